From an optimization exercise on the open Yosys and OpenROAD flow, aimed at small area; shortcuts taken in it are not production practice. Function was checked by simulation only, so behaviour that the tests miss may differ from the original. Runs are listed by start time; runs that overlapped did not see each other's results, and the first one shown may already differ from the original design. Some runs may be left out. An edit can pass the tests and still lose a function that they never use.

[design/flow/config.mk]
export PLATFORM = sky130hd
export DESIGN_NAME = fm_demod
export DESIGN_NICKNAME = fm_demod
export VERILOG_FILES = /design/flow/design.v
export SDC_FILE = /design/flow/constraint.sdc
export NUM_CORES = 4
export LEC_CHECK = 0
export CAP_MARGIN = 20
export CORE_MARGIN = 2
export CORE_UTILIZATION = 40
export SLEW_MARGIN = 20
[design/flow/constraint.sdc]
create_clock -name core_clock -period 35.0 [get_ports {clk}]
set_input_delay 7.0000 -clock core_clock [delete_from_list [all_inputs] [get_ports {clk}]]
set_output_delay 7.0000 -clock core_clock [all_outputs]
set_load 0.01 [all_outputs]
[design/flow/design.v]
module filter(
    input CLK,
    input RSTn,
    input CE,
    input signed [9:0] FIR_IN,
    output reg signed [19:0] FIR_OUT
    );
reg signed [9:0] delay_pipeline1 ;
reg signed [9:0] delay_pipeline2 ;
reg signed [9:0] delay_pipeline3 ;
reg signed [9:0] delay_pipeline4 ;
reg signed [9:0] delay_pipeline5 ;
reg signed [9:0] delay_pipeline6 ;
reg signed [9:0] delay_pipeline7 ;
reg signed [9:0] delay_pipeline8 ;
reg signed [9:0] delay_pipeline9 ;
reg signed [9:0] delay_pipeline10 ;
reg signed [9:0] delay_pipeline11 ;
reg signed [9:0] delay_pipeline12 ;
reg signed [9:0] delay_pipeline13 ;
reg signed [9:0] delay_pipeline14 ;
reg signed [9:0] delay_pipeline15 ;
reg signed [9:0] delay_pipeline16 ;
reg signed [9:0] delay_pipeline17 ;
reg signed [9:0] delay_pipeline18 ;
reg signed [9:0] delay_pipeline19 ;
reg signed [9:0] delay_pipeline20 ;
reg signed [9:0] delay_pipeline21 ;
reg signed [9:0] delay_pipeline22 ;
reg signed [9:0] delay_pipeline23 ;
reg signed [9:0] delay_pipeline24 ;
reg signed [9:0] delay_pipeline25 ;
reg signed [9:0] delay_pipeline26 ;
reg signed [9:0] delay_pipeline27 ;
reg signed [9:0] delay_pipeline28 ;
reg signed [9:0] delay_pipeline29 ;
reg signed [9:0] delay_pipeline30 ;
reg signed [9:0] delay_pipeline31 ;
reg signed [9:0] delay_pipeline32 ;
reg signed [9:0] delay_pipeline33 ;
always@(posedge CLK or negedge RSTn)
      if(!RSTn)
             begin
                  delay_pipeline1 <=  10'b0 ;
                  delay_pipeline2 <=  10'b0 ;
                  delay_pipeline3 <=  10'b0 ;
                  delay_pipeline4 <=  10'b0 ;
                  delay_pipeline5 <=  10'b0 ;
                  delay_pipeline6 <=  10'b0 ;
                  delay_pipeline7 <=  10'b0 ;
                  delay_pipeline8 <=  10'b0 ;
                  delay_pipeline9 <=  10'b0 ;
                  delay_pipeline10 <= 10'b0 ;
                  delay_pipeline11 <= 10'b0 ;
                  delay_pipeline12 <= 10'b0 ;
                  delay_pipeline13 <= 10'b0 ;
                  delay_pipeline14 <= 10'b0 ;
                  delay_pipeline15 <= 10'b0 ;
                  delay_pipeline16 <= 10'b0 ;
                  delay_pipeline17 <= 10'b0 ;
                  delay_pipeline18 <= 10'b0 ;
                  delay_pipeline19 <= 10'b0 ;
                  delay_pipeline20 <= 10'b0 ;
                  delay_pipeline21 <= 10'b0 ;
                  delay_pipeline22 <= 10'b0 ;
                  delay_pipeline23 <= 10'b0 ;
                  delay_pipeline24 <= 10'b0 ;
                  delay_pipeline25 <= 10'b0 ;
                  delay_pipeline26 <= 10'b0 ;
                  delay_pipeline27 <= 10'b0 ;
                  delay_pipeline28 <= 10'b0 ;
                  delay_pipeline29 <= 10'b0 ;
                  delay_pipeline30 <= 10'b0 ;
                  delay_pipeline31 <= 10'b0 ;
                  delay_pipeline32 <= 10'b0 ;
                  delay_pipeline33 <= 10'b0 ;
             end
       else if(CE)
             begin
                  delay_pipeline1 <= FIR_IN     ;
                  delay_pipeline2 <= delay_pipeline1 ;
                  delay_pipeline3 <= delay_pipeline2 ;
                  delay_pipeline4 <= delay_pipeline3 ;
                  delay_pipeline5 <= delay_pipeline4 ;
                  delay_pipeline6 <= delay_pipeline5 ;
                  delay_pipeline7 <= delay_pipeline6 ;
                  delay_pipeline8 <= delay_pipeline7 ;
                  delay_pipeline9 <= delay_pipeline8 ;
                  delay_pipeline10 <=   delay_pipeline9;
                  delay_pipeline11 <=   delay_pipeline10 ;
                  delay_pipeline12 <=   delay_pipeline11 ;
                  delay_pipeline13 <=   delay_pipeline12 ;
                  delay_pipeline14 <=   delay_pipeline13 ;
                  delay_pipeline15 <=   delay_pipeline14 ;
                  delay_pipeline16 <=   delay_pipeline15 ;
                  delay_pipeline17 <=   delay_pipeline16 ;
                  delay_pipeline18 <=   delay_pipeline17 ;
                  delay_pipeline19 <=   delay_pipeline18 ;
                  delay_pipeline20 <=   delay_pipeline19 ;
                  delay_pipeline21 <=   delay_pipeline20 ;
                  delay_pipeline22 <=   delay_pipeline21 ;
                  delay_pipeline23 <=   delay_pipeline22 ;
                  delay_pipeline24 <=   delay_pipeline23 ;
                  delay_pipeline25 <=   delay_pipeline24 ;
                  delay_pipeline26 <=   delay_pipeline25 ;
                  delay_pipeline27 <=   delay_pipeline26 ;
                  delay_pipeline28 <=   delay_pipeline27 ;
                  delay_pipeline29 <=   delay_pipeline28 ;
                  delay_pipeline30 <=   delay_pipeline29 ;
                  delay_pipeline31 <=   delay_pipeline30 ;
                  delay_pipeline32 <=   delay_pipeline31 ;
                  delay_pipeline33 <=   delay_pipeline32 ;
             end
wire [7:0] coeff1  = 8'd110;
wire [7:0] coeff2  = 8'd55;
wire [7:0] coeff3  = 8'd68;
wire [7:0] coeff4  = 8'd82;
wire [7:0] coeff5  = 8'd96;
wire [7:0] coeff6  = 8'd110;
wire [7:0] coeff7  = 8'd125;
wire [7:0] coeff8  = 8'd139;
wire [7:0] coeff9  = 8'd153;
wire [7:0] coeff10 = 8'd167;
wire [7:0] coeff11 = 8'd179;
wire [7:0] coeff12 = 8'd190;
wire [7:0] coeff13 = 8'd199;
wire [7:0] coeff14 = 8'd206;
wire [7:0] coeff15 = 8'd212;
wire [7:0] coeff16 = 8'd215;
wire [7:0] coeff17 = 8'd216;
wire [7:0] coeff18 = 8'd215;
wire [7:0] coeff19 = 8'd212;
wire [7:0] coeff20 = 8'd206;
wire [7:0] coeff21 = 8'd199;
wire [7:0] coeff22 = 8'd190;
wire [7:0] coeff23 = 8'd179;
wire [7:0] coeff24 = 8'd167;
wire [7:0] coeff25 = 8'd153;
wire [7:0] coeff26 = 8'd139;
wire [7:0] coeff27 = 8'd125;
wire [7:0] coeff28 = 8'd110;
wire [7:0] coeff29 = 8'd96;
wire [7:0] coeff30 = 8'd82;
wire [7:0] coeff31 = 8'd68;
wire [7:0] coeff32 = 8'd55;
wire [7:0] coeff33 = 8'd110;
reg signed [19:0] multi_data1 ; 
reg signed [19:0] multi_data2 ;
reg signed [19:0] multi_data3 ;
reg signed [19:0] multi_data4 ;
reg signed [19:0] multi_data5 ;
reg signed [19:0] multi_data6 ;
reg signed [19:0] multi_data7 ;
reg signed [19:0] multi_data8 ;
reg signed [19:0] multi_data9 ;
reg signed [19:0] multi_data10 ;
reg signed [19:0] multi_data11 ; 
reg signed [19:0] multi_data12 ;
reg signed [19:0] multi_data13 ;
reg signed [19:0] multi_data14 ;
reg signed [19:0] multi_data15 ;
reg signed [19:0] multi_data16 ;
reg signed [19:0] multi_data17 ;
reg signed [19:0] multi_data18 ;
reg signed [19:0] multi_data19 ;
reg signed [19:0] multi_data20 ;
reg signed [19:0] multi_data21 ; 
reg signed [19:0] multi_data22 ;
reg signed [19:0] multi_data23 ;
reg signed [19:0] multi_data24 ;
reg signed [19:0] multi_data25 ;
reg signed [19:0] multi_data26 ;
reg signed [19:0] multi_data27 ;
reg signed [19:0] multi_data28 ;
reg signed [19:0] multi_data29 ;
reg signed [19:0] multi_data30 ;
reg signed [19:0] multi_data31 ; 
reg signed [19:0] multi_data32 ;
reg signed [19:0] multi_data33 ;
always@(posedge CLK or negedge RSTn)
      if(!RSTn)   begin                               
        multi_data1  <= 20'b0; 
        multi_data2  <= 20'b0;
        multi_data3  <= 20'b0;
        multi_data4  <= 20'b0;
        multi_data5  <= 20'b0;
        multi_data6  <= 20'b0;
        multi_data7  <= 20'b0;
        multi_data8  <= 20'b0;
        multi_data9  <= 20'b0;
        multi_data10 <= 20'b0;
        multi_data11 <= 20'b0;
        multi_data12 <= 20'b0;
        multi_data13 <= 20'b0;
        multi_data14 <= 20'b0;
        multi_data15 <= 20'b0;
        multi_data16 <= 20'b0;
        multi_data17 <= 20'b0;
        multi_data18 <= 20'b0;
        multi_data19 <= 20'b0;
        multi_data20 <= 20'b0;
        multi_data21 <= 20'b0;
        multi_data22 <= 20'b0;
        multi_data23 <= 20'b0;
        multi_data24 <= 20'b0;
        multi_data25 <= 20'b0;
        multi_data26 <= 20'b0;
        multi_data27 <= 20'b0;
        multi_data28 <= 20'b0;
        multi_data29 <= 20'b0;
        multi_data30 <= 20'b0;
        multi_data31 <= 20'b0;
        multi_data32 <= 20'b0;
        multi_data33 <= 20'b0;
        end
       else if(CE) begin
        multi_data1  <= delay_pipeline1  * coeff1  ;
        multi_data2  <= delay_pipeline2  * coeff2 ;
        multi_data3  <= delay_pipeline3  * coeff3 ;
        multi_data4  <= delay_pipeline4  * coeff4 ;
        multi_data5  <= delay_pipeline5  * coeff5 ;
        multi_data6  <= delay_pipeline6  * coeff6 ;
        multi_data7  <= delay_pipeline7  * coeff7 ;
        multi_data8  <= delay_pipeline8  * coeff8 ;
        multi_data9  <= delay_pipeline9  * coeff9 ;
        multi_data10 <= delay_pipeline10 * coeff10;
        multi_data11 <= delay_pipeline11 * coeff11;
        multi_data12 <= delay_pipeline12 * coeff12;
        multi_data13 <= delay_pipeline13 * coeff13;
        multi_data14 <= delay_pipeline14 * coeff14;
        multi_data15 <= delay_pipeline15 * coeff15;
        multi_data16 <= delay_pipeline16 * coeff16;
        multi_data17 <= delay_pipeline17 * coeff17;
        multi_data18 <= delay_pipeline18 * coeff18;
        multi_data19 <= delay_pipeline19 * coeff19;
        multi_data20 <= delay_pipeline20 * coeff20;
        multi_data21 <= delay_pipeline21 * coeff21;
        multi_data22 <= delay_pipeline22 * coeff22;
        multi_data23 <= delay_pipeline23 * coeff23;
        multi_data24 <= delay_pipeline24 * coeff24;
        multi_data25 <= delay_pipeline25 * coeff25;
        multi_data26 <= delay_pipeline26 * coeff26;
        multi_data27 <= delay_pipeline27 * coeff27;
        multi_data28 <= delay_pipeline28 * coeff28;
        multi_data29 <= delay_pipeline29 * coeff29;
        multi_data30 <= delay_pipeline30 * coeff30;
        multi_data31 <= delay_pipeline31 * coeff31;
        multi_data32 <= delay_pipeline32 * coeff32;
        multi_data33 <= delay_pipeline33 * coeff33;
       end
always@(posedge CLK or negedge RSTn)
      if(!RSTn)                                  
          FIR_OUT <= 20'b0 ;
       else if(CE)
       FIR_OUT <= multi_data1 + multi_data2 + multi_data3 + multi_data4 +multi_data5 + multi_data6 + multi_data7 + multi_data8 + multi_data9 + multi_data10+ multi_data11+ multi_data12+ multi_data13+ multi_data14+ multi_data15+ multi_data16+ multi_data17+ multi_data18+ multi_data19+ multi_data20+ multi_data21+ multi_data22+ multi_data23+ multi_data24+ multi_data25+ multi_data26+ multi_data27+ multi_data28+ multi_data29+ multi_data30+ multi_data31+ multi_data32+ multi_data33;
endmodule
module differentiator(
    input en,
    input clk,
    input rstn,
    input [2:0]channel,
    input [9:0] X,
    output wire [9:0] out,
    output wire filter_clk,
    output wire [9:0] un_filtered_out,
    output wire filter_ce_out
);
reg filter_clk_r;
reg filter_ce;
assign filter_ce_out = filter_ce;
assign filter_clk=filter_clk_r;
reg signed [9:0] XI0,XI1,XQ0,XQ1;
wire signed [19:0] temp1,temp2,temp3;
wire signed [9:0] temp4;
wire signed [19:0] filtered;
always @(posedge clk or negedge rstn) begin
    if(!rstn)begin
        XI0 <= 10'b0;
        XQ0 <= 10'b0;
        XI1 <= 10'b0;
        XQ1 <= 10'b0;
        filter_clk_r <= 1'b0;
        filter_ce <= 1'b0;
    end 
    else begin
    filter_ce <= en & ~filter_clk_r;
    if(en) begin
        filter_clk_r <= ~filter_clk_r;
        if(channel==3'b110)
        begin
            XI1 <= XI0;
            XI0 <= X - 10'd512 ;
        end
        else if(channel==3'b100)
        begin
            XQ1 <= XQ0;
            XQ0 <= X - 10'd512;
        end
    end
    end
end
assign temp1 = XI0*XQ1;
assign temp2 = XQ0*XI1;
assign temp3 = temp2 - temp1;
assign temp4 = temp3[19:10] + 10'd512;
assign out = filtered[19:10];
assign un_filtered_out=temp4;
filter filter(
    .CLK(clk),
    .RSTn(rstn),
    .CE(filter_ce),
    .FIR_IN(temp4),
    .FIR_OUT(filtered)
);
endmodule
module SNR_reader (
    input wire clk,
    input wire rstn,
    input wire ce,
    input wire [9:0] filtered,
    input wire [9:0] un_filtered,
    output wire [16:0] SNR
);
reg [7:0] counter;
reg [16:0] SNR_reg,un_filtered_sum,filtered_sum;
assign SNR = SNR_reg;
always @(posedge clk or negedge rstn) begin
    if(~rstn) begin
        counter <= 8'b0;
        SNR_reg <= 17'b0;
        un_filtered_sum <= 17'b0;
        filtered_sum <= 17'b0;
    end
    else if(ce) begin
        if(counter==8'd255) begin
            counter <= 8'b0;
            SNR_reg <= (un_filtered_sum==filtered_sum) ? 17'h1ffff : filtered_sum/(un_filtered_sum-filtered_sum);
            un_filtered_sum <= 17'b0;
            filtered_sum <= 17'b0;
        end
        else begin
            counter <= counter+1'b1;
            un_filtered_sum <= un_filtered_sum + un_filtered;
            filtered_sum <= filtered_sum + filtered;
        end
    end        
end
endmodule
module fm_demod(
    input clk,
    input rstn,
    input en,
    input [2:0] channel,
    input [9:0] X,
    output [9:0] out,
    output [9:0] un_filtered_out,
    output filter_clk,
    output [16:0] snr
);
wire filter_ce;
differentiator differentiator(
    .en(en),
    .clk(clk),
    .rstn(rstn),
    .channel(channel),
    .X(X),
    .out(out),
    .filter_clk(filter_clk),
    .un_filtered_out(un_filtered_out),
    .filter_ce_out(filter_ce)
);
SNR_reader SNR_reader(
    .clk(clk),
    .rstn(rstn),
    .ce(filter_ce),
    .filtered(out),
    .un_filtered(un_filtered_out),
    .SNR(snr)
);
endmodule
[design/flow/run.sh]
#!/bin/bash
# synth_recipe.tcl (not shown) runs the flow's synth.tcl, then flattens the netlist and writes it again
# the make line also repeats each setting of config.mk as NAME=value (left out here)
make -C /OpenROAD-flow-scripts/flow DESIGN_CONFIG=/design/flow/config.mk WORK_HOME=/design/flow/orfs CLKGATE_MAP_FILE= SYNTH_SCRIPT=/design/flow/synth_recipe.tcl finish
==> notes.md, run 1 <==
# TYPE chip_impl_metric gauge
chip_impl_metric{name="die_height",unit="um"} 515
chip_impl_info{name="ctsRootBufferMaster",value="sky130_fd_sc_hd__clkbuf_16"} 1
chip_impl_metric{name="io_buffers",unit=""} 53
chip_impl_metric{name="synth_enable_flop_cells",unit=""} 0
chip_impl_metric{name="initialDrtViolationCount",unit=""} 4001
chip_impl_metric{name="cpPeakStageDelay",unit="ns"} 0.54
chip_impl_metric{name="worst_r2r_path_depth",unit=""} 173
chip_impl_metric{name="multi_input_area",unit="um2"} 72300
chip_impl_metric{name="post-route-period-util",unit="%"} 94.1
chip_impl_metric{name="placement_rows",unit=""} 187
chip_impl_info{name="critical_path.startpoint_type",value="flip-flop"} 1
chip_impl_metric{name="via_count",unit=""} 72100
chip_impl_metric{name="worst_ep_required_time",unit="ns"} 35.65
chip_impl_metric{name="h-tree-depth",unit=""} 3
chip_impl_metric{name="flow.area_growth_from_synthesis",unit="%"} 12.4
chip_impl_info{name="slowest_cell_on_crit_path",value="sky130_fd_sc_hd__or4_1"} 1
chip_impl_info{name="crit_path_start",value="SNR_reader.un_filtered_sum[0]"} 1
chip_impl_metric{name="syn-num-nets",unit=""} 13100
chip_impl_metric{name="core_util_final",unit="%"} 45.2
chip_impl_metric{name="synth_cell_type_count",unit=""} 96
chip_impl_metric{name="slew_margin_rel",unit="%"} 29.9
chip_impl_info{name="status",value="no timing/DRC/antenna violations"} 1
chip_impl_info{name="synth_top_family_by_area",value="adder cells"} 1
chip_impl_metric{name="finalWirelength",unit="um"} 282000
chip_impl_metric{name="drt.antenna.violating_nets",unit=""} 0
chip_impl_metric{name="number_of_antenna_violations_at_the_first_check_in_global_routing",unit=""} 8
chip_impl_metric{name="core_area",unit="um2"} 260000
chip_impl_metric{name="synth.avg_cell_area",unit="um2"} 10.2
chip_impl_metric{name="layout.nets",unit=""} 13600
chip_impl_metric{name="post_drt_wl_per_cell",unit="um"} 19.8
chip_impl_metric{name="timing.final.max_slew_violations",unit=""} 0
chip_impl_metric{name="numClockSinks",unit=""} 938
chip_impl_metric{name="syn-instance-count",unit=""} 10200
chip_impl_metric{name="synth_compound_area_share",unit="%"} 9.44
chip_impl_metric{name="dieWidth",unit="um"} 515
chip_impl_metric{name="nFillCells",unit=""} 24300
chip_impl_metric{name="post_cts_hold_buffer_count",unit=""} 0
chip_impl_metric{name="yosys.area_share.xor_xnor",unit="%"} 4.09
chip_impl_metric{name="synthAdderAreaFrac",unit="%"} 42.9
chip_impl_metric{name="place_inst",unit=""} 14000
chip_impl_metric{name="max_freq",unit="MHz"} 30.3
chip_impl_metric{name="synthesis.yosys.warnings",unit=""} 3
chip_impl_metric{name="initial_standard_cell_utilization_of_the_core",unit="%"} 40.2
chip_impl_metric{name="via_count_of_the_first_global_routing_pass",unit=""} 77600
chip_impl_info{name="hold_class",value="flip-flop to flip-flop"} 1
chip_impl_metric{name="io_pins",unit=""} 54
chip_impl_metric{name="postSynthRegisterBits",unit=""} 938
chip_impl_metric{name="worst-r2r-setup-slack",unit="ns"} 2.05
chip_impl_info{name="path_class",value="flip-flop to flip-flop"} 1
chip_impl_metric{name="worstSkewPairLatency",unit="ns"} 0.78
chip_impl_metric{name="post_route_cell_area",unit="um2"} 117000
chip_impl_metric{name="count_of_final_hold_check_violations",unit=""} 0
chip_impl_info{name="r2r_end",value="SNR_reader.SNR_reg[0]"} 1
chip_impl_metric{name="dp_hpwl",unit="um"} 231000
chip_impl_info{name="synth_ff_type",value="sky130_fd_sc_hd__dfrtp_1"} 1
chip_impl_metric{name="avgViaCountPerCell",unit=""} 5.06
chip_impl_metric{name="clock_skew",unit="ns"} 0.0294
chip_impl_info{name="timing.critical_path.to",value="SNR_reader.SNR_reg[0]"} 1
chip_impl_info{name="most_frequent_standard_cell_in_the_layout_excluding_fill_and_tap_cells",value="sky130_fd_sc_hd__inv_1"} 1
chip_impl_metric{name="first_pass_grt_wire_length",unit="um"} 449000
chip_impl_metric{name="cts_buffers",unit=""} 116
chip_impl_info{name="critPathCaptureType",value="flip-flop"} 1
chip_impl_metric{name="final_layout_size_suffix_gt1_share",unit="%"} 13.3
chip_impl_metric{name="cts-root-to-sink-buffers",unit=""} 3
chip_impl_metric{name="drt_drc_violations_left",unit=""} 0
chip_impl_info{name="cts_tree",value="done"} 1
chip_impl_metric{name="total_grt_overflow",unit=""} 0
chip_impl_metric{name="finalSetupViolations",unit=""} 0
chip_impl_metric{name="clkTransAtPathRegs",unit="ns"} 0.07
chip_impl_info{name="final_cell_mix",value="2169 x sky130_fd_sc_hd__inv_1, 1555 x sky130_fd_sc_hd__ha_1, 1268 x sky130_fd_sc_hd__fa_1"} 1
chip_impl_metric{name="synth.cell_area",unit="um2"} 105000
chip_impl_metric{name="timing.setup.tns",unit="ns"} 0
chip_impl_metric{name="place_congestion",unit=""} 0.932
chip_impl_metric{name="drtPass1Iterations",unit=""} 5
chip_impl_metric{name="global_route.usage.total",unit="%"} 21.7
chip_impl_metric{name="timing_worst_slew_pin_value",unit="ns"} 1.04
chip_impl_metric{name="sequential_cell_area",unit="um2"} 23500
chip_impl_metric{name="synthArstFlopShare",unit="%"} 100
chip_impl_metric{name="synth_sequential_area_ratio",unit="%"} 22.5
chip_impl_metric{name="timing.critical_path.fanout_max",unit=""} 13
chip_impl_metric{name="design.die.area",unit="um2"} 265000
chip_impl_metric{name="placed_cell_area",unit="um2"} 113000
chip_impl_metric{name="final.min_clock_period",unit="ns"} 32.95
chip_impl_metric{name="grt_start_max_net_pins",unit=""} 206
chip_impl_metric{name="cp.arrival",unit="ns"} 33.61
chip_impl_info{name="crit-reg2reg-launch",value="SNR_reader.un_filtered_sum[0]"} 1
chip_impl_metric{name="layout.cells.non_filler",unit=""} 14300
chip_impl_metric{name="maxCapViolations",unit=""} 0
chip_impl_metric{name="area_fraction_in_and_or_nand_and_nor_cells_after_synthesis",unit="%"} 6.36
chip_impl_metric{name="post_synth_mux_area_share",unit="%"} 6.08
## repair_timing
action                                  CTS  global route
gates resized for setup                   0            80
endpoints found under the hold margin     0             0
endpoints found under the setup margin    0             2
setup buffers                             0             8
## routing by layer
layer	routed length (um)	track usage [%]
met1	127000	29.4
met4	10900	7.67
met5	26	0
met3	9770	2.27
met2	134000	36.2
## through the flow
| step | worst slack (ns) | hold WS [ns] |
|---|---|---|
| finish | 2.05 | 0.494 |
| global route | -0.171 | 0.518 |
| CTS | 0.232 | 0.503 |
| detailed placement | 0.510 | 0.488 |
| floorplan | 0.655 | 0.461 |
| global placement | 1.07 | 0.483 |
## kinds of logic after synthesis
kind of cell	Yosys count
adder cells (fa/ha/maj)	2823
flip-flops	938
XOR/XNOR	488
AND/OR/NAND/NOR	1425
buffers and inverters	2408
multiplexers	567
AO/OA/AOI/OAI	1598
## cell usage after synthesis (all sizes together) (77+ instances only)
cell type / count / area (um2)
xor2: 111 / 972
o21a: 78 / 586
ha: 1555 / 19500
xnor2: 377 / 3300
o21bai: 159 / 1190
fa: 1268 / 25400
inv: 2171 / 8150
nand3: 77 / 390
nand2: 537 / 2020
mux2: 545 / 6140
nor2: 361 / 1360
clkbuf: 204 / 766
a21oi: 469 / 2360
a21o: 135 / 1010
nor3: 95 / 480
o21ai: 462 / 2310
dfrtp: 938 / 23500
## worst max-delay path, delay by kind of cell, from the launching register on
family,cells,cell delay [ns]
DFF,1,0.35
muxes,5,1.41
buffers and inverters,23,3.54
AOI/OAI and AO/OA,69,12.36
and+or+nand+nor,58,10.05
adders and majority gates,18,5.08
## worst min path at each step
| stage | startpoint | endpoint | slack [ns] | cells past startpoint |
|---|---|---|---|---|
| after detailed placement | differentiator.filter_clk_r | differentiator.filter_ce | 0.49 | 1 |
| after CTS | differentiator.filter.multi_data18[7] | differentiator.filter.multi_data18[7] | 0.50 | 1 |
| after global placement | SNR_reader.counter[4] | SNR_reader.counter[4] | 0.48 | 1 |
| after floorplan | differentiator.filter.multi_data26[17] | differentiator.filter.multi_data26[17] | 0.46 | 1 |
| final | differentiator.filter_clk_r | differentiator.filter_ce | 0.49 | 1 |
| after global routing | differentiator.filter_clk_r | differentiator.filter_ce | 0.52 | 1 |
## area by class of cell
cell class              count  area share (%)
multi-input cells        6901            61.6
flip-flops and latches    938            20.0
inverters                2173            6.95
repair buffers            632            4.20
well taps                3402            3.62
clock buffers             154            2.88
clock inverters            58           0.768
diodes                      1         0.00213
Power of run 1 is not shown: default switching activity piles up to over one toggle a cycle in this logic, so the estimate is an artifact.
==> run 2, diff against run 1 <==
==> design/flow/design.v (replaced) <==
module filter(
    input CLK,
    input RSTn,
    input CE,
    input [9:0] FIR_IN,
    output [9:0] FIR_OUT
    );
reg phase;
reg [9:0] acc;
reg [19:0] Q;
assign FIR_OUT = acc;
reg [9:0] P1;
reg [9:0] P2;
reg [9:0] P3;
reg [9:0] P4;
reg [9:0] P5;
reg [9:0] P6;
reg [9:0] P7;
reg [9:0] P8;
reg [9:0] P9;
reg [9:0] P10;
reg [9:0] P11;
reg [9:0] P12;
reg [9:0] P13;
reg [9:0] P14;
reg [9:0] P15;
reg [9:0] P16;
reg [9:0] P17;
reg [9:0] P18;
reg [9:0] P19;
reg [9:0] P20;
reg [9:0] P21;
reg [9:0] P22;
reg [9:0] P23;
reg [9:0] P24;
reg [9:0] P25;
reg [9:0] P26;
reg [9:0] P27;
reg [9:0] P28;
reg [9:0] P29;
reg [9:0] P30;
reg [9:0] P31;
reg [9:0] P32;
reg [9:0] P33;
reg [9:0] P34;
wire [9:0] x_in = phase ? FIR_IN : {FIR_IN[4:0], FIR_IN[9:5]};
always @(posedge CLK or negedge RSTn)
  if (!RSTn) begin
    phase <= 1'b0;
    P1 <= 10'd0;
    P2 <= 10'd0;
    P3 <= 10'd0;
    P4 <= 10'd0;
    P5 <= 10'd0;
    P6 <= 10'd0;
    P7 <= 10'd0;
    P8 <= 10'd0;
    P9 <= 10'd0;
    P10 <= 10'd0;
    P11 <= 10'd0;
    P12 <= 10'd0;
    P13 <= 10'd0;
    P14 <= 10'd0;
    P15 <= 10'd0;
    P16 <= 10'd0;
    P17 <= 10'd0;
    P18 <= 10'd0;
    P19 <= 10'd0;
    P20 <= 10'd0;
    P21 <= 10'd0;
    P22 <= 10'd0;
    P23 <= 10'd0;
    P24 <= 10'd0;
    P25 <= 10'd0;
    P26 <= 10'd0;
    P27 <= 10'd0;
    P28 <= 10'd0;
    P29 <= 10'd0;
    P30 <= 10'd0;
    P31 <= 10'd0;
    P32 <= 10'd0;
    P33 <= 10'd0;
    P34 <= 10'd0;
  end else begin
    phase <= ~phase;
    if (CE) begin
      P1 <= x_in;
      P2 <= {P1[4:0], P1[9:5]};
      P3 <= {P2[4:0], P2[9:5]};
      P4 <= {P3[4:0], P3[9:5]};
      P5 <= {P4[4:0], P4[9:5]};
      P6 <= {P5[4:0], P5[9:5]};
      P7 <= {P6[4:0], P6[9:5]};
      P8 <= {P7[4:0], P7[9:5]};
      P9 <= {P8[4:0], P8[9:5]};
      P10 <= {P9[4:0], P9[9:5]};
      P11 <= {P10[4:0], P10[9:5]};
      P12 <= {P11[4:0], P11[9:5]};
      P13 <= {P12[4:0], P12[9:5]};
      P14 <= {P13[4:0], P13[9:5]};
      P15 <= {P14[4:0], P14[9:5]};
      P16 <= {P15[4:0], P15[9:5]};
      P17 <= {P16[4:0], P16[9:5]};
      P18 <= {P17[4:0], P17[9:5]};
      P19 <= {P18[4:0], P18[9:5]};
      P20 <= {P19[4:0], P19[9:5]};
      P21 <= {P20[4:0], P20[9:5]};
      P22 <= {P21[4:0], P21[9:5]};
      P23 <= {P22[4:0], P22[9:5]};
      P24 <= {P23[4:0], P23[9:5]};
      P25 <= {P24[4:0], P24[9:5]};
      P26 <= {P25[4:0], P25[9:5]};
      P27 <= {P26[4:0], P26[9:5]};
      P28 <= {P27[4:0], P27[9:5]};
      P29 <= {P28[4:0], P28[9:5]};
      P30 <= {P29[4:0], P29[9:5]};
      P31 <= {P30[4:0], P30[9:5]};
      P32 <= {P31[4:0], P31[9:5]};
      P33 <= {P32[4:0], P32[9:5]};
      P34 <= {P33[4:0], P33[9:5]};
    end else begin
      P1 <= {P1[4:0], P1[9:5]};
      P2 <= {P2[4:0], P2[9:5]};
      P3 <= {P3[4:0], P3[9:5]};
      P4 <= {P4[4:0], P4[9:5]};
      P5 <= {P5[4:0], P5[9:5]};
      P6 <= {P6[4:0], P6[9:5]};
      P7 <= {P7[4:0], P7[9:5]};
      P8 <= {P8[4:0], P8[9:5]};
      P9 <= {P9[4:0], P9[9:5]};
      P10 <= {P10[4:0], P10[9:5]};
      P11 <= {P11[4:0], P11[9:5]};
      P12 <= {P12[4:0], P12[9:5]};
      P13 <= {P13[4:0], P13[9:5]};
      P14 <= {P14[4:0], P14[9:5]};
      P15 <= {P15[4:0], P15[9:5]};
      P16 <= {P16[4:0], P16[9:5]};
      P17 <= {P17[4:0], P17[9:5]};
      P18 <= {P18[4:0], P18[9:5]};
      P19 <= {P19[4:0], P19[9:5]};
      P20 <= {P20[4:0], P20[9:5]};
      P21 <= {P21[4:0], P21[9:5]};
      P22 <= {P22[4:0], P22[9:5]};
      P23 <= {P23[4:0], P23[9:5]};
      P24 <= {P24[4:0], P24[9:5]};
      P25 <= {P25[4:0], P25[9:5]};
      P26 <= {P26[4:0], P26[9:5]};
      P27 <= {P27[4:0], P27[9:5]};
      P28 <= {P28[4:0], P28[9:5]};
      P29 <= {P29[4:0], P29[9:5]};
      P30 <= {P30[4:0], P30[9:5]};
      P31 <= {P31[4:0], P31[9:5]};
      P32 <= {P32[4:0], P32[9:5]};
      P33 <= {P33[4:0], P33[9:5]};
      P34 <= {P34[4:0], P34[9:5]};
    end
  end
wire [6:0] g1 = P2[4:0] + P7[4:0] + P29[4:0] + P34[4:0];
wire [5:0] g2 = P3[4:0] + P33[4:0];
wire [5:0] g3 = P4[4:0] + P32[4:0];
wire [5:0] g4 = P5[4:0] + P31[4:0];
wire [5:0] g5 = P6[4:0] + P30[4:0];
wire [5:0] g6 = P8[4:0] + P28[4:0];
wire [5:0] g7 = P9[4:0] + P27[4:0];
wire [5:0] g8 = P10[4:0] + P26[4:0];
wire [5:0] g9 = P11[4:0] + P25[4:0];
wire [5:0] g10 = P12[4:0] + P24[4:0];
wire [5:0] g11 = P13[4:0] + P23[4:0];
wire [5:0] g12 = P14[4:0] + P22[4:0];
wire [5:0] g13 = P15[4:0] + P21[4:0];
wire [5:0] g14 = P16[4:0] + P20[4:0];
wire [5:0] g15 = P17[4:0] + P19[4:0];
wire [4:0] g16 = P18[4:0];
wire [17:0] T = ({13'd0, g1} << 7) + ({13'd0, g2} << 6) + ({13'd0, g3} << 2) + ({13'd0, g3} << 6) + ({13'd0, g4} << 1) + ({13'd0, g4} << 4) + ({13'd0, g4} << 6) + ({13'd0, g5} << 7) + ({13'd0, g6} << 0) + ({13'd0, g6} << 7) + ({13'd0, g7} << 4) + ({13'd0, g7} << 7) + ({13'd0, g8} << 0) + ({13'd0, g8} << 5) + ({13'd0, g8} << 7) + ({13'd0, g9} << 3) + ({13'd0, g9} << 5) + ({13'd0, g9} << 7) + ({13'd0, g10} << 2) + ({13'd0, g10} << 8) + ({13'd0, g11} << 8) + ({13'd0, g12} << 3) + ({13'd0, g12} << 8) + ({13'd0, g13} << 4) + ({13'd0, g13} << 8) + ({13'd0, g14} << 2) + ({13'd0, g14} << 4) + ({13'd0, g14} << 8) + ({13'd0, g15} << 8) + ({13'd0, g16} << 8) - ({13'd0, g1} << 1) - ({13'd0, g1} << 4) - ({13'd0, g2} << 0) - ({13'd0, g2} << 3) - ({13'd0, g5} << 5) - ({13'd0, g6} << 2) - ({13'd0, g7} << 0) - ({13'd0, g7} << 2) - ({13'd0, g8} << 3) - ({13'd0, g9} << 0) - ({13'd0, g10} << 0) - ({13'd0, g10} << 4) - ({13'd0, g10} << 6) - ({13'd0, g11} << 1) - ({13'd0, g11} << 6) - ({13'd0, g12} << 0) - ({13'd0, g12} << 6) - ({13'd0, g13} << 1) - ({13'd0, g13} << 6) - ({13'd0, g14} << 6) - ({13'd0, g15} << 0) - ({13'd0, g15} << 3) - ({13'd0, g15} << 5) - ({13'd0, g16} << 3) - ({13'd0, g16} << 5);
wire [19:0] sT = phase ? {T[14:0], 5'd0} : {2'd0, T};
wire [19:0] S = Q + sT;
always @(posedge CLK or negedge RSTn)
  if (!RSTn) begin
    Q <= 20'd0;
    acc <= 10'd0;
  end else begin
    Q <= sT;
    if (CE) acc <= S[19:10];
  end
endmodule
module differentiator(
    input en,
    input clk,
    input rstn,
    input [2:0]channel,
    input [9:0] X,
    output wire [9:0] out,
    output wire filter_clk,
    output wire [9:0] un_filtered_out,
    output wire filter_ce_out
);
reg filter_clk_r;
reg filter_ce;
assign filter_ce_out = filter_ce;
assign filter_clk=filter_clk_r;
reg signed [9:0] XI0,XI1,XQ0,XQ1;
wire signed [19:0] temp1,temp2,temp3;
wire [9:0] temp4;
always @(posedge clk or negedge rstn) begin
    if(!rstn)begin
        XI0 <= 10'b0;
        XQ0 <= 10'b0;
        XI1 <= 10'b0;
        XQ1 <= 10'b0;
        filter_clk_r <= 1'b0;
        filter_ce <= 1'b0;
    end
    else begin
    filter_ce <= en & ~filter_clk_r;
    if(en) begin
        filter_clk_r <= ~filter_clk_r;
        if(channel==3'b110)
        begin
            XI1 <= XI0;
            XI0 <= X - 10'd512 ;
        end
        else if(channel==3'b100)
        begin
            XQ1 <= XQ0;
            XQ0 <= X - 10'd512;
        end
    end
    end
end
assign temp1 = XI0*XQ1;
assign temp2 = XQ0*XI1;
assign temp3 = temp2 - temp1;
assign temp4 = temp3[19:10] + 10'd512;
assign un_filtered_out=temp4;
filter filter(
    .CLK(clk),
    .RSTn(rstn),
    .CE(filter_ce),
    .FIR_IN(temp4),
    .FIR_OUT(out)
);
endmodule
module SNR_reader (
    input wire clk,
    input wire rstn,
    input wire ce,
    input wire [9:0] filtered,
    input wire [9:0] un_filtered,
    output wire [16:0] SNR
);
reg [7:0] counter;
reg [3:0] qx;
reg pa;
reg [16:0] SNR_reg, D, F;
assign SNR = SNR_reg;
wire [16:0] ra [17:5];
wire [16:0] qa;
assign ra[17] = F;
genvar j;
generate for (j = 16; j >= 5; j = j - 1) begin : sa
    wire [16-j:0] a = ra[j+1][16:j];
    wire [16-j:0] b = D[16-j:0];
    wire [17-j:0] dif = {1'b0, a} - {1'b0, b};
    wire ok = (j == 0) ? 1'b1 : ~|(D >> (17-j));
    assign qa[j] = ok & ~dif[17-j];
    if (j > 0)
        assign ra[j] = {qa[j] ? dif[16-j:0] : a, ra[j+1][j-1:0]};
    else
        assign ra[j] = qa[j] ? dif[16-j:0] : a;
end endgenerate
wire [16:0] rb [5:0];
wire [4:0] qb;
assign rb[5] = F;
generate for (j = 4; j >= 0; j = j - 1) begin : sb
    wire [16-j:0] a = rb[j+1][16:j];
    wire [16-j:0] b = D[16-j:0];
    wire [17-j:0] dif = {1'b0, a} - {1'b0, b};
    wire ok = (j == 0) ? 1'b1 : ~|(D >> (17-j));
    assign qb[j] = ok & ~dif[17-j];
    if (j > 0)
        assign rb[j] = {qb[j] ? dif[16-j:0] : a, rb[j+1][j-1:0]};
    else
        assign rb[j] = qb[j] ? dif[16-j:0] : a;
end endgenerate
always @(posedge clk or negedge rstn) begin
    if(~rstn) begin
        counter <= 8'b0;
        qx <= 4'b0;
        pa <= 1'b0;
        SNR_reg <= 17'b0;
        D <= 17'b0;
        F <= 17'b0;
    end
    else if(ce) begin
        if(pa) begin
            pa <= 1'b0;
            counter <= 8'b0;
            SNR_reg <= {qx, counter, qb};
            D <= 17'b0;
            F <= 17'b0;
        end
        else begin
            counter <= counter+1'b1;
            D <= D + un_filtered - filtered;
            F <= F + filtered;
        end
    end
    else if(counter == 8'd255 && !pa) begin
        pa <= 1'b1;
        {qx, counter} <= qa[16:5];
        F <= ra[5];
    end
end
endmodule
module fm_demod(
    input clk,
    input rstn,
    input en,
    input [2:0] channel,
    input [9:0] X,
    output [9:0] out,
    output [9:0] un_filtered_out,
    output filter_clk,
    output [16:0] snr
);
wire filter_ce;
differentiator differentiator(
    .en(en),
    .clk(clk),
    .rstn(rstn),
    .channel(channel),
    .X(X),
    .out(out),
    .filter_clk(filter_clk),
    .un_filtered_out(un_filtered_out),
    .filter_ce_out(filter_ce)
);
SNR_reader SNR_reader(
    .clk(clk),
    .rstn(rstn),
    .ce(filter_ce),
    .filtered(out),
    .un_filtered(un_filtered_out),
    .SNR(snr)
);
endmodule
==> run 2 against run 1 <==
Net effect: still clean; area after synthesis down 55%; non-clock buffer count shrank 534; first-iteration DRC count is 53% lower; cell count fell by 58%; largest cell class unchanged; highest routed layer unchanged.
==> notes.md, run 2 <==
# TYPE chip_impl_metric gauge
chip_impl_info{name="slowest_cell_on_crit_path",value="sky130_fd_sc_hd__o31ai_1"} 1
chip_impl_metric{name="synthDominantCellAreaShare",unit="%"} 25.1
chip_impl_metric{name="count_of_final_hold_check_violations",unit=""} 0
chip_impl_metric{name="maxCapViolations",unit=""} 0
chip_impl_metric{name="synthArstFlopShare",unit="%"} 100
chip_impl_info{name="post-synth-top-area-cell",value="sky130_fd_sc_hd__dfrtp_1"} 1
chip_impl_info{name="ctsRootBufferMaster",value="sky130_fd_sc_hd__clkbuf_16"} 1
chip_impl_metric{name="clock_skew",unit="ns"} 0.0635
chip_impl_metric{name="timing.setup.tns",unit="ns"} 0
chip_impl_info{name="most_frequent_standard_cell_in_the_layout_excluding_fill_and_tap_cells",value="sky130_fd_sc_hd__inv_1"} 1
chip_impl_info{name="worst_hold_startpoint",value="differentiator.filter.P1[4]"} 1
chip_impl_metric{name="dieWidth",unit="um"} 349
chip_impl_info{name="grt_setup_unrepaired",value="false"} 1
chip_impl_metric{name="cts_buffers",unit=""} 58
chip_impl_metric{name="slew_margin_rel",unit="%"} 19.8
chip_impl_metric{name="via_count_of_the_first_global_routing_pass",unit=""} 33100
chip_impl_metric{name="cts-root-to-sink-buffers",unit=""} 3
chip_impl_metric{name="worst_r2r_path_depth",unit=""} 81
chip_impl_info{name="biggest_area_contributors_in_the_synthesized_netlist",value="sky130_fd_sc_hd__dfrtp_1 25%, sky130_fd_sc_hd__fa_1 24%, sky130_fd_sc_hd__ha_1 13%"} 1
chip_impl_metric{name="finalWirelength",unit="um"} 121000
chip_impl_info{name="crit-reg2reg-launch",value="SNR_reader.D[16]"} 1
chip_impl_metric{name="drt_drc_violations_left",unit=""} 0
chip_impl_metric{name="synth.cell_area",unit="um2"} 47500
chip_impl_info{name="yosys.cell_count.top_type",value="sky130_fd_sc_hd__inv_1"} 1
chip_impl_metric{name="io_buffers",unit=""} 53
chip_impl_metric{name="worst-path-buf-inv",unit=""} 7
chip_impl_metric{name="flow.area_growth_from_synthesis",unit="%"} 9.46
chip_impl_metric{name="drt.antenna.violating_nets",unit=""} 0
chip_impl_info{name="synth_ff_type",value="sky130_fd_sc_hd__dfrtp_1"} 1
chip_impl_metric{name="worst_hold_path.num_cells",unit=""} 1
chip_impl_metric{name="worstSkewPairLatency",unit="ns"} 0.70
chip_impl_metric{name="final_layout_size_suffix_gt1_share",unit="%"} 13.7
chip_impl_info{name="hold_class",value="flip-flop to flip-flop"} 1
chip_impl_metric{name="grt_start_max_net_pins",unit=""} 177
chip_impl_metric{name="placement_rows",unit=""} 126
chip_impl_metric{name="h-tree-depth",unit=""} 2
chip_impl_metric{name="worst-r2r-setup-slack",unit="ns"} 13.62
chip_impl_metric{name="first_pass_grt_wire_length",unit="um"} 194000
chip_impl_info{name="critPathCaptureType",value="flip-flop"} 1
chip_impl_info{name="critical_path.startpoint_type",value="flip-flop"} 1
chip_impl_metric{name="synthesis.yosys.warnings",unit=""} 3
chip_impl_metric{name="worst_ep_required_time",unit="ns"} 35.59
chip_impl_metric{name="drtPass1Iterations",unit=""} 6
chip_impl_metric{name="max_freq",unit="MHz"} 46.8
chip_impl_info{name="largest_register",value="differentiator.filter.Q"} 1
chip_impl_metric{name="timing_worst_slew_pin_value",unit="ns"} 1.20
chip_impl_metric{name="global_route.usage.total",unit="%"} 20.5
chip_impl_info{name="endpoint_worst_hold",value="differentiator.filter.P1[9]"} 1
chip_impl_metric{name="cpPeakStageDelay",unit="ns"} 0.73
chip_impl_metric{name="postSynthRegisterBits",unit=""} 477
chip_impl_metric{name="synth_cell_type_count",unit=""} 90
chip_impl_info{name="final_cell_mix",value="691 x sky130_fd_sc_hd__inv_1, 569 x sky130_fd_sc_hd__fa_1, 506 x sky130_fd_sc_hd__ha_1"} 1
chip_impl_metric{name="io_pins",unit=""} 54
chip_impl_metric{name="timing.critical_path.fanout_max",unit=""} 15
chip_impl_info{name="yosys-top-cells-count",value="691 x sky130_fd_sc_hd__inv_1, 569 x sky130_fd_sc_hd__fa_1, 506 x sky130_fd_sc_hd__ha_1"} 1
chip_impl_metric{name="synth_sequential_area_ratio",unit="%"} 25.1
chip_impl_metric{name="total_grt_overflow",unit=""} 0
chip_impl_metric{name="largest_reg_flops",unit=""} 20
chip_impl_metric{name="initialDrtViolationCount",unit=""} 1892
chip_impl_metric{name="numClockSinks",unit=""} 477
chip_impl_metric{name="clkTransAtPathRegs",unit="ns"} 0.07
chip_impl_metric{name="initial_standard_cell_utilization_of_the_core",unit="%"} 40.3
chip_impl_metric{name="dp_hpwl",unit="um"} 97200
chip_impl_metric{name="place_congestion",unit=""} 0.907
chip_impl_metric{name="synth.avg_cell_area",unit="um2"} 10.8
chip_impl_metric{name="timing.final.max_slew_violations",unit=""} 0
chip_impl_metric{name="antenna_cells_inserted",unit=""} 0
chip_impl_info{name="status",value="no timing/DRC/antenna violations"} 1
chip_impl_metric{name="synth_enable_flop_cells",unit=""} 0
chip_impl_info{name="path_common_cell",value="sky130_fd_sc_hd__ha_1"} 1
chip_impl_metric{name="post_cts_buffers",unit=""} 0
chip_impl_metric{name="post_cts_resize_count",unit=""} 0
chip_impl_info{name="path_class",value="flip-flop to flip-flop"} 1
chip_impl_metric{name="layout.nets",unit=""} 5529
chip_impl_metric{name="syn-num-nets",unit=""} 5489
chip_impl_metric{name="die_height",unit="um"} 349
chip_impl_metric{name="final.min_clock_period",unit="ns"} 21.38
chip_impl_info{name="cts_tree",value="done"} 1
chip_impl_metric{name="finalSetupViolations",unit=""} 0
chip_impl_metric{name="design.die.area",unit="um2"} 121000
chip_impl_metric{name="avgViaCountPerCell",unit=""} 5.21
chip_impl_metric{name="number_of_antenna_violations_at_the_first_check_in_global_routing",unit=""} 1
chip_impl_info{name="r2r_end",value="SNR_reader.F[11]"} 1
chip_impl_info{name="cell_family_contributing_the_most_delay_on_the_critical_path",value="compound AO/OA/AOI/OAI gates"} 1
chip_impl_metric{name="post_drt_wl_per_cell",unit="um"} 20.1
chip_impl_metric{name="post-route-period-util",unit="%"} 61.1
chip_impl_metric{name="post_cts_hold_buffer_count",unit=""} 0
chip_impl_metric{name="cp.arrival",unit="ns"} 21.97
chip_impl_metric{name="core_area",unit="um2"} 118000
chip_impl_metric{name="via_count",unit=""} 31400
chip_impl_metric{name="syn-instance-count",unit=""} 4398
-- run 2: cell count changes after synthesis, sizes merged, moves of 95 or more --
| cell | delta |
|---|---|
| inv | -1478 |
| ha | -1049 |
| fa | -699 |
| dfrtp | -461 |
| o21ai | -328 |
| a21oi | -315 |
| nand2 | -295 |
| xnor2 | -241 |
| nor2 | -214 |
| o21bai | -137 |
| mux2 | -112 |
| clkbuf | -95 |
-- run 2: kinds of logic after synthesis --
family	after synthesis	synth area share, %
buffers and inverters	813	6.46
AND/OR/NAND/NOR	731	7.52
AO/OA/AOI/OAI	637	8.90
flip-flops	477	25.1
multiplexers	464	10.9
adder cells (fa/ha/maj)	1075	37.3
XOR/XNOR	201	3.74
-- run 2: per-stage QoR --
stage,setup WS (ns),util (%),instance area [um2],hold WS (ns),instances
floorplan,16.39,-,47500,0.446,4398
global placement,14.18,42.3,49800,0.463,5913
detailed placement,13.90,42.3,49800,0.463,5913
CTS,13.83,44.0,51900,0.458,6021
global route,11.98,44.1,52000,0.479,6022
finish,13.62,44.1,52000,0.445,6022
-- run 2: metal layers --
layer | GRT usage, % | vias to the layer above | part of all wire (%)
met3 | 2.74 | 148 | 4.6
li1 | - | 14700 | -
met4 | 5.15 | 2 | 2.5
met5 | 0 | - | 0.0066
met1 | 28.4 | 15900 | 45
met2 | 33.9 | 594 | 47
-- run 2: cell type report --
class	count	area (um2)
timing repair buffer	98	906
multi-input combinational	3108	32500
clock inverter	33	513
inverter	695	2610
clock buffer	75	1590
tap	1536	1920
sequential	477	11900
fill	11100	65900
-- run 2: worst max-delay path by stage --
| stage | end | depth (start not counted) | startpoint |
|---|---|---|---|
| 2_1_floorplan | SNR_reader.F[15] | 84 | SNR_reader.D[6] |
| 3_3_place_gp | SNR_reader.F[13] | 81 | SNR_reader.D[11] |
| 3_5_place_dp | SNR_reader.F[13] | 82 | SNR_reader.D[11] |
| 4_1_cts | SNR_reader.F[13] | 82 | SNR_reader.D[11] |
| 5_1_grt | SNR_reader.F[11] | 80 | SNR_reader.D[16] |
| 6_report | SNR_reader.F[11] | 81 | SNR_reader.D[16] |
Power of run 2 is left out for the same reason.
==> run 3: too many edits to list; what changed since run 2 <==
design/flow/design.v: 346 -> 2490 lines; modules unchanged: 1
  filter: edited, 185 -> 1103 lines, shown in part
  fa_cell: new, 4 lines
  differentiator: edited, 57 -> 471 lines
  SNR_reader: edited, 72 -> 880 lines, not shown
==> module filter as of run 3, first 96 of 1103 lines <==
module filter(
    input CLK,
    input RSTn,
    input CE,
    input [9:0] FIR_IN,
    output [9:0] FIR_OUT
    );
reg phase;
reg [9:0] acc;
reg [19:0] Q;
assign FIR_OUT = acc;
reg [9:0] P1;
reg [9:0] P2;
reg [9:0] P3;
reg [9:0] P4;
reg [9:0] P5;
reg [9:0] P6;
reg [9:0] P7;
reg [9:0] P8;
reg [9:0] P9;
reg [9:0] P10;
reg [9:0] P11;
reg [9:0] P12;
reg [9:0] P13;
reg [9:0] P14;
reg [9:0] P15;
reg [9:0] P16;
reg [9:0] P17;
reg [9:0] P18;
reg [9:0] P19;
reg [9:0] P20;
reg [9:0] P21;
reg [9:0] P22;
reg [9:0] P23;
reg [9:0] P24;
reg [9:0] P25;
reg [9:0] P26;
reg [9:0] P27;
reg [9:0] P28;
reg [9:0] P29;
reg [9:0] P30;
reg [9:0] P31;
reg [9:0] P32;
reg [9:0] P33;
reg [9:0] P34;
wire [9:0] x_in = phase ? FIR_IN : {FIR_IN[4:0], FIR_IN[9:5]};
always @(posedge CLK or negedge RSTn)
  if (!RSTn) begin
    phase <= 1'b0;
    P1 <= 10'd0;
    P2 <= 10'd0;
    P3 <= 10'd0;
    P4 <= 10'd0;
    P5 <= 10'd0;
    P6 <= 10'd0;
    P7 <= 10'd0;
    P8 <= 10'd0;
    P9 <= 10'd0;
    P10 <= 10'd0;
    P11 <= 10'd0;
    P12 <= 10'd0;
    P13 <= 10'd0;
    P14 <= 10'd0;
    P15 <= 10'd0;
    P16 <= 10'd0;
    P17 <= 10'd0;
    P18 <= 10'd0;
    P19 <= 10'd0;
    P20 <= 10'd0;
    P21 <= 10'd0;
    P22 <= 10'd0;
    P23 <= 10'd0;
    P24 <= 10'd0;
    P25 <= 10'd0;
    P26 <= 10'd0;
    P27 <= 10'd0;
    P28 <= 10'd0;
    P29 <= 10'd0;
    P30 <= 10'd0;
    P31 <= 10'd0;
    P32 <= 10'd0;
    P33 <= 10'd0;
    P34 <= 10'd0;
  end else begin
    phase <= ~phase;
    if (CE) begin
      P1 <= x_in;
      P2 <= {P1[4:0], P1[9:5]};
      P3 <= {P2[4:0], P2[9:5]};
      P4 <= {P3[4:0], P3[9:5]};
      P5 <= {P4[4:0], P4[9:5]};
      P6 <= {P5[4:0], P5[9:5]};
      P7 <= {P6[4:0], P6[9:5]};
      P8 <= {P7[4:0], P7[9:5]};
      P9 <= {P8[4:0], P8[9:5]};
      P10 <= {P9[4:0], P9[9:5]};
==> module fa_cell as of run 3 <==
module fa_cell(input a, input b, input c, output s, output co);
assign s = a ^ b ^ c;
assign co = (a & b) | (a & c) | (b & c);
endmodule
==> module differentiator as of run 3 <==
module differentiator(
    input en,
    input clk,
    input rstn,
    input [2:0]channel,
    input [9:0] X,
    output wire [9:0] out,
    output wire filter_clk,
    output wire [9:0] un_filtered_out,
    output wire filter_ce_out
);
reg filter_clk_r;
reg filter_ce;
assign filter_ce_out = filter_ce;
assign filter_clk=filter_clk_r;
reg [9:0] XI0,XI1,XQ0,XQ1;
always @(posedge clk or negedge rstn) begin
    if(!rstn)begin
        XI0 <= 10'b0;
        XQ0 <= 10'b0;
        XI1 <= 10'b0;
        XQ1 <= 10'b0;
        filter_clk_r <= 1'b0;
        filter_ce <= 1'b0;
    end
    else begin
    filter_ce <= en & ~filter_clk_r;
    if(en) begin
        filter_clk_r <= ~filter_clk_r;
        if(channel==3'b110)
        begin
            XI1 <= XI0;
            XI0 <= X - 10'd512 ;
        end
        else if(channel==3'b100)
        begin
            XQ1 <= XQ0;
            XQ0 <= X - 10'd512;
        end
    end
    end
end
wire d_0;
wire d_1;
wire d_2, d_3;
wire d_4;
wire d_5, d_6;
wire d_7, d_8;
wire d_9, d_10;
wire d_11, d_12;
wire d_13;
wire d_14, d_15;
wire d_16, d_17;
wire d_18, d_19;
wire d_20, d_21;
wire d_22, d_23;
wire d_24, d_25;
wire d_26;
wire d_27, d_28;
wire d_29, d_30;
wire d_31, d_32;
wire d_33, d_34;
wire d_35, d_36;
wire d_37, d_38;
wire d_39, d_40;
wire d_41, d_42;
wire d_43;
wire d_44, d_45;
wire d_46, d_47;
wire d_48, d_49;
wire d_50, d_51;
wire d_52, d_53;
wire d_54, d_55;
wire d_56, d_57;
wire d_58, d_59;
wire d_60, d_61;
wire d_62, d_63;
wire d_64;
wire d_65, d_66;
wire d_67, d_68;
wire d_69, d_70;
wire d_71, d_72;
wire d_73, d_74;
wire d_75, d_76;
wire d_77, d_78;
wire d_79, d_80;
wire d_81, d_82;
wire d_83, d_84;
wire d_85, d_86;
wire d_87, d_88;
wire d_89;
wire d_90, d_91;
wire d_92, d_93;
wire d_94, d_95;
wire d_96, d_97;
wire d_98, d_99;
wire d_100, d_101;
wire d_102, d_103;
wire d_104, d_105;
wire d_106, d_107;
wire d_108, d_109;
wire d_110, d_111;
wire d_112, d_113;
wire d_114, d_115;
wire d_116, d_117;
wire d_118;
wire d_119, d_120;
wire d_121, d_122;
wire d_123, d_124;
wire d_125, d_126;
wire d_127, d_128;
wire d_129, d_130;
wire d_131, d_132;
wire d_133, d_134;
wire d_135, d_136;
wire d_137, d_138;
wire d_139, d_140;
wire d_141, d_142;
wire d_143, d_144;
wire d_145, d_146;
wire d_147, d_148;
wire d_149, d_150;
wire d_151;
wire d_152, d_153;
wire d_154, d_155;
wire d_156, d_157;
wire d_158, d_159;
wire d_160, d_161;
wire d_162, d_163;
wire d_164, d_165;
wire d_166, d_167;
wire d_168, d_169;
wire d_170, d_171;
wire d_172, d_173;
wire d_174, d_175;
wire d_176, d_177;
wire d_178, d_179;
wire d_180, d_181;
wire d_182, d_183;
wire d_184, d_185;
wire d_186, d_187;
wire d_188;
wire d_189, d_190;
wire d_191, d_192;
wire d_193, d_194;
wire d_195, d_196;
wire d_197, d_198;
wire d_199, d_200;
wire d_201, d_202;
wire d_203, d_204;
wire d_205, d_206;
wire d_207, d_208;
wire d_209, d_210;
wire d_211, d_212;
wire d_213, d_214;
wire d_215, d_216;
wire d_217, d_218;
wire d_219, d_220;
wire d_221, d_222;
wire d_223, d_224;
wire d_225;
wire d_226, d_227;
wire d_228, d_229;
wire d_230, d_231;
wire d_232, d_233;
wire d_234, d_235;
wire d_236, d_237;
wire d_238, d_239;
wire d_240, d_241;
wire d_242, d_243;
wire d_244, d_245;
wire d_246, d_247;
wire d_248, d_249;
wire d_250, d_251;
wire d_252, d_253;
wire d_254, d_255;
wire d_256, d_257;
wire d_258, d_259;
wire d_260;
wire d_261, d_262;
wire d_263, d_264;
wire d_265, d_266;
wire d_267, d_268;
wire d_269, d_270;
wire d_271, d_272;
wire d_273, d_274;
wire d_275, d_276;
wire d_277, d_278;
wire d_279, d_280;
wire d_281, d_282;
wire d_283, d_284;
wire d_285, d_286;
wire d_287, d_288;
wire d_289, d_290;
wire d_291;
wire d_292, d_293;
wire d_294, d_295;
wire d_296, d_297;
wire d_298, d_299;
wire d_300, d_301;
wire d_302, d_303;
wire d_304, d_305;
wire d_306, d_307;
wire d_308, d_309;
wire d_310, d_311;
wire d_312, d_313;
wire d_314, d_315;
wire d_316, d_317;
wire d_318;
wire d_319, d_320;
wire d_321, d_322;
wire d_323, d_324;
wire d_325, d_326;
wire d_327, d_328;
wire d_329, d_330;
wire d_331, d_332;
wire d_333, d_334;
wire d_335, d_336;
wire d_337, d_338;
wire d_339, d_340;
wire d_341;
wire d_342, d_343;
wire d_344, d_345;
wire d_346, d_347;
wire d_348, d_349;
wire d_350, d_351;
wire d_352, d_353;
wire d_354, d_355;
wire d_356, d_357;
wire d_358, d_359;
wire d_360;
wire d_361, d_362;
wire d_363, d_364;
wire d_365, d_366;
wire d_367, d_368;
wire d_369, d_370;
wire d_371, d_372;
wire d_373, d_374;
wire d_375;
wire d_376, d_377;
wire d_378, d_379;
wire d_380, d_381;
wire d_382, d_383;
wire d_384, d_385;
wire d_386;
wire d_387, d_388;
wire d_389, d_390;
wire d_391, d_392;
wire d_393;
wire d_394, d_395;
wire d_396;
assign d_0 = (XQ0[0] & XI1[0]) ^ (XI0[0] & XQ1[0]);
assign d_1 = (XQ0[0] & XI1[0]) | ~(XI0[0] & XQ1[0]);
fa_cell d_fa4 (.a((XQ0[0] & XI1[1])), .b((XQ0[1] & XI1[0])), .c(d_1), .s(d_2), .co(d_3));
assign d_4 = ~d_2;
fa_cell d_fa7 (.a((XI0[0] & XQ1[1])), .b((XI0[1] & XQ1[0])), .c(d_4), .s(d_5), .co(d_6));
fa_cell d_fa9 (.a((XQ0[0] & XI1[2])), .b((XQ0[1] & XI1[1])), .c((XQ0[2] & XI1[0])), .s(d_7), .co(d_8));
fa_cell d_fa11 (.a((XI0[0] & XQ1[2])), .b((XI0[1] & XQ1[1])), .c((XI0[2] & XQ1[0])), .s(d_9), .co(d_10));
fa_cell d_fa13 (.a(d_9), .b(d_6), .c(d_5), .s(d_11), .co(d_12));
assign d_13 = ~d_11;
fa_cell d_fa16 (.a(d_7), .b(d_3), .c(d_13), .s(d_14), .co(d_15));
fa_cell d_fa18 (.a((XQ0[0] & XI1[3])), .b((XQ0[1] & XI1[2])), .c((XQ0[2] & XI1[1])), .s(d_16), .co(d_17));
fa_cell d_fa20 (.a((XI0[0] & XQ1[3])), .b((XI0[1] & XQ1[2])), .c((XI0[2] & XQ1[1])), .s(d_18), .co(d_19));
fa_cell d_fa22 (.a((XQ0[3] & XI1[0])), .b(d_8), .c(d_16), .s(d_20), .co(d_21));
fa_cell d_fa24 (.a((XI0[3] & XQ1[0])), .b(d_10), .c(d_18), .s(d_22), .co(d_23));
fa_cell d_fa26 (.a(d_20), .b(d_15), .c(d_14), .s(d_24), .co(d_25));
assign d_26 = ~d_24;
fa_cell d_fa29 (.a(d_22), .b(d_12), .c(d_26), .s(d_27), .co(d_28));
fa_cell d_fa31 (.a((XQ0[0] & XI1[4])), .b((XQ0[1] & XI1[3])), .c((XQ0[2] & XI1[2])), .s(d_29), .co(d_30));
fa_cell d_fa33 (.a((XI0[0] & XQ1[4])), .b((XI0[1] & XQ1[3])), .c((XI0[2] & XQ1[2])), .s(d_31), .co(d_32));
fa_cell d_fa35 (.a((XQ0[3] & XI1[1])), .b((XQ0[4] & XI1[0])), .c(d_17), .s(d_33), .co(d_34));
fa_cell d_fa37 (.a((XI0[3] & XQ1[1])), .b((XI0[4] & XQ1[0])), .c(d_19), .s(d_35), .co(d_36));
fa_cell d_fa39 (.a(d_29), .b(d_33), .c(d_21), .s(d_37), .co(d_38));
fa_cell d_fa41 (.a(d_31), .b(d_35), .c(d_23), .s(d_39), .co(d_40));
fa_cell d_fa43 (.a(d_39), .b(d_28), .c(d_27), .s(d_41), .co(d_42));
assign d_43 = ~d_41;
fa_cell d_fa46 (.a(d_37), .b(d_25), .c(d_43), .s(d_44), .co(d_45));
fa_cell d_fa48 (.a((XQ0[0] & XI1[5])), .b((XQ0[1] & XI1[4])), .c((XQ0[2] & XI1[3])), .s(d_46), .co(d_47));
fa_cell d_fa50 (.a((XQ0[3] & XI1[2])), .b((XQ0[4] & XI1[1])), .c((XQ0[5] & XI1[0])), .s(d_48), .co(d_49));
fa_cell d_fa52 (.a((XI0[0] & XQ1[5])), .b((XI0[1] & XQ1[4])), .c((XI0[2] & XQ1[3])), .s(d_50), .co(d_51));
fa_cell d_fa54 (.a((XI0[3] & XQ1[2])), .b((XI0[4] & XQ1[1])), .c((XI0[5] & XQ1[0])), .s(d_52), .co(d_53));
fa_cell d_fa56 (.a(d_30), .b(d_46), .c(d_48), .s(d_54), .co(d_55));
fa_cell d_fa58 (.a(d_32), .b(d_50), .c(d_52), .s(d_56), .co(d_57));
fa_cell d_fa60 (.a(d_34), .b(d_54), .c(d_38), .s(d_58), .co(d_59));
fa_cell d_fa62 (.a(d_36), .b(d_56), .c(d_40), .s(d_60), .co(d_61));
fa_cell d_fa64 (.a(d_58), .b(d_45), .c(d_44), .s(d_62), .co(d_63));
assign d_64 = ~d_62;
fa_cell d_fa67 (.a(d_60), .b(d_42), .c(d_64), .s(d_65), .co(d_66));
fa_cell d_fa69 (.a((XQ0[0] & XI1[6])), .b((XQ0[1] & XI1[5])), .c((XQ0[2] & XI1[4])), .s(d_67), .co(d_68));
fa_cell d_fa71 (.a((XQ0[3] & XI1[3])), .b((XQ0[4] & XI1[2])), .c((XQ0[5] & XI1[1])), .s(d_69), .co(d_70));
fa_cell d_fa73 (.a((XI0[0] & XQ1[6])), .b((XI0[1] & XQ1[5])), .c((XI0[2] & XQ1[4])), .s(d_71), .co(d_72));
fa_cell d_fa75 (.a((XI0[3] & XQ1[3])), .b((XI0[4] & XQ1[2])), .c((XI0[5] & XQ1[1])), .s(d_73), .co(d_74));
fa_cell d_fa77 (.a((XQ0[6] & XI1[0])), .b(d_47), .c(d_49), .s(d_75), .co(d_76));
fa_cell d_fa79 (.a((XI0[6] & XQ1[0])), .b(d_51), .c(d_53), .s(d_77), .co(d_78));
fa_cell d_fa81 (.a(d_67), .b(d_69), .c(d_75), .s(d_79), .co(d_80));
fa_cell d_fa83 (.a(d_71), .b(d_73), .c(d_77), .s(d_81), .co(d_82));
fa_cell d_fa85 (.a(d_55), .b(d_79), .c(d_59), .s(d_83), .co(d_84));
fa_cell d_fa87 (.a(d_57), .b(d_81), .c(d_61), .s(d_85), .co(d_86));
fa_cell d_fa89 (.a(d_85), .b(d_66), .c(d_65), .s(d_87), .co(d_88));
assign d_89 = ~d_87;
fa_cell d_fa92 (.a(d_83), .b(d_63), .c(d_89), .s(d_90), .co(d_91));
fa_cell d_fa94 (.a((XQ0[0] & XI1[7])), .b((XQ0[1] & XI1[6])), .c((XQ0[2] & XI1[5])), .s(d_92), .co(d_93));
fa_cell d_fa96 (.a((XQ0[3] & XI1[4])), .b((XQ0[4] & XI1[3])), .c((XQ0[5] & XI1[2])), .s(d_94), .co(d_95));
fa_cell d_fa98 (.a((XI0[0] & XQ1[7])), .b((XI0[1] & XQ1[6])), .c((XI0[2] & XQ1[5])), .s(d_96), .co(d_97));
fa_cell d_fa100 (.a((XI0[3] & XQ1[4])), .b((XI0[4] & XQ1[3])), .c((XI0[5] & XQ1[2])), .s(d_98), .co(d_99));
fa_cell d_fa102 (.a((XQ0[6] & XI1[1])), .b((XQ0[7] & XI1[0])), .c(d_68), .s(d_100), .co(d_101));
fa_cell d_fa104 (.a((XI0[6] & XQ1[1])), .b((XI0[7] & XQ1[0])), .c(d_72), .s(d_102), .co(d_103));
fa_cell d_fa106 (.a(d_70), .b(d_92), .c(d_94), .s(d_104), .co(d_105));
fa_cell d_fa108 (.a(d_74), .b(d_96), .c(d_98), .s(d_106), .co(d_107));
fa_cell d_fa110 (.a(d_76), .b(d_100), .c(d_104), .s(d_108), .co(d_109));
fa_cell d_fa112 (.a(d_78), .b(d_102), .c(d_106), .s(d_110), .co(d_111));
fa_cell d_fa114 (.a(d_80), .b(d_108), .c(d_84), .s(d_112), .co(d_113));
fa_cell d_fa116 (.a(d_82), .b(d_110), .c(d_86), .s(d_114), .co(d_115));
fa_cell d_fa118 (.a(d_112), .b(d_91), .c(d_90), .s(d_116), .co(d_117));
assign d_118 = ~d_116;
fa_cell d_fa121 (.a(d_114), .b(d_88), .c(d_118), .s(d_119), .co(d_120));
fa_cell d_fa123 (.a((XQ0[0] & XI1[8])), .b((XQ0[1] & XI1[7])), .c((XQ0[2] & XI1[6])), .s(d_121), .co(d_122));
fa_cell d_fa125 (.a((XQ0[3] & XI1[5])), .b((XQ0[4] & XI1[4])), .c((XQ0[5] & XI1[3])), .s(d_123), .co(d_124));
fa_cell d_fa127 (.a((XQ0[6] & XI1[2])), .b((XQ0[7] & XI1[1])), .c((XQ0[8] & XI1[0])), .s(d_125), .co(d_126));
fa_cell d_fa129 (.a((XI0[0] & XQ1[8])), .b((XI0[1] & XQ1[7])), .c((XI0[2] & XQ1[6])), .s(d_127), .co(d_128));
fa_cell d_fa131 (.a((XI0[3] & XQ1[5])), .b((XI0[4] & XQ1[4])), .c((XI0[5] & XQ1[3])), .s(d_129), .co(d_130));
fa_cell d_fa133 (.a((XI0[6] & XQ1[2])), .b((XI0[7] & XQ1[1])), .c((XI0[8] & XQ1[0])), .s(d_131), .co(d_132));
fa_cell d_fa135 (.a(d_93), .b(d_95), .c(d_121), .s(d_133), .co(d_134));
fa_cell d_fa137 (.a(d_97), .b(d_99), .c(d_127), .s(d_135), .co(d_136));
fa_cell d_fa139 (.a(d_123), .b(d_125), .c(d_101), .s(d_137), .co(d_138));
fa_cell d_fa141 (.a(d_129), .b(d_131), .c(d_103), .s(d_139), .co(d_140));
fa_cell d_fa143 (.a(d_105), .b(d_133), .c(d_137), .s(d_141), .co(d_142));
fa_cell d_fa145 (.a(d_107), .b(d_135), .c(d_139), .s(d_143), .co(d_144));
fa_cell d_fa147 (.a(d_109), .b(d_141), .c(d_113), .s(d_145), .co(d_146));
fa_cell d_fa149 (.a(d_111), .b(d_143), .c(d_115), .s(d_147), .co(d_148));
fa_cell d_fa151 (.a(d_147), .b(d_120), .c(d_119), .s(d_149), .co(d_150));
assign d_151 = ~d_149;
fa_cell d_fa154 (.a(d_145), .b(d_117), .c(d_151), .s(d_152), .co(d_153));
fa_cell d_fa156 (.a((XQ0[1] & XI1[8])), .b((XQ0[2] & XI1[7])), .c((XQ0[3] & XI1[6])), .s(d_154), .co(d_155));
fa_cell d_fa158 (.a((XQ0[4] & XI1[5])), .b((XQ0[5] & XI1[4])), .c((XQ0[6] & XI1[3])), .s(d_156), .co(d_157));
fa_cell d_fa160 (.a((XQ0[7] & XI1[2])), .b((XQ0[8] & XI1[1])), .c((XI0[0] & XQ1[9])), .s(d_158), .co(d_159));
fa_cell d_fa162 (.a((XQ0[0] & XI1[9])), .b((XQ0[9] & XI1[0])), .c((XI0[1] & XQ1[8])), .s(d_160), .co(d_161));
fa_cell d_fa164 (.a((XI0[2] & XQ1[7])), .b((XI0[3] & XQ1[6])), .c((XI0[4] & XQ1[5])), .s(d_162), .co(d_163));
fa_cell d_fa166 (.a((XI0[5] & XQ1[4])), .b((XI0[6] & XQ1[3])), .c((XI0[7] & XQ1[2])), .s(d_164), .co(d_165));
fa_cell d_fa168 (.a((XI0[9] & XQ1[0])), .b(d_122), .c(d_124), .s(d_166), .co(d_167));
fa_cell d_fa170 (.a((XI0[8] & XQ1[1])), .b(d_128), .c(d_130), .s(d_168), .co(d_169));
fa_cell d_fa172 (.a(d_126), .b(d_154), .c(d_156), .s(d_170), .co(d_171));
fa_cell d_fa174 (.a(d_132), .b(d_160), .c(d_162), .s(d_172), .co(d_173));
fa_cell d_fa176 (.a(d_158), .b(d_166), .c(d_134), .s(d_174), .co(d_175));
fa_cell d_fa178 (.a(d_164), .b(d_168), .c(d_136), .s(d_176), .co(d_177));
fa_cell d_fa180 (.a(d_170), .b(d_138), .c(d_174), .s(d_178), .co(d_179));
fa_cell d_fa182 (.a(d_172), .b(d_140), .c(d_176), .s(d_180), .co(d_181));
fa_cell d_fa184 (.a(d_142), .b(d_178), .c(d_146), .s(d_182), .co(d_183));
fa_cell d_fa186 (.a(d_144), .b(d_180), .c(d_148), .s(d_184), .co(d_185));
fa_cell d_fa188 (.a(d_182), .b(d_153), .c(d_152), .s(d_186), .co(d_187));
assign d_188 = ~d_186;
fa_cell d_fa191 (.a(d_184), .b(d_150), .c(d_188), .s(d_189), .co(d_190));
fa_cell d_fa193 (.a((XQ0[2] & XI1[8])), .b((XQ0[3] & XI1[7])), .c((XQ0[4] & XI1[6])), .s(d_191), .co(d_192));
fa_cell d_fa195 (.a((XQ0[5] & XI1[5])), .b((XQ0[6] & XI1[4])), .c((XQ0[7] & XI1[3])), .s(d_193), .co(d_194));
fa_cell d_fa197 (.a((XQ0[8] & XI1[2])), .b((XI0[1] & XQ1[9])), .c((XI0[9] & XQ1[1])), .s(d_195), .co(d_196));
fa_cell d_fa199 (.a((XQ0[1] & XI1[9])), .b((XQ0[9] & XI1[1])), .c((XI0[2] & XQ1[8])), .s(d_197), .co(d_198));
fa_cell d_fa201 (.a((XI0[3] & XQ1[7])), .b((XI0[4] & XQ1[6])), .c((XI0[5] & XQ1[5])), .s(d_199), .co(d_200));
fa_cell d_fa203 (.a((XI0[6] & XQ1[4])), .b((XI0[7] & XQ1[3])), .c((XI0[8] & XQ1[2])), .s(d_201), .co(d_202));
fa_cell d_fa205 (.a(d_155), .b(d_157), .c(d_159), .s(d_203), .co(d_204));
fa_cell d_fa207 (.a(d_161), .b(d_163), .c(d_165), .s(d_205), .co(d_206));
fa_cell d_fa209 (.a(d_191), .b(d_193), .c(d_195), .s(d_207), .co(d_208));
fa_cell d_fa211 (.a(d_197), .b(d_199), .c(d_201), .s(d_209), .co(d_210));
fa_cell d_fa213 (.a(d_167), .b(d_203), .c(d_171), .s(d_211), .co(d_212));
fa_cell d_fa215 (.a(d_169), .b(d_205), .c(d_173), .s(d_213), .co(d_214));
fa_cell d_fa217 (.a(d_207), .b(d_175), .c(d_211), .s(d_215), .co(d_216));
fa_cell d_fa219 (.a(d_209), .b(d_177), .c(d_213), .s(d_217), .co(d_218));
fa_cell d_fa221 (.a(d_179), .b(d_215), .c(d_183), .s(d_219), .co(d_220));
fa_cell d_fa223 (.a(d_181), .b(d_217), .c(d_185), .s(d_221), .co(d_222));
fa_cell d_fa225 (.a(d_221), .b(d_190), .c(d_189), .s(d_223), .co(d_224));
assign d_225 = ~d_223;
fa_cell d_fa228 (.a(d_219), .b(d_187), .c(d_225), .s(d_226), .co(d_227));
fa_cell d_fa230 (.a((XQ0[3] & XI1[8])), .b((XQ0[4] & XI1[7])), .c((XQ0[5] & XI1[6])), .s(d_228), .co(d_229));
fa_cell d_fa232 (.a((XQ0[6] & XI1[5])), .b((XQ0[7] & XI1[4])), .c((XQ0[8] & XI1[3])), .s(d_230), .co(d_231));
fa_cell d_fa234 (.a((XQ0[2] & XI1[9])), .b((XQ0[9] & XI1[2])), .c((XI0[3] & XQ1[8])), .s(d_232), .co(d_233));
fa_cell d_fa236 (.a((XI0[4] & XQ1[7])), .b((XI0[5] & XQ1[6])), .c((XI0[6] & XQ1[5])), .s(d_234), .co(d_235));
fa_cell d_fa238 (.a((XI0[2] & XQ1[9])), .b((XI0[9] & XQ1[2])), .c(d_192), .s(d_236), .co(d_237));
fa_cell d_fa240 (.a((XI0[7] & XQ1[4])), .b((XI0[8] & XQ1[3])), .c(d_198), .s(d_238), .co(d_239));
fa_cell d_fa242 (.a(d_194), .b(d_196), .c(d_228), .s(d_240), .co(d_241));
fa_cell d_fa244 (.a(d_200), .b(d_202), .c(d_232), .s(d_242), .co(d_243));
fa_cell d_fa246 (.a(d_230), .b(d_204), .c(d_236), .s(d_244), .co(d_245));
fa_cell d_fa248 (.a(d_234), .b(d_206), .c(d_238), .s(d_246), .co(d_247));
fa_cell d_fa250 (.a(d_208), .b(d_240), .c(d_212), .s(d_248), .co(d_249));
fa_cell d_fa252 (.a(d_210), .b(d_242), .c(d_214), .s(d_250), .co(d_251));
fa_cell d_fa254 (.a(d_244), .b(d_216), .c(d_248), .s(d_252), .co(d_253));
fa_cell d_fa256 (.a(d_246), .b(d_218), .c(d_250), .s(d_254), .co(d_255));
fa_cell d_fa258 (.a(d_254), .b(d_222), .c(d_224), .s(d_256), .co(d_257));
fa_cell d_fa260 (.a(d_252), .b(d_220), .c(d_227), .s(d_258), .co(d_259));
assign d_260 = ~d_256;
fa_cell d_fa263 (.a(d_226), .b(d_258), .c(d_260), .s(d_261), .co(d_262));
fa_cell d_fa265 (.a((XQ0[4] & XI1[8])), .b((XQ0[5] & XI1[7])), .c((XQ0[6] & XI1[6])), .s(d_263), .co(d_264));
fa_cell d_fa267 (.a((XQ0[7] & XI1[5])), .b((XQ0[8] & XI1[4])), .c((XI0[3] & XQ1[9])), .s(d_265), .co(d_266));
fa_cell d_fa269 (.a((XQ0[3] & XI1[9])), .b((XQ0[9] & XI1[3])), .c((XI0[4] & XQ1[8])), .s(d_267), .co(d_268));
fa_cell d_fa271 (.a((XI0[5] & XQ1[7])), .b((XI0[6] & XQ1[6])), .c((XI0[7] & XQ1[5])), .s(d_269), .co(d_270));
fa_cell d_fa273 (.a((XI0[9] & XQ1[3])), .b(d_229), .c(d_231), .s(d_271), .co(d_272));
fa_cell d_fa275 (.a((XI0[8] & XQ1[4])), .b(d_233), .c(d_235), .s(d_273), .co(d_274));
fa_cell d_fa277 (.a(d_263), .b(d_265), .c(d_237), .s(d_275), .co(d_276));
fa_cell d_fa279 (.a(d_267), .b(d_269), .c(d_239), .s(d_277), .co(d_278));
fa_cell d_fa281 (.a(d_271), .b(d_241), .c(d_245), .s(d_279), .co(d_280));
fa_cell d_fa283 (.a(d_273), .b(d_243), .c(d_247), .s(d_281), .co(d_282));
fa_cell d_fa285 (.a(d_275), .b(d_249), .c(d_279), .s(d_283), .co(d_284));
fa_cell d_fa287 (.a(d_277), .b(d_251), .c(d_281), .s(d_285), .co(d_286));
fa_cell d_fa289 (.a(d_255), .b(d_285), .c(d_257), .s(d_287), .co(d_288));
fa_cell d_fa291 (.a(d_253), .b(d_283), .c(d_259), .s(d_289), .co(d_290));
assign d_291 = ~d_287;
fa_cell d_fa294 (.a(d_262), .b(d_289), .c(d_291), .s(d_292), .co(d_293));
fa_cell d_fa296 (.a((XQ0[5] & XI1[8])), .b((XQ0[6] & XI1[7])), .c((XQ0[7] & XI1[6])), .s(d_294), .co(d_295));
fa_cell d_fa298 (.a((XQ0[8] & XI1[5])), .b((XI0[4] & XQ1[9])), .c((XI0[9] & XQ1[4])), .s(d_296), .co(d_297));
fa_cell d_fa300 (.a((XQ0[4] & XI1[9])), .b((XQ0[9] & XI1[4])), .c((XI0[5] & XQ1[8])), .s(d_298), .co(d_299));
fa_cell d_fa302 (.a((XI0[6] & XQ1[7])), .b((XI0[7] & XQ1[6])), .c((XI0[8] & XQ1[5])), .s(d_300), .co(d_301));
fa_cell d_fa304 (.a(d_264), .b(d_266), .c(d_294), .s(d_302), .co(d_303));
fa_cell d_fa306 (.a(d_268), .b(d_270), .c(d_298), .s(d_304), .co(d_305));
fa_cell d_fa308 (.a(d_296), .b(d_272), .c(d_302), .s(d_306), .co(d_307));
fa_cell d_fa310 (.a(d_300), .b(d_274), .c(d_304), .s(d_308), .co(d_309));
fa_cell d_fa312 (.a(d_276), .b(d_306), .c(d_280), .s(d_310), .co(d_311));
fa_cell d_fa314 (.a(d_278), .b(d_308), .c(d_282), .s(d_312), .co(d_313));
fa_cell d_fa316 (.a(d_286), .b(d_312), .c(d_288), .s(d_314), .co(d_315));
fa_cell d_fa318 (.a(d_284), .b(d_310), .c(d_290), .s(d_316), .co(d_317));
assign d_318 = ~d_314;
fa_cell d_fa321 (.a(d_293), .b(d_316), .c(d_318), .s(d_319), .co(d_320));
fa_cell d_fa323 (.a((XQ0[6] & XI1[8])), .b((XQ0[7] & XI1[7])), .c((XQ0[8] & XI1[6])), .s(d_321), .co(d_322));
fa_cell d_fa325 (.a((XQ0[5] & XI1[9])), .b((XQ0[9] & XI1[5])), .c((XI0[6] & XQ1[8])), .s(d_323), .co(d_324));
fa_cell d_fa327 (.a((XI0[5] & XQ1[9])), .b((XI0[9] & XQ1[5])), .c(d_295), .s(d_325), .co(d_326));
fa_cell d_fa329 (.a((XI0[7] & XQ1[7])), .b((XI0[8] & XQ1[6])), .c(d_299), .s(d_327), .co(d_328));
fa_cell d_fa331 (.a(d_297), .b(d_321), .c(d_325), .s(d_329), .co(d_330));
fa_cell d_fa333 (.a(d_301), .b(d_323), .c(d_327), .s(d_331), .co(d_332));
fa_cell d_fa335 (.a(d_303), .b(d_307), .c(d_329), .s(d_333), .co(d_334));
fa_cell d_fa337 (.a(d_305), .b(d_309), .c(d_331), .s(d_335), .co(d_336));
fa_cell d_fa339 (.a(d_335), .b(d_313), .c(d_315), .s(d_337), .co(d_338));
fa_cell d_fa341 (.a(d_333), .b(d_311), .c(d_317), .s(d_339), .co(d_340));
assign d_341 = ~d_337;
fa_cell d_fa344 (.a(d_320), .b(d_339), .c(d_341), .s(d_342), .co(d_343));
fa_cell d_fa346 (.a((XQ0[7] & XI1[8])), .b((XQ0[8] & XI1[7])), .c((XI0[6] & XQ1[9])), .s(d_344), .co(d_345));
fa_cell d_fa348 (.a((XQ0[6] & XI1[9])), .b((XQ0[9] & XI1[6])), .c((XI0[7] & XQ1[8])), .s(d_346), .co(d_347));
fa_cell d_fa350 (.a((XI0[9] & XQ1[6])), .b(d_322), .c(d_344), .s(d_348), .co(d_349));
fa_cell d_fa352 (.a((XI0[8] & XQ1[7])), .b(d_324), .c(d_346), .s(d_350), .co(d_351));
fa_cell d_fa354 (.a(d_326), .b(d_348), .c(d_330), .s(d_352), .co(d_353));
fa_cell d_fa356 (.a(d_328), .b(d_350), .c(d_332), .s(d_354), .co(d_355));
fa_cell d_fa358 (.a(d_354), .b(d_336), .c(d_338), .s(d_356), .co(d_357));
fa_cell d_fa360 (.a(d_352), .b(d_334), .c(d_340), .s(d_358), .co(d_359));
assign d_360 = ~d_356;
fa_cell d_fa363 (.a(d_343), .b(d_358), .c(d_360), .s(d_361), .co(d_362));
fa_cell d_fa365 (.a((XQ0[8] & XI1[8])), .b((XI0[7] & XQ1[9])), .c((XI0[9] & XQ1[7])), .s(d_363), .co(d_364));
fa_cell d_fa367 (.a((XQ0[7] & XI1[9])), .b((XQ0[9] & XI1[7])), .c((XI0[8] & XQ1[8])), .s(d_365), .co(d_366));
fa_cell d_fa369 (.a(d_345), .b(d_363), .c(d_349), .s(d_367), .co(d_368));
fa_cell d_fa371 (.a(d_347), .b(d_365), .c(d_351), .s(d_369), .co(d_370));
fa_cell d_fa373 (.a(d_369), .b(d_355), .c(d_357), .s(d_371), .co(d_372));
fa_cell d_fa375 (.a(d_367), .b(d_353), .c(d_359), .s(d_373), .co(d_374));
assign d_375 = ~d_371;
fa_cell d_fa378 (.a(d_362), .b(d_373), .c(d_375), .s(d_376), .co(d_377));
fa_cell d_fa380 (.a((XI0[8] & XQ1[9])), .b((XI0[9] & XQ1[8])), .c(d_364), .s(d_378), .co(d_379));
fa_cell d_fa382 (.a((XQ0[8] & XI1[9])), .b((XQ0[9] & XI1[8])), .c(d_366), .s(d_380), .co(d_381));
fa_cell d_fa384 (.a(d_380), .b(d_370), .c(d_372), .s(d_382), .co(d_383));
fa_cell d_fa386 (.a(d_378), .b(d_368), .c(d_374), .s(d_384), .co(d_385));
assign d_386 = ~d_382;
fa_cell d_fa389 (.a(d_377), .b(d_384), .c(d_386), .s(d_387), .co(d_388));
fa_cell d_fa391 (.a((XI0[9] & XQ1[9])), .b(d_381), .c(d_383), .s(d_389), .co(d_390));
fa_cell d_fa393 (.a((XQ0[9] & XI1[9])), .b(d_379), .c(d_385), .s(d_391), .co(d_392));
assign d_393 = ~d_389;
fa_cell d_fa396 (.a(d_388), .b(d_391), .c(d_393), .s(d_394), .co(d_395));
assign d_396 = d_390 ^ d_392 ^ d_395;
wire [9:0] temp3 = {~d_396, d_394, d_387, d_376, d_361, d_342, d_319, d_292, d_261, ~d_226};
wire [9:0] temp4 = temp3 + 10'd512;
assign un_filtered_out=temp4;
filter filter(
    .CLK(clk),
    .RSTn(rstn),
    .CE(filter_ce),
    .FIR_IN(temp4),
    .FIR_OUT(out)
);
endmodule
--- a/design/flow/config.mk
+++ b/design/flow/config.mk
@@ -9,3 +9,4 @@
 export CORE_MARGIN = 2
 export CORE_UTILIZATION = 40
 export SLEW_MARGIN = 20
+export SYNTH_HIERARCHICAL = 1
==> run 3 against run 2 <==
Net effect: critical path depth rose by 26; synthesized cell count shrank 41%; routed wire length down 23%; worst setup slack worse by 12 ns; design area down 19%; via count down 34%; utilization grew 0.14 points; sequential cell count unchanged; critical endpoint unchanged; first-iteration DRC count down 34%; cell count fell by 34%; count of clock-buffer cells in the layout up 7; maximum frequency is 37% lower.
==> notes.md, run 3 <==
# TYPE chip_impl_metric gauge
chip_impl_info{name="status",value="no timing/DRC/antenna violations"} 1
chip_impl_metric{name="number_of_antenna_violations_at_the_first_check_in_global_routing",unit=""} 3
chip_impl_metric{name="global_route.usage.total",unit="%"} 19.8
chip_impl_info{name="slowest_cell_on_crit_path",value="sky130_fd_sc_hd__dfstp_4"} 1
chip_impl_info{name="final_cell_mix",value="756 x sky130_fd_sc_hd__fa_1, 459 x sky130_fd_sc_hd__dfrtp_1, 425 x sky130_fd_sc_hd__mux2_2"} 1
chip_impl_info{name="yosys-top-cells-count",value="761 x sky130_fd_sc_hd__fa_1, 460 x sky130_fd_sc_hd__dfrtp_1, 425 x sky130_fd_sc_hd__mux2_2"} 1
chip_impl_metric{name="post_route_cell_area",unit="um2"} 42000
chip_impl_metric{name="slew_margin_rel",unit="%"} 17.9
chip_impl_metric{name="postSynthRegisterBits",unit=""} 477
chip_impl_metric{name="synth_enable_flop_cells",unit=""} 0
chip_impl_metric{name="cpPeakStageDelay",unit="ns"} 0.71
chip_impl_metric{name="syn-instance-count",unit=""} 2608
chip_impl_metric{name="synth.cell_area",unit="um2"} 38300
chip_impl_info{name="r2r_end",value="SNR_reader.F[11]"} 1
chip_impl_metric{name="finalWirelength",unit="um"} 92700
chip_impl_metric{name="design.die.area",unit="um2"} 98300
chip_impl_metric{name="worst_r2r_path_depth",unit=""} 107
chip_impl_info{name="post-synth-top-area-cell",value="sky130_fd_sc_hd__fa_1"} 1
chip_impl_info{name="cts_tree",value="done"} 1
chip_impl_metric{name="total_grt_overflow",unit=""} 0
chip_impl_metric{name="final_layout_size_suffix_gt1_share",unit="%"} 25.0
chip_impl_metric{name="die_height",unit="um"} 313
chip_impl_metric{name="via_count_of_the_first_global_routing_pass",unit=""} 24500
chip_impl_metric{name="initialDrtViolationCount",unit=""} 1242
chip_impl_info{name="largest_register",value="differentiator.filter.Q"} 1
chip_impl_metric{name="max_freq",unit="MHz"} 29.6
chip_impl_info{name="biggest_area_contributors_in_the_synthesized_netlist",value="sky130_fd_sc_hd__fa_1 40%, sky130_fd_sc_hd__dfrtp_1 30%, sky130_fd_sc_hd__mux2_2 12%"} 1
chip_impl_metric{name="timing.final.max_slew_violations",unit=""} 0
chip_impl_metric{name="count_of_final_hold_check_violations",unit=""} 0
chip_impl_info{name="critPathCaptureType",value="flip-flop"} 1
chip_impl_metric{name="initial_standard_cell_utilization_of_the_core",unit="%"} 40.3
chip_impl_info{name="endpoint_worst_hold",value="differentiator.filter.P34[2]"} 1
chip_impl_metric{name="synth_sequential_area_ratio",unit="%"} 31.2
chip_impl_metric{name="synthDominantCellAreaShare",unit="%"} 39.8
chip_impl_metric{name="h-tree-depth",unit=""} 2
chip_impl_info{name="path_common_cell",value="sky130_fd_sc_hd__fa_1"} 1
chip_impl_metric{name="timing.critical_path.fanout_max",unit=""} 11
chip_impl_metric{name="drt_drc_violations_left",unit=""} 0
chip_impl_metric{name="flow.area_growth_from_synthesis",unit="%"} 9.66
chip_impl_metric{name="synthArstFlopShare",unit="%"} 100
chip_impl_metric{name="cts_buffers",unit=""} 55
chip_impl_metric{name="syn-num-nets",unit=""} 3434
chip_impl_metric{name="core_area",unit="um2"} 95000
chip_impl_info{name="synth_ff_type",value="sky130_fd_sc_hd__dfrtp_1"} 1
chip_impl_metric{name="numClockSinks",unit=""} 477
chip_impl_metric{name="largest_reg_flops",unit=""} 20
chip_impl_metric{name="grt_start_max_net_pins",unit=""} 202
chip_impl_metric{name="placed_cell_area",unit="um2"} 40000
chip_impl_metric{name="drtPass1Iterations",unit=""} 5
chip_impl_metric{name="cp.arrival",unit="ns"} 34.28
chip_impl_info{name="critical_path.startpoint_type",value="flip-flop"} 1
chip_impl_metric{name="cts-root-to-sink-buffers",unit=""} 3
chip_impl_metric{name="io_buffers",unit=""} 53
chip_impl_metric{name="avgViaCountPerCell",unit=""} 5.28
chip_impl_metric{name="worst_hold_path.num_cells",unit=""} 1
chip_impl_metric{name="clkTransAtPathRegs",unit="ns"} 0.06
chip_impl_metric{name="synth_cell_type_count",unit=""} 78
chip_impl_metric{name="worstSkewPairLatency",unit="ns"} 0.64
chip_impl_info{name="crit-reg2reg-launch",value="SNR_reader.Dn[13]"} 1
chip_impl_metric{name="first_pass_grt_wire_length",unit="um"} 148000
chip_impl_metric{name="post_drt_wl_per_cell",unit="um"} 23.5
chip_impl_metric{name="drt.antenna.violating_nets",unit=""} 0
chip_impl_metric{name="synth.avg_cell_area",unit="um2"} 14.7
chip_impl_info{name="worst_hold_startpoint",value="differentiator.filter.P34[7]"} 1
chip_impl_metric{name="worst_ep_required_time",unit="ns"} 35.53
chip_impl_metric{name="placement_rows",unit=""} 113
chip_impl_metric{name="via_count",unit=""} 20800
chip_impl_metric{name="maxCapViolations",unit=""} 0
chip_impl_info{name="ctsRootBufferMaster",value="sky130_fd_sc_hd__clkbuf_16"} 1
chip_impl_info{name="yosys.cell_count.top_type",value="sky130_fd_sc_hd__fa_1"} 1
chip_impl_info{name="path_class",value="flip-flop to flip-flop"} 1
chip_impl_info{name="most_frequent_standard_cell_in_the_layout_excluding_fill_and_tap_cells",value="sky130_fd_sc_hd__fa_1"} 1
chip_impl_metric{name="finalSetupViolations",unit=""} 0
chip_impl_info{name="hold_class",value="flip-flop to flip-flop"} 1
chip_impl_metric{name="synthesis.yosys.warnings",unit=""} 9
chip_impl_metric{name="dieWidth",unit="um"} 313
chip_impl_metric{name="timing_worst_slew_pin_value",unit="ns"} 1.23
chip_impl_metric{name="post-route-period-util",unit="%"} 96.4
chip_impl_metric{name="io_pins",unit=""} 54
chip_impl_metric{name="post_cts_hold_buffer_count",unit=""} 0
chip_impl_metric{name="worst-r2r-setup-slack",unit="ns"} 1.25
chip_impl_metric{name="layout.nets",unit=""} 3465
chip_impl_metric{name="dp_hpwl",unit="um"} 73300
chip_impl_metric{name="place_congestion",unit=""} 0.940
chip_impl_metric{name="final.min_clock_period",unit="ns"} 33.75
chip_impl_metric{name="clock_skew",unit="ns"} 0.0252
-- run 3: logic make-up (layout without fill, tap and decap cells) --
family	count (synthesis)	in the layout	share of synthesized area, %
AOI/OAI and AO/OA	175	175	3.05
xor gates and xnor gates	12	12	0.274
adders and majority gates	810	810	41.4
buffers and inverters	227	304	3.15
DFF	477	477	31.2
muxes	487	487	14.6
other	0	1	0
and+or+nand+nor	420	420	6.32
-- run 3: area by class of cell --
cell class	count	area, um2
antenna	1	2.50
clock buffer	82	1650
clock inverter	21	272
fill	8451	53000
inverter	98	368
multi-input combinational	1904	25200
sequential	477	12000
tap	1265	1580
timing repair buffer	103	936
-- run 3: through the flow --
step / utilization [%] / hold slack (ns) / instances / setup WS, ns / TNS (ns)
5_1_grt: 44.2 / 0.498 / 3950 / -0.0417 / -0.0417
3_3_place_gp: 42.1 / 0.465 / 3842 / 1.09 / 0
2_1_floorplan: - / 0.446 / 2608 / 2.26 / 0
4_1_cts: 44.1 / 0.476 / 3945 / 0.555 / 0
3_5_place_dp: 42.1 / 0.468 / 3842 / 0.673 / 0
6_report: 44.2 / 0.474 / 3951 / 1.25 / 0
-- run 3: worst max-delay path: cells and delay by family (launching register included) --
kind                       cells  cell delay (ns)
adders and majority gates     64            25.85
and+or+nand+nor               25             4.14
AOI/OAI and AO/OA             14             2.35
DFF                            1             0.71
muxes                          2             0.34
buffers and inverters          2             0.21
-- run 3: metal layers --
metal  routed length, um  vias to the layer above  part of all wire, %  global-route usage, %
met5                   0                        -                    0                      0
met4                2240                        0                  2.4                   5.05
met3                4970                      137                  5.4                   3.65
met2               44100                      515                   48                   31.5
met1               41400                    11500                   45                   28.3
li1                    -                     8719                    -                      -
-- run 3: worst max-delay path by stage --
stage | startpoint | end | slack, ns | cells after the start
after floorplan | SNR_reader.Dn[7] | SNR_reader.F[11] | 2.26 | 109
after global placement | SNR_reader.Dn[11] | SNR_reader.F[11] | 1.09 | 107
after detailed placement | SNR_reader.Dn[11] | SNR_reader.F[11] | 0.67 | 107
after CTS | SNR_reader.Dn[11] | SNR_reader.F[11] | 0.56 | 107
after global routing | SNR_reader.Dn[13] | SNR_reader.F[11] | -0.04 | 107
final | SNR_reader.Dn[13] | SNR_reader.F[11] | 1.25 | 107
-- run 3: modules after synthesis, one instance, submodules excluded, excerpt --
module | cells | cell area, um2 | flip-flops and latches | copies in the design
filter | 865 | 14300 | 371 | 1
SNR_reader | 620 | 5440 | 64 | 1
differentiator | 362 | 3310 | 42 | 1
fa_cell | 1 | 20.0 | 0 | 761
-- run 3: timing repair --
action                                 CTS  global route
setup endpoints to repair                0            13
resized for setup                        0            23
endpoints found under the hold margin    0             0
setup buffers                            0             5
Power of run 3 is left out for the same reason.
## Run 4: large edit since run 3, in outline
design/flow/design.v: 2490 -> 2430 lines; modules unchanged: 3
  filter: edited, 1103 -> 1043 lines, shown in part
  differentiator: edited, 471 -> 471 lines
==> module filter, changes in run 4, first 55 of 1632 lines <==
@@ -43,7 +43,7 @@
 reg [9:0] P32;
 reg [9:0] P33;
 reg [9:0] P34;
-wire [9:0] x_in = phase ? FIR_IN : {FIR_IN[4:0], FIR_IN[9:5]};
+wire [9:0] x_in = phase ? ~FIR_IN : {FIR_IN[4:0], FIR_IN[9:5]};
 always @(posedge CLK or negedge RSTn)
   if (!RSTn) begin
     phase <= 1'b0;
@@ -84,90 +84,91 @@
   end else begin
     phase <= ~phase;
     if (CE) begin
-      P1 <= x_in;
-      P2 <= {P1[4:0], P1[9:5]};
-      P3 <= {P2[4:0], P2[9:5]};
-      P4 <= {P3[4:0], P3[9:5]};
-      P5 <= {P4[4:0], P4[9:5]};
-      P6 <= {P5[4:0], P5[9:5]};
-      P7 <= {P6[4:0], P6[9:5]};
-      P8 <= {P7[4:0], P7[9:5]};
-      P9 <= {P8[4:0], P8[9:5]};
-      P10 <= {P9[4:0], P9[9:5]};
-      P11 <= {P10[4:0], P10[9:5]};
-      P12 <= {P11[4:0], P11[9:5]};
-      P13 <= {P12[4:0], P12[9:5]};
-      P14 <= {P13[4:0], P13[9:5]};
-      P15 <= {P14[4:0], P14[9:5]};
-      P16 <= {P15[4:0], P15[9:5]};
-      P17 <= {P16[4:0], P16[9:5]};
-      P18 <= {P17[4:0], P17[9:5]};
-      P19 <= {P18[4:0], P18[9:5]};
-      P20 <= {P19[4:0], P19[9:5]};
-      P21 <= {P20[4:0], P20[9:5]};
-      P22 <= {P21[4:0], P21[9:5]};
-      P23 <= {P22[4:0], P22[9:5]};
-      P24 <= {P23[4:0], P23[9:5]};
-      P25 <= {P24[4:0], P24[9:5]};
-      P26 <= {P25[4:0], P25[9:5]};
-      P27 <= {P26[4:0], P26[9:5]};
-      P28 <= {P27[4:0], P27[9:5]};
-      P29 <= {P28[4:0], P28[9:5]};
-      P30 <= {P29[4:0], P29[9:5]};
-      P31 <= {P30[4:0], P30[9:5]};
-      P32 <= {P31[4:0], P31[9:5]};
-      P33 <= {P32[4:0], P32[9:5]};
-      P34 <= {P33[4:0], P33[9:5]};
+      P1 <= ~x_in;
+      P2 <= ~{P1[4:0], P1[9:5]};
+      P3 <= ~{P2[4:0], P2[9:5]};
+      P4 <= ~{P3[4:0], P3[9:5]};
+      P5 <= ~{P4[4:0], P4[9:5]};
+      P6 <= ~{P5[4:0], P5[9:5]};
+      P7 <= ~{P6[4:0], P6[9:5]};
+      P8 <= ~{P7[4:0], P7[9:5]};
==> module differentiator as of run 4 <==
module differentiator(
    input en,
    input clk,
    input rstn,
    input [2:0]channel,
    input [9:0] X,
    output wire [9:0] out,
    output wire filter_clk,
    output wire [9:0] un_filtered_out,
    output wire filter_ce_out
);
reg filter_clk_r;
reg filter_ce;
assign filter_ce_out = filter_ce;
assign filter_clk=filter_clk_r;
reg [9:0] XI0,XI1,XQ0,XQ1;
always @(posedge clk or negedge rstn) begin
    if(!rstn)begin
        XI0 <= 10'b0;
        XQ0 <= 10'b0;
        XI1 <= 10'b0;
        XQ1 <= 10'b0;
        filter_clk_r <= 1'b0;
        filter_ce <= 1'b0;
    end
    else begin
    filter_ce <= en & ~filter_clk_r;
    if(en) begin
        filter_clk_r <= ~filter_clk_r;
        if(channel==3'b110)
        begin
            XI1 <= XI0;
            XI0 <= X - 10'd512 ;
        end
        else if(channel==3'b100)
        begin
            XQ1 <= XQ0;
            XQ0 <= X - 10'd512;
        end
    end
    end
end
wire d_0;
wire d_1;
wire d_2, d_3;
wire d_4;
wire d_5, d_6;
wire d_7, d_8;
wire d_9, d_10;
wire d_11, d_12;
wire d_13;
wire d_14, d_15;
wire d_16, d_17;
wire d_18, d_19;
wire d_20, d_21;
wire d_22, d_23;
wire d_24, d_25;
wire d_26;
wire d_27, d_28;
wire d_29, d_30;
wire d_31, d_32;
wire d_33, d_34;
wire d_35, d_36;
wire d_37, d_38;
wire d_39, d_40;
wire d_41, d_42;
wire d_43;
wire d_44, d_45;
wire d_46, d_47;
wire d_48, d_49;
wire d_50, d_51;
wire d_52, d_53;
wire d_54, d_55;
wire d_56, d_57;
wire d_58, d_59;
wire d_60, d_61;
wire d_62, d_63;
wire d_64;
wire d_65, d_66;
wire d_67, d_68;
wire d_69, d_70;
wire d_71, d_72;
wire d_73, d_74;
wire d_75, d_76;
wire d_77, d_78;
wire d_79, d_80;
wire d_81, d_82;
wire d_83, d_84;
wire d_85, d_86;
wire d_87, d_88;
wire d_89;
wire d_90, d_91;
wire d_92, d_93;
wire d_94, d_95;
wire d_96, d_97;
wire d_98, d_99;
wire d_100, d_101;
wire d_102, d_103;
wire d_104, d_105;
wire d_106, d_107;
wire d_108, d_109;
wire d_110, d_111;
wire d_112, d_113;
wire d_114, d_115;
wire d_116, d_117;
wire d_118;
wire d_119, d_120;
wire d_121, d_122;
wire d_123, d_124;
wire d_125, d_126;
wire d_127, d_128;
wire d_129, d_130;
wire d_131, d_132;
wire d_133, d_134;
wire d_135, d_136;
wire d_137, d_138;
wire d_139, d_140;
wire d_141, d_142;
wire d_143, d_144;
wire d_145, d_146;
wire d_147, d_148;
wire d_149, d_150;
wire d_151;
wire d_152, d_153;
wire d_154, d_155;
wire d_156, d_157;
wire d_158, d_159;
wire d_160, d_161;
wire d_162, d_163;
wire d_164, d_165;
wire d_166, d_167;
wire d_168, d_169;
wire d_170, d_171;
wire d_172, d_173;
wire d_174, d_175;
wire d_176, d_177;
wire d_178, d_179;
wire d_180, d_181;
wire d_182, d_183;
wire d_184, d_185;
wire d_186, d_187;
wire d_188;
wire d_189, d_190;
wire d_191, d_192;
wire d_193, d_194;
wire d_195, d_196;
wire d_197, d_198;
wire d_199, d_200;
wire d_201, d_202;
wire d_203, d_204;
wire d_205, d_206;
wire d_207, d_208;
wire d_209, d_210;
wire d_211, d_212;
wire d_213, d_214;
wire d_215, d_216;
wire d_217, d_218;
wire d_219, d_220;
wire d_221, d_222;
wire d_223, d_224;
wire d_225;
wire d_226, d_227;
wire d_228, d_229;
wire d_230, d_231;
wire d_232, d_233;
wire d_234, d_235;
wire d_236, d_237;
wire d_238, d_239;
wire d_240, d_241;
wire d_242, d_243;
wire d_244, d_245;
wire d_246, d_247;
wire d_248, d_249;
wire d_250, d_251;
wire d_252, d_253;
wire d_254, d_255;
wire d_256, d_257;
wire d_258, d_259;
wire d_260;
wire d_261, d_262;
wire d_263, d_264;
wire d_265, d_266;
wire d_267, d_268;
wire d_269, d_270;
wire d_271, d_272;
wire d_273, d_274;
wire d_275, d_276;
wire d_277, d_278;
wire d_279, d_280;
wire d_281, d_282;
wire d_283, d_284;
wire d_285, d_286;
wire d_287, d_288;
wire d_289, d_290;
wire d_291;
wire d_292, d_293;
wire d_294, d_295;
wire d_296, d_297;
wire d_298, d_299;
wire d_300, d_301;
wire d_302, d_303;
wire d_304, d_305;
wire d_306, d_307;
wire d_308, d_309;
wire d_310, d_311;
wire d_312, d_313;
wire d_314, d_315;
wire d_316, d_317;
wire d_318;
wire d_319, d_320;
wire d_321, d_322;
wire d_323, d_324;
wire d_325, d_326;
wire d_327, d_328;
wire d_329, d_330;
wire d_331, d_332;
wire d_333, d_334;
wire d_335, d_336;
wire d_337, d_338;
wire d_339, d_340;
wire d_341;
wire d_342, d_343;
wire d_344, d_345;
wire d_346, d_347;
wire d_348, d_349;
wire d_350, d_351;
wire d_352, d_353;
wire d_354, d_355;
wire d_356, d_357;
wire d_358, d_359;
wire d_360;
wire d_361, d_362;
wire d_363, d_364;
wire d_365, d_366;
wire d_367, d_368;
wire d_369, d_370;
wire d_371, d_372;
wire d_373, d_374;
wire d_375;
wire d_376, d_377;
wire d_378, d_379;
wire d_380, d_381;
wire d_382, d_383;
wire d_384, d_385;
wire d_386;
wire d_387, d_388;
wire d_389, d_390;
wire d_391, d_392;
wire d_393;
wire d_394, d_395;
wire d_396;
assign d_0 = ~(XQ0[0] & XI1[0]) ^ ~(XI0[0] & XQ1[0]);
assign d_1 = ~~(XQ0[0] & XI1[0]) | ~(XI0[0] & XQ1[0]);
fa_cell d_fa4 (.a(~(XI0[0] & XQ1[1])), .b(~(XI0[1] & XQ1[0])), .c(d_1), .s(d_2), .co(d_3));
assign d_4 = ~d_2;
fa_cell d_fa7 (.a(~(XQ0[0] & XI1[1])), .b(~(XQ0[1] & XI1[0])), .c(d_4), .s(d_5), .co(d_6));
fa_cell d_fa9 (.a(~(XI0[0] & XQ1[2])), .b(~(XI0[1] & XQ1[1])), .c(~(XI0[2] & XQ1[0])), .s(d_7), .co(d_8));
fa_cell d_fa11 (.a(~(XQ0[0] & XI1[2])), .b(~(XQ0[1] & XI1[1])), .c(~(XQ0[2] & XI1[0])), .s(d_9), .co(d_10));
fa_cell d_fa13 (.a(d_9), .b(d_6), .c(d_5), .s(d_11), .co(d_12));
assign d_13 = ~d_11;
fa_cell d_fa16 (.a(d_7), .b(d_3), .c(d_13), .s(d_14), .co(d_15));
fa_cell d_fa18 (.a(~(XI0[0] & XQ1[3])), .b(~(XI0[1] & XQ1[2])), .c(~(XI0[2] & XQ1[1])), .s(d_16), .co(d_17));
fa_cell d_fa20 (.a(~(XQ0[0] & XI1[3])), .b(~(XQ0[1] & XI1[2])), .c(~(XQ0[2] & XI1[1])), .s(d_18), .co(d_19));
fa_cell d_fa22 (.a(~(XI0[3] & XQ1[0])), .b(d_8), .c(d_16), .s(d_20), .co(d_21));
fa_cell d_fa24 (.a(~(XQ0[3] & XI1[0])), .b(d_10), .c(d_18), .s(d_22), .co(d_23));
fa_cell d_fa26 (.a(d_20), .b(d_15), .c(d_14), .s(d_24), .co(d_25));
assign d_26 = ~d_24;
fa_cell d_fa29 (.a(d_22), .b(d_12), .c(d_26), .s(d_27), .co(d_28));
fa_cell d_fa31 (.a(~(XI0[0] & XQ1[4])), .b(~(XI0[1] & XQ1[3])), .c(~(XI0[2] & XQ1[2])), .s(d_29), .co(d_30));
fa_cell d_fa33 (.a(~(XQ0[0] & XI1[4])), .b(~(XQ0[1] & XI1[3])), .c(~(XQ0[2] & XI1[2])), .s(d_31), .co(d_32));
fa_cell d_fa35 (.a(~(XI0[3] & XQ1[1])), .b(~(XI0[4] & XQ1[0])), .c(d_17), .s(d_33), .co(d_34));
fa_cell d_fa37 (.a(~(XQ0[3] & XI1[1])), .b(~(XQ0[4] & XI1[0])), .c(d_19), .s(d_35), .co(d_36));
fa_cell d_fa39 (.a(d_29), .b(d_33), .c(d_21), .s(d_37), .co(d_38));
fa_cell d_fa41 (.a(d_31), .b(d_35), .c(d_23), .s(d_39), .co(d_40));
fa_cell d_fa43 (.a(d_39), .b(d_28), .c(d_27), .s(d_41), .co(d_42));
assign d_43 = ~d_41;
fa_cell d_fa46 (.a(d_37), .b(d_25), .c(d_43), .s(d_44), .co(d_45));
fa_cell d_fa48 (.a(~(XI0[0] & XQ1[5])), .b(~(XI0[1] & XQ1[4])), .c(~(XI0[2] & XQ1[3])), .s(d_46), .co(d_47));
fa_cell d_fa50 (.a(~(XI0[3] & XQ1[2])), .b(~(XI0[4] & XQ1[1])), .c(~(XI0[5] & XQ1[0])), .s(d_48), .co(d_49));
fa_cell d_fa52 (.a(~(XQ0[0] & XI1[5])), .b(~(XQ0[1] & XI1[4])), .c(~(XQ0[2] & XI1[3])), .s(d_50), .co(d_51));
fa_cell d_fa54 (.a(~(XQ0[3] & XI1[2])), .b(~(XQ0[4] & XI1[1])), .c(~(XQ0[5] & XI1[0])), .s(d_52), .co(d_53));
fa_cell d_fa56 (.a(d_30), .b(d_46), .c(d_48), .s(d_54), .co(d_55));
fa_cell d_fa58 (.a(d_32), .b(d_50), .c(d_52), .s(d_56), .co(d_57));
fa_cell d_fa60 (.a(d_34), .b(d_54), .c(d_38), .s(d_58), .co(d_59));
fa_cell d_fa62 (.a(d_36), .b(d_56), .c(d_40), .s(d_60), .co(d_61));
fa_cell d_fa64 (.a(d_58), .b(d_45), .c(d_44), .s(d_62), .co(d_63));
assign d_64 = ~d_62;
fa_cell d_fa67 (.a(d_60), .b(d_42), .c(d_64), .s(d_65), .co(d_66));
fa_cell d_fa69 (.a(~(XI0[0] & XQ1[6])), .b(~(XI0[1] & XQ1[5])), .c(~(XI0[2] & XQ1[4])), .s(d_67), .co(d_68));
fa_cell d_fa71 (.a(~(XI0[3] & XQ1[3])), .b(~(XI0[4] & XQ1[2])), .c(~(XI0[5] & XQ1[1])), .s(d_69), .co(d_70));
fa_cell d_fa73 (.a(~(XQ0[0] & XI1[6])), .b(~(XQ0[1] & XI1[5])), .c(~(XQ0[2] & XI1[4])), .s(d_71), .co(d_72));
fa_cell d_fa75 (.a(~(XQ0[3] & XI1[3])), .b(~(XQ0[4] & XI1[2])), .c(~(XQ0[5] & XI1[1])), .s(d_73), .co(d_74));
fa_cell d_fa77 (.a(~(XI0[6] & XQ1[0])), .b(d_47), .c(d_49), .s(d_75), .co(d_76));
fa_cell d_fa79 (.a(~(XQ0[6] & XI1[0])), .b(d_51), .c(d_53), .s(d_77), .co(d_78));
fa_cell d_fa81 (.a(d_67), .b(d_69), .c(d_75), .s(d_79), .co(d_80));
fa_cell d_fa83 (.a(d_71), .b(d_73), .c(d_77), .s(d_81), .co(d_82));
fa_cell d_fa85 (.a(d_55), .b(d_79), .c(d_59), .s(d_83), .co(d_84));
fa_cell d_fa87 (.a(d_57), .b(d_81), .c(d_61), .s(d_85), .co(d_86));
fa_cell d_fa89 (.a(d_85), .b(d_66), .c(d_65), .s(d_87), .co(d_88));
assign d_89 = ~d_87;
fa_cell d_fa92 (.a(d_83), .b(d_63), .c(d_89), .s(d_90), .co(d_91));
fa_cell d_fa94 (.a(~(XI0[0] & XQ1[7])), .b(~(XI0[1] & XQ1[6])), .c(~(XI0[2] & XQ1[5])), .s(d_92), .co(d_93));
fa_cell d_fa96 (.a(~(XI0[3] & XQ1[4])), .b(~(XI0[4] & XQ1[3])), .c(~(XI0[5] & XQ1[2])), .s(d_94), .co(d_95));
fa_cell d_fa98 (.a(~(XQ0[0] & XI1[7])), .b(~(XQ0[1] & XI1[6])), .c(~(XQ0[2] & XI1[5])), .s(d_96), .co(d_97));
fa_cell d_fa100 (.a(~(XQ0[3] & XI1[4])), .b(~(XQ0[4] & XI1[3])), .c(~(XQ0[5] & XI1[2])), .s(d_98), .co(d_99));
fa_cell d_fa102 (.a(~(XI0[6] & XQ1[1])), .b(~(XI0[7] & XQ1[0])), .c(d_68), .s(d_100), .co(d_101));
fa_cell d_fa104 (.a(~(XQ0[6] & XI1[1])), .b(~(XQ0[7] & XI1[0])), .c(d_72), .s(d_102), .co(d_103));
fa_cell d_fa106 (.a(d_70), .b(d_92), .c(d_94), .s(d_104), .co(d_105));
fa_cell d_fa108 (.a(d_74), .b(d_96), .c(d_98), .s(d_106), .co(d_107));
fa_cell d_fa110 (.a(d_76), .b(d_100), .c(d_104), .s(d_108), .co(d_109));
fa_cell d_fa112 (.a(d_78), .b(d_102), .c(d_106), .s(d_110), .co(d_111));
fa_cell d_fa114 (.a(d_80), .b(d_108), .c(d_84), .s(d_112), .co(d_113));
fa_cell d_fa116 (.a(d_82), .b(d_110), .c(d_86), .s(d_114), .co(d_115));
fa_cell d_fa118 (.a(d_112), .b(d_91), .c(d_90), .s(d_116), .co(d_117));
assign d_118 = ~d_116;
fa_cell d_fa121 (.a(d_114), .b(d_88), .c(d_118), .s(d_119), .co(d_120));
fa_cell d_fa123 (.a(~(XI0[0] & XQ1[8])), .b(~(XI0[1] & XQ1[7])), .c(~(XI0[2] & XQ1[6])), .s(d_121), .co(d_122));
fa_cell d_fa125 (.a(~(XI0[3] & XQ1[5])), .b(~(XI0[4] & XQ1[4])), .c(~(XI0[5] & XQ1[3])), .s(d_123), .co(d_124));
fa_cell d_fa127 (.a(~(XI0[6] & XQ1[2])), .b(~(XI0[7] & XQ1[1])), .c(~(XI0[8] & XQ1[0])), .s(d_125), .co(d_126));
fa_cell d_fa129 (.a(~(XQ0[0] & XI1[8])), .b(~(XQ0[1] & XI1[7])), .c(~(XQ0[2] & XI1[6])), .s(d_127), .co(d_128));
fa_cell d_fa131 (.a(~(XQ0[3] & XI1[5])), .b(~(XQ0[4] & XI1[4])), .c(~(XQ0[5] & XI1[3])), .s(d_129), .co(d_130));
fa_cell d_fa133 (.a(~(XQ0[6] & XI1[2])), .b(~(XQ0[7] & XI1[1])), .c(~(XQ0[8] & XI1[0])), .s(d_131), .co(d_132));
fa_cell d_fa135 (.a(d_93), .b(d_95), .c(d_121), .s(d_133), .co(d_134));
fa_cell d_fa137 (.a(d_97), .b(d_99), .c(d_127), .s(d_135), .co(d_136));
fa_cell d_fa139 (.a(d_123), .b(d_125), .c(d_101), .s(d_137), .co(d_138));
fa_cell d_fa141 (.a(d_129), .b(d_131), .c(d_103), .s(d_139), .co(d_140));
fa_cell d_fa143 (.a(d_105), .b(d_133), .c(d_137), .s(d_141), .co(d_142));
fa_cell d_fa145 (.a(d_107), .b(d_135), .c(d_139), .s(d_143), .co(d_144));
fa_cell d_fa147 (.a(d_109), .b(d_141), .c(d_113), .s(d_145), .co(d_146));
fa_cell d_fa149 (.a(d_111), .b(d_143), .c(d_115), .s(d_147), .co(d_148));
fa_cell d_fa151 (.a(d_147), .b(d_120), .c(d_119), .s(d_149), .co(d_150));
assign d_151 = ~d_149;
fa_cell d_fa154 (.a(d_145), .b(d_117), .c(d_151), .s(d_152), .co(d_153));
fa_cell d_fa156 (.a(~(XQ0[0] & XI1[9])), .b(~(XQ0[9] & XI1[0])), .c(~(XI0[1] & XQ1[8])), .s(d_154), .co(d_155));
fa_cell d_fa158 (.a(~(XI0[2] & XQ1[7])), .b(~(XI0[3] & XQ1[6])), .c(~(XI0[4] & XQ1[5])), .s(d_156), .co(d_157));
fa_cell d_fa160 (.a(~(XI0[5] & XQ1[4])), .b(~(XI0[6] & XQ1[3])), .c(~(XI0[7] & XQ1[2])), .s(d_158), .co(d_159));
fa_cell d_fa162 (.a(~(XQ0[1] & XI1[8])), .b(~(XQ0[2] & XI1[7])), .c(~(XQ0[3] & XI1[6])), .s(d_160), .co(d_161));
fa_cell d_fa164 (.a(~(XQ0[4] & XI1[5])), .b(~(XQ0[5] & XI1[4])), .c(~(XQ0[6] & XI1[3])), .s(d_162), .co(d_163));
fa_cell d_fa166 (.a(~(XQ0[7] & XI1[2])), .b(~(XQ0[8] & XI1[1])), .c(~(XI0[0] & XQ1[9])), .s(d_164), .co(d_165));
fa_cell d_fa168 (.a(~(XI0[8] & XQ1[1])), .b(d_122), .c(d_124), .s(d_166), .co(d_167));
fa_cell d_fa170 (.a(~(XI0[9] & XQ1[0])), .b(d_128), .c(d_130), .s(d_168), .co(d_169));
fa_cell d_fa172 (.a(d_126), .b(d_154), .c(d_156), .s(d_170), .co(d_171));
fa_cell d_fa174 (.a(d_132), .b(d_160), .c(d_162), .s(d_172), .co(d_173));
fa_cell d_fa176 (.a(d_158), .b(d_166), .c(d_134), .s(d_174), .co(d_175));
fa_cell d_fa178 (.a(d_164), .b(d_168), .c(d_136), .s(d_176), .co(d_177));
fa_cell d_fa180 (.a(d_170), .b(d_138), .c(d_174), .s(d_178), .co(d_179));
fa_cell d_fa182 (.a(d_172), .b(d_140), .c(d_176), .s(d_180), .co(d_181));
fa_cell d_fa184 (.a(d_142), .b(d_178), .c(d_146), .s(d_182), .co(d_183));
fa_cell d_fa186 (.a(d_144), .b(d_180), .c(d_148), .s(d_184), .co(d_185));
fa_cell d_fa188 (.a(d_182), .b(d_153), .c(d_152), .s(d_186), .co(d_187));
assign d_188 = ~d_186;
fa_cell d_fa191 (.a(d_184), .b(d_150), .c(d_188), .s(d_189), .co(d_190));
fa_cell d_fa193 (.a(~(XQ0[1] & XI1[9])), .b(~(XQ0[9] & XI1[1])), .c(~(XI0[2] & XQ1[8])), .s(d_191), .co(d_192));
fa_cell d_fa195 (.a(~(XI0[3] & XQ1[7])), .b(~(XI0[4] & XQ1[6])), .c(~(XI0[5] & XQ1[5])), .s(d_193), .co(d_194));
fa_cell d_fa197 (.a(~(XI0[6] & XQ1[4])), .b(~(XI0[7] & XQ1[3])), .c(~(XI0[8] & XQ1[2])), .s(d_195), .co(d_196));
fa_cell d_fa199 (.a(~(XQ0[2] & XI1[8])), .b(~(XQ0[3] & XI1[7])), .c(~(XQ0[4] & XI1[6])), .s(d_197), .co(d_198));
fa_cell d_fa201 (.a(~(XQ0[5] & XI1[5])), .b(~(XQ0[6] & XI1[4])), .c(~(XQ0[7] & XI1[3])), .s(d_199), .co(d_200));
fa_cell d_fa203 (.a(~(XQ0[8] & XI1[2])), .b(~(XI0[1] & XQ1[9])), .c(~(XI0[9] & XQ1[1])), .s(d_201), .co(d_202));
fa_cell d_fa205 (.a(d_155), .b(d_157), .c(d_159), .s(d_203), .co(d_204));
fa_cell d_fa207 (.a(d_161), .b(d_163), .c(d_165), .s(d_205), .co(d_206));
fa_cell d_fa209 (.a(d_191), .b(d_193), .c(d_195), .s(d_207), .co(d_208));
fa_cell d_fa211 (.a(d_197), .b(d_199), .c(d_201), .s(d_209), .co(d_210));
fa_cell d_fa213 (.a(d_167), .b(d_203), .c(d_171), .s(d_211), .co(d_212));
fa_cell d_fa215 (.a(d_169), .b(d_205), .c(d_173), .s(d_213), .co(d_214));
fa_cell d_fa217 (.a(d_207), .b(d_175), .c(d_211), .s(d_215), .co(d_216));
fa_cell d_fa219 (.a(d_209), .b(d_177), .c(d_213), .s(d_217), .co(d_218));
fa_cell d_fa221 (.a(d_179), .b(d_215), .c(d_183), .s(d_219), .co(d_220));
fa_cell d_fa223 (.a(d_181), .b(d_217), .c(d_185), .s(d_221), .co(d_222));
fa_cell d_fa225 (.a(d_221), .b(d_190), .c(d_189), .s(d_223), .co(d_224));
assign d_225 = ~d_223;
fa_cell d_fa228 (.a(d_219), .b(d_187), .c(d_225), .s(d_226), .co(d_227));
fa_cell d_fa230 (.a(~(XQ0[2] & XI1[9])), .b(~(XQ0[9] & XI1[2])), .c(~(XI0[3] & XQ1[8])), .s(d_228), .co(d_229));
fa_cell d_fa232 (.a(~(XI0[4] & XQ1[7])), .b(~(XI0[5] & XQ1[6])), .c(~(XI0[6] & XQ1[5])), .s(d_230), .co(d_231));
fa_cell d_fa234 (.a(~(XQ0[3] & XI1[8])), .b(~(XQ0[4] & XI1[7])), .c(~(XQ0[5] & XI1[6])), .s(d_232), .co(d_233));
fa_cell d_fa236 (.a(~(XQ0[6] & XI1[5])), .b(~(XQ0[7] & XI1[4])), .c(~(XQ0[8] & XI1[3])), .s(d_234), .co(d_235));
fa_cell d_fa238 (.a(~(XI0[7] & XQ1[4])), .b(~(XI0[8] & XQ1[3])), .c(d_192), .s(d_236), .co(d_237));
fa_cell d_fa240 (.a(~(XI0[2] & XQ1[9])), .b(~(XI0[9] & XQ1[2])), .c(d_198), .s(d_238), .co(d_239));
fa_cell d_fa242 (.a(d_194), .b(d_196), .c(d_228), .s(d_240), .co(d_241));
fa_cell d_fa244 (.a(d_200), .b(d_202), .c(d_232), .s(d_242), .co(d_243));
fa_cell d_fa246 (.a(d_230), .b(d_204), .c(d_236), .s(d_244), .co(d_245));
fa_cell d_fa248 (.a(d_234), .b(d_206), .c(d_238), .s(d_246), .co(d_247));
fa_cell d_fa250 (.a(d_208), .b(d_240), .c(d_212), .s(d_248), .co(d_249));
fa_cell d_fa252 (.a(d_210), .b(d_242), .c(d_214), .s(d_250), .co(d_251));
fa_cell d_fa254 (.a(d_244), .b(d_216), .c(d_248), .s(d_252), .co(d_253));
fa_cell d_fa256 (.a(d_246), .b(d_218), .c(d_250), .s(d_254), .co(d_255));
fa_cell d_fa258 (.a(d_254), .b(d_222), .c(d_224), .s(d_256), .co(d_257));
fa_cell d_fa260 (.a(d_252), .b(d_220), .c(d_227), .s(d_258), .co(d_259));
assign d_260 = ~d_256;
fa_cell d_fa263 (.a(d_226), .b(d_258), .c(d_260), .s(d_261), .co(d_262));
fa_cell d_fa265 (.a(~(XQ0[3] & XI1[9])), .b(~(XQ0[9] & XI1[3])), .c(~(XI0[4] & XQ1[8])), .s(d_263), .co(d_264));
fa_cell d_fa267 (.a(~(XI0[5] & XQ1[7])), .b(~(XI0[6] & XQ1[6])), .c(~(XI0[7] & XQ1[5])), .s(d_265), .co(d_266));
fa_cell d_fa269 (.a(~(XQ0[4] & XI1[8])), .b(~(XQ0[5] & XI1[7])), .c(~(XQ0[6] & XI1[6])), .s(d_267), .co(d_268));
fa_cell d_fa271 (.a(~(XQ0[7] & XI1[5])), .b(~(XQ0[8] & XI1[4])), .c(~(XI0[3] & XQ1[9])), .s(d_269), .co(d_270));
fa_cell d_fa273 (.a(~(XI0[8] & XQ1[4])), .b(d_229), .c(d_231), .s(d_271), .co(d_272));
fa_cell d_fa275 (.a(~(XI0[9] & XQ1[3])), .b(d_233), .c(d_235), .s(d_273), .co(d_274));
fa_cell d_fa277 (.a(d_263), .b(d_265), .c(d_237), .s(d_275), .co(d_276));
fa_cell d_fa279 (.a(d_267), .b(d_269), .c(d_239), .s(d_277), .co(d_278));
fa_cell d_fa281 (.a(d_271), .b(d_241), .c(d_245), .s(d_279), .co(d_280));
fa_cell d_fa283 (.a(d_273), .b(d_243), .c(d_247), .s(d_281), .co(d_282));
fa_cell d_fa285 (.a(d_275), .b(d_249), .c(d_279), .s(d_283), .co(d_284));
fa_cell d_fa287 (.a(d_277), .b(d_251), .c(d_281), .s(d_285), .co(d_286));
fa_cell d_fa289 (.a(d_255), .b(d_285), .c(d_257), .s(d_287), .co(d_288));
fa_cell d_fa291 (.a(d_253), .b(d_283), .c(d_259), .s(d_289), .co(d_290));
assign d_291 = ~d_287;
fa_cell d_fa294 (.a(d_262), .b(d_289), .c(d_291), .s(d_292), .co(d_293));
fa_cell d_fa296 (.a(~(XQ0[4] & XI1[9])), .b(~(XQ0[9] & XI1[4])), .c(~(XI0[5] & XQ1[8])), .s(d_294), .co(d_295));
fa_cell d_fa298 (.a(~(XI0[6] & XQ1[7])), .b(~(XI0[7] & XQ1[6])), .c(~(XI0[8] & XQ1[5])), .s(d_296), .co(d_297));
fa_cell d_fa300 (.a(~(XQ0[5] & XI1[8])), .b(~(XQ0[6] & XI1[7])), .c(~(XQ0[7] & XI1[6])), .s(d_298), .co(d_299));
fa_cell d_fa302 (.a(~(XQ0[8] & XI1[5])), .b(~(XI0[4] & XQ1[9])), .c(~(XI0[9] & XQ1[4])), .s(d_300), .co(d_301));
fa_cell d_fa304 (.a(d_264), .b(d_266), .c(d_294), .s(d_302), .co(d_303));
fa_cell d_fa306 (.a(d_268), .b(d_270), .c(d_298), .s(d_304), .co(d_305));
fa_cell d_fa308 (.a(d_296), .b(d_272), .c(d_302), .s(d_306), .co(d_307));
fa_cell d_fa310 (.a(d_300), .b(d_274), .c(d_304), .s(d_308), .co(d_309));
fa_cell d_fa312 (.a(d_276), .b(d_306), .c(d_280), .s(d_310), .co(d_311));
fa_cell d_fa314 (.a(d_278), .b(d_308), .c(d_282), .s(d_312), .co(d_313));
fa_cell d_fa316 (.a(d_286), .b(d_312), .c(d_288), .s(d_314), .co(d_315));
fa_cell d_fa318 (.a(d_284), .b(d_310), .c(d_290), .s(d_316), .co(d_317));
assign d_318 = ~d_314;
fa_cell d_fa321 (.a(d_293), .b(d_316), .c(d_318), .s(d_319), .co(d_320));
fa_cell d_fa323 (.a(~(XQ0[5] & XI1[9])), .b(~(XQ0[9] & XI1[5])), .c(~(XI0[6] & XQ1[8])), .s(d_321), .co(d_322));
fa_cell d_fa325 (.a(~(XQ0[6] & XI1[8])), .b(~(XQ0[7] & XI1[7])), .c(~(XQ0[8] & XI1[6])), .s(d_323), .co(d_324));
fa_cell d_fa327 (.a(~(XI0[7] & XQ1[7])), .b(~(XI0[8] & XQ1[6])), .c(d_295), .s(d_325), .co(d_326));
fa_cell d_fa329 (.a(~(XI0[5] & XQ1[9])), .b(~(XI0[9] & XQ1[5])), .c(d_299), .s(d_327), .co(d_328));
fa_cell d_fa331 (.a(d_297), .b(d_321), .c(d_325), .s(d_329), .co(d_330));
fa_cell d_fa333 (.a(d_301), .b(d_323), .c(d_327), .s(d_331), .co(d_332));
fa_cell d_fa335 (.a(d_303), .b(d_307), .c(d_329), .s(d_333), .co(d_334));
fa_cell d_fa337 (.a(d_305), .b(d_309), .c(d_331), .s(d_335), .co(d_336));
fa_cell d_fa339 (.a(d_335), .b(d_313), .c(d_315), .s(d_337), .co(d_338));
fa_cell d_fa341 (.a(d_333), .b(d_311), .c(d_317), .s(d_339), .co(d_340));
assign d_341 = ~d_337;
fa_cell d_fa344 (.a(d_320), .b(d_339), .c(d_341), .s(d_342), .co(d_343));
fa_cell d_fa346 (.a(~(XQ0[6] & XI1[9])), .b(~(XQ0[9] & XI1[6])), .c(~(XI0[7] & XQ1[8])), .s(d_344), .co(d_345));
fa_cell d_fa348 (.a(~(XQ0[7] & XI1[8])), .b(~(XQ0[8] & XI1[7])), .c(~(XI0[6] & XQ1[9])), .s(d_346), .co(d_347));
fa_cell d_fa350 (.a(~(XI0[8] & XQ1[7])), .b(d_322), .c(d_344), .s(d_348), .co(d_349));
fa_cell d_fa352 (.a(~(XI0[9] & XQ1[6])), .b(d_324), .c(d_346), .s(d_350), .co(d_351));
fa_cell d_fa354 (.a(d_326), .b(d_348), .c(d_330), .s(d_352), .co(d_353));
fa_cell d_fa356 (.a(d_328), .b(d_350), .c(d_332), .s(d_354), .co(d_355));
fa_cell d_fa358 (.a(d_354), .b(d_336), .c(d_338), .s(d_356), .co(d_357));
fa_cell d_fa360 (.a(d_352), .b(d_334), .c(d_340), .s(d_358), .co(d_359));
assign d_360 = ~d_356;
fa_cell d_fa363 (.a(d_343), .b(d_358), .c(d_360), .s(d_361), .co(d_362));
fa_cell d_fa365 (.a(~(XQ0[7] & XI1[9])), .b(~(XQ0[9] & XI1[7])), .c(~(XI0[8] & XQ1[8])), .s(d_363), .co(d_364));
fa_cell d_fa367 (.a(~(XQ0[8] & XI1[8])), .b(~(XI0[7] & XQ1[9])), .c(~(XI0[9] & XQ1[7])), .s(d_365), .co(d_366));
fa_cell d_fa369 (.a(d_345), .b(d_363), .c(d_349), .s(d_367), .co(d_368));
fa_cell d_fa371 (.a(d_347), .b(d_365), .c(d_351), .s(d_369), .co(d_370));
fa_cell d_fa373 (.a(d_369), .b(d_355), .c(d_357), .s(d_371), .co(d_372));
fa_cell d_fa375 (.a(d_367), .b(d_353), .c(d_359), .s(d_373), .co(d_374));
assign d_375 = ~d_371;
fa_cell d_fa378 (.a(d_362), .b(d_373), .c(d_375), .s(d_376), .co(d_377));
fa_cell d_fa380 (.a(~(XQ0[8] & XI1[9])), .b(~(XQ0[9] & XI1[8])), .c(d_364), .s(d_378), .co(d_379));
fa_cell d_fa382 (.a(~(XI0[8] & XQ1[9])), .b(~(XI0[9] & XQ1[8])), .c(d_366), .s(d_380), .co(d_381));
fa_cell d_fa384 (.a(d_380), .b(d_370), .c(d_372), .s(d_382), .co(d_383));
fa_cell d_fa386 (.a(d_378), .b(d_368), .c(d_374), .s(d_384), .co(d_385));
assign d_386 = ~d_382;
fa_cell d_fa389 (.a(d_377), .b(d_384), .c(d_386), .s(d_387), .co(d_388));
fa_cell d_fa391 (.a(~(XQ0[9] & XI1[9])), .b(d_381), .c(d_383), .s(d_389), .co(d_390));
fa_cell d_fa393 (.a(~(XI0[9] & XQ1[9])), .b(d_379), .c(d_385), .s(d_391), .co(d_392));
assign d_393 = ~d_389;
fa_cell d_fa396 (.a(d_388), .b(d_391), .c(d_393), .s(d_394), .co(d_395));
assign d_396 = d_390 ^ d_392 ^ d_395;
wire [9:0] temp3 = {~d_396, d_394, d_387, d_376, d_361, d_342, d_319, d_292, d_261, ~d_226};
wire [9:0] temp4 = temp3 + 10'd512;
assign un_filtered_out=temp4;
filter filter(
    .CLK(clk),
    .RSTn(rstn),
    .CE(filter_ce),
    .FIR_IN(temp4),
    .FIR_OUT(out)
);
endmodule
==> run 4 against run 3 <==
Net effect: count of clock-buffer cells in the layout fell by 7; routed wire length is 6.6% lower; still clean on timing, DRC and antenna; via count shrank 2.5%; register-to-register slack better by 0.29 ns; largest cell class unchanged; critical path depth is 3 higher; non-clock buffer count rose by 11; design area is 5.8% lower; sequential cell count stayed put; sequential share of layout area up 1.7 points.
==> notes.md, run 4 <==
# TYPE chip_impl_metric gauge
chip_impl_metric{name="h-tree-depth",unit=""} 2
chip_impl_info{name="status",value="no timing/DRC/antenna violations"} 1
chip_impl_info{name="ctsRootBufferMaster",value="sky130_fd_sc_hd__clkbuf_16"} 1
chip_impl_metric{name="die_height",unit="um"} 303
chip_impl_info{name="slowest_cell_on_crit_path",value="sky130_fd_sc_hd__dfstp_4"} 1
chip_impl_metric{name="number_of_antenna_violations_at_the_first_check_in_global_routing",unit=""} 1
chip_impl_metric{name="slew_margin_rel",unit="%"} 29.2
chip_impl_info{name="worst_hold_startpoint",value="differentiator.filter.P34[6]"} 1
chip_impl_info{name="post-synth-top-area-cell",value="sky130_fd_sc_hd__fa_1"} 1
chip_impl_metric{name="final.min_clock_period",unit="ns"} 33.46
chip_impl_metric{name="synth.cell_area",unit="um2"} 35700
chip_impl_metric{name="synth_sequential_area_ratio",unit="%"} 33.5
chip_impl_info{name="critical_path.startpoint_type",value="flip-flop"} 1
chip_impl_metric{name="initialDrtViolationCount",unit=""} 1230
chip_impl_metric{name="numClockSinks",unit=""} 477
chip_impl_metric{name="syn-num-nets",unit=""} 3348
chip_impl_info{name="synth_ff_type",value="sky130_fd_sc_hd__dfrtp_1"} 1
chip_impl_metric{name="largest_reg_flops",unit=""} 20
chip_impl_info{name="crit-reg2reg-launch",value="SNR_reader.Dn[10]"} 1
chip_impl_metric{name="post-route-period-util",unit="%"} 95.6
chip_impl_metric{name="postSynthRegisterBits",unit=""} 477
chip_impl_metric{name="drt_drc_violations_left",unit=""} 0
chip_impl_metric{name="clock_skew",unit="ns"} 0.0487
chip_impl_metric{name="flow.area_growth_from_synthesis",unit="%"} 11.0
chip_impl_info{name="path_common_cell",value="sky130_fd_sc_hd__fa_1"} 1
chip_impl_metric{name="worst_r2r_path_depth",unit=""} 110
chip_impl_info{name="yosys.cell_count.top_type",value="sky130_fd_sc_hd__fa_1"} 1
chip_impl_metric{name="synth_cell_type_count",unit=""} 65
chip_impl_info{name="grt_setup_unrepaired",value="false"} 1
chip_impl_metric{name="dp_hpwl",unit="um"} 66600
chip_impl_metric{name="post_drt_wl_per_cell",unit="um"} 22.6
chip_impl_metric{name="finalSetupViolations",unit=""} 0
chip_impl_metric{name="cts_buffers",unit=""} 56
chip_impl_metric{name="io_pins",unit=""} 54
chip_impl_metric{name="synthDominantCellAreaShare",unit="%"} 37.8
chip_impl_metric{name="grt_start_max_net_pins",unit=""} 181
chip_impl_metric{name="worstSkewPairLatency",unit="ns"} 0.66
chip_impl_info{name="critPathCaptureType",value="flip-flop"} 1
chip_impl_metric{name="count_of_final_hold_check_violations",unit=""} 0
chip_impl_metric{name="final_layout_size_suffix_gt1_share",unit="%"} 11.9
chip_impl_info{name="biggest_area_contributors_in_the_synthesized_netlist",value="sky130_fd_sc_hd__fa_1 38%, sky130_fd_sc_hd__dfrtp_1 32%, sky130_fd_sc_hd__mux2i_1 9.8%"} 1
chip_impl_metric{name="finalWirelength",unit="um"} 86600
chip_impl_metric{name="design.die.area",unit="um2"} 91600
chip_impl_metric{name="placement_rows",unit=""} 109
chip_impl_info{name="path_class",value="flip-flop to flip-flop"} 1
chip_impl_info{name="hold_class",value="flip-flop to flip-flop"} 1
chip_impl_metric{name="antenna_cells_inserted",unit=""} 0
chip_impl_info{name="endpoint_worst_hold",value="differentiator.filter.P34[1]"} 1
chip_impl_info{name="r2r_end",value="SNR_reader.F[11]"} 1
chip_impl_info{name="yosys-top-cells-count",value="673 x sky130_fd_sc_hd__fa_1, 460 x sky130_fd_sc_hd__dfrtp_1, 349 x sky130_fd_sc_hd__mux2i_1"} 1
chip_impl_metric{name="worst-r2r-setup-slack",unit="ns"} 1.54
chip_impl_metric{name="cts-root-to-sink-buffers",unit=""} 3
chip_impl_metric{name="layout.nets",unit=""} 3384
chip_impl_metric{name="initial_standard_cell_utilization_of_the_core",unit="%"} 40.4
chip_impl_metric{name="worst_ep_required_time",unit="ns"} 35.50
chip_impl_info{name="most_frequent_standard_cell_in_the_layout_excluding_fill_and_tap_cells",value="sky130_fd_sc_hd__fa_1"} 1
chip_impl_metric{name="drt.antenna.violating_nets",unit=""} 0
chip_impl_metric{name="synth_enable_flop_cells",unit=""} 0
chip_impl_metric{name="synth.avg_cell_area",unit="um2"} 13.8
chip_impl_metric{name="dieWidth",unit="um"} 303
chip_impl_metric{name="first_pass_grt_wire_length",unit="um"} 140000
chip_impl_metric{name="core_area",unit="um2"} 88400
chip_impl_metric{name="timing.critical_path.fanout_max",unit=""} 11
chip_impl_metric{name="timing.setup.tns",unit="ns"} 0
chip_impl_metric{name="synthesis.yosys.warnings",unit=""} 9
chip_impl_metric{name="timing.final.max_slew_violations",unit=""} 0
chip_impl_metric{name="via_count_of_the_first_global_routing_pass",unit=""} 23700
chip_impl_metric{name="place_congestion",unit=""} 0.888
chip_impl_metric{name="syn-instance-count",unit=""} 2586
chip_impl_metric{name="timing_worst_slew_pin_value",unit="ns"} 1.06
chip_impl_metric{name="max_freq",unit="MHz"} 29.9
chip_impl_metric{name="cp.arrival",unit="ns"} 33.96
chip_impl_metric{name="maxCapViolations",unit=""} 0
chip_impl_metric{name="avgViaCountPerCell",unit=""} 5.30
chip_impl_metric{name="total_grt_overflow",unit=""} 0
chip_impl_metric{name="cpPeakStageDelay",unit="ns"} 0.69
chip_impl_metric{name="via_count",unit=""} 20300
chip_impl_info{name="cts_tree",value="done"} 1
chip_impl_metric{name="io_buffers",unit=""} 53
chip_impl_metric{name="clkTransAtPathRegs",unit="ns"} 0.07
chip_impl_info{name="largest_register",value="differentiator.filter.Q"} 1
chip_impl_metric{name="global_route.usage.total",unit="%"} 19.9
chip_impl_metric{name="worst_hold_path.num_cells",unit=""} 1
chip_impl_metric{name="post_cts_hold_buffer_count",unit=""} 0
chip_impl_info{name="final_cell_mix",value="671 x sky130_fd_sc_hd__fa_1, 459 x sky130_fd_sc_hd__dfrtp_1, 349 x sky130_fd_sc_hd__mux2i_1"} 1
chip_impl_metric{name="drtPass1Iterations",unit=""} 5
chip_impl_metric{name="synthArstFlopShare",unit="%"} 100
==> run 4: cell types whose count changed after synthesis, sizes merged, moves of 6 or more <==
cell / previous run / this run
a221oi: 1 / 7
and2: 205 / 7
ha: 49 / 73
clkbuf: 64 / 75
o211ai: 2 / 10
nand2: 61 / 281
nor2: 62 / 76
mux2i: 20 / 349
inv: 98 / 110
fa: 761 / 673
o21ai: 49 / 59
or2: 6 / 0
mux2: 467 / 125
==> run 4: final cells by class <==
class | instances | area (um2)
fill | 7853 | 48800
clock inverter | 31 | 500
multi-input combinational | 1863 | 22600
tap | 1165 | 1460
timing repair buffer | 114 | 1040
inverter | 110 | 413
sequential | 477 | 12000
clock buffer | 75 | 1590
==> run 4: metrics by stage <==
step | hold slack (ns) | cells | instance area, um2 | utilization [%] | setup slack [ns]
after floorplan | 0.398 | 2586 | 35700 | - | 2.04
after global placement | 0.409 | 3704 | 37200 | 42.1 | 1.02
after detailed placement | 0.403 | 3704 | 37200 | 42.1 | 0.382
after CTS | 0.411 | 3810 | 39300 | 44.5 | 0.327
after global routing | 0.433 | 3835 | 39600 | 44.8 | 0.0430
final | 0.401 | 3835 | 39600 | 44.8 | 1.54
==> run 4: worst max-delay path by stage <==
| stage | from | to | slack [ns] | depth (start not counted) |
|---|---|---|---|---|
| after floorplan | SNR_reader.Dn[4] | SNR_reader.F[11] | 2.04 | 113 |
| after global placement | SNR_reader.Dn[9] | SNR_reader.F[15] | 1.02 | 109 |
| after detailed placement | SNR_reader.Dn[9] | SNR_reader.F[15] | 0.38 | 109 |
| after CTS | SNR_reader.Dn[9] | SNR_reader.F[15] | 0.33 | 109 |
| after global routing | SNR_reader.Dn[10] | SNR_reader.F[16] | 0.04 | 110 |
| final | SNR_reader.Dn[10] | SNR_reader.F[11] | 1.54 | 110 |
==> run 4: per-module statistics from Yosys (local to each module, per instance), excerpt <==
module          area [um2]  times used  flip-flops and latches
fa_cell               20.0         672                       0
differentiator        2750           1                      42
filter               14200           1                     371
SNR_reader            5280           1                      64
==> run 4: per-layer routing <==
layer  global-route usage (%)  part of all wire, %
met4                     5.52                  2.8
met5                        0                0.017
met3                     3.22                  4.5
met2                     33.4                   50
met1                     26.9                   43
==> run 4: worst max-delay path, delay by kind of cell (launching register included) <==
family	cells	cell delay, ns
AOI/OAI and AO/OA	10	1.53
adders and majority gates	66	26.17
buffers and inverters	3	0.35
DFF	1	0.69
muxes	3	0.56
and+or+nand+nor	28	4.00
==> run 4: cells by family after synthesis <==
group,Yosys count,synth area share (%)
multiplexers,474,14.0
AO/OA/AOI/OAI,177,3.10
adder cells (fa/ha/maj),746,40.3
AND/OR/NAND/NOR,453,5.50
XOR/XNOR,13,0.358
flip-flops,477,33.5
buffers and inverters,246,3.24
==> run 4: repair_timing <==
item / in CTS / in global routing
gates resized for setup: 0 / 17
setup endpoints to repair: 0 / 13
buffers inserted: 0 / 24
Power of run 4 is left out for the same reason.
==> run 5, diff against run 4 <==
--- a/design/flow/config.mk
+++ b/design/flow/config.mk
@@ -7,6 +7,7 @@
 export LEC_CHECK = 0
 export CAP_MARGIN = 20
 export CORE_MARGIN = 2
-export CORE_UTILIZATION = 40
+export CORE_UTILIZATION = 65
+export CTS_BUF_LIST = sky130_fd_sc_hd__clkbuf_4 sky130_fd_sc_hd__clkbuf_8
 export SLEW_MARGIN = 20
 export SYNTH_HIERARCHICAL = 1
==> run 5 against run 4 <==
Net effect: maximum frequency is 0.77% lower; routed wire length fell by 5.0%; utilization up 27 points; synthesized cell count unchanged; hold slack improved by 0.012 ns; global-route usage is 11 points higher; sequential share of layout area grew 0.69 points; sequential cell count unchanged; critical path depth rose by 1; via count rose by 2.2%.
==> notes.md, run 5 <==
# TYPE chip_impl_metric gauge
chip_impl_metric{name="core_area",unit="um2"} 54000
chip_impl_info{name="worst_hold_startpoint",value="differentiator.filter.P34[7]"} 1
chip_impl_metric{name="numClockSinks",unit=""} 477
chip_impl_metric{name="synthArstFlopShare",unit="%"} 100
chip_impl_metric{name="cts_buffers",unit=""} 84
chip_impl_info{name="synth_ff_type",value="sky130_fd_sc_hd__dfrtp_1"} 1
chip_impl_metric{name="synth_cell_type_count",unit=""} 65
chip_impl_info{name="path_common_cell",value="sky130_fd_sc_hd__fa_1"} 1
chip_impl_metric{name="dieWidth",unit="um"} 238
chip_impl_metric{name="number_of_antenna_violations_at_the_first_check_in_global_routing",unit=""} 2
chip_impl_metric{name="count_of_final_hold_check_violations",unit=""} 0
chip_impl_metric{name="io_pins",unit=""} 54
chip_impl_metric{name="synth.avg_cell_area",unit="um2"} 13.8
chip_impl_info{name="critPathCaptureType",value="flip-flop"} 1
chip_impl_info{name="critical_path.startpoint_type",value="flip-flop"} 1
chip_impl_metric{name="sequential_cell_area",unit="um2"} 12000
chip_impl_metric{name="multi_input_area",unit="um2"} 22600
chip_impl_metric{name="via_count",unit=""} 20800
chip_impl_metric{name="initial_standard_cell_utilization_of_the_core",unit="%"} 66.0
chip_impl_info{name="grt_setup_unrepaired",value="false"} 1
chip_impl_metric{name="first_pass_grt_wire_length",unit="um"} 133000
chip_impl_metric{name="total_grt_overflow",unit=""} 0
chip_impl_metric{name="post-route-period-util",unit="%"} 96.3
chip_impl_metric{name="die_height",unit="um"} 238
chip_impl_metric{name="via_count_of_the_first_global_routing_pass",unit=""} 23000
chip_impl_info{name="crit-reg2reg-launch",value="SNR_reader.Dn[10]"} 1
chip_impl_metric{name="finalWirelength",unit="um"} 82300
chip_impl_metric{name="synth_enable_flop_cells",unit=""} 0
chip_impl_metric{name="grt_start_max_net_pins",unit=""} 144
chip_impl_info{name="yosys.cell_count.top_type",value="sky130_fd_sc_hd__fa_1"} 1
chip_impl_metric{name="global_route.usage.total",unit="%"} 31.3
chip_impl_metric{name="clkTransAtPathRegs",unit="ns"} 0.06
chip_impl_metric{name="syn-num-nets",unit=""} 3348
chip_impl_info{name="biggest_area_contributors_in_the_synthesized_netlist",value="sky130_fd_sc_hd__fa_1 38%, sky130_fd_sc_hd__dfrtp_1 32%, sky130_fd_sc_hd__mux2i_1 9.8%"} 1
chip_impl_metric{name="largest_reg_flops",unit=""} 20
chip_impl_metric{name="timing.setup.tns",unit="ns"} 0
chip_impl_info{name="status",value="no timing/DRC/antenna violations"} 1
chip_impl_metric{name="synthDominantCellAreaShare",unit="%"} 37.8
chip_impl_metric{name="synthesis.yosys.warnings",unit=""} 9
chip_impl_metric{name="max_freq",unit="MHz"} 29.7
chip_impl_metric{name="flow.area_growth_from_synthesis",unit="%"} 8.61
chip_impl_metric{name="cts-root-to-sink-buffers",unit=""} 3
chip_impl_metric{name="timing.critical_path.fanout_max",unit=""} 12
chip_impl_info{name="hold_class",value="flip-flop to flip-flop"} 1
chip_impl_info{name="most_frequent_standard_cell_in_the_layout_excluding_fill_and_tap_cells",value="sky130_fd_sc_hd__fa_1"} 1
chip_impl_metric{name="final_layout_size_suffix_gt1_share",unit="%"} 13.4
chip_impl_metric{name="postSynthRegisterBits",unit=""} 477
chip_impl_metric{name="placement_rows",unit=""} 85
chip_impl_metric{name="cpPeakStageDelay",unit="ns"} 0.67
chip_impl_metric{name="drt_drc_violations_left",unit=""} 0
chip_impl_metric{name="worst_ep_required_time",unit="ns"} 35.54
chip_impl_info{name="crit_path_start",value="SNR_reader.Dn[10]"} 1
chip_impl_info{name="final_cell_mix",value="670 x sky130_fd_sc_hd__fa_1, 459 x sky130_fd_sc_hd__dfrtp_1, 349 x sky130_fd_sc_hd__mux2i_1"} 1
chip_impl_metric{name="h-tree-depth",unit=""} 3
chip_impl_metric{name="nFillCells",unit=""} 3693
chip_impl_info{name="slowest_cell_on_crit_path",value="sky130_fd_sc_hd__dfstp_4"} 1
chip_impl_metric{name="place_congestion",unit=""} 0.932
chip_impl_info{name="largest_register",value="differentiator.filter.Q"} 1
chip_impl_metric{name="synth_sequential_area_ratio",unit="%"} 33.5
chip_impl_metric{name="drtPass1Iterations",unit=""} 5
chip_impl_metric{name="avgViaCountPerCell",unit=""} 6.10
chip_impl_metric{name="post_drt_wl_per_cell",unit="um"} 24.2
chip_impl_metric{name="slew_margin_rel",unit="%"} 27.9
chip_impl_metric{name="io_buffers",unit=""} 53
chip_impl_metric{name="cp.arrival",unit="ns"} 34.26
chip_impl_metric{name="clock_skew",unit="ns"} 0.0343
chip_impl_metric{name="maxCapViolations",unit=""} 0
chip_impl_info{name="post-synth-top-area-cell",value="sky130_fd_sc_hd__fa_1"} 1
chip_impl_metric{name="drt.antenna.violating_nets",unit=""} 0
chip_impl_metric{name="worstSkewPairLatency",unit="ns"} 0.70
chip_impl_info{name="ctsRootBufferMaster",value="sky130_fd_sc_hd__clkbuf_8"} 1
chip_impl_metric{name="layout.nets",unit=""} 3412
chip_impl_info{name="yosys-top-cells-count",value="673 x sky130_fd_sc_hd__fa_1, 460 x sky130_fd_sc_hd__dfrtp_1, 349 x sky130_fd_sc_hd__mux2i_1"} 1
chip_impl_info{name="path_class",value="flip-flop to flip-flop"} 1
chip_impl_metric{name="syn-instance-count",unit=""} 2586
chip_impl_metric{name="design.die.area",unit="um2"} 56800
chip_impl_metric{name="initialDrtViolationCount",unit=""} 1451
chip_impl_metric{name="timing_worst_slew_pin_value",unit="ns"} 1.08
chip_impl_metric{name="dp_hpwl",unit="um"} 63300
chip_impl_info{name="cts_tree",value="done"} 1
chip_impl_metric{name="final.min_clock_period",unit="ns"} 33.72
chip_impl_metric{name="finalSetupViolations",unit=""} 0
chip_impl_metric{name="synth.cell_area",unit="um2"} 35700
chip_impl_metric{name="timing.final.max_slew_violations",unit=""} 0
==> run 5: cell counts after synthesis <==
Identical to the previous run, type by type.
==> run 5: cells by family after synthesis <==
family / share of synthesized area [%]
AOI/OAI and AO/OA: 3.10
xor gates and xnor gates: 0.358
adders and majority gates: 40.3
buffers and inverters: 3.24
DFF: 33.5
muxes: 14.0
and+or+nand+nor: 5.50
==> run 5: critical path, delay by kind of cell, from the launching register on <==
family | cells | cell delay, ns
DFF | 1 | 0.67
buffers and inverters | 4 | 0.54
AOI/OAI and AO/OA | 10 | 1.44
muxes | 3 | 0.56
adders and majority gates | 66 | 26.22
and+or+nand+nor | 28 | 4.16
==> run 5: per-stage QoR <==
stage | hold slack (ns) | std cells | cell area [um2] | utilization [%] | setup slack (ns)
after CTS | 0.414 | 3375 | 38400 | 71.1 | 0.0904
after floorplan | 0.398 | 2586 | 35700 | - | 2.04
final | 0.413 | 3406 | 38700 | 71.7 | 1.28
after global placement | 0.402 | 3231 | 36600 | 67.7 | 0.947
after detailed placement | 0.413 | 3231 | 36600 | 67.7 | 0.107
after global routing | 0.432 | 3405 | 38700 | 71.7 | 0.0320
==> run 5: layout make-up <==
cell class	count	share of cell area, %
Timing Repair Buffer	114	2.67
Multi-Input combinational cell	1863	58.4
Antenna cell	2	0.0129
Sequential cell	477	30.9
Tap cell	696	2.25
Clock buffer	127	4.08
Clock inverter	17	0.646
Inverter	110	1.07
==> run 5: Yosys stat by module, one instance, submodules excluded, excerpt <==
| module | flops+latches | cells | copies in the design | area [um2] |
|---|---|---|---|---|
| filter | 371 | 906 | 1 | 14200 |
| fa_cell | 0 | 1 | 672 | 20.0 |
| differentiator | 42 | 362 | 1 | 2750 |
| SNR_reader | 64 | 646 | 1 | 5280 |
==> run 5: per-layer routing <==
metal / track usage [%] / up-vias / share of wire (%)
met5: 0 / - / 0
met4: 8.75 / 0 / 2.5
met2: 45.6 / 680 / 45
met3: 7.14 / 131 / 7.8
met1: 48.1 / 11300 / 44
li1: - / 8697 / -
==> run 5: final timing paths <==
path / to / slack [ns] / cells after the start
worst max-delay path: SNR_reader.F[15] / 1.28 / 111
worst min-delay path: differentiator.filter.P34[2] / 0.41 / 1
worst max register to register: SNR_reader.F[15] / 1.28 / 111
worst min register to register: differentiator.filter.P34[2] / 0.41 / 1
max in group asynchronous: differentiator.filter.P19[8] / 26.04 / 4
min in group asynchronous: SNR_reader.counter[2] / 6.31 / 1
==> run 5: what timing repair did <==
item / CTS / global route
hold buffers: 0 / 0
setup endpoints to repair: 0 / 13
gates resized for setup: 0 / 20
setup buffers: 0 / 27
Power of run 5 is left out for the same reason.
==> run 6, diff against run 5 <==
--- a/design/flow/config.mk
+++ b/design/flow/config.mk
@@ -9,5 +9,7 @@
 export CORE_MARGIN = 2
 export CORE_UTILIZATION = 65
 export CTS_BUF_LIST = sky130_fd_sc_hd__clkbuf_4 sky130_fd_sc_hd__clkbuf_8
+export CTS_CLUSTER_DIAMETER = 60
+export CTS_CLUSTER_SIZE = 20
 export SLEW_MARGIN = 20
 export SYNTH_HIERARCHICAL = 1
==> run 6 against run 5 <==
Net effect: cell count down 2.2%; register-to-register slack worse by 0.05 ns; hold slack better by 0.011 ns; non-clock buffer count unchanged; clock skew up 0.0036 ns; area after synthesis unchanged; die area unchanged; first-iteration DRC count down 4.5%; count of clock-buffer cells in the layout down 82.
==> notes.md, run 6 <==
# TYPE chip_impl_metric gauge
chip_impl_metric{name="dieWidth",unit="um"} 238
chip_impl_metric{name="h-tree-depth",unit=""} 2
chip_impl_metric{name="cpPeakStageDelay",unit="ns"} 0.69
chip_impl_info{name="cell_family_contributing_the_most_delay_on_the_critical_path",value="adder cells"} 1
chip_impl_metric{name="synth_sequential_area_ratio",unit="%"} 33.5
chip_impl_metric{name="numClockSinks",unit=""} 477
chip_impl_metric{name="design.die.area",unit="um2"} 56800
chip_impl_metric{name="slew_margin_rel",unit="%"} 28.0
chip_impl_info{name="final_cell_mix",value="670 x sky130_fd_sc_hd__fa_1, 459 x sky130_fd_sc_hd__dfrtp_1, 349 x sky130_fd_sc_hd__mux2i_1"} 1
chip_impl_metric{name="finalSetupViolations",unit=""} 0
chip_impl_metric{name="cp.arrival",unit="ns"} 34.30
chip_impl_info{name="path_class",value="flip-flop to flip-flop"} 1
chip_impl_metric{name="drt.antenna.violating_nets",unit=""} 0
chip_impl_metric{name="via_count",unit=""} 20400
chip_impl_metric{name="postSynthRegisterBits",unit=""} 477
chip_impl_metric{name="syn-num-nets",unit=""} 3348
chip_impl_metric{name="flow.area_growth_from_synthesis",unit="%"} 6.09
chip_impl_info{name="slowest_cell_on_crit_path",value="sky130_fd_sc_hd__dfstp_4"} 1
chip_impl_info{name="biggest_area_contributors_in_the_synthesized_netlist",value="sky130_fd_sc_hd__fa_1 38%, sky130_fd_sc_hd__dfrtp_1 32%, sky130_fd_sc_hd__mux2i_1 9.8%"} 1
chip_impl_metric{name="synth.cell_area",unit="um2"} 35700
chip_impl_info{name="most_frequent_standard_cell_in_the_layout_excluding_fill_and_tap_cells",value="sky130_fd_sc_hd__fa_1"} 1
chip_impl_metric{name="io_pins",unit=""} 54
chip_impl_metric{name="grt_start_max_net_pins",unit=""} 144
chip_impl_metric{name="global_route.usage.total",unit="%"} 30.7
chip_impl_metric{name="final.min_clock_period",unit="ns"} 33.77
chip_impl_metric{name="timing.setup.tns",unit="ns"} 0
chip_impl_metric{name="core_area",unit="um2"} 54000
chip_impl_metric{name="synthDominantCellAreaShare",unit="%"} 37.8
chip_impl_metric{name="clock_skew",unit="ns"} 0.0378
chip_impl_info{name="post-synth-top-area-cell",value="sky130_fd_sc_hd__fa_1"} 1
chip_impl_metric{name="synth_enable_flop_cells",unit=""} 0
chip_impl_metric{name="worst-path-buf-inv",unit=""} 4
chip_impl_metric{name="worst_ep_required_time",unit="ns"} 35.53
chip_impl_metric{name="post-route-period-util",unit="%"} 96.5
chip_impl_metric{name="dp_hpwl",unit="um"} 63300
chip_impl_metric{name="layout.cells.non_filler",unit=""} 3331
chip_impl_metric{name="initialDrtViolationCount",unit=""} 1385
chip_impl_metric{name="final_layout_size_suffix_gt1_share",unit="%"} 11.0
chip_impl_metric{name="synthArstFlopShare",unit="%"} 100
chip_impl_metric{name="worst-r2r-setup-slack",unit="ns"} 1.23
chip_impl_info{name="ctsRootBufferMaster",value="sky130_fd_sc_hd__clkbuf_8"} 1
chip_impl_metric{name="synth.avg_cell_area",unit="um2"} 13.8
chip_impl_metric{name="syn-instance-count",unit=""} 2586
chip_impl_metric{name="finalWirelength",unit="um"} 81400
chip_impl_metric{name="worstSkewPairLatency",unit="ns"} 0.67
chip_impl_metric{name="synth_cell_type_count",unit=""} 65
chip_impl_metric{name="worst_slack",unit="ns"} 1.23
chip_impl_info{name="critical_path.startpoint_type",value="flip-flop"} 1
chip_impl_info{name="synth_ff_type",value="sky130_fd_sc_hd__dfrtp_1"} 1
chip_impl_metric{name="place_congestion",unit=""} 0.932
chip_impl_metric{name="via_count_of_the_first_global_routing_pass",unit=""} 22400
chip_impl_metric{name="preCtsSetupSlack",unit="ns"} 0.107
chip_impl_metric{name="initial_standard_cell_utilization_of_the_core",unit="%"} 66.0
chip_impl_metric{name="number_of_antenna_violations_at_the_first_check_in_global_routing",unit=""} 1
chip_impl_metric{name="maxCapViolations",unit=""} 0
chip_impl_info{name="critPathCaptureType",value="flip-flop"} 1
chip_impl_metric{name="drtPass1Iterations",unit=""} 5
chip_impl_metric{name="max_freq",unit="MHz"} 29.6
chip_impl_metric{name="avgViaCountPerCell",unit=""} 6.14
chip_impl_metric{name="timing.final.max_slew_violations",unit=""} 0
chip_impl_metric{name="layout.nets",unit=""} 3369
chip_impl_info{name="status",value="no timing/DRC/antenna violations"} 1
chip_impl_metric{name="io_buffers",unit=""} 53
chip_impl_metric{name="cts_buffers",unit=""} 41
chip_impl_metric{name="die_height",unit="um"} 238
chip_impl_info{name="yosys-top-cells-count",value="673 x sky130_fd_sc_hd__fa_1, 460 x sky130_fd_sc_hd__dfrtp_1, 349 x sky130_fd_sc_hd__mux2i_1"} 1
chip_impl_info{name="largest_register",value="differentiator.filter.Q"} 1
chip_impl_metric{name="post_drt_wl_per_cell",unit="um"} 24.4
chip_impl_metric{name="synthesis.yosys.warnings",unit=""} 9
chip_impl_metric{name="largest_reg_flops",unit=""} 20
chip_impl_metric{name="clkTransAtPathRegs",unit="ns"} 0.12
chip_impl_metric{name="timing.critical_path.fanout_max",unit=""} 12
chip_impl_metric{name="timing_worst_slew_pin_value",unit="ns"} 1.08
chip_impl_metric{name="placement_rows",unit=""} 85
chip_impl_info{name="path_common_cell",value="sky130_fd_sc_hd__fa_1"} 1
chip_impl_metric{name="total_grt_overflow",unit=""} 0
chip_impl_metric{name="drt_drc_violations_left",unit=""} 0
chip_impl_info{name="cts_tree",value="done"} 1
chip_impl_metric{name="first_pass_grt_wire_length",unit="um"} 131000
chip_impl_metric{name="count_of_final_hold_check_violations",unit=""} 0
chip_impl_info{name="hold_class",value="flip-flop to flip-flop"} 1
chip_impl_info{name="yosys.cell_count.top_type",value="sky130_fd_sc_hd__fa_1"} 1
chip_impl_metric{name="cts-root-to-sink-buffers",unit=""} 3
chip_impl_metric{name="post_cts_hold_buffer_count",unit=""} 0
chip_impl_metric{name="place_inst",unit=""} 3231
run 6: changes by cell type in the layout (fill, tap and decap cells not counted), moves of 2 or more:
cell / previous run / this run
sky130_fd_sc_hd__clkbuf_8: 100 / 44
sky130_fd_sc_hd__clkbuf_4: 27 / 1
sky130_fd_sc_hd__bufinv_16: 4 / 1
sky130_fd_sc_hd__clkinv_4: 0 / 3
sky130_fd_sc_hd__inv_12: 1 / 4
sky130_fd_sc_hd__inv_16: 0 / 3
sky130_fd_sc_hd__inv_8: 1 / 3
run 6: stage by stage:
step                      instance area, um2  utilization [%]  hold WS, ns
final                                  37800             70.0        0.425
after global routing                   37800             70.0        0.440
after CTS                              37500             69.5        0.427
after detailed placement               36600             67.7        0.413
after global placement                 36600             67.7        0.402
after floorplan                        35700                -        0.398
run 6: layer usage:
layer	up-vias	GRT usage (%)	part of all wire, %
met3	106	6.46	7.5
li1	8567	-	-
met5	-	0	0
met2	655	45.2	46
met1	11100	48.0	45
met4	0	7.08	2.2
run 6: path summary, 6_finish.rpt:
kind | depth (start not counted) | end | start
setup reg to reg | 110 | SNR_reader.F[14] | SNR_reader.Dn[10]
hold reg to reg | 1 | differentiator.filter.P34[2] | differentiator.filter.P34[7]
hold / removal | 1 | differentiator.filter.P34[2] | differentiator.filter.P34[7]
max in group asynchronous | 3 | differentiator.filter.P10[3] | rstn
setup / recovery | 110 | SNR_reader.F[14] | SNR_reader.Dn[10]
min in group asynchronous | 1 | SNR_reader.counter[2] | rstn
run 6: kinds of logic (layout without fill, tap and decap cells):
logic type / after synthesis / after routing / share of synthesized area, %
AO/OA/AOI/OAI: 177 / 177 / 3.10
adder cells (fa/ha/maj): 746 / 746 / 40.3
AND/OR/NAND/NOR: 453 / 453 / 5.50
other: 0 / 1 / 0
multiplexers: 474 / 474 / 14.0
XOR/XNOR: 13 / 13 / 0.358
buffers and inverters: 246 / 294 / 3.24
flip-flops: 477 / 477 / 33.5
run 6: layout make-up:
type | instances | area (um2)
multi-input cells | 1863 | 22600
flip-flops and latches | 477 | 12000
inverters | 110 | 413
clock inverters | 25 | 319
clock buffers | 45 | 613
fillers | 3786 | 16200
repair buffers | 114 | 1030
diodes | 1 | 2.50
well taps | 696 | 871
run 6: modules after synthesis (local to each module, per instance), excerpt:
module,cells inside,cell area [um2],flip-flops and latches
SNR_reader,646,5280,64
fa_cell,1,20.0,0
differentiator,362,2750,42
filter,906,14200,371
run 6: what timing repair did:
| action | 4_1_cts | 5_1_grt |
|---|---|---|
| setup buffers | 0 | 27 |
| resized for setup | 0 | 20 |
| setup endpoints to repair | 0 | 13 |
| endpoints found under the hold margin | 0 | 0 |
Power of run 6 is left out for the same reason.
==> run 7, diff against run 6 <==
--- a/design/flow/config.mk
+++ b/design/flow/config.mk
@@ -8,8 +8,8 @@
 export CAP_MARGIN = 20
 export CORE_MARGIN = 2
 export CORE_UTILIZATION = 65
-export CTS_BUF_LIST = sky130_fd_sc_hd__clkbuf_4 sky130_fd_sc_hd__clkbuf_8
-export CTS_CLUSTER_DIAMETER = 60
-export CTS_CLUSTER_SIZE = 20
+export CTS_BUF_LIST = sky130_fd_sc_hd__clkbuf_8 sky130_fd_sc_hd__clkbuf_16
+export CTS_CLUSTER_DIAMETER = 100
+export CTS_CLUSTER_SIZE = 30
 export SLEW_MARGIN = 20
 export SYNTH_HIERARCHICAL = 1
==> run 7 against run 6 <==
Net effect: largest cell class unchanged; routed wire length is 0.75% lower; clock skew is 0.010 ns higher; sequential share of layout area up 0.053 points; maximum frequency rose by 0.12%; worst setup slack improved by 0.039 ns; still clean on timing, DRC and antenna; utilization down 0.12 points; count of clock-buffer cells in the layout decreased by 20.
==> notes.md, run 7 <==
# TYPE chip_impl_metric gauge
chip_impl_info{name="status",value="no timing/DRC/antenna violations"} 1
chip_impl_info{name="final_cell_mix",value="670 x sky130_fd_sc_hd__fa_1, 459 x sky130_fd_sc_hd__dfrtp_1, 349 x sky130_fd_sc_hd__mux2i_1"} 1
chip_impl_metric{name="number_of_antenna_violations_at_the_first_check_in_global_routing",unit=""} 0
chip_impl_metric{name="place_congestion",unit=""} 0.932
chip_impl_metric{name="layout.nets",unit=""} 3352
chip_impl_metric{name="post-route-period-util",unit="%"} 96.4
chip_impl_metric{name="worst-path-buf-inv",unit=""} 4
chip_impl_metric{name="core_util_final",unit="%"} 69.9
chip_impl_metric{name="clkTransAtPathRegs",unit="ns"} 0.11
chip_impl_metric{name="via_count",unit=""} 20400
chip_impl_metric{name="synth.cell_area",unit="um2"} 35700
chip_impl_metric{name="avgViaCountPerCell",unit=""} 6.18
chip_impl_metric{name="initial_standard_cell_utilization_of_the_core",unit="%"} 66.0
chip_impl_info{name="critPathCaptureType",value="flip-flop"} 1
chip_impl_info{name="hold_class",value="flip-flop to flip-flop"} 1
chip_impl_metric{name="synth.avg_cell_area",unit="um2"} 13.8
chip_impl_metric{name="grt_start_max_net_pins",unit=""} 144
chip_impl_info{name="critical_path.startpoint_type",value="flip-flop"} 1
chip_impl_metric{name="io_pins",unit=""} 54
chip_impl_metric{name="maxCapViolations",unit=""} 0
chip_impl_metric{name="timing.setup.tns",unit="ns"} 0
chip_impl_info{name="endpoint_worst_hold",value="differentiator.filter.P34[2]"} 1
chip_impl_metric{name="place_inst",unit=""} 3231
chip_impl_info{name="crit-reg2reg-launch",value="SNR_reader.Dn[10]"} 1
chip_impl_metric{name="via_count_of_the_first_global_routing_pass",unit=""} 22300
chip_impl_metric{name="initialDrtViolationCount",unit=""} 1448
chip_impl_metric{name="flow.area_growth_from_synthesis",unit="%"} 5.91
chip_impl_metric{name="finalSetupViolations",unit=""} 0
chip_impl_metric{name="nFillCells",unit=""} 3788
chip_impl_metric{name="antenna_cells_inserted",unit=""} 0
chip_impl_info{name="cell_family_contributing_the_most_delay_on_the_critical_path",value="adder cells"} 1
chip_impl_metric{name="finalWirelength",unit="um"} 80800
chip_impl_metric{name="global_route.usage.total",unit="%"} 30.5
chip_impl_metric{name="timing_worst_slew_pin_value",unit="ns"} 1.09
chip_impl_info{name="path_common_cell",value="sky130_fd_sc_hd__fa_1"} 1
chip_impl_info{name="largest_register",value="differentiator.filter.Q"} 1
chip_impl_metric{name="design.die.area",unit="um2"} 56800
chip_impl_metric{name="postSynthRegisterBits",unit=""} 477
chip_impl_info{name="biggest_area_contributors_in_the_synthesized_netlist",value="sky130_fd_sc_hd__fa_1 38%, sky130_fd_sc_hd__dfrtp_1 32%, sky130_fd_sc_hd__mux2i_1 9.8%"} 1
chip_impl_metric{name="final.min_clock_period",unit="ns"} 33.73
chip_impl_metric{name="synth_sequential_area_ratio",unit="%"} 33.5
chip_impl_metric{name="cts-root-to-sink-buffers",unit=""} 3
chip_impl_metric{name="synth_enable_flop_cells",unit=""} 0
chip_impl_info{name="cts_tree",value="done"} 1
chip_impl_metric{name="largest_reg_flops",unit=""} 20
chip_impl_info{name="yosys.cell_count.top_type",value="sky130_fd_sc_hd__fa_1"} 1
chip_impl_metric{name="numClockSinks",unit=""} 477
chip_impl_metric{name="core_area",unit="um2"} 54000
chip_impl_metric{name="timing.final.max_slew_violations",unit=""} 0
chip_impl_metric{name="synthArstFlopShare",unit="%"} 100
chip_impl_metric{name="worst_hold_path.num_cells",unit=""} 1
chip_impl_metric{name="worst_ep_required_time",unit="ns"} 35.48
chip_impl_metric{name="worst_r2r_path_depth",unit=""} 111
chip_impl_metric{name="worstSkewPairLatency",unit="ns"} 0.62
chip_impl_metric{name="total_grt_overflow",unit=""} 0
chip_impl_metric{name="drt.antenna.violating_nets",unit=""} 0
chip_impl_metric{name="synthDominantCellAreaShare",unit="%"} 37.8
chip_impl_metric{name="cts_buffers",unit=""} 25
chip_impl_info{name="worst_hold_startpoint",value="differentiator.filter.P34[7]"} 1
chip_impl_metric{name="worst-r2r-setup-slack",unit="ns"} 1.27
chip_impl_metric{name="layout.cells.non_filler",unit=""} 3298
chip_impl_info{name="most_frequent_standard_cell_in_the_layout_excluding_fill_and_tap_cells",value="sky130_fd_sc_hd__fa_1"} 1
chip_impl_metric{name="dp_hpwl",unit="um"} 63300
chip_impl_metric{name="clock_skew",unit="ns"} 0.0480
chip_impl_metric{name="slew_margin_rel",unit="%"} 27.2
chip_impl_metric{name="synth_cell_type_count",unit=""} 65
chip_impl_metric{name="first_pass_grt_wire_length",unit="um"} 131000
chip_impl_metric{name="placement_rows",unit=""} 85
chip_impl_metric{name="drtPass1Iterations",unit=""} 6
chip_impl_info{name="ctsRootBufferMaster",value="sky130_fd_sc_hd__clkbuf_16"} 1
chip_impl_metric{name="timing.critical_path.fanout_max",unit=""} 12
chip_impl_metric{name="multi_input_area",unit="um2"} 22600
chip_impl_metric{name="cpPeakStageDelay",unit="ns"} 0.69
chip_impl_metric{name="synthesis.yosys.warnings",unit=""} 9
chip_impl_metric{name="max_freq",unit="MHz"} 29.6
chip_impl_info{name="r2r_end",value="SNR_reader.F[15]"} 1
chip_impl_info{name="slowest_cell_on_crit_path",value="sky130_fd_sc_hd__dfstp_4"} 1
chip_impl_metric{name="final_layout_size_suffix_gt1_share",unit="%"} 9.80
chip_impl_metric{name="sequential_cell_area",unit="um2"} 12000
chip_impl_metric{name="die_height",unit="um"} 238
chip_impl_info{name="post-synth-top-area-cell",value="sky130_fd_sc_hd__fa_1"} 1
chip_impl_metric{name="cp.arrival",unit="ns"} 34.21
chip_impl_info{name="synth_ff_type",value="sky130_fd_sc_hd__dfrtp_1"} 1
chip_impl_metric{name="dieWidth",unit="um"} 238
chip_impl_metric{name="count_of_final_hold_check_violations",unit=""} 0
chip_impl_metric{name="post_drt_wl_per_cell",unit="um"} 24.5
chip_impl_metric{name="io_buffers",unit=""} 53
chip_impl_metric{name="drt_drc_violations_left",unit=""} 0
chip_impl_info{name="path_class",value="flip-flop to flip-flop"} 1
chip_impl_metric{name="h-tree-depth",unit=""} 1
chip_impl_info{name="yosys-top-cells-count",value="673 x sky130_fd_sc_hd__fa_1, 460 x sky130_fd_sc_hd__dfrtp_1, 349 x sky130_fd_sc_hd__mux2i_1"} 1
chip_impl_metric{name="syn-instance-count",unit=""} 2586
chip_impl_metric{name="syn-num-nets",unit=""} 3348
-- run 7: what timing repair did --
item | 4_1_cts | 5_1_grt
hold buffers | 0 | 0
setup buffers | 0 | 26
gates resized for setup | 0 | 20
setup endpoints to repair | 0 | 13
-- run 7: how the worst max path moves through the flow --
stage / start / endpoint / slack [ns] / cells after the start
finish: SNR_reader.Dn[10] / SNR_reader.F[15] / 1.27 / 111
global route: SNR_reader.Dn[10] / SNR_reader.F[15] / -0.02 / 111
CTS: SNR_reader.Dn[9] / SNR_reader.F[15] / 0.07 / 110
detailed placement: SNR_reader.Dn[9] / SNR_reader.F[15] / 0.11 / 110
global placement: SNR_reader.Dn[9] / SNR_reader.F[15] / 0.95 / 110
floorplan: SNR_reader.Dn[4] / SNR_reader.F[11] / 2.04 / 113
-- run 7: final cells by class --
cell class	count	area share, %
Clock buffer	25	1.66
Clock inverter	14	0.669
Inverter	110	1.09
Multi-Input combinational cell	1863	59.9
Sequential cell	477	31.7
Tap cell	696	2.31
Timing Repair Buffer	113	2.72
-- run 7: cells by family after synthesis --
kind of cell / count (synthesis) / synth area share (%)
adder cells (fa/ha/maj): 746 / 40.3
flip-flops: 477 / 33.5
multiplexers: 474 / 14.0
AND/OR/NAND/NOR: 453 / 5.50
buffers and inverters: 246 / 3.24
AO/OA/AOI/OAI: 177 / 3.10
XOR/XNOR: 13 / 0.358
-- run 7: per-layer routing --
layer | vias to the layer above | routed length, um | GRT usage, % | share of wire [%]
li1 | 8543 | - | - | -
met1 | 11100 | 36400 | 48.3 | 45
met2 | 643 | 36600 | 45.0 | 45
met3 | 91 | 6170 | 5.73 | 7.6
met4 | 0 | 1620 | 6.04 | 2.0
met5 | - | 0 | 0 | 0
-- run 7: stage by stage --
step	hold slack, ns	worst slack (ns)	cell area (um2)
6_report	0.422	1.27	37800
5_1_grt	0.437	-0.0190	37800
4_1_cts	0.423	0.0737	37500
3_5_place_dp	0.413	0.107	36600
3_3_place_gp	0.402	0.947	36600
2_1_floorplan	0.398	2.04	35700
-- run 7: per-module statistics from Yosys (local to each module, per instance), excerpt --
module,cell area (um2),flops+latches
SNR_reader,5280,64
fa_cell,20.0,0
differentiator,2750,42
filter,14200,371
Power of run 7 is left out for the same reason.
==> run 8, diff against run 7 <==
--- a/design/flow/design.v
+++ b/design/flow/design.v
@@ -301,20 +301,22 @@
 wire f_238, f_239;
 wire f_240, f_241;
 wire f_242, f_243;
-wire f_244, f_245;
+wire f_244;
+wire f_245;
 wire f_246;
 wire f_247;
-wire f_248, f_249;
+wire f_248;
+wire f_249;
 wire f_250, f_251;
 wire f_252, f_253;
 wire f_254, f_255;
-wire f_256;
-wire f_257;
+wire f_256, f_257;
 wire f_258;
 wire f_259;
 wire f_260;
 wire f_261;
-wire f_262, f_263;
+wire f_262;
+wire f_263;
 wire f_264, f_265;
 wire f_266, f_267;
 wire f_268, f_269;
@@ -322,16 +324,15 @@
 wire f_272, f_273;
 wire f_274;
 wire f_275;
-wire f_276;
-wire f_277;
+wire f_276, f_277;
 wire f_278, f_279;
 wire f_280, f_281;
 wire f_282, f_283;
 wire f_284, f_285;
 wire f_286, f_287;
-wire f_288, f_289;
-wire f_290;
-wire f_291;
+wire f_288;
+wire f_289;
+wire f_290, f_291;
 wire f_292, f_293;
 wire f_294, f_295;
 wire f_296, f_297;
@@ -339,61 +340,65 @@
 wire f_300, f_301;
 wire f_302;
 wire f_303;
-wire f_304, f_305;
+wire f_304;
+wire f_305;
 wire f_306, f_307;
 wire f_308, f_309;
 wire f_310, f_311;
 wire f_312, f_313;
-wire f_314;
-wire f_315;
+wire f_314, f_315;
 wire f_316;
 wire f_317;
 wire f_318, f_319;
-wire f_320;
-wire f_321, f_322;
-wire f_323, f_324;
-wire f_325, f_326;
-wire f_327, f_328;
+wire f_320, f_321;
+wire f_322, f_323;
+wire f_324, f_325;
+wire f_326, f_327;
+wire f_328;
 wire f_329;
-wire f_330, f_331;
+wire f_330;
+wire f_331;
 wire f_332;
 wire f_333;
 wire f_334, f_335;
-wire f_336, f_337;
+wire f_336;
+wire f_337;
 wire f_338, f_339;
 wire f_340, f_341;
 wire f_342, f_343;
-wire f_344, f_345;
-wire f_346;
-wire f_347, f_348;
-wire f_349, f_350;
-wire f_351, f_352;
-wire f_353, f_354;
-wire f_355, f_356;
-wire f_357, f_358;
-wire f_359, f_360;
-wire f_361, f_362;
-wire f_363, f_364;
-wire f_365;
+wire f_344;
+wire f_345;
+wire f_346, f_347;
+wire f_348, f_349;
+wire f_350, f_351;
+wire f_352, f_353;
+wire f_354, f_355;
+wire f_356;
+wire f_357;
+wire f_358, f_359;
+wire f_360, f_361;
+wire f_362, f_363;
+wire f_364, f_365;
 wire f_366, f_367;
 wire f_368, f_369;
 wire f_370, f_371;
-wire f_372, f_373;
-wire f_374, f_375;
-wire f_376, f_377;
-wire f_378, f_379;
-wire f_380, f_381;
-wire f_382, f_383;
-wire f_384, f_385;
-wire f_386, f_387;
-wire f_388;
+wire f_372;
+wire f_373, f_374;
+wire f_375;
+wire f_376;
+wire f_377, f_378;
+wire f_379, f_380;
+wire f_381, f_382;
+wire f_383, f_384;
+wire f_385, f_386;
+wire f_387, f_388;
 wire f_389, f_390;
-wire f_391;
-wire f_392;
+wire f_391, f_392;
 wire f_393, f_394;
 wire f_395, f_396;
 wire f_397, f_398;
-wire f_399, f_400;
+wire f_399;
+wire f_400;
 wire f_401, f_402;
 wire f_403, f_404;
 wire f_405, f_406;
@@ -404,105 +409,105 @@
 wire f_415, f_416;
 wire f_417, f_418;
 wire f_419, f_420;
-wire f_421;
-wire f_422;
+wire f_421, f_422;
 wire f_423, f_424;
 wire f_425, f_426;
-wire f_427, f_428;
-wire f_429, f_430;
-wire f_431, f_432;
-wire f_433, f_434;
-wire f_435, f_436;
-wire f_437, f_438;
-wire f_439, f_440;
-wire f_441, f_442;
-wire f_443, f_444;
-wire f_445, f_446;
-wire f_447, f_448;
-wire f_449, f_450;
-wire f_451, f_452;
-wire f_453, f_454;
-wire f_455, f_456;
-wire f_457;
+wire f_427;
+wire f_428, f_429;
+wire f_430, f_431;
+wire f_432, f_433;
+wire f_434, f_435;
+wire f_436, f_437;
+wire f_438, f_439;
+wire f_440, f_441;
+wire f_442, f_443;
+wire f_444, f_445;
+wire f_446, f_447;
+wire f_448, f_449;
+wire f_450, f_451;
+wire f_452, f_453;
+wire f_454, f_455;
+wire f_456, f_457;
 wire f_458, f_459;
 wire f_460, f_461;
-wire f_462, f_463;
-wire f_464, f_465;
-wire f_466, f_467;
-wire f_468, f_469;
-wire f_470, f_471;
-wire f_472, f_473;
-wire f_474, f_475;
-wire f_476, f_477;
-wire f_478, f_479;
-wire f_480, f_481;
-wire f_482, f_483;
-wire f_484, f_485;
-wire f_486, f_487;
-wire f_488, f_489;
-wire f_490, f_491;
-wire f_492, f_493;
-wire f_494, f_495;
-wire f_496;
+wire f_462;
+wire f_463, f_464;
+wire f_465, f_466;
+wire f_467, f_468;
+wire f_469, f_470;
+wire f_471, f_472;
+wire f_473, f_474;
+wire f_475, f_476;
+wire f_477, f_478;
+wire f_479, f_480;
+wire f_481, f_482;
+wire f_483, f_484;
+wire f_485, f_486;
+wire f_487, f_488;
+wire f_489, f_490;
+wire f_491, f_492;
+wire f_493, f_494;
+wire f_495, f_496;
 wire f_497, f_498;
-wire f_499, f_500;
-wire f_501, f_502;
-wire f_503, f_504;
-wire f_505, f_506;
-wire f_507, f_508;
-wire f_509, f_510;
-wire f_511, f_512;
-wire f_513, f_514;
-wire f_515, f_516;
-wire f_517, f_518;
-wire f_519, f_520;
-wire f_521, f_522;
-wire f_523, f_524;
-wire f_525, f_526;
-wire f_527, f_528;
-wire f_529, f_530;
-wire f_531, f_532;
-wire f_533;
+wire f_499;
+wire f_500, f_501;
+wire f_502;
+wire f_503;
+wire f_504, f_505;
+wire f_506, f_507;
+wire f_508, f_509;
+wire f_510, f_511;
+wire f_512, f_513;
+wire f_514, f_515;
+wire f_516, f_517;
+wire f_518, f_519;
+wire f_520, f_521;
+wire f_522, f_523;
+wire f_524, f_525;
+wire f_526, f_527;
+wire f_528, f_529;
+wire f_530, f_531;
+wire f_532, f_533;
 wire f_534, f_535;
 wire f_536, f_537;
-wire f_538, f_539;
-wire f_540, f_541;
-wire f_542, f_543;
-wire f_544, f_545;
-wire f_546, f_547;
-wire f_548, f_549;
-wire f_550, f_551;
-wire f_552, f_553;
-wire f_554, f_555;
-wire f_556, f_557;
-wire f_558, f_559;
-wire f_560, f_561;
-wire f_562, f_563;
-wire f_564, f_565;
-wire f_566, f_567;
-wire f_568;
+wire f_538;
+wire f_539, f_540;
+wire f_541;
+wire f_542;
+wire f_543, f_544;
+wire f_545, f_546;
+wire f_547, f_548;
+wire f_549, f_550;
+wire f_551, f_552;
+wire f_553, f_554;
+wire f_555, f_556;
+wire f_557, f_558;
+wire f_559, f_560;
+wire f_561, f_562;
+wire f_563, f_564;
+wire f_565, f_566;
+wire f_567, f_568;
 wire f_569, f_570;
-wire f_571;
-wire f_572;
+wire f_571, f_572;
 wire f_573, f_574;
-wire f_575, f_576;
-wire f_577, f_578;
-wire f_579, f_580;
-wire f_581, f_582;
-wire f_583, f_584;
-wire f_585, f_586;
-wire f_587, f_588;
-wire f_589, f_590;
-wire f_591, f_592;
-wire f_593, f_594;
-wire f_595, f_596;
-wire f_597, f_598;
-wire f_599, f_600;
-wire f_601;
+wire f_575;
+wire f_576, f_577;
+wire f_578, f_579;
+wire f_580, f_581;
+wire f_582, f_583;
+wire f_584, f_585;
+wire f_586, f_587;
+wire f_588, f_589;
+wire f_590, f_591;
+wire f_592, f_593;
+wire f_594, f_595;
+wire f_596, f_597;
+wire f_598, f_599;
+wire f_600, f_601;
 wire f_602, f_603;
-wire f_604;
-wire f_605;
-wire f_606, f_607;
+wire f_604, f_605;
+wire f_606;
+wire f_607;
 wire f_608, f_609;
 wire f_610, f_611;
 wire f_612, f_613;
@@ -513,9 +518,10 @@
 wire f_622, f_623;
 wire f_624, f_625;
 wire f_626, f_627;
-wire f_628, f_629;
-wire f_630;
-wire f_631, f_632;
+wire f_628;
+wire f_629, f_630;
+wire f_631;
+wire f_632;
 wire f_633, f_634;
 wire f_635, f_636;
 wire f_637, f_638;
@@ -536,15 +542,15 @@
 wire f_665, f_666;
 wire f_667, f_668;
 wire f_669, f_670;
-wire f_671, f_672;
-wire f_673;
-wire f_674;
+wire f_671;
+wire f_672;
+wire f_673, f_674;
 wire f_675, f_676;
-wire f_677, f_678;
+wire f_677;
+wire f_678;
 wire f_679, f_680;
 wire f_681, f_682;
-wire f_683, f_684;
-wire f_685;
+wire f_683;
 assign f_0 = P2[0] ^ P34[0];
 assign f_1 = P2[0] & P34[0];
 fa_cell f_fa4 (.a(P2[1]), .b(P34[1]), .c(f_1), .s(f_2), .co(f_3));
@@ -641,20 +647,20 @@
 fa_cell f_fa156 (.a(P17[2]), .b(P19[2]), .c(f_153), .s(f_154), .co(f_155));
 fa_cell f_fa158 (.a(P17[3]), .b(P19[3]), .c(f_155), .s(f_156), .co(f_157));
 fa_cell f_fa160 (.a(P17[4]), .b(P19[4]), .c(f_157), .s(f_158), .co(f_159));
-assign f_160 = f_100 ^ f_10;
-assign f_161 = f_100 & f_10;
-fa_cell f_fa164 (.a(f_161), .b(f_102), .c(f_12), .s(f_162), .co(f_163));
-fa_cell f_fa166 (.a(f_104), .b(f_14), .c(f_163), .s(f_164), .co(f_165));
-fa_cell f_fa168 (.a(f_106), .b(f_16), .c(f_165), .s(f_166), .co(f_167));
-fa_cell f_fa170 (.a(f_108), .b(f_18), .c(f_167), .s(f_168), .co(f_169));
-fa_cell f_fa172 (.a(f_109), .b(f_19), .c(f_169), .s(f_170), .co(f_171));
-assign f_172 = f_110 ^ f_130;
-assign f_173 = f_110 & f_130;
-fa_cell f_fa176 (.a(f_173), .b(f_112), .c(f_132), .s(f_174), .co(f_175));
-fa_cell f_fa178 (.a(f_114), .b(f_134), .c(f_175), .s(f_176), .co(f_177));
-fa_cell f_fa180 (.a(f_116), .b(f_136), .c(f_177), .s(f_178), .co(f_179));
-fa_cell f_fa182 (.a(f_118), .b(f_138), .c(f_179), .s(f_180), .co(f_181));
-fa_cell f_fa184 (.a(f_119), .b(f_139), .c(f_181), .s(f_182), .co(f_183));
+assign f_160 = f_110 ^ f_130;
+assign f_161 = f_110 & f_130;
+fa_cell f_fa164 (.a(f_161), .b(f_112), .c(f_132), .s(f_162), .co(f_163));
+fa_cell f_fa166 (.a(f_114), .b(f_134), .c(f_163), .s(f_164), .co(f_165));
+fa_cell f_fa168 (.a(f_116), .b(f_136), .c(f_165), .s(f_166), .co(f_167));
+fa_cell f_fa170 (.a(f_118), .b(f_138), .c(f_167), .s(f_168), .co(f_169));
+fa_cell f_fa172 (.a(f_119), .b(f_139), .c(f_169), .s(f_170), .co(f_171));
+assign f_172 = f_100 ^ f_80;
+assign f_173 = f_100 & f_80;
+fa_cell f_fa176 (.a(f_173), .b(f_102), .c(f_82), .s(f_174), .co(f_175));
+fa_cell f_fa178 (.a(f_104), .b(f_84), .c(f_175), .s(f_176), .co(f_177));
+fa_cell f_fa180 (.a(f_106), .b(f_86), .c(f_177), .s(f_178), .co(f_179));
+fa_cell f_fa182 (.a(f_108), .b(f_88), .c(f_179), .s(f_180), .co(f_181));
+fa_cell f_fa184 (.a(f_109), .b(f_89), .c(f_181), .s(f_182), .co(f_183));
 assign f_184 = f_140 ^ f_150;
 assign f_185 = f_140 & f_150;
 fa_cell f_fa188 (.a(f_185), .b(f_142), .c(f_152), .s(f_186), .co(f_187));
@@ -662,280 +668,286 @@
 fa_cell f_fa192 (.a(f_146), .b(f_156), .c(f_189), .s(f_190), .co(f_191));
 fa_cell f_fa194 (.a(f_148), .b(f_158), .c(f_191), .s(f_192), .co(f_193));
 fa_cell f_fa196 (.a(f_149), .b(f_159), .c(f_193), .s(f_194), .co(f_195));
-assign f_196 = f_162 ^ f_50;
-assign f_197 = f_162 & f_50;
-fa_cell f_fa200 (.a(f_52), .b(f_197), .c(f_164), .s(f_198), .co(f_199));
-fa_cell f_fa202 (.a(f_54), .b(f_199), .c(f_166), .s(f_200), .co(f_201));
-fa_cell f_fa204 (.a(f_56), .b(f_201), .c(f_168), .s(f_202), .co(f_203));
-fa_cell f_fa206 (.a(f_58), .b(f_170), .c(f_203), .s(f_204), .co(f_205));
-fa_cell f_fa208 (.a(f_59), .b(f_171), .c(f_205), .s(f_206), .co(f_207));
-assign f_208 = f_90 ^ f_120;
-assign f_209 = f_90 & f_120;
-fa_cell f_fa212 (.a(f_209), .b(f_92), .c(f_122), .s(f_210), .co(f_211));
-fa_cell f_fa214 (.a(f_94), .b(f_124), .c(f_211), .s(f_212), .co(f_213));
-fa_cell f_fa216 (.a(f_96), .b(f_126), .c(f_213), .s(f_214), .co(f_215));
-fa_cell f_fa218 (.a(f_98), .b(f_128), .c(f_215), .s(f_216), .co(f_217));
-fa_cell f_fa220 (.a(f_99), .b(f_129), .c(f_217), .s(f_218), .co(f_219));
-assign f_220 = f_196 ^ f_0;
-assign f_221 = f_196 & f_0;
-fa_cell f_fa224 (.a(f_2), .b(f_221), .c(f_198), .s(f_222), .co(f_223));
-fa_cell f_fa226 (.a(f_4), .b(f_200), .c(f_223), .s(f_224), .co(f_225));
-fa_cell f_fa228 (.a(f_6), .b(f_225), .c(f_202), .s(f_226), .co(f_227));
-fa_cell f_fa230 (.a(f_8), .b(f_204), .c(f_227), .s(f_228), .co(f_229));
-fa_cell f_fa232 (.a(f_9), .b(f_206), .c(f_229), .s(f_230), .co(f_231));
+assign f_196 = f_90 ^ f_70;
+assign f_197 = f_90 & f_70;
+fa_cell f_fa200 (.a(f_197), .b(f_92), .c(f_72), .s(f_198), .co(f_199));
+fa_cell f_fa202 (.a(f_94), .b(f_74), .c(f_199), .s(f_200), .co(f_201));
+fa_cell f_fa204 (.a(f_96), .b(f_76), .c(f_201), .s(f_202), .co(f_203));
+fa_cell f_fa206 (.a(f_98), .b(f_78), .c(f_203), .s(f_204), .co(f_205));
+fa_cell f_fa208 (.a(f_99), .b(f_79), .c(f_205), .s(f_206), .co(f_207));
+assign f_208 = f_0 ^ f_50;
+assign f_209 = f_0 & f_50;
+fa_cell f_fa212 (.a(f_209), .b(f_2), .c(f_52), .s(f_210), .co(f_211));
+fa_cell f_fa214 (.a(f_4), .b(f_54), .c(f_211), .s(f_212), .co(f_213));
+fa_cell f_fa216 (.a(f_6), .b(f_56), .c(f_213), .s(f_214), .co(f_215));
+fa_cell f_fa218 (.a(f_8), .b(f_58), .c(f_215), .s(f_216), .co(f_217));
+fa_cell f_fa220 (.a(f_9), .b(f_59), .c(f_217), .s(f_218), .co(f_219));
+assign f_220 = f_196 ^ f_120;
+assign f_221 = f_196 & f_120;
+fa_cell f_fa224 (.a(f_221), .b(f_122), .c(f_198), .s(f_222), .co(f_223));
+fa_cell f_fa226 (.a(f_124), .b(f_200), .c(f_223), .s(f_224), .co(f_225));
+fa_cell f_fa228 (.a(f_126), .b(f_202), .c(f_225), .s(f_226), .co(f_227));
+fa_cell f_fa230 (.a(f_128), .b(f_204), .c(f_227), .s(f_228), .co(f_229));
+fa_cell f_fa232 (.a(f_129), .b(f_206), .c(f_229), .s(f_230), .co(f_231));
 assign f_232 = f_207 ^ f_231;
 assign f_233 = f_207 & f_231;
-assign f_234 = f_70 ^ f_80;
-assign f_235 = f_70 & f_80;
-fa_cell f_fa238 (.a(f_235), .b(f_72), .c(f_82), .s(f_236), .co(f_237));
-fa_cell f_fa240 (.a(f_74), .b(f_84), .c(f_237), .s(f_238), .co(f_239));
-fa_cell f_fa242 (.a(f_76), .b(f_86), .c(f_239), .s(f_240), .co(f_241));
-fa_cell f_fa244 (.a(f_78), .b(f_88), .c(f_241), .s(f_242), .co(f_243));
-fa_cell f_fa246 (.a(f_79), .b(f_89), .c(f_243), .s(f_244), .co(f_245));
-assign f_246 = f_184 ^ P18[0];
-assign f_247 = f_184 & P18[0];
-fa_cell f_fa250 (.a(P18[1]), .b(f_247), .c(f_186), .s(f_248), .co(f_249));
-fa_cell f_fa252 (.a(P18[2]), .b(f_188), .c(f_249), .s(f_250), .co(f_251));
-fa_cell f_fa254 (.a(P18[3]), .b(f_190), .c(f_251), .s(f_252), .co(f_253));
-fa_cell f_fa256 (.a(P18[4]), .b(f_192), .c(f_253), .s(f_254), .co(f_255));
-assign f_256 = f_194 ^ f_255;
-assign f_257 = f_194 & f_255;
-assign f_258 = f_195 ^ f_257;
-assign f_259 = f_195 & f_257;
-assign f_260 = f_220 ^ f_172;
-assign f_261 = f_220 & f_172;
-fa_cell f_fa264 (.a(f_174), .b(f_261), .c(f_222), .s(f_262), .co(f_263));
-fa_cell f_fa266 (.a(f_176), .b(f_224), .c(f_263), .s(f_264), .co(f_265));
-fa_cell f_fa268 (.a(f_178), .b(f_265), .c(f_226), .s(f_266), .co(f_267));
-fa_cell f_fa270 (.a(f_180), .b(f_228), .c(f_267), .s(f_268), .co(f_269));
-fa_cell f_fa272 (.a(f_182), .b(f_230), .c(f_269), .s(f_270), .co(f_271));
-fa_cell f_fa274 (.a(f_183), .b(f_232), .c(f_271), .s(f_272), .co(f_273));
-assign f_274 = f_233 ^ f_273;
-assign f_275 = f_233 & f_273;
-assign f_276 = f_208 ^ f_234;
-assign f_277 = f_208 & f_234;
-fa_cell f_fa280 (.a(f_277), .b(f_210), .c(f_236), .s(f_278), .co(f_279));
-fa_cell f_fa282 (.a(f_212), .b(f_238), .c(f_279), .s(f_280), .co(f_281));
-fa_cell f_fa284 (.a(f_214), .b(f_240), .c(f_281), .s(f_282), .co(f_283));
-fa_cell f_fa286 (.a(f_216), .b(f_242), .c(f_283), .s(f_284), .co(f_285));
-fa_cell f_fa288 (.a(f_218), .b(f_244), .c(f_285), .s(f_286), .co(f_287));
-fa_cell f_fa290 (.a(f_219), .b(f_245), .c(f_287), .s(f_288), .co(f_289));
-assign f_290 = f_100 ^ f_60;
-assign f_291 = f_100 & f_60;
-fa_cell f_fa294 (.a(f_291), .b(f_102), .c(f_62), .s(f_292), .co(f_293));
-fa_cell f_fa296 (.a(f_104), .b(f_64), .c(f_293), .s(f_294), .co(f_295));
-fa_cell f_fa298 (.a(f_106), .b(f_66), .c(f_295), .s(f_296), .co(f_297));
-fa_cell f_fa300 (.a(f_108), .b(f_68), .c(f_297), .s(f_298), .co(f_299));
-fa_cell f_fa302 (.a(f_109), .b(f_69), .c(f_299), .s(f_300), .co(f_301));
-assign f_302 = f_292 ^ f_246;
-assign f_303 = f_292 & f_246;
-fa_cell f_fa306 (.a(f_303), .b(f_294), .c(f_248), .s(f_304), .co(f_305));
-fa_cell f_fa308 (.a(f_296), .b(f_305), .c(f_250), .s(f_306), .co(f_307));
-fa_cell f_fa310 (.a(f_298), .b(f_307), .c(f_252), .s(f_308), .co(f_309));
-fa_cell f_fa312 (.a(f_300), .b(f_254), .c(f_309), .s(f_310), .co(f_311));
-fa_cell f_fa314 (.a(f_301), .b(f_256), .c(f_311), .s(f_312), .co(f_313));
-assign f_314 = f_258 ^ f_313;
-assign f_315 = f_258 & f_313;
-assign f_316 = f_259 ^ f_315;
-assign f_317 = f_259 & f_315;
-fa_cell f_fa320 (.a(f_150), .b(f_208), .c(f_160), .s(f_318), .co(f_319));
-assign f_320 = ~f_318;
-fa_cell f_fa323 (.a(f_60), .b(f_234), .c(f_320), .s(f_321), .co(f_322));
-fa_cell f_fa325 (.a(f_30), .b(f_70), .c(f_62), .s(f_323), .co(f_324));
-fa_cell f_fa327 (.a(f_152), .b(f_319), .c(f_210), .s(f_325), .co(f_326));
-fa_cell f_fa329 (.a(f_236), .b(f_323), .c(f_322), .s(f_327), .co(f_328));
-assign f_329 = ~f_325;
-fa_cell f_fa332 (.a(f_321), .b(f_327), .c(f_329), .s(f_330), .co(f_331));
-assign f_332 = f_260 ^ f_330;
-assign f_333 = ~f_260 | f_330;
-fa_cell f_fa336 (.a(f_20), .b(f_32), .c(f_72), .s(f_334), .co(f_335));
-fa_cell f_fa338 (.a(f_140), .b(f_290), .c(f_154), .s(f_336), .co(f_337));
-fa_cell f_fa340 (.a(f_64), .b(f_324), .c(f_334), .s(f_338), .co(f_339));
-fa_cell f_fa342 (.a(f_212), .b(f_336), .c(f_326), .s(f_340), .co(f_341));
-fa_cell f_fa344 (.a(f_238), .b(f_338), .c(f_328), .s(f_342), .co(f_343));
-fa_cell f_fa346 (.a(f_331), .b(f_342), .c(f_333), .s(f_344), .co(f_345));
-assign f_346 = ~f_344;
-fa_cell f_fa349 (.a(f_340), .b(f_262), .c(f_346), .s(f_347), .co(f_348));
-fa_cell f_fa351 (.a(f_276), .b(f_22), .c(f_34), .s(f_349), .co(f_350));
-fa_cell f_fa353 (.a(f_160), .b(f_142), .c(f_302), .s(f_351), .co(f_352));
-fa_cell f_fa355 (.a(f_74), .b(f_335), .c(f_66), .s(f_353), .co(f_354));
-fa_cell f_fa357 (.a(f_156), .b(f_337), .c(f_351), .s(f_355), .co(f_356));
-fa_cell f_fa359 (.a(f_349), .b(f_339), .c(f_240), .s(f_357), .co(f_358));
-fa_cell f_fa361 (.a(f_214), .b(f_341), .c(f_355), .s(f_359), .co(f_360));
-fa_cell f_fa363 (.a(f_353), .b(f_343), .c(f_357), .s(f_361), .co(f_362));
-fa_cell f_fa365 (.a(f_359), .b(f_264), .c(f_348), .s(f_363), .co(f_364));
-assign f_365 = ~f_363;
-fa_cell f_fa368 (.a(f_361), .b(f_345), .c(f_365), .s(f_366), .co(f_367));
-fa_cell f_fa370 (.a(f_30), .b(f_80), .c(f_130), .s(f_368), .co(f_369));
-fa_cell f_fa372 (.a(f_368), .b(f_24), .c(f_36), .s(f_370), .co(f_371));
-fa_cell f_fa374 (.a(f_76), .b(f_350), .c(f_278), .s(f_372), .co(f_373));
-fa_cell f_fa376 (.a(f_144), .b(f_220), .c(f_352), .s(f_374), .co(f_375));
-fa_cell f_fa378 (.a(f_68), .b(f_354), .c(f_370), .s(f_376), .co(f_377));
-fa_cell f_fa380 (.a(f_158), .b(f_304), .c(f_356), .s(f_378), .co(f_379));
-fa_cell f_fa382 (.a(f_372), .b(f_358), .c(f_242), .s(f_380), .co(f_381));
-fa_cell f_fa384 (.a(f_374), .b(f_216), .c(f_360), .s(f_382), .co(f_383));
-fa_cell f_fa386 (.a(f_376), .b(f_362), .c(f_380), .s(f_384), .co(f_385));
-fa_cell f_fa388 (.a(f_378), .b(f_382), .c(f_266), .s(f_386), .co(f_387));
-assign f_388 = ~f_364;
-fa_cell f_fa391 (.a(f_384), .b(f_367), .c(f_388), .s(f_389), .co(f_390));
-assign f_391 = f_386 ^ f_389;
-assign f_392 = ~f_386 | f_389;
-fa_cell f_fa395 (.a(f_40), .b(f_90), .c(f_369), .s(f_393), .co(f_394));
-fa_cell f_fa397 (.a(f_32), .b(f_82), .c(f_132), .s(f_395), .co(f_396));
-fa_cell f_fa399 (.a(f_393), .b(f_395), .c(f_26), .s(f_397), .co(f_398));
-fa_cell f_fa401 (.a(f_246), .b(f_146), .c(f_159), .s(f_399), .co(f_400));
-fa_cell f_fa403 (.a(f_69), .b(f_38), .c(f_78), .s(f_401), .co(f_402));
-fa_cell f_fa405 (.a(f_371), .b(f_397), .c(f_373), .s(f_403), .co(f_404));
-fa_cell f_fa407 (.a(f_280), .b(f_377), .c(f_401), .s(f_405), .co(f_406));
-fa_cell f_fa409 (.a(f_375), .b(f_399), .c(f_222), .s(f_407), .co(f_408));
-fa_cell f_fa411 (.a(f_403), .b(f_244), .c(f_381), .s(f_409), .co(f_410));
-fa_cell f_fa413 (.a(f_306), .b(f_379), .c(f_218), .s(f_411), .co(f_412));
-fa_cell f_fa415 (.a(f_405), .b(f_385), .c(f_409), .s(f_413), .co(f_414));
-fa_cell f_fa417 (.a(f_407), .b(f_383), .c(f_411), .s(f_415), .co(f_416));
-fa_cell f_fa419 (.a(f_415), .b(f_268), .c(f_387), .s(f_417), .co(f_418));
-fa_cell f_fa421 (.a(f_413), .b(f_390), .c(f_392), .s(f_419), .co(f_420));
-assign f_421 = f_417 ^ f_419;
-assign f_422 = ~f_417 | f_419;
-fa_cell f_fa425 (.a(f_20), .b(f_30), .c(f_40), .s(f_423), .co(f_424));
-fa_cell f_fa427 (.a(f_120), .b(f_172), .c(f_160), .s(f_425), .co(f_426));
-fa_cell f_fa429 (.a(f_42), .b(f_92), .c(f_423), .s(f_427), .co(f_428));
-fa_cell f_fa431 (.a(f_425), .b(f_394), .c(f_34), .s(f_429), .co(f_430));
-fa_cell f_fa433 (.a(f_84), .b(f_134), .c(f_396), .s(f_431), .co(f_432));
-fa_cell f_fa435 (.a(f_427), .b(f_429), .c(f_431), .s(f_433), .co(f_434));
-fa_cell f_fa437 (.a(f_39), .b(f_79), .c(f_28), .s(f_435), .co(f_436));
-fa_cell f_fa439 (.a(f_248), .b(f_148), .c(f_400), .s(f_437), .co(f_438));
-fa_cell f_fa441 (.a(f_398), .b(f_433), .c(f_402), .s(f_439), .co(f_440));
-fa_cell f_fa443 (.a(f_435), .b(f_404), .c(f_282), .s(f_441), .co(f_442));
-fa_cell f_fa445 (.a(f_245), .b(f_406), .c(f_439), .s(f_443), .co(f_444));
-fa_cell f_fa447 (.a(f_219), .b(f_437), .c(f_224), .s(f_445), .co(f_446));
-fa_cell f_fa449 (.a(f_408), .b(f_308), .c(f_412), .s(f_447), .co(f_448));
-fa_cell f_fa451 (.a(f_441), .b(f_410), .c(f_443), .s(f_449), .co(f_450));
-fa_cell f_fa453 (.a(f_445), .b(f_416), .c(f_447), .s(f_451), .co(f_452));
-fa_cell f_fa455 (.a(f_451), .b(f_270), .c(f_418), .s(f_453), .co(f_454));
-fa_cell f_fa457 (.a(f_414), .b(f_449), .c(f_420), .s(f_455), .co(f_456));
-assign f_457 = ~f_453;
-fa_cell f_fa460 (.a(f_422), .b(f_455), .c(f_457), .s(f_458), .co(f_459));
-fa_cell f_fa462 (.a(f_290), .b(f_424), .c(f_276), .s(f_460), .co(f_461));
-fa_cell f_fa464 (.a(f_22), .b(f_32), .c(f_42), .s(f_462), .co(f_463));
-fa_cell f_fa466 (.a(f_122), .b(f_426), .c(f_44), .s(f_464), .co(f_465));
-fa_cell f_fa468 (.a(f_94), .b(f_428), .c(f_460), .s(f_466), .co(f_467));
-fa_cell f_fa470 (.a(f_174), .b(f_462), .c(f_36), .s(f_468), .co(f_469));
-fa_cell f_fa472 (.a(f_86), .b(f_136), .c(f_430), .s(f_470), .co(f_471));
-fa_cell f_fa474 (.a(f_432), .b(f_464), .c(f_466), .s(f_472), .co(f_473));
-fa_cell f_fa476 (.a(f_29), .b(f_260), .c(f_434), .s(f_474), .co(f_475));
-fa_cell f_fa478 (.a(f_468), .b(f_470), .c(f_472), .s(f_476), .co(f_477));
-fa_cell f_fa480 (.a(f_149), .b(f_250), .c(f_438), .s(f_478), .co(f_479));
-fa_cell f_fa482 (.a(f_436), .b(f_474), .c(f_440), .s(f_480), .co(f_481));
-fa_cell f_fa484 (.a(f_476), .b(f_284), .c(f_442), .s(f_482), .co(f_483));
-fa_cell f_fa486 (.a(f_444), .b(f_480), .c(f_482), .s(f_484), .co(f_485));
-fa_cell f_fa488 (.a(f_478), .b(f_446), .c(f_226), .s(f_486), .co(f_487));
-fa_cell f_fa490 (.a(f_310), .b(f_448), .c(f_486), .s(f_488), .co(f_489));
-fa_cell f_fa492 (.a(f_452), .b(f_488), .c(f_272), .s(f_490), .co(f_491));
-fa_cell f_fa494 (.a(f_450), .b(f_484), .c(f_456), .s(f_492), .co(f_493));
-fa_cell f_fa496 (.a(f_459), .b(f_492), .c(f_458), .s(f_494), .co(f_495));
-assign f_496 = ~f_494;
-fa_cell f_fa499 (.a(f_454), .b(f_490), .c(f_496), .s(f_497), .co(f_498));
-fa_cell f_fa501 (.a(f_461), .b(f_24), .c(f_34), .s(f_499), .co(f_500));
-fa_cell f_fa503 (.a(f_44), .b(f_124), .c(f_463), .s(f_501), .co(f_502));
-fa_cell f_fa505 (.a(f_302), .b(f_46), .c(f_96), .s(f_503), .co(f_504));
-fa_cell f_fa507 (.a(f_465), .b(f_467), .c(f_176), .s(f_505), .co(f_506));
-fa_cell f_fa509 (.a(f_499), .b(f_501), .c(f_278), .s(f_507), .co(f_508));
-fa_cell f_fa511 (.a(f_38), .b(f_88), .c(f_138), .s(f_509), .co(f_510));
-fa_cell f_fa513 (.a(f_469), .b(f_471), .c(f_503), .s(f_511), .co(f_512));
-fa_cell f_fa515 (.a(f_473), .b(f_505), .c(f_507), .s(f_513), .co(f_514));
-fa_cell f_fa517 (.a(f_475), .b(f_509), .c(f_511), .s(f_515), .co(f_516));
-fa_cell f_fa519 (.a(f_477), .b(f_513), .c(f_515), .s(f_517), .co(f_518));
-fa_cell f_fa521 (.a(f_481), .b(f_262), .c(f_286), .s(f_519), .co(f_520));
-fa_cell f_fa523 (.a(f_483), .b(f_517), .c(f_485), .s(f_521), .co(f_522));
-fa_cell f_fa525 (.a(f_252), .b(f_479), .c(f_228), .s(f_523), .co(f_524));
-fa_cell f_fa527 (.a(f_312), .b(f_487), .c(f_489), .s(f_525), .co(f_526));
-fa_cell f_fa529 (.a(f_523), .b(f_525), .c(f_274), .s(f_527), .co(f_528));
-fa_cell f_fa531 (.a(f_519), .b(f_521), .c(f_493), .s(f_529), .co(f_530));
-fa_cell f_fa533 (.a(f_491), .b(f_527), .c(f_498), .s(f_531), .co(f_532));
-assign f_533 = ~f_531;
-fa_cell f_fa536 (.a(f_529), .b(f_495), .c(f_533), .s(f_534), .co(f_535));
-fa_cell f_fa538 (.a(f_26), .b(f_36), .c(f_46), .s(f_536), .co(f_537));
-fa_cell f_fa540 (.a(f_126), .b(f_500), .c(f_502), .s(f_538), .co(f_539));
-fa_cell f_fa542 (.a(f_39), .b(f_89), .c(f_139), .s(f_540), .co(f_541));
-fa_cell f_fa544 (.a(f_48), .b(f_98), .c(f_504), .s(f_542), .co(f_543));
-fa_cell f_fa546 (.a(f_506), .b(f_178), .c(f_536), .s(f_544), .co(f_545));
-fa_cell f_fa548 (.a(f_538), .b(f_508), .c(f_280), .s(f_546), .co(f_547));
-fa_cell f_fa550 (.a(f_304), .b(f_510), .c(f_540), .s(f_548), .co(f_549));
-fa_cell f_fa552 (.a(f_512), .b(f_542), .c(f_544), .s(f_550), .co(f_551));
-fa_cell f_fa554 (.a(f_514), .b(f_546), .c(f_548), .s(f_552), .co(f_553));
-fa_cell f_fa556 (.a(f_516), .b(f_550), .c(f_552), .s(f_554), .co(f_555));
-fa_cell f_fa558 (.a(f_518), .b(f_264), .c(f_288), .s(f_556), .co(f_557));
-fa_cell f_fa560 (.a(f_520), .b(f_554), .c(f_522), .s(f_558), .co(f_559));
-fa_cell f_fa562 (.a(f_254), .b(f_314), .c(f_230), .s(f_560), .co(f_561));
-fa_cell f_fa564 (.a(f_524), .b(f_526), .c(f_560), .s(f_562), .co(f_563));
-fa_cell f_fa566 (.a(f_275), .b(f_562), .c(f_528), .s(f_564), .co(f_565));
-fa_cell f_fa568 (.a(f_556), .b(f_558), .c(f_530), .s(f_566), .co(f_567));
-assign f_568 = ~f_564;
-fa_cell f_fa571 (.a(f_566), .b(f_535), .c(f_568), .s(f_569), .co(f_570));
-assign f_571 = f_532 ^ f_569;
-assign f_572 = ~f_532 | f_569;
-fa_cell f_fa575 (.a(f_49), .b(f_99), .c(f_28), .s(f_573), .co(f_574));
-fa_cell f_fa577 (.a(f_38), .b(f_48), .c(f_128), .s(f_575), .co(f_576));
-fa_cell f_fa579 (.a(f_537), .b(f_539), .c(f_541), .s(f_577), .co(f_578));
-fa_cell f_fa581 (.a(f_543), .b(f_545), .c(f_573), .s(f_579), .co(f_580));
-fa_cell f_fa583 (.a(f_575), .b(f_180), .c(f_547), .s(f_581), .co(f_582));
-fa_cell f_fa585 (.a(f_282), .b(f_306), .c(f_549), .s(f_583), .co(f_584));
-fa_cell f_fa587 (.a(f_577), .b(f_551), .c(f_579), .s(f_585), .co(f_586));
-fa_cell f_fa589 (.a(f_581), .b(f_553), .c(f_583), .s(f_587), .co(f_588));
-fa_cell f_fa591 (.a(f_585), .b(f_289), .c(f_555), .s(f_589), .co(f_590));
-fa_cell f_fa593 (.a(f_587), .b(f_266), .c(f_557), .s(f_591), .co(f_592));
-fa_cell f_fa595 (.a(f_256), .b(f_316), .c(f_232), .s(f_593), .co(f_594));
-fa_cell f_fa597 (.a(f_589), .b(f_559), .c(f_591), .s(f_595), .co(f_596));
-fa_cell f_fa599 (.a(f_561), .b(f_593), .c(f_563), .s(f_597), .co(f_598));
-fa_cell f_fa601 (.a(f_595), .b(f_567), .c(f_570), .s(f_599), .co(f_600));
-assign f_601 = ~f_597;
-fa_cell f_fa604 (.a(f_572), .b(f_599), .c(f_601), .s(f_602), .co(f_603));
-assign f_604 = f_565 ^ f_602;
-assign f_605 = ~f_565 & f_602;
-fa_cell f_fa608 (.a(f_29), .b(f_39), .c(f_49), .s(f_606), .co(f_607));
-fa_cell f_fa610 (.a(f_129), .b(f_574), .c(f_576), .s(f_608), .co(f_609));
-fa_cell f_fa612 (.a(f_606), .b(f_578), .c(f_580), .s(f_610), .co(f_611));
-fa_cell f_fa614 (.a(f_608), .b(f_182), .c(f_582), .s(f_612), .co(f_613));
-fa_cell f_fa616 (.a(f_284), .b(f_308), .c(f_584), .s(f_614), .co(f_615));
-fa_cell f_fa618 (.a(f_586), .b(f_610), .c(f_612), .s(f_616), .co(f_617));
-fa_cell f_fa620 (.a(f_588), .b(f_614), .c(f_616), .s(f_618), .co(f_619));
-fa_cell f_fa622 (.a(f_258), .b(f_317), .c(f_233), .s(f_620), .co(f_621));
-fa_cell f_fa624 (.a(f_590), .b(f_268), .c(f_618), .s(f_622), .co(f_623));
-fa_cell f_fa626 (.a(f_592), .b(f_622), .c(f_596), .s(f_624), .co(f_625));
-fa_cell f_fa628 (.a(f_594), .b(f_620), .c(f_598), .s(f_626), .co(f_627));
-fa_cell f_fa630 (.a(f_624), .b(f_600), .c(f_603), .s(f_628), .co(f_629));
-assign f_630 = ~f_626;
-fa_cell f_fa633 (.a(f_605), .b(f_628), .c(f_630), .s(f_631), .co(f_632));
-fa_cell f_fa635 (.a(f_607), .b(f_609), .c(f_183), .s(f_633), .co(f_634));
-fa_cell f_fa637 (.a(f_611), .b(f_633), .c(f_613), .s(f_635), .co(f_636));
-fa_cell f_fa639 (.a(f_286), .b(f_310), .c(f_615), .s(f_637), .co(f_638));
-fa_cell f_fa641 (.a(f_617), .b(f_635), .c(f_637), .s(f_639), .co(f_640));
-fa_cell f_fa643 (.a(f_619), .b(f_639), .c(f_270), .s(f_641), .co(f_642));
-fa_cell f_fa645 (.a(f_623), .b(f_641), .c(f_625), .s(f_643), .co(f_644));
-fa_cell f_fa647 (.a(f_259), .b(f_621), .c(f_627), .s(f_645), .co(f_646));
-fa_cell f_fa649 (.a(f_643), .b(f_629), .c(f_632), .s(f_647), .co(f_648));
-assign f_649 = ~f_645;
-fa_cell f_fa652 (.a(f_631), .b(f_647), .c(f_649), .s(f_650), .co(f_651));
-fa_cell f_fa654 (.a(f_634), .b(f_636), .c(f_288), .s(f_652), .co(f_653));
-fa_cell f_fa656 (.a(f_312), .b(f_638), .c(f_652), .s(f_654), .co(f_655));
-fa_cell f_fa658 (.a(f_640), .b(f_654), .c(f_272), .s(f_656), .co(f_657));
-fa_cell f_fa660 (.a(f_642), .b(f_656), .c(f_644), .s(f_658), .co(f_659));
-fa_cell f_fa662 (.a(f_658), .b(f_648), .c(f_651), .s(f_660), .co(f_661));
-assign f_662 = ~f_646;
-fa_cell f_fa665 (.a(f_650), .b(f_660), .c(f_662), .s(f_663), .co(f_664));
-fa_cell f_fa667 (.a(f_289), .b(f_314), .c(f_653), .s(f_665), .co(f_666));
-fa_cell f_fa669 (.a(f_655), .b(f_665), .c(f_274), .s(f_667), .co(f_668));
-fa_cell f_fa671 (.a(f_657), .b(f_667), .c(f_659), .s(f_669), .co(f_670));
-fa_cell f_fa673 (.a(f_669), .b(f_661), .c(f_664), .s(f_671), .co(f_672));
-assign f_673 = f_663 ^ f_671;
-assign f_674 = f_663 & f_671;
-fa_cell f_fa677 (.a(f_316), .b(f_666), .c(f_275), .s(f_675), .co(f_676));
-fa_cell f_fa679 (.a(f_668), .b(f_675), .c(f_670), .s(f_677), .co(f_678));
-fa_cell f_fa681 (.a(f_677), .b(f_672), .c(f_674), .s(f_679), .co(f_680));
-fa_cell f_fa683 (.a(f_317), .b(f_676), .c(f_678), .s(f_681), .co(f_682));
-fa_cell f_fa685 (.a(f_681), .b(f_680), .c(f_679), .s(f_683), .co(f_684));
-assign f_685 = f_682 ^ f_684 ^ f_683 ^ 1'b1;
-wire [17:0] T = {f_685, ~f_683, ~f_679, f_673, ~f_663, ~f_650, ~f_631, ~f_604, f_571, f_534, ~f_497, ~f_458, f_421, f_391, f_366, ~f_347, f_332, ~f_321};
+assign f_234 = f_184 ^ P18[0];
+assign f_235 = f_184 & P18[0];
+fa_cell f_fa238 (.a(P18[1]), .b(f_235), .c(f_186), .s(f_236), .co(f_237));
+fa_cell f_fa240 (.a(P18[2]), .b(f_188), .c(f_237), .s(f_238), .co(f_239));
+fa_cell f_fa242 (.a(P18[3]), .b(f_190), .c(f_239), .s(f_240), .co(f_241));
+fa_cell f_fa244 (.a(P18[4]), .b(f_192), .c(f_241), .s(f_242), .co(f_243));
+assign f_244 = f_194 ^ f_243;
+assign f_245 = f_194 & f_243;
+assign f_246 = f_195 ^ f_245;
+assign f_247 = f_195 & f_245;
+assign f_248 = f_12 ^ f_208;
+assign f_249 = f_12 & f_208;
+fa_cell f_fa252 (.a(f_249), .b(f_14), .c(f_210), .s(f_250), .co(f_251));
+fa_cell f_fa254 (.a(f_16), .b(f_212), .c(f_251), .s(f_252), .co(f_253));
+fa_cell f_fa256 (.a(f_18), .b(f_214), .c(f_253), .s(f_254), .co(f_255));
+fa_cell f_fa258 (.a(f_19), .b(f_216), .c(f_255), .s(f_256), .co(f_257));
+assign f_258 = f_218 ^ f_257;
+assign f_259 = f_218 & f_257;
+assign f_260 = f_219 ^ f_259;
+assign f_261 = f_219 & f_259;
+assign f_262 = f_174 ^ f_100;
+assign f_263 = f_174 & f_100;
+fa_cell f_fa266 (.a(f_102), .b(f_263), .c(f_176), .s(f_264), .co(f_265));
+fa_cell f_fa268 (.a(f_104), .b(f_265), .c(f_178), .s(f_266), .co(f_267));
+fa_cell f_fa270 (.a(f_106), .b(f_267), .c(f_180), .s(f_268), .co(f_269));
+fa_cell f_fa272 (.a(f_108), .b(f_182), .c(f_269), .s(f_270), .co(f_271));
+fa_cell f_fa274 (.a(f_109), .b(f_183), .c(f_271), .s(f_272), .co(f_273));
+assign f_274 = f_222 ^ f_160;
+assign f_275 = f_222 & f_160;
+fa_cell f_fa278 (.a(f_162), .b(f_275), .c(f_224), .s(f_276), .co(f_277));
+fa_cell f_fa280 (.a(f_164), .b(f_277), .c(f_226), .s(f_278), .co(f_279));
+fa_cell f_fa282 (.a(f_166), .b(f_228), .c(f_279), .s(f_280), .co(f_281));
+fa_cell f_fa284 (.a(f_168), .b(f_230), .c(f_281), .s(f_282), .co(f_283));
+fa_cell f_fa286 (.a(f_170), .b(f_232), .c(f_283), .s(f_284), .co(f_285));
+fa_cell f_fa288 (.a(f_171), .b(f_233), .c(f_285), .s(f_286), .co(f_287));
+assign f_288 = f_250 ^ f_234;
+assign f_289 = f_250 & f_234;
+fa_cell f_fa292 (.a(f_236), .b(f_289), .c(f_252), .s(f_290), .co(f_291));
+fa_cell f_fa294 (.a(f_238), .b(f_291), .c(f_254), .s(f_292), .co(f_293));
+fa_cell f_fa296 (.a(f_240), .b(f_256), .c(f_293), .s(f_294), .co(f_295));
+fa_cell f_fa298 (.a(f_242), .b(f_258), .c(f_295), .s(f_296), .co(f_297));
+fa_cell f_fa300 (.a(f_244), .b(f_260), .c(f_297), .s(f_298), .co(f_299));
+fa_cell f_fa302 (.a(f_261), .b(f_246), .c(f_299), .s(f_300), .co(f_301));
+assign f_302 = f_247 ^ f_301;
+assign f_303 = f_247 & f_301;
+assign f_304 = f_264 ^ f_20;
+assign f_305 = f_264 & f_20;
+fa_cell f_fa308 (.a(f_22), .b(f_305), .c(f_266), .s(f_306), .co(f_307));
+fa_cell f_fa310 (.a(f_24), .b(f_307), .c(f_268), .s(f_308), .co(f_309));
+fa_cell f_fa312 (.a(f_26), .b(f_270), .c(f_309), .s(f_310), .co(f_311));
+fa_cell f_fa314 (.a(f_28), .b(f_272), .c(f_311), .s(f_312), .co(f_313));
+fa_cell f_fa316 (.a(f_29), .b(f_273), .c(f_313), .s(f_314), .co(f_315));
+assign f_316 = f_220 ^ f_60;
+assign f_317 = f_220 & f_60;
+fa_cell f_fa320 (.a(f_62), .b(f_317), .c(f_274), .s(f_318), .co(f_319));
+fa_cell f_fa322 (.a(f_64), .b(f_319), .c(f_276), .s(f_320), .co(f_321));
+fa_cell f_fa324 (.a(f_66), .b(f_321), .c(f_278), .s(f_322), .co(f_323));
+fa_cell f_fa326 (.a(f_68), .b(f_280), .c(f_323), .s(f_324), .co(f_325));
+fa_cell f_fa328 (.a(f_69), .b(f_282), .c(f_325), .s(f_326), .co(f_327));
+assign f_328 = f_284 ^ f_327;
+assign f_329 = f_284 & f_327;
+assign f_330 = f_286 ^ f_329;
+assign f_331 = f_286 & f_329;
+assign f_332 = f_287 ^ f_331;
+assign f_333 = f_287 & f_331;
+fa_cell f_fa336 (.a(f_150), .b(f_10), .c(f_316), .s(f_334), .co(f_335));
+assign f_336 = f_172 ^ f_334;
+assign f_337 = f_172 | ~f_334;
+fa_cell f_fa340 (.a(f_60), .b(f_152), .c(f_248), .s(f_338), .co(f_339));
+fa_cell f_fa342 (.a(f_30), .b(f_262), .c(f_337), .s(f_340), .co(f_341));
+fa_cell f_fa344 (.a(f_335), .b(f_338), .c(f_318), .s(f_342), .co(f_343));
+assign f_344 = f_340 ^ f_342;
+assign f_345 = f_340 & ~f_342;
+fa_cell f_fa348 (.a(f_140), .b(f_62), .c(f_154), .s(f_346), .co(f_347));
+fa_cell f_fa350 (.a(f_339), .b(f_346), .c(f_250), .s(f_348), .co(f_349));
+fa_cell f_fa352 (.a(f_70), .b(f_32), .c(f_341), .s(f_350), .co(f_351));
+fa_cell f_fa354 (.a(f_348), .b(f_343), .c(f_320), .s(f_352), .co(f_353));
+fa_cell f_fa356 (.a(f_304), .b(f_350), .c(f_345), .s(f_354), .co(f_355));
+assign f_356 = f_352 ^ f_354;
+assign f_357 = ~f_352 & f_354;
+fa_cell f_fa360 (.a(f_80), .b(f_220), .c(f_72), .s(f_358), .co(f_359));
+fa_cell f_fa362 (.a(f_10), .b(f_234), .c(f_142), .s(f_360), .co(f_361));
+fa_cell f_fa364 (.a(f_64), .b(f_360), .c(f_156), .s(f_362), .co(f_363));
+fa_cell f_fa366 (.a(f_347), .b(f_362), .c(f_349), .s(f_364), .co(f_365));
+fa_cell f_fa368 (.a(f_34), .b(f_358), .c(f_351), .s(f_366), .co(f_367));
+fa_cell f_fa370 (.a(f_252), .b(f_364), .c(f_353), .s(f_368), .co(f_369));
+fa_cell f_fa372 (.a(f_366), .b(f_306), .c(f_355), .s(f_370), .co(f_371));
+assign f_372 = ~f_322;
+fa_cell f_fa375 (.a(f_357), .b(f_370), .c(f_372), .s(f_373), .co(f_374));
+assign f_375 = f_368 ^ f_373;
+assign f_376 = ~f_368 | f_373;
+fa_cell f_fa379 (.a(f_30), .b(f_130), .c(f_172), .s(f_377), .co(f_378));
+fa_cell f_fa381 (.a(f_82), .b(f_377), .c(f_74), .s(f_379), .co(f_380));
+fa_cell f_fa383 (.a(f_248), .b(f_144), .c(f_361), .s(f_381), .co(f_382));
+fa_cell f_fa385 (.a(f_359), .b(f_36), .c(f_379), .s(f_383), .co(f_384));
+fa_cell f_fa387 (.a(f_66), .b(f_381), .c(f_236), .s(f_385), .co(f_386));
+fa_cell f_fa389 (.a(f_158), .b(f_363), .c(f_385), .s(f_387), .co(f_388));
+fa_cell f_fa391 (.a(f_365), .b(f_254), .c(f_387), .s(f_389), .co(f_390));
+fa_cell f_fa393 (.a(f_222), .b(f_383), .c(f_367), .s(f_391), .co(f_392));
+fa_cell f_fa395 (.a(f_389), .b(f_369), .c(f_324), .s(f_393), .co(f_394));
+fa_cell f_fa397 (.a(f_391), .b(f_308), .c(f_371), .s(f_395), .co(f_396));
+fa_cell f_fa399 (.a(f_374), .b(f_395), .c(f_376), .s(f_397), .co(f_398));
+assign f_399 = f_393 ^ f_397;
+assign f_400 = ~f_393 | f_397;
+fa_cell f_fa403 (.a(f_90), .b(f_32), .c(f_132), .s(f_401), .co(f_402));
+fa_cell f_fa405 (.a(f_378), .b(f_84), .c(f_401), .s(f_403), .co(f_404));
+fa_cell f_fa407 (.a(f_262), .b(f_76), .c(f_380), .s(f_405), .co(f_406));
+fa_cell f_fa409 (.a(f_40), .b(f_146), .c(f_382), .s(f_407), .co(f_408));
+fa_cell f_fa411 (.a(f_159), .b(f_68), .c(f_288), .s(f_409), .co(f_410));
+fa_cell f_fa413 (.a(f_403), .b(f_38), .c(f_384), .s(f_411), .co(f_412));
+fa_cell f_fa415 (.a(f_407), .b(f_386), .c(f_238), .s(f_413), .co(f_414));
+fa_cell f_fa417 (.a(f_405), .b(f_224), .c(f_411), .s(f_415), .co(f_416));
+fa_cell f_fa419 (.a(f_409), .b(f_388), .c(f_413), .s(f_417), .co(f_418));
+fa_cell f_fa421 (.a(f_256), .b(f_390), .c(f_417), .s(f_419), .co(f_420));
+fa_cell f_fa423 (.a(f_415), .b(f_392), .c(f_310), .s(f_421), .co(f_422));
+fa_cell f_fa425 (.a(f_419), .b(f_326), .c(f_394), .s(f_423), .co(f_424));
+fa_cell f_fa427 (.a(f_421), .b(f_396), .c(f_398), .s(f_425), .co(f_426));
+assign f_427 = ~f_423;
+fa_cell f_fa430 (.a(f_400), .b(f_425), .c(f_427), .s(f_428), .co(f_429));
+fa_cell f_fa432 (.a(f_30), .b(f_120), .c(f_10), .s(f_430), .co(f_431));
+fa_cell f_fa434 (.a(f_92), .b(f_430), .c(f_34), .s(f_432), .co(f_433));
+fa_cell f_fa436 (.a(f_134), .b(f_402), .c(f_86), .s(f_434), .co(f_435));
+fa_cell f_fa438 (.a(f_432), .b(f_404), .c(f_39), .s(f_436), .co(f_437));
+fa_cell f_fa440 (.a(f_160), .b(f_42), .c(f_69), .s(f_438), .co(f_439));
+fa_cell f_fa442 (.a(f_78), .b(f_406), .c(f_434), .s(f_440), .co(f_441));
+fa_cell f_fa444 (.a(f_148), .b(f_408), .c(f_438), .s(f_442), .co(f_443));
+fa_cell f_fa446 (.a(f_436), .b(f_304), .c(f_412), .s(f_444), .co(f_445));
+fa_cell f_fa448 (.a(f_410), .b(f_414), .c(f_240), .s(f_446), .co(f_447));
+fa_cell f_fa450 (.a(f_440), .b(f_226), .c(f_416), .s(f_448), .co(f_449));
+fa_cell f_fa452 (.a(f_290), .b(f_442), .c(f_418), .s(f_450), .co(f_451));
+fa_cell f_fa454 (.a(f_258), .b(f_446), .c(f_420), .s(f_452), .co(f_453));
+fa_cell f_fa456 (.a(f_444), .b(f_448), .c(f_312), .s(f_454), .co(f_455));
+fa_cell f_fa458 (.a(f_450), .b(f_452), .c(f_328), .s(f_456), .co(f_457));
+fa_cell f_fa460 (.a(f_422), .b(f_454), .c(f_426), .s(f_458), .co(f_459));
+fa_cell f_fa462 (.a(f_429), .b(f_458), .c(f_428), .s(f_460), .co(f_461));
+assign f_462 = ~f_460;
+fa_cell f_fa465 (.a(f_424), .b(f_456), .c(f_462), .s(f_463), .co(f_464));
+fa_cell f_fa467 (.a(f_40), .b(f_172), .c(f_431), .s(f_465), .co(f_466));
+fa_cell f_fa469 (.a(f_32), .b(f_122), .c(f_316), .s(f_467), .co(f_468));
+fa_cell f_fa471 (.a(f_248), .b(f_94), .c(f_465), .s(f_469), .co(f_470));
+fa_cell f_fa473 (.a(f_467), .b(f_36), .c(f_136), .s(f_471), .co(f_472));
+fa_cell f_fa475 (.a(f_433), .b(f_469), .c(f_79), .s(f_473), .co(f_474));
+fa_cell f_fa477 (.a(f_44), .b(f_162), .c(f_149), .s(f_475), .co(f_476));
+fa_cell f_fa479 (.a(f_88), .b(f_435), .c(f_471), .s(f_477), .co(f_478));
+fa_cell f_fa481 (.a(f_437), .b(f_473), .c(f_441), .s(f_479), .co(f_480));
+fa_cell f_fa483 (.a(f_439), .b(f_475), .c(f_443), .s(f_481), .co(f_482));
+fa_cell f_fa485 (.a(f_477), .b(f_445), .c(f_479), .s(f_483), .co(f_484));
+fa_cell f_fa487 (.a(f_242), .b(f_447), .c(f_292), .s(f_485), .co(f_486));
+fa_cell f_fa489 (.a(f_228), .b(f_306), .c(f_449), .s(f_487), .co(f_488));
+fa_cell f_fa491 (.a(f_481), .b(f_260), .c(f_451), .s(f_489), .co(f_490));
+fa_cell f_fa493 (.a(f_485), .b(f_453), .c(f_489), .s(f_491), .co(f_492));
+fa_cell f_fa495 (.a(f_483), .b(f_487), .c(f_314), .s(f_493), .co(f_494));
+fa_cell f_fa497 (.a(f_491), .b(f_330), .c(f_457), .s(f_495), .co(f_496));
+fa_cell f_fa499 (.a(f_455), .b(f_493), .c(f_459), .s(f_497), .co(f_498));
+assign f_499 = ~f_495;
+fa_cell f_fa502 (.a(f_497), .b(f_461), .c(f_499), .s(f_500), .co(f_501));
+assign f_502 = f_464 ^ f_500;
+assign f_503 = ~f_464 | f_500;
+fa_cell f_fa506 (.a(f_42), .b(f_466), .c(f_34), .s(f_504), .co(f_505));
+fa_cell f_fa508 (.a(f_124), .b(f_174), .c(f_468), .s(f_506), .co(f_507));
+fa_cell f_fa510 (.a(f_96), .b(f_470), .c(f_504), .s(f_508), .co(f_509));
+fa_cell f_fa512 (.a(f_506), .b(f_89), .c(f_38), .s(f_510), .co(f_511));
+fa_cell f_fa514 (.a(f_138), .b(f_472), .c(f_288), .s(f_512), .co(f_513));
+fa_cell f_fa516 (.a(f_46), .b(f_164), .c(f_476), .s(f_514), .co(f_515));
+fa_cell f_fa518 (.a(f_508), .b(f_474), .c(f_478), .s(f_516), .co(f_517));
+fa_cell f_fa520 (.a(f_510), .b(f_318), .c(f_512), .s(f_518), .co(f_519));
+fa_cell f_fa522 (.a(f_480), .b(f_516), .c(f_518), .s(f_520), .co(f_521));
+fa_cell f_fa524 (.a(f_514), .b(f_244), .c(f_482), .s(f_522), .co(f_523));
+fa_cell f_fa526 (.a(f_484), .b(f_230), .c(f_308), .s(f_524), .co(f_525));
+fa_cell f_fa528 (.a(f_261), .b(f_294), .c(f_486), .s(f_526), .co(f_527));
+fa_cell f_fa530 (.a(f_520), .b(f_488), .c(f_524), .s(f_528), .co(f_529));
+fa_cell f_fa532 (.a(f_522), .b(f_490), .c(f_526), .s(f_530), .co(f_531));
+fa_cell f_fa534 (.a(f_528), .b(f_315), .c(f_494), .s(f_532), .co(f_533));
+fa_cell f_fa536 (.a(f_492), .b(f_530), .c(f_332), .s(f_534), .co(f_535));
+fa_cell f_fa538 (.a(f_532), .b(f_498), .c(f_501), .s(f_536), .co(f_537));
+assign f_538 = ~f_496;
+fa_cell f_fa541 (.a(f_503), .b(f_536), .c(f_538), .s(f_539), .co(f_540));
+assign f_541 = f_534 ^ f_539;
+assign f_542 = ~f_534 & f_539;
+fa_cell f_fa545 (.a(f_44), .b(f_36), .c(f_126), .s(f_543), .co(f_544));
+fa_cell f_fa547 (.a(f_505), .b(f_176), .c(f_507), .s(f_545), .co(f_546));
+fa_cell f_fa549 (.a(f_39), .b(f_139), .c(f_98), .s(f_547), .co(f_548));
+fa_cell f_fa551 (.a(f_509), .b(f_543), .c(f_545), .s(f_549), .co(f_550));
+fa_cell f_fa553 (.a(f_511), .b(f_513), .c(f_547), .s(f_551), .co(f_552));
+fa_cell f_fa555 (.a(f_48), .b(f_166), .c(f_515), .s(f_553), .co(f_554));
+fa_cell f_fa557 (.a(f_290), .b(f_549), .c(f_517), .s(f_555), .co(f_556));
+fa_cell f_fa559 (.a(f_519), .b(f_551), .c(f_320), .s(f_557), .co(f_558));
+fa_cell f_fa561 (.a(f_555), .b(f_521), .c(f_232), .s(f_559), .co(f_560));
+fa_cell f_fa563 (.a(f_553), .b(f_246), .c(f_523), .s(f_561), .co(f_562));
+fa_cell f_fa565 (.a(f_557), .b(f_310), .c(f_525), .s(f_563), .co(f_564));
+fa_cell f_fa567 (.a(f_296), .b(f_527), .c(f_561), .s(f_565), .co(f_566));
+fa_cell f_fa569 (.a(f_559), .b(f_529), .c(f_563), .s(f_567), .co(f_568));
+fa_cell f_fa571 (.a(f_531), .b(f_565), .c(f_333), .s(f_569), .co(f_570));
+fa_cell f_fa573 (.a(f_567), .b(f_533), .c(f_537), .s(f_571), .co(f_572));
+fa_cell f_fa575 (.a(f_540), .b(f_571), .c(f_542), .s(f_573), .co(f_574));
+assign f_575 = ~f_573;
+fa_cell f_fa578 (.a(f_535), .b(f_569), .c(f_575), .s(f_576), .co(f_577));
+fa_cell f_fa580 (.a(f_46), .b(f_99), .c(f_38), .s(f_578), .co(f_579));
+fa_cell f_fa582 (.a(f_128), .b(f_544), .c(f_178), .s(f_580), .co(f_581));
+fa_cell f_fa584 (.a(f_546), .b(f_548), .c(f_578), .s(f_582), .co(f_583));
+fa_cell f_fa586 (.a(f_580), .b(f_550), .c(f_552), .s(f_584), .co(f_585));
+fa_cell f_fa588 (.a(f_49), .b(f_168), .c(f_554), .s(f_586), .co(f_587));
+fa_cell f_fa590 (.a(f_582), .b(f_292), .c(f_556), .s(f_588), .co(f_589));
+fa_cell f_fa592 (.a(f_584), .b(f_233), .c(f_558), .s(f_590), .co(f_591));
+fa_cell f_fa594 (.a(f_322), .b(f_588), .c(f_560), .s(f_592), .co(f_593));
+fa_cell f_fa596 (.a(f_247), .b(f_586), .c(f_562), .s(f_594), .co(f_595));
+fa_cell f_fa598 (.a(f_590), .b(f_312), .c(f_564), .s(f_596), .co(f_597));
+fa_cell f_fa600 (.a(f_298), .b(f_566), .c(f_594), .s(f_598), .co(f_599));
+fa_cell f_fa602 (.a(f_592), .b(f_568), .c(f_596), .s(f_600), .co(f_601));
+fa_cell f_fa604 (.a(f_600), .b(f_572), .c(f_574), .s(f_602), .co(f_603));
+fa_cell f_fa606 (.a(f_598), .b(f_570), .c(f_577), .s(f_604), .co(f_605));
+assign f_606 = f_602 ^ f_604;
+assign f_607 = f_602 & ~f_604;
+fa_cell f_fa610 (.a(f_39), .b(f_129), .c(f_48), .s(f_608), .co(f_609));
+fa_cell f_fa612 (.a(f_579), .b(f_581), .c(f_608), .s(f_610), .co(f_611));
+fa_cell f_fa614 (.a(f_180), .b(f_583), .c(f_610), .s(f_612), .co(f_613));
+fa_cell f_fa616 (.a(f_585), .b(f_612), .c(f_294), .s(f_614), .co(f_615));
+fa_cell f_fa618 (.a(f_589), .b(f_591), .c(f_324), .s(f_616), .co(f_617));
+fa_cell f_fa620 (.a(f_170), .b(f_587), .c(f_595), .s(f_618), .co(f_619));
+fa_cell f_fa622 (.a(f_614), .b(f_593), .c(f_616), .s(f_620), .co(f_621));
+fa_cell f_fa624 (.a(f_300), .b(f_599), .c(f_618), .s(f_622), .co(f_623));
+fa_cell f_fa626 (.a(f_314), .b(f_597), .c(f_620), .s(f_624), .co(f_625));
+fa_cell f_fa628 (.a(f_601), .b(f_624), .c(f_603), .s(f_626), .co(f_627));
+assign f_628 = ~f_622;
+fa_cell f_fa631 (.a(f_626), .b(f_607), .c(f_628), .s(f_629), .co(f_630));
+assign f_631 = f_605 ^ f_629;
+assign f_632 = ~f_605 | f_629;
+fa_cell f_fa635 (.a(f_49), .b(f_609), .c(f_611), .s(f_633), .co(f_634));
+fa_cell f_fa637 (.a(f_182), .b(f_613), .c(f_633), .s(f_635), .co(f_636));
+fa_cell f_fa639 (.a(f_635), .b(f_296), .c(f_615), .s(f_637), .co(f_638));
+fa_cell f_fa641 (.a(f_326), .b(f_617), .c(f_637), .s(f_639), .co(f_640));
+fa_cell f_fa643 (.a(f_171), .b(f_619), .c(f_302), .s(f_641), .co(f_642));
+fa_cell f_fa645 (.a(f_315), .b(f_621), .c(f_639), .s(f_643), .co(f_644));
+fa_cell f_fa647 (.a(f_625), .b(f_643), .c(f_627), .s(f_645), .co(f_646));
+fa_cell f_fa649 (.a(f_645), .b(f_630), .c(f_632), .s(f_647), .co(f_648));
+assign f_649 = ~f_647;
+fa_cell f_fa652 (.a(f_623), .b(f_641), .c(f_649), .s(f_650), .co(f_651));
+fa_cell f_fa654 (.a(f_183), .b(f_634), .c(f_636), .s(f_652), .co(f_653));
+fa_cell f_fa656 (.a(f_652), .b(f_298), .c(f_638), .s(f_654), .co(f_655));
+fa_cell f_fa658 (.a(f_328), .b(f_640), .c(f_654), .s(f_656), .co(f_657));
+fa_cell f_fa660 (.a(f_644), .b(f_656), .c(f_646), .s(f_658), .co(f_659));
+fa_cell f_fa662 (.a(f_303), .b(f_642), .c(f_651), .s(f_660), .co(f_661));
+assign f_662 = ~f_660;
+fa_cell f_fa665 (.a(f_658), .b(f_648), .c(f_662), .s(f_663), .co(f_664));
+fa_cell f_fa667 (.a(f_653), .b(f_300), .c(f_655), .s(f_665), .co(f_666));
+fa_cell f_fa669 (.a(f_330), .b(f_657), .c(f_665), .s(f_667), .co(f_668));
+fa_cell f_fa671 (.a(f_667), .b(f_659), .c(f_664), .s(f_669), .co(f_670));
+assign f_671 = f_661 ^ f_669;
+assign f_672 = ~f_661 & f_669;
+fa_cell f_fa675 (.a(f_302), .b(f_666), .c(f_332), .s(f_673), .co(f_674));
+fa_cell f_fa677 (.a(f_668), .b(f_673), .c(f_670), .s(f_675), .co(f_676));
+assign f_677 = f_672 ^ f_675;
+assign f_678 = f_672 | f_675;
+fa_cell f_fa681 (.a(f_303), .b(f_333), .c(f_674), .s(f_679), .co(f_680));
+fa_cell f_fa683 (.a(f_679), .b(f_676), .c(f_678), .s(f_681), .co(f_682));
+assign f_683 = f_680 ^ f_682 ^ f_681 ^ 1'b1;
+wire [17:0] T = {f_683, ~f_681, ~f_677, ~f_671, f_663, ~f_650, f_631, ~f_606, ~f_576, ~f_541, f_502, ~f_463, ~f_428, f_399, f_375, ~f_356, ~f_344, f_336};
 wire [19:0] sT = phase ? {~T[14:0], 5'd0} : {2'd0, T};
 wire s_0;
 wire s_1;
@@ -1032,14 +1044,13 @@
 assign s_63 = s_59 & s_60;
 assign s_64 = Q[19] ^ sT[19] ^ s_61 ^ s_63 ^ 1'b1;
 wire [9:0] S = {s_64, s_62, s_58, ~s_54, s_50, s_46, s_42, ~s_38, s_34, ~s_30};
+always @(posedge CLK)
+    Q <= sT;
 always @(posedge CLK or negedge RSTn)
-  if (!RSTn) begin
-    Q <= 20'd0;
+  if (!RSTn)
     acc <= 10'd0;
-  end else begin
-    Q <= sT;
-    if (CE) acc <= S;
-  end
+  else if (CE)
+    acc <= S;
 endmodule
 module fa_cell(input a, input b, input c, output s, output co);
 assign s = a ^ b ^ c;
==> run 8 against run 7 <==
Net effect: worst setup slack gained 0.027 ns; die area shrank 0.42%; first-iteration DRC count shrank 9.3%; sequential share of layout area is essentially flat; critical endpoint is now SNR_reader.F[11]; still clean on timing, DRC and antenna; non-clock buffer count shrank 4.
==> notes.md, run 8 <==
# TYPE chip_impl_metric gauge
chip_impl_info{name="status",value="no timing/DRC/antenna violations"} 1
chip_impl_metric{name="synthDominantCellAreaShare",unit="%"} 37.4
chip_impl_metric{name="synth_sequential_area_ratio",unit="%"} 33.4
chip_impl_metric{name="drt_drc_violations_left",unit=""} 0
chip_impl_metric{name="via_count_of_the_first_global_routing_pass",unit=""} 22400
chip_impl_metric{name="grt_start_max_net_pins",unit=""} 148
chip_impl_info{name="yosys-top-cells-count",value="664 x sky130_fd_sc_hd__fa_1, 440 x sky130_fd_sc_hd__dfrtp_1, 350 x sky130_fd_sc_hd__mux2i_1"} 1
chip_impl_metric{name="io_buffers",unit=""} 53
chip_impl_info{name="yosys.cell_count.top_type",value="sky130_fd_sc_hd__fa_1"} 1
chip_impl_metric{name="synth_enable_flop_cells",unit=""} 0
chip_impl_metric{name="synth.avg_cell_area",unit="um2"} 13.7
chip_impl_metric{name="drtPass1Iterations",unit=""} 8
chip_impl_info{name="slowest_cell_on_crit_path",value="sky130_fd_sc_hd__dfstp_2"} 1
chip_impl_metric{name="first_pass_grt_wire_length",unit="um"} 130000
chip_impl_metric{name="place_congestion",unit=""} 0.961
chip_impl_metric{name="worstSkewPairLatency",unit="ns"} 0.60
chip_impl_metric{name="syn-instance-count",unit=""} 2588
chip_impl_metric{name="dieWidth",unit="um"} 238
chip_impl_metric{name="number_of_antenna_violations_at_the_first_check_in_global_routing",unit=""} 0
chip_impl_metric{name="synth.cell_area",unit="um2"} 35500
chip_impl_metric{name="final.min_clock_period",unit="ns"} 33.70
chip_impl_metric{name="clock_skew",unit="ns"} 0.0340
chip_impl_metric{name="worst-r2r-setup-slack",unit="ns"} 1.30
chip_impl_metric{name="global_route.usage.total",unit="%"} 30.3
chip_impl_metric{name="finalSetupViolations",unit=""} 0
chip_impl_metric{name="postSynthRegisterBits",unit=""} 477
chip_impl_metric{name="antenna_cells_inserted",unit=""} 0
chip_impl_metric{name="syn-num-nets",unit=""} 3350
chip_impl_metric{name="via_count",unit=""} 20200
chip_impl_metric{name="core_area",unit="um2"} 53900
chip_impl_metric{name="post-route-period-util",unit="%"} 96.3
chip_impl_info{name="critPathCaptureType",value="flip-flop"} 1
chip_impl_metric{name="max_freq",unit="MHz"} 29.7
chip_impl_metric{name="synth_cell_type_count",unit=""} 65
chip_impl_metric{name="timing.final.max_slew_violations",unit=""} 0
chip_impl_metric{name="cts_buffers",unit=""} 23
chip_impl_info{name="post-synth-top-area-cell",value="sky130_fd_sc_hd__fa_1"} 1
chip_impl_info{name="ctsRootBufferMaster",value="sky130_fd_sc_hd__clkbuf_16"} 1
chip_impl_metric{name="total_grt_overflow",unit=""} 0
chip_impl_metric{name="die_height",unit="um"} 238
chip_impl_info{name="largest_register",value="differentiator.filter.Q"} 1
chip_impl_metric{name="post_cts_hold_buffer_count",unit=""} 0
chip_impl_metric{name="clkTransAtPathRegs",unit="ns"} 0.11
chip_impl_metric{name="worst_r2r_path_depth",unit=""} 112
chip_impl_metric{name="dp_hpwl",unit="um"} 62100
chip_impl_metric{name="flow.area_growth_from_synthesis",unit="%"} 5.46
chip_impl_metric{name="count_of_final_hold_check_violations",unit=""} 0
chip_impl_metric{name="core_util_final",unit="%"} 69.5
chip_impl_info{name="cell_family_contributing_the_most_delay_on_the_critical_path",value="adder cells"} 1
chip_impl_info{name="path_common_cell",value="sky130_fd_sc_hd__fa_1"} 1
chip_impl_info{name="final_cell_mix",value="661 x sky130_fd_sc_hd__fa_1, 439 x sky130_fd_sc_hd__dfrtp_1, 350 x sky130_fd_sc_hd__mux2i_1"} 1
chip_impl_info{name="crit-reg2reg-launch",value="SNR_reader.Dn[16]"} 1
chip_impl_metric{name="synthArstFlopShare",unit="%"} 95.8
chip_impl_info{name="biggest_area_contributors_in_the_synthesized_netlist",value="sky130_fd_sc_hd__fa_1 37%, sky130_fd_sc_hd__dfrtp_1 31%, sky130_fd_sc_hd__mux2i_1 9.9%"} 1
chip_impl_info{name="timing.critical_path.to",value="SNR_reader.F[11]"} 1
chip_impl_info{name="hold_class",value="flip-flop to flip-flop"} 1
chip_impl_metric{name="met2_layer_usage_reported_by_global_route",unit="%"} 45.7
chip_impl_metric{name="synthesis.yosys.warnings",unit=""} 9
chip_impl_metric{name="largest_reg_flops",unit=""} 20
chip_impl_metric{name="cp.depth",unit=""} 112
chip_impl_info{name="synth_ff_type",value="sky130_fd_sc_hd__dfrtp_1"} 1
chip_impl_metric{name="layout.nets",unit=""} 3349
chip_impl_metric{name="finalWirelength",unit="um"} 79600
chip_impl_info{name="most_frequent_standard_cell_in_the_layout_excluding_fill_and_tap_cells",value="sky130_fd_sc_hd__fa_1"} 1
chip_impl_metric{name="timing.critical_path.fanout_max",unit=""} 16
chip_impl_metric{name="initialDrtViolationCount",unit=""} 1313
chip_impl_metric{name="numClockSinks",unit=""} 477
chip_impl_info{name="grt_most_used_layer",value="met1"} 1
chip_impl_metric{name="post_drt_wl_per_cell",unit="um"} 24.1
chip_impl_metric{name="h-tree-depth",unit=""} 1
chip_impl_metric{name="met1_usage",unit="%"} 47.6
chip_impl_metric{name="initial_standard_cell_utilization_of_the_core",unit="%"} 65.9
chip_impl_metric{name="worst_ep_required_time",unit="ns"} 35.47
chip_impl_metric{name="maxCapViolations",unit=""} 0
chip_impl_metric{name="avgViaCountPerCell",unit=""} 6.11
chip_impl_metric{name="cpPeakStageDelay",unit="ns"} 0.62
chip_impl_metric{name="worst-path-buf-inv",unit=""} 5
chip_impl_metric{name="timing_worst_slew_pin_value",unit="ns"} 1.02
chip_impl_metric{name="cts-root-to-sink-buffers",unit=""} 3
chip_impl_info{name="r2r_end",value="SNR_reader.F[11]"} 1
chip_impl_metric{name="drt.antenna.violating_nets",unit=""} 0
chip_impl_info{name="critical_path.startpoint_type",value="flip-flop"} 1
chip_impl_metric{name="design.die.area",unit="um2"} 56500
chip_impl_metric{name="use_met3",unit="%"} 5.25
chip_impl_metric{name="cp.arrival",unit="ns"} 34.17
chip_impl_info{name="crit_path_start",value="SNR_reader.Dn[16]"} 1
chip_impl_metric{name="slew_margin_rel",unit="%"} 31.7
chip_impl_metric{name="worst_hold_path.num_cells",unit=""} 1
chip_impl_info{name="path_class",value="flip-flop to flip-flop"} 1
chip_impl_metric{name="io_pins",unit=""} 54
chip_impl_metric{name="placement_rows",unit=""} 85
chip_impl_metric{name="final_layout_size_suffix_gt1_share",unit="%"} 9.92
chip_impl_info{name="cts_tree",value="done"} 1
-- run 8: routing by layer --
metal / wire, um / vias to the layer above
met5: 0 / -
met1: 36000 / 10900
met2: 36600 / 643
li1: - / 8537
met4: 1630 / 0
met3: 5410 / 97
-- run 8: through the flow --
stage | std cells | cell area, um2 | hold WS, ns | setup TNS (ns) | worst slack [ns]
final | 3298 | 37500 | 0.423 | 0 | 1.30
after detailed placement | 3234 | 36500 | 0.407 | 0 | 0.151
after CTS | 3274 | 37200 | 0.429 | 0 | 0.0995
after floorplan | 2588 | 35500 | 0.398 | 0 | 2.04
after global routing | 3298 | 37500 | 0.453 | -0.0365 | -0.0184
after global placement | 3234 | 36500 | 0.406 | 0 | 0.864
-- run 8: area by class of cell --
cell class / instances / area [um2]
flip-flops and latches: 477 / 11900
repair buffers: 109 / 968
clock buffers: 23 / 576
multi-input cells: 1861 / 22600
inverters: 115 / 432
fillers: 3852 / 16500
clock inverters: 17 / 170
well taps: 696 / 871
-- run 8: worst reg2reg max path: cells and delay by family (launching register included) --
| kind | cells | cell delay (ns) |
|---|---|---|
| compound gates | 10 | 1.41 |
| fa+ha+maj | 66 | 26.30 |
| buf+inv | 5 | 0.71 |
| flops | 1 | 0.62 |
| mux | 3 | 0.58 |
| simple gates | 28 | 3.98 |
-- run 8: cell families after synthesis --
kind of cell	synth area share, %
fa+ha+maj	40.3
buf+inv	3.30
flops	33.4
mux	14.1
xor+xnor	0.359
simple gates	5.50
compound gates	3.08
-- run 8: worst min path at each step --
stage | start | endpoint | slack [ns]
after floorplan | differentiator.filter.P34[5] | differentiator.filter.P34[0] | 0.40
after CTS | differentiator.filter.P34[7] | differentiator.filter.P34[2] | 0.43
after detailed placement | differentiator.filter.P34[5] | differentiator.filter.P34[0] | 0.41
after global routing | differentiator.filter.P34[7] | differentiator.filter.P34[2] | 0.45
after global placement | differentiator.filter.P34[9] | differentiator.filter.P34[4] | 0.41
final | differentiator.filter.P34[5] | differentiator.filter.P34[0] | 0.42
-- run 8: timing repair --
item | CTS | global route
endpoints found under the hold margin | 0 | 0
setup buffers | 0 | 24
endpoints found under the setup margin | 0 | 13
gates resized for setup | 0 | 21
-- run 8: per-module statistics from Yosys (local to each module, per instance), excerpt --
module / flops+latches / cells inside / cell area [um2] / times used
differentiator: 42 / 362 / 2750 / 1
fa_cell: 0 / 1 / 20.0 / 664
filter: 371 / 916 / 14200 / 1
SNR_reader: 64 / 646 / 5280 / 1
Power of run 8 is left out for the same reason.
==> run 9, diff against run 8 <==
--- a/design/flow/config.mk
+++ b/design/flow/config.mk
@@ -11,5 +11,7 @@
 export CTS_BUF_LIST = sky130_fd_sc_hd__clkbuf_8 sky130_fd_sc_hd__clkbuf_16
 export CTS_CLUSTER_DIAMETER = 100
 export CTS_CLUSTER_SIZE = 30
+export GPL_ROUTABILITY_DRIVEN = 0
+export GPL_TIMING_DRIVEN = 0
 export SLEW_MARGIN = 20
 export SYNTH_HIERARCHICAL = 1
==> run 9 against run 8 <==
Net effect: count of clock-buffer cells in the layout rose by 2; sequential cell count unchanged; register-to-register slack got worse by 0.29 ns; sequential share of layout area fell by 0.73 points; worst setup slack lost 0.29 ns; non-clock buffer count rose by 128; via count is 4.2% higher; utilization rose by 1.8 points; critical path depth down 4; maximum frequency is 0.85% lower; still clean on timing, DRC and antenna.
==> notes.md, run 9 <==
# TYPE chip_impl_metric gauge
chip_impl_metric{name="postSynthRegisterBits",unit=""} 477
chip_impl_metric{name="drt.antenna.violating_nets",unit=""} 0
chip_impl_metric{name="cp.arrival",unit="ns"} 34.52
chip_impl_info{name="final_cell_mix",value="659 x sky130_fd_sc_hd__fa_1, 440 x sky130_fd_sc_hd__dfrtp_1, 349 x sky130_fd_sc_hd__mux2i_1"} 1
chip_impl_metric{name="syn-num-nets",unit=""} 3350
chip_impl_metric{name="worst-path-buf-inv",unit=""} 3
chip_impl_metric{name="clock_skew",unit="ns"} 0.0298
chip_impl_metric{name="max_freq",unit="MHz"} 29.4
chip_impl_metric{name="timing.setup.tns",unit="ns"} 0
chip_impl_metric{name="avgViaCountPerCell",unit=""} 6.12
chip_impl_metric{name="drt_drc_violations_left",unit=""} 0
chip_impl_metric{name="synthAdderAreaFrac",unit="%"} 40.3
chip_impl_metric{name="placement_rows",unit=""} 85
chip_impl_metric{name="maxCapViolations",unit=""} 0
chip_impl_metric{name="drtPass1Iterations",unit=""} 7
chip_impl_metric{name="timing_worst_slew_pin_value",unit="ns"} 0.818
chip_impl_metric{name="synth_sequential_area_ratio",unit="%"} 33.4
chip_impl_metric{name="worstSkewPairLatency",unit="ns"} 0.61
chip_impl_metric{name="synthArstFlopShare",unit="%"} 95.8
chip_impl_info{name="hold_class",value="flip-flop to flip-flop"} 1
chip_impl_metric{name="final.min_clock_period",unit="ns"} 33.99
chip_impl_info{name="critPathCaptureType",value="flip-flop"} 1
chip_impl_metric{name="dieWidth",unit="um"} 238
chip_impl_metric{name="count_of_final_hold_check_violations",unit=""} 0
chip_impl_info{name="path_common_cell",value="sky130_fd_sc_hd__fa_1"} 1
chip_impl_metric{name="numClockSinks",unit=""} 477
chip_impl_info{name="synth_ff_type",value="sky130_fd_sc_hd__dfrtp_1"} 1
chip_impl_metric{name="sequential_cell_area",unit="um2"} 11900
chip_impl_metric{name="synthesis.yosys.warnings",unit=""} 9
chip_impl_metric{name="global_route.usage.total",unit="%"} 31.4
chip_impl_metric{name="slew_margin_rel",unit="%"} 45.2
chip_impl_metric{name="post_synth_mux_area_share",unit="%"} 14.1
chip_impl_metric{name="post_cts_hold_buffer_count",unit=""} 0
chip_impl_metric{name="core_area",unit="um2"} 53900
chip_impl_metric{name="initialDrtViolationCount",unit=""} 1554
chip_impl_metric{name="initial_standard_cell_utilization_of_the_core",unit="%"} 65.9
chip_impl_info{name="synth_top_family_by_area",value="adder cells"} 1
chip_impl_metric{name="post-route-period-util",unit="%"} 97.1
chip_impl_metric{name="h-tree-depth",unit=""} 1
chip_impl_metric{name="syn-instance-count",unit=""} 2588
chip_impl_metric{name="area_fraction_in_and_or_nand_and_nor_cells_after_synthesis",unit="%"} 5.50
chip_impl_info{name="biggest_area_contributors_in_the_synthesized_netlist",value="sky130_fd_sc_hd__fa_1 37%, sky130_fd_sc_hd__dfrtp_1 31%, sky130_fd_sc_hd__mux2i_1 9.9%"} 1
chip_impl_metric{name="synth.avg_cell_area",unit="um2"} 13.7
chip_impl_metric{name="io_pins",unit=""} 54
chip_impl_metric{name="synth_cell_type_count",unit=""} 65
chip_impl_info{name="yosys.cell_count.top_type",value="sky130_fd_sc_hd__fa_1"} 1
chip_impl_metric{name="layout.nets",unit=""} 3478
chip_impl_metric{name="clkTransAtPathRegs",unit="ns"} 0.11
chip_impl_info{name="slowest_cell_on_crit_path",value="sky130_fd_sc_hd__dfstp_4"} 1
chip_impl_metric{name="timing.final.max_slew_violations",unit=""} 0
chip_impl_metric{name="yosys.area_share.xor_xnor",unit="%"} 0.359
chip_impl_metric{name="total_grt_overflow",unit=""} 0
chip_impl_metric{name="die_height",unit="um"} 238
chip_impl_info{name="critical_path.startpoint_type",value="flip-flop"} 1
chip_impl_metric{name="final.hold.worst_slack",unit="ns"} 0.429
chip_impl_metric{name="number_of_antenna_violations_at_the_first_check_in_global_routing",unit=""} 0
chip_impl_metric{name="largest_reg_flops",unit=""} 20
chip_impl_metric{name="post_drt_wl_per_cell",unit="um"} 24.2
chip_impl_metric{name="multi_input_area",unit="um2"} 22600
chip_impl_metric{name="antenna_cells_inserted",unit=""} 0
chip_impl_metric{name="final_layout_size_suffix_gt1_share",unit="%"} 11.9
chip_impl_metric{name="worst_ep_required_time",unit="ns"} 35.53
chip_impl_metric{name="timing.critical_path.fanout_max",unit=""} 10
chip_impl_metric{name="finalWirelength",unit="um"} 82900
chip_impl_info{name="cts_tree",value="done"} 1
chip_impl_metric{name="finalSetupViolations",unit=""} 0
chip_impl_metric{name="first_pass_grt_wire_length",unit="um"} 134000
chip_impl_metric{name="flow.area_growth_from_synthesis",unit="%"} 8.18
chip_impl_metric{name="synthDominantCellAreaShare",unit="%"} 37.4
chip_impl_info{name="status",value="no timing/DRC/antenna violations"} 1
chip_impl_info{name="ctsRootBufferMaster",value="sky130_fd_sc_hd__clkbuf_16"} 1
chip_impl_info{name="most_frequent_standard_cell_in_the_layout_excluding_fill_and_tap_cells",value="sky130_fd_sc_hd__fa_1"} 1
chip_impl_metric{name="cpPeakStageDelay",unit="ns"} 0.70
chip_impl_metric{name="synth_enable_flop_cells",unit=""} 0
chip_impl_info{name="cell_family_contributing_the_most_delay_on_the_critical_path",value="adder cells"} 1
chip_impl_metric{name="synth.cell_area",unit="um2"} 35500
chip_impl_metric{name="design.die.area",unit="um2"} 56500
chip_impl_metric{name="via_count",unit=""} 21000
chip_impl_metric{name="io_buffers",unit=""} 53
chip_impl_info{name="path_class",value="flip-flop to flip-flop"} 1
chip_impl_metric{name="dp_hpwl",unit="um"} 65900
chip_impl_metric{name="cts-root-to-sink-buffers",unit=""} 3
chip_impl_metric{name="grt_start_max_net_pins",unit=""} 100
chip_impl_info{name="largest_register",value="differentiator.filter.Q"} 1
chip_impl_metric{name="via_count_of_the_first_global_routing_pass",unit=""} 23600
chip_impl_info{name="post-synth-top-area-cell",value="sky130_fd_sc_hd__fa_1"} 1
chip_impl_metric{name="synth_compound_area_share",unit="%"} 3.08
chip_impl_metric{name="cts_buffers",unit=""} 24
chip_impl_info{name="yosys-top-cells-count",value="664 x sky130_fd_sc_hd__fa_1, 440 x sky130_fd_sc_hd__dfrtp_1, 350 x sky130_fd_sc_hd__mux2i_1"} 1
chip_impl_metric{name="nFillCells",unit=""} 3689
run 9: per-module statistics from Yosys (local to each module, per instance), excerpt:
| module | area, um2 | copies in the design | cells inside |
|---|---|---|---|
| filter | 14200 | 1 | 916 |
| SNR_reader | 5280 | 1 | 646 |
| differentiator | 2750 | 1 | 362 |
| fa_cell | 20.0 | 664 | 1 |
run 9: stage by stage:
stage | cell area, um2 | setup slack, ns | instances | utilization, %
floorplan | 35500 | 2.04 | 2588 | -
global placement | 36900 | -1.52 | 3337 | 68.5
detailed placement | 37000 | -1.90 | 3341 | 68.7
CTS | 38100 | 0.0154 | 3396 | 70.6
global route | 38400 | -0.0744 | 3430 | 71.3
finish | 38400 | 1.01 | 3430 | 71.3
run 9: final cells by class:
| cell class | instances | area share [%] |
|---|---|---|
| plain buffers | 133 | 1.93 |
| clock buffers | 25 | 1.63 |
| clock inverters | 19 | 0.615 |
| inverters | 115 | 1.13 |
| multi-input cells | 1861 | 58.9 |
| flip-flops and latches | 477 | 31.0 |
| well taps | 696 | 2.27 |
| repair buffers | 104 | 2.60 |
run 9: worst paths after layout:
path,start,to,slack [ns],depth (start not counted)
setup reg to reg,SNR_reader.Dn[11],SNR_reader.F[15],1.01,108
min in group asynchronous,rstn,differentiator.filter.P23[0],6.38,1
hold reg to reg,differentiator.filter.P34[6],differentiator.filter.P34[1],0.43,1
setup / recovery,SNR_reader.Dn[11],SNR_reader.F[15],1.01,108
hold / removal,differentiator.filter.P34[6],differentiator.filter.P34[1],0.43,1
max in group asynchronous,rstn,differentiator.XI1[6],27.19,3
run 9: cell families after synthesis:
logic type	Yosys count
AOI/OAI and AO/OA	175
xor gates and xnor gates	13
adders and majority gates	746
buffers and inverters	250
DFF	477
muxes	476
and+or+nand+nor	451
run 9: worst register-to-register path, delay by kind of cell (launching register included):
family	cells	cell delay (ns)
AO/OA/AOI/OAI	9	1.69
adder cells (fa/ha/maj)	66	26.53
AND/OR/NAND/NOR	27	4.10
buffers and inverters	3	0.34
flip-flops	1	0.70
multiplexers	3	0.53
run 9: repair_timing:
item	CTS	global route
setup endpoints to repair	13	13
setup buffers	11	36
pin swaps	1	4
gates resized for setup	22	25
run 9: metal layers:
layer  vias up  track usage [%]  part of all wire, %
met5         -                0                    0
met4         0             6.37                  2.3
met3       131             7.10                  7.5
met2       739             48.3                   47
met1     11400             46.9                   43
li1       8776                -                    -
Power of run 9 is left out for the same reason.
==> run 10, diff against run 9 <==
--- a/design/flow/config.mk
+++ b/design/flow/config.mk
@@ -7,11 +7,9 @@
 export LEC_CHECK = 0
 export CAP_MARGIN = 20
 export CORE_MARGIN = 2
-export CORE_UTILIZATION = 65
+export CORE_UTILIZATION = 55
 export CTS_BUF_LIST = sky130_fd_sc_hd__clkbuf_8 sky130_fd_sc_hd__clkbuf_16
 export CTS_CLUSTER_DIAMETER = 100
 export CTS_CLUSTER_SIZE = 30
-export GPL_ROUTABILITY_DRIVEN = 0
-export GPL_TIMING_DRIVEN = 0
 export SLEW_MARGIN = 20
 export SYNTH_HIERARCHICAL = 1
==> run 10 against run 9 <==
Net effect: sequential cell count did not move; synthesized cell count did not move; critical path type unchanged; clock skew rose by 0.024 ns; sequential share of layout area rose by 0.33 points; hold slack got worse by 0.0022 ns; count of clock-buffer cells in the layout rose by 3; via count fell by 4.0%; critical path depth rose by 5; routed wire length rose by 0.31%; area after synthesis did not move.
==> notes.md, run 10 <==
# TYPE chip_impl_metric gauge
chip_impl_metric{name="final_layout_size_suffix_gt1_share",unit="%"} 10.4
chip_impl_metric{name="initialDrtViolationCount",unit=""} 1325
chip_impl_metric{name="max_freq",unit="MHz"} 29.9
chip_impl_metric{name="synth_cell_type_count",unit=""} 65
chip_impl_info{name="critical_path.startpoint_type",value="flip-flop"} 1
chip_impl_metric{name="number_of_antenna_violations_at_the_first_check_in_global_routing",unit=""} 0
chip_impl_metric{name="flow.area_growth_from_synthesis",unit="%"} 6.83
chip_impl_metric{name="timing.final.max_slew_violations",unit=""} 0
chip_impl_metric{name="drt_drc_violations_left",unit=""} 0
chip_impl_metric{name="timing.setup.tns",unit="ns"} 0
chip_impl_metric{name="initial_standard_cell_utilization_of_the_core",unit="%"} 55.4
chip_impl_info{name="yosys.cell_count.top_type",value="sky130_fd_sc_hd__fa_1"} 1
chip_impl_metric{name="timing.critical_path.fanout_max",unit=""} 16
chip_impl_metric{name="total_grt_overflow",unit=""} 0
chip_impl_info{name="cts_tree",value="done"} 1
chip_impl_metric{name="antenna_cells_inserted",unit=""} 0
chip_impl_metric{name="layout.cells.non_filler",unit=""} 3463
chip_impl_metric{name="avgViaCountPerCell",unit=""} 5.82
chip_impl_metric{name="post-route-period-util",unit="%"} 95.5
chip_impl_metric{name="synth.cell_area",unit="um2"} 35500
chip_impl_metric{name="cpPeakStageDelay",unit="ns"} 0.70
chip_impl_metric{name="postSynthRegisterBits",unit=""} 477
chip_impl_metric{name="via_count_of_the_first_global_routing_pass",unit=""} 22500
chip_impl_metric{name="worstSkewPairLatency",unit="ns"} 0.62
chip_impl_metric{name="io_buffers",unit=""} 53
chip_impl_info{name="most_frequent_standard_cell_in_the_layout_excluding_fill_and_tap_cells",value="sky130_fd_sc_hd__fa_1"} 1
chip_impl_info{name="yosys-top-cells-count",value="664 x sky130_fd_sc_hd__fa_1, 440 x sky130_fd_sc_hd__dfrtp_1, 350 x sky130_fd_sc_hd__mux2i_1"} 1
chip_impl_metric{name="post_cts_hold_buffer_count",unit=""} 0
chip_impl_info{name="cell_family_contributing_the_most_delay_on_the_critical_path",value="adder cells"} 1
chip_impl_metric{name="synthArstFlopShare",unit="%"} 95.8
chip_impl_metric{name="die_height",unit="um"} 258
chip_impl_metric{name="core_area",unit="um2"} 64100
chip_impl_metric{name="dieWidth",unit="um"} 258
chip_impl_info{name="largest_register",value="differentiator.filter.Q"} 1
chip_impl_metric{name="post_drt_wl_per_cell",unit="um"} 24.0
chip_impl_info{name="path_class",value="flip-flop to flip-flop"} 1
chip_impl_metric{name="worst_slack",unit="ns"} 1.58
chip_impl_metric{name="count_of_final_hold_check_violations",unit=""} 0
chip_impl_info{name="ctsRootBufferMaster",value="sky130_fd_sc_hd__clkbuf_16"} 1
chip_impl_metric{name="synth_enable_flop_cells",unit=""} 0
chip_impl_info{name="final_cell_mix",value="660 x sky130_fd_sc_hd__fa_1, 439 x sky130_fd_sc_hd__dfrtp_1, 350 x sky130_fd_sc_hd__mux2i_1"} 1
chip_impl_metric{name="syn-instance-count",unit=""} 2588
chip_impl_metric{name="maxCapViolations",unit=""} 0
chip_impl_metric{name="worst_ep_required_time",unit="ns"} 35.44
chip_impl_info{name="slowest_cell_on_crit_path",value="sky130_fd_sc_hd__dfstp_4"} 1
chip_impl_metric{name="timing_worst_slew_pin_value",unit="ns"} 1.23
chip_impl_metric{name="cp.arrival",unit="ns"} 33.85
chip_impl_metric{name="cts_buffers",unit=""} 26
chip_impl_info{name="status",value="no timing/DRC/antenna violations"} 1
chip_impl_info{name="post-synth-top-area-cell",value="sky130_fd_sc_hd__fa_1"} 1
chip_impl_metric{name="slew_margin_rel",unit="%"} 17.9
chip_impl_metric{name="largest_reg_flops",unit=""} 20
chip_impl_metric{name="place_inst",unit=""} 3392
chip_impl_metric{name="synth_sequential_area_ratio",unit="%"} 33.4
chip_impl_metric{name="clock_skew",unit="ns"} 0.0542
chip_impl_metric{name="drtPass1Iterations",unit=""} 5
chip_impl_metric{name="numClockSinks",unit=""} 477
chip_impl_metric{name="final.min_clock_period",unit="ns"} 33.42
chip_impl_metric{name="worst-r2r-setup-slack",unit="ns"} 1.58
chip_impl_metric{name="place_congestion",unit=""} 0.913
chip_impl_metric{name="first_pass_grt_wire_length",unit="um"} 135000
chip_impl_metric{name="drt.antenna.violating_nets",unit=""} 0
chip_impl_metric{name="via_count",unit=""} 20200
chip_impl_metric{name="finalWirelength",unit="um"} 83200
chip_impl_metric{name="finalSetupViolations",unit=""} 0
chip_impl_info{name="hold_class",value="flip-flop to flip-flop"} 1
chip_impl_info{name="synth_ff_type",value="sky130_fd_sc_hd__dfrtp_1"} 1
chip_impl_metric{name="dp_hpwl",unit="um"} 64200
chip_impl_info{name="critPathCaptureType",value="flip-flop"} 1
chip_impl_metric{name="global_route.usage.total",unit="%"} 26.6
chip_impl_metric{name="clkTransAtPathRegs",unit="ns"} 0.11
chip_impl_metric{name="layout.nets",unit=""} 3353
chip_impl_metric{name="placement_rows",unit=""} 93
chip_impl_metric{name="h-tree-depth",unit=""} 1
chip_impl_metric{name="synthesis.yosys.warnings",unit=""} 9
chip_impl_metric{name="grt_start_max_net_pins",unit=""} 167
chip_impl_info{name="path_common_cell",value="sky130_fd_sc_hd__fa_1"} 1
chip_impl_info{name="biggest_area_contributors_in_the_synthesized_netlist",value="sky130_fd_sc_hd__fa_1 37%, sky130_fd_sc_hd__dfrtp_1 31%, sky130_fd_sc_hd__mux2i_1 9.9%"} 1
chip_impl_metric{name="core_util_final",unit="%"} 59.2
chip_impl_metric{name="io_pins",unit=""} 54
chip_impl_metric{name="synthDominantCellAreaShare",unit="%"} 37.4
chip_impl_metric{name="syn-num-nets",unit=""} 3350
chip_impl_metric{name="preCtsSetupSlack",unit="ns"} 0.139
chip_impl_metric{name="design.die.area",unit="um2"} 66600
chip_impl_metric{name="worst-path-buf-inv",unit=""} 6
chip_impl_metric{name="synth.avg_cell_area",unit="um2"} 13.7
chip_impl_metric{name="cts-root-to-sink-buffers",unit=""} 3
## run 10: cell counts after synthesis
Identical to the previous run, type by type.
## run 10: kinds of logic (layout without fill, tap and decap cells)
kind of cell | Yosys count | count (layout) | share of synthesized area [%]
buf+inv | 250 | 270 | 3.30
fa+ha+maj | 746 | 746 | 40.3
simple gates | 451 | 451 | 5.50
xor+xnor | 13 | 13 | 0.359
mux | 476 | 476 | 14.1
compound gates | 175 | 175 | 3.08
flops | 477 | 477 | 33.4
## run 10: final timing paths
kind / endpoint / cells past startpoint / start
worst max register to register: SNR_reader.F[16] / 113 / SNR_reader.Dn[12]
max in group asynchronous: differentiator.filter_ce / 3 / rstn
worst min register to register: differentiator.filter.P5[1] / 1 / differentiator.filter.P5[6]
worst max-delay path: SNR_reader.F[16] / 113 / SNR_reader.Dn[12]
min in group asynchronous: differentiator.filter.P20[0] / 1 / rstn
worst min-delay path: differentiator.filter.P5[1] / 1 / differentiator.filter.P5[6]
## run 10: cell type report
type                    count  area, um2
flip-flops and latches    477      11900
clock inverters            17        295
fillers                  5165      26200
well taps                 855       1070
multi-input cells        1861      22600
repair buffers            110       1000
inverters                 115        432
clock buffers              28        689
## run 10: per-layer routing
layer / share of wire [%] / track usage (%) / vias to the layer above
li1: - / - / 8574
met3: 5.4 / 4.13 / 61
met5: 0 / 0 / -
met1: 47 / 42.0 / 11000
met2: 46 / 40.5 / 520
met4: 1.5 / 3.81 / 0
## run 10: modules after synthesis, one instance, submodules excluded, excerpt
| module | flops+latches | area (um2) | cells | times used |
|---|---|---|---|---|
| filter | 371 | 14200 | 916 | 1 |
| SNR_reader | 64 | 5280 | 646 | 1 |
| differentiator | 42 | 2750 | 362 | 1 |
| fa_cell | 0 | 20.0 | 1 | 664 |
## run 10: stage by stage
stage	instance area (um2)	hold WS, ns
4_1_cts	37700	0.432
2_1_floorplan	35500	0.398
3_3_place_gp	36700	0.412
5_1_grt	37900	0.430
3_5_place_dp	36700	0.417
6_report	37900	0.427
## run 10: timing repair
item / in CTS / in global routing
setup buffers: 0 / 26
setup endpoints to repair: 0 / 13
gates resized for setup: 0 / 26
Power of run 10 is left out for the same reason.
==> run 11, diff against run 10 <==
--- a/design/flow/design.v
+++ b/design/flow/design.v
@@ -996,24 +996,19 @@
 wire s_62;
 wire s_63;
 wire s_64;
-assign s_0 = Q[0] ^ sT[0];
 assign s_1 = Q[0] & sT[0];
-fa_cell s_fa4 (.a(Q[1]), .b(sT[1]), .c(s_1), .s(s_2), .co(s_3));
-fa_cell s_fa6 (.a(Q[2]), .b(sT[2]), .c(s_3), .s(s_4), .co(s_5));
-fa_cell s_fa8 (.a(Q[3]), .b(sT[3]), .c(s_5), .s(s_6), .co(s_7));
-fa_cell s_fa10 (.a(Q[4]), .b(sT[4]), .c(s_7), .s(s_8), .co(s_9));
+assign s_3 = (Q[1] & sT[1]) | (Q[1] & s_1) | (sT[1] & s_1);
+assign s_5 = (Q[2] & sT[2]) | (Q[2] & s_3) | (sT[2] & s_3);
+assign s_7 = (Q[3] & sT[3]) | (Q[3] & s_5) | (sT[3] & s_5);
+assign s_9 = (Q[4] & sT[4]) | (Q[4] & s_7) | (sT[4] & s_7);
 fa_cell s_fa12 (.a(Q[5]), .b(sT[5]), .c(s_9), .s(s_10), .co(s_11));
 fa_cell s_fa14 (.a(Q[6]), .b(sT[6]), .c(s_11), .s(s_12), .co(s_13));
-assign s_14 = s_10 ^ s_12;
 assign s_15 = s_10 & s_12;
 fa_cell s_fa18 (.a(Q[7]), .b(sT[7]), .c(s_13), .s(s_16), .co(s_17));
-assign s_18 = s_15 ^ s_16;
 assign s_19 = s_15 | s_16;
 fa_cell s_fa22 (.a(Q[8]), .b(sT[8]), .c(s_17), .s(s_20), .co(s_21));
-assign s_22 = s_19 ^ s_20;
 assign s_23 = s_19 & s_20;
 fa_cell s_fa26 (.a(Q[9]), .b(sT[9]), .c(s_21), .s(s_24), .co(s_25));
-assign s_26 = s_23 ^ s_24;
 assign s_27 = s_23 & s_24;
 fa_cell s_fa30 (.a(Q[10]), .b(sT[10]), .c(s_25), .s(s_28), .co(s_29));
 assign s_30 = s_27 ^ s_28;
@@ -1307,7 +1302,6 @@
 wire d_393;
 wire d_394, d_395;
 wire d_396;
-assign d_0 = ~(XQ0[0] & XI1[0]) ^ ~(XI0[0] & XQ1[0]);
 assign d_1 = ~~(XQ0[0] & XI1[0]) | ~(XI0[0] & XQ1[0]);
 fa_cell d_fa4 (.a(~(XI0[0] & XQ1[1])), .b(~(XI0[1] & XQ1[0])), .c(d_1), .s(d_2), .co(d_3));
 assign d_4 = ~d_2;
@@ -2336,42 +2330,24 @@
 assign n_515 = qb1 ? n_495 : n_466;
 assign n_516 = qb1 ? n_497 : n_467;
 assign n_517 = qb1 ? n_499 : n_468;
-assign n_518 = F[0] ^ Dn[0];
 assign n_519 = F[0] | Dn[0];
-fa_cell n_fa522 (.a(Dn[1]), .b(n_519), .c(n_502), .s(n_520), .co(n_521));
-fa_cell n_fa524 (.a(Dn[2]), .b(n_503), .c(n_521), .s(n_522), .co(n_523));
-fa_cell n_fa526 (.a(Dn[3]), .b(n_504), .c(n_523), .s(n_524), .co(n_525));
-fa_cell n_fa528 (.a(Dn[4]), .b(n_505), .c(n_525), .s(n_526), .co(n_527));
-fa_cell n_fa530 (.a(Dn[5]), .b(n_506), .c(n_527), .s(n_528), .co(n_529));
-fa_cell n_fa532 (.a(Dn[6]), .b(n_507), .c(n_529), .s(n_530), .co(n_531));
-fa_cell n_fa534 (.a(Dn[7]), .b(n_508), .c(n_531), .s(n_532), .co(n_533));
-fa_cell n_fa536 (.a(Dn[8]), .b(n_509), .c(n_533), .s(n_534), .co(n_535));
-fa_cell n_fa538 (.a(Dn[9]), .b(n_510), .c(n_535), .s(n_536), .co(n_537));
-fa_cell n_fa540 (.a(Dn[10]), .b(n_511), .c(n_537), .s(n_538), .co(n_539));
-fa_cell n_fa542 (.a(Dn[11]), .b(n_512), .c(n_539), .s(n_540), .co(n_541));
-fa_cell n_fa544 (.a(Dn[12]), .b(n_513), .c(n_541), .s(n_542), .co(n_543));
-fa_cell n_fa546 (.a(Dn[13]), .b(n_514), .c(n_543), .s(n_544), .co(n_545));
-fa_cell n_fa548 (.a(Dn[14]), .b(n_515), .c(n_545), .s(n_546), .co(n_547));
-fa_cell n_fa550 (.a(Dn[15]), .b(n_516), .c(n_547), .s(n_548), .co(n_549));
-fa_cell n_fa552 (.a(Dn[16]), .b(n_517), .c(n_549), .s(n_550), .co(n_551));
+assign n_521 = (Dn[1] & n_519) | (Dn[1] & n_502) | (n_519 & n_502);
+assign n_523 = (Dn[2] & n_503) | (Dn[2] & n_521) | (n_503 & n_521);
+assign n_525 = (Dn[3] & n_504) | (Dn[3] & n_523) | (n_504 & n_523);
+assign n_527 = (Dn[4] & n_505) | (Dn[4] & n_525) | (n_505 & n_525);
+assign n_529 = (Dn[5] & n_506) | (Dn[5] & n_527) | (n_506 & n_527);
+assign n_531 = (Dn[6] & n_507) | (Dn[6] & n_529) | (n_507 & n_529);
+assign n_533 = (Dn[7] & n_508) | (Dn[7] & n_531) | (n_508 & n_531);
+assign n_535 = (Dn[8] & n_509) | (Dn[8] & n_533) | (n_509 & n_533);
+assign n_537 = (Dn[9] & n_510) | (Dn[9] & n_535) | (n_510 & n_535);
+assign n_539 = (Dn[10] & n_511) | (Dn[10] & n_537) | (n_511 & n_537);
+assign n_541 = (Dn[11] & n_512) | (Dn[11] & n_539) | (n_512 & n_539);
+assign n_543 = (Dn[12] & n_513) | (Dn[12] & n_541) | (n_513 & n_541);
+assign n_545 = (Dn[13] & n_514) | (Dn[13] & n_543) | (n_514 & n_543);
+assign n_547 = (Dn[14] & n_515) | (Dn[14] & n_545) | (n_515 & n_545);
+assign n_549 = (Dn[15] & n_516) | (Dn[15] & n_547) | (n_516 & n_547);
+assign n_551 = (Dn[16] & n_517) | (Dn[16] & n_549) | (n_517 & n_549);
 assign qb0 = n_551;
-assign n_552 = qb0 ? ~n_518 : F[0];
-assign n_553 = qb0 ? n_520 : n_502;
-assign n_554 = qb0 ? n_522 : n_503;
-assign n_555 = qb0 ? n_524 : n_504;
-assign n_556 = qb0 ? n_526 : n_505;
-assign n_557 = qb0 ? n_528 : n_506;
-assign n_558 = qb0 ? n_530 : n_507;
-assign n_559 = qb0 ? n_532 : n_508;
-assign n_560 = qb0 ? n_534 : n_509;
-assign n_561 = qb0 ? n_536 : n_510;
-assign n_562 = qb0 ? n_538 : n_511;
-assign n_563 = qb0 ? n_540 : n_512;
-assign n_564 = qb0 ? n_542 : n_513;
-assign n_565 = qb0 ? n_544 : n_514;
-assign n_566 = qb0 ? n_546 : n_515;
-assign n_567 = qb0 ? n_548 : n_516;
-assign n_568 = qb0 ? n_550 : n_517;
 wire [16:0] F_add = {n_32, n_30, n_28, n_26, n_24, n_22, n_20, n_18, n_16, n_14, n_12, n_10, n_8, n_6, n_4, n_2, n_0};
 wire [16:0] Dn_add = {n_93, ~n_91, ~n_89, ~n_87, ~n_85, ~n_83, ~n_81, n_79, n_74, n_69, n_64, n_59, n_54, n_49, n_44, n_39, ~n_34};
 wire [16:0] F_a = {n_339, n_338, n_337, n_336, n_335, n_334, n_333, n_332, n_331, n_330, n_329, n_328, F[4], F[3], F[2], F[1], F[0]};
==> design/flow/flow/run.sh (new file) <==
#!/bin/bash
# Standard layout, with two changes: ports are buffered with the smallest
# buffer, and clock tree synthesis inserts no dummy loads.
set -e
export BUFFER_PORTS_ARGS="-buffer_cell sky130_fd_sc_hd__buf_1"
export CTS_ARGS="-sink_clustering_enable -repair_clock_nets -sink_clustering_size 30 -sink_clustering_max_diameter 100 -buf_list {sky130_fd_sc_hd__clkbuf_8 sky130_fd_sc_hd__clkbuf_16} -dont_use_dummy_load"
bash standard.sh > standard.log 2>&1
==> design/flow/standard.sh (new file) <==
#!/bin/bash
# synth_recipe.tcl (not shown) runs the flow's synth.tcl, then flattens the netlist and writes it again
# the make line also repeats each setting of config.mk as NAME=value (left out here)
make -C /OpenROAD-flow-scripts/flow DESIGN_CONFIG=/design/flow/config.mk WORK_HOME=/design/flow/orfs CLKGATE_MAP_FILE= SYNTH_SCRIPT=/design/flow/synth_recipe.tcl "${@:-finish}"
--- a/design/flow/config.mk
+++ b/design/flow/config.mk
@@ -7,7 +7,7 @@
 export LEC_CHECK = 0
 export CAP_MARGIN = 20
 export CORE_MARGIN = 2
-export CORE_UTILIZATION = 55
+export CORE_UTILIZATION = 65
 export CTS_BUF_LIST = sky130_fd_sc_hd__clkbuf_8 sky130_fd_sc_hd__clkbuf_16
 export CTS_CLUSTER_DIAMETER = 100
 export CTS_CLUSTER_SIZE = 30
removed: design/flow/run.sh
==> run 11 against run 10 <==
Net effect: register-to-register slack worse by 0.20 ns; count of clock-buffer cells in the layout is 2 lower; largest cell class unchanged; critical path type unchanged; sequential share of layout area is 1.0 points higher; still clean; routed wire length is 0.63% lower; cell count is 3.7% lower; non-clock buffer count is 32 lower; worst setup slack worse by 0.20 ns.
==> notes.md, run 11 <==
# TYPE chip_impl_metric gauge
chip_impl_metric{name="synth_enable_flop_cells",unit=""} 0
chip_impl_metric{name="worst_hold_path.num_cells",unit=""} 1
chip_impl_info{name="r2r_end",value="SNR_reader.F[16]"} 1
chip_impl_metric{name="drtPass1Iterations",unit=""} 6
chip_impl_metric{name="cp.arrival",unit="ns"} 34.05
chip_impl_info{name="largest_register",value="differentiator.filter.Q"} 1
chip_impl_metric{name="count_of_final_hold_check_violations",unit=""} 0
chip_impl_info{name="path_common_cell",value="sky130_fd_sc_hd__fa_1"} 1
chip_impl_metric{name="post-route-period-util",unit="%"} 96.1
chip_impl_metric{name="clock_skew",unit="ns"} 0.0599
chip_impl_metric{name="synthesis.yosys.warnings",unit=""} 9
chip_impl_info{name="post-synth-top-area-cell",value="sky130_fd_sc_hd__fa_1"} 1
chip_impl_info{name="status",value="no timing/DRC/antenna violations"} 1
chip_impl_metric{name="timing.critical_path.fanout_max",unit=""} 19
chip_impl_metric{name="finalWirelength",unit="um"} 82600
chip_impl_info{name="synth_ff_type",value="sky130_fd_sc_hd__dfrtp_1"} 1
chip_impl_info{name="yosys-top-cells-count",value="644 x sky130_fd_sc_hd__fa_1, 440 x sky130_fd_sc_hd__dfrtp_1, 353 x sky130_fd_sc_hd__mux2i_1"} 1
chip_impl_metric{name="post_drt_wl_per_cell",unit="um"} 24.8
chip_impl_info{name="critPathCaptureType",value="flip-flop"} 1
chip_impl_metric{name="design.die.area",unit="um2"} 56500
chip_impl_info{name="yosys.cell_count.top_type",value="sky130_fd_sc_hd__fa_1"} 1
chip_impl_metric{name="preCtsSetupSlack",unit="ns"} 1.10
chip_impl_metric{name="timing.setup.tns",unit="ns"} 0
chip_impl_info{name="grt_setup_unrepaired",value="false"} 1
chip_impl_metric{name="die_height",unit="um"} 238
chip_impl_metric{name="drt.antenna.violating_nets",unit=""} 0
chip_impl_metric{name="core_area",unit="um2"} 53900
chip_impl_metric{name="place_congestion",unit=""} 0.915
chip_impl_info{name="most_frequent_standard_cell_in_the_layout_excluding_fill_and_tap_cells",value="sky130_fd_sc_hd__fa_1"} 1
chip_impl_metric{name="worst_r2r_path_depth",unit=""} 101
chip_impl_info{name="slowest_cell_on_crit_path",value="sky130_fd_sc_hd__dfstp_2"} 1
chip_impl_metric{name="postSynthRegisterBits",unit=""} 477
chip_impl_info{name="path_class",value="flip-flop to flip-flop"} 1
chip_impl_info{name="biggest_area_contributors_in_the_synthesized_netlist",value="sky130_fd_sc_hd__fa_1 36%, sky130_fd_sc_hd__dfrtp_1 31%, sky130_fd_sc_hd__mux2i_1 9.9%"} 1
chip_impl_info{name="final_cell_mix",value="644 x sky130_fd_sc_hd__fa_1, 439 x sky130_fd_sc_hd__dfrtp_1, 353 x sky130_fd_sc_hd__mux2i_1"} 1
chip_impl_metric{name="io_buffers",unit=""} 53
chip_impl_metric{name="worstSkewPairLatency",unit="ns"} 0.61
chip_impl_info{name="critical_path.startpoint_type",value="flip-flop"} 1
chip_impl_metric{name="global_route.usage.total",unit="%"} 31.5
chip_impl_metric{name="numClockSinks",unit=""} 477
chip_impl_metric{name="first_pass_grt_wire_length",unit="um"} 135000
chip_impl_info{name="crit_path_start",value="SNR_reader.Dn[16]"} 1
chip_impl_metric{name="layout.cells.non_filler",unit=""} 3336
chip_impl_metric{name="placement_rows",unit=""} 85
chip_impl_metric{name="max_freq",unit="MHz"} 29.7
chip_impl_metric{name="post_cts_hold_buffer_count",unit=""} 0
chip_impl_metric{name="h-tree-depth",unit=""} 1
chip_impl_metric{name="worst_ep_required_time",unit="ns"} 35.43
chip_impl_metric{name="cts-root-to-sink-buffers",unit=""} 3
chip_impl_metric{name="final.min_clock_period",unit="ns"} 33.62
chip_impl_metric{name="timing_worst_slew_pin_value",unit="ns"} 1.04
chip_impl_info{name="worst_hold_startpoint",value="differentiator.filter.P14[9]"} 1
chip_impl_metric{name="layout.nets",unit=""} 3384
chip_impl_metric{name="worst-r2r-setup-slack",unit="ns"} 1.38
chip_impl_metric{name="final_layout_size_suffix_gt1_share",unit="%"} 6.59
chip_impl_metric{name="dieWidth",unit="um"} 238
chip_impl_metric{name="dp_hpwl",unit="um"} 64600
chip_impl_metric{name="syn-instance-count",unit=""} 2675
chip_impl_info{name="cts_tree",value="done"} 1
chip_impl_metric{name="total_grt_overflow",unit=""} 0
chip_impl_metric{name="number_of_antenna_violations_at_the_first_check_in_global_routing",unit=""} 0
chip_impl_metric{name="io_pins",unit=""} 54
chip_impl_metric{name="synthArstFlopShare",unit="%"} 95.8
chip_impl_metric{name="cpPeakStageDelay",unit="ns"} 0.73
chip_impl_metric{name="synth.avg_cell_area",unit="um2"} 13.3
chip_impl_info{name="endpoint_worst_hold",value="differentiator.filter.P14[4]"} 1
chip_impl_metric{name="worst_slack",unit="ns"} 1.38
chip_impl_metric{name="synth_cell_type_count",unit=""} 78
chip_impl_metric{name="initial_standard_cell_utilization_of_the_core",unit="%"} 65.9
chip_impl_metric{name="synth_sequential_area_ratio",unit="%"} 33.4
chip_impl_metric{name="core_util_final",unit="%"} 68.0
chip_impl_info{name="hold_class",value="flip-flop to flip-flop"} 1
chip_impl_metric{name="avgViaCountPerCell",unit=""} 6.26
chip_impl_info{name="ctsRootBufferMaster",value="sky130_fd_sc_hd__clkbuf_16"} 1
chip_impl_metric{name="timing.final.max_slew_violations",unit=""} 0
chip_impl_metric{name="largest_reg_flops",unit=""} 20
chip_impl_metric{name="clkTransAtPathRegs",unit="ns"} 0.11
chip_impl_metric{name="flow.area_growth_from_synthesis",unit="%"} 3.28
chip_impl_metric{name="finalSetupViolations",unit=""} 0
chip_impl_metric{name="via_count",unit=""} 20900
chip_impl_metric{name="cts_buffers",unit=""} 26
chip_impl_metric{name="initialDrtViolationCount",unit=""} 1927
chip_impl_metric{name="synthDominantCellAreaShare",unit="%"} 36.3
chip_impl_metric{name="grt_start_max_net_pins",unit=""} 83
chip_impl_metric{name="drt_drc_violations_left",unit=""} 0
chip_impl_metric{name="place_inst",unit=""} 3309
chip_impl_metric{name="slew_margin_rel",unit="%"} 30.5
chip_impl_info{name="crit-reg2reg-launch",value="SNR_reader.Dn[16]"} 1
chip_impl_metric{name="antenna_cells_inserted",unit=""} 0
chip_impl_metric{name="maxCapViolations",unit=""} 0
chip_impl_metric{name="via_count_of_the_first_global_routing_pass",unit=""} 23200
chip_impl_metric{name="syn-num-nets",unit=""} 3417
chip_impl_metric{name="synth.cell_area",unit="um2"} 35500
## run 11: cell count changes after synthesis, moves of 11 or more
cell                      change
sky130_fd_sc_hd__o21ai_0     +12
sky130_fd_sc_hd__a31oi_1     +14
sky130_fd_sc_hd__inv_1       +13
sky130_fd_sc_hd__mux2_2      -45
sky130_fd_sc_hd__a21oi_1     +11
sky130_fd_sc_hd__nor2_1      +29
sky130_fd_sc_hd__fa_1        -20
sky130_fd_sc_hd__nand2_1     +21
## run 11: modules after synthesis (local to each module, per instance), a selection
| module | cells inside | flip-flops and latches |
|---|---|---|
| differentiator | 362 | 42 |
| filter | 926 | 371 |
| fa_cell | 1 | 0 |
| SNR_reader | 743 | 64 |
## run 11: through the flow
stage,hold WS [ns],instance area (um2)
finish,0.385,36700
global route,0.391,36700
CTS,0.385,36700
detailed placement,0.409,36000
global placement,0.408,36000
floorplan,0.398,35500
## run 11: metal layers
layer  track usage, %  routed length (um)  vias to the layer above
met5                0                   0                        -
met4             6.08                1850                        0
met3             4.83                5700                      117
met2             48.2               38600                      769
met1             49.2               36400                    11200
li1                 -                   -                     8775
## run 11: cell type report
cell class,count,area [um2]
tap,696,871
timing repair buffer,78,398
fill,3910,17200
inverter,128,480
clock buffer,26,651
sequential,477,11900
multi-input combinational,1931,22400
## run 11: worst max path at each step
stage          slack [ns]                to
5_1_grt              0.04  SNR_reader.F[16]
3_3_place_gp         1.71  SNR_reader.F[16]
3_5_place_dp         1.10  SNR_reader.F[16]
4_1_cts              1.09  SNR_reader.F[16]
6_report             1.38  SNR_reader.F[16]
2_1_floorplan        3.25  SNR_reader.F[15]
## run 11: cells by family after synthesis
| kind of cell | count (synthesis) | share of synthesized area (%) |
|---|---|---|
| adder cells (fa/ha/maj) | 728 | 39.2 |
| AND/OR/NAND/NOR | 509 | 6.19 |
| buffers and inverters | 268 | 3.53 |
| flip-flops | 477 | 33.4 |
| AO/OA/AOI/OAI | 244 | 4.48 |
| multiplexers | 436 | 12.8 |
| XOR/XNOR | 13 | 0.359 |
## run 11: critical path, delay by kind of cell (launching register included)
kind | cells | cell delay [ns]
adders and majority gates | 64 | 25.46
buffers and inverters | 3 | 0.68
DFF | 1 | 0.73
muxes | 4 | 1.14
and+or+nand+nor | 20 | 4.03
AOI/OAI and AO/OA | 10 | 1.42
## run 11: repair_timing
action / 4_1_cts / 5_1_grt
gates resized for setup: 0 / 2
setup endpoints to repair: 0 / 12
setup buffers: 0 / 0
Power of run 11 is left out for the same reason.
==> run 12, diff against run 11 <==
==> design/flow/run.sh (new file) <==
#!/bin/bash
# synth_recipe.tcl (not shown) runs the flow's synth.tcl, then flattens the netlist and writes it again
# the make line also repeats each setting of config.mk as NAME=value (left out here)
make -C /OpenROAD-flow-scripts/flow DESIGN_CONFIG=/design/flow/config.mk WORK_HOME=/design/flow/orfs CLKGATE_MAP_FILE= SYNTH_SCRIPT=/design/flow/synth_recipe.tcl finish
--- a/design/flow/config.mk
+++ b/design/flow/config.mk
@@ -5,11 +5,11 @@
 export SDC_FILE = /design/flow/constraint.sdc
 export NUM_CORES = 4
 export LEC_CHECK = 0
-export CAP_MARGIN = 20
+export CAP_MARGIN = 5
 export CORE_MARGIN = 2
 export CORE_UTILIZATION = 65
 export CTS_BUF_LIST = sky130_fd_sc_hd__clkbuf_8 sky130_fd_sc_hd__clkbuf_16
 export CTS_CLUSTER_DIAMETER = 100
 export CTS_CLUSTER_SIZE = 30
-export SLEW_MARGIN = 20
+export SLEW_MARGIN = 5
 export SYNTH_HIERARCHICAL = 1
removed: design/flow/flow/run.sh
removed: design/flow/standard.sh
==> run 12 against run 11 <==
Net effect: critical path type unchanged; sequential share of layout area decreased by 0.52 points; hold slack improved by 0.043 ns; via count decreased by 0.67%; still clean; global-route usage decreased by 0.45 points; design area increased by 1.7%; maximum frequency increased by 0.25%.
==> notes.md, run 12 <==
# TYPE chip_impl_metric gauge
chip_impl_metric{name="core_util_final",unit="%"} 69.2
chip_impl_metric{name="final_layout_size_suffix_gt1_share",unit="%"} 7.11
chip_impl_metric{name="timing_worst_slew_pin_value",unit="ns"} 0.964
chip_impl_info{name="status",value="no timing/DRC/antenna violations"} 1
chip_impl_metric{name="first_pass_grt_wire_length",unit="um"} 133000
chip_impl_metric{name="initialDrtViolationCount",unit=""} 1740
chip_impl_metric{name="via_count",unit=""} 20800
chip_impl_metric{name="largest_reg_flops",unit=""} 20
chip_impl_info{name="biggest_area_contributors_in_the_synthesized_netlist",value="sky130_fd_sc_hd__fa_1 36%, sky130_fd_sc_hd__dfrtp_1 31%, sky130_fd_sc_hd__mux2i_1 9.9%"} 1
chip_impl_metric{name="postSynthRegisterBits",unit=""} 477
chip_impl_info{name="path_class",value="flip-flop to flip-flop"} 1
chip_impl_metric{name="layout.cells.non_filler",unit=""} 3353
chip_impl_metric{name="global_route.usage.total",unit="%"} 31.1
chip_impl_metric{name="flow.area_growth_from_synthesis",unit="%"} 5.07
chip_impl_metric{name="worst_slack",unit="ns"} 1.46
chip_impl_metric{name="drt.antenna.violating_nets",unit=""} 0
chip_impl_metric{name="preCtsSetupSlack",unit="ns"} 1.01
chip_impl_info{name="synth_ff_type",value="sky130_fd_sc_hd__dfrtp_1"} 1
chip_impl_metric{name="worst_ep_required_time",unit="ns"} 35.47
chip_impl_metric{name="syn-num-nets",unit=""} 3417
chip_impl_metric{name="worstSkewPairLatency",unit="ns"} 0.64
chip_impl_metric{name="synthesis.yosys.warnings",unit=""} 9
chip_impl_metric{name="post-route-period-util",unit="%"} 95.8
chip_impl_metric{name="worst_hold_path.num_cells",unit=""} 1
chip_impl_metric{name="final.hold.worst_slack",unit="ns"} 0.428
chip_impl_metric{name="io_pins",unit=""} 54
chip_impl_metric{name="number_of_antenna_violations_at_the_first_check_in_global_routing",unit=""} 0
chip_impl_info{name="post-synth-top-area-cell",value="sky130_fd_sc_hd__fa_1"} 1
chip_impl_info{name="critical_path.startpoint_type",value="flip-flop"} 1
chip_impl_metric{name="avgViaCountPerCell",unit=""} 6.19
chip_impl_metric{name="grt_start_max_net_pins",unit=""} 136
chip_impl_metric{name="finalSetupViolations",unit=""} 0
chip_impl_info{name="path_common_cell",value="sky130_fd_sc_hd__fa_1"} 1
chip_impl_metric{name="design.die.area",unit="um2"} 56500
chip_impl_metric{name="synth_sequential_area_ratio",unit="%"} 33.4
chip_impl_info{name="largest_register",value="differentiator.filter.Q"} 1
chip_impl_metric{name="placement_rows",unit=""} 85
chip_impl_metric{name="numClockSinks",unit=""} 477
chip_impl_metric{name="total_grt_overflow",unit=""} 0
chip_impl_metric{name="via_count_of_the_first_global_routing_pass",unit=""} 23000
chip_impl_metric{name="worst-path-buf-inv",unit=""} 3
chip_impl_info{name="most_frequent_standard_cell_in_the_layout_excluding_fill_and_tap_cells",value="sky130_fd_sc_hd__fa_1"} 1
chip_impl_metric{name="cp.arrival",unit="ns"} 34.01
chip_impl_metric{name="core_area",unit="um2"} 53900
chip_impl_metric{name="count_of_final_hold_check_violations",unit=""} 0
chip_impl_info{name="cell_family_contributing_the_most_delay_on_the_critical_path",value="adder cells"} 1
chip_impl_info{name="critPathCaptureType",value="flip-flop"} 1
chip_impl_metric{name="maxCapViolations",unit=""} 0
chip_impl_metric{name="dieWidth",unit="um"} 238
chip_impl_metric{name="cts_buffers",unit=""} 25
chip_impl_info{name="ctsRootBufferMaster",value="sky130_fd_sc_hd__clkbuf_16"} 1
chip_impl_metric{name="nFillCells",unit=""} 3764
chip_impl_metric{name="timing.critical_path.fanout_max",unit=""} 19
chip_impl_metric{name="drtPass1Iterations",unit=""} 5
chip_impl_metric{name="synth_enable_flop_cells",unit=""} 0
chip_impl_metric{name="place_inst",unit=""} 3307
chip_impl_metric{name="synthDominantCellAreaShare",unit="%"} 36.3
chip_impl_metric{name="place_congestion",unit=""} 0.973
chip_impl_info{name="hold_class",value="flip-flop to flip-flop"} 1
chip_impl_info{name="yosys-top-cells-count",value="644 x sky130_fd_sc_hd__fa_1, 440 x sky130_fd_sc_hd__dfrtp_1, 353 x sky130_fd_sc_hd__mux2i_1"} 1
chip_impl_metric{name="antenna_cells_inserted",unit=""} 0
chip_impl_metric{name="die_height",unit="um"} 238
chip_impl_metric{name="finalWirelength",unit="um"} 82200
chip_impl_metric{name="post_drt_wl_per_cell",unit="um"} 24.5
chip_impl_info{name="final_cell_mix",value="644 x sky130_fd_sc_hd__fa_1, 439 x sky130_fd_sc_hd__dfrtp_1, 353 x sky130_fd_sc_hd__mux2i_1"} 1
chip_impl_metric{name="worst_r2r_path_depth",unit=""} 103
chip_impl_metric{name="cpPeakStageDelay",unit="ns"} 0.74
chip_impl_metric{name="timing.final.max_slew_violations",unit=""} 0
chip_impl_metric{name="synth.cell_area",unit="um2"} 35500
chip_impl_metric{name="synth_cell_type_count",unit=""} 78
chip_impl_info{name="yosys.cell_count.top_type",value="sky130_fd_sc_hd__fa_1"} 1
chip_impl_metric{name="dp_hpwl",unit="um"} 63600
chip_impl_info{name="slowest_cell_on_crit_path",value="sky130_fd_sc_hd__dfstp_4"} 1
chip_impl_metric{name="cp.depth",unit=""} 103
chip_impl_metric{name="h-tree-depth",unit=""} 1
chip_impl_metric{name="cts-root-to-sink-buffers",unit=""} 3
chip_impl_metric{name="max_freq",unit="MHz"} 29.8
chip_impl_metric{name="clock_skew",unit="ns"} 0.0451
chip_impl_metric{name="synth.avg_cell_area",unit="um2"} 13.3
chip_impl_metric{name="synthArstFlopShare",unit="%"} 95.8
chip_impl_metric{name="syn-instance-count",unit=""} 2675
chip_impl_metric{name="drt_drc_violations_left",unit=""} 0
chip_impl_metric{name="io_buffers",unit=""} 53
chip_impl_info{name="cts_tree",value="done"} 1
chip_impl_metric{name="slew_margin_rel",unit="%"} 35.8
chip_impl_metric{name="final.min_clock_period",unit="ns"} 33.54
chip_impl_metric{name="layout.nets",unit=""} 3383
chip_impl_metric{name="initial_standard_cell_utilization_of_the_core",unit="%"} 65.9
chip_impl_metric{name="clkTransAtPathRegs",unit="ns"} 0.11
==> run 12: cell counts after synthesis <==
Identical to the previous run, type by type.
==> run 12: final cells by class <==
cell class	count	area (um2)	area share, %
multi-input combinational	1931	22400	60.1
inverter	128	480	1.29
clock buffer	26	651	1.74
clock inverter	17	260	0.697
timing repair buffer	78	736	1.97
sequential	477	11900	31.8
tap	696	871	2.33
==> run 12: timing repair <==
item,4_1_cts,5_1_grt
resized for setup,0,10
setup endpoints to repair,0,13
hold buffers,0,0
buffers inserted,0,2
==> run 12: logic make-up after synthesis <==
kind of cell / Yosys count / synth area share [%]
buffers and inverters: 268 / 3.53
multiplexers: 436 / 12.8
XOR/XNOR: 13 / 0.359
adder cells (fa/ha/maj): 728 / 39.2
AND/OR/NAND/NOR: 509 / 6.19
AO/OA/AOI/OAI: 244 / 4.48
flip-flops: 477 / 33.4
==> run 12: routing by layer <==
layer	wire, um	vias to the layer above	global-route usage [%]	part of all wire [%]
met3	6660	131	7.92	8.1
met5	0	-	0	0
met4	2220	0	7.24	2.7
met2	37600	722	46.8	46
li1	-	8820	-	-
met1	35700	11100	46.4	43
==> run 12: path summary, 6_finish.rpt <==
path | from | endpoint | slack [ns]
setup / recovery | SNR_reader.Dn[16] | SNR_reader.F[16] | 1.46
hold / removal | differentiator.filter.P34[8] | differentiator.filter.P34[3] | 0.43
setup reg to reg | SNR_reader.Dn[16] | SNR_reader.F[16] | 1.46
hold reg to reg | differentiator.filter.P34[8] | differentiator.filter.P34[3] | 0.43
max in group asynchronous | rstn | differentiator.XQ0[8] | 25.46
min in group asynchronous | rstn | differentiator.filter.P16[5] | 6.49
==> run 12: stage by stage <==
step / instance area (um2) / TNS [ns]
finish: 37300 / 0
global route: 37300 / -0.00918
CTS: 37300 / 0
detailed placement: 36300 / 0
global placement: 36300 / 0
floorplan: 35500 / 0
==> run 12: per-module statistics from Yosys, one instance, submodules excluded, excerpt <==
module          flops+latches  cells inside
SNR_reader                 64           743
fa_cell                     0             1
filter                    371           926
differentiator             42           362
Power of run 12 is left out for the same reason.
==> run 13, diff against run 12 <==
==> design/flow/flow/run.sh (new file) <==
#!/bin/bash
# Standard layout, with two changes: ports are buffered with the smallest
# buffer, and clock tree synthesis inserts no dummy loads.
set -e
export BUFFER_PORTS_ARGS="-buffer_cell sky130_fd_sc_hd__buf_1"
export CTS_ARGS="-sink_clustering_enable -repair_clock_nets -sink_clustering_size 30 -sink_clustering_max_diameter 100 -buf_list {sky130_fd_sc_hd__clkbuf_8 sky130_fd_sc_hd__clkbuf_16} -dont_use_dummy_load"
bash standard.sh > standard.log 2>&1
==> design/flow/standard.sh (new file) <==
#!/bin/bash
# synth_recipe.tcl (not shown) runs the flow's synth.tcl, then flattens the netlist and writes it again
# the make line also repeats each setting of config.mk as NAME=value (left out here)
make -C /OpenROAD-flow-scripts/flow DESIGN_CONFIG=/design/flow/config.mk WORK_HOME=/design/flow/orfs CLKGATE_MAP_FILE= SYNTH_SCRIPT=/design/flow/synth_recipe.tcl "${@:-finish}"
removed: design/flow/run.sh
==> run 13 against run 12 <==
Net effect: design area fell by 1.7%; utilization fell by 1.2 points; worst setup slack lost 0.11 ns; sequential cell count unchanged; cell count is 0.51% lower; global-route usage increased by 0.45 points; clock skew rose by 0.015 ns; via count is 0.58% higher; first-iteration DRC count is 9.8% higher; register-to-register slack worse by 0.11 ns.
==> notes.md, run 13 <==
# TYPE chip_impl_metric gauge
chip_impl_info{name="status",value="no timing/DRC/antenna violations"} 1
chip_impl_metric{name="synth.avg_cell_area",unit="um2"} 13.3
chip_impl_info{name="largest_register",value="differentiator.filter.Q"} 1
chip_impl_metric{name="count_of_final_hold_check_violations",unit=""} 0
chip_impl_metric{name="via_count_of_the_first_global_routing_pass",unit=""} 23200
chip_impl_metric{name="max_freq",unit="MHz"} 29.7
chip_impl_metric{name="place_inst",unit=""} 3309
chip_impl_metric{name="initialDrtViolationCount",unit=""} 1910
chip_impl_metric{name="cp.arrival",unit="ns"} 34.08
chip_impl_metric{name="place_congestion",unit=""} 0.915
chip_impl_metric{name="synth_sequential_area_ratio",unit="%"} 33.4
chip_impl_info{name="critical_path.startpoint_type",value="flip-flop"} 1
chip_impl_metric{name="final_layout_size_suffix_gt1_share",unit="%"} 6.59
chip_impl_metric{name="timing.setup.tns",unit="ns"} 0
chip_impl_metric{name="largest_reg_flops",unit=""} 20
chip_impl_info{name="synth_ff_type",value="sky130_fd_sc_hd__dfrtp_1"} 1
chip_impl_metric{name="total_grt_overflow",unit=""} 0
chip_impl_info{name="yosys.cell_count.top_type",value="sky130_fd_sc_hd__fa_1"} 1
chip_impl_metric{name="layout.nets",unit=""} 3384
chip_impl_metric{name="io_pins",unit=""} 54
chip_impl_metric{name="design.die.area",unit="um2"} 56500
chip_impl_info{name="path_class",value="flip-flop to flip-flop"} 1
chip_impl_metric{name="yosys.area_share.xor_xnor",unit="%"} 0.359
chip_impl_metric{name="flow.area_growth_from_synthesis",unit="%"} 3.26
chip_impl_metric{name="synth.cell_area",unit="um2"} 35500
chip_impl_metric{name="drt.antenna.violating_nets",unit=""} 0
chip_impl_metric{name="via_count",unit=""} 20900
chip_impl_metric{name="first_pass_grt_wire_length",unit="um"} 135000
chip_impl_metric{name="core_area",unit="um2"} 53900
chip_impl_metric{name="initial_standard_cell_utilization_of_the_core",unit="%"} 65.9
chip_impl_info{name="most_frequent_standard_cell_in_the_layout_excluding_fill_and_tap_cells",value="sky130_fd_sc_hd__fa_1"} 1
chip_impl_metric{name="post-route-period-util",unit="%"} 96.1
chip_impl_metric{name="io_buffers",unit=""} 53
chip_impl_info{name="yosys-top-cells-count",value="644 x sky130_fd_sc_hd__fa_1, 440 x sky130_fd_sc_hd__dfrtp_1, 353 x sky130_fd_sc_hd__mux2i_1"} 1
chip_impl_metric{name="area_fraction_in_and_or_nand_and_nor_cells_after_synthesis",unit="%"} 6.19
chip_impl_metric{name="postSynthRegisterBits",unit=""} 477
chip_impl_metric{name="worstSkewPairLatency",unit="ns"} 0.61
chip_impl_metric{name="clock_skew",unit="ns"} 0.0600
chip_impl_info{name="worst_hold_startpoint",value="differentiator.filter.P14[9]"} 1
chip_impl_metric{name="timing.final.max_slew_violations",unit=""} 0
chip_impl_metric{name="post_cts_hold_buffer_count",unit=""} 0
chip_impl_metric{name="worst-path-buf-inv",unit=""} 3
chip_impl_metric{name="h-tree-depth",unit=""} 1
chip_impl_metric{name="drt_drc_violations_left",unit=""} 0
chip_impl_metric{name="layout.cells.non_filler",unit=""} 3336
chip_impl_metric{name="synth_enable_flop_cells",unit=""} 0
chip_impl_metric{name="timing_worst_slew_pin_value",unit="ns"} 1.14
chip_impl_info{name="hold_class",value="flip-flop to flip-flop"} 1
chip_impl_info{name="grt_setup_unrepaired",value="false"} 1
chip_impl_metric{name="number_of_antenna_violations_at_the_first_check_in_global_routing",unit=""} 0
chip_impl_info{name="cts_tree",value="done"} 1
chip_impl_metric{name="final.min_clock_period",unit="ns"} 33.65
chip_impl_info{name="final_cell_mix",value="644 x sky130_fd_sc_hd__fa_1, 439 x sky130_fd_sc_hd__dfrtp_1, 353 x sky130_fd_sc_hd__mux2i_1"} 1
chip_impl_metric{name="avgViaCountPerCell",unit=""} 6.26
chip_impl_info{name="slowest_cell_on_crit_path",value="sky130_fd_sc_hd__dfstp_2"} 1
chip_impl_metric{name="dieWidth",unit="um"} 238
chip_impl_metric{name="dp_hpwl",unit="um"} 64600
chip_impl_info{name="biggest_area_contributors_in_the_synthesized_netlist",value="sky130_fd_sc_hd__fa_1 36%, sky130_fd_sc_hd__dfrtp_1 31%, sky130_fd_sc_hd__mux2i_1 9.9%"} 1
chip_impl_metric{name="cts_buffers",unit=""} 26
chip_impl_metric{name="synthAdderAreaFrac",unit="%"} 39.2
chip_impl_metric{name="worst_ep_required_time",unit="ns"} 35.43
chip_impl_metric{name="syn-instance-count",unit=""} 2675
chip_impl_metric{name="finalSetupViolations",unit=""} 0
chip_impl_metric{name="synthDominantCellAreaShare",unit="%"} 36.3
chip_impl_metric{name="slew_margin_rel",unit="%"} 24.2
chip_impl_info{name="post-synth-top-area-cell",value="sky130_fd_sc_hd__fa_1"} 1
chip_impl_info{name="cell_family_contributing_the_most_delay_on_the_critical_path",value="adder cells"} 1
chip_impl_info{name="crit_path_start",value="SNR_reader.Dn[16]"} 1
chip_impl_metric{name="synthesis.yosys.warnings",unit=""} 9
chip_impl_metric{name="placement_rows",unit=""} 85
chip_impl_metric{name="die_height",unit="um"} 238
chip_impl_metric{name="grt_start_max_net_pins",unit=""} 83
chip_impl_info{name="synth_top_family_by_area",value="adder cells"} 1
chip_impl_metric{name="numClockSinks",unit=""} 477
chip_impl_metric{name="worst_r2r_path_depth",unit=""} 101
chip_impl_metric{name="post_synth_mux_area_share",unit="%"} 12.8
chip_impl_metric{name="core_util_final",unit="%"} 68.0
chip_impl_metric{name="synth_cell_type_count",unit=""} 78
chip_impl_metric{name="post_drt_wl_per_cell",unit="um"} 24.8
chip_impl_info{name="critPathCaptureType",value="flip-flop"} 1
chip_impl_metric{name="worst_hold_path.num_cells",unit=""} 1
chip_impl_info{name="crit-reg2reg-launch",value="SNR_reader.Dn[16]"} 1
chip_impl_metric{name="clkTransAtPathRegs",unit="ns"} 0.11
chip_impl_info{name="r2r_end",value="SNR_reader.F[16]"} 1
chip_impl_metric{name="syn-num-nets",unit=""} 3417
chip_impl_info{name="ctsRootBufferMaster",value="sky130_fd_sc_hd__clkbuf_16"} 1
chip_impl_metric{name="cpPeakStageDelay",unit="ns"} 0.73
chip_impl_info{name="endpoint_worst_hold",value="differentiator.filter.P14[4]"} 1
chip_impl_metric{name="global_route.usage.total",unit="%"} 31.5
chip_impl_metric{name="maxCapViolations",unit=""} 0
chip_impl_metric{name="cts-root-to-sink-buffers",unit=""} 3
chip_impl_metric{name="synth_compound_area_share",unit="%"} 4.48
chip_impl_info{name="path_common_cell",value="sky130_fd_sc_hd__fa_1"} 1
chip_impl_metric{name="timing.critical_path.fanout_max",unit=""} 19
chip_impl_metric{name="antenna_cells_inserted",unit=""} 0
chip_impl_metric{name="drtPass1Iterations",unit=""} 6
chip_impl_metric{name="worst-r2r-setup-slack",unit="ns"} 1.35
chip_impl_metric{name="finalWirelength",unit="um"} 82800
chip_impl_metric{name="synthArstFlopShare",unit="%"} 95.8
run 13: changes by cell type in the layout (fill, tap and decap cells not counted), sizes merged:
cell           previous run  this run
clkbuf                   26        27
clkinv                    6         1
inv                     139       127
buf                      26        77
clkdlybuf4s50            52         0
run 13: worst max-delay path by stage:
stage	end	slack, ns	cells after the start
6_report	SNR_reader.F[16]	1.35	101
5_1_grt	SNR_reader.F[16]	0.04	101
4_1_cts	SNR_reader.F[16]	1.09	101
3_5_place_dp	SNR_reader.F[16]	1.10	101
3_3_place_gp	SNR_reader.F[16]	1.71	101
2_1_floorplan	SNR_reader.F[15]	3.25	98
run 13: what timing repair did:
item,in CTS,in global routing
buffers inserted,0,0
endpoints found under the setup margin,0,12
gates resized for setup,0,2
run 13: per-module statistics from Yosys (local to each module, per instance), excerpt:
module	area, um2	copies in the design	flops+latches
fa_cell	20.0	644	0
filter	14300	1	371
differentiator	2760	1	42
SNR_reader	5610	1	64
run 13: area by class of cell:
class,instances,area [um2]
Clock buffer,26,651
Inverter,128,480
Fill cell,3911,17200
Timing Repair Buffer,78,390
Multi-Input combinational cell,1931,22400
Tap cell,696,871
Sequential cell,477,11900
run 13: stage by stage:
stage | worst slack, ns | hold slack (ns) | cell area, um2
finish | 1.35 | 0.387 | 36700
global route | 0.0426 | 0.391 | 36700
CTS | 1.09 | 0.385 | 36700
detailed placement | 1.10 | 0.409 | 36000
global placement | 1.71 | 0.408 | 36000
floorplan | 3.25 | 0.398 | 35500
run 13: metal layers:
metal / global-route usage [%] / vias up / wire length (um)
met3: 4.83 / 119 / 5470
met4: 6.08 / 0 / 1840
met5: 0 / - / 0
li1: - / 8780 / -
met2: 48.2 / 771 / 38700
met1: 49.2 / 11200 / 36800
run 13: kinds of logic after synthesis:
family | after synthesis
fa+ha+maj | 728
simple gates | 509
flops | 477
mux | 436
buf+inv | 268
compound gates | 244
xor+xnor | 13
Power of run 13 is left out for the same reason.
==> run 14, diff against run 13 <==
==> design/flow/flow/run.sh (replaced) <==
#!/bin/bash
# Standard layout, with two changes: ports are buffered with the smallest
# buffer, and clock tree synthesis inserts no dummy loads.
set -e
export BUFFER_PORTS_ARGS="-buffer_cell sky130_fd_sc_hd__buf_1"
export CTS_ARGS="-sink_clustering_enable -repair_clock_nets -sink_clustering_size 14 -sink_clustering_max_diameter 80 -buf_list {sky130_fd_sc_hd__clkbuf_8} -dont_use_dummy_load"
bash standard.sh > standard.log 2>&1
==> run 14 against run 13 <==
Net effect: routed wire length shrank 0.25%; die area unchanged; sequential share of layout area about the same; cell count grew 0.57%; still clean; via count about the same; highest routed layer unchanged; critical path depth unchanged; critical endpoint unchanged; first-iteration DRC count shrank 8.0%; non-clock buffer count unchanged; synthesized cell count did not move; clock skew grew 0.012 ns; hold slack improved by 0.030 ns; area after synthesis unchanged.
==> notes.md, run 14 <==
# TYPE chip_impl_metric gauge
chip_impl_metric{name="cts-root-to-sink-buffers",unit=""} 3
chip_impl_metric{name="largest_reg_flops",unit=""} 20
chip_impl_info{name="cts_tree",value="done"} 1
chip_impl_metric{name="timing.setup.tns",unit="ns"} 0
chip_impl_metric{name="layout.cells.non_filler",unit=""} 3355
chip_impl_metric{name="finalSetupViolations",unit=""} 0
chip_impl_info{name="hold_class",value="flip-flop to flip-flop"} 1
chip_impl_metric{name="max_freq",unit="MHz"} 29.8
chip_impl_info{name="crit-reg2reg-launch",value="SNR_reader.Dn[15]"} 1
chip_impl_metric{name="dp_hpwl",unit="um"} 64600
chip_impl_metric{name="final.min_clock_period",unit="ns"} 33.61
chip_impl_info{name="largest_register",value="differentiator.filter.Q"} 1
chip_impl_metric{name="drtPass1Iterations",unit=""} 5
chip_impl_metric{name="drt_drc_violations_left",unit=""} 0
chip_impl_info{name="slowest_cell_on_crit_path",value="sky130_fd_sc_hd__dfstp_2"} 1
chip_impl_info{name="yosys-top-cells-count",value="644 x sky130_fd_sc_hd__fa_1, 440 x sky130_fd_sc_hd__dfrtp_1, 353 x sky130_fd_sc_hd__mux2i_1"} 1
chip_impl_metric{name="synth_cell_type_count",unit=""} 78
chip_impl_metric{name="synth_enable_flop_cells",unit=""} 0
chip_impl_metric{name="worstSkewPairLatency",unit="ns"} 0.66
chip_impl_metric{name="place_inst",unit=""} 3309
chip_impl_info{name="path_common_cell",value="sky130_fd_sc_hd__fa_1"} 1
chip_impl_metric{name="number_of_antenna_violations_at_the_first_check_in_global_routing",unit=""} 0
chip_impl_metric{name="post-route-period-util",unit="%"} 96.0
chip_impl_metric{name="slew_margin_rel",unit="%"} 23.7
chip_impl_metric{name="place_congestion",unit=""} 0.915
chip_impl_info{name="yosys.cell_count.top_type",value="sky130_fd_sc_hd__fa_1"} 1
chip_impl_metric{name="dieWidth",unit="um"} 238
chip_impl_metric{name="synth_sequential_area_ratio",unit="%"} 33.4
chip_impl_metric{name="finalWirelength",unit="um"} 82600
chip_impl_info{name="critPathCaptureType",value="flip-flop"} 1
chip_impl_info{name="biggest_area_contributors_in_the_synthesized_netlist",value="sky130_fd_sc_hd__fa_1 36%, sky130_fd_sc_hd__dfrtp_1 31%, sky130_fd_sc_hd__mux2i_1 9.9%"} 1
chip_impl_metric{name="post_cts_buffers",unit=""} 0
chip_impl_metric{name="synthesis.yosys.warnings",unit=""} 9
chip_impl_metric{name="placed_cell_area",unit="um2"} 36000
chip_impl_info{name="most_frequent_standard_cell_in_the_layout_excluding_fill_and_tap_cells",value="sky130_fd_sc_hd__fa_1"} 1
chip_impl_info{name="r2r_end",value="SNR_reader.F[16]"} 1
chip_impl_metric{name="syn-instance-count",unit=""} 2675
chip_impl_metric{name="timing.critical_path.fanout_max",unit=""} 15
chip_impl_metric{name="met3_wirelength",unit="um"} 5710
chip_impl_info{name="ctsRootBufferMaster",value="sky130_fd_sc_hd__clkbuf_8"} 1
chip_impl_metric{name="via_count",unit=""} 20900
chip_impl_metric{name="layout.nets",unit=""} 3402
chip_impl_metric{name="via_count_of_the_first_global_routing_pass",unit=""} 23100
chip_impl_metric{name="core_area",unit="um2"} 53900
chip_impl_metric{name="cpPeakStageDelay",unit="ns"} 0.72
chip_impl_info{name="synth_ff_type",value="sky130_fd_sc_hd__dfrtp_1"} 1
chip_impl_metric{name="post_route_cell_area",unit="um2"} 36600
chip_impl_metric{name="cp.arrival",unit="ns"} 34.08
chip_impl_metric{name="io_pins",unit=""} 54
chip_impl_info{name="grt_setup_unrepaired",value="false"} 1
chip_impl_metric{name="synth.cell_area",unit="um2"} 35500
chip_impl_info{name="endpoint_worst_hold",value="differentiator.filter.P34[2]"} 1
chip_impl_info{name="worst_hold_startpoint",value="differentiator.filter.P34[7]"} 1
chip_impl_metric{name="syn-num-nets",unit=""} 3417
chip_impl_metric{name="count_of_final_hold_check_violations",unit=""} 0
chip_impl_metric{name="worst_hold_path.num_cells",unit=""} 1
chip_impl_metric{name="numClockSinks",unit=""} 477
chip_impl_metric{name="first_pass_grt_wire_length",unit="um"} 135000
chip_impl_info{name="final_cell_mix",value="644 x sky130_fd_sc_hd__fa_1, 439 x sky130_fd_sc_hd__dfrtp_1, 353 x sky130_fd_sc_hd__mux2i_1"} 1
chip_impl_metric{name="worst-r2r-setup-slack",unit="ns"} 1.39
chip_impl_metric{name="worst-path-buf-inv",unit=""} 3
chip_impl_metric{name="global_route.usage.total",unit="%"} 31.7
chip_impl_info{name="critical_path.startpoint_type",value="flip-flop"} 1
chip_impl_metric{name="maxCapViolations",unit=""} 0
chip_impl_metric{name="total_grt_overflow",unit=""} 0
chip_impl_info{name="routed.top_layer",value="met4"} 1
chip_impl_metric{name="timing_worst_slew_pin_value",unit="ns"} 1.14
chip_impl_metric{name="drt.antenna.violating_nets",unit=""} 0
chip_impl_metric{name="post_drt_wl_per_cell",unit="um"} 24.6
chip_impl_metric{name="design.die.area",unit="um2"} 56500
chip_impl_metric{name="io_buffers",unit=""} 53
chip_impl_metric{name="avgViaCountPerCell",unit=""} 6.22
chip_impl_metric{name="grt_start_max_net_pins",unit=""} 83
chip_impl_info{name="post-synth-top-area-cell",value="sky130_fd_sc_hd__fa_1"} 1
chip_impl_metric{name="h-tree-depth",unit=""} 2
chip_impl_info{name="cell_family_contributing_the_most_delay_on_the_critical_path",value="adder cells"} 1
chip_impl_metric{name="timing.final.max_slew_violations",unit=""} 0
chip_impl_metric{name="initial_standard_cell_utilization_of_the_core",unit="%"} 65.9
chip_impl_metric{name="clock_skew",unit="ns"} 0.0724
chip_impl_metric{name="routed-wl-met2",unit="um"} 38400
chip_impl_metric{name="die_height",unit="um"} 238
chip_impl_metric{name="initialDrtViolationCount",unit=""} 1757
chip_impl_metric{name="postSynthRegisterBits",unit=""} 477
chip_impl_metric{name="worst_ep_required_time",unit="ns"} 35.47
chip_impl_metric{name="flow.area_growth_from_synthesis",unit="%"} 3.14
chip_impl_metric{name="clkTransAtPathRegs",unit="ns"} 0.09
chip_impl_metric{name="final_layout_size_suffix_gt1_share",unit="%"} 7.22
chip_impl_metric{name="placement_rows",unit=""} 85
chip_impl_metric{name="worst_r2r_path_depth",unit=""} 101
chip_impl_metric{name="cts_buffers",unit=""} 44
chip_impl_info{name="status",value="no timing/DRC/antenna violations"} 1
chip_impl_metric{name="wl_met1",unit="um"} 36600
chip_impl_metric{name="synthArstFlopShare",unit="%"} 95.8
chip_impl_metric{name="synth.avg_cell_area",unit="um2"} 13.3
chip_impl_info{name="path_class",value="flip-flop to flip-flop"} 1
chip_impl_metric{name="synthDominantCellAreaShare",unit="%"} 36.3
==> run 14: cell counts after synthesis <==
No cell type changed its count.
==> run 14: area by class of cell <==
class / count / area [um2]
tap: 696 / 871
fill: 3932 / 17300
clock buffer: 44 / 606
antenna: 1 / 2.50
inverter: 128 / 480
multi-input combinational: 1931 / 22400
sequential: 477 / 11900
timing repair buffer: 78 / 390
==> run 14: worst max-delay path by stage <==
stage | start | end | slack, ns | cells after the start
after floorplan | SNR_reader.Dn[8] | SNR_reader.F[15] | 3.25 | 98
after global placement | SNR_reader.Dn[16] | SNR_reader.F[16] | 1.71 | 101
after detailed placement | SNR_reader.Dn[16] | SNR_reader.F[16] | 1.10 | 101
after CTS | SNR_reader.Dn[15] | SNR_reader.F[16] | 1.08 | 101
after global routing | SNR_reader.Dn[15] | SNR_reader.F[16] | 0.02 | 101
final | SNR_reader.Dn[15] | SNR_reader.F[16] | 1.39 | 101
==> run 14: what timing repair did <==
| action | 4_1_cts | 5_1_grt |
|---|---|---|
| setup endpoints to repair | 0 | 12 |
| hold buffers | 0 | 0 |
| endpoints found under the hold margin | 0 | 0 |
| gates resized for setup | 0 | 2 |
==> run 14: routing by layer <==
layer	up-vias	global-route usage, %
met1	11200	48.8
met3	116	6.09
li1	8820	-
met5	-	0
met4	0	6.80
met2	697	47.9
==> run 14: logic make-up after synthesis <==
group,synth area share (%)
buffers and inverters,3.53
adders and majority gates,39.2
DFF,33.4
and+or+nand+nor,6.19
AOI/OAI and AO/OA,4.48
muxes,12.8
xor gates and xnor gates,0.359
==> run 14: through the flow <==
stage | hold WS, ns | worst slack [ns] | utilization, %
after floorplan | 0.398 | 3.25 | -
after global placement | 0.408 | 1.71 | 66.8
after detailed placement | 0.409 | 1.10 | 66.8
after CTS | 0.424 | 1.08 | 67.9
after global routing | 0.444 | 0.0233 | 67.9
final | 0.417 | 1.39 | 67.9
==> run 14: worst register-to-register path: cells and delay by family, from the launching register on <==
kind                       cells  cell delay [ns]
AOI/OAI and AO/OA             10             1.44
adders and majority gates     64            25.52
buffers and inverters          3             0.68
DFF                            1             0.72
muxes                          4             1.13
and+or+nand+nor               20             4.03
==> run 14: per-module statistics from Yosys, one instance, submodules excluded, a selection <==
module          copies in the design  flip-flops and latches  cells
fa_cell                          644                       0      1
SNR_reader                         1                      64    743
differentiator                     1                      42    362
filter                             1                     371    926
Power of run 14 is left out for the same reason.
==> run 15, diff against run 14 <==
==> design/flow/flow/run.sh (replaced) <==
#!/bin/bash
# Standard layout with three changes: ports are buffered with the smallest
# buffer, clock tree synthesis inserts no dummy loads, and after placement the
# resizer sizes down cells on paths with slack to spare (power recovery).
set -e
export BUFFER_PORTS_ARGS="-buffer_cell sky130_fd_sc_hd__buf_1"
export CTS_ARGS="-sink_clustering_enable -repair_clock_nets -sink_clustering_size 30 -sink_clustering_max_diameter 100 -buf_list {sky130_fd_sc_hd__clkbuf_8 sky130_fd_sc_hd__clkbuf_16} -dont_use_dummy_load"
bash standard.sh place > standard_place.log 2>&1
openroad -no_init -exit flow/recover.tcl > recover.log 2>&1
bash standard.sh finish > standard.log 2>&1
==> design/flow/flow/recover.tcl (new file) <==
set P $::env(FLOW_HOME)/platforms/sky130hd
set R orfs/results/sky130hd/fm_demod/base
read_lef $P/lef/sky130_fd_sc_hd.tlef
read_lef $P/lef/sky130_fd_sc_hd_merged.lef
read_liberty $P/lib/sky130_fd_sc_hd__tt_025C_1v80.lib
read_db $R/3_place.odb
read_sdc $R/3_place.sdc
source $P/setRC.tcl
set_dont_use {sky130_fd_sc_hd__probe_p_8 sky130_fd_sc_hd__probec_p_8 sky130_fd_sc_hd__lpflow_*}
estimate_parasitics -placement
report_design_area
report_worst_slack -max
repair_timing -recover_power 100 -verbose
detailed_placement
check_placement
estimate_parasitics -placement
report_design_area
report_worst_slack -max
write_db $R/3_place.odb
==> run 15 against run 14 <==
Net effect: worst setup slack worse by 0.015 ns; sequential share of layout area shrank 0.12 points; design area is 0.42% higher; global-route usage fell by 0.23 points; first-iteration DRC count is 9.1% higher; routed wire length rose by 0.24%; die area stayed put.
==> notes.md, run 15 <==
# TYPE chip_impl_metric gauge
chip_impl_info{name="status",value="no timing/DRC/antenna violations"} 1
chip_impl_info{name="path_class",value="flip-flop to flip-flop"} 1
chip_impl_metric{name="final_layout_size_suffix_gt1_share",unit="%"} 5.59
chip_impl_metric{name="worstSkewPairLatency",unit="ns"} 0.61
chip_impl_metric{name="met2_layer_usage_reported_by_global_route",unit="%"} 47.9
chip_impl_metric{name="flow.area_growth_from_synthesis",unit="%"} 3.58
chip_impl_metric{name="cp.arrival",unit="ns"} 34.06
chip_impl_metric{name="synth.cell_area",unit="um2"} 35500
chip_impl_info{name="critPathCaptureType",value="flip-flop"} 1
chip_impl_metric{name="post_cts_hold_buffer_count",unit=""} 0
chip_impl_metric{name="via_count",unit=""} 20900
chip_impl_metric{name="die_height",unit="um"} 238
chip_impl_metric{name="drtPass1Iterations",unit=""} 5
chip_impl_info{name="final_cell_mix",value="644 x sky130_fd_sc_hd__fa_1, 439 x sky130_fd_sc_hd__dfrtp_1, 353 x sky130_fd_sc_hd__mux2i_1"} 1
chip_impl_metric{name="post_route_cell_area",unit="um2"} 36800
chip_impl_metric{name="timing_worst_slew_pin_value",unit="ns"} 1.23
chip_impl_metric{name="synthArstFlopShare",unit="%"} 95.8
chip_impl_metric{name="design.die.area",unit="um2"} 56500
chip_impl_metric{name="met1_usage",unit="%"} 49.0
chip_impl_metric{name="nFillCells",unit=""} 3910
chip_impl_info{name="ctsRootBufferMaster",value="sky130_fd_sc_hd__clkbuf_16"} 1
chip_impl_metric{name="cts-root-to-sink-buffers",unit=""} 3
chip_impl_metric{name="postSynthRegisterBits",unit=""} 477
chip_impl_metric{name="placed_cell_area",unit="um2"} 36000
chip_impl_metric{name="synthesis.yosys.warnings",unit=""} 9
chip_impl_metric{name="synth.avg_cell_area",unit="um2"} 13.3
chip_impl_metric{name="global_route.usage.total",unit="%"} 31.5
chip_impl_metric{name="timing.setup.tns",unit="ns"} 0
chip_impl_metric{name="numClockSinks",unit=""} 477
chip_impl_metric{name="synth_enable_flop_cells",unit=""} 0
chip_impl_metric{name="use_met3",unit="%"} 5.05
chip_impl_metric{name="drt_drc_violations_left",unit=""} 0
chip_impl_metric{name="h-tree-depth",unit=""} 1
chip_impl_metric{name="synth_sequential_area_ratio",unit="%"} 33.4
chip_impl_metric{name="post_drt_wl_per_cell",unit="um"} 24.7
chip_impl_metric{name="cts_buffers",unit=""} 25
chip_impl_metric{name="worst-path-buf-inv",unit=""} 3
chip_impl_metric{name="syn-num-nets",unit=""} 3417
chip_impl_metric{name="drt.antenna.violating_nets",unit=""} 0
chip_impl_metric{name="synthDominantCellAreaShare",unit="%"} 36.3
chip_impl_metric{name="initialDrtViolationCount",unit=""} 1917
chip_impl_info{name="largest_register",value="differentiator.filter.Q"} 1
chip_impl_metric{name="finalWirelength",unit="um"} 82800
chip_impl_metric{name="initial_standard_cell_utilization_of_the_core",unit="%"} 65.9
chip_impl_metric{name="worst_ep_required_time",unit="ns"} 35.44
chip_impl_metric{name="number_of_antenna_violations_at_the_first_check_in_global_routing",unit=""} 0
chip_impl_metric{name="layout.nets",unit=""} 3393
chip_impl_metric{name="place_congestion",unit=""} 0.915
chip_impl_metric{name="max_freq",unit="MHz"} 29.7
chip_impl_info{name="path_common_cell",value="sky130_fd_sc_hd__fa_1"} 1
chip_impl_metric{name="largest_reg_flops",unit=""} 20
chip_impl_info{name="post-synth-top-area-cell",value="sky130_fd_sc_hd__fa_1"} 1
chip_impl_info{name="hold_class",value="flip-flop to flip-flop"} 1
chip_impl_metric{name="io_buffers",unit=""} 53
chip_impl_info{name="slowest_cell_on_crit_path",value="sky130_fd_sc_hd__dfstp_4"} 1
chip_impl_metric{name="count_of_final_hold_check_violations",unit=""} 0
chip_impl_metric{name="io_pins",unit=""} 54
chip_impl_metric{name="first_pass_grt_wire_length",unit="um"} 135000
chip_impl_info{name="grt_most_used_layer",value="met1"} 1
chip_impl_info{name="critical_path.startpoint_type",value="flip-flop"} 1
chip_impl_metric{name="clkTransAtPathRegs",unit="ns"} 0.10
chip_impl_metric{name="post-route-period-util",unit="%"} 96.1
chip_impl_metric{name="slew_margin_rel",unit="%"} 18.2
chip_impl_metric{name="maxCapViolations",unit=""} 0
chip_impl_info{name="yosys-top-cells-count",value="644 x sky130_fd_sc_hd__fa_1, 440 x sky130_fd_sc_hd__dfrtp_1, 353 x sky130_fd_sc_hd__mux2i_1"} 1
chip_impl_metric{name="via_count_of_the_first_global_routing_pass",unit=""} 23200
chip_impl_metric{name="timing.critical_path.fanout_max",unit=""} 19
chip_impl_metric{name="worst-r2r-setup-slack",unit="ns"} 1.38
chip_impl_metric{name="core_area",unit="um2"} 53900
chip_impl_metric{name="total_grt_overflow",unit=""} 0
chip_impl_metric{name="finalSetupViolations",unit=""} 0
chip_impl_metric{name="timing.final.max_slew_violations",unit=""} 0
chip_impl_info{name="yosys.cell_count.top_type",value="sky130_fd_sc_hd__fa_1"} 1
chip_impl_metric{name="final.min_clock_period",unit="ns"} 33.62
chip_impl_metric{name="syn-instance-count",unit=""} 2675
chip_impl_info{name="cell_family_contributing_the_most_delay_on_the_critical_path",value="adder cells"} 1
chip_impl_info{name="most_frequent_standard_cell_in_the_layout_excluding_fill_and_tap_cells",value="sky130_fd_sc_hd__fa_1"} 1
chip_impl_info{name="grt_setup_unrepaired",value="false"} 1
chip_impl_info{name="cts_tree",value="done"} 1
chip_impl_metric{name="avgViaCountPerCell",unit=""} 6.25
chip_impl_metric{name="cpPeakStageDelay",unit="ns"} 0.73
chip_impl_metric{name="dp_hpwl",unit="um"} 64600
chip_impl_metric{name="sequential_cell_area",unit="um2"} 11900
chip_impl_metric{name="synth_cell_type_count",unit=""} 78
chip_impl_info{name="biggest_area_contributors_in_the_synthesized_netlist",value="sky130_fd_sc_hd__fa_1 36%, sky130_fd_sc_hd__dfrtp_1 31%, sky130_fd_sc_hd__mux2i_1 9.9%"} 1
chip_impl_metric{name="placement_rows",unit=""} 85
chip_impl_metric{name="dieWidth",unit="um"} 238
chip_impl_info{name="synth_ff_type",value="sky130_fd_sc_hd__dfrtp_1"} 1
chip_impl_metric{name="grt_start_max_net_pins",unit=""} 83
chip_impl_metric{name="clock_skew",unit="ns"} 0.0651
chip_impl_metric{name="post_cts_buffers",unit=""} 0
chip_impl_metric{name="multi_input_area",unit="um2"} 22300
[run 15: cell types whose count changed in the layout (fill, tap and decap cells not counted), moves of 4 or more]
| cell | previous run | this run |
|---|---|---|
| sky130_fd_sc_hd__buf_12 | 0 | 4 |
| sky130_fd_sc_hd__buf_4 | 25 | 7 |
| sky130_fd_sc_hd__and2_0 | 1 | 5 |
| sky130_fd_sc_hd__mux2_1 | 0 | 28 |
| sky130_fd_sc_hd__clkbuf_1 | 0 | 4 |
| sky130_fd_sc_hd__mux2_2 | 61 | 55 |
| sky130_fd_sc_hd__and2_1 | 7 | 3 |
| sky130_fd_sc_hd__clkbuf_8 | 44 | 0 |
| sky130_fd_sc_hd__clkbuf_4 | 1 | 12 |
| sky130_fd_sc_hd__clkbuf_16 | 0 | 25 |
| sky130_fd_sc_hd__buf_16 | 0 | 6 |
| sky130_fd_sc_hd__mux2_4 | 22 | 0 |
[run 15: stage by stage]
| stage | utilization [%] | std cells | hold WS [ns] | setup slack [ns] |
|---|---|---|---|---|
| floorplan | - | 2675 | 0.398 | 3.25 |
| global placement | 66.8 | 3309 | 0.408 | 1.71 |
| detailed placement | 66.8 | 3309 | 0.409 | 1.10 |
| CTS | 67.6 | 3334 | 0.413 | 0.518 |
| global route | 68.2 | 3345 | 0.427 | 0.0152 |
| finish | 68.2 | 3346 | 0.414 | 1.38 |
[run 15: layout make-up]
class	count	share of cell area, %
antenna	1	0.00680
clock buffer	25	1.70
inverter	128	1.31
multi-input combinational	1931	60.7
sequential	477	32.3
tap	696	2.37
timing repair buffer	88	1.67
[run 15: per-module statistics from Yosys (local to each module, per instance), a selection]
module / times used / cell area [um2]
SNR_reader: 1 / 5610
differentiator: 1 / 2760
filter: 1 / 14300
fa_cell: 644 / 20.0
[run 15: kinds of logic after synthesis]
family | count (synthesis) | synth area share (%)
AOI/OAI and AO/OA | 244 | 4.48
DFF | 477 | 33.4
and+or+nand+nor | 509 | 6.19
muxes | 436 | 12.8
xor gates and xnor gates | 13 | 0.359
adders and majority gates | 728 | 39.2
buffers and inverters | 268 | 3.53
[run 15: per-layer routing]
layer / wire (um) / vias to the layer above / share of wire, %
li1: - / 8830 / -
met1: 36500 / 11200 / 44
met2: 38700 / 709 / 47
met3: 5650 / 114 / 6.8
met4: 1880 / 0 / 2.3
met5: 0 / - / 0
[run 15: path summary, 6_finish.rpt]
kind	startpoint	to	depth (start not counted)
max	SNR_reader.Dn[16]	SNR_reader.F[16]	101
min	differentiator.filter.P11[8]	differentiator.filter.P12[3]	1
max reg2reg	SNR_reader.Dn[16]	SNR_reader.F[16]	101
min reg2reg	differentiator.filter.P11[8]	differentiator.filter.P12[3]	1
max in group asynchronous	rstn	differentiator.filter.P27[4]	3
min in group asynchronous	rstn	differentiator.filter.P16[5]	1
[run 15: what timing repair did]
action	CTS	global route
resized for setup	0	8
endpoints found under the setup margin	0	13
hold endpoints to repair	0	0
Power of run 15 is left out for the same reason.
==> run 16, diff against run 15 <==
--- a/design/flow/design.v
+++ b/design/flow/design.v
@@ -2,6 +2,7 @@
     input CLK,
     input RSTn,
     input CE,
+    input CEn,      
     input [9:0] FIR_IN,
     output [9:0] FIR_OUT
     );
@@ -83,77 +84,40 @@
     P34 <= 10'd0;
   end else begin
     phase <= ~phase;
-    if (CE) begin
-      P1 <= ~x_in;
-      P2 <= ~{P1[4:0], P1[9:5]};
-      P3 <= ~{P2[4:0], P2[9:5]};
-      P4 <= ~{P3[4:0], P3[9:5]};
-      P5 <= ~{P4[4:0], P4[9:5]};
-      P6 <= ~{P5[4:0], P5[9:5]};
-      P7 <= ~{P6[4:0], P6[9:5]};
-      P8 <= ~{P7[4:0], P7[9:5]};
-      P9 <= ~{P8[4:0], P8[9:5]};
-      P10 <= ~{P9[4:0], P9[9:5]};
-      P11 <= ~{P10[4:0], P10[9:5]};
-      P12 <= ~{P11[4:0], P11[9:5]};
-      P13 <= ~{P12[4:0], P12[9:5]};
-      P14 <= ~{P13[4:0], P13[9:5]};
-      P15 <= ~{P14[4:0], P14[9:5]};
-      P16 <= ~{P15[4:0], P15[9:5]};
-      P17 <= ~{P16[4:0], P16[9:5]};
-      P18 <= ~{P17[4:0], P17[9:5]};
-      P19 <= ~{P18[4:0], P18[9:5]};
-      P20 <= ~{P19[4:0], P19[9:5]};
-      P21 <= ~{P20[4:0], P20[9:5]};
-      P22 <= ~{P21[4:0], P21[9:5]};
-      P23 <= ~{P22[4:0], P22[9:5]};
-      P24 <= ~{P23[4:0], P23[9:5]};
-      P25 <= ~{P24[4:0], P24[9:5]};
-      P26 <= ~{P25[4:0], P25[9:5]};
-      P27 <= ~{P26[4:0], P26[9:5]};
-      P28 <= ~{P27[4:0], P27[9:5]};
-      P29 <= ~{P28[4:0], P28[9:5]};
-      P30 <= ~{P29[4:0], P29[9:5]};
-      P31 <= ~{P30[4:0], P30[9:5]};
-      P32 <= ~{P31[4:0], P31[9:5]};
-      P33 <= ~{P32[4:0], P32[9:5]};
-      P34 <= ~{P33[4:0], P33[9:5]};
-    end else begin
-      P1 <= ~{P1[4:0], P1[9:5]};
-      P2 <= ~{P2[4:0], P2[9:5]};
-      P3 <= ~{P3[4:0], P3[9:5]};
-      P4 <= ~{P4[4:0], P4[9:5]};
-      P5 <= ~{P5[4:0], P5[9:5]};
-      P6 <= ~{P6[4:0], P6[9:5]};
-      P7 <= ~{P7[4:0], P7[9:5]};
-      P8 <= ~{P8[4:0], P8[9:5]};
-      P9 <= ~{P9[4:0], P9[9:5]};
-      P10 <= ~{P10[4:0], P10[9:5]};
-      P11 <= ~{P11[4:0], P11[9:5]};
-      P12 <= ~{P12[4:0], P12[9:5]};
-      P13 <= ~{P13[4:0], P13[9:5]};
-      P14 <= ~{P14[4:0], P14[9:5]};
-      P15 <= ~{P15[4:0], P15[9:5]};
-      P16 <= ~{P16[4:0], P16[9:5]};
-      P17 <= ~{P17[4:0], P17[9:5]};
-      P18 <= ~{P18[4:0], P18[9:5]};
-      P19 <= ~{P19[4:0], P19[9:5]};
-      P20 <= ~{P20[4:0], P20[9:5]};
-      P21 <= ~{P21[4:0], P21[9:5]};
-      P22 <= ~{P22[4:0], P22[9:5]};
-      P23 <= ~{P23[4:0], P23[9:5]};
-      P24 <= ~{P24[4:0], P24[9:5]};
-      P25 <= ~{P25[4:0], P25[9:5]};
-      P26 <= ~{P26[4:0], P26[9:5]};
-      P27 <= ~{P27[4:0], P27[9:5]};
-      P28 <= ~{P28[4:0], P28[9:5]};
-      P29 <= ~{P29[4:0], P29[9:5]};
-      P30 <= ~{P30[4:0], P30[9:5]};
-      P31 <= ~{P31[4:0], P31[9:5]};
-      P32 <= ~{P32[4:0], P32[9:5]};
-      P33 <= ~{P33[4:0], P33[9:5]};
-      P34 <= ~{P34[4:0], P34[9:5]};
-    end
+    P1 <= ~(({10{CE}} & x_in) | ({10{CEn}} & {P1[4:0], P1[9:5]}));
+    P2 <= ~(({10{CE}} & {P1[4:0], P1[9:5]}) | ({10{CEn}} & {P2[4:0], P2[9:5]}));
+    P3 <= ~(({10{CE}} & {P2[4:0], P2[9:5]}) | ({10{CEn}} & {P3[4:0], P3[9:5]}));
+    P4 <= ~(({10{CE}} & {P3[4:0], P3[9:5]}) | ({10{CEn}} & {P4[4:0], P4[9:5]}));
+    P5 <= ~(({10{CE}} & {P4[4:0], P4[9:5]}) | ({10{CEn}} & {P5[4:0], P5[9:5]}));
+    P6 <= ~(({10{CE}} & {P5[4:0], P5[9:5]}) | ({10{CEn}} & {P6[4:0], P6[9:5]}));
+    P7 <= ~(({10{CE}} & {P6[4:0], P6[9:5]}) | ({10{CEn}} & {P7[4:0], P7[9:5]}));
+    P8 <= ~(({10{CE}} & {P7[4:0], P7[9:5]}) | ({10{CEn}} & {P8[4:0], P8[9:5]}));
+    P9 <= ~(({10{CE}} & {P8[4:0], P8[9:5]}) | ({10{CEn}} & {P9[4:0], P9[9:5]}));
+    P10 <= ~(({10{CE}} & {P9[4:0], P9[9:5]}) | ({10{CEn}} & {P10[4:0], P10[9:5]}));
+    P11 <= ~(({10{CE}} & {P10[4:0], P10[9:5]}) | ({10{CEn}} & {P11[4:0], P11[9:5]}));
+    P12 <= ~(({10{CE}} & {P11[4:0], P11[9:5]}) | ({10{CEn}} & {P12[4:0], P12[9:5]}));
+    P13 <= ~(({10{CE}} & {P12[4:0], P12[9:5]}) | ({10{CEn}} & {P13[4:0], P13[9:5]}));
+    P14 <= ~(({10{CE}} & {P13[4:0], P13[9:5]}) | ({10{CEn}} & {P14[4:0], P14[9:5]}));
+    P15 <= ~(({10{CE}} & {P14[4:0], P14[9:5]}) | ({10{CEn}} & {P15[4:0], P15[9:5]}));
+    P16 <= ~(({10{CE}} & {P15[4:0], P15[9:5]}) | ({10{CEn}} & {P16[4:0], P16[9:5]}));
+    P17 <= ~(({10{CE}} & {P16[4:0], P16[9:5]}) | ({10{CEn}} & {P17[4:0], P17[9:5]}));
+    P18 <= ~(({10{CE}} & {P17[4:0], P17[9:5]}) | ({10{CEn}} & {P18[4:0], P18[9:5]}));
+    P19 <= ~(({10{CE}} & {P18[4:0], P18[9:5]}) | ({10{CEn}} & {P19[4:0], P19[9:5]}));
+    P20 <= ~(({10{CE}} & {P19[4:0], P19[9:5]}) | ({10{CEn}} & {P20[4:0], P20[9:5]}));
+    P21 <= ~(({10{CE}} & {P20[4:0], P20[9:5]}) | ({10{CEn}} & {P21[4:0], P21[9:5]}));
+    P22 <= ~(({10{CE}} & {P21[4:0], P21[9:5]}) | ({10{CEn}} & {P22[4:0], P22[9:5]}));
+    P23 <= ~(({10{CE}} & {P22[4:0], P22[9:5]}) | ({10{CEn}} & {P23[4:0], P23[9:5]}));
+    P24 <= ~(({10{CE}} & {P23[4:0], P23[9:5]}) | ({10{CEn}} & {P24[4:0], P24[9:5]}));
+    P25 <= ~(({10{CE}} & {P24[4:0], P24[9:5]}) | ({10{CEn}} & {P25[4:0], P25[9:5]}));
+    P26 <= ~(({10{CE}} & {P25[4:0], P25[9:5]}) | ({10{CEn}} & {P26[4:0], P26[9:5]}));
+    P27 <= ~(({10{CE}} & {P26[4:0], P26[9:5]}) | ({10{CEn}} & {P27[4:0], P27[9:5]}));
+    P28 <= ~(({10{CE}} & {P27[4:0], P27[9:5]}) | ({10{CEn}} & {P28[4:0], P28[9:5]}));
+    P29 <= ~(({10{CE}} & {P28[4:0], P28[9:5]}) | ({10{CEn}} & {P29[4:0], P29[9:5]}));
+    P30 <= ~(({10{CE}} & {P29[4:0], P29[9:5]}) | ({10{CEn}} & {P30[4:0], P30[9:5]}));
+    P31 <= ~(({10{CE}} & {P30[4:0], P30[9:5]}) | ({10{CEn}} & {P31[4:0], P31[9:5]}));
+    P32 <= ~(({10{CE}} & {P31[4:0], P31[9:5]}) | ({10{CEn}} & {P32[4:0], P32[9:5]}));
+    P33 <= ~(({10{CE}} & {P32[4:0], P32[9:5]}) | ({10{CEn}} & {P33[4:0], P33[9:5]}));
+    P34 <= ~(({10{CE}} & {P33[4:0], P33[9:5]}) | ({10{CEn}} & {P34[4:0], P34[9:5]}));
   end
 wire f_0;
 wire f_1;
@@ -1064,6 +1028,7 @@
 );
 reg filter_clk_r;
 reg filter_ce;
+reg filter_ce_n;    
 assign filter_ce_out = filter_ce;
 assign filter_clk=filter_clk_r;
 reg [9:0] XI0,XI1,XQ0,XQ1;
@@ -1075,9 +1040,11 @@
         XQ1 <= 10'b0;
         filter_clk_r <= 1'b0;
         filter_ce <= 1'b0;
+        filter_ce_n <= 1'b1;
     end
     else begin
     filter_ce <= en & ~filter_clk_r;
+    filter_ce_n <= ~(en & ~filter_clk_r);
     if(en) begin
         filter_clk_r <= ~filter_clk_r;
         if(channel==3'b110)
@@ -1517,6 +1484,7 @@
     .CLK(clk),
     .RSTn(rstn),
     .CE(filter_ce),
+    .CEn(filter_ce_n),
     .FIR_IN(temp4),
     .FIR_OUT(out)
 );
==> design/flow/flow/run.sh (replaced) <==
#!/bin/bash
# Standard layout, with two changes: ports are buffered with the smallest
# buffer, and clock tree synthesis inserts no dummy loads.
set -e
export BUFFER_PORTS_ARGS="-buffer_cell sky130_fd_sc_hd__buf_1"
export CTS_ARGS="-sink_clustering_enable -repair_clock_nets -sink_clustering_size 30 -sink_clustering_max_diameter 100 -buf_list {sky130_fd_sc_hd__clkbuf_8 sky130_fd_sc_hd__clkbuf_16} -dont_use_dummy_load"
bash standard.sh > standard.log 2>&1
removed: design/flow/flow/recover.tcl
==> run 16 against run 15 <==
Net effect: via count is 3.9% higher; count of clock-buffer cells in the layout is 2 lower; non-clock buffer count down 10; register-to-register slack gained 0.08 ns; still clean on timing, DRC and antenna; cell count shrank 0.87%; sequential share of layout area rose by 0.80 points; clock skew up 0.033 ns; die area decreased by 1.6%; global-route usage fell by 0.057 points; design area is 2.2% lower; utilization decreased by 0.16 points.
==> notes.md, run 16 <==
# TYPE chip_impl_metric gauge
chip_impl_metric{name="worst_ep_required_time",unit="ns"} 35.36
chip_impl_metric{name="timing.critical_path.fanout_max",unit=""} 19
chip_impl_metric{name="place_congestion",unit=""} 0.929
chip_impl_metric{name="dieWidth",unit="um"} 236
chip_impl_metric{name="via_count_of_the_first_global_routing_pass",unit=""} 23500
chip_impl_metric{name="drtPass1Iterations",unit=""} 6
chip_impl_metric{name="final.hold.worst_slack",unit="ns"} 0.426
chip_impl_metric{name="finalWirelength",unit="um"} 83000
chip_impl_metric{name="cts-root-to-sink-buffers",unit=""} 3
chip_impl_metric{name="synth.cell_area",unit="um2"} 35000
chip_impl_info{name="post-synth-top-area-cell",value="sky130_fd_sc_hd__fa_1"} 1
chip_impl_metric{name="postSynthRegisterBits",unit=""} 478
chip_impl_metric{name="final_layout_size_suffix_gt1_share",unit="%"} 7.38
chip_impl_info{name="critPathCaptureType",value="flip-flop"} 1
chip_impl_metric{name="post-route-period-util",unit="%"} 95.8
chip_impl_metric{name="synthesis.yosys.warnings",unit=""} 9
chip_impl_metric{name="antenna_cells_inserted",unit=""} 0
chip_impl_metric{name="worst_r2r_path_depth",unit=""} 101
chip_impl_info{name="synth_ff_type",value="sky130_fd_sc_hd__dfrtp_1"} 1
chip_impl_metric{name="global_route.usage.total",unit="%"} 31.4
chip_impl_metric{name="post_cts_resize_count",unit=""} 0
chip_impl_metric{name="syn-num-nets",unit=""} 3445
chip_impl_metric{name="worstSkewPairLatency",unit="ns"} 0.61
chip_impl_metric{name="final.min_clock_period",unit="ns"} 33.54
chip_impl_metric{name="drt_drc_violations_left",unit=""} 0
chip_impl_metric{name="slew_margin_rel",unit="%"} 17.6
chip_impl_info{name="r2r_end",value="SNR_reader.F[13]"} 1
chip_impl_metric{name="first_pass_grt_wire_length",unit="um"} 135000
chip_impl_metric{name="finalSetupViolations",unit=""} 0
chip_impl_metric{name="synthDominantCellAreaShare",unit="%"} 36.9
chip_impl_metric{name="grt_start_max_net_pins",unit=""} 253
chip_impl_metric{name="io_buffers",unit=""} 53
chip_impl_metric{name="initialDrtViolationCount",unit=""} 2050
chip_impl_info{name="crit-reg2reg-launch",value="SNR_reader.Dn[5]"} 1
chip_impl_metric{name="flow.area_growth_from_synthesis",unit="%"} 2.95
chip_impl_info{name="yosys.cell_count.top_type",value="sky130_fd_sc_hd__fa_1"} 1
chip_impl_info{name="hold_class",value="flip-flop to flip-flop"} 1
chip_impl_metric{name="initial_standard_cell_utilization_of_the_core",unit="%"} 66.1
chip_impl_metric{name="worst_hold_path.num_cells",unit=""} 1
chip_impl_metric{name="maxCapViolations",unit=""} 0
chip_impl_info{name="ctsRootBufferMaster",value="sky130_fd_sc_hd__clkbuf_16"} 1
chip_impl_metric{name="h-tree-depth",unit=""} 1
chip_impl_metric{name="post_cts_hold_buffer_count",unit=""} 0
chip_impl_info{name="worst_hold_startpoint",value="differentiator.filter.P34[7]"} 1
chip_impl_info{name="most_frequent_standard_cell_in_the_layout_excluding_fill_and_tap_cells",value="sky130_fd_sc_hd__fa_1"} 1
chip_impl_metric{name="placement_rows",unit=""} 84
chip_impl_info{name="final_cell_mix",value="644 x sky130_fd_sc_hd__fa_1, 439 x sky130_fd_sc_hd__dfrtp_1, 347 x sky130_fd_sc_hd__a22oi_1"} 1
chip_impl_info{name="path_class",value="flip-flop to flip-flop"} 1
chip_impl_metric{name="count_of_final_hold_check_violations",unit=""} 0
chip_impl_metric{name="number_of_antenna_violations_at_the_first_check_in_global_routing",unit=""} 0
chip_impl_info{name="yosys-top-cells-count",value="644 x sky130_fd_sc_hd__fa_1, 440 x sky130_fd_sc_hd__dfrtp_1, 347 x sky130_fd_sc_hd__a22oi_1"} 1
chip_impl_metric{name="clock_skew",unit="ns"} 0.0977
chip_impl_metric{name="design.die.area",unit="um2"} 55600
chip_impl_metric{name="worst-r2r-setup-slack",unit="ns"} 1.46
chip_impl_metric{name="avgViaCountPerCell",unit=""} 6.55
chip_impl_metric{name="synth_sequential_area_ratio",unit="%"} 34.0
chip_impl_metric{name="post_cts_buffers",unit=""} 0
chip_impl_info{name="largest_register",value="differentiator.filter.Q"} 1
chip_impl_info{name="status",value="no timing/DRC/antenna violations"} 1
chip_impl_metric{name="largest_reg_flops",unit=""} 20
chip_impl_metric{name="layout.nets",unit=""} 3373
chip_impl_metric{name="core_area",unit="um2"} 52900
chip_impl_metric{name="timing.final.max_slew_violations",unit=""} 0
chip_impl_metric{name="post_drt_wl_per_cell",unit="um"} 25.0
chip_impl_metric{name="total_grt_overflow",unit=""} 0
chip_impl_metric{name="synth.avg_cell_area",unit="um2"} 12.9
chip_impl_metric{name="cpPeakStageDelay",unit="ns"} 0.86
chip_impl_info{name="cts_tree",value="done"} 1
chip_impl_metric{name="timing.setup.tns",unit="ns"} 0
chip_impl_metric{name="timing_worst_slew_pin_value",unit="ns"} 1.24
chip_impl_info{name="endpoint_worst_hold",value="differentiator.filter.P34[2]"} 1
chip_impl_metric{name="clkTransAtPathRegs",unit="ns"} 0.11
chip_impl_info{name="slowest_cell_on_crit_path",value="sky130_fd_sc_hd__dfstp_4"} 1
chip_impl_metric{name="via_count",unit=""} 21700
chip_impl_metric{name="max_freq",unit="MHz"} 29.8
chip_impl_info{name="grt_setup_unrepaired",value="false"} 1
chip_impl_metric{name="die_height",unit="um"} 236
chip_impl_info{name="biggest_area_contributors_in_the_synthesized_netlist",value="sky130_fd_sc_hd__fa_1 37%, sky130_fd_sc_hd__dfrtp_1 32%, sky130_fd_sc_hd__a22oi_1 7.5%"} 1
chip_impl_metric{name="synthArstFlopShare",unit="%"} 95.8
chip_impl_metric{name="cts_buffers",unit=""} 23
chip_impl_metric{name="synth_cell_type_count",unit=""} 79
chip_impl_info{name="critical_path.startpoint_type",value="flip-flop"} 1
chip_impl_metric{name="synth_enable_flop_cells",unit=""} 0
chip_impl_metric{name="syn-instance-count",unit=""} 2703
chip_impl_metric{name="dp_hpwl",unit="um"} 64000
chip_impl_info{name="path_common_cell",value="sky130_fd_sc_hd__fa_1"} 1
chip_impl_metric{name="io_pins",unit=""} 54
chip_impl_metric{name="drt.antenna.violating_nets",unit=""} 0
chip_impl_metric{name="cp.arrival",unit="ns"} 33.90
chip_impl_metric{name="numClockSinks",unit=""} 478
==> run 16: metrics by stage <==
stage / instance area (um2) / setup slack [ns] / utilization (%) / instances
3_5_place_dp: 35400 / 1.06 / 67.0 / 3294
5_1_grt: 36000 / 0.0181 / 68.1 / 3317
3_3_place_gp: 35400 / 1.63 / 67.0 / 3294
2_1_floorplan: 35000 / 2.74 / - / 2703
4_1_cts: 36000 / 0.940 / 68.0 / 3317
6_report: 36000 / 1.46 / 68.1 / 3317
==> run 16: worst max-delay path, delay by kind of cell (launching register included) <==
family / cells / cell delay, ns
adder cells (fa/ha/maj): 64 / 25.41
buffers and inverters: 4 / 0.76
flip-flops: 1 / 0.86
AO/OA/AOI/OAI: 14 / 2.57
AND/OR/NAND/NOR: 18 / 3.32
multiplexers: 1 / 0.41
==> run 16: logic make-up (layout without fill, tap and decap cells) <==
group                    Yosys count  in the layout  share of synthesized area [%]
AO/OA/AOI/OAI                    560            560                           11.4
flip-flops                       478            478                           34.0
AND/OR/NAND/NOR                  506            506                           6.43
buffers and inverters            300            226                           3.74
adder cells (fa/ha/maj)          730            730                           39.9
XOR/XNOR                          15             15                          0.397
multiplexers                     114            114                           4.12
==> run 16: cell type report <==
type / instances / area (um2)
clock buffers: 23 / 576
fillers: 3828 / 16900
inverters: 125 / 469
multi-input cells: 1925 / 21800
flip-flops and latches: 478 / 11900
well taps: 688 / 861
repair buffers: 78 / 415
==> run 16: worst max path at each step <==
stage	from	end	cells past startpoint
6_report	SNR_reader.Dn[5]	SNR_reader.F[13]	101
5_1_grt	SNR_reader.Dn[5]	SNR_reader.F[13]	101
4_1_cts	SNR_reader.Dn[5]	SNR_reader.F[15]	100
3_5_place_dp	SNR_reader.Dn[5]	SNR_reader.F[15]	100
3_3_place_gp	SNR_reader.Dn[5]	SNR_reader.F[15]	100
2_1_floorplan	SNR_reader.Dn[8]	SNR_reader.F[10]	106
==> run 16: Yosys stat by module, one instance, submodules excluded, excerpt <==
module          flip-flops and latches  cells inside  cell area, um2
filter                             371           965           13500
SNR_reader                          64           730            5700
differentiator                      43           364            2850
fa_cell                              0             1            20.0
==> run 16: layer usage <==
layer	wire [um]	part of all wire [%]	track usage, %	vias to the layer above
li1	-	-	-	9080
met1	36700	44	49.2	11700
met2	39000	47	47.7	787
met3	5100	6.1	4.15	113
met4	2150	2.6	7.60	0
met5	0	0	0	-
Power of run 16 is left out for the same reason.
==> run 17, diff against run 16 <==
--- a/design/flow/design.v
+++ b/design/flow/design.v
@@ -1060,35 +1060,80 @@
     end
     end
 end
+wire one_XQ0XI1_0 = XI1[0] ^ 1'b0;
+wire two_XQ0XI1_0 = (XI1[1] & ~XI1[0] & ~1'b0) | (~XI1[1] & XI1[0] & 1'b0);
+wire neg_XQ0XI1_0 = XI1[1] & ~(XI1[0] & 1'b0);
+wire [9:0] y_XQ0XI1_0 = XQ0 ^ {10{neg_XQ0XI1_0}};
+wire one_XQ0XI1_1 = XI1[2] ^ XI1[1];
+wire two_XQ0XI1_1 = (XI1[3] & ~XI1[2] & ~XI1[1]) | (~XI1[3] & XI1[2] & XI1[1]);
+wire neg_XQ0XI1_1 = XI1[3] & ~(XI1[2] & XI1[1]);
+wire [9:0] y_XQ0XI1_1 = XQ0 ^ {10{neg_XQ0XI1_1}};
+wire one_XQ0XI1_2 = XI1[4] ^ XI1[3];
+wire two_XQ0XI1_2 = (XI1[5] & ~XI1[4] & ~XI1[3]) | (~XI1[5] & XI1[4] & XI1[3]);
+wire neg_XQ0XI1_2 = XI1[5] & ~(XI1[4] & XI1[3]);
+wire [9:0] y_XQ0XI1_2 = XQ0 ^ {10{neg_XQ0XI1_2}};
+wire one_XQ0XI1_3 = XI1[6] ^ XI1[5];
+wire two_XQ0XI1_3 = (XI1[7] & ~XI1[6] & ~XI1[5]) | (~XI1[7] & XI1[6] & XI1[5]);
+wire neg_XQ0XI1_3 = XI1[7] & ~(XI1[6] & XI1[5]);
+wire [9:0] y_XQ0XI1_3 = XQ0 ^ {10{neg_XQ0XI1_3}};
+wire one_XQ0XI1_4 = XI1[8] ^ XI1[7];
+wire two_XQ0XI1_4 = (XI1[9] & ~XI1[8] & ~XI1[7]) | (~XI1[9] & XI1[8] & XI1[7]);
+wire neg_XQ0XI1_4 = XI1[9] & ~(XI1[8] & XI1[7]);
+wire [9:0] y_XQ0XI1_4 = XQ0 ^ {10{neg_XQ0XI1_4}};
+wire one_XI0XQ1_0 = XQ1[0] ^ 1'b0;
+wire two_XI0XQ1_0 = (XQ1[1] & ~XQ1[0] & ~1'b0) | (~XQ1[1] & XQ1[0] & 1'b0);
+wire neg_XI0XQ1_0 = ~XQ1[1] & (XQ1[0] | 1'b0);
+wire [9:0] y_XI0XQ1_0 = XI0 ^ {10{neg_XI0XQ1_0}};
+wire one_XI0XQ1_1 = XQ1[2] ^ XQ1[1];
+wire two_XI0XQ1_1 = (XQ1[3] & ~XQ1[2] & ~XQ1[1]) | (~XQ1[3] & XQ1[2] & XQ1[1]);
+wire neg_XI0XQ1_1 = ~XQ1[3] & (XQ1[2] | XQ1[1]);
+wire [9:0] y_XI0XQ1_1 = XI0 ^ {10{neg_XI0XQ1_1}};
+wire one_XI0XQ1_2 = XQ1[4] ^ XQ1[3];
+wire two_XI0XQ1_2 = (XQ1[5] & ~XQ1[4] & ~XQ1[3]) | (~XQ1[5] & XQ1[4] & XQ1[3]);
+wire neg_XI0XQ1_2 = ~XQ1[5] & (XQ1[4] | XQ1[3]);
+wire [9:0] y_XI0XQ1_2 = XI0 ^ {10{neg_XI0XQ1_2}};
+wire one_XI0XQ1_3 = XQ1[6] ^ XQ1[5];
+wire two_XI0XQ1_3 = (XQ1[7] & ~XQ1[6] & ~XQ1[5]) | (~XQ1[7] & XQ1[6] & XQ1[5]);
+wire neg_XI0XQ1_3 = ~XQ1[7] & (XQ1[6] | XQ1[5]);
+wire [9:0] y_XI0XQ1_3 = XI0 ^ {10{neg_XI0XQ1_3}};
+wire one_XI0XQ1_4 = XQ1[8] ^ XQ1[7];
+wire two_XI0XQ1_4 = (XQ1[9] & ~XQ1[8] & ~XQ1[7]) | (~XQ1[9] & XQ1[8] & XQ1[7]);
+wire neg_XI0XQ1_4 = ~XQ1[9] & (XQ1[8] | XQ1[7]);
+wire [9:0] y_XI0XQ1_4 = XI0 ^ {10{neg_XI0XQ1_4}};
 wire d_0;
-wire d_1;
-wire d_2, d_3;
+wire d_1, d_2;
+wire d_3;
 wire d_4;
-wire d_5, d_6;
-wire d_7, d_8;
-wire d_9, d_10;
-wire d_11, d_12;
-wire d_13;
-wire d_14, d_15;
-wire d_16, d_17;
-wire d_18, d_19;
-wire d_20, d_21;
-wire d_22, d_23;
-wire d_24, d_25;
+wire d_5;
+wire d_6, d_7;
+wire d_8;
+wire d_9;
+wire d_10, d_11;
+wire d_12, d_13;
+wire d_14;
+wire d_15, d_16;
+wire d_17;
+wire d_18;
+wire d_19, d_20;
+wire d_21, d_22;
+wire d_23, d_24;
+wire d_25;
 wire d_26;
 wire d_27, d_28;
 wire d_29, d_30;
 wire d_31, d_32;
 wire d_33, d_34;
-wire d_35, d_36;
-wire d_37, d_38;
-wire d_39, d_40;
-wire d_41, d_42;
-wire d_43;
+wire d_35;
+wire d_36, d_37;
+wire d_38;
+wire d_39;
+wire d_40, d_41;
+wire d_42, d_43;
 wire d_44, d_45;
 wire d_46, d_47;
 wire d_48, d_49;
-wire d_50, d_51;
+wire d_50;
+wire d_51;
 wire d_52, d_53;
 wire d_54, d_55;
 wire d_56, d_57;
@@ -1097,7 +1142,8 @@
 wire d_62, d_63;
 wire d_64;
 wire d_65, d_66;
-wire d_67, d_68;
+wire d_67;
+wire d_68;
 wire d_69, d_70;
 wire d_71, d_72;
 wire d_73, d_74;
@@ -1105,379 +1151,228 @@
 wire d_77, d_78;
 wire d_79, d_80;
 wire d_81, d_82;
-wire d_83, d_84;
+wire d_83;
+wire d_84;
 wire d_85, d_86;
 wire d_87, d_88;
-wire d_89;
-wire d_90, d_91;
-wire d_92, d_93;
-wire d_94, d_95;
-wire d_96, d_97;
-wire d_98, d_99;
-wire d_100, d_101;
+wire d_89, d_90;
+wire d_91, d_92;
+wire d_93, d_94;
+wire d_95, d_96;
+wire d_97, d_98;
+wire d_99, d_100;
+wire d_101;
 wire d_102, d_103;
-wire d_104, d_105;
+wire d_104;
+wire d_105;
 wire d_106, d_107;
 wire d_108, d_109;
 wire d_110, d_111;
 wire d_112, d_113;
 wire d_114, d_115;
 wire d_116, d_117;
-wire d_118;
-wire d_119, d_120;
-wire d_121, d_122;
-wire d_123, d_124;
-wire d_125, d_126;
-wire d_127, d_128;
-wire d_129, d_130;
-wire d_131, d_132;
-wire d_133, d_134;
-wire d_135, d_136;
-wire d_137, d_138;
-wire d_139, d_140;
-wire d_141, d_142;
+wire d_118, d_119;
+wire d_120, d_121;
+wire d_122, d_123;
+wire d_124;
+wire d_125;
+wire d_126, d_127;
+wire d_128, d_129;
+wire d_130, d_131;
+wire d_132, d_133;
+wire d_134, d_135;
+wire d_136, d_137;
+wire d_138, d_139;
+wire d_140, d_141;
+wire d_142;
 wire d_143, d_144;
-wire d_145, d_146;
+wire d_145;
+wire d_146;
 wire d_147, d_148;
 wire d_149, d_150;
-wire d_151;
-wire d_152, d_153;
-wire d_154, d_155;
-wire d_156, d_157;
-wire d_158, d_159;
-wire d_160, d_161;
-wire d_162, d_163;
-wire d_164, d_165;
-wire d_166, d_167;
-wire d_168, d_169;
-wire d_170, d_171;
-wire d_172, d_173;
-wire d_174, d_175;
-wire d_176, d_177;
-wire d_178, d_179;
+wire d_151, d_152;
+wire d_153, d_154;
+wire d_155, d_156;
+wire d_157, d_158;
+wire d_159, d_160;
+wire d_161, d_162;
+wire d_163;
+wire d_164;
+wire d_165, d_166;
+wire d_167, d_168;
+wire d_169, d_170;
+wire d_171, d_172;
+wire d_173, d_174;
+wire d_175, d_176;
+wire d_177, d_178;
+wire d_179;
 wire d_180, d_181;
 wire d_182, d_183;
 wire d_184, d_185;
 wire d_186, d_187;
-wire d_188;
-wire d_189, d_190;
-wire d_191, d_192;
-wire d_193, d_194;
+wire d_188, d_189;
+wire d_190, d_191;
+wire d_192, d_193;
+wire d_194;
 wire d_195, d_196;
 wire d_197, d_198;
 wire d_199, d_200;
 wire d_201, d_202;
 wire d_203, d_204;
 wire d_205, d_206;
-wire d_207, d_208;
-wire d_209, d_210;
-wire d_211, d_212;
-wire d_213, d_214;
-wire d_215, d_216;
-wire d_217, d_218;
+wire d_207;
+wire d_208, d_209;
+wire d_210, d_211;
+wire d_212, d_213;
+wire d_214, d_215;
+wire d_216, d_217;
+wire d_218;
 wire d_219, d_220;
 wire d_221, d_222;
 wire d_223, d_224;
-wire d_225;
-wire d_226, d_227;
+wire d_225, d_226;
+wire d_227;
 wire d_228, d_229;
 wire d_230, d_231;
 wire d_232, d_233;
-wire d_234, d_235;
-wire d_236, d_237;
-wire d_238, d_239;
+wire d_234;
+wire d_235, d_236;
+wire d_237, d_238;
+wire d_239;
 wire d_240, d_241;
-wire d_242, d_243;
-wire d_244, d_245;
-wire d_246, d_247;
-wire d_248, d_249;
-wire d_250, d_251;
-wire d_252, d_253;
-wire d_254, d_255;
-wire d_256, d_257;
-wire d_258, d_259;
-wire d_260;
-wire d_261, d_262;
-wire d_263, d_264;
-wire d_265, d_266;
-wire d_267, d_268;
-wire d_269, d_270;
-wire d_271, d_272;
-wire d_273, d_274;
-wire d_275, d_276;
-wire d_277, d_278;
-wire d_279, d_280;
-wire d_281, d_282;
-wire d_283, d_284;
-wire d_285, d_286;
-wire d_287, d_288;
-wire d_289, d_290;
-wire d_291;
-wire d_292, d_293;
-wire d_294, d_295;
-wire d_296, d_297;
-wire d_298, d_299;
-wire d_300, d_301;
-wire d_302, d_303;
-wire d_304, d_305;
-wire d_306, d_307;
-wire d_308, d_309;
-wire d_310, d_311;
-wire d_312, d_313;
-wire d_314, d_315;
-wire d_316, d_317;
-wire d_318;
-wire d_319, d_320;
-wire d_321, d_322;
-wire d_323, d_324;
-wire d_325, d_326;
-wire d_327, d_328;
-wire d_329, d_330;
-wire d_331, d_332;
-wire d_333, d_334;
-wire d_335, d_336;
-wire d_337, d_338;
-wire d_339, d_340;
-wire d_341;
-wire d_342, d_343;
-wire d_344, d_345;
-wire d_346, d_347;
-wire d_348, d_349;
-wire d_350, d_351;
-wire d_352, d_353;
-wire d_354, d_355;
-wire d_356, d_357;
-wire d_358, d_359;
-wire d_360;
-wire d_361, d_362;
-wire d_363, d_364;
-wire d_365, d_366;
-wire d_367, d_368;
-wire d_369, d_370;
-wire d_371, d_372;
-wire d_373, d_374;
-wire d_375;
-wire d_376, d_377;
-wire d_378, d_379;
-wire d_380, d_381;
-wire d_382, d_383;
-wire d_384, d_385;
-wire d_386;
-wire d_387, d_388;
-wire d_389, d_390;
-wire d_391, d_392;
-wire d_393;
-wire d_394, d_395;
-wire d_396;
-assign d_1 = ~~(XQ0[0] & XI1[0]) | ~(XI0[0] & XQ1[0]);
-fa_cell d_fa4 (.a(~(XI0[0] & XQ1[1])), .b(~(XI0[1] & XQ1[0])), .c(d_1), .s(d_2), .co(d_3));
-assign d_4 = ~d_2;
-fa_cell d_fa7 (.a(~(XQ0[0] & XI1[1])), .b(~(XQ0[1] & XI1[0])), .c(d_4), .s(d_5), .co(d_6));
-fa_cell d_fa9 (.a(~(XI0[0] & XQ1[2])), .b(~(XI0[1] & XQ1[1])), .c(~(XI0[2] & XQ1[0])), .s(d_7), .co(d_8));
-fa_cell d_fa11 (.a(~(XQ0[0] & XI1[2])), .b(~(XQ0[1] & XI1[1])), .c(~(XQ0[2] & XI1[0])), .s(d_9), .co(d_10));
-fa_cell d_fa13 (.a(d_9), .b(d_6), .c(d_5), .s(d_11), .co(d_12));
-assign d_13 = ~d_11;
-fa_cell d_fa16 (.a(d_7), .b(d_3), .c(d_13), .s(d_14), .co(d_15));
-fa_cell d_fa18 (.a(~(XI0[0] & XQ1[3])), .b(~(XI0[1] & XQ1[2])), .c(~(XI0[2] & XQ1[1])), .s(d_16), .co(d_17));
-fa_cell d_fa20 (.a(~(XQ0[0] & XI1[3])), .b(~(XQ0[1] & XI1[2])), .c(~(XQ0[2] & XI1[1])), .s(d_18), .co(d_19));
-fa_cell d_fa22 (.a(~(XI0[3] & XQ1[0])), .b(d_8), .c(d_16), .s(d_20), .co(d_21));
-fa_cell d_fa24 (.a(~(XQ0[3] & XI1[0])), .b(d_10), .c(d_18), .s(d_22), .co(d_23));
-fa_cell d_fa26 (.a(d_20), .b(d_15), .c(d_14), .s(d_24), .co(d_25));
-assign d_26 = ~d_24;
-fa_cell d_fa29 (.a(d_22), .b(d_12), .c(d_26), .s(d_27), .co(d_28));
-fa_cell d_fa31 (.a(~(XI0[0] & XQ1[4])), .b(~(XI0[1] & XQ1[3])), .c(~(XI0[2] & XQ1[2])), .s(d_29), .co(d_30));
-fa_cell d_fa33 (.a(~(XQ0[0] & XI1[4])), .b(~(XQ0[1] & XI1[3])), .c(~(XQ0[2] & XI1[2])), .s(d_31), .co(d_32));
-fa_cell d_fa35 (.a(~(XI0[3] & XQ1[1])), .b(~(XI0[4] & XQ1[0])), .c(d_17), .s(d_33), .co(d_34));
-fa_cell d_fa37 (.a(~(XQ0[3] & XI1[1])), .b(~(XQ0[4] & XI1[0])), .c(d_19), .s(d_35), .co(d_36));
-fa_cell d_fa39 (.a(d_29), .b(d_33), .c(d_21), .s(d_37), .co(d_38));
-fa_cell d_fa41 (.a(d_31), .b(d_35), .c(d_23), .s(d_39), .co(d_40));
-fa_cell d_fa43 (.a(d_39), .b(d_28), .c(d_27), .s(d_41), .co(d_42));
-assign d_43 = ~d_41;
-fa_cell d_fa46 (.a(d_37), .b(d_25), .c(d_43), .s(d_44), .co(d_45));
-fa_cell d_fa48 (.a(~(XI0[0] & XQ1[5])), .b(~(XI0[1] & XQ1[4])), .c(~(XI0[2] & XQ1[3])), .s(d_46), .co(d_47));
-fa_cell d_fa50 (.a(~(XI0[3] & XQ1[2])), .b(~(XI0[4] & XQ1[1])), .c(~(XI0[5] & XQ1[0])), .s(d_48), .co(d_49));
-fa_cell d_fa52 (.a(~(XQ0[0] & XI1[5])), .b(~(XQ0[1] & XI1[4])), .c(~(XQ0[2] & XI1[3])), .s(d_50), .co(d_51));
-fa_cell d_fa54 (.a(~(XQ0[3] & XI1[2])), .b(~(XQ0[4] & XI1[1])), .c(~(XQ0[5] & XI1[0])), .s(d_52), .co(d_53));
-fa_cell d_fa56 (.a(d_30), .b(d_46), .c(d_48), .s(d_54), .co(d_55));
-fa_cell d_fa58 (.a(d_32), .b(d_50), .c(d_52), .s(d_56), .co(d_57));
-fa_cell d_fa60 (.a(d_34), .b(d_54), .c(d_38), .s(d_58), .co(d_59));
-fa_cell d_fa62 (.a(d_36), .b(d_56), .c(d_40), .s(d_60), .co(d_61));
-fa_cell d_fa64 (.a(d_58), .b(d_45), .c(d_44), .s(d_62), .co(d_63));
-assign d_64 = ~d_62;
-fa_cell d_fa67 (.a(d_60), .b(d_42), .c(d_64), .s(d_65), .co(d_66));
-fa_cell d_fa69 (.a(~(XI0[0] & XQ1[6])), .b(~(XI0[1] & XQ1[5])), .c(~(XI0[2] & XQ1[4])), .s(d_67), .co(d_68));
-fa_cell d_fa71 (.a(~(XI0[3] & XQ1[3])), .b(~(XI0[4] & XQ1[2])), .c(~(XI0[5] & XQ1[1])), .s(d_69), .co(d_70));
-fa_cell d_fa73 (.a(~(XQ0[0] & XI1[6])), .b(~(XQ0[1] & XI1[5])), .c(~(XQ0[2] & XI1[4])), .s(d_71), .co(d_72));
-fa_cell d_fa75 (.a(~(XQ0[3] & XI1[3])), .b(~(XQ0[4] & XI1[2])), .c(~(XQ0[5] & XI1[1])), .s(d_73), .co(d_74));
-fa_cell d_fa77 (.a(~(XI0[6] & XQ1[0])), .b(d_47), .c(d_49), .s(d_75), .co(d_76));
-fa_cell d_fa79 (.a(~(XQ0[6] & XI1[0])), .b(d_51), .c(d_53), .s(d_77), .co(d_78));
-fa_cell d_fa81 (.a(d_67), .b(d_69), .c(d_75), .s(d_79), .co(d_80));
-fa_cell d_fa83 (.a(d_71), .b(d_73), .c(d_77), .s(d_81), .co(d_82));
-fa_cell d_fa85 (.a(d_55), .b(d_79), .c(d_59), .s(d_83), .co(d_84));
-fa_cell d_fa87 (.a(d_57), .b(d_81), .c(d_61), .s(d_85), .co(d_86));
-fa_cell d_fa89 (.a(d_85), .b(d_66), .c(d_65), .s(d_87), .co(d_88));
-assign d_89 = ~d_87;
-fa_cell d_fa92 (.a(d_83), .b(d_63), .c(d_89), .s(d_90), .co(d_91));
-fa_cell d_fa94 (.a(~(XI0[0] & XQ1[7])), .b(~(XI0[1] & XQ1[6])), .c(~(XI0[2] & XQ1[5])), .s(d_92), .co(d_93));
-fa_cell d_fa96 (.a(~(XI0[3] & XQ1[4])), .b(~(XI0[4] & XQ1[3])), .c(~(XI0[5] & XQ1[2])), .s(d_94), .co(d_95));
-fa_cell d_fa98 (.a(~(XQ0[0] & XI1[7])), .b(~(XQ0[1] & XI1[6])), .c(~(XQ0[2] & XI1[5])), .s(d_96), .co(d_97));
-fa_cell d_fa100 (.a(~(XQ0[3] & XI1[4])), .b(~(XQ0[4] & XI1[3])), .c(~(XQ0[5] & XI1[2])), .s(d_98), .co(d_99));
-fa_cell d_fa102 (.a(~(XI0[6] & XQ1[1])), .b(~(XI0[7] & XQ1[0])), .c(d_68), .s(d_100), .co(d_101));
-fa_cell d_fa104 (.a(~(XQ0[6] & XI1[1])), .b(~(XQ0[7] & XI1[0])), .c(d_72), .s(d_102), .co(d_103));
-fa_cell d_fa106 (.a(d_70), .b(d_92), .c(d_94), .s(d_104), .co(d_105));
-fa_cell d_fa108 (.a(d_74), .b(d_96), .c(d_98), .s(d_106), .co(d_107));
-fa_cell d_fa110 (.a(d_76), .b(d_100), .c(d_104), .s(d_108), .co(d_109));
-fa_cell d_fa112 (.a(d_78), .b(d_102), .c(d_106), .s(d_110), .co(d_111));
-fa_cell d_fa114 (.a(d_80), .b(d_108), .c(d_84), .s(d_112), .co(d_113));
-fa_cell d_fa116 (.a(d_82), .b(d_110), .c(d_86), .s(d_114), .co(d_115));
-fa_cell d_fa118 (.a(d_112), .b(d_91), .c(d_90), .s(d_116), .co(d_117));
-assign d_118 = ~d_116;
-fa_cell d_fa121 (.a(d_114), .b(d_88), .c(d_118), .s(d_119), .co(d_120));
-fa_cell d_fa123 (.a(~(XI0[0] & XQ1[8])), .b(~(XI0[1] & XQ1[7])), .c(~(XI0[2] & XQ1[6])), .s(d_121), .co(d_122));
-fa_cell d_fa125 (.a(~(XI0[3] & XQ1[5])), .b(~(XI0[4] & XQ1[4])), .c(~(XI0[5] & XQ1[3])), .s(d_123), .co(d_124));
-fa_cell d_fa127 (.a(~(XI0[6] & XQ1[2])), .b(~(XI0[7] & XQ1[1])), .c(~(XI0[8] & XQ1[0])), .s(d_125), .co(d_126));
-fa_cell d_fa129 (.a(~(XQ0[0] & XI1[8])), .b(~(XQ0[1] & XI1[7])), .c(~(XQ0[2] & XI1[6])), .s(d_127), .co(d_128));
-fa_cell d_fa131 (.a(~(XQ0[3] & XI1[5])), .b(~(XQ0[4] & XI1[4])), .c(~(XQ0[5] & XI1[3])), .s(d_129), .co(d_130));
-fa_cell d_fa133 (.a(~(XQ0[6] & XI1[2])), .b(~(XQ0[7] & XI1[1])), .c(~(XQ0[8] & XI1[0])), .s(d_131), .co(d_132));
-fa_cell d_fa135 (.a(d_93), .b(d_95), .c(d_121), .s(d_133), .co(d_134));
-fa_cell d_fa137 (.a(d_97), .b(d_99), .c(d_127), .s(d_135), .co(d_136));
-fa_cell d_fa139 (.a(d_123), .b(d_125), .c(d_101), .s(d_137), .co(d_138));
-fa_cell d_fa141 (.a(d_129), .b(d_131), .c(d_103), .s(d_139), .co(d_140));
-fa_cell d_fa143 (.a(d_105), .b(d_133), .c(d_137), .s(d_141), .co(d_142));
-fa_cell d_fa145 (.a(d_107), .b(d_135), .c(d_139), .s(d_143), .co(d_144));
-fa_cell d_fa147 (.a(d_109), .b(d_141), .c(d_113), .s(d_145), .co(d_146));
-fa_cell d_fa149 (.a(d_111), .b(d_143), .c(d_115), .s(d_147), .co(d_148));
-fa_cell d_fa151 (.a(d_147), .b(d_120), .c(d_119), .s(d_149), .co(d_150));
-assign d_151 = ~d_149;
-fa_cell d_fa154 (.a(d_145), .b(d_117), .c(d_151), .s(d_152), .co(d_153));
-fa_cell d_fa156 (.a(~(XQ0[0] & XI1[9])), .b(~(XQ0[9] & XI1[0])), .c(~(XI0[1] & XQ1[8])), .s(d_154), .co(d_155));
-fa_cell d_fa158 (.a(~(XI0[2] & XQ1[7])), .b(~(XI0[3] & XQ1[6])), .c(~(XI0[4] & XQ1[5])), .s(d_156), .co(d_157));
-fa_cell d_fa160 (.a(~(XI0[5] & XQ1[4])), .b(~(XI0[6] & XQ1[3])), .c(~(XI0[7] & XQ1[2])), .s(d_158), .co(d_159));
-fa_cell d_fa162 (.a(~(XQ0[1] & XI1[8])), .b(~(XQ0[2] & XI1[7])), .c(~(XQ0[3] & XI1[6])), .s(d_160), .co(d_161));
-fa_cell d_fa164 (.a(~(XQ0[4] & XI1[5])), .b(~(XQ0[5] & XI1[4])), .c(~(XQ0[6] & XI1[3])), .s(d_162), .co(d_163));
-fa_cell d_fa166 (.a(~(XQ0[7] & XI1[2])), .b(~(XQ0[8] & XI1[1])), .c(~(XI0[0] & XQ1[9])), .s(d_164), .co(d_165));
-fa_cell d_fa168 (.a(~(XI0[8] & XQ1[1])), .b(d_122), .c(d_124), .s(d_166), .co(d_167));
-fa_cell d_fa170 (.a(~(XI0[9] & XQ1[0])), .b(d_128), .c(d_130), .s(d_168), .co(d_169));
-fa_cell d_fa172 (.a(d_126), .b(d_154), .c(d_156), .s(d_170), .co(d_171));
-fa_cell d_fa174 (.a(d_132), .b(d_160), .c(d_162), .s(d_172), .co(d_173));
-fa_cell d_fa176 (.a(d_158), .b(d_166), .c(d_134), .s(d_174), .co(d_175));
-fa_cell d_fa178 (.a(d_164), .b(d_168), .c(d_136), .s(d_176), .co(d_177));
-fa_cell d_fa180 (.a(d_170), .b(d_138), .c(d_174), .s(d_178), .co(d_179));
-fa_cell d_fa182 (.a(d_172), .b(d_140), .c(d_176), .s(d_180), .co(d_181));
-fa_cell d_fa184 (.a(d_142), .b(d_178), .c(d_146), .s(d_182), .co(d_183));
-fa_cell d_fa186 (.a(d_144), .b(d_180), .c(d_148), .s(d_184), .co(d_185));
-fa_cell d_fa188 (.a(d_182), .b(d_153), .c(d_152), .s(d_186), .co(d_187));
-assign d_188 = ~d_186;
-fa_cell d_fa191 (.a(d_184), .b(d_150), .c(d_188), .s(d_189), .co(d_190));
-fa_cell d_fa193 (.a(~(XQ0[1] & XI1[9])), .b(~(XQ0[9] & XI1[1])), .c(~(XI0[2] & XQ1[8])), .s(d_191), .co(d_192));
-fa_cell d_fa195 (.a(~(XI0[3] & XQ1[7])), .b(~(XI0[4] & XQ1[6])), .c(~(XI0[5] & XQ1[5])), .s(d_193), .co(d_194));
-fa_cell d_fa197 (.a(~(XI0[6] & XQ1[4])), .b(~(XI0[7] & XQ1[3])), .c(~(XI0[8] & XQ1[2])), .s(d_195), .co(d_196));
-fa_cell d_fa199 (.a(~(XQ0[2] & XI1[8])), .b(~(XQ0[3] & XI1[7])), .c(~(XQ0[4] & XI1[6])), .s(d_197), .co(d_198));
-fa_cell d_fa201 (.a(~(XQ0[5] & XI1[5])), .b(~(XQ0[6] & XI1[4])), .c(~(XQ0[7] & XI1[3])), .s(d_199), .co(d_200));
-fa_cell d_fa203 (.a(~(XQ0[8] & XI1[2])), .b(~(XI0[1] & XQ1[9])), .c(~(XI0[9] & XQ1[1])), .s(d_201), .co(d_202));
-fa_cell d_fa205 (.a(d_155), .b(d_157), .c(d_159), .s(d_203), .co(d_204));
-fa_cell d_fa207 (.a(d_161), .b(d_163), .c(d_165), .s(d_205), .co(d_206));
-fa_cell d_fa209 (.a(d_191), .b(d_193), .c(d_195), .s(d_207), .co(d_208));
-fa_cell d_fa211 (.a(d_197), .b(d_199), .c(d_201), .s(d_209), .co(d_210));
-fa_cell d_fa213 (.a(d_167), .b(d_203), .c(d_171), .s(d_211), .co(d_212));
-fa_cell d_fa215 (.a(d_169), .b(d_205), .c(d_173), .s(d_213), .co(d_214));
-fa_cell d_fa217 (.a(d_207), .b(d_175), .c(d_211), .s(d_215), .co(d_216));
-fa_cell d_fa219 (.a(d_209), .b(d_177), .c(d_213), .s(d_217), .co(d_218));
-fa_cell d_fa221 (.a(d_179), .b(d_215), .c(d_183), .s(d_219), .co(d_220));
-fa_cell d_fa223 (.a(d_181), .b(d_217), .c(d_185), .s(d_221), .co(d_222));
-fa_cell d_fa225 (.a(d_221), .b(d_190), .c(d_189), .s(d_223), .co(d_224));
-assign d_225 = ~d_223;
-fa_cell d_fa228 (.a(d_219), .b(d_187), .c(d_225), .s(d_226), .co(d_227));
-fa_cell d_fa230 (.a(~(XQ0[2] & XI1[9])), .b(~(XQ0[9] & XI1[2])), .c(~(XI0[3] & XQ1[8])), .s(d_228), .co(d_229));
-fa_cell d_fa232 (.a(~(XI0[4] & XQ1[7])), .b(~(XI0[5] & XQ1[6])), .c(~(XI0[6] & XQ1[5])), .s(d_230), .co(d_231));
-fa_cell d_fa234 (.a(~(XQ0[3] & XI1[8])), .b(~(XQ0[4] & XI1[7])), .c(~(XQ0[5] & XI1[6])), .s(d_232), .co(d_233));
-fa_cell d_fa236 (.a(~(XQ0[6] & XI1[5])), .b(~(XQ0[7] & XI1[4])), .c(~(XQ0[8] & XI1[3])), .s(d_234), .co(d_235));
-fa_cell d_fa238 (.a(~(XI0[7] & XQ1[4])), .b(~(XI0[8] & XQ1[3])), .c(d_192), .s(d_236), .co(d_237));
-fa_cell d_fa240 (.a(~(XI0[2] & XQ1[9])), .b(~(XI0[9] & XQ1[2])), .c(d_198), .s(d_238), .co(d_239));
-fa_cell d_fa242 (.a(d_194), .b(d_196), .c(d_228), .s(d_240), .co(d_241));
-fa_cell d_fa244 (.a(d_200), .b(d_202), .c(d_232), .s(d_242), .co(d_243));
-fa_cell d_fa246 (.a(d_230), .b(d_204), .c(d_236), .s(d_244), .co(d_245));
-fa_cell d_fa248 (.a(d_234), .b(d_206), .c(d_238), .s(d_246), .co(d_247));
-fa_cell d_fa250 (.a(d_208), .b(d_240), .c(d_212), .s(d_248), .co(d_249));
-fa_cell d_fa252 (.a(d_210), .b(d_242), .c(d_214), .s(d_250), .co(d_251));
-fa_cell d_fa254 (.a(d_244), .b(d_216), .c(d_248), .s(d_252), .co(d_253));
-fa_cell d_fa256 (.a(d_246), .b(d_218), .c(d_250), .s(d_254), .co(d_255));
-fa_cell d_fa258 (.a(d_254), .b(d_222), .c(d_224), .s(d_256), .co(d_257));
-fa_cell d_fa260 (.a(d_252), .b(d_220), .c(d_227), .s(d_258), .co(d_259));
-assign d_260 = ~d_256;
-fa_cell d_fa263 (.a(d_226), .b(d_258), .c(d_260), .s(d_261), .co(d_262));
-fa_cell d_fa265 (.a(~(XQ0[3] & XI1[9])), .b(~(XQ0[9] & XI1[3])), .c(~(XI0[4] & XQ1[8])), .s(d_263), .co(d_264));
-fa_cell d_fa267 (.a(~(XI0[5] & XQ1[7])), .b(~(XI0[6] & XQ1[6])), .c(~(XI0[7] & XQ1[5])), .s(d_265), .co(d_266));
-fa_cell d_fa269 (.a(~(XQ0[4] & XI1[8])), .b(~(XQ0[5] & XI1[7])), .c(~(XQ0[6] & XI1[6])), .s(d_267), .co(d_268));
-fa_cell d_fa271 (.a(~(XQ0[7] & XI1[5])), .b(~(XQ0[8] & XI1[4])), .c(~(XI0[3] & XQ1[9])), .s(d_269), .co(d_270));
-fa_cell d_fa273 (.a(~(XI0[8] & XQ1[4])), .b(d_229), .c(d_231), .s(d_271), .co(d_272));
-fa_cell d_fa275 (.a(~(XI0[9] & XQ1[3])), .b(d_233), .c(d_235), .s(d_273), .co(d_274));
-fa_cell d_fa277 (.a(d_263), .b(d_265), .c(d_237), .s(d_275), .co(d_276));
-fa_cell d_fa279 (.a(d_267), .b(d_269), .c(d_239), .s(d_277), .co(d_278));
-fa_cell d_fa281 (.a(d_271), .b(d_241), .c(d_245), .s(d_279), .co(d_280));
-fa_cell d_fa283 (.a(d_273), .b(d_243), .c(d_247), .s(d_281), .co(d_282));
-fa_cell d_fa285 (.a(d_275), .b(d_249), .c(d_279), .s(d_283), .co(d_284));
-fa_cell d_fa287 (.a(d_277), .b(d_251), .c(d_281), .s(d_285), .co(d_286));
-fa_cell d_fa289 (.a(d_255), .b(d_285), .c(d_257), .s(d_287), .co(d_288));
-fa_cell d_fa291 (.a(d_253), .b(d_283), .c(d_259), .s(d_289), .co(d_290));
-assign d_291 = ~d_287;
-fa_cell d_fa294 (.a(d_262), .b(d_289), .c(d_291), .s(d_292), .co(d_293));
-fa_cell d_fa296 (.a(~(XQ0[4] & XI1[9])), .b(~(XQ0[9] & XI1[4])), .c(~(XI0[5] & XQ1[8])), .s(d_294), .co(d_295));
-fa_cell d_fa298 (.a(~(XI0[6] & XQ1[7])), .b(~(XI0[7] & XQ1[6])), .c(~(XI0[8] & XQ1[5])), .s(d_296), .co(d_297));
-fa_cell d_fa300 (.a(~(XQ0[5] & XI1[8])), .b(~(XQ0[6] & XI1[7])), .c(~(XQ0[7] & XI1[6])), .s(d_298), .co(d_299));
-fa_cell d_fa302 (.a(~(XQ0[8] & XI1[5])), .b(~(XI0[4] & XQ1[9])), .c(~(XI0[9] & XQ1[4])), .s(d_300), .co(d_301));
-fa_cell d_fa304 (.a(d_264), .b(d_266), .c(d_294), .s(d_302), .co(d_303));
-fa_cell d_fa306 (.a(d_268), .b(d_270), .c(d_298), .s(d_304), .co(d_305));
-fa_cell d_fa308 (.a(d_296), .b(d_272), .c(d_302), .s(d_306), .co(d_307));
-fa_cell d_fa310 (.a(d_300), .b(d_274), .c(d_304), .s(d_308), .co(d_309));
-fa_cell d_fa312 (.a(d_276), .b(d_306), .c(d_280), .s(d_310), .co(d_311));
-fa_cell d_fa314 (.a(d_278), .b(d_308), .c(d_282), .s(d_312), .co(d_313));
-fa_cell d_fa316 (.a(d_286), .b(d_312), .c(d_288), .s(d_314), .co(d_315));
-fa_cell d_fa318 (.a(d_284), .b(d_310), .c(d_290), .s(d_316), .co(d_317));
-assign d_318 = ~d_314;
-fa_cell d_fa321 (.a(d_293), .b(d_316), .c(d_318), .s(d_319), .co(d_320));
-fa_cell d_fa323 (.a(~(XQ0[5] & XI1[9])), .b(~(XQ0[9] & XI1[5])), .c(~(XI0[6] & XQ1[8])), .s(d_321), .co(d_322));
-fa_cell d_fa325 (.a(~(XQ0[6] & XI1[8])), .b(~(XQ0[7] & XI1[7])), .c(~(XQ0[8] & XI1[6])), .s(d_323), .co(d_324));
-fa_cell d_fa327 (.a(~(XI0[7] & XQ1[7])), .b(~(XI0[8] & XQ1[6])), .c(d_295), .s(d_325), .co(d_326));
-fa_cell d_fa329 (.a(~(XI0[5] & XQ1[9])), .b(~(XI0[9] & XQ1[5])), .c(d_299), .s(d_327), .co(d_328));
-fa_cell d_fa331 (.a(d_297), .b(d_321), .c(d_325), .s(d_329), .co(d_330));
-fa_cell d_fa333 (.a(d_301), .b(d_323), .c(d_327), .s(d_331), .co(d_332));
-fa_cell d_fa335 (.a(d_303), .b(d_307), .c(d_329), .s(d_333), .co(d_334));
-fa_cell d_fa337 (.a(d_305), .b(d_309), .c(d_331), .s(d_335), .co(d_336));
-fa_cell d_fa339 (.a(d_335), .b(d_313), .c(d_315), .s(d_337), .co(d_338));
-fa_cell d_fa341 (.a(d_333), .b(d_311), .c(d_317), .s(d_339), .co(d_340));
-assign d_341 = ~d_337;
-fa_cell d_fa344 (.a(d_320), .b(d_339), .c(d_341), .s(d_342), .co(d_343));
-fa_cell d_fa346 (.a(~(XQ0[6] & XI1[9])), .b(~(XQ0[9] & XI1[6])), .c(~(XI0[7] & XQ1[8])), .s(d_344), .co(d_345));
-fa_cell d_fa348 (.a(~(XQ0[7] & XI1[8])), .b(~(XQ0[8] & XI1[7])), .c(~(XI0[6] & XQ1[9])), .s(d_346), .co(d_347));
-fa_cell d_fa350 (.a(~(XI0[8] & XQ1[7])), .b(d_322), .c(d_344), .s(d_348), .co(d_349));
-fa_cell d_fa352 (.a(~(XI0[9] & XQ1[6])), .b(d_324), .c(d_346), .s(d_350), .co(d_351));
-fa_cell d_fa354 (.a(d_326), .b(d_348), .c(d_330), .s(d_352), .co(d_353));
-fa_cell d_fa356 (.a(d_328), .b(d_350), .c(d_332), .s(d_354), .co(d_355));
-fa_cell d_fa358 (.a(d_354), .b(d_336), .c(d_338), .s(d_356), .co(d_357));
-fa_cell d_fa360 (.a(d_352), .b(d_334), .c(d_340), .s(d_358), .co(d_359));
-assign d_360 = ~d_356;
-fa_cell d_fa363 (.a(d_343), .b(d_358), .c(d_360), .s(d_361), .co(d_362));
-fa_cell d_fa365 (.a(~(XQ0[7] & XI1[9])), .b(~(XQ0[9] & XI1[7])), .c(~(XI0[8] & XQ1[8])), .s(d_363), .co(d_364));
-fa_cell d_fa367 (.a(~(XQ0[8] & XI1[8])), .b(~(XI0[7] & XQ1[9])), .c(~(XI0[9] & XQ1[7])), .s(d_365), .co(d_366));
-fa_cell d_fa369 (.a(d_345), .b(d_363), .c(d_349), .s(d_367), .co(d_368));
-fa_cell d_fa371 (.a(d_347), .b(d_365), .c(d_351), .s(d_369), .co(d_370));
-fa_cell d_fa373 (.a(d_369), .b(d_355), .c(d_357), .s(d_371), .co(d_372));
-fa_cell d_fa375 (.a(d_367), .b(d_353), .c(d_359), .s(d_373), .co(d_374));
-assign d_375 = ~d_371;
-fa_cell d_fa378 (.a(d_362), .b(d_373), .c(d_375), .s(d_376), .co(d_377));
-fa_cell d_fa380 (.a(~(XQ0[8] & XI1[9])), .b(~(XQ0[9] & XI1[8])), .c(d_364), .s(d_378), .co(d_379));
-fa_cell d_fa382 (.a(~(XI0[8] & XQ1[9])), .b(~(XI0[9] & XQ1[8])), .c(d_366), .s(d_380), .co(d_381));
-fa_cell d_fa384 (.a(d_380), .b(d_370), .c(d_372), .s(d_382), .co(d_383));
-fa_cell d_fa386 (.a(d_378), .b(d_368), .c(d_374), .s(d_384), .co(d_385));
-assign d_386 = ~d_382;
-fa_cell d_fa389 (.a(d_377), .b(d_384), .c(d_386), .s(d_387), .co(d_388));
-fa_cell d_fa391 (.a(~(XQ0[9] & XI1[9])), .b(d_381), .c(d_383), .s(d_389), .co(d_390));
-fa_cell d_fa393 (.a(~(XI0[9] & XQ1[9])), .b(d_379), .c(d_385), .s(d_391), .co(d_392));
-assign d_393 = ~d_389;
-fa_cell d_fa396 (.a(d_388), .b(d_391), .c(d_393), .s(d_394), .co(d_395));
-assign d_396 = d_390 ^ d_392 ^ d_395;
-wire [9:0] temp3 = {~d_396, d_394, d_387, d_376, d_361, d_342, d_319, d_292, d_261, ~d_226};
+wire d_242;
+assign d_0 = ~~((one_XQ0XI1_0 & y_XQ0XI1_0[0]) | (two_XQ0XI1_0 & neg_XQ0XI1_0));
+fa_cell d_fa3 (.a(neg_XQ0XI1_0), .b(neg_XI0XQ1_0), .c(d_0), .s(d_1), .co(d_2));
+assign d_4 = ~~((one_XI0XQ1_0 & y_XI0XQ1_0[0]) | (two_XI0XQ1_0 & neg_XI0XQ1_0)) & d_1;
+assign d_5 = ~~((one_XQ0XI1_0 & y_XQ0XI1_0[1]) | (two_XQ0XI1_0 & y_XQ0XI1_0[0]));
+fa_cell d_fa8 (.a(d_2), .b(d_4), .c(d_5), .s(d_6), .co(d_7));
+assign d_9 = ~~((one_XI0XQ1_0 & y_XI0XQ1_0[1]) | (two_XI0XQ1_0 & y_XI0XQ1_0[0])) & d_6;
+fa_cell d_fa12 (.a(~((one_XQ0XI1_0 & y_XQ0XI1_0[2]) | (two_XQ0XI1_0 & y_XQ0XI1_0[1]))), .b(~((one_XQ0XI1_1 & y_XQ0XI1_1[0]) | (two_XQ0XI1_1 & neg_XQ0XI1_1))), .c(~((one_XI0XQ1_0 & y_XI0XQ1_0[2]) | (two_XI0XQ1_0 & y_XI0XQ1_0[1]))), .s(d_10), .co(d_11));
+fa_cell d_fa14 (.a(neg_XQ0XI1_1), .b(neg_XI0XQ1_1), .c(d_7), .s(d_12), .co(d_13));
+assign d_14 = ~~((one_XI0XQ1_1 & y_XI0XQ1_1[0]) | (two_XI0XQ1_1 & neg_XI0XQ1_1));
+fa_cell d_fa17 (.a(d_9), .b(d_12), .c(d_14), .s(d_15), .co(d_16));
+assign d_18 = ~d_10 & d_15;
+fa_cell d_fa21 (.a(~((one_XQ0XI1_0 & y_XQ0XI1_0[3]) | (two_XQ0XI1_0 & y_XQ0XI1_0[2]))), .b(~((one_XQ0XI1_1 & y_XQ0XI1_1[1]) | (two_XQ0XI1_1 & y_XQ0XI1_1[0]))), .c(~((one_XI0XQ1_0 & y_XI0XQ1_0[3]) | (two_XI0XQ1_0 & y_XI0XQ1_0[2]))), .s(d_19), .co(d_20));
+fa_cell d_fa23 (.a(~((one_XI0XQ1_1 & y_XI0XQ1_1[1]) | (two_XI0XQ1_1 & y_XI0XQ1_1[0]))), .b(d_11), .c(d_19), .s(d_21), .co(d_22));
+fa_cell d_fa25 (.a(d_13), .b(d_16), .c(d_18), .s(d_23), .co(d_24));
+assign d_26 = ~d_21 & d_23;
+fa_cell d_fa29 (.a(~((one_XQ0XI1_0 & y_XQ0XI1_0[4]) | (two_XQ0XI1_0 & y_XQ0XI1_0[3]))), .b(~((one_XQ0XI1_1 & y_XQ0XI1_1[2]) | (two_XQ0XI1_1 & y_XQ0XI1_1[1]))), .c(~((one_XQ0XI1_2 & y_XQ0XI1_2[0]) | (two_XQ0XI1_2 & neg_XQ0XI1_2))), .s(d_27), .co(d_28));
+fa_cell d_fa31 (.a(~((one_XI0XQ1_0 & y_XI0XQ1_0[4]) | (two_XI0XQ1_0 & y_XI0XQ1_0[3]))), .b(~((one_XI0XQ1_1 & y_XI0XQ1_1[2]) | (two_XI0XQ1_1 & y_XI0XQ1_1[1]))), .c(~((one_XI0XQ1_2 & y_XI0XQ1_2[0]) | (two_XI0XQ1_2 & neg_XI0XQ1_2))), .s(d_29), .co(d_30));
+fa_cell d_fa33 (.a(d_20), .b(d_27), .c(d_29), .s(d_31), .co(d_32));
+fa_cell d_fa35 (.a(neg_XQ0XI1_2), .b(neg_XI0XQ1_2), .c(d_24), .s(d_33), .co(d_34));
+assign d_35 = ~d_22;
+fa_cell d_fa38 (.a(d_26), .b(d_33), .c(d_35), .s(d_36), .co(d_37));
+assign d_39 = ~d_31 & d_36;
+fa_cell d_fa42 (.a(~((one_XQ0XI1_0 & y_XQ0XI1_0[5]) | (two_XQ0XI1_0 & y_XQ0XI1_0[4]))), .b(~((one_XQ0XI1_1 & y_XQ0XI1_1[3]) | (two_XQ0XI1_1 & y_XQ0XI1_1[2]))), .c(~((one_XQ0XI1_2 & y_XQ0XI1_2[1]) | (two_XQ0XI1_2 & y_XQ0XI1_2[0]))), .s(d_40), .co(d_41));
+fa_cell d_fa44 (.a(~((one_XI0XQ1_0 & y_XI0XQ1_0[5]) | (two_XI0XQ1_0 & y_XI0XQ1_0[4]))), .b(~((one_XI0XQ1_1 & y_XI0XQ1_1[3]) | (two_XI0XQ1_1 & y_XI0XQ1_1[2]))), .c(~((one_XI0XQ1_2 & y_XI0XQ1_2[1]) | (two_XI0XQ1_2 & y_XI0XQ1_2[0]))), .s(d_42), .co(d_43));
+fa_cell d_fa46 (.a(d_28), .b(d_30), .c(d_40), .s(d_44), .co(d_45));
+fa_cell d_fa48 (.a(d_42), .b(d_32), .c(d_44), .s(d_46), .co(d_47));
+fa_cell d_fa50 (.a(d_34), .b(d_37), .c(d_39), .s(d_48), .co(d_49));
+assign d_51 = ~d_46 & d_48;
+fa_cell d_fa54 (.a(~((one_XQ0XI1_0 & y_XQ0XI1_0[6]) | (two_XQ0XI1_0 & y_XQ0XI1_0[5]))), .b(~((one_XQ0XI1_1 & y_XQ0XI1_1[4]) | (two_XQ0XI1_1 & y_XQ0XI1_1[3]))), .c(~((one_XQ0XI1_2 & y_XQ0XI1_2[2]) | (two_XQ0XI1_2 & y_XQ0XI1_2[1]))), .s(d_52), .co(d_53));
+fa_cell d_fa56 (.a(~((one_XQ0XI1_3 & y_XQ0XI1_3[0]) | (two_XQ0XI1_3 & neg_XQ0XI1_3))), .b(~((one_XI0XQ1_0 & y_XI0XQ1_0[6]) | (two_XI0XQ1_0 & y_XI0XQ1_0[5]))), .c(~((one_XI0XQ1_1 & y_XI0XQ1_1[4]) | (two_XI0XQ1_1 & y_XI0XQ1_1[3]))), .s(d_54), .co(d_55));
+fa_cell d_fa58 (.a(~((one_XI0XQ1_2 & y_XI0XQ1_2[2]) | (two_XI0XQ1_2 & y_XI0XQ1_2[1]))), .b(~((one_XI0XQ1_3 & y_XI0XQ1_3[0]) | (two_XI0XQ1_3 & neg_XI0XQ1_3))), .c(d_41), .s(d_56), .co(d_57));
+fa_cell d_fa60 (.a(d_43), .b(d_52), .c(d_54), .s(d_58), .co(d_59));
+fa_cell d_fa62 (.a(d_56), .b(d_45), .c(d_58), .s(d_60), .co(d_61));
+fa_cell d_fa64 (.a(neg_XQ0XI1_3), .b(neg_XI0XQ1_3), .c(d_49), .s(d_62), .co(d_63));
+assign d_64 = ~d_47;
+fa_cell d_fa67 (.a(d_51), .b(d_62), .c(d_64), .s(d_65), .co(d_66));
+assign d_68 = ~d_60 & d_65;
+fa_cell d_fa71 (.a(~((one_XQ0XI1_0 & y_XQ0XI1_0[7]) | (two_XQ0XI1_0 & y_XQ0XI1_0[6]))), .b(~((one_XQ0XI1_1 & y_XQ0XI1_1[5]) | (two_XQ0XI1_1 & y_XQ0XI1_1[4]))), .c(~((one_XQ0XI1_2 & y_XQ0XI1_2[3]) | (two_XQ0XI1_2 & y_XQ0XI1_2[2]))), .s(d_69), .co(d_70));
+fa_cell d_fa73 (.a(~((one_XQ0XI1_3 & y_XQ0XI1_3[1]) | (two_XQ0XI1_3 & y_XQ0XI1_3[0]))), .b(~((one_XI0XQ1_0 & y_XI0XQ1_0[7]) | (two_XI0XQ1_0 & y_XI0XQ1_0[6]))), .c(~((one_XI0XQ1_1 & y_XI0XQ1_1[5]) | (two_XI0XQ1_1 & y_XI0XQ1_1[4]))), .s(d_71), .co(d_72));
+fa_cell d_fa75 (.a(~((one_XI0XQ1_2 & y_XI0XQ1_2[3]) | (two_XI0XQ1_2 & y_XI0XQ1_2[2]))), .b(~((one_XI0XQ1_3 & y_XI0XQ1_3[1]) | (two_XI0XQ1_3 & y_XI0XQ1_3[0]))), .c(d_53), .s(d_73), .co(d_74));
+fa_cell d_fa77 (.a(d_55), .b(d_69), .c(d_71), .s(d_75), .co(d_76));
+fa_cell d_fa79 (.a(d_57), .b(d_73), .c(d_59), .s(d_77), .co(d_78));
+fa_cell d_fa81 (.a(d_75), .b(d_61), .c(d_77), .s(d_79), .co(d_80));
+fa_cell d_fa83 (.a(d_63), .b(d_66), .c(d_68), .s(d_81), .co(d_82));
+assign d_84 = ~d_79 & d_81;
+fa_cell d_fa87 (.a(~((one_XQ0XI1_0 & y_XQ0XI1_0[8]) | (two_XQ0XI1_0 & y_XQ0XI1_0[7]))), .b(~((one_XQ0XI1_1 & y_XQ0XI1_1[6]) | (two_XQ0XI1_1 & y_XQ0XI1_1[5]))), .c(~((one_XQ0XI1_2 & y_XQ0XI1_2[4]) | (two_XQ0XI1_2 & y_XQ0XI1_2[3]))), .s(d_85), .co(d_86));
+fa_cell d_fa89 (.a(~((one_XQ0XI1_3 & y_XQ0XI1_3[2]) | (two_XQ0XI1_3 & y_XQ0XI1_3[1]))), .b(~((one_XQ0XI1_4 & y_XQ0XI1_4[0]) | (two_XQ0XI1_4 & neg_XQ0XI1_4))), .c(~((one_XI0XQ1_0 & y_XI0XQ1_0[8]) | (two_XI0XQ1_0 & y_XI0XQ1_0[7]))), .s(d_87), .co(d_88));
+fa_cell d_fa91 (.a(~((one_XI0XQ1_1 & y_XI0XQ1_1[6]) | (two_XI0XQ1_1 & y_XI0XQ1_1[5]))), .b(~((one_XI0XQ1_2 & y_XI0XQ1_2[4]) | (two_XI0XQ1_2 & y_XI0XQ1_2[3]))), .c(~((one_XI0XQ1_3 & y_XI0XQ1_3[2]) | (two_XI0XQ1_3 & y_XI0XQ1_3[1]))), .s(d_89), .co(d_90));
+fa_cell d_fa93 (.a(~((one_XI0XQ1_4 & y_XI0XQ1_4[0]) | (two_XI0XQ1_4 & neg_XI0XQ1_4))), .b(d_70), .c(d_72), .s(d_91), .co(d_92));
+fa_cell d_fa95 (.a(d_85), .b(d_87), .c(d_89), .s(d_93), .co(d_94));
+fa_cell d_fa97 (.a(d_74), .b(d_91), .c(d_76), .s(d_95), .co(d_96));
+fa_cell d_fa99 (.a(d_93), .b(d_78), .c(d_95), .s(d_97), .co(d_98));
+fa_cell d_fa101 (.a(neg_XQ0XI1_4), .b(neg_XI0XQ1_4), .c(d_82), .s(d_99), .co(d_100));
+assign d_101 = ~d_80;
+fa_cell d_fa104 (.a(d_84), .b(d_99), .c(d_101), .s(d_102), .co(d_103));
+assign d_105 = ~d_97 & d_102;
+fa_cell d_fa108 (.a(~((one_XQ0XI1_0 & y_XQ0XI1_0[9]) | (two_XQ0XI1_0 & y_XQ0XI1_0[8]))), .b(~((one_XQ0XI1_1 & y_XQ0XI1_1[7]) | (two_XQ0XI1_1 & y_XQ0XI1_1[6]))), .c(~((one_XQ0XI1_2 & y_XQ0XI1_2[5]) | (two_XQ0XI1_2 & y_XQ0XI1_2[4]))), .s(d_106), .co(d_107));
+fa_cell d_fa110 (.a(~((one_XQ0XI1_3 & y_XQ0XI1_3[3]) | (two_XQ0XI1_3 & y_XQ0XI1_3[2]))), .b(~((one_XQ0XI1_4 & y_XQ0XI1_4[1]) | (two_XQ0XI1_4 & y_XQ0XI1_4[0]))), .c(~((one_XI0XQ1_0 & y_XI0XQ1_0[9]) | (two_XI0XQ1_0 & y_XI0XQ1_0[8]))), .s(d_108), .co(d_109));
+fa_cell d_fa112 (.a(~((one_XI0XQ1_1 & y_XI0XQ1_1[7]) | (two_XI0XQ1_1 & y_XI0XQ1_1[6]))), .b(~((one_XI0XQ1_2 & y_XI0XQ1_2[5]) | (two_XI0XQ1_2 & y_XI0XQ1_2[4]))), .c(~((one_XI0XQ1_3 & y_XI0XQ1_3[3]) | (two_XI0XQ1_3 & y_XI0XQ1_3[2]))), .s(d_110), .co(d_111));
+fa_cell d_fa114 (.a(~((one_XI0XQ1_4 & y_XI0XQ1_4[1]) | (two_XI0XQ1_4 & y_XI0XQ1_4[0]))), .b(d_86), .c(d_88), .s(d_112), .co(d_113));
+fa_cell d_fa116 (.a(d_90), .b(d_106), .c(d_108), .s(d_114), .co(d_115));
+fa_cell d_fa118 (.a(d_110), .b(d_92), .c(d_112), .s(d_116), .co(d_117));
+fa_cell d_fa120 (.a(d_94), .b(d_114), .c(d_96), .s(d_118), .co(d_119));
+fa_cell d_fa122 (.a(d_116), .b(d_98), .c(d_118), .s(d_120), .co(d_121));
+fa_cell d_fa124 (.a(d_100), .b(d_103), .c(d_105), .s(d_122), .co(d_123));
+assign d_125 = ~d_120 & d_122;
+fa_cell d_fa128 (.a(~((one_XQ0XI1_1 & y_XQ0XI1_1[8]) | (two_XQ0XI1_1 & y_XQ0XI1_1[7]))), .b(~((one_XQ0XI1_2 & y_XQ0XI1_2[6]) | (two_XQ0XI1_2 & y_XQ0XI1_2[5]))), .c(~((one_XQ0XI1_3 & y_XQ0XI1_3[4]) | (two_XQ0XI1_3 & y_XQ0XI1_3[3]))), .s(d_126), .co(d_127));
+fa_cell d_fa130 (.a(~((one_XQ0XI1_4 & y_XQ0XI1_4[2]) | (two_XQ0XI1_4 & y_XQ0XI1_4[1]))), .b(~((one_XI0XQ1_1 & y_XI0XQ1_1[8]) | (two_XI0XQ1_1 & y_XI0XQ1_1[7]))), .c(~((one_XI0XQ1_2 & y_XI0XQ1_2[6]) | (two_XI0XQ1_2 & y_XI0XQ1_2[5]))), .s(d_128), .co(d_129));
+fa_cell d_fa132 (.a(~((one_XI0XQ1_3 & y_XI0XQ1_3[4]) | (two_XI0XQ1_3 & y_XI0XQ1_3[3]))), .b(~((one_XI0XQ1_4 & y_XI0XQ1_4[2]) | (two_XI0XQ1_4 & y_XI0XQ1_4[1]))), .c(d_107), .s(d_130), .co(d_131));
+fa_cell d_fa134 (.a(d_109), .b(d_111), .c(d_126), .s(d_132), .co(d_133));
+fa_cell d_fa136 (.a(d_128), .b(d_113), .c(d_130), .s(d_134), .co(d_135));
+fa_cell d_fa138 (.a(d_115), .b(d_132), .c(d_117), .s(d_136), .co(d_137));
+fa_cell d_fa140 (.a(d_134), .b(d_119), .c(d_136), .s(d_138), .co(d_139));
+fa_cell d_fa142 (.a(~((one_XQ0XI1_0 | two_XQ0XI1_0) & y_XQ0XI1_0[9])), .b(~((one_XI0XQ1_0 | two_XI0XQ1_0) & y_XI0XQ1_0[9])), .c(d_123), .s(d_140), .co(d_141));
+assign d_142 = ~d_121;
+fa_cell d_fa145 (.a(d_125), .b(d_140), .c(d_142), .s(d_143), .co(d_144));
+assign d_145 = d_138 ^ d_143;
+assign d_146 = ~d_138 & d_143;
+fa_cell d_fa149 (.a(~((one_XQ0XI1_1 & y_XQ0XI1_1[9]) | (two_XQ0XI1_1 & y_XQ0XI1_1[8]))), .b(~((one_XQ0XI1_2 & y_XQ0XI1_2[7]) | (two_XQ0XI1_2 & y_XQ0XI1_2[6]))), .c(~((one_XQ0XI1_3 & y_XQ0XI1_3[5]) | (two_XQ0XI1_3 & y_XQ0XI1_3[4]))), .s(d_147), .co(d_148));
+fa_cell d_fa151 (.a(~((one_XQ0XI1_4 & y_XQ0XI1_4[3]) | (two_XQ0XI1_4 & y_XQ0XI1_4[2]))), .b(~((one_XI0XQ1_1 & y_XI0XQ1_1[9]) | (two_XI0XQ1_1 & y_XI0XQ1_1[8]))), .c(~((one_XI0XQ1_2 & y_XI0XQ1_2[7]) | (two_XI0XQ1_2 & y_XI0XQ1_2[6]))), .s(d_149), .co(d_150));
+fa_cell d_fa153 (.a(~((one_XI0XQ1_3 & y_XI0XQ1_3[5]) | (two_XI0XQ1_3 & y_XI0XQ1_3[4]))), .b(~((one_XI0XQ1_4 & y_XI0XQ1_4[3]) | (two_XI0XQ1_4 & y_XI0XQ1_4[2]))), .c(d_127), .s(d_151), .co(d_152));
+fa_cell d_fa155 (.a(d_129), .b(d_147), .c(d_149), .s(d_153), .co(d_154));
+fa_cell d_fa157 (.a(d_131), .b(d_151), .c(d_133), .s(d_155), .co(d_156));
+fa_cell d_fa159 (.a(d_153), .b(d_135), .c(d_155), .s(d_157), .co(d_158));
+fa_cell d_fa161 (.a(d_137), .b(d_157), .c(d_139), .s(d_159), .co(d_160));
+fa_cell d_fa163 (.a(d_141), .b(d_144), .c(d_146), .s(d_161), .co(d_162));
+assign d_163 = d_159 ^ d_161;
+assign d_164 = ~d_159 | d_161;
+fa_cell d_fa167 (.a(~((one_XQ0XI1_2 & y_XQ0XI1_2[8]) | (two_XQ0XI1_2 & y_XQ0XI1_2[7]))), .b(~((one_XQ0XI1_3 & y_XQ0XI1_3[6]) | (two_XQ0XI1_3 & y_XQ0XI1_3[5]))), .c(~((one_XQ0XI1_4 & y_XQ0XI1_4[4]) | (two_XQ0XI1_4 & y_XQ0XI1_4[3]))), .s(d_165), .co(d_166));
+fa_cell d_fa169 (.a(~((one_XI0XQ1_2 & y_XI0XQ1_2[8]) | (two_XI0XQ1_2 & y_XI0XQ1_2[7]))), .b(~((one_XI0XQ1_3 & y_XI0XQ1_3[6]) | (two_XI0XQ1_3 & y_XI0XQ1_3[5]))), .c(~((one_XI0XQ1_4 & y_XI0XQ1_4[4]) | (two_XI0XQ1_4 & y_XI0XQ1_4[3]))), .s(d_167), .co(d_168));
+fa_cell d_fa171 (.a(d_148), .b(d_150), .c(d_165), .s(d_169), .co(d_170));
+fa_cell d_fa173 (.a(d_167), .b(d_152), .c(d_154), .s(d_171), .co(d_172));
+fa_cell d_fa175 (.a(d_169), .b(d_156), .c(d_171), .s(d_173), .co(d_174));
+fa_cell d_fa177 (.a(d_158), .b(d_173), .c(d_160), .s(d_175), .co(d_176));
+fa_cell d_fa179 (.a(~((one_XQ0XI1_1 | two_XQ0XI1_1) & y_XQ0XI1_1[9])), .b(~((one_XI0XQ1_1 | two_XI0XQ1_1) & y_XI0XQ1_1[9])), .c(d_162), .s(d_177), .co(d_178));
+assign d_179 = ~d_175;
+fa_cell d_fa182 (.a(d_164), .b(d_177), .c(d_179), .s(d_180), .co(d_181));
+fa_cell d_fa184 (.a(~((one_XQ0XI1_2 & y_XQ0XI1_2[9]) | (two_XQ0XI1_2 & y_XQ0XI1_2[8]))), .b(~((one_XQ0XI1_3 & y_XQ0XI1_3[7]) | (two_XQ0XI1_3 & y_XQ0XI1_3[6]))), .c(~((one_XQ0XI1_4 & y_XQ0XI1_4[5]) | (two_XQ0XI1_4 & y_XQ0XI1_4[4]))), .s(d_182), .co(d_183));
+fa_cell d_fa186 (.a(~((one_XI0XQ1_2 & y_XI0XQ1_2[9]) | (two_XI0XQ1_2 & y_XI0XQ1_2[8]))), .b(~((one_XI0XQ1_3 & y_XI0XQ1_3[7]) | (two_XI0XQ1_3 & y_XI0XQ1_3[6]))), .c(~((one_XI0XQ1_4 & y_XI0XQ1_4[5]) | (two_XI0XQ1_4 & y_XI0XQ1_4[4]))), .s(d_184), .co(d_185));
+fa_cell d_fa188 (.a(d_166), .b(d_168), .c(d_182), .s(d_186), .co(d_187));
+fa_cell d_fa190 (.a(d_184), .b(d_170), .c(d_186), .s(d_188), .co(d_189));
+fa_cell d_fa192 (.a(d_172), .b(d_188), .c(d_174), .s(d_190), .co(d_191));
+fa_cell d_fa194 (.a(d_178), .b(d_181), .c(d_180), .s(d_192), .co(d_193));
+assign d_194 = ~d_192;
+fa_cell d_fa197 (.a(d_190), .b(d_176), .c(d_194), .s(d_195), .co(d_196));
+fa_cell d_fa199 (.a(~((one_XQ0XI1_3 & y_XQ0XI1_3[8]) | (two_XQ0XI1_3 & y_XQ0XI1_3[7]))), .b(~((one_XQ0XI1_4 & y_XQ0XI1_4[6]) | (two_XQ0XI1_4 & y_XQ0XI1_4[5]))), .c(~((one_XI0XQ1_3 & y_XI0XQ1_3[8]) | (two_XI0XQ1_3 & y_XI0XQ1_3[7]))), .s(d_197), .co(d_198));
+fa_cell d_fa201 (.a(~((one_XI0XQ1_4 & y_XI0XQ1_4[6]) | (two_XI0XQ1_4 & y_XI0XQ1_4[5]))), .b(d_183), .c(d_185), .s(d_199), .co(d_200));
+fa_cell d_fa203 (.a(d_197), .b(d_199), .c(d_187), .s(d_201), .co(d_202));
+fa_cell d_fa205 (.a(d_189), .b(d_201), .c(d_191), .s(d_203), .co(d_204));
+fa_cell d_fa207 (.a(~((one_XQ0XI1_2 | two_XQ0XI1_2) & y_XQ0XI1_2[9])), .b(~((one_XI0XQ1_2 | two_XI0XQ1_2) & y_XI0XQ1_2[9])), .c(d_193), .s(d_205), .co(d_206));
+assign d_207 = ~d_205;
+fa_cell d_fa210 (.a(d_203), .b(d_196), .c(d_207), .s(d_208), .co(d_209));
+fa_cell d_fa212 (.a(~((one_XQ0XI1_3 & y_XQ0XI1_3[9]) | (two_XQ0XI1_3 & y_XQ0XI1_3[8]))), .b(~((one_XQ0XI1_4 & y_XQ0XI1_4[7]) | (two_XQ0XI1_4 & y_XQ0XI1_4[6]))), .c(~((one_XI0XQ1_3 & y_XI0XQ1_3[9]) | (two_XI0XQ1_3 & y_XI0XQ1_3[8]))), .s(d_210), .co(d_211));
+fa_cell d_fa214 (.a(~((one_XI0XQ1_4 & y_XI0XQ1_4[7]) | (two_XI0XQ1_4 & y_XI0XQ1_4[6]))), .b(d_198), .c(d_210), .s(d_212), .co(d_213));
+fa_cell d_fa216 (.a(d_200), .b(d_212), .c(d_202), .s(d_214), .co(d_215));
+fa_cell d_fa218 (.a(d_214), .b(d_204), .c(d_209), .s(d_216), .co(d_217));
+assign d_218 = ~d_206;
+fa_cell d_fa221 (.a(d_208), .b(d_216), .c(d_218), .s(d_219), .co(d_220));
+fa_cell d_fa223 (.a(~((one_XQ0XI1_4 & y_XQ0XI1_4[8]) | (two_XQ0XI1_4 & y_XQ0XI1_4[7]))), .b(~((one_XI0XQ1_4 & y_XI0XQ1_4[8]) | (two_XI0XQ1_4 & y_XI0XQ1_4[7]))), .c(d_211), .s(d_221), .co(d_222));
+fa_cell d_fa225 (.a(d_221), .b(d_213), .c(d_215), .s(d_223), .co(d_224));
+fa_cell d_fa227 (.a(d_223), .b(d_217), .c(d_220), .s(d_225), .co(d_226));
+assign d_227 = ~d_225;
+fa_cell d_fa230 (.a(~((one_XQ0XI1_3 | two_XQ0XI1_3) & y_XQ0XI1_3[9])), .b(~((one_XI0XQ1_3 | two_XI0XQ1_3) & y_XI0XQ1_3[9])), .c(d_227), .s(d_228), .co(d_229));
+fa_cell d_fa232 (.a(~((one_XQ0XI1_4 & y_XQ0XI1_4[9]) | (two_XQ0XI1_4 & y_XQ0XI1_4[8]))), .b(~((one_XI0XQ1_4 & y_XI0XQ1_4[9]) | (two_XI0XQ1_4 & y_XI0XQ1_4[8]))), .c(d_222), .s(d_230), .co(d_231));
+fa_cell d_fa234 (.a(d_230), .b(d_224), .c(d_226), .s(d_232), .co(d_233));
+assign d_234 = ~d_232;
+fa_cell d_fa237 (.a(d_229), .b(d_228), .c(d_234), .s(d_235), .co(d_236));
+fa_cell d_fa239 (.a(~((one_XQ0XI1_4 | two_XQ0XI1_4) & y_XQ0XI1_4[9])), .b(~((one_XI0XQ1_4 | two_XI0XQ1_4) & y_XI0XQ1_4[9])), .c(d_236), .s(d_237), .co(d_238));
+assign d_239 = ~d_237;
+fa_cell d_fa242 (.a(d_231), .b(d_233), .c(d_239), .s(d_240), .co(d_241));
+assign d_242 = d_238 ^ d_241 ^ d_240;
+wire [9:0] temp3 = {d_242, d_240, d_235, ~d_228, ~d_219, d_208, ~d_195, ~d_180, d_163, ~d_145};
 wire [9:0] temp4 = temp3 + 10'd512;
 assign un_filtered_out=temp4;
 filter filter(
==> run 17 against run 16 <==
Net effect: routed wire length decreased by 0.16%; die area decreased by 1.5%; register-to-register slack got worse by 0.10 ns; non-clock buffer count increased by 3; first-iteration DRC count increased by 6.0%; critical path depth unchanged; count of clock-buffer cells in the layout increased by 2; worst setup slack got worse by 0.10 ns; critical path type unchanged; largest cell class unchanged; highest routed layer unchanged.
==> notes.md, run 17 <==
# TYPE chip_impl_metric gauge
chip_impl_metric{name="cts_buffers",unit=""} 25
chip_impl_metric{name="cp.arrival",unit="ns"} 34.12
chip_impl_metric{name="timing.final.max_slew_violations",unit=""} 0
chip_impl_metric{name="worst_r2r_path_depth",unit=""} 101
chip_impl_info{name="post-synth-top-area-cell",value="sky130_fd_sc_hd__fa_1"} 1
chip_impl_metric{name="post_drt_wl_per_cell",unit="um"} 24.7
chip_impl_info{name="most_frequent_standard_cell_in_the_layout_excluding_fill_and_tap_cells",value="sky130_fd_sc_hd__fa_1"} 1
chip_impl_metric{name="finalSetupViolations",unit=""} 0
chip_impl_info{name="cts_tree",value="done"} 1
chip_impl_info{name="largest_register",value="differentiator.filter.Q"} 1
chip_impl_metric{name="clkTransAtPathRegs",unit="ns"} 0.11
chip_impl_metric{name="initialDrtViolationCount",unit=""} 2174
chip_impl_metric{name="timing.critical_path.fanout_max",unit=""} 19
chip_impl_info{name="yosys.cell_count.top_type",value="sky130_fd_sc_hd__fa_1"} 1
chip_impl_metric{name="number_of_antenna_violations_at_the_first_check_in_global_routing",unit=""} 1
chip_impl_metric{name="worstSkewPairLatency",unit="ns"} 0.61
chip_impl_info{name="biggest_area_contributors_in_the_synthesized_netlist",value="sky130_fd_sc_hd__fa_1 32%, sky130_fd_sc_hd__dfrtp_1 32%, sky130_fd_sc_hd__a22oi_1 9.4%"} 1
chip_impl_info{name="r2r_end",value="SNR_reader.F[16]"} 1
chip_impl_info{name="synth_ff_type",value="sky130_fd_sc_hd__dfrtp_1"} 1
chip_impl_metric{name="h-tree-depth",unit=""} 1
chip_impl_metric{name="synth_cell_type_count",unit=""} 81
chip_impl_metric{name="synth.avg_cell_area",unit="um2"} 12.6
chip_impl_metric{name="drt_drc_violations_left",unit=""} 0
chip_impl_metric{name="io_pins",unit=""} 54
chip_impl_metric{name="synth_enable_flop_cells",unit=""} 0
chip_impl_metric{name="syn-instance-count",unit=""} 2739
chip_impl_info{name="final_cell_mix",value="558 x sky130_fd_sc_hd__fa_1, 439 x sky130_fd_sc_hd__dfrtp_1, 429 x sky130_fd_sc_hd__a22oi_1"} 1
chip_impl_metric{name="flow.area_growth_from_synthesis",unit="%"} 3.08
chip_impl_info{name="ctsRootBufferMaster",value="sky130_fd_sc_hd__clkbuf_16"} 1
chip_impl_metric{name="first_pass_grt_wire_length",unit="um"} 132000
chip_impl_metric{name="grt_start_max_net_pins",unit=""} 184
chip_impl_info{name="critPathCaptureType",value="flip-flop"} 1
chip_impl_metric{name="synth_sequential_area_ratio",unit="%"} 34.5
chip_impl_metric{name="drt.antenna.violating_nets",unit=""} 0
chip_impl_metric{name="finalWirelength",unit="um"} 82900
chip_impl_metric{name="synthesis.yosys.warnings",unit=""} 9
chip_impl_metric{name="final_layout_size_suffix_gt1_share",unit="%"} 6.57
chip_impl_metric{name="cpPeakStageDelay",unit="ns"} 0.74
chip_impl_metric{name="final.min_clock_period",unit="ns"} 33.65
chip_impl_info{name="timing.critical_path.to",value="SNR_reader.F[16]"} 1
chip_impl_metric{name="via_count",unit=""} 22000
chip_impl_metric{name="placement_rows",unit=""} 84
chip_impl_info{name="hold_class",value="flip-flop to flip-flop"} 1
chip_impl_metric{name="io_buffers",unit=""} 53
chip_impl_metric{name="via_count_of_the_first_global_routing_pass",unit=""} 22900
chip_impl_info{name="yosys-top-cells-count",value="558 x sky130_fd_sc_hd__fa_1, 440 x sky130_fd_sc_hd__dfrtp_1, 429 x sky130_fd_sc_hd__a22oi_1"} 1
chip_impl_metric{name="post_cts_buffers",unit=""} 0
chip_impl_metric{name="dp_hpwl",unit="um"} 64500
chip_impl_metric{name="drtPass1Iterations",unit=""} 7
chip_impl_metric{name="total_grt_overflow",unit=""} 0
chip_impl_metric{name="core_area",unit="um2"} 52400
chip_impl_metric{name="count_of_final_hold_check_violations",unit=""} 0
chip_impl_metric{name="clock_skew",unit="ns"} 0.0750
chip_impl_metric{name="maxCapViolations",unit=""} 0
chip_impl_metric{name="slew_margin_rel",unit="%"} 11.3
chip_impl_metric{name="synthDominantCellAreaShare",unit="%"} 32.5
chip_impl_info{name="grt_setup_unrepaired",value="false"} 1
chip_impl_metric{name="synth.cell_area",unit="um2"} 34400
chip_impl_metric{name="place_congestion",unit=""} 0.963
chip_impl_info{name="slowest_cell_on_crit_path",value="sky130_fd_sc_hd__dfstp_2"} 1
chip_impl_metric{name="postSynthRegisterBits",unit=""} 478
chip_impl_info{name="path_common_cell",value="sky130_fd_sc_hd__fa_1"} 1
chip_impl_info{name="path_class",value="flip-flop to flip-flop"} 1
chip_impl_metric{name="worst-r2r-setup-slack",unit="ns"} 1.35
chip_impl_metric{name="design.die.area",unit="um2"} 54800
chip_impl_metric{name="timing.setup.tns",unit="ns"} 0
chip_impl_metric{name="die_height",unit="um"} 234
chip_impl_metric{name="avgViaCountPerCell",unit=""} 6.57
chip_impl_metric{name="synthArstFlopShare",unit="%"} 95.8
chip_impl_metric{name="post-route-period-util",unit="%"} 96.1
chip_impl_metric{name="max_freq",unit="MHz"} 29.7
chip_impl_metric{name="layout.nets",unit=""} 3330
chip_impl_info{name="status",value="no timing/DRC/antenna violations"} 1
chip_impl_metric{name="largest_reg_flops",unit=""} 20
chip_impl_metric{name="worst_ep_required_time",unit="ns"} 35.47
chip_impl_metric{name="timing_worst_slew_pin_value",unit="ns"} 1.32
chip_impl_info{name="crit_path_start",value="SNR_reader.Dn[16]"} 1
chip_impl_metric{name="numClockSinks",unit=""} 478
chip_impl_metric{name="dieWidth",unit="um"} 234
chip_impl_info{name="critical_path.startpoint_type",value="flip-flop"} 1
chip_impl_metric{name="syn-num-nets",unit=""} 3405
chip_impl_info{name="crit-reg2reg-launch",value="SNR_reader.Dn[16]"} 1
chip_impl_metric{name="global_route.usage.total",unit="%"} 31.8
chip_impl_metric{name="cts-root-to-sink-buffers",unit=""} 3
chip_impl_metric{name="initial_standard_cell_utilization_of_the_core",unit="%"} 65.6
[run 17: final cells by class]
cell class,instances,area (um2)
multi-input cells,1938,21100
fillers,3826,17000
flip-flops and latches,478,11900
well taps,688,861
clock buffers,25,626
inverters,140,526
repair buffers,81,438
diodes,1,2.50
[run 17: kinds of logic (layout without fill, tap and decap cells)]
kind of cell	after synthesis	after routing	share of synthesized area, %
compound gates	703	703	14.4
mux	110	110	3.52
other cells	0	1	0
flops	478	478	34.5
buf+inv	324	246	4.12
simple gates	376	377	5.08
fa+ha+maj	652	652	35.9
xor+xnor	96	96	2.46
[run 17: how the worst min path moves through the flow]
stage	end	startpoint	slack (ns)	cells past startpoint
finish	differentiator.filter.P29[2]	differentiator.filter.P28[7]	0.41	1
global route	differentiator.filter.P29[2]	differentiator.filter.P28[7]	0.41	1
CTS	differentiator.filter.P29[2]	differentiator.filter.P28[7]	0.41	1
detailed placement	differentiator.filter.P34[3]	differentiator.filter.P34[8]	0.42	1
global placement	differentiator.filter.P34[1]	differentiator.filter.P34[6]	0.40	1
floorplan	differentiator.filter.P34[0]	differentiator.filter.P34[5]	0.40	1
[run 17: routing by layer]
metal  up-vias  part of all wire [%]  global-route usage, %
li1       9413                     -                      -
met4         0                   2.2                   6.69
met3       106                   7.2                   5.05
met2       777                    46                   48.2
met1     11700                    44                   49.4
met5         -                     0                      0
[run 17: per-stage QoR]
stage	cell area (um2)	worst slack, ns	util [%]	hold slack [ns]	instances
finish	35500	1.35	67.7	0.410	3351
global route	35500	0.0212	67.7	0.412	3350
CTS	35500	1.10	67.6	0.412	3349
detailed placement	34800	1.04	66.4	0.416	3324
global placement	34800	1.73	66.4	0.404	3324
floorplan	34400	3.25	-	0.401	2739
[run 17: Yosys stat by module, one instance, submodules excluded, a selection]
module,cells inside,times used
filter,965,1
SNR_reader,743,1
fa_cell,1,558
differentiator,473,1
[run 17: worst max-delay path: cells and delay by family, from the launching register on]
family / cells / cell delay [ns]
flip-flops: 1 / 0.74
multiplexers: 3 / 0.77
AO/OA/AOI/OAI: 11 / 1.61
buffers and inverters: 2 / 0.45
AND/OR/NAND/NOR: 20 / 4.15
adder cells (fa/ha/maj): 65 / 25.80
[run 17: repair_timing]
item | 4_1_cts | 5_1_grt
setup endpoints to repair | 0 | 13
gates resized for setup | 0 | 3
hold buffers | 0 | 0
Power of run 17 is left out for the same reason.

what the ideal ports hide:
The results above use ideal ports. As a check the final layouts listed here were re-extracted and re-timed, cells and wires unchanged. Step 1 sets driving cells, clkbuf_16 on the clock port and buf_2 on the other inputs (assumed; they add their load-dependent delay and slew). Step 2 moves the port delays by t, midway between the first and last clock arrival at a register: inputs arrive t later, outputs are due t later. That takes back most of the time a late clock gives input paths. Slacks: ideal ports / drivers / drivers and shift; pairs: ideal ports / drivers.
run | shift t [ns] | setup WS [ns] | clock arrival spread, ns | cell pins on the clock port's net
run 1 | 0.875 | 2.048 / 2.048 / 2.048 | 0.033 / 0.033 | 1
run 2 | 0.733 | 13.625 / 13.625 / 13.625 | 0.067 / 0.068 | 1
run 3 | 0.692 | 1.246 / 1.246 / 1.246 | 0.031 / 0.030 | 1
run 4 | 0.705 | 1.541 / 1.541 / 1.541 | 0.055 / 0.055 | 1
run 5 | 0.730 | 1.281 / 1.281 / 1.281 | 0.036 / 0.036 | 1
run 6 | 0.705 | 1.233 / 1.233 / 1.233 | 0.038 / 0.038 | 1
run 7 | 0.657 | 1.273 / 1.273 / 1.273 | 0.053 / 0.053 | 1
run 8 | 0.647 | 1.299 / 1.299 / 1.299 | 0.034 / 0.034 | 1
run 9 | 0.651 | 1.009 / 1.009 / 1.009 | 0.033 / 0.033 | 1
run 10 | 0.658 | 1.584 / 1.584 / 1.584 | 0.055 / 0.056 | 1
run 11 | 0.640 | 1.379 / 1.379 / 1.379 | 0.068 / 0.068 | 1
run 12 | 0.670 | 1.463 / 1.463 / 1.463 | 0.055 / 0.054 | 1
run 13 | 0.639 | 1.351 / 1.351 / 1.351 | 0.067 / 0.067 | 1
run 14 | 0.674 | 1.393 / 1.393 / 1.393 | 0.088 / 0.088 | 1
run 15 | 0.641 | 1.378 / 1.378 / 1.378 | 0.065 / 0.066 | 1
run 16 | 0.624 | 1.457 / 1.457 / 1.457 | 0.103 / 0.104 | 1
run 17 | 0.633 | 1.353 / 1.353 / 1.353 | 0.077 / 0.077 | 1
After both steps every run listed still meets setup and hold.
